What follows belongs to an exercise in optimizing a design on an open flow for small area and a short achievable clock period; a production flow would make more cautious choices.
RTL that was checked went through simulation tests only; none was proved equivalent to the original.
The runs stand in the order in which they began. Some may have run side by side, so a run need not build on the results above it, and the first need not be the original design.
Some runs may be left out. An edit can pass the tests and still lose a function that they never use.
Function not checked in runs 3 to 5, 10 to 14, 22 and 28: the RTL went through the layout flow alone.

## flow/design.v

```verilog
module float_larger (
  a, b, isLarger
);
  input [15:0] a, b;
  output isLarger;
  wire isEqualSign, isSign, isEx, isEqualEx, isMan;
  assign isEqualSign = a[15] ~^ b[15];
  assign isSign = ~a[15] & b[15];
  assign isEx   = a[14:10] > b[14:10];
  assign isEqualEx   = a[14:10] == b[14:10];
  assign isMan = a[9:0] > b[9:0];
  assign isLarger = isSign | (isEqualSign & (isEx | (isEqualEx & isMan)));
endmodule
module add_float (
  a, b, c
);
  input wire [15:0] a;
  input wire [15:0] b;
  output wire [15:0] c;
  wire [11:0] temp_mantisa_a1, temp_mantisa_b1, temp_mantisa_a2, temp_mantisa_b2, sum;
  wire [4:0] exponent;
  wire aIsLarger;
  float_larger fl (.a(a), .b(b), .isLarger(aIsLarger));
  assign temp_mantisa_a1 = a[9:0] | 11'h400;
  assign temp_mantisa_b1 = b[9:0] | 11'h400;
  assign temp_mantisa_a2 = aIsLarger ? temp_mantisa_a1 : temp_mantisa_a1 >> (b[14:10] - a[14:10]);
  assign temp_mantisa_b2 = ~aIsLarger ? temp_mantisa_b1 : temp_mantisa_b1 >> (a[14:10] - b[14:10]);
  assign sum = (a[15] ? (~temp_mantisa_a2 + 1) : temp_mantisa_a2) + (b[15] ? (~temp_mantisa_b2 + 1) : temp_mantisa_b2);
  assign exponent = sum[11] ? -1 :
                    sum[10] ? 4'd0 :
                    sum[9] ? 4'd1 :
                    sum[8] ? 4'd2 :
                    sum[7] ? 4'd3 :
                    sum[6] ? 4'd4 :
                    sum[5] ? 4'd5 :
                    sum[4] ? 4'd6 :
                    sum[3] ? 4'd7 :
                    sum[2] ? 4'd8 :
                    sum[1] ? 4'd9 : 
                    sum[0] ? 4'd10 : 4'd11;
  assign c[15] = aIsLarger ? a[15] : b[15];
  assign c[14:10] = exponent == 4'd11 ? 0 : ((aIsLarger ? a[14:10] : b[14:10]) - exponent);
  assign c[9:0]  = sum << exponent;
endmodule
module sub_float(
  a, b, c
);
  input wire [15:0] a, b;
  output wire [15:0] c;
  wire [15:0] n_b;
  assign n_b[15] = 1;
  assign n_b[14:0] = b[14:0];
  add_float a1(.a(a), .b(n_b), .c(c));
endmodule
module Multiply (a, b, result);
  input [15:0] a, b;
  output [15:0] result;
  wire [10:0] c1, c2;
  wire [21:0] temp, temp1;
  wire [15:0] re, fb;
  wire [4:0] ex;
  assign re[15] = a[15] ^ b[15];
  assign c1[10] = 1;
  assign c1[9:0] = a[9:0];
  assign c2[10] = 1;
  assign c2[9:0] = b[9:0];
  assign temp = c1 * c2;
  assign ex = temp[21] ? 5'h1f:  
              temp[20] ? 5'd0:
              temp[19] ? 5'd1:
              temp[18] ? 5'd2:
              temp[17] ? 5'd3:
              temp[16] ? 5'd4:
              temp[15] ? 5'd5:
              temp[14] ? 5'd6:
              temp[13] ? 5'd7:
              temp[12] ? 5'd8:
              temp[11] ? 5'd9:
              temp[10] ? 5'd10:
              temp[9] ? 5'd11:
              temp[8] ? 5'd12:
              temp[7] ? 5'd13:
              temp[6] ? 5'd14:
              temp[5] ? 5'd15:
              temp[4] ? 5'd16:
              temp[3] ? 5'd17:
              temp[2] ? 5'd18:
              temp[1] ? 5'd19: 5'd20;
  assign temp1 = temp << (ex == 5'h1f ? 1: (ex + 2));
  assign re[9:0] = temp1[21:12];
  assign re[14:10] = a[14:10] + b[14:10] - 5'd15 - ex;
  assign result = (a == 0 || b == 0) ? 0:re;
endmodule
module resize_datapath (
  clk,
  reset_n,
  enable,
  data_in1,
  data_in2,
  scale, 
  data_out
);
  input wire [15:0] data_in1, data_in2, scale;
  input wire clk, reset_n, enable;
  output reg [15:0] data_out;
  wire [15:0] fsum, fproduct1, fproduct2, sub_scale;
  Multiply  m1(.a(data_in2), .b(scale), .result(fproduct1));
  sub_float sf (.a(16'h3C00), .b(scale), .c(sub_scale));           
  Multiply  m2(.a(data_in1), .b(sub_scale), .result(fproduct2));
  add_float af (.a(fproduct1), .b(fproduct2), .c(fsum));           
  always @(posedge clk or negedge reset_n) begin
      if (~reset_n) begin
          data_out <= 0;
      end
      else begin
        if (enable) begin
          data_out = fsum;
        end
      end
  end
endmodule
```

## flow/run.sh

```bash
#!/bin/bash
# synth_recipe.tcl (not shown) runs the flow's synth.tcl, then flattens the netlist and writes it again
# the make line also repeats each setting of config.mk as NAME=value (left out here)
make -C /OpenROAD-flow-scripts/flow DESIGN_CONFIG=/design/flow/config.mk WORK_HOME=/design/flow/orfs CLKGATE_MAP_FILE= SYNTH_SCRIPT=/design/flow/synth_recipe.tcl finish
```

## flow/config.mk

```make
export PLATFORM = sky130hd
export DESIGN_NAME = resize_datapath
export DESIGN_NICKNAME = resize_datapath
export VERILOG_FILES = /design/flow/design.v
export SDC_FILE = /design/flow/constraint.sdc
export NUM_CORES = 4
export LEC_CHECK = 0
export CAP_MARGIN = 20
export CORE_MARGIN = 2
export CORE_UTILIZATION = 40
export PLACE_DENSITY = 0.6
export SLEW_MARGIN = 20
```

## flow/constraint.sdc

```tcl
create_clock -name core_clock -period 25.0 [get_ports {clk}]
set_input_delay 5.0000 -clock core_clock [delete_from_list [all_inputs] [get_ports {clk}]]
set_output_delay 5.0000 -clock core_clock [all_outputs]
set_load 0.01 [all_outputs]
```

==> results of run 1 <==
==> critical path: cells and delay by family <==
kind	cells	cell delay, ps
compound gates	29	7040
simple gates	11	1680
xor+xnor	9	1490
mux	3	1080
buf+inv	11	1540
fa+ha+maj	16	5810
==> layer usage <==
metal,vias to the layer above,track usage (%),wire length (um)
met5,-,0,0
met4,0,5.55,1530
met3,106,2.25,3990
met2,793,41.8,29400
met1,9511,36.0,29500
li1,9131,-,-
==> layout by cell type (no fill, tap or decap), types with 11 or more instances in the layout <==
cell and instances:
a22oi_1 16, mux2i_1 39, a211oi_1 31, clkdlybuf4s50_1 60
a21oi_1 145, o221ai_1 11, or3_1 12, o22ai_1 16
nand2_1 220, nor2b_1 12, a32oi_1 11, a21o_1 33
ha_1 167, o2111ai_1 16, o21bai_1 15, and3_1 26
a31oi_1 34, nand3_1 63, o21a_1 13, xor2_1 32
buf_4 52, o211ai_1 38, nor2_1 190, o31ai_1 13
nor4_1 29, and2_1 157, o21ai_0 107, o21ai_1 19
fa_1 174, dfrtp_1 16, nand4_1 22, a221oi_1 11
inv_1 299, nand2b_1 17, nor3_1 68, xnor2_1 55
mux2_2 18
==> worst min path at each step <==
| stage | cells past startpoint | slack [ps] | startpoint | end |
|---|---|---|---|---|
| final | 1 | 490 | data_out[11]$_DFFE_PN0P_ | data_out[11]$_DFFE_PN0P_ |
| after detailed placement | 2 | 480 | data_out[0]$_DFFE_PN0P_ | data_out[0]$_DFFE_PN0P_ |
| after floorplan | 2 | 520 | data_out[0]$_DFFE_PN0P_ | data_out[0]$_DFFE_PN0P_ |
| after global placement | 1 | 480 | data_out[10]$_DFFE_PN0P_ | data_out[10]$_DFFE_PN0P_ |
| after CTS | 1 | 490 | data_out[14]$_DFFE_PN0P_ | data_out[14]$_DFFE_PN0P_ |
| after global routing | 1 | 510 | data_out[14]$_DFFE_PN0P_ | data_out[14]$_DFFE_PN0P_ |
==> stage by stage <==
step / setup WS [ps] / hold slack, ps / utilization [%] / area [um^2] / instances
2_1_floorplan: 2670 / 518 / - / 19400 / 2582
3_3_place_gp: 908 / 481 / 42.9 / 20500 / 3167
3_5_place_dp: 391 / 479 / 42.9 / 20500 / 3167
5_1_grt: 18.8 / 509 / 43.3 / 20700 / 3176
4_1_cts: 605 / 493 / 43.1 / 20600 / 3171
6_report: 1450 / 491 / 43.3 / 20700 / 3177
==> repair_timing <==
item / in CTS / in global routing
gates resized for setup: 0 / 25
setup buffers: 0 / 5
setup endpoints to repair: 0 / 15
==> cells by family after synthesis <==
group | after synthesis
flip-flops | 16
XOR/XNOR | 95
multiplexers | 65
buffers and inverters | 450
adder cells (fa/ha/maj) | 342
AO/OA/AOI/OAI | 711
AND/OR/NAND/NOR | 903
==> area by class of cell <==
cell class | count | area (um^2)
Fill cell | 4877 | 27100
Multi-Input combinational cell | 2116 | 17200
Inverter | 307 | 1150
Timing Repair Buffer | 118 | 1070
Tap cell | 615 | 769
Sequential cell | 16 | 400
Clock buffer | 4 | 88.8
Antenna cell | 1 | 2.50
==> out/metrics.yaml, run 1 <==
r2r_slack_ps: 23760
synth-seq-cells: 16
synth_top_area_cell: "fa_1"
clock.fmax_mhz: 42.5
clock-sinks: 16
hold_path.class: "flop to flop"
fin_nets: 2954
required_ps: 25130
reg.largest.list: "data_out (16)"
critPathLaunch: "scale[3]"
die_h_um: 224
critPathMaxStageDelay_ps: 620
overflow: 0
regMostFlops: "data_out"
crit_slowest_cell: "clkdlybuf4s50_1"
grt_pass1_vias: 19105
synth_edf_count: 0
cts_buffer_depth: 2
synth_top_family_by_area: "adder cells"
port_buffers: 66
synth_compound_area_share_pct: 27.1
synth_ff_type: "dfrtp_1"
rows: 80
place.gp.congestion: 0.973
vias: 19541
cp_common_cell: "fa_1"
cts_hold_buf: 0
remaining_drc_errors: 0
hold_violations: 0
synthXorXnorAreaFrac_pct: 4.60
wirelength_um: 64400
crit_end: "data_out[14]$_DFFE_PN0P_"
finClkSkew_ps: 0
area_growth_pct: 6.54
finalCritPeriodShare_pct: 94.2
grt_pass1_wl_um: 105000
ys_warn_count: 1
synth.avg_cell_area_um2: 7.53
tns_ps: 0
synth_most_common_cell: "inv_1"
reg2reg_depth: 5
synth-simple-area-share_pct: 23.9
tightest_slew_ps: 907
io_pins: 67
synth_top_cells_by_area: "fa_1 18%, ha_1 11%, inv_1 5.8%"
clk_pin_slew_ps: 50
routedWlPerCell_um: 20.3
synthArstFlopShare_pct: 100
largest_reg_flops: 16
ys_types: 141
status: "finished clean"
reg2reg_to: "data_out[7]$_DFFE_PN0P_"
crit_type: "primary input to flop"
final-setup-viol-count: 0
ant_nets: 0
grt_use_total_pct: 25.4
syn_area_um2: 19400
drt_iter0_markers: 1961
crit_arrival_ps: 23680
cp-start-kind: "primary input"
synthAdderAreaFrac_pct: 28.7
cts_tree: "yes"
grt_max_degree: 46
finalCriticalPeriod_ps: 23550
yosys-top-cells-count: "299 x inv_1, 220 x nand2_1, 197 x nor2_1"
start_util_pct: 40.6
core_um2: 47800
synth_mux_area_share_pct: 3.93
maxSlewViolCount: 0
path_max_fanout: 15
cts_root_buffer: "clkbuf_16"
clk_latency_ps: 240
die_w_um: 224
antenna_found_initial: 0
yosysSeqAreaShare_pct: 2.06
die-area_um2: 50400
drive_gt1_share_pct: 7.54
maxCapViolations: 0
dp_hpwl_um: 52300
grt_setup_unrepaired: "false"
maxSlewHeadroom_pct: 39.5
synth_top_area_share_pct: 17.9
avgViaCountPerCell: 6.15
rr_startpoint: "data_out[7]$_DFFE_PN0P_"
htree_levels: 1
detail_route.first_pass.iterations: 8
synth_cells: 2582
cp-end-kind: "flop"
cts_made_buffers: 3
Power of run 1 is not shown: default switching activity piles up to over one toggle a cycle in this logic, so the estimate is an artifact.
==> run 2, diff against run 1 <==
==> flow/design.v (replaced) <==
module float_larger (a, b, isLarger);
  input  [15:0] a, b;
  output        isLarger;
  assign isLarger = (~a[15] & b[15]) | ((a[15] ~^ b[15]) & (a[14:0] > b[14:0]));
endmodule
module add_float (a, b, c);
  input  [15:0] a, b;
  output [15:0] c;
  wire l;
  float_larger fl (.a(a), .b(b), .isLarger(l));
  wire [15:0] x = l ? a : b;
  wire [15:0] y = l ? b : a;
  wire [4:0]  d = x[14:10] - y[14:10];
  wire [10:0] my = {1'b1, y[9:0]} >> d;
  wire [11:0] ax = x[15] ? -{1'b1, x[9:0]} : {1'b1, x[9:0]};
  wire [11:0] ay = y[15] ? -{1'b0, my}     : {1'b0, my};
  wire [11:0] s  = ax + ay;
  reg  [3:0]  lz;
  integer i;
  always @* begin
    lz = 4'd11;
    for (i = 0; i <= 10; i = i + 1)
      if (s[i]) lz = 4'd10 - i[3:0];
  end
  wire [10:0] sn = s[10:0] << lz;
  assign c[15]    = x[15];
  assign c[14:10] = s[11] ? x[14:10] + 5'd1 :
                    (s == 12'd0) ? 5'd0 : x[14:10] - {1'b0, lz};
  assign c[9:0]   = s[11] ? 10'd0 : sn[9:0];
endmodule
module sub_float (b, c);
  input  [14:0] b;
  output [15:0] c;
  wire [4:0]  k  = 5'd15 - b[14:10];
  wire [10:0] ms = {1'b1, b[9:0]} >> k;
  wire [11:0] d  = 12'h400 - {1'b0, ms};
  reg  [3:0]  lz;
  integer i;
  always @* begin
    lz = 4'd10;
    for (i = 0; i <= 10; i = i + 1)
      if (d[i]) lz = 4'd10 - i[3:0];
  end
  wire [10:0] dn = d[10:0] << lz;
  assign c = (d == 12'd0) ? 16'd0 :
             d[11]        ? 16'h4000 :
                            {1'b0, 5'd15 - {1'b0, lz}, dn[9:0]};
endmodule
module Multiply (a, b, result);
  input  [15:0] a, b;
  output [15:0] result;
  wire pp0_0 = a[0] & b[0];
  wire pp0_1 = a[0] & b[1];
  wire pp0_2 = a[0] & b[2];
  wire pp0_3 = a[0] & b[3];
  wire pp0_4 = a[0] & b[4];
  wire pp0_5 = a[0] & b[5];
  wire pp0_6 = a[0] & b[6];
  wire pp0_7 = a[0] & b[7];
  wire pp0_8 = a[0] & b[8];
  wire pp0_9 = a[0] & b[9];
  wire pp1_0 = a[1] & b[0];
  wire pp1_1 = a[1] & b[1];
  wire pp1_2 = a[1] & b[2];
  wire pp1_3 = a[1] & b[3];
  wire pp1_4 = a[1] & b[4];
  wire pp1_5 = a[1] & b[5];
  wire pp1_6 = a[1] & b[6];
  wire pp1_7 = a[1] & b[7];
  wire pp1_8 = a[1] & b[8];
  wire pp1_9 = a[1] & b[9];
  wire pp2_0 = a[2] & b[0];
  wire pp2_1 = a[2] & b[1];
  wire pp2_2 = a[2] & b[2];
  wire pp2_3 = a[2] & b[3];
  wire pp2_4 = a[2] & b[4];
  wire pp2_5 = a[2] & b[5];
  wire pp2_6 = a[2] & b[6];
  wire pp2_7 = a[2] & b[7];
  wire pp2_8 = a[2] & b[8];
  wire pp2_9 = a[2] & b[9];
  wire pp3_0 = a[3] & b[0];
  wire pp3_1 = a[3] & b[1];
  wire pp3_2 = a[3] & b[2];
  wire pp3_3 = a[3] & b[3];
  wire pp3_4 = a[3] & b[4];
  wire pp3_5 = a[3] & b[5];
  wire pp3_6 = a[3] & b[6];
  wire pp3_7 = a[3] & b[7];
  wire pp3_8 = a[3] & b[8];
  wire pp3_9 = a[3] & b[9];
  wire pp4_0 = a[4] & b[0];
  wire pp4_1 = a[4] & b[1];
  wire pp4_2 = a[4] & b[2];
  wire pp4_3 = a[4] & b[3];
  wire pp4_4 = a[4] & b[4];
  wire pp4_5 = a[4] & b[5];
  wire pp4_6 = a[4] & b[6];
  wire pp4_7 = a[4] & b[7];
  wire pp4_8 = a[4] & b[8];
  wire pp4_9 = a[4] & b[9];
  wire pp5_0 = a[5] & b[0];
  wire pp5_1 = a[5] & b[1];
  wire pp5_2 = a[5] & b[2];
  wire pp5_3 = a[5] & b[3];
  wire pp5_4 = a[5] & b[4];
  wire pp5_5 = a[5] & b[5];
  wire pp5_6 = a[5] & b[6];
  wire pp5_7 = a[5] & b[7];
  wire pp5_8 = a[5] & b[8];
  wire pp5_9 = a[5] & b[9];
  wire pp6_0 = a[6] & b[0];
  wire pp6_1 = a[6] & b[1];
  wire pp6_2 = a[6] & b[2];
  wire pp6_3 = a[6] & b[3];
  wire pp6_4 = a[6] & b[4];
  wire pp6_5 = a[6] & b[5];
  wire pp6_6 = a[6] & b[6];
  wire pp6_7 = a[6] & b[7];
  wire pp6_8 = a[6] & b[8];
  wire pp6_9 = a[6] & b[9];
  wire pp7_0 = a[7] & b[0];
  wire pp7_1 = a[7] & b[1];
  wire pp7_2 = a[7] & b[2];
  wire pp7_3 = a[7] & b[3];
  wire pp7_4 = a[7] & b[4];
  wire pp7_5 = a[7] & b[5];
  wire pp7_6 = a[7] & b[6];
  wire pp7_7 = a[7] & b[7];
  wire pp7_8 = a[7] & b[8];
  wire pp7_9 = a[7] & b[9];
  wire pp8_0 = a[8] & b[0];
  wire pp8_1 = a[8] & b[1];
  wire pp8_2 = a[8] & b[2];
  wire pp8_3 = a[8] & b[3];
  wire pp8_4 = a[8] & b[4];
  wire pp8_5 = a[8] & b[5];
  wire pp8_6 = a[8] & b[6];
  wire pp8_7 = a[8] & b[7];
  wire pp8_8 = a[8] & b[8];
  wire pp8_9 = a[8] & b[9];
  wire pp9_0 = a[9] & b[0];
  wire pp9_1 = a[9] & b[1];
  wire pp9_2 = a[9] & b[2];
  wire pp9_3 = a[9] & b[3];
  wire pp9_4 = a[9] & b[4];
  wire pp9_5 = a[9] & b[5];
  wire pp9_6 = a[9] & b[6];
  wire pp9_7 = a[9] & b[7];
  wire pp9_8 = a[9] & b[8];
  wire pp9_9 = a[9] & b[9];
  wire s0 = pp0_9 ^ pp1_8;
  wire c0 = pp0_9 & pp1_8;
  wire s1 = pp1_9 ^ pp2_8 ^ pp3_7;
  wire c1 = (pp1_9 & pp2_8) | (pp1_9 & pp3_7) | (pp2_8 & pp3_7);
  wire s2 = pp4_6 ^ pp5_5;
  wire c2 = pp4_6 & pp5_5;
  wire s3 = pp2_9 ^ pp3_8 ^ pp4_7;
  wire c3 = (pp2_9 & pp3_8) | (pp2_9 & pp4_7) | (pp3_8 & pp4_7);
  wire s4 = pp5_6 ^ pp6_5;
  wire c4 = pp5_6 & pp6_5;
  wire s5 = pp3_9 ^ pp4_8 ^ pp5_7;
  wire c5 = (pp3_9 & pp4_8) | (pp3_9 & pp5_7) | (pp4_8 & pp5_7);
  wire s6 = pp0_6 ^ pp1_5;
  wire c6 = pp0_6 & pp1_5;
  wire s7 = pp0_7 ^ pp1_6 ^ pp2_5;
  wire c7 = (pp0_7 & pp1_6) | (pp0_7 & pp2_5) | (pp1_6 & pp2_5);
  wire s8 = pp3_4 ^ pp4_3;
  wire c8 = pp3_4 & pp4_3;
  wire s9 = pp0_8 ^ pp1_7 ^ pp2_6;
  wire c9 = (pp0_8 & pp1_7) | (pp0_8 & pp2_6) | (pp1_7 & pp2_6);
  wire s10 = pp3_5 ^ pp4_4 ^ pp5_3;
  wire c10 = (pp3_5 & pp4_4) | (pp3_5 & pp5_3) | (pp4_4 & pp5_3);
  wire s11 = pp6_2 ^ pp7_1;
  wire c11 = pp6_2 & pp7_1;
  wire s12 = s0 ^ pp2_7 ^ pp3_6;
  wire c12 = (s0 & pp2_7) | (s0 & pp3_6) | (pp2_7 & pp3_6);
  wire s13 = pp4_5 ^ pp5_4 ^ pp6_3;
  wire c13 = (pp4_5 & pp5_4) | (pp4_5 & pp6_3) | (pp5_4 & pp6_3);
  wire s14 = pp7_2 ^ pp8_1 ^ pp9_0;
  wire c14 = (pp7_2 & pp8_1) | (pp7_2 & pp9_0) | (pp8_1 & pp9_0);
  wire s15 = c0 ^ s1 ^ s2;
  wire c15 = (c0 & s1) | (c0 & s2) | (s1 & s2);
  wire s16 = pp6_4 ^ pp7_3 ^ pp8_2;
  wire c16 = (pp6_4 & pp7_3) | (pp6_4 & pp8_2) | (pp7_3 & pp8_2);
  wire s17 = pp9_1 ^ a[0] ^ b[0];
  wire c17 = (pp9_1 & a[0]) | (pp9_1 & b[0]) | (a[0] & b[0]);
  wire s18 = c1 ^ c2 ^ s3;
  wire c18 = (c1 & c2) | (c1 & s3) | (c2 & s3);
  wire s19 = s4 ^ pp7_4 ^ pp8_3;
  wire c19 = (s4 & pp7_4) | (s4 & pp8_3) | (pp7_4 & pp8_3);
  wire s20 = pp9_2 ^ a[1] ^ b[1];
  wire c20 = (pp9_2 & a[1]) | (pp9_2 & b[1]) | (a[1] & b[1]);
  wire s21 = c3 ^ c4 ^ s5;
  wire c21 = (c3 & c4) | (c3 & s5) | (c4 & s5);
  wire s22 = pp6_6 ^ pp7_5 ^ pp8_4;
  wire c22 = (pp6_6 & pp7_5) | (pp6_6 & pp8_4) | (pp7_5 & pp8_4);
  wire s23 = pp9_3 ^ a[2] ^ b[2];
  wire c23 = (pp9_3 & a[2]) | (pp9_3 & b[2]) | (a[2] & b[2]);
  wire s24 = c5 ^ pp4_9 ^ pp5_8;
  wire c24 = (c5 & pp4_9) | (c5 & pp5_8) | (pp4_9 & pp5_8);
  wire s25 = pp6_7 ^ pp7_6 ^ pp8_5;
  wire c25 = (pp6_7 & pp7_6) | (pp6_7 & pp8_5) | (pp7_6 & pp8_5);
  wire s26 = pp9_4 ^ a[3] ^ b[3];
  wire c26 = (pp9_4 & a[3]) | (pp9_4 & b[3]) | (a[3] & b[3]);
  wire s27 = pp5_9 ^ pp6_8 ^ pp7_7;
  wire c27 = (pp5_9 & pp6_8) | (pp5_9 & pp7_7) | (pp6_8 & pp7_7);
  wire s28 = pp8_6 ^ pp9_5 ^ a[4];
  wire c28 = (pp8_6 & pp9_5) | (pp8_6 & a[4]) | (pp9_5 & a[4]);
  wire s29 = pp6_9 ^ pp7_8 ^ pp8_7;
  wire c29 = (pp6_9 & pp7_8) | (pp6_9 & pp8_7) | (pp7_8 & pp8_7);
  wire s30 = pp0_4 ^ pp1_3;
  wire c30 = pp0_4 & pp1_3;
  wire s31 = pp0_5 ^ pp1_4 ^ pp2_3;
  wire c31 = (pp0_5 & pp1_4) | (pp0_5 & pp2_3) | (pp1_4 & pp2_3);
  wire s32 = pp3_2 ^ pp4_1;
  wire c32 = pp3_2 & pp4_1;
  wire s33 = s6 ^ pp2_4 ^ pp3_3;
  wire c33 = (s6 & pp2_4) | (s6 & pp3_3) | (pp2_4 & pp3_3);
  wire s34 = pp4_2 ^ pp5_1 ^ pp6_0;
  wire c34 = (pp4_2 & pp5_1) | (pp4_2 & pp6_0) | (pp5_1 & pp6_0);
  wire s35 = c6 ^ s7 ^ s8;
  wire c35 = (c6 & s7) | (c6 & s8) | (s7 & s8);
  wire s36 = pp5_2 ^ pp6_1 ^ pp7_0;
  wire c36 = (pp5_2 & pp6_1) | (pp5_2 & pp7_0) | (pp6_1 & pp7_0);
  wire s37 = c7 ^ c8 ^ s9;
  wire c37 = (c7 & c8) | (c7 & s9) | (c8 & s9);
  wire s38 = s10 ^ s11 ^ pp8_0;
  wire c38 = (s10 & s11) | (s10 & pp8_0) | (s11 & pp8_0);
  wire s39 = c9 ^ c10 ^ c11;
  wire c39 = (c9 & c10) | (c9 & c11) | (c10 & c11);
  wire s40 = s12 ^ s13 ^ s14;
  wire c40 = (s12 & s13) | (s12 & s14) | (s13 & s14);
  wire s41 = c12 ^ c13 ^ c14;
  wire c41 = (c12 & c13) | (c12 & c14) | (c13 & c14);
  wire s42 = s15 ^ s16 ^ s17;
  wire c42 = (s15 & s16) | (s15 & s17) | (s16 & s17);
  wire s43 = c15 ^ c16 ^ c17;
  wire c43 = (c15 & c16) | (c15 & c17) | (c16 & c17);
  wire s44 = s18 ^ s19 ^ s20;
  wire c44 = (s18 & s19) | (s18 & s20) | (s19 & s20);
  wire s45 = c18 ^ c19 ^ c20;
  wire c45 = (c18 & c19) | (c18 & c20) | (c19 & c20);
  wire s46 = s21 ^ s22 ^ s23;
  wire c46 = (s21 & s22) | (s21 & s23) | (s22 & s23);
  wire s47 = c21 ^ c22 ^ c23;
  wire c47 = (c21 & c22) | (c21 & c23) | (c22 & c23);
  wire s48 = s24 ^ s25 ^ s26;
  wire c48 = (s24 & s25) | (s24 & s26) | (s25 & s26);
  wire s49 = c24 ^ c25 ^ c26;
  wire c49 = (c24 & c25) | (c24 & c26) | (c25 & c26);
  wire s50 = s27 ^ s28 ^ b[4];
  wire c50 = (s27 & s28) | (s27 & b[4]) | (s28 & b[4]);
  wire s51 = c27 ^ c28 ^ s29;
  wire c51 = (c27 & c28) | (c27 & s29) | (c28 & s29);
  wire s52 = pp9_6 ^ a[5] ^ b[5];
  wire c52 = (pp9_6 & a[5]) | (pp9_6 & b[5]) | (a[5] & b[5]);
  wire s53 = c29 ^ pp7_9 ^ pp8_8;
  wire c53 = (c29 & pp7_9) | (c29 & pp8_8) | (pp7_9 & pp8_8);
  wire s54 = pp9_7 ^ a[6] ^ b[6];
  wire c54 = (pp9_7 & a[6]) | (pp9_7 & b[6]) | (a[6] & b[6]);
  wire s55 = pp8_9 ^ pp9_8 ^ a[7];
  wire c55 = (pp8_9 & pp9_8) | (pp8_9 & a[7]) | (pp9_8 & a[7]);
  wire s56 = pp0_3 ^ pp1_2;
  wire c56 = pp0_3 & pp1_2;
  wire s57 = s30 ^ pp2_2 ^ pp3_1;
  wire c57 = (s30 & pp2_2) | (s30 & pp3_1) | (pp2_2 & pp3_1);
  wire s58 = c30 ^ s31 ^ s32;
  wire c58 = (c30 & s31) | (c30 & s32) | (s31 & s32);
  wire s59 = c31 ^ c32 ^ s33;
  wire c59 = (c31 & c32) | (c31 & s33) | (c32 & s33);
  wire s60 = c33 ^ c34 ^ s35;
  wire c60 = (c33 & c34) | (c33 & s35) | (c34 & s35);
  wire s61 = c35 ^ c36 ^ s37;
  wire c61 = (c35 & c36) | (c35 & s37) | (c36 & s37);
  wire s62 = c37 ^ c38 ^ s39;
  wire c62 = (c37 & c38) | (c37 & s39) | (c38 & s39);
  wire s63 = c39 ^ c40 ^ s41;
  wire c63 = (c39 & c40) | (c39 & s41) | (c40 & s41);
  wire s64 = c41 ^ c42 ^ s43;
  wire c64 = (c41 & c42) | (c41 & s43) | (c42 & s43);
  wire s65 = c43 ^ c44 ^ s45;
  wire c65 = (c43 & c44) | (c43 & s45) | (c44 & s45);
  wire s66 = c45 ^ c46 ^ s47;
  wire c66 = (c45 & c46) | (c45 & s47) | (c46 & s47);
  wire s67 = c47 ^ c48 ^ s49;
  wire c67 = (c47 & c48) | (c47 & s49) | (c48 & s49);
  wire s68 = c49 ^ c50 ^ s51;
  wire c68 = (c49 & c50) | (c49 & s51) | (c50 & s51);
  wire s69 = c51 ^ c52 ^ s53;
  wire c69 = (c51 & c52) | (c51 & s53) | (c52 & s53);
  wire s70 = c53 ^ c54 ^ s55;
  wire c70 = (c53 & c54) | (c53 & s55) | (c54 & s55);
  wire s71 = c55 ^ pp9_9 ^ a[8];
  wire c71 = (c55 & pp9_9) | (c55 & a[8]) | (pp9_9 & a[8]);
  wire s72 = pp0_2 ^ pp1_1;
  wire c72 = pp0_2 & pp1_1;
  wire s73 = s56 ^ pp2_1 ^ pp3_0;
  wire c73 = (s56 & pp2_1) | (s56 & pp3_0) | (pp2_1 & pp3_0);
  wire s74 = c56 ^ s57 ^ pp4_0;
  wire c74 = (c56 & s57) | (c56 & pp4_0) | (s57 & pp4_0);
  wire s75 = c57 ^ s58 ^ pp5_0;
  wire c75 = (c57 & s58) | (c57 & pp5_0) | (s58 & pp5_0);
  wire s76 = c58 ^ s59 ^ s34;
  wire c76 = (c58 & s59) | (c58 & s34) | (s59 & s34);
  wire s77 = c59 ^ s60 ^ s36;
  wire c77 = (c59 & s60) | (c59 & s36) | (s60 & s36);
  wire s78 = c60 ^ s61 ^ s38;
  wire c78 = (c60 & s61) | (c60 & s38) | (s61 & s38);
  wire s79 = c61 ^ s62 ^ s40;
  wire c79 = (c61 & s62) | (c61 & s40) | (s62 & s40);
  wire s80 = c62 ^ s63 ^ s42;
  wire c80 = (c62 & s63) | (c62 & s42) | (s63 & s42);
  wire s81 = c63 ^ s64 ^ s44;
  wire c81 = (c63 & s64) | (c63 & s44) | (s64 & s44);
  wire s82 = c64 ^ s65 ^ s46;
  wire c82 = (c64 & s65) | (c64 & s46) | (s65 & s46);
  wire s83 = c65 ^ s66 ^ s48;
  wire c83 = (c65 & s66) | (c65 & s48) | (s66 & s48);
  wire s84 = c66 ^ s67 ^ s50;
  wire c84 = (c66 & s67) | (c66 & s50) | (s67 & s50);
  wire s85 = c67 ^ s68 ^ s52;
  wire c85 = (c67 & s68) | (c67 & s52) | (s68 & s52);
  wire s86 = c68 ^ s69 ^ s54;
  wire c86 = (c68 & s69) | (c68 & s54) | (s69 & s54);
  wire s87 = c69 ^ s70 ^ b[7];
  wire c87 = (c69 & s70) | (c69 & b[7]) | (s70 & b[7]);
  wire s88 = c70 ^ s71 ^ b[8];
  wire c88 = (c70 & s71) | (c70 & b[8]) | (s71 & b[8]);
  wire s89 = c71 ^ a[9] ^ b[9];
  wire c89 = (c71 & a[9]) | (c71 & b[9]) | (a[9] & b[9]);
  wire [21:0] ra = {1'b0, c89, c88, c87, c86, c85, c84, c83, c82, c81, c80, c79, c78, c77, c76, c75, c74, c73, c72, s72, pp0_1, pp0_0};
  wire [21:0] rb = {1'b0, 1'b0, s89, s88, s87, s86, s85, s84, s83, s82, s81, s80, s79, s78, s77, s76, s75, s74, s73, pp2_0, pp1_0, 1'b0};
  wire [21:0] t = ra + rb + 22'h100000;
  wire        h = t[21];
  wire [9:0]  m = h ? t[20:11] : t[19:10];
  wire [4:0]  e = a[14:10] + b[14:10] + 5'd17 + {4'd0, h};    
  assign result = (a == 16'd0 || b == 16'd0) ? 16'd0 : {a[15] ^ b[15], e, m};
endmodule
module resize_datapath (
  clk,
  reset_n,
  enable,
  data_in1,
  data_in2,
  scale,
  data_out
);
  input wire [15:0] data_in1, data_in2, scale;
  input wire clk, reset_n, enable;
  output reg [15:0] data_out;
  wire [15:0] fsum, fproduct1, fproduct2, sub_scale;
  Multiply  m1 (.a(data_in2), .b(scale), .result(fproduct1));
  sub_float sf (.b(scale[14:0]), .c(sub_scale));                   
  Multiply  m2 (.a(data_in1), .b(sub_scale), .result(fproduct2));
  add_float af (.a(fproduct1), .b(fproduct2), .c(fsum));
  always @(posedge clk or negedge reset_n) begin
    if (~reset_n)
      data_out <= 16'd0;
    else if (enable)
      data_out <= fsum;
  end
endmodule
==> out/metrics.yaml, run 2 <==
status: "finished clean"
clock.fmax_mhz: 42.7  # +0.49%
port_buffers: 66  # unchanged
ys_types: 104  # -26%
antenna_found_initial: 0  # unchanged
place.gp.congestion: 0.942  # -3.3%
synth_ff_type: "dfrtp_1"
overflow: 0  # unchanged
synth_edf_count: 0  # unchanged
rows: 66  # -18%
synth-seq-cells: 16  # unchanged
synth_most_common_cell: "inv_1"
start_util_pct: 40.3  # -0.35 points
critPathBufInv: 11  # unchanged
core_um2: 32300  # -33%
required_ps: 25090  # -40 ps
grt_use_total_pct: 21.5  # -3.8 points
synth_top_area_share_pct: 25.2  # +7.3 points
final-setup-viol-count: 0  # unchanged
synth_cells: 1672  # -35%
synth-simple-area-share_pct: 23.6  # -0.26 points
syn_area_um2: 13000  # -33%
cts_buffer_depth: 2  # unchanged
maxSlewHeadroom_pct: 25.7  # -14 points
tns_ps: 0  # unchanged
grt_pass1_wl_um: 60000  # -43%
cts_made_buffers: 3  # unchanged
avgViaCountPerCell: 5.55  # -9.7%
io_pins: 67  # unchanged
maxCapViolations: 0  # unchanged
grt_setup_unrepaired: "false"
cp_top_family: "compound AO/OA/AOI/OAI gates"
insertedDiodeCount: 0  # -1
synth_mux_area_share_pct: 5.37  # +1.4 points
finalCritPeriodShare_pct: 93.7  # -0.46 points
synthArstFlopShare_pct: 100  # unchanged
yosysSeqAreaShare_pct: 3.08  # +1.0 points
area_growth_pct: 8.46
cts_root_buffer: "clkbuf_16"
routedWlPerCell_um: 17.0  # -16%
synth_top_area_cell: "fa_1"
regMostFlops: "data_out"
synth_compound_area_share_pct: 17.8  # -9.3 points
grt_pass1_vias: 12122  # -37%
vias: 11781  # -40%
final_common_cell: "inv_1"
multi_input_area_um2: 11300  # -34%
hold_path.class: "flop to flop"
tightest_slew_ps: 1090  # +179 ps
die_w_um: 184  # -18%
wirelength_um: 36000  # -44%
synth.avg_cell_area_um2: 7.78  # +3.3%
hold_violations: 0  # unchanged
cp-end-kind: "flop"
die_h_um: 184  # -18%
finalCriticalPeriod_ps: 23430  # -115 ps
layout_common_cells: "268 x inv_1, 164 x fa_1, 161 x nand2_1, 153 x and2_1, 110 x ha_1"
clk_latency_ps: 240  # about the same
fin_nets: 2007  # -32%
cp-start-kind: "primary input"
synth_top_cells_by_area: "fa_1 25%, ha_1 11%, inv_1 7.7%"
clock-sinks: 16  # unchanged
maxSlewViolCount: 0  # unchanged
ys_warn_count: 3  # +2
largest_reg_flops: 16  # unchanged
synth_top_family_by_area: "adder cells"
htree_levels: 1  # unchanged
critPathMaxStageDelay_ps: 830  # +210 ps
drive_gt1_share_pct: 4.46  # -3.1 points
grt_max_degree: 26  # -43%
crit_slowest_cell: "clkdlybuf4s50_1"
drt_iter0_markers: 806  # -59%
finClkSkew_ps: 0  # unchanged
detail_route.first_pass.iterations: 5  # -3
synthXorXnorAreaFrac_pct: 3.90  # -0.71 points
remaining_drc_errors: 0  # unchanged
yosys-top-cells-count: "268 x inv_1, 164 x fa_1, 162 x nand2_1"
path_max_fanout: 17  # +2
clk_pin_slew_ps: 50  # about the same
cts_tree: "yes"
die-area_um2: 34000  # -33%
cts_hold_buf: 0  # unchanged
crit_type: "primary input to flop"
seq_area_um2: 400  # unchanged
reg.largest.list: "data_out (16)"
post_cts_buffers: 0  # unchanged
synthAdderAreaFrac_pct: 35.9  # +7.2 points
crit_arrival_ps: 23530  # -150 ps
n_fill_cell: 3230  # -34%
ant_nets: 0  # unchanged
dp_hpwl_um: 29600  # -44%
## run 2: layout make-up
| class | instances | area share, % |
|---|---|---|
| inverters | 270 | 7.18 |
| well taps | 442 | 3.92 |
| multi-input cells | 1311 | 80.0 |
| clock buffers | 4 | 0.630 |
| repair buffers | 79 | 5.39 |
| flip-flops and latches | 16 | 2.84 |
## run 2: worst paths after layout
kind                                                  to  cells after the start  slack [ps]               startpoint
worst max-delay path            data_out[14]$_DFFE_PN0P_                     81        1570                 scale[7]
worst min-delay path             data_out[9]$_DFFE_PN0P_                      1         500  data_out[9]$_DFFE_PN0P_
worst max register to register   data_out[6]$_DFFE_PN0P_                      2       24160  data_out[6]$_DFFE_PN0P_
worst min register to register   data_out[9]$_DFFE_PN0P_                      1         500  data_out[9]$_DFFE_PN0P_
max in group asynchronous       data_out[13]$_DFFE_PN0P_                      1       19350                  reset_n
min in group asynchronous        data_out[3]$_DFFE_PN0P_                      1        5190                  reset_n
## run 2: worst reg2reg max path, delay by kind of cell, from the launching register on
family,cells,cell delay (ps)
compound gates,1,220
flops,1,370
simple gates,1,130
## run 2: cell families after synthesis
family,Yosys count
buffers and inverters,345
multiplexers,63
adder cells (fa/ha/maj),275
AO/OA/AOI/OAI,325
AND/OR/NAND/NOR,591
XOR/XNOR,57
flip-flops,16
## run 2: through the flow
stage / cell area (um^2) / instances / hold slack (ps) / util (%) / worst slack (ps)
4_1_cts: 14100 / 2122 / 500 / 43.6 / 1190
6_report: 14100 / 2122 / 500 / 43.7 / 1570
3_3_place_gp: 14000 / 2118 / 477 / 43.4 / 1530
2_1_floorplan: 13000 / 1672 / 521 / - / 3240
3_5_place_dp: 14000 / 2118 / 473 / 43.4 / 972
5_1_grt: 14100 / 2122 / 523 / 43.7 / 113
## run 2: what timing repair did
action                                  4_1_cts  5_1_grt
endpoints found under the setup margin        0        6
endpoints found under the hold margin         0        0
gates resized for setup                       0        6
## run 2: per-layer routing
layer	global-route usage, %	wire, um	vias to the layer above
met5	0	0	-
met4	4.74	793	0
met3	1.34	1190	51
met2	39.5	18000	282
met1	27.6	16000	5819
li1	-	-	5629
Power of run 2 is left out for the same reason.
==> run 3, diff against run 2 <==
==> flow/design.v (replaced) <==
module float_larger (a, b, isLarger);
  input  [15:0] a, b;
  output        isLarger;
  assign isLarger = (~a[15] & b[15]) | ((a[15] ~^ b[15]) & (a[14:0] > b[14:0]));
endmodule
module add_float (a, b, c);
  input  [15:0] a, b;
  output [15:0] c;
  wire l;
  float_larger fl (.a(a), .b(b), .isLarger(l));
  wire        sx = l ? a[15] : b[15];
  wire        sy = l ? b[15] : a[15];
  wire [4:0]  ex = l ? a[14:10] : b[14:10];
  wire [4:0]  ey = l ? b[14:10] : a[14:10];
  wire [9:0]  mx = l ? a[9:0] : b[9:0];
  wire [9:0]  my = l ? b[9:0] : a[9:0];
  wire [4:0]  d  = ex - ey;
  wire [10:0] y0 = {1'b1, my};
  wire [10:0] y1 = d[0] ? {1'd0, y0[10:1]} : y0;
  wire [10:0] y2 = d[1] ? {2'd0, y1[10:2]} : y1;
  wire [10:0] y3 = d[2] ? {4'd0, y2[10:4]} : y2;
  wire [10:0] y4 = d[3] ? {8'd0, y3[10:8]} : y3;
  wire [10:0] ys = d[4] ? 11'd0 : y4;
  wire [11:0] s = ({1'b0, 1'b1, mx} ^ {12{sx}}) + ({1'b0, ys} ^ {12{sy}})
                  + {10'd0, sx, sy & ~sx};
  wire [10:0] x0 = s[10:0];
  wire        z8 = ~|x0[10:3];
  wire [10:0] x1 = z8 ? {x0[2:0], 8'd0} : x0;
  wire        z4 = ~|x1[10:7];
  wire [10:0] x2 = z4 ? {x1[6:0], 4'd0} : x1;
  wire        z2 = ~|x2[10:9];
  wire [10:0] x3 = z2 ? {x2[8:0], 2'd0} : x2;
  wire        z1 = ~x3[10];
  wire [10:0] x4 = z1 ? {x3[9:0], 1'd0} : x3;
  wire zero = (s == 12'd0);
  assign c[15]    = sx;
  assign c[14:10] = s[11] ? ex + 5'd1 :
                    zero  ? 5'd0 : ex - {1'b0, z8, z4, z2, z1};
  assign c[9:0]   = s[11] ? 10'd0 : x4[9:0];
endmodule
module sub_float (b, c);
  input  [14:0] b;
  output [15:0] c;
  wire [4:0]  se = b[14:10];
  wire [4:0]  k  = 5'd15 - se;
  wire [10:0] v  = {1'b1, b[9:0]} >> k;
  wire        e14 = (se == 5'd14);
  wire [8:0]  w  = -(e14 ? b[9:1] : v[8:0]);
  wire        z8 = ~|w[8:1];
  wire [8:0]  w0 = z8 ? {w[0], 8'd0} : w;
  wire        z4 = ~|w0[8:5];
  wire [8:0]  w1 = z4 ? {w0[4:0], 4'd0} : w0;
  wire        z2 = ~|w1[8:7];
  wire [8:0]  w2 = z2 ? {w1[6:0], 2'd0} : w1;
  wire        z1 = ~w2[8];
  wire [8:0]  w3 = z1 ? {w2[7:0], 1'd0} : w2;
  wire [4:0]  en = 5'd13 - {1'd0, z8, z4, z2, z1};
  wire one  = se[4] | (se <= 5'd4);
  wire e15  = (se == 5'd15);
  wire norm = e14 & (w != 9'd0);
  assign c = one  ? 16'h3C00 :
             e15  ? ((b[9:0] == 10'd0) ? 16'h0000 : 16'h4000) :
             norm ? {1'b0, en, w3[7:0], 2'd0} :
                    {1'b0, 5'd14, w, 1'b0};
endmodule
module Multiply (a, b, result);
  input  [15:0] a, b;
  output [15:0] result;
  wire [9:0] an = ~a[9:0];
  wire [9:0] bn = ~b[9:0];
  wire pn0_0 = ~(a[0] & b[0]);
  wire pn0_1 = ~(a[0] & b[1]);
  wire pn0_2 = ~(a[0] & b[2]);
  wire pn0_3 = ~(a[0] & b[3]);
  wire pn0_4 = ~(a[0] & b[4]);
  wire pn0_5 = ~(a[0] & b[5]);
  wire pn0_6 = ~(a[0] & b[6]);
  wire pn0_7 = ~(a[0] & b[7]);
  wire pn0_8 = ~(a[0] & b[8]);
  wire pn0_9 = ~(a[0] & b[9]);
  wire pn1_0 = ~(a[1] & b[0]);
  wire pn1_1 = ~(a[1] & b[1]);
  wire pn1_2 = ~(a[1] & b[2]);
  wire pn1_3 = ~(a[1] & b[3]);
  wire pn1_4 = ~(a[1] & b[4]);
  wire pn1_5 = ~(a[1] & b[5]);
  wire pn1_6 = ~(a[1] & b[6]);
  wire pn1_7 = ~(a[1] & b[7]);
  wire pn1_8 = ~(a[1] & b[8]);
  wire pn1_9 = ~(a[1] & b[9]);
  wire pn2_0 = ~(a[2] & b[0]);
  wire pn2_1 = ~(a[2] & b[1]);
  wire pn2_2 = ~(a[2] & b[2]);
  wire pn2_3 = ~(a[2] & b[3]);
  wire pn2_4 = ~(a[2] & b[4]);
  wire pn2_5 = ~(a[2] & b[5]);
  wire pn2_6 = ~(a[2] & b[6]);
  wire pn2_7 = ~(a[2] & b[7]);
  wire pn2_8 = ~(a[2] & b[8]);
  wire pn2_9 = ~(a[2] & b[9]);
  wire pn3_0 = ~(a[3] & b[0]);
  wire pn3_1 = ~(a[3] & b[1]);
  wire pn3_2 = ~(a[3] & b[2]);
  wire pn3_3 = ~(a[3] & b[3]);
  wire pn3_4 = ~(a[3] & b[4]);
  wire pn3_5 = ~(a[3] & b[5]);
  wire pn3_6 = ~(a[3] & b[6]);
  wire pn3_7 = ~(a[3] & b[7]);
  wire pn3_8 = ~(a[3] & b[8]);
  wire pn3_9 = ~(a[3] & b[9]);
  wire pn4_0 = ~(a[4] & b[0]);
  wire pn4_1 = ~(a[4] & b[1]);
  wire pn4_2 = ~(a[4] & b[2]);
  wire pn4_3 = ~(a[4] & b[3]);
  wire pn4_4 = ~(a[4] & b[4]);
  wire pn4_5 = ~(a[4] & b[5]);
  wire pn4_6 = ~(a[4] & b[6]);
  wire pn4_7 = ~(a[4] & b[7]);
  wire pn4_8 = ~(a[4] & b[8]);
  wire pn4_9 = ~(a[4] & b[9]);
  wire pn5_0 = ~(a[5] & b[0]);
  wire pn5_1 = ~(a[5] & b[1]);
  wire pn5_2 = ~(a[5] & b[2]);
  wire pn5_3 = ~(a[5] & b[3]);
  wire pn5_4 = ~(a[5] & b[4]);
  wire pn5_5 = ~(a[5] & b[5]);
  wire pn5_6 = ~(a[5] & b[6]);
  wire pn5_7 = ~(a[5] & b[7]);
  wire pn5_8 = ~(a[5] & b[8]);
  wire pn5_9 = ~(a[5] & b[9]);
  wire pn6_0 = ~(a[6] & b[0]);
  wire pn6_1 = ~(a[6] & b[1]);
  wire pn6_2 = ~(a[6] & b[2]);
  wire pn6_3 = ~(a[6] & b[3]);
  wire pn6_4 = ~(a[6] & b[4]);
  wire pn6_5 = ~(a[6] & b[5]);
  wire pn6_6 = ~(a[6] & b[6]);
  wire pn6_7 = ~(a[6] & b[7]);
  wire pn6_8 = ~(a[6] & b[8]);
  wire pn6_9 = ~(a[6] & b[9]);
  wire pn7_0 = ~(a[7] & b[0]);
  wire pn7_1 = ~(a[7] & b[1]);
  wire pn7_2 = ~(a[7] & b[2]);
  wire pn7_3 = ~(a[7] & b[3]);
  wire pn7_4 = ~(a[7] & b[4]);
  wire pn7_5 = ~(a[7] & b[5]);
  wire pn7_6 = ~(a[7] & b[6]);
  wire pn7_7 = ~(a[7] & b[7]);
  wire pn7_8 = ~(a[7] & b[8]);
  wire pn7_9 = ~(a[7] & b[9]);
  wire pn8_0 = ~(a[8] & b[0]);
  wire pn8_1 = ~(a[8] & b[1]);
  wire pn8_2 = ~(a[8] & b[2]);
  wire pn8_3 = ~(a[8] & b[3]);
  wire pn8_4 = ~(a[8] & b[4]);
  wire pn8_5 = ~(a[8] & b[5]);
  wire pn8_6 = ~(a[8] & b[6]);
  wire pn8_7 = ~(a[8] & b[7]);
  wire pn8_8 = ~(a[8] & b[8]);
  wire pn8_9 = ~(a[8] & b[9]);
  wire pn9_0 = ~(a[9] & b[0]);
  wire pn9_1 = ~(a[9] & b[1]);
  wire pn9_2 = ~(a[9] & b[2]);
  wire pn9_3 = ~(a[9] & b[3]);
  wire pn9_4 = ~(a[9] & b[4]);
  wire pn9_5 = ~(a[9] & b[5]);
  wire pn9_6 = ~(a[9] & b[6]);
  wire pn9_7 = ~(a[9] & b[7]);
  wire pn9_8 = ~(a[9] & b[8]);
  wire pn9_9 = ~(a[9] & b[9]);
  wire s0, c0;
  fa u0 (.a(pn0_9), .b(pn1_8), .c(1'b1), .s(s0), .co(c0));
  wire s1, c1;
  fa u1 (.a(pn1_9), .b(pn2_8), .c(pn3_7), .s(s1), .co(c1));
  wire s2, c2;
  fa u2 (.a(pn4_6), .b(pn5_5), .c(1'b1), .s(s2), .co(c2));
  wire s3, c3;
  fa u3 (.a(pn2_9), .b(pn3_8), .c(pn4_7), .s(s3), .co(c3));
  wire s4, c4;
  fa u4 (.a(pn5_6), .b(pn6_5), .c(1'b1), .s(s4), .co(c4));
  wire s5, c5;
  fa u5 (.a(pn3_9), .b(pn4_8), .c(pn5_7), .s(s5), .co(c5));
  wire s6, c6;
  fa u6 (.a(pn0_6), .b(pn1_5), .c(1'b1), .s(s6), .co(c6));
  wire s7, c7;
  fa u7 (.a(pn0_7), .b(pn1_6), .c(pn2_5), .s(s7), .co(c7));
  wire s8, c8;
  fa u8 (.a(pn3_4), .b(pn4_3), .c(1'b1), .s(s8), .co(c8));
  wire s9, c9;
  fa u9 (.a(pn0_8), .b(pn1_7), .c(pn2_6), .s(s9), .co(c9));
  wire s10, c10;
  fa u10 (.a(pn3_5), .b(pn4_4), .c(pn5_3), .s(s10), .co(c10));
  wire s11, c11;
  fa u11 (.a(pn6_2), .b(pn7_1), .c(1'b1), .s(s11), .co(c11));
  wire s12, c12;
  fa u12 (.a(s0), .b(pn2_7), .c(pn3_6), .s(s12), .co(c12));
  wire s13, c13;
  fa u13 (.a(pn4_5), .b(pn5_4), .c(pn6_3), .s(s13), .co(c13));
  wire s14, c14;
  fa u14 (.a(pn7_2), .b(pn8_1), .c(pn9_0), .s(s14), .co(c14));
  wire s15, c15;
  fa u15 (.a(c0), .b(s1), .c(s2), .s(s15), .co(c15));
  wire s16, c16;
  fa u16 (.a(pn6_4), .b(pn7_3), .c(pn8_2), .s(s16), .co(c16));
  wire s17, c17;
  fa u17 (.a(pn9_1), .b(an[0]), .c(bn[0]), .s(s17), .co(c17));
  wire s18, c18;
  fa u18 (.a(c1), .b(c2), .c(s3), .s(s18), .co(c18));
  wire s19, c19;
  fa u19 (.a(s4), .b(pn7_4), .c(pn8_3), .s(s19), .co(c19));
  wire s20, c20;
  fa u20 (.a(pn9_2), .b(an[1]), .c(bn[1]), .s(s20), .co(c20));
  wire s21, c21;
  fa u21 (.a(c3), .b(c4), .c(s5), .s(s21), .co(c21));
  wire s22, c22;
  fa u22 (.a(pn6_6), .b(pn7_5), .c(pn8_4), .s(s22), .co(c22));
  wire s23, c23;
  fa u23 (.a(pn9_3), .b(an[2]), .c(bn[2]), .s(s23), .co(c23));
  wire s24, c24;
  fa u24 (.a(c5), .b(pn4_9), .c(pn5_8), .s(s24), .co(c24));
  wire s25, c25;
  fa u25 (.a(pn6_7), .b(pn7_6), .c(pn8_5), .s(s25), .co(c25));
  wire s26, c26;
  fa u26 (.a(pn9_4), .b(an[3]), .c(bn[3]), .s(s26), .co(c26));
  wire s27, c27;
  fa u27 (.a(pn5_9), .b(pn6_8), .c(pn7_7), .s(s27), .co(c27));
  wire s28, c28;
  fa u28 (.a(pn8_6), .b(pn9_5), .c(an[4]), .s(s28), .co(c28));
  wire s29, c29;
  fa u29 (.a(pn6_9), .b(pn7_8), .c(pn8_7), .s(s29), .co(c29));
  wire s30, c30;
  fa u30 (.a(pn0_4), .b(pn1_3), .c(1'b1), .s(s30), .co(c30));
  wire s31, c31;
  fa u31 (.a(pn0_5), .b(pn1_4), .c(pn2_3), .s(s31), .co(c31));
  wire s32, c32;
  fa u32 (.a(pn3_2), .b(pn4_1), .c(1'b1), .s(s32), .co(c32));
  wire s33, c33;
  fa u33 (.a(s6), .b(pn2_4), .c(pn3_3), .s(s33), .co(c33));
  wire s34, c34;
  fa u34 (.a(pn4_2), .b(pn5_1), .c(pn6_0), .s(s34), .co(c34));
  wire s35, c35;
  fa u35 (.a(c6), .b(s7), .c(s8), .s(s35), .co(c35));
  wire s36, c36;
  fa u36 (.a(pn5_2), .b(pn6_1), .c(pn7_0), .s(s36), .co(c36));
  wire s37, c37;
  fa u37 (.a(c7), .b(c8), .c(s9), .s(s37), .co(c37));
  wire s38, c38;
  fa u38 (.a(s10), .b(s11), .c(pn8_0), .s(s38), .co(c38));
  wire s39, c39;
  fa u39 (.a(c9), .b(c10), .c(c11), .s(s39), .co(c39));
  wire s40, c40;
  fa u40 (.a(s12), .b(s13), .c(s14), .s(s40), .co(c40));
  wire s41, c41;
  fa u41 (.a(c12), .b(c13), .c(c14), .s(s41), .co(c41));
  wire s42, c42;
  fa u42 (.a(s15), .b(s16), .c(s17), .s(s42), .co(c42));
  wire s43, c43;
  fa u43 (.a(c15), .b(c16), .c(c17), .s(s43), .co(c43));
  wire s44, c44;
  fa u44 (.a(s18), .b(s19), .c(s20), .s(s44), .co(c44));
  wire s45, c45;
  fa u45 (.a(c18), .b(c19), .c(c20), .s(s45), .co(c45));
  wire s46, c46;
  fa u46 (.a(s21), .b(s22), .c(s23), .s(s46), .co(c46));
  wire s47, c47;
  fa u47 (.a(c21), .b(c22), .c(c23), .s(s47), .co(c47));
  wire s48, c48;
  fa u48 (.a(s24), .b(s25), .c(s26), .s(s48), .co(c48));
  wire s49, c49;
  fa u49 (.a(c24), .b(c25), .c(c26), .s(s49), .co(c49));
  wire s50, c50;
  fa u50 (.a(s27), .b(s28), .c(bn[4]), .s(s50), .co(c50));
  wire s51, c51;
  fa u51 (.a(c27), .b(c28), .c(s29), .s(s51), .co(c51));
  wire s52, c52;
  fa u52 (.a(pn9_6), .b(an[5]), .c(bn[5]), .s(s52), .co(c52));
  wire s53, c53;
  fa u53 (.a(c29), .b(pn7_9), .c(pn8_8), .s(s53), .co(c53));
  wire s54, c54;
  fa u54 (.a(pn9_7), .b(an[6]), .c(bn[6]), .s(s54), .co(c54));
  wire s55, c55;
  fa u55 (.a(pn8_9), .b(pn9_8), .c(an[7]), .s(s55), .co(c55));
  wire s56, c56;
  fa u56 (.a(pn0_3), .b(pn1_2), .c(1'b1), .s(s56), .co(c56));
  wire s57, c57;
  fa u57 (.a(s30), .b(pn2_2), .c(pn3_1), .s(s57), .co(c57));
  wire s58, c58;
  fa u58 (.a(c30), .b(s31), .c(s32), .s(s58), .co(c58));
  wire s59, c59;
  fa u59 (.a(c31), .b(c32), .c(s33), .s(s59), .co(c59));
  wire s60, c60;
  fa u60 (.a(c33), .b(c34), .c(s35), .s(s60), .co(c60));
  wire s61, c61;
  fa u61 (.a(c35), .b(c36), .c(s37), .s(s61), .co(c61));
  wire s62, c62;
  fa u62 (.a(c37), .b(c38), .c(s39), .s(s62), .co(c62));
  wire s63, c63;
  fa u63 (.a(c39), .b(c40), .c(s41), .s(s63), .co(c63));
  wire s64, c64;
  fa u64 (.a(c41), .b(c42), .c(s43), .s(s64), .co(c64));
  wire s65, c65;
  fa u65 (.a(c43), .b(c44), .c(s45), .s(s65), .co(c65));
  wire s66, c66;
  fa u66 (.a(c45), .b(c46), .c(s47), .s(s66), .co(c66));
  wire s67, c67;
  fa u67 (.a(c47), .b(c48), .c(s49), .s(s67), .co(c67));
  wire s68, c68;
  fa u68 (.a(c49), .b(c50), .c(s51), .s(s68), .co(c68));
  wire s69, c69;
  fa u69 (.a(c51), .b(c52), .c(s53), .s(s69), .co(c69));
  wire s70, c70;
  fa u70 (.a(c53), .b(c54), .c(s55), .s(s70), .co(c70));
  wire s71, c71;
  fa u71 (.a(c55), .b(pn9_9), .c(an[8]), .s(s71), .co(c71));
  wire s72, c72;
  fa u72 (.a(pn0_2), .b(pn1_1), .c(1'b1), .s(s72), .co(c72));
  wire s73, c73;
  fa u73 (.a(s56), .b(pn2_1), .c(pn3_0), .s(s73), .co(c73));
  wire s74, c74;
  fa u74 (.a(c56), .b(s57), .c(pn4_0), .s(s74), .co(c74));
  wire s75, c75;
  fa u75 (.a(c57), .b(s58), .c(pn5_0), .s(s75), .co(c75));
  wire s76, c76;
  fa u76 (.a(c58), .b(s59), .c(s34), .s(s76), .co(c76));
  wire s77, c77;
  fa u77 (.a(c59), .b(s60), .c(s36), .s(s77), .co(c77));
  wire s78, c78;
  fa u78 (.a(c60), .b(s61), .c(s38), .s(s78), .co(c78));
  wire s79, c79;
  fa u79 (.a(c61), .b(s62), .c(s40), .s(s79), .co(c79));
  wire s80, c80;
  fa u80 (.a(c62), .b(s63), .c(s42), .s(s80), .co(c80));
  wire s81, c81;
  fa u81 (.a(c63), .b(s64), .c(s44), .s(s81), .co(c81));
  wire s82, c82;
  fa u82 (.a(c64), .b(s65), .c(s46), .s(s82), .co(c82));
  wire s83, c83;
  fa u83 (.a(c65), .b(s66), .c(s48), .s(s83), .co(c83));
  wire s84, c84;
  fa u84 (.a(c66), .b(s67), .c(s50), .s(s84), .co(c84));
  wire s85, c85;
  fa u85 (.a(c67), .b(s68), .c(s52), .s(s85), .co(c85));
  wire s86, c86;
  fa u86 (.a(c68), .b(s69), .c(s54), .s(s86), .co(c86));
  wire s87, c87;
  fa u87 (.a(c69), .b(s70), .c(bn[7]), .s(s87), .co(c87));
  wire s88, c88;
  fa u88 (.a(c70), .b(s71), .c(bn[8]), .s(s88), .co(c88));
  wire s89, c89;
  fa u89 (.a(c71), .b(an[9]), .c(bn[9]), .s(s89), .co(c89));
  wire [21:0] ran = {1'b1, c89, c88, c87, c86, c85, c84, c83, c82, c81, c80, c79, c78, c77, c76, c75, c74, c73, c72, s72, pn0_1, pn0_0};
  wire [21:0] rbn = {1'b1, 1'b1, s89, s88, s87, s86, s85, s84, s83, s82, s81, s80, s79, s78, s77, s76, s75, s74, s73, pn2_0, pn1_0, 1'b1};
  wire [22:0] cn;    
  assign cn[0] = 1'b1;
  assign cn[1] = (ran[0] & rbn[0]) | (ran[0] & cn[0]) | (rbn[0] & cn[0]);
  assign cn[2] = (ran[1] & rbn[1]) | (ran[1] & cn[1]) | (rbn[1] & cn[1]);
  assign cn[3] = (ran[2] & rbn[2]) | (ran[2] & cn[2]) | (rbn[2] & cn[2]);
  assign cn[4] = (ran[3] & rbn[3]) | (ran[3] & cn[3]) | (rbn[3] & cn[3]);
  assign cn[5] = (ran[4] & rbn[4]) | (ran[4] & cn[4]) | (rbn[4] & cn[4]);
  assign cn[6] = (ran[5] & rbn[5]) | (ran[5] & cn[5]) | (rbn[5] & cn[5]);
  assign cn[7] = (ran[6] & rbn[6]) | (ran[6] & cn[6]) | (rbn[6] & cn[6]);
  assign cn[8] = (ran[7] & rbn[7]) | (ran[7] & cn[7]) | (rbn[7] & cn[7]);
  assign cn[9] = (ran[8] & rbn[8]) | (ran[8] & cn[8]) | (rbn[8] & cn[8]);
  assign cn[10] = (ran[9] & rbn[9]) | (ran[9] & cn[9]) | (rbn[9] & cn[9]);
  wire [21:0] tn;
  fa v10 (.a(ran[10]), .b(rbn[10]), .c(cn[10]), .s(tn[10]), .co(cn[11]));
  fa v11 (.a(ran[11]), .b(rbn[11]), .c(cn[11]), .s(tn[11]), .co(cn[12]));
  fa v12 (.a(ran[12]), .b(rbn[12]), .c(cn[12]), .s(tn[12]), .co(cn[13]));
  fa v13 (.a(ran[13]), .b(rbn[13]), .c(cn[13]), .s(tn[13]), .co(cn[14]));
  fa v14 (.a(ran[14]), .b(rbn[14]), .c(cn[14]), .s(tn[14]), .co(cn[15]));
  fa v15 (.a(ran[15]), .b(rbn[15]), .c(cn[15]), .s(tn[15]), .co(cn[16]));
  fa v16 (.a(ran[16]), .b(rbn[16]), .c(cn[16]), .s(tn[16]), .co(cn[17]));
  fa v17 (.a(ran[17]), .b(rbn[17]), .c(cn[17]), .s(tn[17]), .co(cn[18]));
  fa v18 (.a(ran[18]), .b(rbn[18]), .c(cn[18]), .s(tn[18]), .co(cn[19]));
  fa v19 (.a(ran[19]), .b(rbn[19]), .c(cn[19]), .s(tn[19]), .co(cn[20]));
  wire x20n, k20n;   
  fa v20 (.a(ran[20]), .b(rbn[20]), .c(cn[20]), .s(tn[20]), .co(cn[21]));
  fa v21 (.a(ran[21]), .b(rbn[21]), .c(cn[21]), .s(tn[21]), .co(cn[22]));
  wire [21:0] t = ~tn + 22'h100000;
  wire        h = t[21];
  wire [9:0]  m = h ? t[20:11] : t[19:10];
  wire [4:0]  e = a[14:10] + b[14:10] + 5'd17 + {4'd0, h};    
  assign result = (a == 16'd0 || b == 16'd0) ? 16'd0 : {a[15] ^ b[15], e, m};
endmodule
module fa (a, b, c, s, co);
  input a, b, c;
  output s, co;
  assign s  = a ^ b ^ c;
  assign co = (a & b) | (a & c) | (b & c);
endmodule
module resize_datapath (
  clk,
  reset_n,
  enable,
  data_in1,
  data_in2,
  scale,
  data_out
);
  input wire [15:0] data_in1, data_in2, scale;
  input wire clk, reset_n, enable;
  output reg [15:0] data_out;
  wire [15:0] fsum, fproduct1, fproduct2, sub_scale;
  Multiply  m1 (.a(data_in2), .b(scale), .result(fproduct1));
  sub_float sf (.b(scale[14:0]), .c(sub_scale));                   
  Multiply  m2 (.a(data_in1), .b(sub_scale), .result(fproduct2));
  add_float af (.a(fproduct1), .b(fproduct2), .c(fsum));
  always @(posedge clk or negedge reset_n) begin
    if (~reset_n)
      data_out <= 16'd0;
    else if (enable)
      data_out <= fsum;
  end
endmodule
--- a/flow/config.mk
+++ b/flow/config.mk
@@ -5,8 +5,10 @@
 export SDC_FILE = /design/flow/constraint.sdc
 export NUM_CORES = 4
 export LEC_CHECK = 0
+export ABC_AREA = 1
 export CAP_MARGIN = 20
 export CORE_MARGIN = 2
 export CORE_UTILIZATION = 40
 export PLACE_DENSITY = 0.6
+export SETUP_SLACK_MARGIN = 5
 export SLEW_MARGIN = 20
==> out/metrics.yaml, run 3 <==
clk_pin_slew_ps: 50  # about the same
maxSlewViolCount: 0  # unchanged
hold_violations: 0  # unchanged
ys_warn_count: 21  # +18
die-area_um2: 29900  # -12%
placedCellCount: 2069  # -2.3%
clock.fmax_mhz: 48.5  # +14%
fin_util_pct: 52.3  # +8.6 points
synthArstFlopShare_pct: 100  # unchanged
clk_latency_ps: 240  # about the same
cts_made_buffers: 3  # unchanged
finalCriticalPeriod_ps: 20620  # -2820 ps
rr_startpoint: "data_out[15]$_DFFE_PN0P_"
avgViaCountPerCell: 5.07  # -8.7%
cp_top_family: "adder cells"
grt_pass1_vias: 11438  # -5.6%
maxCapViolations: 0  # unchanged
core_um2: 27900  # -13%
cp-start-kind: "primary input"
ys_types: 52  # -50%
cts_root_buffer: "clkbuf_16"
dp_hpwl_um: 25300  # -14%
finalNonFillerCells: 2206  # +4.0%
yosys-top-cells-count: "456 x nand2_1, 356 x inv_1, 177 x fa_1"
htree_levels: 1  # unchanged
antenna_found_initial: 0  # unchanged
hold_path.class: "flop to flop"
tightest_slew_ps: 728  # -358 ps
status: "finished clean"
finalCritPeriodShare_pct: 82.5  # -11 points
cts_hold_buf: 0  # unchanged
synth_top_cells_by_area: "fa_1 31%, nand2_1 15%, inv_1 12%"
overflow: 0  # unchanged
largest_reg_flops: 16  # unchanged
yosysSeqAreaShare_pct: 3.50  # +0.42 points
port_buffers: 66  # unchanged
reg2reg_depth: 2  # unchanged
synth-seq-cells: 16  # unchanged
start_util_pct: 40.9  # +0.63 points
clock-sinks: 16  # unchanged
critPathMaxStageDelay_ps: 560  # -270 ps
synth_edf_count: 0  # unchanged
synth_top_area_share_pct: 31.0  # +5.8 points
remaining_drc_errors: 0  # unchanged
cts_buffer_depth: 2  # unchanged
io_pins: 67  # unchanged
rows: 61  # -7.6%
grt_max_degree: 20  # -23%
critPathLaunch: "scale[13]"
crit_slowest_cell: "fa_1"
syn_area_um2: 11400  # -12%
wirelength_um: 34500  # -4.1%
layout_common_cells: "414 x nand2_1, 327 x inv_1, 160 x fa_1, 118 x buf_4, 102 x nor2_1"
synth_ff_type: "dfrtp_1"
final-setup-viol-count: 0  # unchanged
grt_setup_unrepaired: "true"
cts_tree: "yes"
regMostFlops: "data_out"
reg2reg_to: "data_out[15]$_DFFE_PN0P_"
hold_path_end: "data_out[10]$_DFFE_PN0P_"
crit_type: "primary input to flop"
detail_route.first_pass.iterations: 6  # +1
place.gp.congestion: 0.906  # -3.8%
synth.avg_cell_area_um2: 6.86  # -12%
synth_most_common_cell: "nand2_1"
crit_arrival_ps: 20750  # -2780 ps
reg.largest.list: "data_out (16)"
r2r_slack_ps: 24320  # +160 ps
path_max_fanout: 9  # -8
die_w_um: 173  # -6.1%
fin_hold_ws_ps: 475  # -24.9 ps
die_h_um: 173  # -6.1%
synth_top_area_cell: "fa_1"
min-delay-start: "data_out[10]$_DFFE_PN0P_"
critPathBufInv: 17  # +6
vias: 11182  # -5.1%
ant_nets: 0  # unchanged
maxSlewHeadroom_pct: 51.3  # +26 points
synth_cells: 1667  # -0.30%
area_growth_pct: 27.9
required_ps: 25130  # +40 ps
finClkSkew_ps: 0  # unchanged
cp-end-kind: "flop"
grt_use_total_pct: 22.3  # +0.76 points
tns_ps: 0  # unchanged
routedWlPerCell_um: 15.6  # -7.7%
min_delay_path_depth: 2  # +1
final_common_cell: "nand2_1"
drive_gt1_share_pct: 23.2  # +19 points
n_fill_cell: 2712  # -16%
fin_nets: 2147  # +7.0%
grt_pass1_wl_um: 55900  # -6.8%
drt_iter0_markers: 790  # -2.0%
[run 3: cell types whose count changed after synthesis, sizes merged, moves of 18 or more]
| cell | before | now |
|---|---|---|
| a21o | 25 | 1 |
| a21oi | 86 | 39 |
| and2 | 153 | 1 |
| clkbuf | 59 | 36 |
| ha | 111 | 91 |
| inv | 269 | 369 |
| mux2i | 48 | 1 |
| nand2 | 162 | 486 |
| nand3 | 37 | 111 |
| nor2 | 93 | 124 |
| nor3 | 26 | 8 |
| o21ai | 45 | 65 |
| xnor2 | 34 | 9 |
[run 3: final cells by class]
cell class	count	area, um^2	area share (%)
Inverter	375	1480	10.1
Multi-Input combinational cell	1231	10400	71.2
Tap cell	378	473	3.24
Antenna cell	1	2.50	0.0171
Timing Repair Buffer	200	1760	12.0
Sequential cell	16	400	2.74
Clock buffer	4	88.8	0.608
Timing Repair inverter	1	6.26	0.0428
[run 3: per-layer routing]
layer | vias to the layer above | share of wire [%] | GRT usage [%]
met5 | - | 0 | 0
met4 | 0 | 1.2 | 3.28
met3 | 44 | 4.1 | 1.69
met2 | 311 | 49 | 39.1
met1 | 5412 | 46 | 30.7
li1 | 5415 | - | -
[run 3: stage by stage]
step	area [um^2]	worst slack, ps
after global placement	12500	1750
after CTS	14000	4690
after global routing	14600	3500
after floorplan	11600	4750
after detailed placement	12500	1450
final	14600	4380
[run 3: logic make-up (layout without fill, tap and decap cells)]
| logic type | count (synthesis) | after routing | synth area share, % |
|---|---|---|---|
| compound gates | 151 | 151 | 8.08 |
| buf+inv | 422 | 580 | 14.2 |
| fa+ha+maj | 268 | 268 | 41.0 |
| xor+xnor | 38 | 38 | 2.91 |
| simple gates | 771 | 773 | 30.2 |
| flops | 16 | 16 | 3.50 |
| other cells | 0 | 1 | 0 |
| mux | 1 | 1 | 0.0876 |
[run 3: how the worst max path moves through the flow]
stage / slack (ps) / depth (start not counted) / end
global route: 3500 / 111 / data_out[14]$_DFFE_PN0P_
detailed placement: 1450 / 108 / data_out[14]$_DFFE_PN0P_
global placement: 1750 / 108 / data_out[14]$_DFFE_PN0P_
finish: 4380 / 108 / data_out[14]$_DFFE_PN0P_
floorplan: 4750 / 109 / data_out[14]$_DFFE_PN0P_
CTS: 4690 / 109 / data_out[14]$_DFFE_PN0P_
[run 3: worst register-to-register path, delay by kind of cell (launching register included)]
family,cells,cell delay (ps)
simple gates,1,70
compound gates,1,90
flops,1,390
[run 3: timing repair]
item,CTS,global route
setup endpoints to repair,15,15
gates cloned,3,1
resized for setup,245,99
hold endpoints to repair,0,0
setup buffers,99,29
pin swaps,113,59
Power of run 3 is left out for the same reason.
==> run 4, diff against run 3 <==
--- a/flow/design.v
+++ b/flow/design.v
@@ -8,20 +8,16 @@
   output [15:0] c;
   wire l;
   float_larger fl (.a(a), .b(b), .isLarger(l));
+  wire [4:0]  da = a[14:10] - b[14:10];
+  wire [4:0]  db = b[14:10] - a[14:10];
+  wire [10:0] ya = align({1'b1, b[9:0]}, da);    
+  wire [10:0] yb = align({1'b1, a[9:0]}, db);    
   wire        sx = l ? a[15] : b[15];
   wire        sy = l ? b[15] : a[15];
   wire [4:0]  ex = l ? a[14:10] : b[14:10];
-  wire [4:0]  ey = l ? b[14:10] : a[14:10];
   wire [9:0]  mx = l ? a[9:0] : b[9:0];
-  wire [9:0]  my = l ? b[9:0] : a[9:0];
-  wire [4:0]  d  = ex - ey;
-  wire [10:0] y0 = {1'b1, my};
-  wire [10:0] y1 = d[0] ? {1'd0, y0[10:1]} : y0;
-  wire [10:0] y2 = d[1] ? {2'd0, y1[10:2]} : y1;
-  wire [10:0] y3 = d[2] ? {4'd0, y2[10:4]} : y2;
-  wire [10:0] y4 = d[3] ? {8'd0, y3[10:8]} : y3;
-  wire [10:0] ys = d[4] ? 11'd0 : y4;
-  wire [11:0] s = ({1'b0, 1'b1, mx} ^ {12{sx}}) + ({1'b0, ys} ^ {12{sy}})
+  wire [10:0] ys = l ? ya : yb;
+  wire [11:0] s = ({2'b01, mx} ^ {12{sx}}) + ({1'b0, ys} ^ {12{sy}})
                   + {10'd0, sx, sy & ~sx};
   wire [10:0] x0 = s[10:0];
   wire        z8 = ~|x0[10:3];
@@ -37,15 +33,25 @@
   assign c[14:10] = s[11] ? ex + 5'd1 :
                     zero  ? 5'd0 : ex - {1'b0, z8, z4, z2, z1};
   assign c[9:0]   = s[11] ? 10'd0 : x4[9:0];
+  function [10:0] align(input [10:0] m, input [4:0] d);
+    reg [10:0] t;
+    begin
+      t = d[0] ? {1'd0, m[10:1]} : m;
+      t = d[1] ? {2'd0, t[10:2]} : t;
+      t = d[2] ? {4'd0, t[10:4]} : t;
+      t = d[3] ? {8'd0, t[10:8]} : t;
+      align = d[4] ? 11'd0 : t;
+    end
+  endfunction
 endmodule
 module sub_float (b, c);
   input  [14:0] b;
   output [15:0] c;
   wire [4:0]  se = b[14:10];
-  wire [4:0]  k  = 5'd15 - se;
+  wire [3:0]  k  = 4'd15 - se[3:0];
   wire [10:0] v  = {1'b1, b[9:0]} >> k;
-  wire        e14 = (se == 5'd14);
-  wire [8:0]  w  = -(e14 ? b[9:1] : v[8:0]);
+  wire [8:0]  wv = -v[8:0];
+  wire [8:0]  w  = -b[9:1];
   wire        z8 = ~|w[8:1];
   wire [8:0]  w0 = z8 ? {w[0], 8'd0} : w;
   wire        z4 = ~|w0[8:5];
@@ -55,13 +61,14 @@
   wire        z1 = ~w2[8];
   wire [8:0]  w3 = z1 ? {w2[7:0], 1'd0} : w2;
   wire [4:0]  en = 5'd13 - {1'd0, z8, z4, z2, z1};
+  wire        wz = (b[9:1] == 9'd0);
   wire one  = se[4] | (se <= 5'd4);
   wire e15  = (se == 5'd15);
-  wire norm = e14 & (w != 9'd0);
+  wire e14  = (se == 5'd14);
   assign c = one  ? 16'h3C00 :
              e15  ? ((b[9:0] == 10'd0) ? 16'h0000 : 16'h4000) :
-             norm ? {1'b0, en, w3[7:0], 2'd0} :
-                    {1'b0, 5'd14, w, 1'b0};
+             e14  ? (wz ? 16'h3800 : {1'b0, en, w3[7:0], 2'd0}) :
+                    {1'b0, 5'd14, wv, 1'b0};
 endmodule
 module Multiply (a, b, result);
   input  [15:0] a, b;
@@ -350,33 +357,123 @@
   fa u89 (.a(c71), .b(an[9]), .c(bn[9]), .s(s89), .co(c89));
   wire [21:0] ran = {1'b1, c89, c88, c87, c86, c85, c84, c83, c82, c81, c80, c79, c78, c77, c76, c75, c74, c73, c72, s72, pn0_1, pn0_0};
   wire [21:0] rbn = {1'b1, 1'b1, s89, s88, s87, s86, s85, s84, s83, s82, s81, s80, s79, s78, s77, s76, s75, s74, s73, pn2_0, pn1_0, 1'b1};
-  wire [22:0] cn;    
-  assign cn[0] = 1'b1;
-  assign cn[1] = (ran[0] & rbn[0]) | (ran[0] & cn[0]) | (rbn[0] & cn[0]);
-  assign cn[2] = (ran[1] & rbn[1]) | (ran[1] & cn[1]) | (rbn[1] & cn[1]);
-  assign cn[3] = (ran[2] & rbn[2]) | (ran[2] & cn[2]) | (rbn[2] & cn[2]);
-  assign cn[4] = (ran[3] & rbn[3]) | (ran[3] & cn[3]) | (rbn[3] & cn[3]);
-  assign cn[5] = (ran[4] & rbn[4]) | (ran[4] & cn[4]) | (rbn[4] & cn[4]);
-  assign cn[6] = (ran[5] & rbn[5]) | (ran[5] & cn[5]) | (rbn[5] & cn[5]);
-  assign cn[7] = (ran[6] & rbn[6]) | (ran[6] & cn[6]) | (rbn[6] & cn[6]);
-  assign cn[8] = (ran[7] & rbn[7]) | (ran[7] & cn[7]) | (rbn[7] & cn[7]);
-  assign cn[9] = (ran[8] & rbn[8]) | (ran[8] & cn[8]) | (rbn[8] & cn[8]);
-  assign cn[10] = (ran[9] & rbn[9]) | (ran[9] & cn[9]) | (rbn[9] & cn[9]);
-  wire [21:0] tn;
-  fa v10 (.a(ran[10]), .b(rbn[10]), .c(cn[10]), .s(tn[10]), .co(cn[11]));
-  fa v11 (.a(ran[11]), .b(rbn[11]), .c(cn[11]), .s(tn[11]), .co(cn[12]));
-  fa v12 (.a(ran[12]), .b(rbn[12]), .c(cn[12]), .s(tn[12]), .co(cn[13]));
-  fa v13 (.a(ran[13]), .b(rbn[13]), .c(cn[13]), .s(tn[13]), .co(cn[14]));
-  fa v14 (.a(ran[14]), .b(rbn[14]), .c(cn[14]), .s(tn[14]), .co(cn[15]));
-  fa v15 (.a(ran[15]), .b(rbn[15]), .c(cn[15]), .s(tn[15]), .co(cn[16]));
-  fa v16 (.a(ran[16]), .b(rbn[16]), .c(cn[16]), .s(tn[16]), .co(cn[17]));
-  fa v17 (.a(ran[17]), .b(rbn[17]), .c(cn[17]), .s(tn[17]), .co(cn[18]));
-  fa v18 (.a(ran[18]), .b(rbn[18]), .c(cn[18]), .s(tn[18]), .co(cn[19]));
-  fa v19 (.a(ran[19]), .b(rbn[19]), .c(cn[19]), .s(tn[19]), .co(cn[20]));
-  wire x20n, k20n;   
-  fa v20 (.a(ran[20]), .b(rbn[20]), .c(cn[20]), .s(tn[20]), .co(cn[21]));
-  fa v21 (.a(ran[21]), .b(rbn[21]), .c(cn[21]), .s(tn[21]), .co(cn[22]));
-  wire [21:0] t = ~tn + 22'h100000;
+  wire [21:0] g0 = ~(ran | rbn);
+  wire [21:0] p0 = ~(ran & rbn);
+  wire [21:0] x0 = ran ^ rbn;
+  wire G1_1 = g0[1] | (p0[1] & g0[0]);
+  wire P1_1 = p0[1] & p0[0];
+  wire G1_3 = g0[3] | (p0[3] & g0[2]);
+  wire P1_3 = p0[3] & p0[2];
+  wire G1_5 = g0[5] | (p0[5] & g0[4]);
+  wire P1_5 = p0[5] & p0[4];
+  wire G1_7 = g0[7] | (p0[7] & g0[6]);
+  wire P1_7 = p0[7] & p0[6];
+  wire G1_9 = g0[9] | (p0[9] & g0[8]);
+  wire P1_9 = p0[9] & p0[8];
+  wire G1_11 = g0[11] | (p0[11] & g0[10]);
+  wire P1_11 = p0[11] & p0[10];
+  wire G1_13 = g0[13] | (p0[13] & g0[12]);
+  wire P1_13 = p0[13] & p0[12];
+  wire G1_15 = g0[15] | (p0[15] & g0[14]);
+  wire P1_15 = p0[15] & p0[14];
+  wire G1_17 = g0[17] | (p0[17] & g0[16]);
+  wire P1_17 = p0[17] & p0[16];
+  wire G1_19 = g0[19] | (p0[19] & g0[18]);
+  wire P1_19 = p0[19] & p0[18];
+  wire G1_21 = g0[21] | (p0[21] & g0[20]);
+  wire P1_21 = p0[21] & p0[20];
+  wire G2_2 = g0[2] | (p0[2] & G1_1);
+  wire P2_2 = p0[2] & P1_1;
+  wire G2_3 = G1_3 | (P1_3 & G1_1);
+  wire P2_3 = P1_3 & P1_1;
+  wire G2_6 = g0[6] | (p0[6] & G1_5);
+  wire P2_6 = p0[6] & P1_5;
+  wire G2_7 = G1_7 | (P1_7 & G1_5);
+  wire P2_7 = P1_7 & P1_5;
+  wire G2_10 = g0[10] | (p0[10] & G1_9);
+  wire P2_10 = p0[10] & P1_9;
+  wire G2_11 = G1_11 | (P1_11 & G1_9);
+  wire P2_11 = P1_11 & P1_9;
+  wire G2_14 = g0[14] | (p0[14] & G1_13);
+  wire P2_14 = p0[14] & P1_13;
+  wire G2_15 = G1_15 | (P1_15 & G1_13);
+  wire P2_15 = P1_15 & P1_13;
+  wire G2_18 = g0[18] | (p0[18] & G1_17);
+  wire P2_18 = p0[18] & P1_17;
+  wire G2_19 = G1_19 | (P1_19 & G1_17);
+  wire P2_19 = P1_19 & P1_17;
+  wire G3_4 = g0[4] | (p0[4] & G2_3);
+  wire P3_4 = p0[4] & P2_3;
+  wire G3_5 = G1_5 | (P1_5 & G2_3);
+  wire P3_5 = P1_5 & P2_3;
+  wire G3_6 = G2_6 | (P2_6 & G2_3);
+  wire P3_6 = P2_6 & P2_3;
+  wire G3_7 = G2_7 | (P2_7 & G2_3);
+  wire P3_7 = P2_7 & P2_3;
+  wire G3_12 = g0[12] | (p0[12] & G2_11);
+  wire P3_12 = p0[12] & P2_11;
+  wire G3_13 = G1_13 | (P1_13 & G2_11);
+  wire P3_13 = P1_13 & P2_11;
+  wire G3_14 = G2_14 | (P2_14 & G2_11);
+  wire P3_14 = P2_14 & P2_11;
+  wire G3_15 = G2_15 | (P2_15 & G2_11);
+  wire P3_15 = P2_15 & P2_11;
+  wire G3_20 = g0[20] | (p0[20] & G2_19);
+  wire P3_20 = p0[20] & P2_19;
+  wire G3_21 = G1_21 | (P1_21 & G2_19);
+  wire P3_21 = P1_21 & P2_19;
+  wire G4_8 = g0[8] | (p0[8] & G3_7);
+  wire P4_8 = p0[8] & P3_7;
+  wire G4_9 = G1_9 | (P1_9 & G3_7);
+  wire P4_9 = P1_9 & P3_7;
+  wire G4_10 = G2_10 | (P2_10 & G3_7);
+  wire P4_10 = P2_10 & P3_7;
+  wire G4_11 = G2_11 | (P2_11 & G3_7);
+  wire P4_11 = P2_11 & P3_7;
+  wire G4_12 = G3_12 | (P3_12 & G3_7);
+  wire P4_12 = P3_12 & P3_7;
+  wire G4_13 = G3_13 | (P3_13 & G3_7);
+  wire P4_13 = P3_13 & P3_7;
+  wire G4_14 = G3_14 | (P3_14 & G3_7);
+  wire P4_14 = P3_14 & P3_7;
+  wire G4_15 = G3_15 | (P3_15 & G3_7);
+  wire P4_15 = P3_15 & P3_7;
+  wire G5_16 = g0[16] | (p0[16] & G4_15);
+  wire P5_16 = p0[16] & P4_15;
+  wire G5_17 = G1_17 | (P1_17 & G4_15);
+  wire P5_17 = P1_17 & P4_15;
+  wire G5_18 = G2_18 | (P2_18 & G4_15);
+  wire P5_18 = P2_18 & P4_15;
+  wire G5_19 = G2_19 | (P2_19 & G4_15);
+  wire P5_19 = P2_19 & P4_15;
+  wire G5_20 = G3_20 | (P3_20 & G4_15);
+  wire P5_20 = P3_20 & P4_15;
+  wire G5_21 = G3_21 | (P3_21 & G4_15);
+  wire P5_21 = P3_21 & P4_15;
+  wire [21:0] sm;
+  assign sm[0] = x0[0];
+  assign sm[1] = x0[1] ^ g0[0];
+  assign sm[2] = x0[2] ^ G1_1;
+  assign sm[3] = x0[3] ^ G2_2;
+  assign sm[4] = x0[4] ^ G2_3;
+  assign sm[5] = x0[5] ^ G3_4;
+  assign sm[6] = x0[6] ^ G3_5;
+  assign sm[7] = x0[7] ^ G3_6;
+  assign sm[8] = x0[8] ^ G3_7;
+  assign sm[9] = x0[9] ^ G4_8;
+  assign sm[10] = x0[10] ^ G4_9;
+  assign sm[11] = x0[11] ^ G4_10;
+  assign sm[12] = x0[12] ^ G4_11;
+  assign sm[13] = x0[13] ^ G4_12;
+  assign sm[14] = x0[14] ^ G4_13;
+  assign sm[15] = x0[15] ^ G4_14;
+  assign sm[16] = x0[16] ^ G4_15;
+  assign sm[17] = x0[17] ^ G5_16;
+  assign sm[18] = x0[18] ^ G5_17;
+  assign sm[19] = x0[19] ^ G5_18;
+  assign sm[20] = x0[20] ^ G5_19;
+  assign sm[21] = x0[21] ^ G5_20;
+  wire [21:0] t = {sm[21] ^ sm[20], ~sm[20], sm[19:0]};
   wire        h = t[21];
   wire [9:0]  m = h ? t[20:11] : t[19:10];
   wire [4:0]  e = a[14:10] + b[14:10] + 5'd17 + {4'd0, h};    
--- a/flow/config.mk
+++ b/flow/config.mk
@@ -12,3 +12,5 @@
 export PLACE_DENSITY = 0.6
 export SETUP_SLACK_MARGIN = 5
 export SLEW_MARGIN = 20
+export SYNTH_HIERARCHICAL = 1
+export SYNTH_MINIMUM_KEEP_SIZE = 0
==> out/metrics.yaml, run 4 <==
fin_util_pct: 44.4  # -8.0 points
cp-end-kind: "flop"
fin_nets: 2259  # +5.2%
min_delay_path_depth: 2  # unchanged
synth_top_area_share_pct: 29.1  # -1.9 points
largest_reg_flops: 16  # unchanged
yosysSeqAreaShare_pct: 3.08  # -0.42 points
drt_iter0_markers: 767  # -2.9%
avgViaCountPerCell: 5.04  # -0.53%
crit_slowest_cell: "dlymetal6s2s_1"
ant_nets: 0  # unchanged
die_h_um: 184  # +6.4%
vias: 11823  # +5.7%
path_max_fanout: 33  # +24
reg.largest.list: "data_out (16)"
area_growth_pct: 8.61
clk_pin_slew_ps: 50  # about the same
final_common_cell: "nand2_1"
port_buffers: 66  # unchanged
htree_levels: 1  # unchanged
reg2reg_depth: 2  # unchanged
io_pins: 67  # unchanged
status: "finished clean"
critPathMaxStageDelay_ps: 590  # +30 ps
dp_hpwl_um: 29000  # +14%
regMostFlops: "data_out"
drive_gt1_share_pct: 6.60  # -17 points
detail_route.first_pass.iterations: 5  # -1
crit_type: "primary input to flop"
die_w_um: 184  # +6.4%
synth_top_cells_by_area: "fa_1 29%, nand2_1 18%, ha_1 10%"
synthArstFlopShare_pct: 100  # unchanged
clock-sinks: 16  # unchanged
grt_setup_unrepaired: "false"
maxCapViolations: 0  # unchanged
grt_pass1_vias: 12180  # +6.5%
overflow: 0  # unchanged
grt_use_total_pct: 21.1  # -1.2 points
crit_arrival_ps: 19040  # -1710 ps
cts_root_buffer: "clkbuf_16"
routedWlPerCell_um: 14.7  # -6.0%
hold_path.class: "flop to flop"
multi_input_area_um2: 11300  # +8.7%
rows: 65  # +6.6%
synth_ff_type: "dfrtp_1"
maxSlewHeadroom_pct: 36.5  # -15 points
cp_common_cell: "nand2_1"
yosys-top-cells-count: "608 x nand2_1, 266 x inv_1, 189 x fa_1"
cts_buffer_depth: 2  # unchanged
final-setup-viol-count: 0  # unchanged
synth-seq-cells: 16  # unchanged
ys_types: 56  # +7.7%
syn_area_um2: 13000  # +14%
ys_warn_count: 8  # -62%
clock.fmax_mhz: 53.0  # +9.3%
synth_cells: 1885  # +13%
cts_made_buffers: 3  # unchanged
finalCriticalPeriod_ps: 18860  # -1750 ps
die-area_um2: 33900  # +13%
tns_ps: 0  # unchanged
placedCellCount: 2341  # +13%
layout_common_cells: "607 x nand2_1, 266 x inv_1, 189 x fa_1, 122 x nor2_1, 107 x ha_1"
required_ps: 25180  # +50 ps
finalCritPeriodShare_pct: 75.4  # -7.0 points
n_fill_cell: 3274  # +21%
finalNonFillerCells: 2345  # +6.3%
place.gp.congestion: 0.895  # -1.2%
seq_area_um2: 400  # unchanged
insertedDiodeCount: 0  # -1
synth_top_area_cell: "fa_1"
finClkSkew_ps: 0  # unchanged
cp-start-kind: "primary input"
tightest_slew_ps: 953  # +225 ps
synth_most_common_cell: "nand2_1"
cts_tree: "yes"
wirelength_um: 34500  # -0.10%
start_util_pct: 40.8  # -0.082 points
core_um2: 31800  # +14%
maxSlewViolCount: 0  # unchanged
synth_edf_count: 0  # unchanged
antenna_found_initial: 0  # unchanged
clk_latency_ps: 240  # about the same
hold_violations: 0  # unchanged
grt_pass1_wl_um: 58600  # +4.9%
remaining_drc_errors: 0  # unchanged
grt_max_degree: 36  # +80%
synth.avg_cell_area_um2: 6.89  # +0.47%
## run 4: path summary, 6_finish.rpt
kind	from	to	slack, ps
max in group asynchronous	reset_n	data_out[0]$_DFFE_PN0P_	19330
min in group asynchronous	reset_n	data_out[6]$_DFFE_PN0P_	5200
min	data_out[13]$_DFFE_PN0P_	data_out[13]$_DFFE_PN0P_	470
max reg2reg	data_out[15]$_DFFE_PN0P_	data_out[15]$_DFFE_PN0P_	24370
max	scale[6]	data_out[14]$_DFFE_PN0P_	6140
min reg2reg	data_out[13]$_DFFE_PN0P_	data_out[13]$_DFFE_PN0P_	470
## run 4: cell type report
class | instances | share of cell area [%]
inverter | 279 | 7.53
clock buffer | 3 | 0.532
sequential | 16 | 2.84
timing repair buffer | 70 | 5.04
multi-input combinational | 1542 | 80.2
tap | 435 | 3.86
## run 4: logic make-up after synthesis
logic type | Yosys count | share of synthesized area [%]
muxes | 7 | 0.540
xor gates and xnor gates | 60 | 4.25
adders and majority gates | 296 | 39.4
DFF | 16 | 3.08
other | 3 | 0.0867
buffers and inverters | 346 | 10.9
and+or+nand+nor | 961 | 32.7
AOI/OAI and AO/OA | 196 | 8.98
## run 4: per-module statistics from Yosys (local to each module, per instance)
module,area [um^2],cells,flip-flops and latches
Multiply,1940,376,0
add_float,3040,541,0
fa,20.0,1,0
float_larger,474,80,0
resize_datapath,644,68,16
sub_float,1340,264,0
## run 4: through the flow
| step | area (um^2) | setup slack (ps) | hold slack (ps) |
|---|---|---|---|
| 6_report | 14100 | 6140 | 466 |
| 4_1_cts | 14000 | 5100 | 471 |
| 3_5_place_dp | 13900 | 3900 | 459 |
| 5_1_grt | 14100 | 5020 | 485 |
| 2_1_floorplan | 13100 | 7270 | 505 |
| 3_3_place_gp | 13900 | 4410 | 454 |
## run 4: repair_timing
item                                    4_1_cts  5_1_grt
endpoints found under the setup margin        7       15
buffers inserted                              0        1
hold buffers                                  0        0
resized for setup                             6       28
pin swaps                                     0        1
## run 4: layer usage
layer	routed length, um	GRT usage [%]	vias up
li1	-	-	5872
met4	548	3.90	0
met3	1430	0.869	36
met1	15300	27.6	5616
met2	17200	38.9	299
met5	0	0	-
## run 4: worst max-delay path, delay by kind of cell
| family | cells | cell delay, ps |
|---|---|---|
| AOI/OAI and AO/OA | 8 | 1470 |
| adders and majority gates | 15 | 5440 |
| xor gates and xnor gates | 2 | 370 |
| and+or+nand+nor | 50 | 5440 |
| buffers and inverters | 9 | 1300 |
Power of run 4 is left out for the same reason.
==> run 5, diff against run 4 <==
--- a/flow/config.mk
+++ b/flow/config.mk
@@ -12,5 +12,3 @@
 export PLACE_DENSITY = 0.6
 export SETUP_SLACK_MARGIN = 5
 export SLEW_MARGIN = 20
-export SYNTH_HIERARCHICAL = 1
-export SYNTH_MINIMUM_KEEP_SIZE = 0
==> out/metrics.yaml, run 5 <==
yosys-top-cells-count: "487 x nand2_1, 421 x inv_1, 161 x fa_1"
cts_made_buffers: 3  # unchanged
routedWlPerCell_um: 14.2  # -3.3%
tns_ps: 0  # unchanged
wirelength_um: 33800  # -2.0%
cp-start-kind: "primary input"
cts_buffer_depth: 2  # unchanged
ant_nets: 0  # unchanged
busiest_layer: "met2"
synthArstFlopShare_pct: 100  # unchanged
die_h_um: 181  # -1.6%
drive_gt1_share_pct: 8.38  # +1.8 points
core_um2: 30700  # -3.3%
cp_common_cell: "nand2_1"
synth_top_cells_by_area: "fa_1 26%, nand2_1 15%, ha_1 13%"
final-setup-viol-count: 0  # unchanged
final_common_cell: "nand2_1"
insertedDiodeCount: 0  # unchanged
clock-sinks: 16  # unchanged
cp-end-kind: "flop"
fin_nets: 2326  # +3.0%
grt_setup_unrepaired: "false"
ys_types: 52  # -7.1%
maxSlewViolCount: 0  # unchanged
place_area_um2: 13600  # -2.7%
io_pins: 67  # unchanged
rows: 64  # -1.5%
synth_most_common_cell: "nand2_1"
status: "finished clean"
critPathLaunch: "scale[3]"
cp_top_family: "adder cells"
clock.fmax_mhz: 52.5  # -1.0%
finClkSkew_ps: 0  # unchanged
hold_path.class: "flop to flop"
finalInstanceArea_um2: 14100  # -0.28%
finalCritPeriodShare_pct: 76.2  # +0.79 points
cts_root_buffer: "clkbuf_16"
layout_common_cells: "481 x nand2_1, 415 x inv_1, 158 x fa_1, 148 x nor2_1, 129 x ha_1"
min-delay-start: "data_out[1]$_DFFE_PN0P_"
place.gp.congestion: 0.964  # +7.7%
start_util_pct: 40.9  # +0.043 points
ys_warn_count: 2  # -6
path_max_fanout: 16  # -52%
crit_type: "primary input to flop"
synth_ff_type: "dfrtp_1"
required_ps: 25170  # about the same
remaining_drc_errors: 0  # unchanged
synth_top_area_share_pct: 25.6  # -3.5 points
grt_use_total_pct: 20.9  # -0.15 points
reg.largest.list: "data_out (16)"
grt_max_degree: 25  # -31%
synth_cells: 1918  # +1.8%
n_fill_cell: 3234  # -1.2%
critPathBufInv: 16  # +7
crit_slowest_cell: "fa_1"
detail_route.first_pass.iterations: 7  # +2
die_w_um: 181  # -1.6%
cts_tree: "yes"
synth-seq-cells: 16  # unchanged
vias: 11902  # +0.67%
regMostFlops: "data_out"
hold_violations: 0  # unchanged
synth.avg_cell_area_um2: 6.55  # -4.9%
htree_levels: 1  # unchanged
critPathMaxStageDelay_ps: 540  # -50 ps
die-area_um2: 32900  # -3.1%
avgViaCountPerCell: 5.01  # -0.65%
clk_latency_ps: 240  # about the same
syn_area_um2: 12600  # -3.2%
overflow: 0  # unchanged
antenna_found_initial: 0  # unchanged
dp_hpwl_um: 28100  # -2.9%
cts_hold_buf: 0  # unchanged
rr_startpoint: "data_out[9]$_DFFE_PN0P_"
met1_usage_pct: 27.7  # +0.050 points
grt_pass1_vias: 12232  # +0.43%
area_growth_pct: 11.9
grt_util_met2_pct: 37.9  # -1.1 points
tightest_slew_ps: 870  # -83.6 ps
clk_pin_slew_ps: 50  # about the same
grt_pass1_wl_um: 57900  # -1.3%
synth_top_area_cell: "fa_1"
maxCapViolations: 0  # unchanged
largest_reg_flops: 16  # unchanged
use_met3_pct: 1.57  # +0.70 points
crit_arrival_ps: 19230  # +190 ps
synth_edf_count: 0  # unchanged
yosysSeqAreaShare_pct: 3.19  # +0.10 points
port_buffers: 66  # unchanged
drt_iter0_markers: 896  # +17%
maxSlewHeadroom_pct: 41.9  # +5.5 points
finalCriticalPeriod_ps: 19060  # +197 ps
run 5: cell count changes in the layout (fill, tap and decap cells not counted), moves of 12 or more:
| cell | change |
|---|---|
| ha_1 | +22 |
| buf_4 | +31 |
| nand2_1 | -126 |
| nand3_1 | +12 |
| fa_1 | -31 |
| nor2_1 | +26 |
| nand4_1 | +13 |
| nand2_2 | -16 |
| conb_1 | -22 |
| inv_2 | +12 |
| inv_1 | +149 |
run 5: path summary, 6_finish.rpt:
check,to,slack [ps],depth (start not counted)
max reg2reg,data_out[9]$_DFFE_PN0P_,24320,2
max in group asynchronous,data_out[2]$_DFFE_PN0P_,19330,1
min in group asynchronous,data_out[15]$_DFFE_PN0P_,5200,1
min,data_out[1]$_DFFE_PN0P_,480,2
max,data_out[14]$_DFFE_PN0P_,5940,94
min reg2reg,data_out[1]$_DFFE_PN0P_,480,2
run 5: area by class of cell:
cell class,instances,area [um^2],area share [%]
repair inverters,1,5.00,0.0356
well taps,396,495,3.52
flip-flops and latches,16,400,2.85
repair buffers,102,928,6.60
clock buffers,4,88.8,0.632
inverters,446,1690,12.0
multi-input cells,1411,10500,74.3
run 5: worst register-to-register path, cell delays in order (launching register included):
cell and delay [ps]:
dfrtp_1 370, nand2_1 90, o31ai_1 90
run 5: kinds of logic after synthesis:
kind of cell,share of synthesized area [%]
AOI/OAI and AO/OA,8.56
xor gates and xnor gates,3.69
DFF,3.19
buffers and inverters,15.1
and+or+nand+nor,30.3
adders and majority gates,38.9
muxes,0.319
run 5: what timing repair did:
action	CTS	global route
setup endpoints to repair	15	15
gates resized for setup	18	59
pin swaps	1	14
buffers inserted	3	28
cloned	1	2
run 5: routing by layer:
layer / vias up / share of wire [%]
met3: 50 / 4.1
met1: 5592 / 46
li1: 5979 / -
met5: - / 0
met4: 0 / 1.7
met2: 281 / 48
run 5: through the flow:
step / utilization [%] / hold slack [ps] / instances / setup WS [ps]
after floorplan: - / 516 / 1918 / 6230
after global placement: 44.1 / 465 / 2338 / 3980
after detailed placement: 44.1 / 470 / 2338 / 3440
after CTS: 44.5 / 486 / 2346 / 5000
after global routing: 45.7 / 511 / 2376 / 4840
final: 45.7 / 485 / 2376 / 5940
Power of run 5 is left out for the same reason.
==> run 6, diff against run 5 <==
--- a/flow/design.v
+++ b/flow/design.v
@@ -44,31 +44,44 @@
     end
   endfunction
 endmodule
-module sub_float (b, c);
+module sub_float (b, x, se, zs);
   input  [14:0] b;
-  output [15:0] c;
-  wire [4:0]  se = b[14:10];
-  wire [3:0]  k  = 4'd15 - se[3:0];
-  wire [10:0] v  = {1'b1, b[9:0]} >> k;
-  wire [8:0]  wv = -v[8:0];
-  wire [8:0]  w  = -b[9:1];
-  wire        z8 = ~|w[8:1];
-  wire [8:0]  w0 = z8 ? {w[0], 8'd0} : w;
-  wire        z4 = ~|w0[8:5];
-  wire [8:0]  w1 = z4 ? {w0[4:0], 4'd0} : w0;
-  wire        z2 = ~|w1[8:7];
-  wire [8:0]  w2 = z2 ? {w1[6:0], 2'd0} : w1;
-  wire        z1 = ~w2[8];
-  wire [8:0]  w3 = z1 ? {w2[7:0], 1'd0} : w2;
-  wire [4:0]  en = 5'd13 - {1'd0, z8, z4, z2, z1};
-  wire        wz = (b[9:1] == 9'd0);
-  wire one  = se[4] | (se <= 5'd4);
-  wire e15  = (se == 5'd15);
-  wire e14  = (se == 5'd14);
-  assign c = one  ? 16'h3C00 :
-             e15  ? ((b[9:0] == 10'd0) ? 16'h0000 : 16'h4000) :
-             e14  ? (wz ? 16'h3800 : {1'b0, en, w3[7:0], 2'd0}) :
-                    {1'b0, 5'd14, wv, 1'b0};
+  output [9:0]  x;
+  output [4:0]  se;
+  output        zs;
+  wire [4:0]  e   = b[14:10];
+  wire        mid = ~e[4] & (e >= 5'd5) & (e <= 5'd13);
+  wire        e14 = (e == 5'd14);
+  wire        e15 = (e == 5'd15);
+  wire [10:0] v   = {1'b1, b[9:0]} >> ~e[3:0];
+  wire [8:0]  u   = b[9:1];
+  wire [9:0]  t;
+  assign t[0] = 1'b1;
+  genvar j;
+  generate
+    for (j = 1; j < 9; j = j + 1) begin : th
+      assign t[j] = ~(&u[8:j] & |u[j-1:0]);
+    end
+  endgenerate
+  assign t[9] = ~|u;
+  wire [9:0]  oh  = t & ~{1'b0, t[9:1]};
+  reg  [9:0]  us;
+  reg  [3:0]  lz;
+  integer q;
+  always @* begin
+    us = 10'd0;
+    lz = 4'd0;
+    for (q = 0; q <= 9; q = q + 1)
+      if (oh[q]) begin
+        us = us | ({u, 10'd0} >> q);
+        lz = lz | (4'd10 - q[3:0]);
+      end
+  end
+  assign x = mid ? {v[8:0], 1'b0} : e14 ? us : 10'd0;
+  wire   xz = (x == 10'd0);
+  assign se = e14 ? 5'd15 - {1'b0, lz} - {4'd0, xz} :
+              e15 ? 5'd15 : 5'd14;
+  assign zs = e15 & (b[9:0] == 10'd0);
 endmodule
 module Multiply (a, b, result);
   input  [15:0] a, b;
@@ -356,7 +369,7 @@
   wire s89, c89;
   fa u89 (.a(c71), .b(an[9]), .c(bn[9]), .s(s89), .co(c89));
   wire [21:0] ran = {1'b1, c89, c88, c87, c86, c85, c84, c83, c82, c81, c80, c79, c78, c77, c76, c75, c74, c73, c72, s72, pn0_1, pn0_0};
-  wire [21:0] rbn = {1'b1, 1'b1, s89, s88, s87, s86, s85, s84, s83, s82, s81, s80, s79, s78, s77, s76, s75, s74, s73, pn2_0, pn1_0, 1'b1};
+  wire [21:0] rbn = {1'b1, 1'b0, s89, s88, s87, s86, s85, s84, s83, s82, s81, s80, s79, s78, s77, s76, s75, s74, s73, pn2_0, pn1_0, 1'b1};
   wire [21:0] g0 = ~(ran | rbn);
   wire [21:0] p0 = ~(ran & rbn);
   wire [21:0] x0 = ran ^ rbn;
@@ -450,35 +463,464 @@
   wire P5_20 = P3_20 & P4_15;
   wire G5_21 = G3_21 | (P3_21 & G4_15);
   wire P5_21 = P3_21 & P4_15;
-  wire [21:0] sm;
-  assign sm[0] = x0[0];
-  assign sm[1] = x0[1] ^ g0[0];
-  assign sm[2] = x0[2] ^ G1_1;
-  assign sm[3] = x0[3] ^ G2_2;
-  assign sm[4] = x0[4] ^ G2_3;
-  assign sm[5] = x0[5] ^ G3_4;
-  assign sm[6] = x0[6] ^ G3_5;
-  assign sm[7] = x0[7] ^ G3_6;
-  assign sm[8] = x0[8] ^ G3_7;
-  assign sm[9] = x0[9] ^ G4_8;
-  assign sm[10] = x0[10] ^ G4_9;
-  assign sm[11] = x0[11] ^ G4_10;
-  assign sm[12] = x0[12] ^ G4_11;
-  assign sm[13] = x0[13] ^ G4_12;
-  assign sm[14] = x0[14] ^ G4_13;
-  assign sm[15] = x0[15] ^ G4_14;
-  assign sm[16] = x0[16] ^ G4_15;
-  assign sm[17] = x0[17] ^ G5_16;
-  assign sm[18] = x0[18] ^ G5_17;
-  assign sm[19] = x0[19] ^ G5_18;
-  assign sm[20] = x0[20] ^ G5_19;
-  assign sm[21] = x0[21] ^ G5_20;
-  wire [21:0] t = {sm[21] ^ sm[20], ~sm[20], sm[19:0]};
+  wire [21:0] t;
+  assign t[0] = x0[0];
+  assign t[1] = x0[1] ^ g0[0];
+  assign t[2] = x0[2] ^ G1_1;
+  assign t[3] = x0[3] ^ G2_2;
+  assign t[4] = x0[4] ^ G2_3;
+  assign t[5] = x0[5] ^ G3_4;
+  assign t[6] = x0[6] ^ G3_5;
+  assign t[7] = x0[7] ^ G3_6;
+  assign t[8] = x0[8] ^ G3_7;
+  assign t[9] = x0[9] ^ G4_8;
+  assign t[10] = x0[10] ^ G4_9;
+  assign t[11] = x0[11] ^ G4_10;
+  assign t[12] = x0[12] ^ G4_11;
+  assign t[13] = x0[13] ^ G4_12;
+  assign t[14] = x0[14] ^ G4_13;
+  assign t[15] = x0[15] ^ G4_14;
+  assign t[16] = x0[16] ^ G4_15;
+  assign t[17] = x0[17] ^ G5_16;
+  assign t[18] = x0[18] ^ G5_17;
+  assign t[19] = x0[19] ^ G5_18;
+  assign t[20] = x0[20] ^ G5_19;
+  assign t[21] = x0[21] ^ G5_20;
   wire        h = t[21];
   wire [9:0]  m = h ? t[20:11] : t[19:10];
   wire [4:0]  e = a[14:10] + b[14:10] + 5'd17 + {4'd0, h};    
   assign result = (a == 16'd0 || b == 16'd0) ? 16'd0 : {a[15] ^ b[15], e, m};
 endmodule
+module Multiply_one_minus (a, x, se, zs, result);
+  input  [15:0] a;
+  input  [9:0]  x;       
+  input  [4:0]  se;      
+  input         zs;      
+  output [15:0] result;
+  wire [9:0] an = ~a[9:0];
+  wire pn0_0 = ~(a[0] & ~x[0]);
+  wire pn0_1 = ~(a[0] & ~x[1]);
+  wire pn0_2 = ~(a[0] & ~x[2]);
+  wire pn0_3 = ~(a[0] & ~x[3]);
+  wire pn0_4 = ~(a[0] & ~x[4]);
+  wire pn0_5 = ~(a[0] & ~x[5]);
+  wire pn0_6 = ~(a[0] & ~x[6]);
+  wire pn0_7 = ~(a[0] & ~x[7]);
+  wire pn0_8 = ~(a[0] & ~x[8]);
+  wire pn0_9 = ~(a[0] & ~x[9]);
+  wire pn1_0 = ~(a[1] & ~x[0]);
+  wire pn1_1 = ~(a[1] & ~x[1]);
+  wire pn1_2 = ~(a[1] & ~x[2]);
+  wire pn1_3 = ~(a[1] & ~x[3]);
+  wire pn1_4 = ~(a[1] & ~x[4]);
+  wire pn1_5 = ~(a[1] & ~x[5]);
+  wire pn1_6 = ~(a[1] & ~x[6]);
+  wire pn1_7 = ~(a[1] & ~x[7]);
+  wire pn1_8 = ~(a[1] & ~x[8]);
+  wire pn1_9 = ~(a[1] & ~x[9]);
+  wire pn2_0 = ~(a[2] & ~x[0]);
+  wire pn2_1 = ~(a[2] & ~x[1]);
+  wire pn2_2 = ~(a[2] & ~x[2]);
+  wire pn2_3 = ~(a[2] & ~x[3]);
+  wire pn2_4 = ~(a[2] & ~x[4]);
+  wire pn2_5 = ~(a[2] & ~x[5]);
+  wire pn2_6 = ~(a[2] & ~x[6]);
+  wire pn2_7 = ~(a[2] & ~x[7]);
+  wire pn2_8 = ~(a[2] & ~x[8]);
+  wire pn2_9 = ~(a[2] & ~x[9]);
+  wire pn3_0 = ~(a[3] & ~x[0]);
+  wire pn3_1 = ~(a[3] & ~x[1]);
+  wire pn3_2 = ~(a[3] & ~x[2]);
+  wire pn3_3 = ~(a[3] & ~x[3]);
+  wire pn3_4 = ~(a[3] & ~x[4]);
+  wire pn3_5 = ~(a[3] & ~x[5]);
+  wire pn3_6 = ~(a[3] & ~x[6]);
+  wire pn3_7 = ~(a[3] & ~x[7]);
+  wire pn3_8 = ~(a[3] & ~x[8]);
+  wire pn3_9 = ~(a[3] & ~x[9]);
+  wire pn4_0 = ~(a[4] & ~x[0]);
+  wire pn4_1 = ~(a[4] & ~x[1]);
+  wire pn4_2 = ~(a[4] & ~x[2]);
+  wire pn4_3 = ~(a[4] & ~x[3]);
+  wire pn4_4 = ~(a[4] & ~x[4]);
+  wire pn4_5 = ~(a[4] & ~x[5]);
+  wire pn4_6 = ~(a[4] & ~x[6]);
+  wire pn4_7 = ~(a[4] & ~x[7]);
+  wire pn4_8 = ~(a[4] & ~x[8]);
+  wire pn4_9 = ~(a[4] & ~x[9]);
+  wire pn5_0 = ~(a[5] & ~x[0]);
+  wire pn5_1 = ~(a[5] & ~x[1]);
+  wire pn5_2 = ~(a[5] & ~x[2]);
+  wire pn5_3 = ~(a[5] & ~x[3]);
+  wire pn5_4 = ~(a[5] & ~x[4]);
+  wire pn5_5 = ~(a[5] & ~x[5]);
+  wire pn5_6 = ~(a[5] & ~x[6]);
+  wire pn5_7 = ~(a[5] & ~x[7]);
+  wire pn5_8 = ~(a[5] & ~x[8]);
+  wire pn5_9 = ~(a[5] & ~x[9]);
+  wire pn6_0 = ~(a[6] & ~x[0]);
+  wire pn6_1 = ~(a[6] & ~x[1]);
+  wire pn6_2 = ~(a[6] & ~x[2]);
+  wire pn6_3 = ~(a[6] & ~x[3]);
+  wire pn6_4 = ~(a[6] & ~x[4]);
+  wire pn6_5 = ~(a[6] & ~x[5]);
+  wire pn6_6 = ~(a[6] & ~x[6]);
+  wire pn6_7 = ~(a[6] & ~x[7]);
+  wire pn6_8 = ~(a[6] & ~x[8]);
+  wire pn6_9 = ~(a[6] & ~x[9]);
+  wire pn7_0 = ~(a[7] & ~x[0]);
+  wire pn7_1 = ~(a[7] & ~x[1]);
+  wire pn7_2 = ~(a[7] & ~x[2]);
+  wire pn7_3 = ~(a[7] & ~x[3]);
+  wire pn7_4 = ~(a[7] & ~x[4]);
+  wire pn7_5 = ~(a[7] & ~x[5]);
+  wire pn7_6 = ~(a[7] & ~x[6]);
+  wire pn7_7 = ~(a[7] & ~x[7]);
+  wire pn7_8 = ~(a[7] & ~x[8]);
+  wire pn7_9 = ~(a[7] & ~x[9]);
+  wire pn8_0 = ~(a[8] & ~x[0]);
+  wire pn8_1 = ~(a[8] & ~x[1]);
+  wire pn8_2 = ~(a[8] & ~x[2]);
+  wire pn8_3 = ~(a[8] & ~x[3]);
+  wire pn8_4 = ~(a[8] & ~x[4]);
+  wire pn8_5 = ~(a[8] & ~x[5]);
+  wire pn8_6 = ~(a[8] & ~x[6]);
+  wire pn8_7 = ~(a[8] & ~x[7]);
+  wire pn8_8 = ~(a[8] & ~x[8]);
+  wire pn8_9 = ~(a[8] & ~x[9]);
+  wire pn9_0 = ~(a[9] & ~x[0]);
+  wire pn9_1 = ~(a[9] & ~x[1]);
+  wire pn9_2 = ~(a[9] & ~x[2]);
+  wire pn9_3 = ~(a[9] & ~x[3]);
+  wire pn9_4 = ~(a[9] & ~x[4]);
+  wire pn9_5 = ~(a[9] & ~x[5]);
+  wire pn9_6 = ~(a[9] & ~x[6]);
+  wire pn9_7 = ~(a[9] & ~x[7]);
+  wire pn9_8 = ~(a[9] & ~x[8]);
+  wire pn9_9 = ~(a[9] & ~x[9]);
+  wire s0, c0;
+  fa u0 (.a(pn0_8), .b(pn1_7), .c(1'b1), .s(s0), .co(c0));
+  wire s1, c1;
+  fa u1 (.a(pn0_9), .b(pn1_8), .c(pn2_7), .s(s1), .co(c1));
+  wire s2, c2;
+  fa u2 (.a(pn3_6), .b(pn4_5), .c(1'b1), .s(s2), .co(c2));
+  wire s3, c3;
+  fa u3 (.a(pn1_9), .b(pn2_8), .c(pn3_7), .s(s3), .co(c3));
+  wire s4, c4;
+  fa u4 (.a(pn4_6), .b(pn5_5), .c(pn6_4), .s(s4), .co(c4));
+  wire s5, c5;
+  fa u5 (.a(pn7_3), .b(pn8_2), .c(1'b1), .s(s5), .co(c5));
+  wire s6, c6;
+  fa u6 (.a(pn2_9), .b(pn3_8), .c(pn4_7), .s(s6), .co(c6));
+  wire s7, c7;
+  fa u7 (.a(pn5_6), .b(pn6_5), .c(pn7_4), .s(s7), .co(c7));
+  wire s8, c8;
+  fa u8 (.a(pn3_9), .b(pn4_8), .c(pn5_7), .s(s8), .co(c8));
+  wire s9, c9;
+  fa u9 (.a(pn0_5), .b(pn1_4), .c(1'b1), .s(s9), .co(c9));
+  wire s10, c10;
+  fa u10 (.a(pn0_6), .b(pn1_5), .c(pn2_4), .s(s10), .co(c10));
+  wire s11, c11;
+  fa u11 (.a(pn3_3), .b(pn4_2), .c(1'b1), .s(s11), .co(c11));
+  wire s12, c12;
+  fa u12 (.a(pn0_7), .b(pn1_6), .c(pn2_5), .s(s12), .co(c12));
+  wire s13, c13;
+  fa u13 (.a(pn3_4), .b(pn4_3), .c(pn5_2), .s(s13), .co(c13));
+  wire s14, c14;
+  fa u14 (.a(pn6_1), .b(pn7_0), .c(1'b1), .s(s14), .co(c14));
+  wire s15, c15;
+  fa u15 (.a(s0), .b(pn2_6), .c(pn3_5), .s(s15), .co(c15));
+  wire s16, c16;
+  fa u16 (.a(pn4_4), .b(pn5_3), .c(pn6_2), .s(s16), .co(c16));
+  wire s17, c17;
+  fa u17 (.a(pn7_1), .b(pn8_0), .c(an[8]), .s(s17), .co(c17));
+  wire s18, c18;
+  fa u18 (.a(c0), .b(s1), .c(s2), .s(s18), .co(c18));
+  wire s19, c19;
+  fa u19 (.a(pn5_4), .b(pn6_3), .c(pn7_2), .s(s19), .co(c19));
+  wire s20, c20;
+  fa u20 (.a(pn8_1), .b(pn9_0), .c(an[9]), .s(s20), .co(c20));
+  wire s21, c21;
+  fa u21 (.a(c1), .b(c2), .c(s3), .s(s21), .co(c21));
+  wire s22, c22;
+  fa u22 (.a(s4), .b(s5), .c(pn9_1), .s(s22), .co(c22));
+  wire s23, c23;
+  fa u23 (.a(an[0]), .b(x[0]), .c(1'b0), .s(s23), .co(c23));
+  wire s24, c24;
+  fa u24 (.a(c3), .b(c4), .c(c5), .s(s24), .co(c24));
+  wire s25, c25;
+  fa u25 (.a(s6), .b(s7), .c(pn8_3), .s(s25), .co(c25));
+  wire s26, c26;
+  fa u26 (.a(pn9_2), .b(an[1]), .c(x[1]), .s(s26), .co(c26));
+  wire s27, c27;
+  fa u27 (.a(c6), .b(c7), .c(s8), .s(s27), .co(c27));
+  wire s28, c28;
+  fa u28 (.a(pn6_6), .b(pn7_5), .c(pn8_4), .s(s28), .co(c28));
+  wire s29, c29;
+  fa u29 (.a(pn9_3), .b(an[2]), .c(x[2]), .s(s29), .co(c29));
+  wire s30, c30;
+  fa u30 (.a(c8), .b(pn4_9), .c(pn5_8), .s(s30), .co(c30));
+  wire s31, c31;
+  fa u31 (.a(pn6_7), .b(pn7_6), .c(pn8_5), .s(s31), .co(c31));
+  wire s32, c32;
+  fa u32 (.a(pn9_4), .b(an[3]), .c(x[3]), .s(s32), .co(c32));
+  wire s33, c33;
+  fa u33 (.a(pn5_9), .b(pn6_8), .c(pn7_7), .s(s33), .co(c33));
+  wire s34, c34;
+  fa u34 (.a(pn8_6), .b(pn9_5), .c(an[4]), .s(s34), .co(c34));
+  wire s35, c35;
+  fa u35 (.a(pn6_9), .b(pn7_8), .c(pn8_7), .s(s35), .co(c35));
+  wire s36, c36;
+  fa u36 (.a(pn0_3), .b(pn1_2), .c(1'b1), .s(s36), .co(c36));
+  wire s37, c37;
+  fa u37 (.a(pn0_4), .b(pn1_3), .c(pn2_2), .s(s37), .co(c37));
+  wire s38, c38;
+  fa u38 (.a(pn3_1), .b(pn4_0), .c(1'b1), .s(s38), .co(c38));
+  wire s39, c39;
+  fa u39 (.a(s9), .b(pn2_3), .c(pn3_2), .s(s39), .co(c39));
+  wire s40, c40;
+  fa u40 (.a(pn4_1), .b(pn5_0), .c(an[5]), .s(s40), .co(c40));
+  wire s41, c41;
+  fa u41 (.a(c9), .b(s10), .c(s11), .s(s41), .co(c41));
+  wire s42, c42;
+  fa u42 (.a(pn5_1), .b(pn6_0), .c(an[6]), .s(s42), .co(c42));
+  wire s43, c43;
+  fa u43 (.a(c10), .b(c11), .c(s12), .s(s43), .co(c43));
+  wire s44, c44;
+  fa u44 (.a(s13), .b(s14), .c(an[7]), .s(s44), .co(c44));
+  wire s45, c45;
+  fa u45 (.a(c12), .b(c13), .c(c14), .s(s45), .co(c45));
+  wire s46, c46;
+  fa u46 (.a(s15), .b(s16), .c(s17), .s(s46), .co(c46));
+  wire s47, c47;
+  fa u47 (.a(c15), .b(c16), .c(c17), .s(s47), .co(c47));
+  wire s48, c48;
+  fa u48 (.a(s18), .b(s19), .c(s20), .s(s48), .co(c48));
+  wire s49, c49;
+  fa u49 (.a(c18), .b(c19), .c(c20), .s(s49), .co(c49));
+  wire s50, c50;
+  fa u50 (.a(s21), .b(s22), .c(s23), .s(s50), .co(c50));
+  wire s51, c51;
+  fa u51 (.a(c21), .b(c22), .c(c23), .s(s51), .co(c51));
+  wire s52, c52;
+  fa u52 (.a(s24), .b(s25), .c(s26), .s(s52), .co(c52));
+  wire s53, c53;
+  fa u53 (.a(c24), .b(c25), .c(c26), .s(s53), .co(c53));
+  wire s54, c54;
+  fa u54 (.a(s27), .b(s28), .c(s29), .s(s54), .co(c54));
+  wire s55, c55;
+  fa u55 (.a(c27), .b(c28), .c(c29), .s(s55), .co(c55));
+  wire s56, c56;
+  fa u56 (.a(s30), .b(s31), .c(s32), .s(s56), .co(c56));
+  wire s57, c57;
+  fa u57 (.a(c30), .b(c31), .c(c32), .s(s57), .co(c57));
+  wire s58, c58;
+  fa u58 (.a(s33), .b(s34), .c(x[4]), .s(s58), .co(c58));
+  wire s59, c59;
+  fa u59 (.a(c33), .b(c34), .c(s35), .s(s59), .co(c59));
+  wire s60, c60;
+  fa u60 (.a(pn9_6), .b(an[5]), .c(x[5]), .s(s60), .co(c60));
+  wire s61, c61;
+  fa u61 (.a(c35), .b(pn7_9), .c(pn8_8), .s(s61), .co(c61));
+  wire s62, c62;
+  fa u62 (.a(pn9_7), .b(an[6]), .c(x[6]), .s(s62), .co(c62));
+  wire s63, c63;
+  fa u63 (.a(pn8_9), .b(pn9_8), .c(an[7]), .s(s63), .co(c63));
+  wire s64, c64;
+  fa u64 (.a(pn0_2), .b(pn1_1), .c(1'b1), .s(s64), .co(c64));
+  wire s65, c65;
+  fa u65 (.a(s36), .b(pn2_1), .c(pn3_0), .s(s65), .co(c65));
+  wire s66, c66;
+  fa u66 (.a(c36), .b(s37), .c(s38), .s(s66), .co(c66));
+  wire s67, c67;
+  fa u67 (.a(c37), .b(c38), .c(s39), .s(s67), .co(c67));
+  wire s68, c68;
+  fa u68 (.a(c39), .b(c40), .c(s41), .s(s68), .co(c68));
+  wire s69, c69;
+  fa u69 (.a(c41), .b(c42), .c(s43), .s(s69), .co(c69));
+  wire s70, c70;
+  fa u70 (.a(c43), .b(c44), .c(s45), .s(s70), .co(c70));
+  wire s71, c71;
+  fa u71 (.a(c45), .b(c46), .c(s47), .s(s71), .co(c71));
+  wire s72, c72;
+  fa u72 (.a(c47), .b(c48), .c(s49), .s(s72), .co(c72));
+  wire s73, c73;
+  fa u73 (.a(c49), .b(c50), .c(s51), .s(s73), .co(c73));
+  wire s74, c74;
+  fa u74 (.a(c51), .b(c52), .c(s53), .s(s74), .co(c74));
+  wire s75, c75;
+  fa u75 (.a(c53), .b(c54), .c(s55), .s(s75), .co(c75));
+  wire s76, c76;
+  fa u76 (.a(c55), .b(c56), .c(s57), .s(s76), .co(c76));
+  wire s77, c77;
+  fa u77 (.a(c57), .b(c58), .c(s59), .s(s77), .co(c77));
+  wire s78, c78;
+  fa u78 (.a(c59), .b(c60), .c(s61), .s(s78), .co(c78));
+  wire s79, c79;
+  fa u79 (.a(c61), .b(c62), .c(s63), .s(s79), .co(c79));
+  wire s80, c80;
+  fa u80 (.a(c63), .b(pn9_9), .c(an[8]), .s(s80), .co(c80));
+  wire s81, c81;
+  fa u81 (.a(pn0_1), .b(pn1_0), .c(1'b1), .s(s81), .co(c81));
+  wire s82, c82;
+  fa u82 (.a(s64), .b(pn2_0), .c(an[2]), .s(s82), .co(c82));
+  wire s83, c83;
+  fa u83 (.a(c64), .b(s65), .c(an[3]), .s(s83), .co(c83));
+  wire s84, c84;
+  fa u84 (.a(c65), .b(s66), .c(an[4]), .s(s84), .co(c84));
+  wire s85, c85;
+  fa u85 (.a(c66), .b(s67), .c(s40), .s(s85), .co(c85));
+  wire s86, c86;
+  fa u86 (.a(c67), .b(s68), .c(s42), .s(s86), .co(c86));
+  wire s87, c87;
+  fa u87 (.a(c68), .b(s69), .c(s44), .s(s87), .co(c87));
+  wire s88, c88;
+  fa u88 (.a(c69), .b(s70), .c(s46), .s(s88), .co(c88));
+  wire s89, c89;
+  fa u89 (.a(c70), .b(s71), .c(s48), .s(s89), .co(c89));
+  wire s90, c90;
+  fa u90 (.a(c71), .b(s72), .c(s50), .s(s90), .co(c90));
+  wire s91, c91;
+  fa u91 (.a(c72), .b(s73), .c(s52), .s(s91), .co(c91));
+  wire s92, c92;
+  fa u92 (.a(c73), .b(s74), .c(s54), .s(s92), .co(c92));
+  wire s93, c93;
+  fa u93 (.a(c74), .b(s75), .c(s56), .s(s93), .co(c93));
+  wire s94, c94;
+  fa u94 (.a(c75), .b(s76), .c(s58), .s(s94), .co(c94));
+  wire s95, c95;
+  fa u95 (.a(c76), .b(s77), .c(s60), .s(s95), .co(c95));
+  wire s96, c96;
+  fa u96 (.a(c77), .b(s78), .c(s62), .s(s96), .co(c96));
+  wire s97, c97;
+  fa u97 (.a(c78), .b(s79), .c(x[7]), .s(s97), .co(c97));
+  wire s98, c98;
+  fa u98 (.a(c79), .b(s80), .c(x[8]), .s(s98), .co(c98));
+  wire s99, c99;
+  fa u99 (.a(c80), .b(an[9]), .c(x[9]), .s(s99), .co(c99));
+  wire [21:0] ran = {1'b1, c99, c98, c97, c96, c95, c94, c93, c92, c91, c90, c89, c88, c87, c86, c85, c84, c83, c82, c81, s81, pn0_0};
+  wire [21:0] rbn = {1'b1, 1'b0, s99, s98, s97, s96, s95, s94, s93, s92, s91, s90, s89, s88, s87, s86, s85, s84, s83, s82, an[1], an[0]};
+  wire [21:0] g0 = ~(ran | rbn);
+  wire [21:0] p0 = ~(ran & rbn);
+  wire [21:0] x0 = ran ^ rbn;
+  wire G1_1 = g0[1] | (p0[1] & g0[0]);
+  wire P1_1 = p0[1] & p0[0];
+  wire G1_3 = g0[3] | (p0[3] & g0[2]);
+  wire P1_3 = p0[3] & p0[2];
+  wire G1_5 = g0[5] | (p0[5] & g0[4]);
+  wire P1_5 = p0[5] & p0[4];
+  wire G1_7 = g0[7] | (p0[7] & g0[6]);
+  wire P1_7 = p0[7] & p0[6];
+  wire G1_9 = g0[9] | (p0[9] & g0[8]);
+  wire P1_9 = p0[9] & p0[8];
+  wire G1_11 = g0[11] | (p0[11] & g0[10]);
+  wire P1_11 = p0[11] & p0[10];
+  wire G1_13 = g0[13] | (p0[13] & g0[12]);
+  wire P1_13 = p0[13] & p0[12];
+  wire G1_15 = g0[15] | (p0[15] & g0[14]);
+  wire P1_15 = p0[15] & p0[14];
+  wire G1_17 = g0[17] | (p0[17] & g0[16]);
+  wire P1_17 = p0[17] & p0[16];
+  wire G1_19 = g0[19] | (p0[19] & g0[18]);
+  wire P1_19 = p0[19] & p0[18];
+  wire G1_21 = g0[21] | (p0[21] & g0[20]);
+  wire P1_21 = p0[21] & p0[20];
+  wire G2_2 = g0[2] | (p0[2] & G1_1);
+  wire P2_2 = p0[2] & P1_1;
+  wire G2_3 = G1_3 | (P1_3 & G1_1);
+  wire P2_3 = P1_3 & P1_1;
+  wire G2_6 = g0[6] | (p0[6] & G1_5);
+  wire P2_6 = p0[6] & P1_5;
+  wire G2_7 = G1_7 | (P1_7 & G1_5);
+  wire P2_7 = P1_7 & P1_5;
+  wire G2_10 = g0[10] | (p0[10] & G1_9);
+  wire P2_10 = p0[10] & P1_9;
+  wire G2_11 = G1_11 | (P1_11 & G1_9);
+  wire P2_11 = P1_11 & P1_9;
+  wire G2_14 = g0[14] | (p0[14] & G1_13);
+  wire P2_14 = p0[14] & P1_13;
+  wire G2_15 = G1_15 | (P1_15 & G1_13);
+  wire P2_15 = P1_15 & P1_13;
+  wire G2_18 = g0[18] | (p0[18] & G1_17);
+  wire P2_18 = p0[18] & P1_17;
+  wire G2_19 = G1_19 | (P1_19 & G1_17);
+  wire P2_19 = P1_19 & P1_17;
+  wire G3_4 = g0[4] | (p0[4] & G2_3);
+  wire P3_4 = p0[4] & P2_3;
+  wire G3_5 = G1_5 | (P1_5 & G2_3);
+  wire P3_5 = P1_5 & P2_3;
+  wire G3_6 = G2_6 | (P2_6 & G2_3);
+  wire P3_6 = P2_6 & P2_3;
+  wire G3_7 = G2_7 | (P2_7 & G2_3);
+  wire P3_7 = P2_7 & P2_3;
+  wire G3_12 = g0[12] | (p0[12] & G2_11);
+  wire P3_12 = p0[12] & P2_11;
+  wire G3_13 = G1_13 | (P1_13 & G2_11);
+  wire P3_13 = P1_13 & P2_11;
+  wire G3_14 = G2_14 | (P2_14 & G2_11);
+  wire P3_14 = P2_14 & P2_11;
+  wire G3_15 = G2_15 | (P2_15 & G2_11);
+  wire P3_15 = P2_15 & P2_11;
+  wire G3_20 = g0[20] | (p0[20] & G2_19);
+  wire P3_20 = p0[20] & P2_19;
+  wire G3_21 = G1_21 | (P1_21 & G2_19);
+  wire P3_21 = P1_21 & P2_19;
+  wire G4_8 = g0[8] | (p0[8] & G3_7);
+  wire P4_8 = p0[8] & P3_7;
+  wire G4_9 = G1_9 | (P1_9 & G3_7);
+  wire P4_9 = P1_9 & P3_7;
+  wire G4_10 = G2_10 | (P2_10 & G3_7);
+  wire P4_10 = P2_10 & P3_7;
+  wire G4_11 = G2_11 | (P2_11 & G3_7);
+  wire P4_11 = P2_11 & P3_7;
+  wire G4_12 = G3_12 | (P3_12 & G3_7);
+  wire P4_12 = P3_12 & P3_7;
+  wire G4_13 = G3_13 | (P3_13 & G3_7);
+  wire P4_13 = P3_13 & P3_7;
+  wire G4_14 = G3_14 | (P3_14 & G3_7);
+  wire P4_14 = P3_14 & P3_7;
+  wire G4_15 = G3_15 | (P3_15 & G3_7);
+  wire P4_15 = P3_15 & P3_7;
+  wire G5_16 = g0[16] | (p0[16] & G4_15);
+  wire P5_16 = p0[16] & P4_15;
+  wire G5_17 = G1_17 | (P1_17 & G4_15);
+  wire P5_17 = P1_17 & P4_15;
+  wire G5_18 = G2_18 | (P2_18 & G4_15);
+  wire P5_18 = P2_18 & P4_15;
+  wire G5_19 = G2_19 | (P2_19 & G4_15);
+  wire P5_19 = P2_19 & P4_15;
+  wire G5_20 = G3_20 | (P3_20 & G4_15);
+  wire P5_20 = P3_20 & P4_15;
+  wire G5_21 = G3_21 | (P3_21 & G4_15);
+  wire P5_21 = P3_21 & P4_15;
+  wire [21:0] t;
+  assign t[0] = x0[0];
+  assign t[1] = x0[1] ^ g0[0];
+  assign t[2] = x0[2] ^ G1_1;
+  assign t[3] = x0[3] ^ G2_2;
+  assign t[4] = x0[4] ^ G2_3;
+  assign t[5] = x0[5] ^ G3_4;
+  assign t[6] = x0[6] ^ G3_5;
+  assign t[7] = x0[7] ^ G3_6;
+  assign t[8] = x0[8] ^ G3_7;
+  assign t[9] = x0[9] ^ G4_8;
+  assign t[10] = x0[10] ^ G4_9;
+  assign t[11] = x0[11] ^ G4_10;
+  assign t[12] = x0[12] ^ G4_11;
+  assign t[13] = x0[13] ^ G4_12;
+  assign t[14] = x0[14] ^ G4_13;
+  assign t[15] = x0[15] ^ G4_14;
+  assign t[16] = x0[16] ^ G4_15;
+  assign t[17] = x0[17] ^ G5_16;
+  assign t[18] = x0[18] ^ G5_17;
+  assign t[19] = x0[19] ^ G5_18;
+  assign t[20] = x0[20] ^ G5_19;
+  assign t[21] = x0[21] ^ G5_20;
+  wire        h = t[21];
+  wire [9:0]  m = h ? t[20:11] : t[19:10];
+  wire [4:0]  e = a[14:10] + se + 5'd17 + {4'd0, h};    
+  assign result = (a == 16'd0 || zs) ? 16'd0 : {a[15], e, m};
+endmodule
 module fa (a, b, c, s, co);
   input a, b, c;
   output s, co;
@@ -497,10 +939,13 @@
   input wire [15:0] data_in1, data_in2, scale;
   input wire clk, reset_n, enable;
   output reg [15:0] data_out;
-  wire [15:0] fsum, fproduct1, fproduct2, sub_scale;
-  Multiply  m1 (.a(data_in2), .b(scale), .result(fproduct1));
-  sub_float sf (.b(scale[14:0]), .c(sub_scale));                   
-  Multiply  m2 (.a(data_in1), .b(sub_scale), .result(fproduct2));
+  wire [15:0] fsum, fproduct1, fproduct2;
+  wire [9:0] sx;
+  wire [4:0] se;
+  wire       zs;
+  Multiply           m1 (.a(data_in2), .b(scale), .result(fproduct1));
+  sub_float          sf (.b(scale[14:0]), .x(sx), .se(se), .zs(zs));   
+  Multiply_one_minus m2 (.a(data_in1), .x(sx), .se(se), .zs(zs), .result(fproduct2));
   add_float af (.a(fproduct1), .b(fproduct2), .c(fsum));
   always @(posedge clk or negedge reset_n) begin
     if (~reset_n)
==> flow/flow/run.sh (new file) <==
#!/bin/bash
# Own layout flow: the standard synthesis, then the combinational logic
# between the registers and the adder cells is mapped again by ABC for area,
# then the standard layout from the floorplan on.
set -euo pipefail
W=$(pwd)
R=$W/orfs/results/$FLOW_PLATFORM/resize_datapath/base
YOSYS=$FLOW_HOME/../tools/install/yosys/bin/yosys
LIB=$FLOW_HOME/platforms/sky130hd/lib/sky130_fd_sc_hd__tt_025C_1v80.lib

bash standard.sh synth > "$W/flow_synth.log" 2>&1
cp "$R/1_2_yosys.v" "$W/standard_1_2_yosys.v"

# cells the platform marks don't-use
DONT=$(sed -n '/^export DONT_USE_CELLS/,/^[^ ]/p' "$FLOW_HOME/platforms/sky130hd/config.mk" \
       | grep -o 'sky130_fd_sc_hd__[A-Za-z0-9_]*' | sed 's/^/-dont_use /' | tr '\n' ' ')
# ABC is not to map to the multi-output adder cells
MO=$(for c in fa_1 fa_2 fa_4 fah_1 fahcin_1 fahcon_1 ha_1 ha_2 ha_4; do printf -- "-dont_use sky130_fd_sc_hd__$c "; done)
printf 'set_driving_cell sky130_fd_sc_hd__buf_1\nset_load 5\n' > "$W/resyn.constr"
cat > "$W/resyn.ys" <<EOS
read_liberty -ignore_miss_func $LIB
blackbox sky130_fd_sc_hd__fa_1 sky130_fd_sc_hd__fa_2 sky130_fd_sc_hd__fa_4 sky130_fd_sc_hd__ha_1 sky130_fd_sc_hd__ha_2 sky130_fd_sc_hd__ha_4 sky130_fd_sc_hd__dfrtp_1 sky130_fd_sc_hd__dfrtp_2 sky130_fd_sc_hd__dfrtp_4
read_verilog $W/standard_1_2_yosys.v
hierarchy -top $FLOW_TOP
flatten
opt_clean -purge
abc -liberty $LIB -constr $W/resyn.constr $DONT $MO
opt_clean -purge
hilomap -singleton -hicell sky130_fd_sc_hd__conb_1 HI -locell sky130_fd_sc_hd__conb_1 LO
splitnets
opt_clean -purge
stat -liberty $LIB
write_verilog -noattr -nohex -nodec $W/resyn.v
EOS
"$YOSYS" -s "$W/resyn.ys" > "$W/flow_resyn.log" 2>&1
# read the new netlist back on its own and check it
"$YOSYS" -p "read_liberty -lib $LIB; read_verilog $W/resyn.v; hierarchy -check -top $FLOW_TOP; check -assert -mapped" > "$W/flow_resyn_check.log" 2>&1
cp "$W/resyn.v" "$R/1_2_yosys.v"
touch "$R/1_2_yosys.v"

bash standard.sh finish > "$W/flow_finish.log" 2>&1
==> flow/standard.sh (new file) <==
#!/bin/bash
# synth_recipe.tcl (not shown) runs the flow's synth.tcl, then flattens the netlist and writes it again
# the make line also repeats each setting of config.mk as NAME=value (left out here)
make -C /OpenROAD-flow-scripts/flow DESIGN_CONFIG=/design/flow/config.mk WORK_HOME=/design/flow/orfs CLKGATE_MAP_FILE= SYNTH_SCRIPT=/design/flow/synth_recipe.tcl "${@:-finish}"
--- a/flow/config.mk
+++ b/flow/config.mk
@@ -12,3 +12,5 @@
 export PLACE_DENSITY = 0.6
 export SETUP_SLACK_MARGIN = 5
 export SLEW_MARGIN = 20
+export SYNTH_HIERARCHICAL = 1
+export SYNTH_MINIMUM_KEEP_SIZE = 0
removed: flow/run.sh
==> out/metrics.yaml, run 6 <==
routedWlPerCell_um: 18.4  # +29%
synth.avg_cell_area_um2: 8.11  # +24%
finalNonFillerCells: 1884  # -21%
cp-start-kind: "primary input"
cts_root_buffer: "clkbuf_16"
crit_slowest_cell: "fa_1"
reg.largest.list: "data_out (16)"
tns_ps: 0  # unchanged
ys_warn_count: 9  # +7
clock.fmax_mhz: 51.4  # -2.1%
cp.depth: 74  # -21%
hold_path.class: "flop to flop"
grt_pass1_vias: 10466  # -14%
insertedDiodeCount: 0  # unchanged
wl_met2_um: 16600  # +1.7%
vias: 10490  # -12%
drive_gt1_share_pct: 11.4  # +3.0 points
min-delay-start: "data_out[15]$_DFFE_PN0P_"
clock-sinks: 16  # unchanged
clk_latency_ps: 250  # about the same
start_util_pct: 40.6  # -0.29 points
cp_common_cell: "a21oi_2"
regMostFlops: "data_out"
finalCritPeriodShare_pct: 77.8  # +1.6 points
area_growth_pct: 16.3
cp-end-kind: "flop"
reg2reg_depth: 2  # unchanged
critPathBufInv: 8  # -8
required_ps: 25170  # about the same
fin_hold_ws_ps: 528  # +43.2 ps
reg2reg_to: "data_out[13]$_DFFE_PN0P_"
dp_hpwl_um: 27500  # -2.3%
grt_pass1_wl_um: 55600  # -3.9%
hold_violations: 0  # unchanged
synth_cells: 1432  # -25%
grt_max_degree: 32  # +28%
io_pins: 67  # unchanged
clk_pin_slew_ps: 50  # about the same
cts_buffer_depth: 2  # unchanged
place.gp.congestion: 0.943  # -2.2%
rr_startpoint: "data_out[13]$_DFFE_PN0P_"
status: "finished clean"
fin_nets: 1859  # -20%
m1WireLength_um: 15300  # -1.9%
finClkSkew_ps: 0  # unchanged
wirelength_um: 34700  # +2.6%
critPathMaxStageDelay_ps: 590  # +50 ps
crit_arrival_ps: 19630  # +400 ps
final_common_cell: "nand2_1"
crit_type: "primary input to flop"
layout_common_cells: "280 x nand2_1, 191 x fa_1, 145 x inv_1, 103 x ha_1, 69 x nor2_1"
finalCriticalPeriod_ps: 19460  # +402 ps
tightest_slew_ps: 1010  # +143 ps
cp_top_family: "compound AO/OA/AOI/OAI gates"
die_w_um: 174  # -3.8%
crit_end: "data_out[14]$_DFFE_PN0P_"
ant_nets: 0  # unchanged
wl_met3_um: 2260  # +64%
detail_route.first_pass.iterations: 8  # +1
maxCapViolations: 0  # unchanged
core_um2: 28600  # -6.9%
remaining_drc_errors: 0  # unchanged
rows: 62  # -3.1%
placedCellCount: 1837  # -21%
maxSlewViolCount: 0  # unchanged
die_h_um: 174  # -3.8%
port_buffers: 66  # unchanged
cts_made_buffers: 3  # unchanged
htree_levels: 1  # unchanged
drt_iter0_markers: 958  # +6.9%
maxSlewHeadroom_pct: 31.6  # -10 points
largest_reg_flops: 16  # unchanged
cts_tree: "yes"
avgViaCountPerCell: 5.57  # +11%
final-setup-viol-count: 0  # unchanged
grt_use_total_pct: 22.6  # +1.7 points
die-area_um2: 30400  # -7.4%
grt_setup_unrepaired: "true"
critPathLaunch: "scale[7]"
highest_layer: "met4"
r2r_slack_ps: 24250  # -70 ps
antenna_found_initial: 0  # unchanged
syn_area_um2: 11600  # -7.6%
overflow: 0  # unchanged
path_max_fanout: 11  # -5
[run 6: how the worst min path moves through the flow]
stage / endpoint / slack, ps / cells past startpoint
global route: data_out[9]$_DFFE_PN0P_ / 580 / 2
floorplan: data_out[0]$_DFFE_PN0P_ / 550 / 2
finish: data_out[15]$_DFFE_PN0P_ / 530 / 2
global placement: data_out[15]$_DFFE_PN0P_ / 510 / 2
detailed placement: data_out[15]$_DFFE_PN0P_ / 520 / 2
CTS: data_out[15]$_DFFE_PN0P_ / 540 / 2
[run 6: worst min-delay path, stage by stage, from the launching register on]
cell	delay, ps
dfrtp_1	340
nor2_1	50
a21oi_1	100
[run 6: area by class of cell]
| cell class | instances | area [um^2] |
|---|---|---|
| multi-input cells | 1201 | 10800 |
| clock buffers | 4 | 88.8 |
| well taps | 384 | 480 |
| inverters | 153 | 574 |
| flip-flops and latches | 16 | 400 |
| repair buffers | 126 | 1150 |
| fillers | 2786 | 15100 |
[run 6: layer usage]
layer	up-vias	track usage (%)
met2	432	38.7
li1	4900	-
met5	-	0
met1	5110	31.5
met3	48	2.45
met4	0	3.71
[run 6: what timing repair did]
action,4_1_cts,5_1_grt
pin swaps,12,46
buffers inserted,11,29
hold buffers,0,0
endpoints found under the setup margin,15,15
gates cloned,1,2
gates resized for setup,40,78
[run 6: metrics by stage]
stage          area (um^2)  utilization (%)  worst slack, ps
4_1_cts              13000             45.3             5030
2_1_floorplan        11700                -             5090
6_report             13500             47.2             5540
5_1_grt              13500             47.2             4850
3_5_place_dp         12700             44.2             2440
3_3_place_gp         12700             44.2             3120
Power of run 6 is left out for the same reason.
==> run 7, diff against run 6 <==
==> flow/run.sh (new file) <==
#!/bin/bash
# synth_recipe.tcl (not shown) runs the flow's synth.tcl, then flattens the netlist and writes it again
# the make line also repeats each setting of config.mk as NAME=value (left out here)
make -C /OpenROAD-flow-scripts/flow DESIGN_CONFIG=/design/flow/config.mk WORK_HOME=/design/flow/orfs CLKGATE_MAP_FILE= SYNTH_SCRIPT=/design/flow/synth_recipe.tcl finish
removed: flow/flow/run.sh
removed: flow/standard.sh
==> out/metrics.yaml, run 7 <==
n_fill_cell: 3494  # +25%
synth.avg_cell_area_um2: 6.99  # -14%
hold_violations: 0  # unchanged
synth_cells: 1920  # +34%
die_h_um: 187  # +7.3%
grt_max_degree: 35  # +9.4%
clk_latency_ps: 250  # about the same
port_buffers: 66  # unchanged
htree_levels: 1  # unchanged
cp-end-kind: "flop"
tightest_slew_ps: 957  # -56.3 ps
antenna_found_initial: 0  # unchanged
finalCritPeriodShare_pct: 74.9  # -3.0 points
area_growth_pct: 8.30
finalCriticalPeriod_ps: 18720  # -738 ps
final-setup-viol-count: 0  # unchanged
critPathMaxStageDelay_ps: 1080  # +490 ps
synth_compound_area_share_pct: 9.66
finClkSkew_ps: 0  # unchanged
synth_edf_count: 0
yosysSeqAreaShare_pct: 2.98
avgViaCountPerCell: 5.09  # -8.6%
cts_resized: 0  # -100%
cts_root_buffer: "clkbuf_16"
clk_pin_slew_ps: 50  # about the same
wirelength_um: 35700  # +3.0%
insertedDiodeCount: 0  # unchanged
largest_reg_flops: 16  # unchanged
path_max_fanout: 32  # +21
status: "finished clean"
maxCapViolations: 0  # unchanged
ant_nets: 0  # unchanged
clock.fmax_mhz: 53.4  # +3.9%
die-area_um2: 35000  # +15%
layout_common_cells: "634 x nand2_1, 265 x inv_1, 200 x fa_1, 107 x ha_1, 99 x nand3_1"
overflow: 0  # unchanged
hold_path.class: "flop to flop"
synth-simple-area-share_pct: 33.0
remaining_drc_errors: 0  # unchanged
synth-seq-cells: 16
cp-start-kind: "primary input"
final_common_cell: "nand2_1"
maxSlewViolCount: 0  # unchanged
synthArstFlopShare_pct: 100
grt_use_total_pct: 21.0  # -1.6 points
required_ps: 25190  # +20 ps
regMostFlops: "data_out"
core_um2: 33300  # +16%
start_util_pct: 40.3  # -0.25 points
ys_types: 63
drt_iter0_markers: 648  # -32%
cp_common_cell: "nand2_1"
crit_arrival_ps: 18910  # -720 ps
tns_ps: 0  # unchanged
maxSlewHeadroom_pct: 36.2  # +4.6 points
io_pins: 67  # unchanged
synth_top_family_by_area: "adder cells"
grt_pass1_vias: 12476  # +19%
crit_type: "primary input to flop"
cts_buffer_depth: 2  # unchanged
rows: 67  # +8.1%
reg.largest.list: "data_out (16)"
vias: 12233  # +17%
grt_setup_unrepaired: "false"
crit_slowest_cell: "clkdlybuf4s50_1"
synth_most_common_cell: "nand2_1"
synthAdderAreaFrac_pct: 39.8
detail_route.first_pass.iterations: 5  # -3
place.gp.congestion: 0.921  # -2.4%
synth_top_cells_by_area: "fa_1 30%, nand2_1 18%, ha_1 10%"
cts_made_buffers: 3  # unchanged
synth_mux_area_share_pct: 0.373
clock-sinks: 16  # unchanged
synthXorXnorAreaFrac_pct: 3.39
synth_top_area_cell: "fa_1"
routedWlPerCell_um: 14.9  # -19%
die_w_um: 187  # +7.3%
syn_area_um2: 13400  # +16%
dp_hpwl_um: 29800  # +8.5%
synth_top_area_share_pct: 29.8
synth_ff_type: "dfrtp_1"
fin_nets: 2314  # +24%
post_cts_buffers: 0  # -11
cts_hold_buf: 0  # unchanged
cts_tree: "yes"
drive_gt1_share_pct: 7.93  # -3.5 points
yosys-top-cells-count: "635 x nand2_1, 265 x inv_1, 200 x fa_1"
ys_warn_count: 9  # unchanged
grt_pass1_wl_um: 61100  # +9.8%
==> run 7: cell type report <==
class / count / area (um^2) / share of cell area, %
Sequential cell: 16 / 400 / 2.75
Multi-Input combinational cell: 1571 / 11700 / 80.3
Inverter: 291 / 1100 / 7.60
Timing Repair Buffer: 73 / 716 / 4.92
Tap cell: 448 / 561 / 3.86
Clock buffer: 4 / 88.8 / 0.611
==> run 7: cell families (layout without fill, tap and decap cells) <==
group | Yosys count | count (layout)
DFF | 16 | 16
buffers and inverters | 351 | 368
and+or+nand+nor | 979 | 979
xor gates and xnor gates | 49 | 49
muxes | 5 | 5
AOI/OAI and AO/OA | 209 | 209
adders and majority gates | 307 | 307
other | 4 | 22
==> run 7: worst max-delay path, delay by kind of cell <==
kind            cells  cell delay [ps]
xor+xnor            2              410
fa+ha+maj          15             5450
buf+inv             8             1930
simple gates       39             4230
compound gates      8             1820
==> run 7: path summary, 6_finish.rpt <==
path | start | end | slack, ps | depth (start not counted)
min reg2reg | data_out[5]$_DFFE_PN0P_ | data_out[5]$_DFFE_PN0P_ | 470 | 2
min in group asynchronous | reset_n | data_out[3]$_DFFE_PN0P_ | 5190 | 1
max in group asynchronous | reset_n | data_out[6]$_DFFE_PN0P_ | 19360 | 1
min | data_out[5]$_DFFE_PN0P_ | data_out[5]$_DFFE_PN0P_ | 470 | 2
max reg2reg | data_out[15]$_DFFE_PN0P_ | data_out[15]$_DFFE_PN0P_ | 24370 | 2
max | scale[8] | data_out[14]$_DFFE_PN0P_ | 6280 | 72
==> run 7: stage by stage <==
| stage | cells | hold WS, ps | area, um^2 | worst slack, ps | util [%] |
|---|---|---|---|---|---|
| floorplan | 1938 | 505 | 13500 | 7950 | - |
| global placement | 2399 | 456 | 14400 | 5480 | 43.4 |
| detailed placement | 2399 | 460 | 14400 | 4930 | 43.4 |
| CTS | 2403 | 472 | 14500 | 5170 | 43.6 |
| global route | 2403 | 498 | 14500 | 5010 | 43.7 |
| finish | 2403 | 469 | 14500 | 6280 | 43.7 |
==> run 7: per-module statistics from Yosys (local to each module, per instance) <==
module,cells inside,area (um^2),flops+latches,copies in the design
Multiply,379,2010,0,1
Multiply_one_minus,373,1970,0,1
fa,1,20.0,0,190
add_float,543,3070,0,1
float_larger,80,474,0,1
resize_datapath,68,644,16,1
sub_float,287,1450,0,1
==> run 7: per-layer routing <==
metal	GRT usage (%)	vias to the layer above	part of all wire [%]
met1	27.1	5836	43
met4	4.98	0	2.5
li1	-	5999	-
met5	0	-	0
met2	38.0	340	49
met3	1.99	58	5.0
Power of run 7 is left out for the same reason.
==> run 8, diff against run 7 <==
==> flow/flow/run.sh (new file) <==
#!/bin/bash
# Own layout flow: the standard synthesis, then the combinational logic
# between the registers and the adder cells is mapped again by ABC for area,
# then the standard layout from the floorplan on.
set -euo pipefail
W=$(pwd)
R=$W/orfs/results/$FLOW_PLATFORM/resize_datapath/base
YOSYS=$FLOW_HOME/../tools/install/yosys/bin/yosys
LIB=$FLOW_HOME/platforms/sky130hd/lib/sky130_fd_sc_hd__tt_025C_1v80.lib

# delay cells are not to be used as port buffers (nor anywhere else)
export DONT_USE_CELLS="sky130_fd_sc_hd__clkdlybuf4s15_1 sky130_fd_sc_hd__clkdlybuf4s15_2 sky130_fd_sc_hd__clkdlybuf4s18_1 sky130_fd_sc_hd__clkdlybuf4s18_2 sky130_fd_sc_hd__clkdlybuf4s25_1 sky130_fd_sc_hd__clkdlybuf4s25_2 sky130_fd_sc_hd__clkdlybuf4s50_1 sky130_fd_sc_hd__clkdlybuf4s50_2 sky130_fd_sc_hd__dlygate4sd1_1 sky130_fd_sc_hd__dlygate4sd2_1 sky130_fd_sc_hd__dlygate4sd3_1 sky130_fd_sc_hd__dlymetal6s2s_1 sky130_fd_sc_hd__dlymetal6s4s_1 sky130_fd_sc_hd__dlymetal6s6s_1"

export SETUP_SLACK_MARGIN=8
bash standard.sh synth > "$W/flow_synth.log" 2>&1
cp "$R/1_2_yosys.v" "$W/standard_1_2_yosys.v"

# cells the platform marks don't-use
DONT=$( (echo $DONT_USE_CELLS; sed -n '/^export DONT_USE_CELLS/,/^[^ ]/p' "$FLOW_HOME/platforms/sky130hd/config.mk") \
       | grep -o 'sky130_fd_sc_hd__[A-Za-z0-9_]*' | sed 's/^/-dont_use /' | tr '\n' ' ')
# ABC is not to map to the multi-output adder cells
MO=$(for c in fa_1 fa_2 fa_4 fah_1 fahcin_1 fahcon_1 ha_1 ha_2 ha_4; do printf -- "-dont_use sky130_fd_sc_hd__$c "; done)
printf 'set_driving_cell sky130_fd_sc_hd__buf_1\nset_load 5\n' > "$W/resyn.constr"
cat > "$W/resyn.ys" <<EOS
read_liberty -ignore_miss_func $LIB
blackbox sky130_fd_sc_hd__fa_1 sky130_fd_sc_hd__fa_2 sky130_fd_sc_hd__fa_4 sky130_fd_sc_hd__ha_1 sky130_fd_sc_hd__ha_2 sky130_fd_sc_hd__ha_4 sky130_fd_sc_hd__dfrtp_1 sky130_fd_sc_hd__dfrtp_2 sky130_fd_sc_hd__dfrtp_4
read_verilog $W/standard_1_2_yosys.v
hierarchy -top $FLOW_TOP
flatten
opt_clean -purge
abc -liberty $LIB -constr $W/resyn.constr $DONT $MO
opt_clean -purge
hilomap -singleton -hicell sky130_fd_sc_hd__conb_1 HI -locell sky130_fd_sc_hd__conb_1 LO
splitnets
opt_clean -purge
stat -liberty $LIB
write_verilog -noattr -nohex -nodec $W/resyn.v
EOS
"$YOSYS" -s "$W/resyn.ys" > "$W/flow_resyn.log" 2>&1
# read the new netlist back on its own and check it
"$YOSYS" -p "read_liberty -lib $LIB; read_verilog $W/resyn.v; hierarchy -check -top $FLOW_TOP; check -assert -mapped" > "$W/flow_resyn_check.log" 2>&1
cp "$W/resyn.v" "$R/1_2_yosys.v"
touch "$R/1_2_yosys.v"

bash standard.sh finish > "$W/flow_finish.log" 2>&1
==> flow/standard.sh (new file) <==
#!/bin/bash
# synth_recipe.tcl (not shown) runs the flow's synth.tcl, then flattens the netlist and writes it again
# the make line also repeats each setting of config.mk as NAME=value (left out here)
make -C /OpenROAD-flow-scripts/flow DESIGN_CONFIG=/design/flow/config.mk WORK_HOME=/design/flow/orfs CLKGATE_MAP_FILE= SYNTH_SCRIPT=/design/flow/synth_recipe.tcl "${@:-finish}"
--- a/flow/config.mk
+++ b/flow/config.mk
@@ -10,7 +10,6 @@
 export CORE_MARGIN = 2
 export CORE_UTILIZATION = 40
 export PLACE_DENSITY = 0.6
-export SETUP_SLACK_MARGIN = 5
 export SLEW_MARGIN = 20
 export SYNTH_HIERARCHICAL = 1
 export SYNTH_MINIMUM_KEEP_SIZE = 0
removed: flow/run.sh
==> out/metrics.yaml, run 8 <==
regMostFlops: "data_out"
clock-sinks: 16  # unchanged
drive_gt1_share_pct: 17.0  # +9.0 points
cts_hold_buf: 0  # unchanged
cp-end-kind: "flop"
avgViaCountPerCell: 5.60  # +10%
place.gp.congestion: 0.858  # -6.9%
final-setup-viol-count: 0  # unchanged
rows: 62  # -7.5%
hold_violations: 0  # unchanged
core_um2: 28600  # -14%
path_max_fanout: 6  # -81%
reg2reg_to: "data_out[12]$_DFFE_PN0P_"
final_common_cell: "nand2_1"
cp_common_cell: "buf_4"
placedCellCount: 1835  # -24%
m1WireLength_um: 15200  # -2.2%
cp.depth: 77  # +6.9%
place_area_um2: 12900  # -11%
critPathBufInv: 19  # +11
clk_pin_slew_ps: 50  # about the same
dp_hpwl_um: 27300  # -8.4%
tightest_slew_ps: 1020  # +61.7 ps
maxCapViolations: 0  # unchanged
io_pins: 67  # unchanged
syn_area_um2: 11600  # -13%
reg.largest.list: "data_out (16)"
maxSlewHeadroom_pct: 31.6  # -4.6 points
cts_root_buffer: "clkbuf_16"
cts_tree: "yes"
vias: 10836  # -11%
crit_type: "primary input to flop"
r2r_slack_ps: 24240  # -130 ps
grt_pass1_vias: 11297  # -9.5%
ant_nets: 0  # unchanged
drt_iter0_markers: 789  # +22%
rr_startpoint: "data_out[12]$_DFFE_PN0P_"
status: "finished clean"
die-area_um2: 30400  # -13%
reg2reg_depth: 2  # unchanged
finalCritPeriodShare_pct: 75.4  # +0.56 points
start_util_pct: 40.6  # +0.25 points
grt_max_degree: 32  # -8.6%
tns_ps: 0  # unchanged
crit_end: "data_out[14]$_DFFE_PN0P_"
wirelength_um: 36100  # +1.2%
finClkSkew_ps: 0  # unchanged
detail_route.first_pass.iterations: 5  # unchanged
routedWlPerCell_um: 18.7  # +26%
cts_made_buffers: 3  # unchanged
cp-start-kind: "primary input"
layout_common_cells: "275 x nand2_1, 191 x fa_1, 138 x inv_1, 97 x ha_1, 95 x buf_4"
die_h_um: 174  # -6.8%
port_buffers: 66  # unchanged
critPathLaunch: "scale[7]"
required_ps: 25160  # -30 ps
cts_buffer_depth: 2  # unchanged
remaining_drc_errors: 0  # unchanged
fin_hold_ws_ps: 533  # +64.4 ps
ys_warn_count: 9  # unchanged
hold_path.class: "flop to flop"
wl_met3_um: 2380  # +32%
die_w_um: 174  # -6.8%
clock.fmax_mhz: 53.0  # -0.74%
finalCriticalPeriod_ps: 18860  # +140 ps
clk_latency_ps: 240  # about the same
grt_use_total_pct: 23.6  # +2.5 points
wl_met2_um: 17700  # +1.4%
grt_setup_unrepaired: "true"
cp_top_family: "compound AO/OA/AOI/OAI gates"
crit_slowest_cell: "fa_1"
htree_levels: 1  # unchanged
fin_nets: 1909  # -18%
antenna_found_initial: 0  # unchanged
critPathMaxStageDelay_ps: 580  # -500 ps
crit_arrival_ps: 19020  # +110 ps
insertedDiodeCount: 0  # unchanged
maxSlewViolCount: 0  # unchanged
largest_reg_flops: 16  # unchanged
overflow: 0  # unchanged
finalInstanceArea_um2: 14400  # -1.1%
synth_cells: 1432  # -25%
grt_pass1_wl_um: 58300  # -4.5%
highest_layer: "met4"
finalNonFillerCells: 1934  # -20%
area_growth_pct: 23.7
synth.avg_cell_area_um2: 8.11  # +16%
-- run 8: how the worst min path moves through the flow --
stage / cells past startpoint / slack, ps / start / to
3_3_place_gp: 2 / 510 / data_out[15]$_DFFE_PN0P_ / data_out[15]$_DFFE_PN0P_
3_5_place_dp: 2 / 520 / data_out[0]$_DFFE_PN0P_ / data_out[0]$_DFFE_PN0P_
6_report: 2 / 530 / data_out[0]$_DFFE_PN0P_ / data_out[0]$_DFFE_PN0P_
5_1_grt: 2 / 570 / data_out[0]$_DFFE_PN0P_ / data_out[0]$_DFFE_PN0P_
2_1_floorplan: 2 / 550 / data_out[0]$_DFFE_PN0P_ / data_out[0]$_DFFE_PN0P_
4_1_cts: 2 / 540 / data_out[0]$_DFFE_PN0P_ / data_out[0]$_DFFE_PN0P_
-- run 8: layer usage --
metal  vias up  GRT usage [%]
met2       438           41.9
met1      5317           30.6
met4         0           4.83
met3        74           3.19
met5         -              0
li1       5007              -
-- run 8: area by class of cell --
type	count	area (um^2)
Clock buffer	4	88.8
Fill cell	2700	14200
Inverter	153	588
Multi-Input combinational cell	1202	11200
Sequential cell	16	400
Tap cell	384	480
Timing Repair Buffer	175	1660
-- run 8: per-stage QoR --
stage / utilization [%] / worst slack, ps
3_3_place_gp: 45.0 / 3300
3_5_place_dp: 45.0 / 2960
5_1_grt: 50.2 / 5600
2_1_floorplan: - / 6650
4_1_cts: 48.7 / 6490
6_report: 50.2 / 6140
-- run 8: worst min-delay path, stage by stage (launching register included) --
cell and delay (ps):
dfrtp_1 370, inv_1 60, o32ai_1 60
-- run 8: repair_timing --
action / CTS / global route
gates cloned: 5 / 0
endpoints found under the hold margin: 0 / 0
buffers inserted: 63 / 27
gates resized for setup: 125 / 40
pin swaps: 76 / 33
setup endpoints to repair: 16 / 15
Power of run 8 is left out for the same reason.
==> run 9, diff against run 8 <==
--- a/flow/flow/run.sh
+++ b/flow/flow/run.sh
@@ -11,7 +11,6 @@
 # delay cells are not to be used as port buffers (nor anywhere else)
 export DONT_USE_CELLS="sky130_fd_sc_hd__clkdlybuf4s15_1 sky130_fd_sc_hd__clkdlybuf4s15_2 sky130_fd_sc_hd__clkdlybuf4s18_1 sky130_fd_sc_hd__clkdlybuf4s18_2 sky130_fd_sc_hd__clkdlybuf4s25_1 sky130_fd_sc_hd__clkdlybuf4s25_2 sky130_fd_sc_hd__clkdlybuf4s50_1 sky130_fd_sc_hd__clkdlybuf4s50_2 sky130_fd_sc_hd__dlygate4sd1_1 sky130_fd_sc_hd__dlygate4sd2_1 sky130_fd_sc_hd__dlygate4sd3_1 sky130_fd_sc_hd__dlymetal6s2s_1 sky130_fd_sc_hd__dlymetal6s4s_1 sky130_fd_sc_hd__dlymetal6s6s_1"
 
-export SETUP_SLACK_MARGIN=8
 bash standard.sh synth > "$W/flow_synth.log" 2>&1
 cp "$R/1_2_yosys.v" "$W/standard_1_2_yosys.v"
 
--- a/flow/config.mk
+++ b/flow/config.mk
@@ -10,6 +10,7 @@
 export CORE_MARGIN = 2
 export CORE_UTILIZATION = 40
 export PLACE_DENSITY = 0.6
+export SETUP_SLACK_MARGIN = 5
 export SLEW_MARGIN = 20
 export SYNTH_HIERARCHICAL = 1
 export SYNTH_MINIMUM_KEEP_SIZE = 0
==> out/metrics.yaml, run 9 <==
regMostFlops: "data_out"
rows: 62  # unchanged
grt_pass1_wl_um: 55400  # -5.1%
cp-start-kind: "primary input"
cts_tree: "yes"
synth.avg_cell_area_um2: 8.11  # unchanged
crit_arrival_ps: 19680  # +660 ps
hold_path.class: "flop to flop"
clk_latency_ps: 250  # about the same
start_util_pct: 40.6  # unchanged
final-setup-viol-count: 0  # unchanged
min-delay-start: "data_out[15]$_DFFE_PN0P_"
overflow: 0  # unchanged
wirelength_um: 34600  # -4.3%
ant_nets: 0  # unchanged
die_h_um: 174  # unchanged
avgViaCountPerCell: 5.55  # -0.88%
largest_reg_flops: 16  # unchanged
reg2reg_to: "data_out[5]$_DFFE_PN0P_"
r2r_slack_ps: 24290  # +50 ps
grt_use_total_pct: 22.5  # -1.1 points
rr_startpoint: "data_out[5]$_DFFE_PN0P_"
crit_type: "primary input to flop"
critPathMaxStageDelay_ps: 550  # -30 ps
seq_area_um2: 400  # unchanged
final_common_cell: "nand2_1"
dp_hpwl_um: 27300  # -0.11%
maxSlewHeadroom_pct: 34.4  # +2.8 points
cts_buffer_depth: 2  # unchanged
drive_gt1_share_pct: 10.7  # -6.3 points
n_fill_cell: 2776  # +2.8%
place.gp.congestion: 0.906  # +5.6%
fin_nets: 1867  # -2.2%
tightest_slew_ps: 980  # -38.0 ps
cts_made_buffers: 3  # unchanged
tns_ps: 0  # unchanged
cp-end-kind: "flop"
grt_pass1_vias: 10605  # -6.1%
die_w_um: 174  # unchanged
maxSlewViolCount: 0  # unchanged
maxCapViolations: 0  # unchanged
detail_route.first_pass.iterations: 12  # +7
antenna_found_initial: 0  # unchanged
core_um2: 28600  # unchanged
htree_levels: 1  # unchanged
fin_util_pct: 47.4  # -2.9 points
routedWlPerCell_um: 18.3  # -2.2%
grt_setup_unrepaired: "true"
status: "finished clean"
drt_iter0_markers: 834  # +5.7%
grt_max_degree: 32  # unchanged
synth_cells: 1432  # unchanged
reg.largest.list: "data_out (16)"
clock.fmax_mhz: 51.3  # -3.3%
clk_pin_slew_ps: 50  # about the same
syn_area_um2: 11600  # unchanged
multi_input_area_um2: 10700  # -3.9%
port_buffers: 66  # unchanged
path_max_fanout: 24  # +18
required_ps: 25180  # +20 ps
layout_common_cells: "282 x nand2_1, 192 x fa_1, 148 x inv_1, 104 x ha_1, 70 x nor2_1"
min_delay_path_depth: 2  # unchanged
reg2reg_depth: 2  # unchanged
finalCritPeriodShare_pct: 78.0  # +2.6 points
die-area_um2: 30400  # unchanged
hold_violations: 0  # unchanged
io_pins: 67  # unchanged
area_growth_pct: 16.7
ys_warn_count: 9  # unchanged
hold_path_end: "data_out[15]$_DFFE_PN0P_"
vias: 10507  # -3.0%
cts_hold_buf: 0  # unchanged
clock-sinks: 16  # unchanged
crit_slowest_cell: "fa_1"
finClkSkew_ps: 0  # unchanged
finalCriticalPeriod_ps: 19500  # +638 ps
fin_hold_ws_ps: 533  # -0.0870 ps
cts_root_buffer: "clkbuf_16"
remaining_drc_errors: 0  # unchanged
insertedDiodeCount: 0  # unchanged
[run 9: layer usage]
layer	wire length, um	GRT usage (%)
met1	15200	31.4
met2	16600	38.7
met5	0	0
met4	547	3.99
met3	2180	1.66
[run 9: worst max-delay path, delay by kind of cell]
kind	cells	cell delay (ps)
and+or+nand+nor	20	3090
adders and majority gates	15	4950
buffers and inverters	13	1520
AOI/OAI and AO/OA	26	4490
xor gates and xnor gates	4	610
[run 9: cell type report]
class	count	area share, %
Clock buffer	4	0.655
Inverter	153	4.24
Multi-Input combinational cell	1201	79.1
Sequential cell	16	2.95
Tap cell	384	3.54
Timing Repair Buffer	134	9.51
[run 9: worst max-delay path by stage]
stage                                           to     start  cells after the start  slack [ps]
after floorplan           data_out[14]$_DFFE_PN0P_  scale[7]                     77        5080
after global placement    data_out[14]$_DFFE_PN0P_  scale[6]                     74        2620
after CTS                 data_out[14]$_DFFE_PN0P_  scale[7]                     79        5000
final                     data_out[14]$_DFFE_PN0P_  scale[2]                     78        5500
after detailed placement  data_out[14]$_DFFE_PN0P_  scale[4]                     74        2020
after global routing      data_out[14]$_DFFE_PN0P_  scale[7]                     79        4740
[run 9: through the flow]
stage          std cells  setup slack, ps  instance area, um^2
2_1_floorplan       1452             5080                11700
3_3_place_gp        1837             2620                12700
3_5_place_dp        1837             2020                12700
4_1_cts             1860             5000                13100
5_1_grt             1892             4740                13600
6_report            1892             5500                13600
[run 9: timing repair]
action / in CTS / in global routing
endpoints found under the setup margin: 15 / 15
gates resized for setup: 40 / 62
setup buffers: 18 / 29
cloned: 1 / 3
pin swaps: 10 / 38
Power of run 9 is left out for the same reason.
==> run 10, diff against run 9 <==
--- a/flow/design.v
+++ b/flow/design.v
@@ -1,46 +1,60 @@
-module float_larger (a, b, isLarger);
-  input  [15:0] a, b;
-  output        isLarger;
-  assign isLarger = (~a[15] & b[15]) | ((a[15] ~^ b[15]) & (a[14:0] > b[14:0]));
+module float_larger (sa, ea, ma, sb, eb, mb, isLarger);
+  input        sa, sb;
+  input  [4:0] ea, eb;
+  input  [9:0] ma, mb;
+  output       isLarger;
+  assign isLarger = (~sa & sb) | ((sa ~^ sb) & ({ea, ma} > {eb, mb}));
 endmodule
-module add_float (a, b, c);
-  input  [15:0] a, b;
+module add_float (za, sa, pa, ha, ma, zb, sb, pb, hb, mb, c);
+  input        za, sa, ha, zb, sb, hb;
+  input  [4:0] pa, pb;
+  input  [9:0] ma, mb;
   output [15:0] c;
+  wire        s1 = ~za & sa;
+  wire        s2 = ~zb & sb;
+  wire        h1 = ~za & ha;
+  wire        h2 = ~zb & hb;
+  wire [4:0]  p1 = za ? 5'd0 : pa;
+  wire [4:0]  p2 = zb ? 5'd0 : pb;
+  wire [9:0]  m1 = za ? 10'd0 : ma;
+  wire [9:0]  m2 = zb ? 10'd0 : mb;
+  wire [4:0]  e1 = p1 + {4'd0, h1};
+  wire [4:0]  e2 = p2 + {4'd0, h2};
   wire l;
-  float_larger fl (.a(a), .b(b), .isLarger(l));
-  wire [4:0]  da = a[14:10] - b[14:10];
-  wire [4:0]  db = b[14:10] - a[14:10];
-  wire [10:0] ya = align({1'b1, b[9:0]}, da);    
-  wire [10:0] yb = align({1'b1, a[9:0]}, db);    
-  wire        sx = l ? a[15] : b[15];
-  wire        sy = l ? b[15] : a[15];
-  wire [4:0]  ex = l ? a[14:10] : b[14:10];
-  wire [9:0]  mx = l ? a[9:0] : b[9:0];
+  float_larger fl (.sa(s1), .ea(e1), .ma(m1),
+                   .sb(s2), .eb(e2), .mb(m2), .isLarger(l));
+  wire [4:0]  da = e1 - e2;
+  wire [4:0]  db = e2 - e1;
+  wire [10:0] ya = align({1'b1, m2}, da);    
+  wire [10:0] yb = align({1'b1, m1}, db);    
+  wire        sx = l ? s1 : s2;
+  wire        sy = l ? s2 : s1;
+  wire [4:0]  ex = l ? e1 : e2;
+  wire [9:0]  mx = l ? m1 : m2;
   wire [10:0] ys = l ? ya : yb;
   wire [11:0] s = ({2'b01, mx} ^ {12{sx}}) + ({1'b0, ys} ^ {12{sy}})
                   + {10'd0, sx, sy & ~sx};
-  wire [10:0] x0 = s[10:0];
-  wire        z8 = ~|x0[10:3];
-  wire [10:0] x1 = z8 ? {x0[2:0], 8'd0} : x0;
-  wire        z4 = ~|x1[10:7];
-  wire [10:0] x2 = z4 ? {x1[6:0], 4'd0} : x1;
-  wire        z2 = ~|x2[10:9];
-  wire [10:0] x3 = z2 ? {x2[8:0], 2'd0} : x2;
-  wire        z1 = ~x3[10];
-  wire [10:0] x4 = z1 ? {x3[9:0], 1'd0} : x3;
+  reg  [3:0]  lz;
+  integer i;
+  always @* begin
+    lz = 4'd0;
+    for (i = 0; i <= 10; i = i + 1)
+      if (s[i]) lz = 4'd10 - i[3:0];
+  end
+  wire [10:0] sn = s[10:0] << lz;
   wire zero = (s == 12'd0);
   assign c[15]    = sx;
   assign c[14:10] = s[11] ? ex + 5'd1 :
-                    zero  ? 5'd0 : ex - {1'b0, z8, z4, z2, z1};
-  assign c[9:0]   = s[11] ? 10'd0 : x4[9:0];
-  function [10:0] align(input [10:0] m, input [4:0] d);
+                    zero  ? 5'd0 : ex - {1'b0, lz};
+  assign c[9:0]   = s[11] ? 10'd0 : sn[9:0];
+  function [10:0] align(input [10:0] mm, input [4:0] sh);
     reg [10:0] t;
     begin
-      t = d[0] ? {1'd0, m[10:1]} : m;
-      t = d[1] ? {2'd0, t[10:2]} : t;
-      t = d[2] ? {4'd0, t[10:4]} : t;
-      t = d[3] ? {8'd0, t[10:8]} : t;
-      align = d[4] ? 11'd0 : t;
+      t = sh[0] ? {1'd0, mm[10:1]} : mm;
+      t = sh[1] ? {2'd0, t[10:2]} : t;
+      t = sh[2] ? {4'd0, t[10:4]} : t;
+      t = sh[3] ? {8'd0, t[10:8]} : t;
+      align = sh[4] ? 11'd0 : t;
     end
   endfunction
 endmodule
@@ -83,9 +97,13 @@
               e15 ? 5'd15 : 5'd14;
   assign zs = e15 & (b[9:0] == 10'd0);
 endmodule
-module Multiply (a, b, result);
+module Multiply (a, b, z, s, ep, h, m);
   input  [15:0] a, b;
-  output [15:0] result;
+  output        z;       
+  output        s;       
+  output [4:0]  ep;      
+  output        h;       
+  output [9:0]  m;       
   wire [9:0] an = ~a[9:0];
   wire [9:0] bn = ~b[9:0];
   wire pn0_0 = ~(a[0] & b[0]);
@@ -486,17 +504,22 @@
   assign t[19] = x0[19] ^ G5_18;
   assign t[20] = x0[20] ^ G5_19;
   assign t[21] = x0[21] ^ G5_20;
-  wire        h = t[21];
-  wire [9:0]  m = h ? t[20:11] : t[19:10];
-  wire [4:0]  e = a[14:10] + b[14:10] + 5'd17 + {4'd0, h};    
-  assign result = (a == 16'd0 || b == 16'd0) ? 16'd0 : {a[15] ^ b[15], e, m};
+  assign h  = t[21];
+  assign m  = h ? t[20:11] : t[19:10];
+  assign ep = a[14:10] + b[14:10] + 5'd17;    
+  assign s  = a[15] ^ b[15];
+  assign z  = (a == 16'd0) | (b == 16'd0);
 endmodule
-module Multiply_one_minus (a, x, se, zs, result);
+module Multiply_one_minus (a, x, se, zs, z, s, ep, h, m);
   input  [15:0] a;
   input  [9:0]  x;       
   input  [4:0]  se;      
   input         zs;      
-  output [15:0] result;
+  output        z;       
+  output        s;       
+  output [4:0]  ep;      
+  output        h;       
+  output [9:0]  m;       
   wire [9:0] an = ~a[9:0];
   wire pn0_0 = ~(a[0] & ~x[0]);
   wire pn0_1 = ~(a[0] & ~x[1]);
@@ -916,10 +939,11 @@
   assign t[19] = x0[19] ^ G5_18;
   assign t[20] = x0[20] ^ G5_19;
   assign t[21] = x0[21] ^ G5_20;
-  wire        h = t[21];
-  wire [9:0]  m = h ? t[20:11] : t[19:10];
-  wire [4:0]  e = a[14:10] + se + 5'd17 + {4'd0, h};    
-  assign result = (a == 16'd0 || zs) ? 16'd0 : {a[15], e, m};
+  assign h  = t[21];
+  assign m  = h ? t[20:11] : t[19:10];
+  assign ep = a[14:10] + se + 5'd17;    
+  assign s  = a[15];
+  assign z  = (a == 16'd0) | zs;
 endmodule
 module fa (a, b, c, s, co);
   input a, b, c;
@@ -939,14 +963,19 @@
   input wire [15:0] data_in1, data_in2, scale;
   input wire clk, reset_n, enable;
   output reg [15:0] data_out;
-  wire [15:0] fsum, fproduct1, fproduct2;
+  wire [15:0] fsum;
+  wire        z1, s1, h1, z2, s2, h2;
+  wire [4:0]  p1, p2;
+  wire [9:0]  q1, q2;
   wire [9:0] sx;
   wire [4:0] se;
   wire       zs;
-  Multiply           m1 (.a(data_in2), .b(scale), .result(fproduct1));
+  Multiply           m1 (.a(data_in2), .b(scale), .z(z1), .s(s1), .ep(p1), .h(h1), .m(q1));
   sub_float          sf (.b(scale[14:0]), .x(sx), .se(se), .zs(zs));   
-  Multiply_one_minus m2 (.a(data_in1), .x(sx), .se(se), .zs(zs), .result(fproduct2));
-  add_float af (.a(fproduct1), .b(fproduct2), .c(fsum));
+  Multiply_one_minus m2 (.a(data_in1), .x(sx), .se(se), .zs(zs),
+                         .z(z2), .s(s2), .ep(p2), .h(h2), .m(q2));
+  add_float          af (.za(z1), .sa(s1), .pa(p1), .ha(h1), .ma(q1),
+                         .zb(z2), .sb(s2), .pb(p2), .hb(h2), .mb(q2), .c(fsum));
   always @(posedge clk or negedge reset_n) begin
     if (~reset_n)
       data_out <= 16'd0;
--- a/flow/flow/run.sh
+++ b/flow/flow/run.sh
@@ -8,14 +8,13 @@
 YOSYS=$FLOW_HOME/../tools/install/yosys/bin/yosys
 LIB=$FLOW_HOME/platforms/sky130hd/lib/sky130_fd_sc_hd__tt_025C_1v80.lib
 
-# delay cells are not to be used as port buffers (nor anywhere else)
-export DONT_USE_CELLS="sky130_fd_sc_hd__clkdlybuf4s15_1 sky130_fd_sc_hd__clkdlybuf4s15_2 sky130_fd_sc_hd__clkdlybuf4s18_1 sky130_fd_sc_hd__clkdlybuf4s18_2 sky130_fd_sc_hd__clkdlybuf4s25_1 sky130_fd_sc_hd__clkdlybuf4s25_2 sky130_fd_sc_hd__clkdlybuf4s50_1 sky130_fd_sc_hd__clkdlybuf4s50_2 sky130_fd_sc_hd__dlygate4sd1_1 sky130_fd_sc_hd__dlygate4sd2_1 sky130_fd_sc_hd__dlygate4sd3_1 sky130_fd_sc_hd__dlymetal6s2s_1 sky130_fd_sc_hd__dlymetal6s4s_1 sky130_fd_sc_hd__dlymetal6s6s_1"
-
 bash standard.sh synth > "$W/flow_synth.log" 2>&1
 cp "$R/1_2_yosys.v" "$W/standard_1_2_yosys.v"
 
 # cells the platform marks don't-use
-DONT=$( (echo $DONT_USE_CELLS; sed -n '/^export DONT_USE_CELLS/,/^[^ ]/p' "$FLOW_HOME/platforms/sky130hd/config.mk") \
+DL="sky130_fd_sc_hd__clkdlybuf4s15_1 sky130_fd_sc_hd__clkdlybuf4s15_2 sky130_fd_sc_hd__clkdlybuf4s18_1 sky130_fd_sc_hd__clkdlybuf4s18_2 sky130_fd_sc_hd__clkdlybuf4s25_1 sky130_fd_sc_hd__clkdlybuf4s25_2 sky130_fd_sc_hd__clkdlybuf4s50_1 sky130_fd_sc_hd__clkdlybuf4s50_2 sky130_fd_sc_hd__dlygate4sd1_1 sky130_fd_sc_hd__dlygate4sd2_1 sky130_fd_sc_hd__dlygate4sd3_1 sky130_fd_sc_hd__dlymetal6s2s_1 sky130_fd_sc_hd__dlymetal6s4s_1 sky130_fd_sc_hd__dlymetal6s6s_1"
+DONT_ALL="$DL $(sed -n '/^export DONT_USE_CELLS/,/^[^ ]/p' "$FLOW_HOME/platforms/sky130hd/config.mk" | grep -o 'sky130_fd_sc_hd__[A-Za-z0-9_]*' | tr '\n' ' ')"
+DONT=$( (echo $DL; sed -n '/^export DONT_USE_CELLS/,/^[^ ]/p' "$FLOW_HOME/platforms/sky130hd/config.mk") \
        | grep -o 'sky130_fd_sc_hd__[A-Za-z0-9_]*' | sed 's/^/-dont_use /' | tr '\n' ' ')
 # ABC is not to map to the multi-output adder cells
 MO=$(for c in fa_1 fa_2 fa_4 fah_1 fahcin_1 fahcon_1 ha_1 ha_2 ha_4; do printf -- "-dont_use sky130_fd_sc_hd__$c "; done)
@@ -41,4 +40,4 @@
 cp "$W/resyn.v" "$R/1_2_yosys.v"
 touch "$R/1_2_yosys.v"
 
-bash standard.sh finish > "$W/flow_finish.log" 2>&1
+bash standard.sh "DONT_USE_CELLS=$DONT_ALL" finish > "$W/flow_finish.log" 2>&1
==> out/metrics.yaml, run 10 <==
min_delay_path_depth: 1  # -1
status: "finished clean"
synth_cells: 1403  # -2.0%
grt_max_degree: 30  # -6.3%
die-area_um2: 30400  # about the same
final_common_cell: "nand2_1"
setup_slack_ps: 5670  # +174 ps
hold_path_end: "data_out[3]$_DFFE_PN0P_"
grt_pass1_vias: 10413  # -1.8%
htree_levels: 1  # unchanged
cts_tree: "yes"
area_growth_pct: 8.64
tightest_slew_ps: 1150  # +171 ps
clock.fmax_mhz: 51.7  # +0.90%
final-setup-viol-count: 0  # unchanged
core_um2: 28600  # unchanged
insertedDiodeCount: 0  # unchanged
io_pins: 67  # unchanged
finClkSkew_ps: 0  # unchanged
grt_setup_unrepaired: "false"
port_buffers: 66  # unchanged
place.gp.congestion: 0.905  # about the same
cp-end-kind: "flop"
cts_root_buffer: "clkbuf_16"
critPathMaxStageDelay_ps: 580  # +30 ps
rows: 62  # unchanged
maxSlewHeadroom_pct: 23.2  # -11 points
path_max_fanout: 12  # -50%
crit_type: "primary input to flop"
routedWlPerCell_um: 18.1  # -1.0%
grt_pass1_wl_um: 53600  # -3.1%
reg2reg_depth: 2  # unchanged
hold_path.class: "flop to flop"
rr_startpoint: "data_out[10]$_DFFE_PN0P_"
cp_common_cell: "fa_1"
fin_nets: 1822  # -2.4%
placedCellCount: 1820  # -0.93%
clk_pin_slew_ps: 50  # about the same
start_util_pct: 40.6  # about the same
drt_iter0_markers: 925  # +11%
detail_route.first_pass.iterations: 8  # -4
reg.largest.list: "data_out (16)"
crit_slowest_cell: "fa_1"
finalNonFillerCells: 1846  # -2.4%
largest_reg_flops: 16  # unchanged
cts_made_buffers: 3  # unchanged
dp_hpwl_um: 26800  # -1.9%
dp_worst_setup_slack_ps: 3370  # +1350 ps
tns_ps: 0  # unchanged
avgViaCountPerCell: 5.58  # +0.41%
crit_arrival_ps: 19460  # -220 ps
required_ps: 25130  # -50 ps
finalCritPeriodShare_pct: 77.3  # -0.70 points
layout_common_cells: "258 x nand2_1, 199 x fa_1, 145 x inv_1, 108 x ha_1, 85 x buf_1"
die_w_um: 174  # about the same
r2r_slack_ps: 24270  # -20 ps
vias: 10294  # -2.0%
reg2reg_to: "data_out[10]$_DFFE_PN0P_"
maxCapViolations: 0  # unchanged
grt_use_total_pct: 21.7  # -0.75 points
regMostFlops: "data_out"
overflow: 0  # unchanged
syn_area_um2: 11600  # about the same
cts_hold_buf: 0  # unchanged
hold_violations: 0  # unchanged
cts_buffer_depth: 2  # unchanged
antenna_found_initial: 0  # unchanged
ys_warn_count: 9  # unchanged
clk_latency_ps: 240  # about the same
synth.avg_cell_area_um2: 8.28  # +2.1%
finalCriticalPeriod_ps: 19330  # -174 ps
wirelength_um: 33400  # -3.4%
remaining_drc_errors: 0  # unchanged
cp-start-kind: "primary input"
clock-sinks: 16  # unchanged
min-delay-start: "data_out[3]$_DFFE_PN0P_"
drive_gt1_share_pct: 6.77  # -3.9 points
maxSlewViolCount: 0  # unchanged
ant_nets: 0  # unchanged
die_h_um: 174  # about the same
-- run 10: what timing repair did --
action | in CTS | in global routing
setup endpoints to repair | 15 | 15
gates resized for setup | 23 | 36
pin swaps | 2 | 10
setup buffers | 4 | 18
endpoints found under the hold margin | 0 | 0
-- run 10: worst max path at each step --
| stage | from | slack [ps] | end | cells after the start |
|---|---|---|---|---|
| 6_report | scale[2] | 5670 | data_out[14]$_DFFE_PN0P_ | 65 |
| 5_1_grt | scale[2] | 4990 | data_out[14]$_DFFE_PN0P_ | 70 |
| 4_1_cts | scale[2] | 5060 | data_out[14]$_DFFE_PN0P_ | 66 |
| 3_5_place_dp | scale[2] | 3370 | data_out[14]$_DFFE_PN0P_ | 69 |
| 3_3_place_gp | scale[2] | 3700 | data_out[14]$_DFFE_PN0P_ | 69 |
| 2_1_floorplan | scale[1] | 5500 | data_out[14]$_DFFE_PN0P_ | 67 |
-- run 10: area by class of cell --
type / instances / area, um^2
Fill cell: 2841 / 16000
Multi-Input combinational cell: 1183 / 10600
Inverter: 146 / 549
Tap cell: 384 / 480
Timing Repair Buffer: 113 / 469
Sequential cell: 16 / 400
Clock buffer: 4 / 88.8
-- run 10: layer usage --
metal,global-route usage [%],vias up,routed length (um)
li1,-,4770,-
met1,30.2,5017,14700
met2,36.3,447,15500
met3,2.54,60,2320
met4,5.11,0,825
met5,0,-,0
-- run 10: critical path, delay by kind of cell --
family / cells / cell delay [ps]
AOI/OAI and AO/OA: 26 / 5070
xor gates and xnor gates: 4 / 620
muxes: 1 / 310
and+or+nand+nor: 14 / 2300
buffers and inverters: 7 / 1330
adders and majority gates: 13 / 4790
-- run 10: stage by stage --
stage	hold slack [ps]	util (%)	instance area, um^2
final	480	44.1	12600
after floorplan	522	-	11700
after global routing	498	44.1	12600
after detailed placement	475	42.7	12200
after CTS	490	43.3	12400
after global placement	474	42.7	12200
Power of run 10 is left out for the same reason.
==> run 11, diff against run 10 <==
==> flow/flow/run.sh (replaced) <==
#!/bin/bash
# Own layout flow: the standard flow, except that the layout steps may not
# use the delay cells (so that the port buffers are plain buffers). The
# platform's own don't-use cells stay don't-use.
set -euo pipefail
W=$(pwd)
bash standard.sh synth > "$W/flow_synth.log" 2>&1
DONT="sky130_fd_sc_hd__clkdlybuf4s15_1 sky130_fd_sc_hd__clkdlybuf4s15_2 sky130_fd_sc_hd__clkdlybuf4s18_1 sky130_fd_sc_hd__clkdlybuf4s18_2 sky130_fd_sc_hd__clkdlybuf4s25_1 sky130_fd_sc_hd__clkdlybuf4s25_2 sky130_fd_sc_hd__clkdlybuf4s50_1 sky130_fd_sc_hd__clkdlybuf4s50_2 sky130_fd_sc_hd__dlygate4sd1_1 sky130_fd_sc_hd__dlygate4sd2_1 sky130_fd_sc_hd__dlygate4sd3_1 sky130_fd_sc_hd__dlymetal6s2s_1 sky130_fd_sc_hd__dlymetal6s4s_1 sky130_fd_sc_hd__dlymetal6s6s_1"
DONT="$DONT $(sed -n '/^export DONT_USE_CELLS/,/^[^ ]/p' "$FLOW_HOME/platforms/sky130hd/config.mk" | grep -o 'sky130_fd_sc_hd__[A-Za-z0-9_]*' | tr '\n' ' ')"
bash standard.sh "DONT_USE_CELLS=$DONT" finish > "$W/flow_finish.log" 2>&1
==> out/metrics.yaml, run 11 <==
post_cts_buffers: 0  # -4
cts_hold_buf: 0  # unchanged
synth_cells: 2031  # +45%
seq_area_um2: 400  # unchanged
tns_ps: 0  # unchanged
cp-end-kind: "flop"
regMostFlops: "data_out"
wirelength_um: 36700  # +9.9%
grt_pass1_wl_um: 63100  # +18%
synth_top_area_cell: "fa_1"
cp_common_cell: "nand2_1"
fin_util_pct: 42.3  # -1.8 points
multi_input_area_um2: 11900  # +12%
dp_hpwl_um: 31300  # +17%
synth.avg_cell_area_um2: 6.81  # -18%
fin_nets: 2429  # +33%
area_growth_pct: 4.74
final_common_cell: "nand2_1"
detail_route.first_pass.iterations: 5  # -3
syn_area_um2: 13800  # +19%
tightest_slew_ps: 1040  # -112 ps
core_um2: 34300  # +20%
htree_levels: 1  # unchanged
wl_met2_um: 18200  # +17%
synth_most_common_cell: "nand2_1"
die_h_um: 190  # +8.9%
vias: 12743  # +24%
crit_arrival_ps: 18240  # -1220 ps
cp-start-kind: "primary input"
ys_warn_count: 9  # unchanged
dp_worst_setup_slack_ps: 6770  # +3400 ps
required_ps: 25140  # about the same
yosysSeqAreaShare_pct: 2.89
highest_layer: "met4"
clk_latency_ps: 240  # about the same
finalCritPeriodShare_pct: 72.4  # -4.9 points
setup_slack_ps: 6900  # +1220 ps
port_buffers: 66  # unchanged
place_area_um2: 14400  # +18%
avgViaCountPerCell: 5.05  # -9.4%
grt_pass1_vias: 13051  # +25%
finalCriticalPeriod_ps: 18100  # -1220 ps
io_pins: 67  # unchanged
crit_slowest_cell: "buf_1"
ant_nets: 0  # unchanged
maxSlewHeadroom_pct: 30.7  # +7.5 points
remaining_drc_errors: 0  # unchanged
synth_top_area_share_pct: 28.8
clock-sinks: 16  # unchanged
path_max_fanout: 22  # +10
start_util_pct: 40.4  # -0.24 points
routedWlPerCell_um: 14.5  # -20%
finalInstanceArea_um2: 14500  # +15%
clock.fmax_mhz: 55.2  # +6.8%
drt_iter0_markers: 709  # -23%
reg.largest.list: "data_out (16)"
hold_path.class: "flop to flop"
synth_ff_type: "dfrtp_1"
maxCapViolations: 0  # unchanged
final-setup-viol-count: 0  # unchanged
cts_made_buffers: 3  # unchanged
ys_types: 61
yosys-top-cells-count: "672 x nand2_1, 308 x inv_1, 199 x fa_1"
hold_violations: 0  # unchanged
antenna_found_initial: 0  # unchanged
largest_reg_flops: 16  # unchanged
cts_resized: 0  # -100%
drive_gt1_share_pct: 7.21  # +0.43 points
die_w_um: 190  # +8.9%
layout_common_cells: "672 x nand2_1, 308 x inv_1, 199 x fa_1, 129 x nand3_1, 109 x ha_1"
synth-seq-cells: 16
maxSlewViolCount: 0  # unchanged
synth_top_cells_by_area: "fa_1 29%, nand2_1 18%, ha_1 9.9%"
die-area_um2: 36100  # +19%
synth_edf_count: 0
n_fill_cell: 3647  # +28%
cts_buffer_depth: 2  # unchanged
overflow: 0  # unchanged
clk_pin_slew_ps: 50  # about the same
place.gp.congestion: 0.899  # -0.66%
crit_type: "primary input to flop"
status: "finished clean"
finClkSkew_ps: 0  # unchanged
grt_setup_unrepaired: "false"
synthArstFlopShare_pct: 100
insertedDiodeCount: 0  # unchanged
grt_max_degree: 23  # -23%
cts_root_buffer: "clkbuf_16"
critPathMaxStageDelay_ps: 600  # +20 ps
wl_met3_um: 1660  # -28%
grt_use_total_pct: 21.2  # -0.57 points
m1WireLength_um: 16200  # +10%
cts_tree: "yes"
rows: 68  # +9.7%
-- run 11: cells by family (layout without fill, tap and decap cells) --
group / after synthesis / in the layout / share of synthesized area (%)
compound gates: 191 / 191 / 8.05
xor+xnor: 48 / 48 / 3.36
fa+ha+maj: 308 / 308 / 38.6
buf+inv: 401 / 420 / 11.8
flops: 16 / 16 / 2.89
mux: 2 / 2 / 0.145
other cells: 4 / 22 / 0.108
simple gates: 1061 / 1061 / 35.0
-- run 11: per-module statistics from Yosys (local to each module, per instance) --
module	copies in the design	cell area, um^2	flip-flops and latches	cells inside
Multiply	1	1890	0	356
resize_datapath	1	644	16	68
Multiply_one_minus	1	1760	0	348
sub_float	1	1450	0	287
fa	190	20.0	0	1
float_larger	1	474	0	80
add_float	1	3810	0	702
-- run 11: area by class of cell --
type / count / share of cell area (%)
multi-input combinational: 1632 / 81.9
sequential: 16 / 2.76
inverter: 340 / 8.92
clock buffer: 3 / 0.518
tap: 455 / 3.93
timing repair buffer: 77 / 1.99
-- run 11: per-layer routing --
| metal | up-vias | global-route usage [%] |
|---|---|---|
| li1 | 6318 | - |
| met2 | 309 | 38.6 |
| met3 | 40 | 1.24 |
| met1 | 6076 | 28.0 |
| met5 | - | 0 |
| met4 | 0 | 3.52 |
-- run 11: worst max-delay path: cells and delay by family --
family / cells / cell delay [ps]
adders and majority gates: 14 / 5020
AOI/OAI and AO/OA: 5 / 650
xor gates and xnor gates: 2 / 490
and+or+nand+nor: 39 / 4110
buffers and inverters: 14 / 2930
-- run 11: per-stage QoR --
step	hold WS, ps	std cells
5_1_grt	499	2523
2_1_floorplan	505	2049
4_1_cts	471	2523
6_report	472	2523
3_5_place_dp	459	2520
3_3_place_gp	453	2520
-- run 11: final timing paths --
kind	from	end	slack, ps	cells past startpoint
hold reg to reg	data_out[13]$_DFFE_PN0P_	data_out[13]$_DFFE_PN0P_	470	2
min in group asynchronous	reset_n	data_out[13]$_DFFE_PN0P_	4840	1
setup / recovery	scale[1]	data_out[14]$_DFFE_PN0P_	6900	74
hold / removal	data_out[13]$_DFFE_PN0P_	data_out[13]$_DFFE_PN0P_	470	2
max in group asynchronous	reset_n	data_out[7]$_DFFE_PN0P_	19630	1
setup reg to reg	data_out[4]$_DFFE_PN0P_	data_out[4]$_DFFE_PN0P_	24390	2
Power of run 11 is left out for the same reason.
==> run 12, diff against run 11 <==
--- a/flow/design.v
+++ b/flow/design.v
@@ -1,9 +1,8 @@
-module float_larger (sa, ea, ma, sb, eb, mb, isLarger);
+module float_larger (sa, ea, sb, eb, isLarger);
   input        sa, sb;
   input  [4:0] ea, eb;
-  input  [9:0] ma, mb;
   output       isLarger;
-  assign isLarger = (~sa & sb) | ((sa ~^ sb) & ({ea, ma} > {eb, mb}));
+  assign isLarger = (sa ^ sb) ? ~sa : (ea >= eb);
 endmodule
 module add_float (za, sa, pa, ha, ma, zb, sb, pb, hb, mb, c);
   input        za, sa, ha, zb, sb, hb;
@@ -21,16 +20,13 @@
   wire [4:0]  e1 = p1 + {4'd0, h1};
   wire [4:0]  e2 = p2 + {4'd0, h2};
   wire l;
-  float_larger fl (.sa(s1), .ea(e1), .ma(m1),
-                   .sb(s2), .eb(e2), .mb(m2), .isLarger(l));
-  wire [4:0]  da = e1 - e2;
-  wire [4:0]  db = e2 - e1;
-  wire [10:0] ya = align({1'b1, m2}, da);    
-  wire [10:0] yb = align({1'b1, m1}, db);    
+  float_larger fl (.sa(s1), .ea(e1), .sb(s2), .eb(e2), .isLarger(l));
   wire        sx = l ? s1 : s2;
   wire        sy = l ? s2 : s1;
   wire [4:0]  ex = l ? e1 : e2;
   wire [9:0]  mx = l ? m1 : m2;
+  wire [10:0] ya = align({1'b1, m2}, e1 - e2);    
+  wire [10:0] yb = align({1'b1, m1}, e2 - e1);    
   wire [10:0] ys = l ? ya : yb;
   wire [11:0] s = ({2'b01, mx} ^ {12{sx}}) + ({1'b0, ys} ^ {12{sy}})
                   + {10'd0, sx, sy & ~sx};
@@ -391,119 +387,101 @@
   wire [21:0] g0 = ~(ran | rbn);
   wire [21:0] p0 = ~(ran & rbn);
   wire [21:0] x0 = ran ^ rbn;
-  wire G1_1 = g0[1] | (p0[1] & g0[0]);
-  wire P1_1 = p0[1] & p0[0];
-  wire G1_3 = g0[3] | (p0[3] & g0[2]);
-  wire P1_3 = p0[3] & p0[2];
-  wire G1_5 = g0[5] | (p0[5] & g0[4]);
-  wire P1_5 = p0[5] & p0[4];
-  wire G1_7 = g0[7] | (p0[7] & g0[6]);
-  wire P1_7 = p0[7] & p0[6];
-  wire G1_9 = g0[9] | (p0[9] & g0[8]);
-  wire P1_9 = p0[9] & p0[8];
-  wire G1_11 = g0[11] | (p0[11] & g0[10]);
-  wire P1_11 = p0[11] & p0[10];
-  wire G1_13 = g0[13] | (p0[13] & g0[12]);
-  wire P1_13 = p0[13] & p0[12];
-  wire G1_15 = g0[15] | (p0[15] & g0[14]);
-  wire P1_15 = p0[15] & p0[14];
-  wire G1_17 = g0[17] | (p0[17] & g0[16]);
-  wire P1_17 = p0[17] & p0[16];
-  wire G1_19 = g0[19] | (p0[19] & g0[18]);
-  wire P1_19 = p0[19] & p0[18];
-  wire G1_21 = g0[21] | (p0[21] & g0[20]);
-  wire P1_21 = p0[21] & p0[20];
-  wire G2_2 = g0[2] | (p0[2] & G1_1);
-  wire P2_2 = p0[2] & P1_1;
-  wire G2_3 = G1_3 | (P1_3 & G1_1);
-  wire P2_3 = P1_3 & P1_1;
-  wire G2_6 = g0[6] | (p0[6] & G1_5);
-  wire P2_6 = p0[6] & P1_5;
-  wire G2_7 = G1_7 | (P1_7 & G1_5);
-  wire P2_7 = P1_7 & P1_5;
-  wire G2_10 = g0[10] | (p0[10] & G1_9);
-  wire P2_10 = p0[10] & P1_9;
-  wire G2_11 = G1_11 | (P1_11 & G1_9);
-  wire P2_11 = P1_11 & P1_9;
-  wire G2_14 = g0[14] | (p0[14] & G1_13);
-  wire P2_14 = p0[14] & P1_13;
-  wire G2_15 = G1_15 | (P1_15 & G1_13);
-  wire P2_15 = P1_15 & P1_13;
-  wire G2_18 = g0[18] | (p0[18] & G1_17);
-  wire P2_18 = p0[18] & P1_17;
-  wire G2_19 = G1_19 | (P1_19 & G1_17);
-  wire P2_19 = P1_19 & P1_17;
-  wire G3_4 = g0[4] | (p0[4] & G2_3);
-  wire P3_4 = p0[4] & P2_3;
-  wire G3_5 = G1_5 | (P1_5 & G2_3);
-  wire P3_5 = P1_5 & P2_3;
-  wire G3_6 = G2_6 | (P2_6 & G2_3);
-  wire P3_6 = P2_6 & P2_3;
-  wire G3_7 = G2_7 | (P2_7 & G2_3);
-  wire P3_7 = P2_7 & P2_3;
-  wire G3_12 = g0[12] | (p0[12] & G2_11);
-  wire P3_12 = p0[12] & P2_11;
-  wire G3_13 = G1_13 | (P1_13 & G2_11);
-  wire P3_13 = P1_13 & P2_11;
-  wire G3_14 = G2_14 | (P2_14 & G2_11);
-  wire P3_14 = P2_14 & P2_11;
-  wire G3_15 = G2_15 | (P2_15 & G2_11);
-  wire P3_15 = P2_15 & P2_11;
-  wire G3_20 = g0[20] | (p0[20] & G2_19);
-  wire P3_20 = p0[20] & P2_19;
-  wire G3_21 = G1_21 | (P1_21 & G2_19);
-  wire P3_21 = P1_21 & P2_19;
-  wire G4_8 = g0[8] | (p0[8] & G3_7);
-  wire P4_8 = p0[8] & P3_7;
-  wire G4_9 = G1_9 | (P1_9 & G3_7);
-  wire P4_9 = P1_9 & P3_7;
-  wire G4_10 = G2_10 | (P2_10 & G3_7);
-  wire P4_10 = P2_10 & P3_7;
-  wire G4_11 = G2_11 | (P2_11 & G3_7);
-  wire P4_11 = P2_11 & P3_7;
-  wire G4_12 = G3_12 | (P3_12 & G3_7);
-  wire P4_12 = P3_12 & P3_7;
-  wire G4_13 = G3_13 | (P3_13 & G3_7);
-  wire P4_13 = P3_13 & P3_7;
-  wire G4_14 = G3_14 | (P3_14 & G3_7);
-  wire P4_14 = P3_14 & P3_7;
-  wire G4_15 = G3_15 | (P3_15 & G3_7);
-  wire P4_15 = P3_15 & P3_7;
-  wire G5_16 = g0[16] | (p0[16] & G4_15);
-  wire P5_16 = p0[16] & P4_15;
-  wire G5_17 = G1_17 | (P1_17 & G4_15);
-  wire P5_17 = P1_17 & P4_15;
-  wire G5_18 = G2_18 | (P2_18 & G4_15);
-  wire P5_18 = P2_18 & P4_15;
-  wire G5_19 = G2_19 | (P2_19 & G4_15);
-  wire P5_19 = P2_19 & P4_15;
-  wire G5_20 = G3_20 | (P3_20 & G4_15);
-  wire P5_20 = P3_20 & P4_15;
-  wire G5_21 = G3_21 | (P3_21 & G4_15);
-  wire P5_21 = P3_21 & P4_15;
+  wire G_1 = g0[1] | (p0[1] & g0[0]);
+  wire P_1 = p0[1] & p0[0];
+  wire G_2 = g0[3] | (p0[3] & g0[2]);
+  wire P_2 = p0[3] & p0[2];
+  wire G_3 = g0[5] | (p0[5] & g0[4]);
+  wire P_3 = p0[5] & p0[4];
+  wire G_4 = g0[7] | (p0[7] & g0[6]);
+  wire P_4 = p0[7] & p0[6];
+  wire G_5 = g0[9] | (p0[9] & g0[8]);
+  wire P_5 = p0[9] & p0[8];
+  wire G_6 = g0[11] | (p0[11] & g0[10]);
+  wire P_6 = p0[11] & p0[10];
+  wire G_7 = g0[13] | (p0[13] & g0[12]);
+  wire P_7 = p0[13] & p0[12];
+  wire G_8 = g0[15] | (p0[15] & g0[14]);
+  wire P_8 = p0[15] & p0[14];
+  wire G_9 = g0[17] | (p0[17] & g0[16]);
+  wire P_9 = p0[17] & p0[16];
+  wire G_10 = g0[19] | (p0[19] & g0[18]);
+  wire P_10 = p0[19] & p0[18];
+  wire G_11 = g0[21] | (p0[21] & g0[20]);
+  wire P_11 = p0[21] & p0[20];
+  wire G_12 = G_2 | (P_2 & G_1);
+  wire P_12 = P_2 & P_1;
+  wire G_13 = G_4 | (P_4 & G_3);
+  wire P_13 = P_4 & P_3;
+  wire G_14 = G_6 | (P_6 & G_5);
+  wire P_14 = P_6 & P_5;
+  wire G_15 = G_8 | (P_8 & G_7);
+  wire P_15 = P_8 & P_7;
+  wire G_16 = G_10 | (P_10 & G_9);
+  wire P_16 = P_10 & P_9;
+  wire G_17 = G_13 | (P_13 & G_12);
+  wire P_17 = P_13 & P_12;
+  wire G_18 = G_15 | (P_15 & G_14);
+  wire P_18 = P_15 & P_14;
+  wire G_19 = G_18 | (P_18 & G_17);
+  wire P_19 = P_18 & P_17;
+  wire G_20 = G_14 | (P_14 & G_17);
+  wire P_20 = P_14 & P_17;
+  wire G_21 = G_16 | (P_16 & G_19);
+  wire P_21 = P_16 & P_19;
+  wire G_22 = G_3 | (P_3 & G_12);
+  wire P_22 = P_3 & P_12;
+  wire G_23 = G_5 | (P_5 & G_17);
+  wire P_23 = P_5 & P_17;
+  wire G_24 = G_7 | (P_7 & G_20);
+  wire P_24 = P_7 & P_20;
+  wire G_25 = G_9 | (P_9 & G_19);
+  wire P_25 = P_9 & P_19;
+  wire G_26 = G_11 | (P_11 & G_21);
+  wire P_26 = P_11 & P_21;
+  wire G_27 = g0[2] | (p0[2] & G_1);
+  wire P_27 = p0[2] & P_1;
+  wire G_28 = g0[4] | (p0[4] & G_12);
+  wire P_28 = p0[4] & P_12;
+  wire G_29 = g0[6] | (p0[6] & G_22);
+  wire P_29 = p0[6] & P_22;
+  wire G_30 = g0[8] | (p0[8] & G_17);
+  wire P_30 = p0[8] & P_17;
+  wire G_31 = g0[10] | (p0[10] & G_23);
+  wire P_31 = p0[10] & P_23;
+  wire G_32 = g0[12] | (p0[12] & G_20);
+  wire P_32 = p0[12] & P_20;
+  wire G_33 = g0[14] | (p0[14] & G_24);
+  wire P_33 = p0[14] & P_24;
+  wire G_34 = g0[16] | (p0[16] & G_19);
+  wire P_34 = p0[16] & P_19;
+  wire G_35 = g0[18] | (p0[18] & G_25);
+  wire P_35 = p0[18] & P_25;
+  wire G_36 = g0[20] | (p0[20] & G_21);
+  wire P_36 = p0[20] & P_21;
   wire [21:0] t;
   assign t[0] = x0[0];
   assign t[1] = x0[1] ^ g0[0];
-  assign t[2] = x0[2] ^ G1_1;
-  assign t[3] = x0[3] ^ G2_2;
-  assign t[4] = x0[4] ^ G2_3;
-  assign t[5] = x0[5] ^ G3_4;
-  assign t[6] = x0[6] ^ G3_5;
-  assign t[7] = x0[7] ^ G3_6;
-  assign t[8] = x0[8] ^ G3_7;
-  assign t[9] = x0[9] ^ G4_8;
-  assign t[10] = x0[10] ^ G4_9;
-  assign t[11] = x0[11] ^ G4_10;
-  assign t[12] = x0[12] ^ G4_11;
-  assign t[13] = x0[13] ^ G4_12;
-  assign t[14] = x0[14] ^ G4_13;
-  assign t[15] = x0[15] ^ G4_14;
-  assign t[16] = x0[16] ^ G4_15;
-  assign t[17] = x0[17] ^ G5_16;
-  assign t[18] = x0[18] ^ G5_17;
-  assign t[19] = x0[19] ^ G5_18;
-  assign t[20] = x0[20] ^ G5_19;
-  assign t[21] = x0[21] ^ G5_20;
+  assign t[2] = x0[2] ^ G_1;
+  assign t[3] = x0[3] ^ G_27;
+  assign t[4] = x0[4] ^ G_12;
+  assign t[5] = x0[5] ^ G_28;
+  assign t[6] = x0[6] ^ G_22;
+  assign t[7] = x0[7] ^ G_29;
+  assign t[8] = x0[8] ^ G_17;
+  assign t[9] = x0[9] ^ G_30;
+  assign t[10] = x0[10] ^ G_23;
+  assign t[11] = x0[11] ^ G_31;
+  assign t[12] = x0[12] ^ G_20;
+  assign t[13] = x0[13] ^ G_32;
+  assign t[14] = x0[14] ^ G_24;
+  assign t[15] = x0[15] ^ G_33;
+  assign t[16] = x0[16] ^ G_19;
+  assign t[17] = x0[17] ^ G_34;
+  assign t[18] = x0[18] ^ G_25;
+  assign t[19] = x0[19] ^ G_35;
+  assign t[20] = x0[20] ^ G_21;
+  assign t[21] = x0[21] ^ G_36;
   assign h  = t[21];
   assign m  = h ? t[20:11] : t[19:10];
   assign ep = a[14:10] + b[14:10] + 5'd17;    
==> out/metrics.yaml, run 12 <==
vias: 12159  # -4.6%
synth.avg_cell_area_um2: 6.83  # +0.25%
synth_edf_count: 0  # unchanged
layout_common_cells: "655 x nand2_1, 255 x inv_1, 203 x fa_1, 126 x nand3_1, 109 x nor2_1"
port_buffers: 66  # unchanged
cts_made_buffers: 3  # unchanged
cts_resized: 0  # unchanged
post_cts_buffers: 0  # unchanged
cts_tree: "yes"
overflow: 0  # unchanged
io_pins: 67  # unchanged
synth_top_cells_by_area: "fa_1 31%, nand2_1 19%, ha_1 9.2%"
largest_reg_flops: 16  # unchanged
wirelength_um: 35300  # -3.8%
setup_slack_ps: 7050  # +158 ps
rows: 66  # -2.9%
rr_startpoint: "data_out[4]$_DFFE_PN0P_"
synth_top_area_cell: "fa_1"
die_h_um: 186  # -2.2%
reg2reg_depth: 2  # unchanged
avgViaCountPerCell: 5.05  # about the same
critPathMaxStageDelay_ps: 680  # +80 ps
yosys-top-cells-count: "655 x nand2_1, 255 x inv_1, 203 x fa_1"
dp_hpwl_um: 30000  # -4.4%
finalCritPeriodShare_pct: 71.8  # -0.63 points
reg2reg_to: "data_out[4]$_DFFE_PN0P_"
clock.fmax_mhz: 55.7  # +0.88%
grt_use_total_pct: 21.3  # +0.14 points
min_delay_path_depth: 2  # unchanged
die_w_um: 186  # -2.2%
synth_most_common_cell: "nand2_1"
hold_path.class: "flop to flop"
ys_warn_count: 9  # unchanged
start_util_pct: 40.6  # +0.27 points
grt_pass1_wl_um: 59900  # -5.1%
ant_nets: 0  # unchanged
hold_violations: 0  # unchanged
detail_route.first_pass.iterations: 6  # +1
regMostFlops: "data_out"
grt_setup_unrepaired: "false"
synthArstFlopShare_pct: 100  # unchanged
dp_worst_setup_slack_ps: 6630  # -140 ps
finClkSkew_ps: 0  # unchanged
drive_gt1_share_pct: 6.62  # -0.58 points
syn_area_um2: 13200  # -4.5%
remaining_drc_errors: 0  # unchanged
core_um2: 32500  # -5.1%
finalCriticalPeriod_ps: 17950  # -158 ps
antenna_found_initial: 1  # +1
htree_levels: 1  # unchanged
clk_latency_ps: 240  # about the same
tns_ps: 0  # unchanged
ys_types: 57  # -6.6%
area_growth_pct: 4.76  # about the same
synth_ff_type: "dfrtp_1"
cts_root_buffer: "clkbuf_16"
drt_iter0_markers: 780  # +10%
grt_max_degree: 24  # +4.3%
maxCapViolations: 0  # unchanged
fin_util_pct: 42.6  # +0.29 points
final-setup-viol-count: 0  # unchanged
maxSlewHeadroom_pct: 30.2  # -0.52 points
hold_path_end: "data_out[8]$_DFFE_PN0P_"
grt_pass1_vias: 12225  # -6.3%
cp-end-kind: "flop"
routedWlPerCell_um: 14.7  # +0.88%
synth_cells: 1935  # -4.7%
cts_buffer_depth: 2  # unchanged
crit_slowest_cell: "buf_1"
crit_arrival_ps: 18080  # -160 ps
synth-seq-cells: 16  # unchanged
required_ps: 25130  # about the same
reg.largest.list: "data_out (16)"
tightest_slew_ps: 1050  # +7.81 ps
fin_nets: 2316  # -4.7%
die-area_um2: 34500  # -4.4%
maxSlewViolCount: 0  # unchanged
cp_common_cell: "nand2_1"
synth_top_area_share_pct: 30.7  # +2.0 points
yosysSeqAreaShare_pct: 3.03  # +0.14 points
cts_hold_buf: 0  # unchanged
cp-start-kind: "primary input"
status: "finished clean"
r2r_slack_ps: 24390  # about the same
final_common_cell: "nand2_1"
clk_pin_slew_ps: 40  # about the same
min-delay-start: "data_out[8]$_DFFE_PN0P_"
crit_type: "primary input to flop"
clock-sinks: 16  # unchanged
place.gp.congestion: 0.971  # +8.0%
path_max_fanout: 23  # +4.5%
==> run 12: changes by cell type after synthesis, sizes merged, moves of 8 or more <==
cell,change
a21oi,-10
nand3,-8
nand2,-33
inv,-48
o21ai,-16
ha,-12
nand4,+10
xor2,+8
==> run 12: layout make-up <==
class	instances	area, um^2
Fill cell	3493	18700
Multi-Input combinational cell	1578	11400
Inverter	292	1110
Tap cell	442	553
Sequential cell	16	400
Timing Repair Buffer	74	278
Clock buffer	3	75.1
Antenna cell	1	2.50
==> run 12: through the flow <==
step / std cells / area, um^2 / hold slack (ps)
3_5_place_dp: 2402 / 13800 / 458
2_1_floorplan: 1953 / 13300 / 505
6_report: 2406 / 13800 / 467
3_3_place_gp: 2402 / 13800 / 453
4_1_cts: 2405 / 13800 / 470
5_1_grt: 2405 / 13800 / 499
==> run 12: worst max-delay path by stage <==
stage / startpoint / endpoint / slack [ps] / depth (start not counted)
finish: scale[7] / data_out[14]$_DFFE_PN0P_ / 7050 / 72
global route: scale[7] / data_out[14]$_DFFE_PN0P_ / 5720 / 72
CTS: scale[7] / data_out[14]$_DFFE_PN0P_ / 6860 / 71
detailed placement: scale[7] / data_out[14]$_DFFE_PN0P_ / 6630 / 71
global placement: scale[7] / data_out[14]$_DFFE_PN0P_ / 7010 / 71
floorplan: scale[4] / data_out[14]$_DFFE_PN0P_ / 9220 / 73
==> run 12: per-module statistics from Yosys, one instance, submodules excluded, excerpt <==
module	flip-flops and latches	times used	cells
fa	0	190	1
sub_float	0	1	287
Multiply_one_minus	0	1	348
resize_datapath	16	1	68
add_float	0	1	684
float_larger	0	1	31
==> run 12: worst max-delay path, delay by kind of cell <==
family                     cells  cell delay, ps
buffers and inverters         18            3810
and+or+nand+nor               31            2780
adders and majority gates     14            5000
xor gates and xnor gates       2             400
AOI/OAI and AO/OA              7            1060
==> run 12: cells by family (layout without fill, tap and decap cells) <==
kind of cell    Yosys count  in the layout  share of synthesized area (%)
fa+ha+maj               300            300                           39.9
buf+inv                 359            369                           11.0
compound gates          167            167                           7.37
simple gates           1035           1035                           34.7
xor+xnor                 54             54                           3.80
other cells               4             23                          0.114
flops                    16             16                           3.03
==> run 12: layer usage <==
layer / vias to the layer above / global-route usage [%] / part of all wire (%)
met1: 5803 / 28.9 / 45
met3: 48 / 1.13 / 4.6
met4: 0 / 4.41 / 2.4
met5: - / 0 / 0
met2: 298 / 37.6 / 48
li1: 6010 / - / -
Power of run 12 is left out for the same reason.
==> run 13, diff against run 12 <==
==> flow/flow/run.sh: back to that of run 10 <==
==> out/metrics.yaml, run 13 <==
layout_common_cells: "268 x nand2_1, 202 x fa_1, 154 x inv_1, 95 x ha_1"
remaining_drc_errors: 0  # unchanged
grt_setup_unrepaired: "false"
cp-end-kind: "flop"
final_common_cell: "nand2_1"
die_h_um: 173  # -6.8%
start_util_pct: 40.9  # +0.26 points
crit_end: "data_out[14]$_DFFE_PN0P_"
tightest_slew_ps: 981  # -66.6 ps
path_max_fanout: 17  # -26%
synth.avg_cell_area_um2: 8.18  # +20%
drive_gt1_share_pct: 4.97  # -1.7 points
critPathMaxStageDelay_ps: 770  # +90 ps
crit_type: "primary input to flop"
hold_path.class: "flop to flop"
clk_pin_slew_ps: 50  # about the same
hold_violations: 0  # unchanged
finalCritPeriodShare_pct: 75.9  # +4.1 points
place.gp.congestion: 0.920  # -5.3%
avgViaCountPerCell: 5.47  # +8.3%
core_um2: 28000  # -14%
maxSlewHeadroom_pct: 34.6  # +4.4 points
grt_max_degree: 33  # +38%
routedWlPerCell_um: 17.2  # +18%
antenna_found_initial: 0  # -1
wirelength_um: 31500  # -11%
port_buffers: 66  # unchanged
final-setup-viol-count: 0  # unchanged
die_w_um: 173  # -6.8%
cts_buffer_depth: 2  # unchanged
reg.largest.list: "data_out (16)"
cts_hold_buf: 0  # unchanged
reg2reg_depth: 2  # unchanged
io_pins: 67  # unchanged
detail_route.first_pass.iterations: 7  # +1
maxCapViolations: 0  # unchanged
fin_nets: 1800  # -22%
n_fill_cell: 2818  # -19%
die-area_um2: 30000  # -13%
finalCriticalPeriod_ps: 18980  # +1040 ps
syn_area_um2: 11500  # -13%
largest_reg_flops: 16  # unchanged
critPathLaunch: "scale[1]"
place_area_um2: 12000  # -13%
grt_pass1_wl_um: 52800  # -12%
ant_nets: 0  # unchanged
cp-start-kind: "primary input"
clock.fmax_mhz: 52.7  # -5.5%
r2r_slack_ps: 24260  # -130 ps
htree_levels: 1  # unchanged
maxSlewViolCount: 0  # unchanged
crit_slowest_cell: "fa_2"
clock-sinks: 16  # unchanged
ys_warn_count: 9  # unchanged
reg2reg_to: "data_out[10]$_DFFE_PN0P_"
dp_hpwl_um: 25900  # -13%
vias: 9993  # -18%
finClkSkew_ps: 0  # unchanged
cts_tree: "yes"
grt_use_total_pct: 21.3  # -0.056 points
overflow: 0  # unchanged
status: "finished clean"
tns_ps: 0  # unchanged
cts_root_buffer: "clkbuf_16"
crit_arrival_ps: 19140  # +1060 ps
synth_cells: 1401  # -28%
area_growth_pct: 7.66
rows: 61  # -7.6%
grt_pass1_vias: 10180  # -17%
drt_iter0_markers: 772  # -1.0%
rr_startpoint: "data_out[10]$_DFFE_PN0P_"
seq_area_um2: 400  # unchanged
multi_input_area_um2: 10400  # -9.3%
finalInstanceArea_um2: 12300  # -11%
insertedDiodeCount: 0  # -1
required_ps: 25160  # +30 ps
clk_latency_ps: 240  # about the same
cts_made_buffers: 3  # unchanged
regMostFlops: "data_out"
run 13: through the flow:
stage | hold WS [ps] | setup slack, ps | util [%] | cells
after floorplan | 549 | 6360 | - | 1421
after global placement | 496 | 4630 | 42.9 | 1807
after detailed placement | 503 | 4240 | 42.9 | 1807
after CTS | 514 | 5050 | 43.3 | 1811
after global routing | 539 | 5030 | 44.0 | 1826
final | 506 | 6020 | 44.0 | 1826
run 13: layer usage:
metal  part of all wire (%)  GRT usage, %
met1                     45          30.0
met2                     48          36.7
met3                    5.3          1.10
met4                    1.5          3.53
met5                      0             0
run 13: final cells by class:
type	count	area share [%]
Timing Repair Buffer	99	3.34
Tap cell	378	3.84
Clock buffer	4	0.720
Sequential cell	16	3.25
Inverter	156	4.78
Multi-Input combinational cell	1173	84.1
run 13: repair_timing:
item,CTS,global route
setup endpoints to repair,6,15
hold endpoints to repair,0,0
pin swaps,0,1
resized for setup,5,26
setup buffers,0,15
run 13: worst min-delay path by stage:
stage | start | end | slack, ps | cells past startpoint
6_report | data_out[13]$_DFFE_PN0P_ | data_out[13]$_DFFE_PN0P_ | 510 | 1
5_1_grt | data_out[13]$_DFFE_PN0P_ | data_out[13]$_DFFE_PN0P_ | 540 | 1
4_1_cts | data_out[13]$_DFFE_PN0P_ | data_out[13]$_DFFE_PN0P_ | 510 | 1
3_5_place_dp | data_out[13]$_DFFE_PN0P_ | data_out[13]$_DFFE_PN0P_ | 500 | 1
3_3_place_gp | data_out[13]$_DFFE_PN0P_ | data_out[13]$_DFFE_PN0P_ | 500 | 1
2_1_floorplan | data_out[12]$_DFFE_PN0P_ | data_out[12]$_DFFE_PN0P_ | 550 | 1
run 13: worst max-delay path: cells and delay by family:
| family | cells | cell delay, ps |
|---|---|---|
| adder cells (fa/ha/maj) | 13 | 5390 |
| AO/OA/AOI/OAI | 24 | 4330 |
| buffers and inverters | 8 | 1610 |
| AND/OR/NAND/NOR | 8 | 1280 |
| multiplexers | 3 | 740 |
| XOR/XNOR | 4 | 730 |
Power of run 13 is left out for the same reason.
==> run 14, diff against run 13 <==
==> flow/flow/run.sh (replaced) <==
#!/bin/bash
# Own layout flow: the standard flow, except that the layout steps may not
# use the delay cells (so that the port buffers are plain buffers). The
# platform's own don't-use cells stay don't-use.
set -euo pipefail
W=$(pwd)
bash standard.sh synth > "$W/flow_synth.log" 2>&1
DONT="sky130_fd_sc_hd__clkdlybuf4s15_1 sky130_fd_sc_hd__clkdlybuf4s15_2 sky130_fd_sc_hd__clkdlybuf4s18_1 sky130_fd_sc_hd__clkdlybuf4s18_2 sky130_fd_sc_hd__clkdlybuf4s25_1 sky130_fd_sc_hd__clkdlybuf4s25_2 sky130_fd_sc_hd__clkdlybuf4s50_1 sky130_fd_sc_hd__clkdlybuf4s50_2 sky130_fd_sc_hd__dlygate4sd1_1 sky130_fd_sc_hd__dlygate4sd2_1 sky130_fd_sc_hd__dlygate4sd3_1 sky130_fd_sc_hd__dlymetal6s2s_1 sky130_fd_sc_hd__dlymetal6s4s_1 sky130_fd_sc_hd__dlymetal6s6s_1"
DONT="$DONT $(sed -n '/^export DONT_USE_CELLS/,/^[^ ]/p' "$FLOW_HOME/platforms/sky130hd/config.mk" | grep -o 'sky130_fd_sc_hd__[A-Za-z0-9_]*' | tr '\n' ' ')"
bash standard.sh "DONT_USE_CELLS=$DONT" SETUP_SLACK_MARGIN=7 finish > "$W/flow_finish.log" 2>&1
==> out/metrics.yaml, run 14 <==
yosys-top-cells-count: "655 x nand2_1, 255 x inv_1, 203 x fa_1"
clock-sinks: 16  # unchanged
syn_area_um2: 13200  # +15%
final-setup-viol-count: 0  # unchanged
crit_type: "primary input to flop"
routedWlPerCell_um: 14.7  # -15%
port_buffers: 66  # unchanged
synth_top_area_share_pct: 30.7
hold_path.class: "flop to flop"
die-area_um2: 34500  # +15%
tns_ps: 0  # unchanged
io_pins: 67  # unchanged
hold_violations: 0  # unchanged
min-delay-start: "data_out[8]$_DFFE_PN0P_"
clock.fmax_mhz: 59.1  # +12%
cts_buffer_depth: 2  # unchanged
htree_levels: 1  # unchanged
layout_common_cells: "655 x nand2_1, 253 x inv_1, 203 x fa_1, 126 x nand3_1, 109 x nor2_1"
critPathMaxStageDelay_ps: 750  # -20 ps
synth_edf_count: 0
grt_use_total_pct: 21.3  # +0.060 points
antenna_found_initial: 1  # +1
final_common_cell: "nand2_1"
ant_nets: 0  # unchanged
synth_top_cells_by_area: "fa_1 31%, nand2_1 19%, ha_1 9.2%"
overflow: 0  # unchanged
core_um2: 32500  # +16%
detail_route.first_pass.iterations: 5  # -2
multi_input_area_um2: 11500  # +11%
maxSlewViolCount: 0  # unchanged
reg.largest.list: "data_out (16)"
cp-start-kind: "primary input"
grt_setup_unrepaired: "false"
clk_latency_ps: 240  # about the same
rr_startpoint: "data_out[4]$_DFFE_PN0P_"
n_fill_cell: 3478  # +23%
synthArstFlopShare_pct: 100
seq_area_um2: 400  # unchanged
ys_warn_count: 9  # unchanged
grt_max_degree: 24  # -27%
grt_pass1_vias: 12226  # +20%
place.gp.congestion: 0.971  # +5.6%
rows: 66  # +8.2%
cp-end-kind: "flop"
cp_common_cell: "nand2_1"
fin_nets: 2329  # +29%
vias: 12220  # +22%
avgViaCountPerCell: 5.05  # -7.7%
r2r_slack_ps: 24390  # +130 ps
finalCritPeriodShare_pct: 67.7  # -8.3 points
finalNonFillerCells: 2419  # +32%
ys_types: 57
cts_root_buffer: "clkbuf_16"
remaining_drc_errors: 0  # unchanged
tightest_slew_ps: 1050  # +66.1 ps
path_max_fanout: 18  # +1
status: "finished clean"
start_util_pct: 40.6  # -0.26 points
crit_arrival_ps: 17050  # -2090 ps
drive_gt1_share_pct: 7.74  # +2.8 points
synth-seq-cells: 16
yosysSeqAreaShare_pct: 3.03
regMostFlops: "data_out"
finalCriticalPeriod_ps: 16920  # -2060 ps
cts_made_buffers: 3  # unchanged
area_growth_pct: 5.61
finClkSkew_ps: 0  # unchanged
synth_ff_type: "dfrtp_1"
dp_hpwl_um: 30000  # +16%
synth_top_area_cell: "fa_1"
placedCellCount: 2402  # +33%
maxCapViolations: 0  # unchanged
drt_iter0_markers: 731  # -5.3%
maxSlewHeadroom_pct: 30.2  # -4.4 points
required_ps: 25130  # -30 ps
clk_pin_slew_ps: 50  # about the same
grt_pass1_wl_um: 59900  # +13%
synth.avg_cell_area_um2: 6.83  # -16%
crit_slowest_cell: "fa_1"
largest_reg_flops: 16  # unchanged
synth_most_common_cell: "nand2_1"
die_w_um: 186  # +7.3%
synth_cells: 1935  # +38%
wirelength_um: 35400  # +13%
cts_tree: "yes"
die_h_um: 186  # +7.3%
critPathLaunch: "scale[3]"
==> run 14: changes by cell type in the layout (fill, tap and decap cells not counted), sizes merged, moves of 10 or more <==
cell    before  now
buf         91   80
a31oi       12    2
nand4        8   27
nand3       28  137
o21ai       61   84
xnor2       56   21
inv        155  279
a21oi       85   40
nand2b      15    0
nor2        78  135
mux2i       28    0
nor3        19    9
nand2      268  697
clkinv       0   10
==> run 14: cell families (layout without fill, tap and decap cells) <==
kind of cell | count (synthesis) | in the layout | share of synthesized area, %
other | 4 | 23 | 0.114
AO/OA/AOI/OAI | 167 | 167 | 7.37
XOR/XNOR | 54 | 54 | 3.80
flip-flops | 16 | 16 | 3.03
adder cells (fa/ha/maj) | 300 | 300 | 39.9
buffers and inverters | 359 | 382 | 11.0
AND/OR/NAND/NOR | 1035 | 1035 | 34.7
==> run 14: critical path: cells and delay by family <==
kind / cells / cell delay [ps]
AO/OA/AOI/OAI: 10 / 1440
buffers and inverters: 12 / 1590
AND/OR/NAND/NOR: 27 / 3060
adder cells (fa/ha/maj): 14 / 5600
XOR/XNOR: 2 / 340
==> run 14: metal layers <==
| layer | vias up | global-route usage (%) | wire [um] |
|---|---|---|---|
| li1 | 6033 | - | - |
| met1 | 5804 | 28.9 | 16000 |
| met2 | 333 | 37.6 | 17000 |
| met3 | 50 | 1.13 | 1690 |
| met4 | 0 | 4.41 | 816 |
| met5 | - | 0 | 0 |
==> run 14: timing repair <==
item | 4_1_cts | 5_1_grt
gates resized for setup | 1 | 14
setup buffers | 0 | 11
pin swaps | 0 | 1
hold buffers | 0 | 0
cloned | 0 | 2
setup endpoints to repair | 2 | 15
==> run 14: final timing paths <==
check,end,cells past startpoint
min reg2reg,data_out[8]$_DFFE_PN0P_,2
max,data_out[14]$_DFFE_PN0P_,65
max reg2reg,data_out[4]$_DFFE_PN0P_,2
max in group asynchronous,data_out[6]$_DFFE_PN0P_,1
min,data_out[8]$_DFFE_PN0P_,2
min in group asynchronous,data_out[0]$_DFFE_PN0P_,1
==> run 14: through the flow <==
stage / util (%) / cell area, um^2 / hold WS (ps) / setup WS, ps
6_report: 42.9 / 14000 / 467 / 8080
5_1_grt: 42.9 / 14000 / 499 / 7000
4_1_cts: 42.6 / 13800 / 470 / 7130
3_5_place_dp: 42.3 / 13800 / 458 / 6630
3_3_place_gp: 42.3 / 13800 / 453 / 7010
2_1_floorplan: - / 13300 / 505 / 9220
==> run 14: final cells by class <==
| cell class | instances | share of cell area, % |
|---|---|---|
| Multi-Input combinational cell | 1578 | 82.1 |
| Inverter | 292 | 8.00 |
| Tap cell | 442 | 3.96 |
| Sequential cell | 16 | 2.87 |
| Timing Repair Buffer | 85 | 2.47 |
| Clock buffer | 3 | 0.538 |
| Timing Repair inverter | 2 | 0.0717 |
| Antenna cell | 1 | 0.0179 |
==> run 14: Yosys stat by module, one instance, submodules excluded, a selection <==
module              cells inside  flip-flops and latches
Multiply_one_minus           348                       0
add_float                    684                       0
fa                             1                       0
float_larger                  31                       0
resize_datapath               68                      16
sub_float                    287                       0
Power of run 14 is left out for the same reason.
==> run 15, diff against run 14 <==
--- a/flow/design.v
+++ b/flow/design.v
@@ -25,9 +25,10 @@
   wire        sy = l ? s2 : s1;
   wire [4:0]  ex = l ? e1 : e2;
   wire [9:0]  mx = l ? m1 : m2;
-  wire [10:0] ya = align({1'b1, m2}, e1 - e2);    
-  wire [10:0] yb = align({1'b1, m1}, e2 - e1);    
-  wire [10:0] ys = l ? ya : yb;
+  wire [9:0]  my = l ? m2 : m1;
+  wire [4:0]  da = e1 - e2;
+  wire [4:0]  db = e2 - e1;
+  wire [10:0] ys = align({1'b1, my}, l ? da : db);
   wire [11:0] s = ({2'b01, mx} ^ {12{sx}}) + ({1'b0, ys} ^ {12{sy}})
                   + {10'd0, sx, sy & ~sx};
   reg  [3:0]  lz;
@@ -203,29 +204,35 @@
   wire pn9_8 = ~(a[9] & b[8]);
   wire pn9_9 = ~(a[9] & b[9]);
   wire s0, c0;
-  fa u0 (.a(pn0_9), .b(pn1_8), .c(1'b1), .s(s0), .co(c0));
+  assign s0 = ~(pn0_9 ^ pn1_8);
+  assign c0 = pn0_9 | pn1_8;
   wire s1, c1;
   fa u1 (.a(pn1_9), .b(pn2_8), .c(pn3_7), .s(s1), .co(c1));
   wire s2, c2;
-  fa u2 (.a(pn4_6), .b(pn5_5), .c(1'b1), .s(s2), .co(c2));
+  assign s2 = ~(pn4_6 ^ pn5_5);
+  assign c2 = pn4_6 | pn5_5;
   wire s3, c3;
   fa u3 (.a(pn2_9), .b(pn3_8), .c(pn4_7), .s(s3), .co(c3));
   wire s4, c4;
-  fa u4 (.a(pn5_6), .b(pn6_5), .c(1'b1), .s(s4), .co(c4));
+  assign s4 = ~(pn5_6 ^ pn6_5);
+  assign c4 = pn5_6 | pn6_5;
   wire s5, c5;
   fa u5 (.a(pn3_9), .b(pn4_8), .c(pn5_7), .s(s5), .co(c5));
   wire s6, c6;
-  fa u6 (.a(pn0_6), .b(pn1_5), .c(1'b1), .s(s6), .co(c6));
+  assign s6 = ~(pn0_6 ^ pn1_5);
+  assign c6 = pn0_6 | pn1_5;
   wire s7, c7;
   fa u7 (.a(pn0_7), .b(pn1_6), .c(pn2_5), .s(s7), .co(c7));
   wire s8, c8;
-  fa u8 (.a(pn3_4), .b(pn4_3), .c(1'b1), .s(s8), .co(c8));
+  assign s8 = ~(pn3_4 ^ pn4_3);
+  assign c8 = pn3_4 | pn4_3;
   wire s9, c9;
   fa u9 (.a(pn0_8), .b(pn1_7), .c(pn2_6), .s(s9), .co(c9));
   wire s10, c10;
   fa u10 (.a(pn3_5), .b(pn4_4), .c(pn5_3), .s(s10), .co(c10));
   wire s11, c11;
-  fa u11 (.a(pn6_2), .b(pn7_1), .c(1'b1), .s(s11), .co(c11));
+  assign s11 = ~(pn6_2 ^ pn7_1);
+  assign c11 = pn6_2 | pn7_1;
   wire s12, c12;
   fa u12 (.a(s0), .b(pn2_7), .c(pn3_6), .s(s12), .co(c12));
   wire s13, c13;
@@ -263,11 +270,13 @@
   wire s29, c29;
   fa u29 (.a(pn6_9), .b(pn7_8), .c(pn8_7), .s(s29), .co(c29));
   wire s30, c30;
-  fa u30 (.a(pn0_4), .b(pn1_3), .c(1'b1), .s(s30), .co(c30));
+  assign s30 = ~(pn0_4 ^ pn1_3);
+  assign c30 = pn0_4 | pn1_3;
   wire s31, c31;
   fa u31 (.a(pn0_5), .b(pn1_4), .c(pn2_3), .s(s31), .co(c31));
   wire s32, c32;
-  fa u32 (.a(pn3_2), .b(pn4_1), .c(1'b1), .s(s32), .co(c32));
+  assign s32 = ~(pn3_2 ^ pn4_1);
+  assign c32 = pn3_2 | pn4_1;
   wire s33, c33;
   fa u33 (.a(s6), .b(pn2_4), .c(pn3_3), .s(s33), .co(c33));
   wire s34, c34;
@@ -315,7 +324,8 @@
   wire s55, c55;
   fa u55 (.a(pn8_9), .b(pn9_8), .c(an[7]), .s(s55), .co(c55));
   wire s56, c56;
-  fa u56 (.a(pn0_3), .b(pn1_2), .c(1'b1), .s(s56), .co(c56));
+  assign s56 = ~(pn0_3 ^ pn1_2);
+  assign c56 = pn0_3 | pn1_2;
   wire s57, c57;
   fa u57 (.a(s30), .b(pn2_2), .c(pn3_1), .s(s57), .co(c57));
   wire s58, c58;
@@ -347,7 +357,8 @@
   wire s71, c71;
   fa u71 (.a(c55), .b(pn9_9), .c(an[8]), .s(s71), .co(c71));
   wire s72, c72;
-  fa u72 (.a(pn0_2), .b(pn1_1), .c(1'b1), .s(s72), .co(c72));
+  assign s72 = ~(pn0_2 ^ pn1_1);
+  assign c72 = pn0_2 | pn1_1;
   wire s73, c73;
   fa u73 (.a(s56), .b(pn2_1), .c(pn3_0), .s(s73), .co(c73));
   wire s74, c74;
@@ -600,17 +611,20 @@
   wire pn9_8 = ~(a[9] & ~x[8]);
   wire pn9_9 = ~(a[9] & ~x[9]);
   wire s0, c0;
-  fa u0 (.a(pn0_8), .b(pn1_7), .c(1'b1), .s(s0), .co(c0));
+  assign s0 = ~(pn0_8 ^ pn1_7);
+  assign c0 = pn0_8 | pn1_7;
   wire s1, c1;
   fa u1 (.a(pn0_9), .b(pn1_8), .c(pn2_7), .s(s1), .co(c1));
   wire s2, c2;
-  fa u2 (.a(pn3_6), .b(pn4_5), .c(1'b1), .s(s2), .co(c2));
+  assign s2 = ~(pn3_6 ^ pn4_5);
+  assign c2 = pn3_6 | pn4_5;
   wire s3, c3;
   fa u3 (.a(pn1_9), .b(pn2_8), .c(pn3_7), .s(s3), .co(c3));
   wire s4, c4;
   fa u4 (.a(pn4_6), .b(pn5_5), .c(pn6_4), .s(s4), .co(c4));
   wire s5, c5;
-  fa u5 (.a(pn7_3), .b(pn8_2), .c(1'b1), .s(s5), .co(c5));
+  assign s5 = ~(pn7_3 ^ pn8_2);
+  assign c5 = pn7_3 | pn8_2;
   wire s6, c6;
   fa u6 (.a(pn2_9), .b(pn3_8), .c(pn4_7), .s(s6), .co(c6));
   wire s7, c7;
@@ -618,17 +632,20 @@
   wire s8, c8;
   fa u8 (.a(pn3_9), .b(pn4_8), .c(pn5_7), .s(s8), .co(c8));
   wire s9, c9;
-  fa u9 (.a(pn0_5), .b(pn1_4), .c(1'b1), .s(s9), .co(c9));
+  assign s9 = ~(pn0_5 ^ pn1_4);
+  assign c9 = pn0_5 | pn1_4;
   wire s10, c10;
   fa u10 (.a(pn0_6), .b(pn1_5), .c(pn2_4), .s(s10), .co(c10));
   wire s11, c11;
-  fa u11 (.a(pn3_3), .b(pn4_2), .c(1'b1), .s(s11), .co(c11));
+  assign s11 = ~(pn3_3 ^ pn4_2);
+  assign c11 = pn3_3 | pn4_2;
   wire s12, c12;
   fa u12 (.a(pn0_7), .b(pn1_6), .c(pn2_5), .s(s12), .co(c12));
   wire s13, c13;
   fa u13 (.a(pn3_4), .b(pn4_3), .c(pn5_2), .s(s13), .co(c13));
   wire s14, c14;
-  fa u14 (.a(pn6_1), .b(pn7_0), .c(1'b1), .s(s14), .co(c14));
+  assign s14 = ~(pn6_1 ^ pn7_0);
+  assign c14 = pn6_1 | pn7_0;
   wire s15, c15;
   fa u15 (.a(s0), .b(pn2_6), .c(pn3_5), .s(s15), .co(c15));
   wire s16, c16;
@@ -646,7 +663,8 @@
   wire s22, c22;
   fa u22 (.a(s4), .b(s5), .c(pn9_1), .s(s22), .co(c22));
   wire s23, c23;
-  fa u23 (.a(an[0]), .b(x[0]), .c(1'b0), .s(s23), .co(c23));
+  assign s23 = an[0] ^ x[0];
+  assign c23 = an[0] & x[0];
   wire s24, c24;
   fa u24 (.a(c3), .b(c4), .c(c5), .s(s24), .co(c24));
   wire s25, c25;
@@ -672,11 +690,13 @@
   wire s35, c35;
   fa u35 (.a(pn6_9), .b(pn7_8), .c(pn8_7), .s(s35), .co(c35));
   wire s36, c36;
-  fa u36 (.a(pn0_3), .b(pn1_2), .c(1'b1), .s(s36), .co(c36));
+  assign s36 = ~(pn0_3 ^ pn1_2);
+  assign c36 = pn0_3 | pn1_2;
   wire s37, c37;
   fa u37 (.a(pn0_4), .b(pn1_3), .c(pn2_2), .s(s37), .co(c37));
   wire s38, c38;
-  fa u38 (.a(pn3_1), .b(pn4_0), .c(1'b1), .s(s38), .co(c38));
+  assign s38 = ~(pn3_1 ^ pn4_0);
+  assign c38 = pn3_1 | pn4_0;
   wire s39, c39;
   fa u39 (.a(s9), .b(pn2_3), .c(pn3_2), .s(s39), .co(c39));
   wire s40, c40;
@@ -728,7 +748,8 @@
   wire s63, c63;
   fa u63 (.a(pn8_9), .b(pn9_8), .c(an[7]), .s(s63), .co(c63));
   wire s64, c64;
-  fa u64 (.a(pn0_2), .b(pn1_1), .c(1'b1), .s(s64), .co(c64));
+  assign s64 = ~(pn0_2 ^ pn1_1);
+  assign c64 = pn0_2 | pn1_1;
   wire s65, c65;
   fa u65 (.a(s36), .b(pn2_1), .c(pn3_0), .s(s65), .co(c65));
   wire s66, c66;
@@ -762,7 +783,8 @@
   wire s80, c80;
   fa u80 (.a(c63), .b(pn9_9), .c(an[8]), .s(s80), .co(c80));
   wire s81, c81;
-  fa u81 (.a(pn0_1), .b(pn1_0), .c(1'b1), .s(s81), .co(c81));
+  assign s81 = ~(pn0_1 ^ pn1_0);
+  assign c81 = pn0_1 | pn1_0;
   wire s82, c82;
   fa u82 (.a(s64), .b(pn2_0), .c(an[2]), .s(s82), .co(c82));
   wire s83, c83;
==> flow/flow/run.sh (replaced) <==
#!/bin/bash
# Own layout flow:
#  1. the standard synthesis (bash standard.sh synth);
#  2. the logic between the registers and the full-adder cells is mapped
#     again by ABC for area (registers and full adders kept as they are);
#  3. the standard layout from the floorplan on, except that the delay
#     cells may not be used (so the port buffers are plain buffers); the
#     platform's own don't-use cells stay don't-use.
# Each tool's output goes to a log file of its own here (flow_*.log).
set -euo pipefail
W=$(pwd)
R=$W/orfs/results/$FLOW_PLATFORM/resize_datapath/base
YOSYS=$FLOW_HOME/../tools/install/yosys/bin/yosys
LIB=$FLOW_HOME/platforms/sky130hd/lib/sky130_fd_sc_hd__tt_025C_1v80.lib

bash standard.sh synth > "$W/flow_synth.log" 2>&1
cp "$R/1_2_yosys.v" "$W/standard_1_2_yosys.v"

DL="sky130_fd_sc_hd__clkdlybuf4s15_1 sky130_fd_sc_hd__clkdlybuf4s15_2 sky130_fd_sc_hd__clkdlybuf4s18_1 sky130_fd_sc_hd__clkdlybuf4s18_2 sky130_fd_sc_hd__clkdlybuf4s25_1 sky130_fd_sc_hd__clkdlybuf4s25_2 sky130_fd_sc_hd__clkdlybuf4s50_1 sky130_fd_sc_hd__clkdlybuf4s50_2 sky130_fd_sc_hd__dlygate4sd1_1 sky130_fd_sc_hd__dlygate4sd2_1 sky130_fd_sc_hd__dlygate4sd3_1 sky130_fd_sc_hd__dlymetal6s2s_1 sky130_fd_sc_hd__dlymetal6s4s_1 sky130_fd_sc_hd__dlymetal6s6s_1"
PLAT=$(sed -n '/^export DONT_USE_CELLS/,/^[^ ]/p' "$FLOW_HOME/platforms/sky130hd/config.mk" | grep -o 'sky130_fd_sc_hd__[A-Za-z0-9_]*' | tr '\n' ' ')
DONT_ALL="$DL $PLAT"
# ABC may not use the don't-use cells, nor the multi-output adder cells
ABC_DONT=$(for c in $DONT_ALL sky130_fd_sc_hd__fa_1 sky130_fd_sc_hd__fa_2 sky130_fd_sc_hd__fa_4 sky130_fd_sc_hd__fah_1 sky130_fd_sc_hd__fahcin_1 sky130_fd_sc_hd__fahcon_1 sky130_fd_sc_hd__ha_1 sky130_fd_sc_hd__ha_2 sky130_fd_sc_hd__ha_4; do printf -- "-dont_use $c "; done)
printf 'set_driving_cell sky130_fd_sc_hd__buf_1\nset_load 5\n' > "$W/resyn.constr"
echo 'strash; dch; map -a; topo; stime -c; upsize -c; dnsize -c' > "$W/resyn.abc"
cat > "$W/resyn.ys" <<EOS
read_liberty -ignore_miss_func $LIB
blackbox sky130_fd_sc_hd__fa_1 sky130_fd_sc_hd__fa_2 sky130_fd_sc_hd__fa_4 sky130_fd_sc_hd__dfrtp_1 sky130_fd_sc_hd__dfrtp_2 sky130_fd_sc_hd__dfrtp_4
read_verilog $W/standard_1_2_yosys.v
hierarchy -top $FLOW_TOP
flatten
opt_clean -purge
abc -liberty $LIB -constr $W/resyn.constr -script $W/resyn.abc $ABC_DONT
opt_clean -purge
hilomap -singleton -hicell sky130_fd_sc_hd__conb_1 HI -locell sky130_fd_sc_hd__conb_1 LO
splitnets
opt_clean -purge
write_verilog -noattr -nohex -nodec $W/resyn.v
EOS
"$YOSYS" -s "$W/resyn.ys" > "$W/flow_resyn.log" 2>&1
# read the new netlist back on its own and check it
"$YOSYS" -p "read_liberty -lib $LIB; read_verilog $W/resyn.v; hierarchy -check -top $FLOW_TOP; check -assert -mapped; stat -liberty $LIB" > "$W/flow_resyn_check.log" 2>&1
cp "$W/resyn.v" "$R/1_2_yosys.v"
touch "$R/1_2_yosys.v"

bash standard.sh "DONT_USE_CELLS=$DONT_ALL" SETUP_SLACK_MARGIN=8 finish > "$W/flow_finish.log" 2>&1
==> out/metrics.yaml, run 15 <==
status: "finished clean"
reg.largest.list: "data_out (16)"
reg2reg_depth: 1  # -1
maxSlewViolCount: 0  # unchanged
fin_nets: 1919  # -18%
reg2reg_to: "data_out[0]$_DFFE_PN0P_"
tightest_slew_ps: 1160  # +115 ps
critPathLaunch: "scale[2]"
critPathMaxStageDelay_ps: 530  # -220 ps
crit_type: "primary input to flop"
crit_end: "data_out[14]$_DFFE_PN0P_"
final_common_cell: "nand2_1"
detail_route.first_pass.iterations: 7  # +2
maxSlewHeadroom_pct: 22.3  # -7.9 points
htree_levels: 1  # unchanged
min_delay_path_depth: 2  # unchanged
clock.fmax_mhz: 60.2  # +1.9%
hold_path.class: "flop to flop"
cp_common_cell: "nor2_4"
drive_gt1_share_pct: 21.2  # +13 points
rows: 58  # -12%
vias: 10800  # -12%
cts_hold_buf: 0  # unchanged
n_fill_cell: 2565  # -26%
grt_pass1_wl_um: 51300  # -14%
finalCritPeriodShare_pct: 66.4  # -1.3 points
layout_common_cells: "352 x nand2_1, 206 x nor2_1, 168 x fa_1, 138 x clkinv_1, 87 x buf_1"
finalCriticalPeriod_ps: 16600  # -314 ps
largest_reg_flops: 16  # unchanged
cts_tree: "yes"
grt_pass1_vias: 10016  # -18%
wirelength_um: 33100  # -6.7%
finClkSkew_ps: 0  # unchanged
r2r_slack_ps: 24310  # -80 ps
maxCapViolations: 0  # unchanged
io_pins: 67  # unchanged
overflow: 0  # unchanged
port_buffers: 66  # unchanged
die_w_um: 164  # -12%
ys_warn_count: 9  # unchanged
antenna_found_initial: 0  # -1
cp-end-kind: "flop"
start_util_pct: 40.8  # +0.21 points
synth_cells: 1507  # -22%
crit_arrival_ps: 16720  # -330 ps
drt_iter0_markers: 770  # +5.3%
syn_area_um2: 10300  # -22%
core_um2: 25200  # -23%
clk_pin_slew_ps: 50  # about the same
dp_hpwl_um: 25700  # -14%
die-area_um2: 27000  # -22%
hold_violations: 0  # unchanged
path_max_fanout: 6  # -12
tns_ps: 0  # unchanged
final-setup-viol-count: 0  # unchanged
cts_made_buffers: 3  # unchanged
clock-sinks: 16  # unchanged
grt_setup_unrepaired: "true"
cts_buffer_depth: 2  # unchanged
synth.avg_cell_area_um2: 6.82  # -0.11%
place_area_um2: 10900  # -21%
dp_worst_setup_slack_ps: 6370  # -263 ps
regMostFlops: "data_out"
avgViaCountPerCell: 5.36  # +6.2%
rr_startpoint: "data_out[0]$_DFFE_PN0P_"
cp-start-kind: "primary input"
area_growth_pct: 20.2
grt_max_degree: 22  # -8.3%
cts_root_buffer: "clkbuf_16"
ant_nets: 0  # unchanged
grt_use_total_pct: 23.8  # +2.5 points
place.gp.congestion: 0.926  # -4.6%
insertedDiodeCount: 0  # -1
finalInstanceArea_um2: 12400  # -11%
required_ps: 25120  # about the same
remaining_drc_errors: 0  # unchanged
setup_slack_ps: 8400  # +314 ps
routedWlPerCell_um: 16.4  # +12%
crit_slowest_cell: "fa_2"
die_h_um: 164  # -12%
clk_latency_ps: 240  # about the same
## run 15: cell types whose count changed in the layout (fill, tap and decap cells not counted), sizes merged, moves of 41 or more
cell    delta
a21oi     +41
buf       +88
clkinv   +133
ha        -97
inv      -199
nand2    -318
nand3    -112
nor2     +140
## run 15: timing repair
action,4_1_cts,5_1_grt
setup endpoints to repair,15,15
resized for setup,30,219
buffers inserted,14,90
cloned,3,2
pin swaps,10,103
## run 15: metrics by stage
step	std cells	util (%)	hold WS, ps
after floorplan	1507	-	517
after global placement	1902	43.5	467
after detailed placement	1902	43.5	473
after CTS	1922	44.5	490
after global routing	2014	49.1	513
final	2014	49.1	486
## run 15: how the worst min path moves through the flow
stage	startpoint	to
finish	data_out[6]$_DFFE_PN0P_	data_out[6]$_DFFE_PN0P_
global route	data_out[9]$_DFFE_PN0P_	data_out[9]$_DFFE_PN0P_
CTS	data_out[9]$_DFFE_PN0P_	data_out[9]$_DFFE_PN0P_
detailed placement	data_out[6]$_DFFE_PN0P_	data_out[6]$_DFFE_PN0P_
global placement	data_out[8]$_DFFE_PN0P_	data_out[8]$_DFFE_PN0P_
floorplan	data_out[8]$_DFFE_PN0P_	data_out[8]$_DFFE_PN0P_
## run 15: worst max-delay path, delay by kind of cell
kind | cells | cell delay, ps
AO/OA/AOI/OAI | 18 | 2700
XOR/XNOR | 2 | 340
adder cells (fa/ha/maj) | 8 | 3330
buffers and inverters | 16 | 1090
AND/OR/NAND/NOR | 40 | 4220
## run 15: metal layers
metal / vias up / global-route usage, % / part of all wire, %
li1: 5154 / - / -
met5: - / 0 / 0
met2: 429 / 40.5 / 48
met4: 0 / 5.78 / 3.0
met3: 66 / 1.01 / 6.4
met1: 5151 / 33.5 / 42
## run 15: area by class of cell
class | instances | area [um^2] | share of cell area [%]
clock buffers | 3 | 75.1 | 0.607
inverters | 230 | 930 | 7.52
multi-input cells | 1260 | 9660 | 78.1
flip-flops and latches | 16 | 400 | 3.24
well taps | 330 | 413 | 3.34
repair buffers | 175 | 887 | 7.18
Power of run 15 is left out for the same reason.
==> run 16, diff against run 15 <==
--- a/flow/flow/run.sh
+++ b/flow/flow/run.sh
@@ -43,4 +43,4 @@
 cp "$W/resyn.v" "$R/1_2_yosys.v"
 touch "$R/1_2_yosys.v"
 
-bash standard.sh "DONT_USE_CELLS=$DONT_ALL" SETUP_SLACK_MARGIN=8 finish > "$W/flow_finish.log" 2>&1
+bash standard.sh "DONT_USE_CELLS=$DONT_ALL" finish > "$W/flow_finish.log" 2>&1
==> out/metrics.yaml, run 16 <==
detail_route.first_pass.iterations: 6  # -1
die-area_um2: 27000  # unchanged
crit_type: "primary input to flop"
required_ps: 25120  # about the same
critPathBufInv: 17  # +1
grt_max_degree: 50  # +130%
cp_common_cell: "nor2_1"
cts_resized: 0  # -100%
cp-end-kind: "flop"
grt_setup_unrepaired: "false"
layout_common_cells: "371 x nand2_1, 243 x nor2_1, 182 x fa_1, 160 x clkinv_1"
rr_startpoint: "data_out[12]$_DFFE_PN0P_"
core_um2: 25200  # unchanged
vias: 9969  # -7.7%
grt_use_total_pct: 23.4  # -0.45 points
dp_hpwl_um: 25700  # unchanged
grt_pass1_wl_um: 50300  # -2.0%
ant_nets: 0  # unchanged
finClkSkew_ps: 0  # unchanged
largest_reg_flops: 16  # unchanged
crit_slowest_cell: "fa_1"
area_growth_pct: 7.12
die_h_um: 164  # unchanged
status: "finished clean"
die_w_um: 164  # unchanged
cp_top_family: "simple AND/OR/NAND/NOR gates"
tns_ps: 0  # unchanged
cts_tree: "yes"
routedWlPerCell_um: 15.9  # -3.0%
finalCriticalPeriod_ps: 18600  # +2000 ps
avgViaCountPerCell: 5.23  # -2.4%
grt_pass1_vias: 9820  # -2.0%
cp-start-kind: "primary input"
critPathLaunch: "scale[9]"
overflow: 0  # unchanged
clk_latency_ps: 240  # about the same
maxSlewViolCount: 0  # unchanged
post_cts_buffers: 0  # -14
final-setup-viol-count: 0  # unchanged
final_common_cell: "nand2_1"
syn_area_um2: 10300  # unchanged
start_util_pct: 40.8  # unchanged
clock.fmax_mhz: 53.8  # -11%
remaining_drc_errors: 0  # unchanged
hold_path.class: "flop to flop"
port_buffers: 66  # unchanged
finalCritPeriodShare_pct: 74.4  # +8.0 points
tightest_slew_ps: 881  # -281 ps
insertedDiodeCount: 0  # unchanged
maxSlewHeadroom_pct: 41.3  # +19 points
path_max_fanout: 49  # +43
drt_iter0_markers: 755  # -1.9%
htree_levels: 1  # unchanged
io_pins: 67  # unchanged
rows: 58  # unchanged
clk_pin_slew_ps: 50  # about the same
synth.avg_cell_area_um2: 6.82  # unchanged
critPathMaxStageDelay_ps: 540  # about the same
cts_buffer_depth: 2  # unchanged
reg.largest.list: "data_out (16)"
crit_arrival_ps: 18730  # +2010 ps
cts_root_buffer: "clkbuf_16"
cts_made_buffers: 3  # unchanged
wirelength_um: 30400  # -8.2%
clock-sinks: 16  # unchanged
hold_violations: 0  # unchanged
ys_warn_count: 9  # unchanged
min-delay-start: "data_out[6]$_DFFE_PN0P_"
maxCapViolations: 0  # unchanged
antenna_found_initial: 0  # unchanged
synth_cells: 1507  # unchanged
place.gp.congestion: 0.926  # unchanged
cts_hold_buf: 0  # unchanged
drive_gt1_share_pct: 7.87  # -13 points
regMostFlops: "data_out"
fin_nets: 1810  # -5.7%
-- run 16: final cells by class --
cell class,count,area [um^2]
repair buffers,71,267
clock buffers,3,75.1
flip-flops and latches,16,400
multi-input cells,1255,8980
fillers,2666,14200
inverters,230,878
well taps,330,413
-- run 16: path summary, 6_finish.rpt --
path,slack (ps),cells past startpoint,endpoint
max,6400,82,data_out[14]$_DFFE_PN0P_
min,490,2,data_out[6]$_DFFE_PN0P_
max reg2reg,24310,2,data_out[12]$_DFFE_PN0P_
min reg2reg,490,2,data_out[6]$_DFFE_PN0P_
max in group asynchronous,19620,1,data_out[11]$_DFFE_PN0P_
min in group asynchronous,4850,1,data_out[0]$_DFFE_PN0P_
-- run 16: per-layer routing --
layer | up-vias | share of wire, % | track usage [%]
met5 | - | 0 | 0
met4 | 0 | 2.9 | 5.78
met3 | 56 | 4.9 | 1.11
met2 | 283 | 47 | 39.4
met1 | 4704 | 46 | 33.0
li1 | 4926 | - | -
-- run 16: worst reg2reg max path, cell delays in order (launching register included) --
cell and delay (ps):
dfrtp_1 400, nor2_1 110, a31oi_1 50
-- run 16: stage by stage --
| step | setup slack, ps | area [um^2] | util [%] | std cells | hold WS, ps |
|---|---|---|---|---|---|
| after floorplan | 8460 | 10300 | - | 1507 | 517 |
| final | 6400 | 11000 | 43.7 | 1905 | 488 |
| after CTS | 6560 | 11000 | 43.7 | 1905 | 490 |
| after global placement | 6530 | 10900 | 43.5 | 1902 | 467 |
| after global routing | 5040 | 11000 | 43.7 | 1905 | 513 |
| after detailed placement | 6370 | 10900 | 43.5 | 1902 | 473 |
Power of run 16 is left out for the same reason.
==> run 17, diff against run 16 <==
--- a/flow/config.mk
+++ b/flow/config.mk
@@ -8,8 +8,8 @@
 export ABC_AREA = 1
 export CAP_MARGIN = 20
 export CORE_MARGIN = 2
-export CORE_UTILIZATION = 40
-export PLACE_DENSITY = 0.6
+export CORE_UTILIZATION = 55
+export PLACE_DENSITY = 0.7
 export SETUP_SLACK_MARGIN = 5
 export SLEW_MARGIN = 20
 export SYNTH_HIERARCHICAL = 1
==> out/metrics.yaml, run 17 <==
status: "finished clean"
dp_hpwl_um: 24600  # -4.1%
cp-end-kind: "flop"
cp-start-kind: "primary input"
critPathMaxStageDelay_ps: 550  # about the same
final-setup-viol-count: 0  # unchanged
finClkSkew_ps: 0  # unchanged
hold_violations: 0  # unchanged
avgViaCountPerCell: 5.65  # +7.9%
tightest_slew_ps: 958  # +76.8 ps
cts_hold_buf: 0  # unchanged
synth.avg_cell_area_um2: 6.82  # unchanged
reg2reg_depth: 1  # -1
grt_setup_unrepaired: "false"
cts_root_buffer: "clkbuf_16"
layout_common_cells: "371 x nand2_1, 243 x nor2_1, 182 x fa_1, 160 x clkinv_1"
htree_levels: 1  # unchanged
rows: 50  # -14%
core_um2: 18500  # -26%
maxSlewViolCount: 0  # unchanged
regMostFlops: "data_out"
drt_iter0_markers: 732  # -3.0%
clock.fmax_mhz: 54.7  # +1.8%
cts_made_buffers: 3  # unchanged
crit_slowest_cell: "fa_1"
post_cts_buffers: 0  # unchanged
die_w_um: 141  # -14%
maxSlewHeadroom_pct: 35.9  # -5.4 points
area_growth_pct: 6.01
syn_area_um2: 10300  # unchanged
crit_arrival_ps: 18390  # -340 ps
die_h_um: 141  # -14%
grt_use_total_pct: 30.6  # +7.3 points
finalCriticalPeriod_ps: 18270  # -337 ps
insertedDiodeCount: 0  # unchanged
path_max_fanout: 49  # unchanged
required_ps: 25130  # about the same
ys_warn_count: 9  # unchanged
clock-sinks: 16  # unchanged
tns_ps: 0  # unchanged
antenna_found_initial: 0  # unchanged
detail_route.first_pass.iterations: 5  # -1
place.gp.congestion: 0.996  # +7.6%
final_common_cell: "nand2_1"
clk_pin_slew_ps: 50  # about the same
routedWlPerCell_um: 16.3  # +2.1%
vias: 10213  # +2.4%
finalCritPeriodShare_pct: 73.1  # -1.3 points
maxCapViolations: 0  # unchanged
overflow: 0  # unchanged
fin_nets: 1808  # -0.11%
grt_pass1_vias: 10023  # +2.1%
remaining_drc_errors: 0  # unchanged
largest_reg_flops: 16  # unchanged
drive_gt1_share_pct: 7.94  # +0.069 points
cts_tree: "yes"
wirelength_um: 29400  # -3.1%
clk_latency_ps: 240  # about the same
min_delay_path_depth: 2  # unchanged
grt_max_degree: 50  # unchanged
port_buffers: 66  # unchanged
crit_type: "primary input to flop"
cts_resized: 0  # unchanged
io_pins: 67  # unchanged
synth_cells: 1507  # unchanged
start_util_pct: 55.5  # +15 points
ant_nets: 0  # unchanged
grt_pass1_wl_um: 49100  # -2.3%
hold_path.class: "flop to flop"
reg.largest.list: "data_out (16)"
cp_common_cell: "nor2_1"
cts_buffer_depth: 2  # unchanged
die-area_um2: 19800  # -27%
## run 17: worst max-delay path, delay by kind of cell
family | cells | cell delay (ps)
xor+xnor | 2 | 620
compound gates | 17 | 2070
buf+inv | 16 | 2410
simple gates | 34 | 4770
fa+ha+maj | 8 | 3460
## run 17: path summary, 6_finish.rpt
path                                          from                        to  slack [ps]
max                                       scale[9]  data_out[14]$_DFFE_PN0P_        6730
max in group asynchronous                  reset_n   data_out[9]$_DFFE_PN0P_       19630
min in group asynchronous                  reset_n   data_out[0]$_DFFE_PN0P_        4850
min                        data_out[8]$_DFFE_PN0P_   data_out[8]$_DFFE_PN0P_         480
min reg2reg                data_out[8]$_DFFE_PN0P_   data_out[8]$_DFFE_PN0P_         480
max reg2reg                data_out[0]$_DFFE_PN0P_   data_out[0]$_DFFE_PN0P_       24310
## run 17: layout make-up
class,count,area [um^2]
multi-input cells,1255,8980
fillers,1830,7610
inverters,230,878
flip-flops and latches,16,400
well taps,234,293
repair buffers,69,259
clock buffers,4,88.8
## run 17: per-stage QoR
stage,hold slack [ps],setup slack (ps),instance area [um^2],utilization [%],cells
after floorplan,517,8460,10300,-,1507
after global placement,466,6770,10800,58.4,1804
after detailed placement,476,6630,10800,58.4,1804
after CTS,489,6830,10900,58.9,1808
after global routing,503,5230,10900,58.9,1808
final,482,6730,10900,58.9,1808
## run 17: metal layers
layer | share of wire (%) | GRT usage [%] | wire length [um]
met4 | 3.4 | 10.8 | 1000
met5 | 0 | 0 | 0
met1 | 43 | 42.8 | 12500
met2 | 45 | 48.8 | 13300
met3 | 8.9 | 4.86 | 2620
Power of run 17 is left out for the same reason.
==> run 18, diff against run 17 <==
--- a/flow/design.v
+++ b/flow/design.v
@@ -29,8 +29,10 @@
   wire [4:0]  da = e1 - e2;
   wire [4:0]  db = e2 - e1;
   wire [10:0] ys = align({1'b1, my}, l ? da : db);
-  wire [11:0] s = ({2'b01, mx} ^ {12{sx}}) + ({1'b0, ys} ^ {12{sy}})
-                  + {10'd0, sx, sy & ~sx};
+  wire [11:0] xp = {2'b01, mx};
+  wire [11:0] xn = ~xp + 12'd1;
+  wire [11:0] ax = sx ? xn : xp;
+  wire [11:0] s  = ax + ({1'b0, ys} ^ {12{sy}}) + {11'd0, sy};
   reg  [3:0]  lz;
   integer i;
   always @* begin
==> out/metrics.yaml, run 18 <==
status: "finished clean"
crit_type: "primary input to flop"
largest_reg_flops: 16  # unchanged
drive_gt1_share_pct: 9.78  # +1.8 points
tightest_slew_ps: 1000  # +46.2 ps
crit_slowest_cell: "fa_1"
crit_arrival_ps: 18340  # -50 ps
remaining_drc_errors: 0  # unchanged
area_growth_pct: 6.19
final_common_cell: "nand2_1"
clk_latency_ps: 240  # about the same
grt_pass1_wl_um: 48700  # -0.89%
maxSlewHeadroom_pct: 33.1  # -2.8 points
cp_top_family: "simple AND/OR/NAND/NOR gates"
vias: 9915  # -2.9%
finalCritPeriodShare_pct: 72.7  # -0.34 points
finalCriticalPeriod_ps: 18180  # -84.6 ps
maxCapViolations: 0  # unchanged
ant_nets: 0  # unchanged
regMostFlops: "data_out"
clock-sinks: 16  # unchanged
post_cts_buffers: 0  # unchanged
hold_violations: 0  # unchanged
routedWlPerCell_um: 16.3  # about the same
synth.avg_cell_area_um2: 6.99  # +2.5%
grt_max_degree: 23  # -54%
critPathBufInv: 17  # +1
reg.largest.list: "data_out (16)"
cts_made_buffers: 3  # unchanged
clock.fmax_mhz: 55.0  # +0.47%
core_um2: 18500  # unchanged
die_h_um: 141  # about the same
hold_path.class: "flop to flop"
finClkSkew_ps: 0  # unchanged
clk_pin_slew_ps: 50  # about the same
die_w_um: 141  # about the same
min-delay-start: "data_out[11]$_DFFE_PN0P_"
overflow: 0  # unchanged
rr_startpoint: "data_out[9]$_DFFE_PN0P_"
fin_util_pct: 59.0  # +0.15 points
cp_common_cell: "inv_2"
cts_tree: "yes"
die-area_um2: 19800  # about the same
wirelength_um: 28900  # -1.6%
detail_route.first_pass.iterations: 8  # +3
ys_warn_count: 9  # unchanged
tns_ps: 0  # unchanged
maxSlewViolCount: 0  # unchanged
synth_cells: 1472  # -2.3%
required_ps: 25160  # +30 ps
grt_setup_unrepaired: "false"
grt_pass1_vias: 9920  # -1.0%
start_util_pct: 55.6  # about the same
drt_iter0_markers: 774  # +5.7%
antenna_found_initial: 0  # unchanged
n_fill_cell: 1849  # +1.0%
htree_levels: 1  # unchanged
insertedDiodeCount: 0  # unchanged
avgViaCountPerCell: 5.58  # -1.3%
port_buffers: 66  # unchanged
cts_hold_buf: 0  # unchanged
path_max_fanout: 20  # -59%
fin_nets: 1777  # -1.7%
cts_buffer_depth: 2  # unchanged
layout_common_cells: "402 x nand2_1, 202 x nor2_1, 181 x fa_1, 138 x clkinv_1, 74 x buf_1"
rows: 50  # unchanged
critPathMaxStageDelay_ps: 540  # about the same
dp_hpwl_um: 24300  # -1.4%
syn_area_um2: 10300  # about the same
final-setup-viol-count: 0  # unchanged
io_pins: 67  # unchanged
cp-end-kind: "flop"
cts_resized: 0  # unchanged
dp_worst_setup_slack_ps: 6720  # +95.1 ps
place.gp.congestion: 0.961  # -3.6%
cts_root_buffer: "clkbuf_16"
critPathLaunch: "scale[1]"
setup_slack_ps: 6820  # +84.6 ps
cp-start-kind: "primary input"
grt_use_total_pct: 30.3  # -0.34 points
run 18: area by class of cell:
type                       instances  area (um^2)  area share, %
multi-input combinational       1234         9040           82.7
sequential                        16          400           3.66
inverter                         216          835           7.64
clock buffer                       4         88.8          0.813
tap                              234          293           2.68
timing repair buffer              74          278           2.54
run 18: worst paths after layout:
check | to | slack [ps] | cells past startpoint
hold / removal | data_out[11]$_DFFE_PN0P_ | 480 | 2
hold reg to reg | data_out[11]$_DFFE_PN0P_ | 480 | 2
setup / recovery | data_out[14]$_DFFE_PN0P_ | 6820 | 78
setup reg to reg | data_out[9]$_DFFE_PN0P_ | 24290 | 1
min in group asynchronous | data_out[6]$_DFFE_PN0P_ | 4830 | 1
max in group asynchronous | data_out[11]$_DFFE_PN0P_ | 19660 | 1
run 18: per-stage QoR:
stage / cell area (um^2) / hold slack [ps] / instances
after floorplan: 10300 / 519 / 1472
after detailed placement: 10800 / 476 / 1774
final: 10900 / 483 / 1778
after CTS: 10900 / 488 / 1778
after global routing: 10900 / 504 / 1778
after global placement: 10800 / 466 / 1774
run 18: routing by layer:
layer,up-vias,global-route usage [%],routed length (um)
li1,4847,-,-
met1,4628,42.0,12600
met2,373,52.2,13700
met3,67,1.97,1910
met4,0,7.58,770
met5,-,0,0
Power of run 18 is left out for the same reason.
==> run 19, diff against run 18 <==
--- a/flow/flow/run.sh
+++ b/flow/flow/run.sh
@@ -43,4 +43,4 @@
 cp "$W/resyn.v" "$R/1_2_yosys.v"
 touch "$R/1_2_yosys.v"
 
-bash standard.sh "DONT_USE_CELLS=$DONT_ALL" finish > "$W/flow_finish.log" 2>&1
+bash standard.sh "DONT_USE_CELLS=$DONT_ALL" SETUP_SLACK_MARGIN=6.5 finish > "$W/flow_finish.log" 2>&1
==> out/metrics.yaml, run 19 <==
status: "finished clean"
clock-sinks: 16  # unchanged
cts_tree: "yes"
cp-start-kind: "primary input"
cp-end-kind: "flop"
antenna_found_initial: 0  # unchanged
min_delay_path_depth: 2  # unchanged
io_pins: 67  # unchanged
syn_area_um2: 10300  # unchanged
maxSlewViolCount: 0  # unchanged
grt_pass1_vias: 9920  # unchanged
cts_root_buffer: "clkbuf_16"
rows: 50  # unchanged
finClkSkew_ps: 0  # unchanged
crit_type: "primary input to flop"
fin_nets: 1795  # +1.0%
area_growth_pct: 7.63
place.gp.congestion: 0.961  # unchanged
hold_path.class: "flop to flop"
drt_iter0_markers: 751  # -3.0%
htree_levels: 1  # unchanged
maxCapViolations: 0  # unchanged
grt_setup_unrepaired: "false"
hold_violations: 0  # unchanged
clk_pin_slew_ps: 50  # about the same
seq_area_um2: 400  # unchanged
drive_gt1_share_pct: 11.4  # +1.6 points
cts_hold_buf: 0  # unchanged
reg2reg_depth: 1  # unchanged
crit_arrival_ps: 17690  # -650 ps
remaining_drc_errors: 0  # unchanged
cp_common_cell: "inv_2"
highest_layer: "met4"
setup_slack_ps: 7470  # +646 ps
ant_nets: 0  # unchanged
die-area_um2: 19800  # unchanged
clock.fmax_mhz: 57.0  # +3.7%
port_buffers: 66  # unchanged
overflow: 0  # unchanged
reg.largest.list: "data_out (16)"
final-setup-viol-count: 0  # unchanged
wirelength_um: 29400  # +1.4%
wl_met2_um: 14000  # +2.3%
grt_use_total_pct: 30.3  # unchanged
m1WireLength_um: 12500  # -0.63%
tns_ps: 0  # unchanged
maxSlewHeadroom_pct: 36.3  # +3.3 points
cts_made_buffers: 3  # unchanged
critPathMaxStageDelay_ps: 530  # about the same
fin_util_pct: 59.8  # +0.80 points
grt_max_degree: 23  # unchanged
core_um2: 18500  # unchanged
cp_top_family: "compound AO/OA/AOI/OAI gates"
finalCriticalPeriod_ps: 17530  # -646 ps
start_util_pct: 55.6  # unchanged
wl_met3_um: 2110  # +10%
regMostFlops: "data_out"
synth_cells: 1472  # unchanged
routedWlPerCell_um: 16.3  # +0.40%
avgViaCountPerCell: 5.62  # +0.77%
detail_route.first_pass.iterations: 7  # -1
clk_latency_ps: 240  # about the same
die_h_um: 141  # unchanged
largest_reg_flops: 16  # unchanged
grt_pass1_wl_um: 48700  # unchanged
layout_common_cells: "401 x nand2_1, 200 x nor2_1, 181 x fa_1, 135 x clkinv_1, 77 x buf_1"
cts_buffer_depth: 2  # unchanged
synth.avg_cell_area_um2: 6.99  # unchanged
dp_hpwl_um: 24300  # unchanged
die_w_um: 141  # unchanged
dp_worst_setup_slack_ps: 6720  # unchanged
insertedDiodeCount: 0  # unchanged
critPathBufInv: 18  # +1
required_ps: 25160  # about the same
crit_slowest_cell: "fa_1"
multi_input_area_um2: 9090  # +0.58%
vias: 10092  # +1.8%
final_common_cell: "nand2_1"
tightest_slew_ps: 955  # -49.2 ps
cp.depth: 82  # +5.1%
finalCritPeriodShare_pct: 70.1  # -2.6 points
n_fill_cell: 1847  # -0.11%
ys_warn_count: 9  # unchanged
path_max_fanout: 15  # -25%
-- run 19: stage by stage --
step                      cell area, um^2  std cells  hold slack (ps)
after floorplan                     10300       1472              519
after global routing                11100       1796              504
after detailed placement            10800       1774              476
after global placement              10800       1774              466
final                               11100       1796              483
after CTS                           10900       1778              488
-- run 19: cell type report --
cell class	instances	share of cell area, %
clock buffers	4	0.802
well taps	234	2.64
inverters	216	7.69
flip-flops and latches	16	3.61
repair buffers	90	3.22
multi-input cells	1236	82.0
-- run 19: worst paths after layout --
kind / start / to / slack (ps)
max in group asynchronous: reset_n / data_out[11]$_DFFE_PN0P_ / 19660
max reg2reg: data_out[9]$_DFFE_PN0P_ / data_out[9]$_DFFE_PN0P_ / 24290
min: data_out[11]$_DFFE_PN0P_ / data_out[11]$_DFFE_PN0P_ / 480
min in group asynchronous: reset_n / data_out[6]$_DFFE_PN0P_ / 4830
min reg2reg: data_out[11]$_DFFE_PN0P_ / data_out[11]$_DFFE_PN0P_ / 480
max: scale[1] / data_out[14]$_DFFE_PN0P_ / 7470
-- run 19: what timing repair did --
| item | in CTS | in global routing |
|---|---|---|
| endpoints found under the hold margin | 0 | 0 |
| resized for setup | 0 | 22 |
| endpoints found under the setup margin | 0 | 15 |
| setup buffers | 0 | 16 |
-- run 19: per-layer routing --
metal  global-route usage [%]  vias up
met5                        0        -
met3                     1.97       57
met1                     42.0     4742
met4                     7.58        0
met2                     52.2      409
li1                         -     4884
Power of run 19 is left out for the same reason.
==> run 20, diff against run 19 <==
--- a/flow/flow/run.sh
+++ b/flow/flow/run.sh
@@ -22,7 +22,7 @@
 # ABC may not use the don't-use cells, nor the multi-output adder cells
 ABC_DONT=$(for c in $DONT_ALL sky130_fd_sc_hd__fa_1 sky130_fd_sc_hd__fa_2 sky130_fd_sc_hd__fa_4 sky130_fd_sc_hd__fah_1 sky130_fd_sc_hd__fahcin_1 sky130_fd_sc_hd__fahcon_1 sky130_fd_sc_hd__ha_1 sky130_fd_sc_hd__ha_2 sky130_fd_sc_hd__ha_4; do printf -- "-dont_use $c "; done)
 printf 'set_driving_cell sky130_fd_sc_hd__buf_1\nset_load 5\n' > "$W/resyn.constr"
-echo 'strash; dch; map -a; topo; stime -c; upsize -c; dnsize -c' > "$W/resyn.abc"
+echo 'strash; balance; dch; map -a; topo; stime -c; upsize -c; dnsize -c' > "$W/resyn.abc"
 cat > "$W/resyn.ys" <<EOS
 read_liberty -ignore_miss_func $LIB
 blackbox sky130_fd_sc_hd__fa_1 sky130_fd_sc_hd__fa_2 sky130_fd_sc_hd__fa_4 sky130_fd_sc_hd__dfrtp_1 sky130_fd_sc_hd__dfrtp_2 sky130_fd_sc_hd__dfrtp_4
==> out/metrics.yaml, run 20 <==
hold_path_end: "data_out[3]$_DFFE_PN0P_"
place_area_um2: 10700  # -1.5%
layout_common_cells: "388 x nand2_1, 230 x nor2_1, 181 x fa_1, 138 x clkinv_1, 68 x buf_1"
cts_made_buffers: 3  # unchanged
crit_slowest_cell: "fa_1"
overflow: 0  # unchanged
reg2reg_to: "data_out[1]$_DFFE_PN0P_"
die_w_um: 140  # -0.66%
min-delay-start: "data_out[3]$_DFFE_PN0P_"
vias: 10012  # -0.79%
fin_nets: 1773  # -1.2%
hold_path.class: "flop to flop"
io_pins: 67  # unchanged
tightest_slew_ps: 1010  # +54.3 ps
rows: 49  # -2.0%
maxSlewHeadroom_pct: 32.0  # -4.3 points
fin_hold_ws_ps: 484  # +0.576 ps
finalInstanceArea_um2: 10800  # -2.6%
min_delay_path_depth: 2  # unchanged
place.gp.congestion: 0.991  # +3.1%
start_util_pct: 56.3  # +0.74 points
clk_latency_ps: 250  # about the same
multi_input_area_um2: 8950  # -1.5%
final-setup-viol-count: 0  # unchanged
cp-start-kind: "primary input"
seq_area_um2: 400  # unchanged
area_growth_pct: 6.31
clk_pin_slew_ps: 50  # about the same
r2r_slack_ps: 24310  # +20 ps
crit_arrival_ps: 17620  # -70 ps
path_max_fanout: 23  # +8
insertedDiodeCount: 0  # unchanged
final_common_cell: "nand2_1"
grt_max_degree: 24  # +4.3%
finClkSkew_ps: 0  # unchanged
cts_root_buffer: "clkbuf_16"
cp-end-kind: "flop"
grt_use_total_pct: 30.5  # +0.16 points
critPathMaxStageDelay_ps: 570  # +40 ps
synth_cells: 1469  # -0.20%
grt_pass1_vias: 9658  # -2.6%
avgViaCountPerCell: 5.66  # +0.72%
die_h_um: 140  # -0.66%
crit_type: "primary input to flop"
core_um2: 18000  # -2.7%
finalCritPeriodShare_pct: 69.8  # -0.34 points
synth.avg_cell_area_um2: 6.91  # -1.2%
syn_area_um2: 10200  # -1.4%
cts_tree: "yes"
finalCriticalPeriod_ps: 17450  # -85.2 ps
reg.largest.list: "data_out (16)"
largest_reg_flops: 16  # unchanged
antenna_found_initial: 0  # unchanged
required_ps: 25170  # about the same
dp_hpwl_um: 24700  # +1.6%
remaining_drc_errors: 0  # unchanged
clock-sinks: 16  # unchanged
cts_hold_buf: 0  # unchanged
rr_startpoint: "data_out[1]$_DFFE_PN0P_"
grt_setup_unrepaired: "false"
die-area_um2: 19600  # -1.3%
n_fill_cell: 1792  # -3.0%
status: "finished clean"
port_buffers: 66  # unchanged
placedCellCount: 1761  # -0.73%
drt_iter0_markers: 891  # +19%
drive_gt1_share_pct: 7.53  # -3.9 points
cp_common_cell: "nand2_1"
reg2reg_depth: 1  # unchanged
finalNonFillerCells: 1769  # -1.5%
tns_ps: 0  # unchanged
maxSlewViolCount: 0  # unchanged
clock.fmax_mhz: 57.3  # +0.49%
hold_violations: 0  # unchanged
ant_nets: 0  # unchanged
cts_buffer_depth: 2  # unchanged
routedWlPerCell_um: 16.6  # +1.6%
detail_route.first_pass.iterations: 5  # -2
ys_warn_count: 9  # unchanged
regMostFlops: "data_out"
wirelength_um: 29400  # about the same
grt_pass1_wl_um: 48600  # -0.16%
htree_levels: 1  # unchanged
maxCapViolations: 0  # unchanged
==> run 20: per-layer routing <==
metal / up-vias / routed length (um) / track usage, %
li1: 4860 / - / -
met1: 4701 / 12800 / 43.5
met2: 393 / 13600 / 49.8
met3: 58 / 2170 / 4.75
met4: 0 / 732 / 5.84
met5: - / 0 / 0
==> run 20: layout make-up <==
type | count | area share, %
clock buffer | 4 | 0.823
inverter | 206 | 7.27
multi-input combinational | 1241 | 82.9
sequential | 16 | 3.71
tap | 229 | 2.65
timing repair buffer | 73 | 2.60
==> run 20: timing repair <==
action | CTS | global route
endpoints found under the setup margin | 0 | 5
gates resized for setup | 0 | 4
setup buffers | 0 | 4
==> run 20: critical path: cells and delay by family <==
family | cells | cell delay (ps)
fa+ha+maj | 7 | 3100
mux | 1 | 110
compound gates | 20 | 3410
buf+inv | 12 | 1600
simple gates | 35 | 4370
==> run 20: per-stage QoR <==
| step | setup WS [ps] | util [%] |
|---|---|---|
| 6_report | 7550 | 59.9 |
| 3_3_place_gp | 7390 | 59.2 |
| 3_5_place_dp | 7240 | 59.2 |
| 4_1_cts | 7460 | 59.7 |
| 2_1_floorplan | 9250 | - |
| 5_1_grt | 6500 | 59.9 |
==> run 20: worst max path at each step <==
| stage | start | to | slack [ps] | cells after the start |
|---|---|---|---|---|
| after detailed placement | scale[9] | data_out[14]$_DFFE_PN0P_ | 7240 | 79 |
| after global routing | scale[7] | data_out[14]$_DFFE_PN0P_ | 6500 | 73 |
| final | scale[2] | data_out[14]$_DFFE_PN0P_ | 7550 | 75 |
| after CTS | scale[9] | data_out[14]$_DFFE_PN0P_ | 7460 | 79 |
| after floorplan | scale[1] | data_out[14]$_DFFE_PN0P_ | 9250 | 72 |
| after global placement | scale[9] | data_out[14]$_DFFE_PN0P_ | 7390 | 75 |
Power of run 20 is left out for the same reason.
==> run 21, diff against run 20 <==
--- a/flow/flow/run.sh
+++ b/flow/flow/run.sh
@@ -43,4 +43,4 @@
 cp "$W/resyn.v" "$R/1_2_yosys.v"
 touch "$R/1_2_yosys.v"
 
-bash standard.sh "DONT_USE_CELLS=$DONT_ALL" SETUP_SLACK_MARGIN=6.5 finish > "$W/flow_finish.log" 2>&1
+bash standard.sh "DONT_USE_CELLS=$DONT_ALL" SETUP_SLACK_MARGIN=7 finish > "$W/flow_finish.log" 2>&1
==> out/metrics.yaml, run 21 <==
status: "finished clean"
rows: 49  # unchanged
routedWlPerCell_um: 16.5  # -0.34%
io_pins: 67  # unchanged
finalCritPeriodShare_pct: 68.3  # -1.5 points
critPathLaunch: "scale[3]"
rr_startpoint: "data_out[1]$_DFFE_PN0P_"
crit_slowest_cell: "fa_1"
cts_hold_buf: 0  # unchanged
reg2reg_to: "data_out[1]$_DFFE_PN0P_"
tightest_slew_ps: 999  # -9.95 ps
core_um2: 18000  # unchanged
cp_common_cell: "nand2_1"
tns_ps: 0  # unchanged
wirelength_um: 29400  # +0.28%
start_util_pct: 56.3  # unchanged
antenna_found_initial: 0  # unchanged
ant_nets: 0  # unchanged
critPathBufInv: 13  # +1
die-area_um2: 19600  # unchanged
fin_nets: 1784  # +0.62%
final-setup-viol-count: 0  # unchanged
crit_type: "primary input to flop"
grt_pass1_vias: 9658  # unchanged
grt_setup_unrepaired: "false"
die_w_um: 140  # unchanged
drive_gt1_share_pct: 9.16  # +1.6 points
reg2reg_depth: 1  # unchanged
hold_violations: 0  # unchanged
grt_pass1_wl_um: 48600  # unchanged
place.gp.congestion: 0.991  # unchanged
required_ps: 25170  # about the same
r2r_slack_ps: 24310  # about the same
cts_buffer_depth: 2  # unchanged
clk_latency_ps: 250  # about the same
finalCriticalPeriod_ps: 17070  # -384 ps
grt_max_degree: 24  # unchanged
maxSlewViolCount: 0  # unchanged
vias: 10067  # +0.55%
dp_hpwl_um: 24700  # unchanged
cts_tree: "yes"
reg.largest.list: "data_out (16)"
maxCapViolations: 0  # unchanged
n_fill_cell: 1787  # -0.28%
synth.avg_cell_area_um2: 6.91  # unchanged
regMostFlops: "data_out"
hold_path_end: "data_out[3]$_DFFE_PN0P_"
syn_area_um2: 10200  # unchanged
area_growth_pct: 7.36
die_h_um: 140  # unchanged
layout_common_cells: "386 x nand2_1, 229 x nor2_1, 181 x fa_1, 134 x clkinv_1, 65 x o21ai_0"
synth_cells: 1469  # unchanged
min_delay_path_depth: 2  # unchanged
maxSlewHeadroom_pct: 32.7  # +0.67 points
largest_reg_flops: 16  # unchanged
min-delay-start: "data_out[3]$_DFFE_PN0P_"
htree_levels: 1  # unchanged
avgViaCountPerCell: 5.66  # about the same
drt_iter0_markers: 902  # +1.2%
remaining_drc_errors: 0  # unchanged
ys_warn_count: 9  # unchanged
critPathMaxStageDelay_ps: 570  # about the same
cp-start-kind: "primary input"
detail_route.first_pass.iterations: 7  # +2
cts_made_buffers: 3  # unchanged
insertedDiodeCount: 0  # unchanged
hold_path.class: "flop to flop"
grt_use_total_pct: 30.5  # unchanged
crit_arrival_ps: 17230  # -390 ps
finClkSkew_ps: 0  # unchanged
cp-end-kind: "flop"
port_buffers: 66  # unchanged
overflow: 0  # unchanged
cts_root_buffer: "clkbuf_16"
cp_top_family: "simple AND/OR/NAND/NOR gates"
final_common_cell: "nand2_1"
clk_pin_slew_ps: 50  # about the same
clock.fmax_mhz: 58.6  # +2.2%
fin_util_pct: 60.5  # +0.59 points
clock-sinks: 16  # unchanged
path_max_fanout: 23  # unchanged
run 21: cell type report:
type	count	area, um^2	share of cell area (%)
Multi-Input combinational cell	1241	8980	82.4
Tap cell	229	287	2.63
Clock buffer	4	88.8	0.815
Timing Repair Buffer	84	348	3.19
Inverter	206	800	7.33
Sequential cell	16	400	3.67
run 21: through the flow:
| stage | setup WS, ps | hold WS (ps) | instances | area (um^2) |
|---|---|---|---|---|
| after global routing | 6990 | 511 | 1780 | 10900 |
| after floorplan | 9250 | 516 | 1469 | 10200 |
| final | 7930 | 484 | 1780 | 10900 |
| after global placement | 7390 | 462 | 1761 | 10700 |
| after detailed placement | 7240 | 477 | 1761 | 10700 |
| after CTS | 7460 | 489 | 1765 | 10800 |
run 21: worst max-delay path by stage:
stage / slack, ps / depth (start not counted) / endpoint
2_1_floorplan: 9250 / 72 / data_out[14]$_DFFE_PN0P_
3_3_place_gp: 7390 / 75 / data_out[14]$_DFFE_PN0P_
3_5_place_dp: 7240 / 79 / data_out[14]$_DFFE_PN0P_
4_1_cts: 7460 / 79 / data_out[14]$_DFFE_PN0P_
5_1_grt: 6990 / 72 / data_out[14]$_DFFE_PN0P_
6_report: 7930 / 73 / data_out[14]$_DFFE_PN0P_
run 21: layer usage:
layer | part of all wire (%) | vias up | GRT usage (%)
li1 | - | 4874 | -
met1 | 43 | 4722 | 43.5
met2 | 47 | 418 | 49.8
met3 | 8.5 | 53 | 4.75
met4 | 2.3 | 0 | 5.84
met5 | 0 | - | 0
run 21: what timing repair did:
action	4_1_cts	5_1_grt
setup buffers	0	15
resized for setup	0	25
endpoints found under the setup margin	0	15
Power of run 21 is left out for the same reason.
==> run 22, diff against run 21 <==
--- a/flow/design.v
+++ b/flow/design.v
@@ -25,10 +25,9 @@
   wire        sy = l ? s2 : s1;
   wire [4:0]  ex = l ? e1 : e2;
   wire [9:0]  mx = l ? m1 : m2;
-  wire [9:0]  my = l ? m2 : m1;
-  wire [4:0]  da = e1 - e2;
-  wire [4:0]  db = e2 - e1;
-  wire [10:0] ys = align({1'b1, my}, l ? da : db);
+  wire [10:0] ya = align({1'b1, m2}, e1 - e2);    
+  wire [10:0] yb = align({1'b1, m1}, e2 - e1);    
+  wire [10:0] ys = l ? ya : yb;
   wire [11:0] xp = {2'b01, mx};
   wire [11:0] xn = ~xp + 12'd1;
   wire [11:0] ax = sx ? xn : xp;
==> out/metrics.yaml, run 22 <==
start_util_pct: 55.6  # -0.77 points
crit_slowest_cell: "fa_2"
clk_pin_slew_ps: 50  # about the same
crit_type: "primary input to flop"
drt_iter0_markers: 864  # -4.2%
synth_cells: 1565  # +6.5%
synth.avg_cell_area_um2: 6.84  # -1.0%
vias: 10418  # +3.5%
fin_nets: 1864  # +4.5%
wirelength_um: 30100  # +2.1%
final-setup-viol-count: 0  # unchanged
cts_root_buffer: "clkbuf_16"
min_delay_path_depth: 2  # unchanged
hold_violations: 0  # unchanged
path_max_fanout: 16  # -30%
clock-sinks: 16  # unchanged
finalCritPeriodShare_pct: 67.1  # -1.1 points
maxSlewHeadroom_pct: 36.3  # +3.6 points
cp_top_family: "adder cells"
maxCapViolations: 0  # unchanged
maxSlewViolCount: 0  # unchanged
status: "finished clean"
hold_path.class: "flop to flop"
htree_levels: 1  # unchanged
rows: 51  # +4.1%
grt_use_total_pct: 30.2  # -0.23 points
drive_gt1_share_pct: 11.3  # +2.2 points
cts_hold_buf: 0  # unchanged
clk_latency_ps: 250  # about the same
reg2reg_depth: 1  # unchanged
layout_common_cells: "404 x nand2_1, 212 x nor2_1, 180 x fa_1, 145 x clkinv_1, 77 x o21ai_0"
finalCriticalPeriod_ps: 16790  # -278 ps
grt_pass1_vias: 10168  # +5.3%
antenna_found_initial: 0  # unchanged
grt_pass1_wl_um: 50000  # +3.0%
syn_area_um2: 10700  # +5.5%
cts_tree: "yes"
critPathMaxStageDelay_ps: 680  # +110 ps
regMostFlops: "data_out"
required_ps: 25130  # -40 ps
die_h_um: 144  # +2.6%
area_growth_pct: 6.24
cts_made_buffers: 3  # unchanged
ys_warn_count: 9  # unchanged
crit_arrival_ps: 16910  # -320 ps
ant_nets: 0  # unchanged
clock.fmax_mhz: 59.6  # +1.7%
cp_common_cell: "inv_2"
largest_reg_flops: 16  # unchanged
post_cts_buffers: 0  # unchanged
avgViaCountPerCell: 5.49  # -2.8%
reg.largest.list: "data_out (16)"
die_w_um: 144  # +2.6%
grt_max_degree: 31  # +29%
overflow: 0  # unchanged
port_buffers: 66  # unchanged
detail_route.first_pass.iterations: 5  # -2
finClkSkew_ps: 0  # unchanged
io_pins: 67  # unchanged
place.gp.congestion: 0.995  # +0.43%
grt_setup_unrepaired: "false"
die-area_um2: 20600  # +5.3%
dp_hpwl_um: 25400  # +2.8%
remaining_drc_errors: 0  # unchanged
routedWlPerCell_um: 15.9  # -4.2%
tightest_slew_ps: 955  # -44.2 ps
core_um2: 19300  # +6.9%
cp-start-kind: "primary input"
insertedDiodeCount: 0  # unchanged
cp.depth: 79  # +8.2%
cp-end-kind: "flop"
final_common_cell: "nand2_1"
tns_ps: 0  # unchanged
critPathBufInv: 17  # +4
cts_buffer_depth: 2  # unchanged
-- run 22: cell types whose count changed in the layout (fill, tap and decap cells not counted), sizes merged, moves of 6 or more --
cell,change
nor3,+6
a32o,-6
clkinv,+12
inv,+27
xnor2,+10
xor2,-12
a21oi,+10
nand2,+26
nor2,+6
nand3,+10
buf,-16
o21ai,+20
-- run 22: worst paths after layout --
kind                            slack, ps               startpoint                        to
max in group asynchronous           19630                  reset_n  data_out[10]$_DFFE_PN0P_
min in group asynchronous            4840                  reset_n   data_out[2]$_DFFE_PN0P_
worst min register to register        480  data_out[2]$_DFFE_PN0P_   data_out[2]$_DFFE_PN0P_
worst min-delay path                  480  data_out[2]$_DFFE_PN0P_   data_out[2]$_DFFE_PN0P_
worst max-delay path                 8210                 scale[9]  data_out[14]$_DFFE_PN0P_
worst max register to register      24320  data_out[7]$_DFFE_PN0P_   data_out[7]$_DFFE_PN0P_
-- run 22: stage by stage --
stage,cells,hold slack [ps],worst slack (ps),instance area (um^2),utilization [%]
6_report,1896,478,8210,11400,59.0
5_1_grt,1896,513,7050,11400,59.0
4_1_cts,1896,484,7820,11400,59.0
3_5_place_dp,1892,471,7610,11300,58.5
3_3_place_gp,1892,467,7890,11300,58.5
2_1_floorplan,1565,518,9400,10700,-
-- run 22: area by class of cell --
class                   instances  area [um^2]
fillers                      1910         7900
well taps                     265          332
clock buffers                   4         88.8
repair buffers                 68          265
flip-flops and latches         16          400
multi-input cells            1303         9370
inverters                     240          917
-- run 22: worst min-delay path, stage by stage, from the launching register on --
cell	delay, ps
dfrtp_1	340
nand2_1	50
o21ai_0	50
-- run 22: timing repair --
item                                    4_1_cts  5_1_grt
resized for setup                             0       10
hold endpoints to repair                      0        0
endpoints found under the setup margin        0        4
-- run 22: layer usage --
layer	up-vias	routed length (um)	track usage, %
met5	-	0	0
met4	0	862	7.43
met3	75	2800	7.50
met2	413	13300	47.2
met1	4802	13100	42.4
li1	5128	-	-
Power of run 22 is left out for the same reason.
==> run 23, diff against run 22 <==
--- a/flow/design.v
+++ b/flow/design.v
@@ -25,9 +25,10 @@
   wire        sy = l ? s2 : s1;
   wire [4:0]  ex = l ? e1 : e2;
   wire [9:0]  mx = l ? m1 : m2;
-  wire [10:0] ya = align({1'b1, m2}, e1 - e2);    
-  wire [10:0] yb = align({1'b1, m1}, e2 - e1);    
-  wire [10:0] ys = l ? ya : yb;
+  wire [9:0]  my = l ? m2 : m1;
+  wire [4:0]  da = e1 - e2;
+  wire [4:0]  db = e2 - e1;
+  wire [10:0] ys = align({1'b1, my}, l ? da : db);
   wire [11:0] xp = {2'b01, mx};
   wire [11:0] xn = ~xp + 12'd1;
   wire [11:0] ax = sx ? xn : xp;
--- a/flow/flow/run.sh
+++ b/flow/flow/run.sh
@@ -43,4 +43,4 @@
 cp "$W/resyn.v" "$R/1_2_yosys.v"
 touch "$R/1_2_yosys.v"
 
-bash standard.sh "DONT_USE_CELLS=$DONT_ALL" SETUP_SLACK_MARGIN=7 finish > "$W/flow_finish.log" 2>&1
+bash standard.sh "DONT_USE_CELLS=$DONT_ALL" SETUP_SLACK_MARGIN=8.5 finish > "$W/flow_finish.log" 2>&1
==> out/metrics.yaml, run 23 <==
status: "finished clean"
maxCapViolations: 0  # unchanged
crit_slowest_cell: "fa_2"
finClkSkew_ps: 0  # unchanged
clk_latency_ps: 250  # about the same
cp_top_family: "simple AND/OR/NAND/NOR gates"
critPathLaunch: "scale[5]"
reg.largest.list: "data_out (16)"
area_growth_pct: 17.0
largest_reg_flops: 16  # unchanged
die_w_um: 140  # -2.5%
clock-sinks: 16  # unchanged
final_common_cell: "nand2_1"
rr_startpoint: "data_out[1]$_DFFE_PN0P_"
hold_path_end: "data_out[3]$_DFFE_PN0P_"
routedWlPerCell_um: 17.1  # +7.9%
remaining_drc_errors: 0  # unchanged
die-area_um2: 19600  # -5.0%
cts_root_buffer: "clkbuf_16"
ant_nets: 0  # unchanged
finalCriticalPeriod_ps: 16240  # -545 ps
critPathBufInv: 17  # unchanged
hold_path.class: "flop to flop"
overflow: 0  # unchanged
htree_levels: 1  # unchanged
core_um2: 18000  # -6.5%
regMostFlops: "data_out"
vias: 10568  # +1.4%
cts_tree: "yes"
finalCritPeriodShare_pct: 65.0  # -2.2 points
wirelength_um: 31800  # +5.7%
placedCellCount: 1761  # -6.9%
reg2reg_to: "data_out[1]$_DFFE_PN0P_"
drive_gt1_share_pct: 17.6  # +6.3 points
maxSlewViolCount: 0  # unchanged
dp_hpwl_um: 24700  # -2.7%
avgViaCountPerCell: 5.69  # +3.6%
finalNonFillerCells: 1857  # -2.1%
start_util_pct: 56.3  # +0.77 points
cp-end-kind: "flop"
final-setup-viol-count: 0  # unchanged
cts_made_buffers: 3  # unchanged
io_pins: 67  # unchanged
grt_max_degree: 23  # -26%
clk_pin_slew_ps: 50  # about the same
cp_common_cell: "nor2_4"
cts_buffer_depth: 2  # unchanged
rows: 49  # -3.9%
tightest_slew_ps: 1260  # +304 ps
detail_route.first_pass.iterations: 5  # unchanged
place.gp.congestion: 0.991  # -0.43%
die_h_um: 140  # -2.5%
tns_ps: 0  # unchanged
grt_use_total_pct: 30.7  # +0.50 points
crit_arrival_ps: 16370  # -540 ps
ys_warn_count: 9  # unchanged
antenna_found_initial: 0  # unchanged
fin_nets: 1861  # -0.16%
hold_violations: 0  # unchanged
insertedDiodeCount: 0  # unchanged
critPathMaxStageDelay_ps: 590  # -90 ps
r2r_slack_ps: 24310  # about the same
maxSlewHeadroom_pct: 15.2  # -21 points
required_ps: 25120  # about the same
n_fill_cell: 1666  # -13%
clock.fmax_mhz: 61.6  # +3.4%
grt_pass1_wl_um: 49000  # -2.0%
drt_iter0_markers: 1049  # +21%
syn_area_um2: 10200  # -5.2%
path_max_fanout: 12  # -4
min_delay_path_depth: 2  # unchanged
grt_pass1_vias: 9745  # -4.2%
min-delay-start: "data_out[3]$_DFFE_PN0P_"
synth_cells: 1469  # -6.1%
grt_setup_unrepaired: "true"
reg2reg_depth: 1  # unchanged
cp-start-kind: "primary input"
layout_common_cells: "377 x nand2_1, 204 x nor2_1, 165 x fa_1, 126 x clkinv_1, 89 x buf_1"
port_buffers: 66  # unchanged
crit_type: "primary input to flop"
fin_hold_ws_ps: 484  # +5.95 ps
synth.avg_cell_area_um2: 6.91  # +1.0%
==> run 23: area by class of cell <==
cell class / instances / area [um^2] / area share (%)
tap: 229 / 287 / 2.41
inverter: 206 / 851 / 7.16
sequential: 16 / 400 / 3.37
timing repair buffer: 158 / 776 / 6.53
clock buffer: 4 / 88.8 / 0.748
multi-input combinational: 1244 / 9480 / 79.8
==> run 23: how the worst max path moves through the flow <==
| stage | cells past startpoint | endpoint | slack [ps] |
|---|---|---|---|
| finish | 72 | data_out[14]$_DFFE_PN0P_ | 8760 |
| global route | 77 | data_out[14]$_DFFE_PN0P_ | 8170 |
| CTS | 79 | data_out[14]$_DFFE_PN0P_ | 8520 |
| detailed placement | 79 | data_out[14]$_DFFE_PN0P_ | 7240 |
| global placement | 75 | data_out[14]$_DFFE_PN0P_ | 7390 |
| floorplan | 72 | data_out[14]$_DFFE_PN0P_ | 9250 |
==> run 23: repair_timing <==
action                     in CTS  in global routing
gates cloned                    1                  2
resized for setup              41                161
hold buffers                    0                  0
pin swaps                       8                 92
buffers inserted                7                 82
setup endpoints to repair      15                 15
==> run 23: metal layers <==
| metal | share of wire, % | GRT usage [%] |
|---|---|---|
| met4 | 2.5 | 5.47 |
| met5 | 0 | 0 |
| met2 | 48 | 50.8 |
| met3 | 8.5 | 4.99 |
| met1 | 41 | 43.4 |
==> run 23: through the flow <==
step                      area [um^2]  worst slack (ps)  utilization [%]
after floorplan                 10200              9250                -
after global placement          10700              7390             59.2
after detailed placement        10700              7240             59.2
after CTS                       10900              8520             60.6
after global routing            11900              8170             65.9
final                           11900              8760             65.9
Power of run 23 is left out for the same reason.
==> run 24, diff against run 23 <==
--- a/flow/flow/run.sh
+++ b/flow/flow/run.sh
@@ -43,4 +43,4 @@
 cp "$W/resyn.v" "$R/1_2_yosys.v"
 touch "$R/1_2_yosys.v"
 
-bash standard.sh "DONT_USE_CELLS=$DONT_ALL" SETUP_SLACK_MARGIN=8.5 finish > "$W/flow_finish.log" 2>&1
+bash standard.sh "DONT_USE_CELLS=$DONT_ALL" SETUP_SLACK_MARGIN=7 finish > "$W/flow_finish.log" 2>&1
--- a/flow/config.mk
+++ b/flow/config.mk
@@ -8,8 +8,8 @@
 export ABC_AREA = 1
 export CAP_MARGIN = 20
 export CORE_MARGIN = 2
-export CORE_UTILIZATION = 55
-export PLACE_DENSITY = 0.7
+export CORE_UTILIZATION = 65
+export PLACE_DENSITY = 0.8
 export SETUP_SLACK_MARGIN = 5
 export SLEW_MARGIN = 20
 export SYNTH_HIERARCHICAL = 1
==> out/metrics.yaml, run 24 <==
status: "finished clean"
remaining_drc_errors: 0  # unchanged
cts_made_buffers: 3  # unchanged
clock.fmax_mhz: 58.5  # -5.1%
crit_slowest_cell: "fa_1"
min-delay-start: "data_out[15]$_DFFE_PN0P_"
reg2reg_depth: 2  # +1
routedWlPerCell_um: 17.2  # +0.66%
final_common_cell: "nand2_1"
core_um2: 15300  # -15%
synth_cells: 1469  # unchanged
antenna_found_initial: 0  # unchanged
largest_reg_flops: 16  # unchanged
cts_root_buffer: "clkbuf_16"
path_max_fanout: 23  # +11
grt_use_total_pct: 37.1  # +6.4 points
overflow: 0  # unchanged
reg.largest.list: "data_out (16)"
avgViaCountPerCell: 5.92  # +4.0%
synth.avg_cell_area_um2: 6.91  # unchanged
highest_layer: "met4"
drt_iter0_markers: 886  # -16%
die-area_um2: 16600  # -15%
die_h_um: 129  # -7.8%
n_fill_cell: 1316  # -21%
drive_gt1_share_pct: 9.13  # -8.5 points
grt_max_degree: 24  # +4.3%
critPathMaxStageDelay_ps: 590  # about the same
wl_met3_um: 3070  # +14%
tns_ps: 0  # unchanged
wl_met2_um: 13900  # -8.4%
clk_latency_ps: 240  # about the same
io_pins: 67  # unchanged
cp-end-kind: "flop"
clock-sinks: 16  # unchanged
placedCellCount: 1743  # -1.0%
start_util_pct: 66.5  # +10 points
cts_buffer_depth: 2  # unchanged
maxSlewViolCount: 0  # unchanged
tightest_slew_ps: 1080  # -182 ps
insertedDiodeCount: 0  # unchanged
grt_pass1_vias: 10022  # +2.8%
rr_startpoint: "data_out[11]$_DFFE_PN0P_"
min_delay_path_depth: 2  # unchanged
hold_path.class: "flop to flop"
cp-start-kind: "primary input"
area_growth_pct: 6.99
crit_type: "primary input to flop"
cp_top_family: "simple AND/OR/NAND/NOR gates"
m1WireLength_um: 12100  # -8.2%
cp_common_cell: "nor2_1"
cts_tree: "yes"
wirelength_um: 30200  # -4.9%
dp_hpwl_um: 25300  # +2.5%
finalNonFillerCells: 1755  # -5.5%
syn_area_um2: 10200  # unchanged
finalCriticalPeriod_ps: 17110  # +865 ps
r2r_slack_ps: 24280  # -30 ps
port_buffers: 66  # unchanged
hold_path_end: "data_out[15]$_DFFE_PN0P_"
ant_nets: 0  # unchanged
grt_setup_unrepaired: "false"
finClkSkew_ps: 0  # unchanged
detail_route.first_pass.iterations: 8  # +3
maxCapViolations: 0  # unchanged
final-setup-viol-count: 0  # unchanged
grt_pass1_wl_um: 49200  # +0.34%
place.gp.congestion: 0.984  # -0.65%
layout_common_cells: "386 x nand2_1, 229 x nor2_1, 181 x fa_1, 133 x clkinv_1, 65 x o21ai_0"
crit_arrival_ps: 17270  # +900 ps
ys_warn_count: 9  # unchanged
reg2reg_to: "data_out[11]$_DFFE_PN0P_"
clk_pin_slew_ps: 50  # about the same
regMostFlops: "data_out"
finalCritPeriodShare_pct: 68.4  # +3.5 points
rows: 45  # -8.2%
die_w_um: 129  # -7.8%
fin_nets: 1778  # -4.5%
place_area_um2: 10700  # -0.22%
maxSlewHeadroom_pct: 27.4  # +12 points
vias: 10384  # -1.7%
critPathBufInv: 14  # -3
hold_violations: 0  # unchanged
fin_util_pct: 71.2  # +5.3 points
cts_hold_buf: 0  # unchanged
required_ps: 25170  # +50 ps
finalInstanceArea_um2: 10900  # -8.6%
htree_levels: 1  # unchanged
## run 24: layer usage
metal	track usage, %	vias to the layer above
li1	-	4876
met2	61.3	549
met5	0	-
met3	7.11	103
met1	49.6	4856
met4	12.3	0
## run 24: cell type report
class                   count  area [um^2]  area share (%)
repair buffers             78          320            2.95
clock buffers               3         75.1           0.691
inverters                 206          803            7.39
well taps                 211          264            2.43
multi-input cells        1241         9000            82.8
flip-flops and latches     16          400            3.69
## run 24: repair_timing
item / in CTS / in global routing
resized for setup: 0 / 32
endpoints found under the setup margin: 0 / 15
buffers inserted: 0 / 9
endpoints found under the hold margin: 0 / 0
## run 24: worst max path at each step
| stage | from | endpoint | slack [ps] | cells past startpoint |
|---|---|---|---|---|
| 6_report | scale[3] | data_out[14]$_DFFE_PN0P_ | 7890 | 76 |
| 5_1_grt | scale[3] | data_out[14]$_DFFE_PN0P_ | 6890 | 76 |
| 4_1_cts | scale[9] | data_out[14]$_DFFE_PN0P_ | 7380 | 79 |
| 3_5_place_dp | scale[9] | data_out[14]$_DFFE_PN0P_ | 7180 | 79 |
| 3_3_place_gp | scale[9] | data_out[14]$_DFFE_PN0P_ | 7470 | 79 |
| 2_1_floorplan | scale[1] | data_out[14]$_DFFE_PN0P_ | 9250 | 72 |
## run 24: metrics by stage
step,setup WS (ps),hold WS [ps]
global route,6890,506
global placement,7470,465
finish,7890,478
detailed placement,7180,471
floorplan,9250,516
CTS,7380,482
## run 24: worst min-delay path: stages (launching register included)
cell and delay, ps:
dfrtp_1 330, nand2_1 50, o21ai_0 60
Power of run 24 is left out for the same reason.
==> run 25, diff against run 24 <==
--- a/flow/flow/run.sh
+++ b/flow/flow/run.sh
@@ -22,7 +22,7 @@
 # ABC may not use the don't-use cells, nor the multi-output adder cells
 ABC_DONT=$(for c in $DONT_ALL sky130_fd_sc_hd__fa_1 sky130_fd_sc_hd__fa_2 sky130_fd_sc_hd__fa_4 sky130_fd_sc_hd__fah_1 sky130_fd_sc_hd__fahcin_1 sky130_fd_sc_hd__fahcon_1 sky130_fd_sc_hd__ha_1 sky130_fd_sc_hd__ha_2 sky130_fd_sc_hd__ha_4; do printf -- "-dont_use $c "; done)
 printf 'set_driving_cell sky130_fd_sc_hd__buf_1\nset_load 5\n' > "$W/resyn.constr"
-echo 'strash; balance; dch; map -a; topo; stime -c; upsize -c; dnsize -c' > "$W/resyn.abc"
+echo 'strash; dc2; balance; dch; map -a; topo; stime -c; upsize -c; dnsize -c' > "$W/resyn.abc"
 cat > "$W/resyn.ys" <<EOS
 read_liberty -ignore_miss_func $LIB
 blackbox sky130_fd_sc_hd__fa_1 sky130_fd_sc_hd__fa_2 sky130_fd_sc_hd__fa_4 sky130_fd_sc_hd__dfrtp_1 sky130_fd_sc_hd__dfrtp_2 sky130_fd_sc_hd__dfrtp_4
--- a/flow/config.mk
+++ b/flow/config.mk
@@ -8,8 +8,8 @@
 export ABC_AREA = 1
 export CAP_MARGIN = 20
 export CORE_MARGIN = 2
-export CORE_UTILIZATION = 65
-export PLACE_DENSITY = 0.8
+export CORE_UTILIZATION = 55
+export PLACE_DENSITY = 0.7
 export SETUP_SLACK_MARGIN = 5
 export SLEW_MARGIN = 20
 export SYNTH_HIERARCHICAL = 1
==> out/metrics.yaml, run 25 <==
status: "finished clean"
routedWlPerCell_um: 17.0  # -1.6%
rows: 49  # +8.9%
multi_input_area_um2: 9070  # +0.74%
largest_reg_flops: 16  # unchanged
io_pins: 67  # unchanged
required_ps: 25160  # about the same
r2r_slack_ps: 24270  # about the same
finClkSkew_ps: 0  # unchanged
avgViaCountPerCell: 5.82  # -1.6%
regMostFlops: "data_out"
clk_latency_ps: 240  # about the same
die_h_um: 138  # +7.2%
grt_max_degree: 28  # +17%
grt_use_total_pct: 30.5  # -6.6 points
core_um2: 17800  # +17%
final_common_cell: "nand2_1"
n_fill_cell: 1680  # +28%
grt_pass1_vias: 9918  # -1.0%
cp.depth: 90  # +18%
hold_path.class: "flop to flop"
cp_top_family: "simple AND/OR/NAND/NOR gates"
hold_violations: 0  # unchanged
maxCapViolations: 0  # unchanged
die-area_um2: 19100  # +15%
clock.fmax_mhz: 58.4  # about the same
clock-sinks: 16  # unchanged
layout_common_cells: "377 x nand2_1, 174 x fa_1, 147 x nor2_1, 126 x clkinv_1, 87 x buf_1"
min-delay-start: "data_out[15]$_DFFE_PN0P_"
tightest_slew_ps: 1000  # -73.3 ps
drt_iter0_markers: 893  # +0.79%
syn_area_um2: 9920  # -2.3%
critPathMaxStageDelay_ps: 540  # -50 ps
port_buffers: 66  # unchanged
place.gp.congestion: 0.993  # +0.92%
finalCriticalPeriod_ps: 17110  # +6.53 ps
cts_tree: "yes"
fin_hold_ws_ps: 474  # -4.12 ps
grt_pass1_wl_um: 48200  # -1.9%
crit_end: "data_out[14]$_DFFE_PN0P_"
detail_route.first_pass.iterations: 6  # -2
reg2reg_depth: 1  # -1
cp_common_cell: "nand2_1"
overflow: 0  # unchanged
ant_nets: 0  # unchanged
seq_area_um2: 400  # unchanged
critPathBufInv: 14  # unchanged
remaining_drc_errors: 0  # unchanged
cp-end-kind: "flop"
drive_gt1_share_pct: 13.2  # +4.0 points
reg2reg_to: "data_out[5]$_DFFE_PN0P_"
final-setup-viol-count: 0  # unchanged
area_growth_pct: 11.8
die_w_um: 138  # +7.2%
synth.avg_cell_area_um2: 7.15  # +3.5%
tns_ps: 0  # unchanged
maxSlewHeadroom_pct: 33.1  # +5.6 points
synth_cells: 1387  # -5.6%
dp_hpwl_um: 23700  # -6.4%
critPathLaunch: "scale[2]"
cp-start-kind: "primary input"
cts_made_buffers: 3  # unchanged
rr_startpoint: "data_out[5]$_DFFE_PN0P_"
start_util_pct: 55.6  # -11 points
fin_nets: 1744  # -1.9%
cts_buffer_depth: 2  # unchanged
htree_levels: 1  # unchanged
reg.largest.list: "data_out (16)"
crit_slowest_cell: "fa_1"
antenna_found_initial: 1  # +1
finalCritPeriodShare_pct: 68.5  # about the same
clk_pin_slew_ps: 40  # about the same
wirelength_um: 29500  # -2.4%
cts_root_buffer: "clkbuf_16"
ys_warn_count: 9  # unchanged
grt_setup_unrepaired: "false"
path_max_fanout: 7  # -70%
cts_hold_buf: 0  # unchanged
vias: 10133  # -2.4%
crit_type: "primary input to flop"
crit_arrival_ps: 17280  # about the same
maxSlewViolCount: 0  # unchanged
## run 25: through the flow
step | cell area [um^2] | cells | util [%] | setup WS [ps]
final | 11100 | 1740 | 62.2 | 7890
after CTS | 10500 | 1688 | 59.1 | 7150
after detailed placement | 10500 | 1685 | 58.7 | 6550
after global routing | 11100 | 1739 | 62.2 | 6870
after global placement | 10500 | 1685 | 58.7 | 6790
after floorplan | 9920 | 1387 | - | 8680
## run 25: timing repair
item | in CTS | in global routing
buffers inserted | 0 | 47
gates resized for setup | 3 | 79
pin swaps | 0 | 44
cloned | 0 | 4
setup endpoints to repair | 1 | 15
## run 25: worst min-delay path by stage
| stage | depth (start not counted) | end | slack [ps] |
|---|---|---|---|
| final | 2 | data_out[15]$_DFFE_PN0P_ | 470 |
| after global routing | 2 | data_out[15]$_DFFE_PN0P_ | 520 |
| after CTS | 2 | data_out[15]$_DFFE_PN0P_ | 480 |
| after detailed placement | 2 | data_out[15]$_DFFE_PN0P_ | 470 |
| after global placement | 2 | data_out[15]$_DFFE_PN0P_ | 470 |
| after floorplan | 2 | data_out[15]$_DFFE_PN0P_ | 520 |
## run 25: metal layers
layer | routed length (um) | track usage [%]
met2 | 13600 | 49.1
met1 | 12200 | 41.9
met5 | 0 | 0
met3 | 2560 | 5.51
met4 | 1070 | 10.5
## run 25: layout make-up
type                    count  area share (%)
clock buffers               3           0.677
multi-input cells        1184            81.7
repair buffers            122            4.85
well taps                 229            2.58
repair inverters            1          0.0451
inverters                 184            6.50
diodes                      1          0.0226
flip-flops and latches     16            3.61
Power of run 25 is left out for the same reason.
==> run 26, diff against run 25 <==
--- a/flow/flow/run.sh
+++ b/flow/flow/run.sh
@@ -22,7 +22,7 @@
 # ABC may not use the don't-use cells, nor the multi-output adder cells
 ABC_DONT=$(for c in $DONT_ALL sky130_fd_sc_hd__fa_1 sky130_fd_sc_hd__fa_2 sky130_fd_sc_hd__fa_4 sky130_fd_sc_hd__fah_1 sky130_fd_sc_hd__fahcin_1 sky130_fd_sc_hd__fahcon_1 sky130_fd_sc_hd__ha_1 sky130_fd_sc_hd__ha_2 sky130_fd_sc_hd__ha_4; do printf -- "-dont_use $c "; done)
 printf 'set_driving_cell sky130_fd_sc_hd__buf_1\nset_load 5\n' > "$W/resyn.constr"
-echo 'strash; dc2; balance; dch; map -a; topo; stime -c; upsize -c; dnsize -c' > "$W/resyn.abc"
+echo 'strash; &get -n; &syn2; &put; dc2; balance; dch; map -a; topo; stime -c; upsize -c; dnsize -c' > "$W/resyn.abc"
 cat > "$W/resyn.ys" <<EOS
 read_liberty -ignore_miss_func $LIB
 blackbox sky130_fd_sc_hd__fa_1 sky130_fd_sc_hd__fa_2 sky130_fd_sc_hd__fa_4 sky130_fd_sc_hd__dfrtp_1 sky130_fd_sc_hd__dfrtp_2 sky130_fd_sc_hd__dfrtp_4
==> out/metrics.yaml, run 26 <==
status: "finished clean"
largest_reg_flops: 16  # unchanged
cp_common_cell: "nand2_2"
syn_area_um2: 9890  # -0.37%
drt_iter0_markers: 759  # -15%
hold_violations: 0  # unchanged
crit_slowest_cell: "fa_1"
place_area_um2: 10400  # -0.38%
vias: 10042  # -0.90%
critPathMaxStageDelay_ps: 560  # +20 ps
synth_cells: 1389  # +0.14%
finalInstanceArea_um2: 10800  # -2.7%
multi_input_area_um2: 8820  # -2.8%
crit_type: "primary input to flop"
detail_route.first_pass.iterations: 6  # unchanged
grt_pass1_vias: 9779  # -1.4%
finClkSkew_ps: 0  # unchanged
port_buffers: 66  # unchanged
start_util_pct: 55.6  # about the same
htree_levels: 1  # unchanged
grt_use_total_pct: 30.4  # -0.13 points
required_ps: 25170  # about the same
cts_hold_buf: 0  # unchanged
finalCritPeriodShare_pct: 68.9  # +0.49 points
setup_slack_ps: 7760  # -122 ps
cp-end-kind: "flop"
rows: 49  # unchanged
maxSlewViolCount: 0  # unchanged
finalCriticalPeriod_ps: 17240  # +122 ps
place.gp.congestion: 0.944  # -4.9%
dp_worst_setup_slack_ps: 5960  # -590 ps
die_h_um: 138  # -0.18%
final_common_cell: "nand2_1"
die-area_um2: 19100  # -0.36%
synth.avg_cell_area_um2: 7.12  # -0.51%
hold_path.class: "flop to flop"
routedWlPerCell_um: 16.9  # -0.46%
crit_arrival_ps: 17400  # +120 ps
tightest_slew_ps: 935  # -69.1 ps
fin_nets: 1728  # -0.92%
clk_pin_slew_ps: 50  # about the same
n_fill_cell: 1667  # -0.77%
ant_nets: 0  # unchanged
grt_setup_unrepaired: "false"
ys_warn_count: 9  # unchanged
cts_tree: "yes"
core_um2: 17800  # -0.34%
overflow: 0  # unchanged
insertedDiodeCount: 0  # -1
cp-start-kind: "primary input"
cts_root_buffer: "clkbuf_16"
antenna_found_initial: 0  # -1
final-setup-viol-count: 0  # unchanged
dp_hpwl_um: 23800  # +0.58%
clock-sinks: 16  # unchanged
io_pins: 67  # unchanged
avgViaCountPerCell: 5.82  # about the same
layout_common_cells: "360 x nand2_1, 180 x fa_1, 154 x nor2_1, 132 x clkinv_1, 80 x o21ai_0"
cts_buffer_depth: 2  # unchanged
grt_max_degree: 25  # -11%
die_w_um: 138  # -0.18%
path_max_fanout: 24  # +17
reg.largest.list: "data_out (16)"
drive_gt1_share_pct: 10.8  # -2.4 points
area_growth_pct: 9.19
remaining_drc_errors: 0  # unchanged
clock.fmax_mhz: 58.0  # -0.71%
tns_ps: 0  # unchanged
grt_pass1_wl_um: 47700  # -1.0%
regMostFlops: "data_out"
cts_made_buffers: 3  # unchanged
seq_area_um2: 400  # unchanged
wirelength_um: 29100  # -1.4%
maxSlewHeadroom_pct: 37.7  # +4.6 points
maxCapViolations: 0  # unchanged
clk_latency_ps: 240  # about the same
[run 26: path summary, 6_finish.rpt]
path                                         start                  endpoint  slack (ps)  cells after the start
setup / recovery                          scale[2]  data_out[14]$_DFFE_PN0P_        7760                     82
hold / removal             data_out[9]$_DFFE_PN0P_   data_out[9]$_DFFE_PN0P_         480                      2
setup reg to reg           data_out[8]$_DFFE_PN0P_   data_out[8]$_DFFE_PN0P_       24280                      1
hold reg to reg            data_out[9]$_DFFE_PN0P_   data_out[9]$_DFFE_PN0P_         480                      2
max in group asynchronous                  reset_n  data_out[13]$_DFFE_PN0P_       19680                      1
min in group asynchronous                  reset_n   data_out[5]$_DFFE_PN0P_        4820                      1
[run 26: layout make-up]
type                       count  area share, %
inverter                     185           6.76
multi-input combinational   1183           81.7
sequential                    16           3.71
timing repair buffer         106           4.34
clock buffer                   4          0.823
timing repair inverter         1         0.0464
tap                          229           2.65
[run 26: through the flow]
step                utilization [%]  instances  hold WS (ps)
floorplan                         -       1389           516
CTS                            59.2       1691           484
detailed placement             58.6       1686           471
global route                   60.7       1724           507
global placement               58.6       1686           467
finish                         60.7       1724           477
[run 26: layer usage]
layer  part of all wire, %  GRT usage [%]  wire length, um  up-vias
met3                   8.0           2.91             2340       74
met2                    46           49.7            13300      468
met5                     0              0                0        -
li1                      -              -                -     4762
met1                    43           43.1            12500     4738
met4                   3.3           9.67              948        0
[run 26: repair_timing]
action,4_1_cts,5_1_grt
gates resized for setup,6,24
setup endpoints to repair,15,15
setup buffers,0,32
cloned,1,1
pin swaps,1,9
[run 26: critical path, delay by kind of cell]
family,cells,cell delay (ps)
AOI/OAI and AO/OA,23,3690
and+or+nand+nor,37,4100
adders and majority gates,7,2940
buffers and inverters,14,1360
xor gates and xnor gates,1,260
Power of run 26 is left out for the same reason.
==> run 27, diff against run 26 <==
--- a/flow/flow/run.sh
+++ b/flow/flow/run.sh
@@ -22,7 +22,7 @@
 # ABC may not use the don't-use cells, nor the multi-output adder cells
 ABC_DONT=$(for c in $DONT_ALL sky130_fd_sc_hd__fa_1 sky130_fd_sc_hd__fa_2 sky130_fd_sc_hd__fa_4 sky130_fd_sc_hd__fah_1 sky130_fd_sc_hd__fahcin_1 sky130_fd_sc_hd__fahcon_1 sky130_fd_sc_hd__ha_1 sky130_fd_sc_hd__ha_2 sky130_fd_sc_hd__ha_4; do printf -- "-dont_use $c "; done)
 printf 'set_driving_cell sky130_fd_sc_hd__buf_1\nset_load 5\n' > "$W/resyn.constr"
-echo 'strash; &get -n; &syn2; &put; dc2; balance; dch; map -a; topo; stime -c; upsize -c; dnsize -c' > "$W/resyn.abc"
+echo 'strash; balance; dch; map -a; topo; stime -c; upsize -c; dnsize -c' > "$W/resyn.abc"
 cat > "$W/resyn.ys" <<EOS
 read_liberty -ignore_miss_func $LIB
 blackbox sky130_fd_sc_hd__fa_1 sky130_fd_sc_hd__fa_2 sky130_fd_sc_hd__fa_4 sky130_fd_sc_hd__dfrtp_1 sky130_fd_sc_hd__dfrtp_2 sky130_fd_sc_hd__dfrtp_4
@@ -43,4 +43,4 @@
 cp "$W/resyn.v" "$R/1_2_yosys.v"
 touch "$R/1_2_yosys.v"
 
-bash standard.sh "DONT_USE_CELLS=$DONT_ALL" SETUP_SLACK_MARGIN=7 finish > "$W/flow_finish.log" 2>&1
+bash standard.sh "DONT_USE_CELLS=$DONT_ALL" SETUP_SLACK_MARGIN=7.5 finish > "$W/flow_finish.log" 2>&1
==> out/metrics.yaml, run 27 <==
regMostFlops: "data_out"
reg2reg_depth: 1  # unchanged
crit_end: "data_out[14]$_DFFE_PN0P_"
maxSlewViolCount: 0  # unchanged
grt_pass1_wl_um: 48600  # +1.8%
synth_cells: 1469  # +5.8%
cts_buffer_depth: 2  # unchanged
detail_route.first_pass.iterations: 5  # -1
final-setup-viol-count: 0  # unchanged
insertedDiodeCount: 0  # unchanged
clock.fmax_mhz: 59.8  # +3.1%
remaining_drc_errors: 0  # unchanged
grt_max_degree: 24  # -4.0%
critPathBufInv: 14  # unchanged
drt_iter0_markers: 977  # +29%
avgViaCountPerCell: 5.68  # -2.5%
cp.depth: 73  # -11%
antenna_found_initial: 0  # unchanged
cp-end-kind: "flop"
tns_ps: 0  # unchanged
crit_type: "primary input to flop"
reg.largest.list: "data_out (16)"
maxSlewHeadroom_pct: 32.5  # -5.2 points
port_buffers: 66  # unchanged
required_ps: 25170  # about the same
place.gp.congestion: 0.991  # +4.9%
die_h_um: 140  # +1.3%
finalCritPeriodShare_pct: 66.8  # -2.1 points
status: "finished clean"
min_delay_path_depth: 2  # unchanged
crit_arrival_ps: 16880  # -520 ps
synth.avg_cell_area_um2: 6.91  # -2.9%
core_um2: 18000  # +1.4%
cts_made_buffers: 3  # unchanged
clock-sinks: 16  # unchanged
fin_hold_ws_ps: 484  # +6.91 ps
area_growth_pct: 8.59
cp-start-kind: "primary input"
rr_startpoint: "data_out[1]$_DFFE_PN0P_"
reg2reg_to: "data_out[1]$_DFFE_PN0P_"
layout_common_cells: "385 x nand2_1, 224 x nor2_1, 181 x fa_1, 132 x clkinv_1, 65 x o21ai_0"
r2r_slack_ps: 24310  # +30 ps
tightest_slew_ps: 1000  # +67.5 ps
syn_area_um2: 10200  # +2.7%
grt_use_total_pct: 30.5  # +0.088 points
largest_reg_flops: 16  # unchanged
maxCapViolations: 0  # unchanged
dp_hpwl_um: 24700  # +3.6%
critPathMaxStageDelay_ps: 600  # +40 ps
dp_worst_setup_slack_ps: 7240  # +1280 ps
routedWlPerCell_um: 16.6  # -1.7%
cts_root_buffer: "clkbuf_16"
hold_path.class: "flop to flop"
finalCriticalPeriod_ps: 16710  # -525 ps
cts_tree: "yes"
clk_pin_slew_ps: 50  # about the same
critPathLaunch: "scale[4]"
cts_hold_buf: 0  # unchanged
die-area_um2: 19600  # +2.6%
wirelength_um: 29700  # +2.2%
vias: 10178  # +1.4%
n_fill_cell: 1775  # +6.5%
crit_slowest_cell: "buf_1"
fin_nets: 1797  # +4.0%
hold_violations: 0  # unchanged
final_common_cell: "nand2_1"
ys_warn_count: 9  # unchanged
clk_latency_ps: 250  # about the same
setup_slack_ps: 8290  # +525 ps
ant_nets: 0  # unchanged
drive_gt1_share_pct: 10.7  # -0.028 points
start_util_pct: 56.3  # +0.73 points
grt_setup_unrepaired: "false"
cp_top_family: "simple AND/OR/NAND/NOR gates"
die_w_um: 140  # +1.3%
overflow: 0  # unchanged
io_pins: 67  # unchanged
finClkSkew_ps: 0  # unchanged
path_max_fanout: 16  # -33%
grt_pass1_vias: 9658  # -1.2%
rows: 49  # unchanged
htree_levels: 1  # unchanged
[run 27: what timing repair did]
| item | 4_1_cts | 5_1_grt |
|---|---|---|
| buffers inserted | 0 | 27 |
| cloned | 0 | 1 |
| setup endpoints to repair | 1 | 15 |
| pin swaps | 0 | 10 |
| resized for setup | 1 | 43 |
[run 27: final cells by class]
cell class	instances	area, um^2	area share, %
flip-flops and latches	16	400	3.63
well taps	229	287	2.60
inverters	206	810	7.34
multi-input cells	1242	9030	81.9
clock buffers	4	88.8	0.806
repair buffers	96	407	3.69
[run 27: how the worst min path moves through the flow]
| stage | from | endpoint | slack, ps |
|---|---|---|---|
| 2_1_floorplan | data_out[8]$_DFFE_PN0P_ | data_out[8]$_DFFE_PN0P_ | 520 |
| 3_3_place_gp | data_out[8]$_DFFE_PN0P_ | data_out[8]$_DFFE_PN0P_ | 460 |
| 4_1_cts | data_out[8]$_DFFE_PN0P_ | data_out[8]$_DFFE_PN0P_ | 490 |
| 6_report | data_out[3]$_DFFE_PN0P_ | data_out[3]$_DFFE_PN0P_ | 480 |
| 3_5_place_dp | data_out[3]$_DFFE_PN0P_ | data_out[3]$_DFFE_PN0P_ | 480 |
| 5_1_grt | data_out[5]$_DFFE_PN0P_ | data_out[5]$_DFFE_PN0P_ | 510 |
[run 27: per-layer routing]
layer	up-vias	routed length, um	global-route usage (%)
met2	443	13900	49.8
met4	0	699	5.84
met1	4779	12800	43.5
met5	-	0	0
li1	4903	-	-
met3	53	2440	4.75
[run 27: through the flow]
stage / cell area (um^2) / utilization, % / instances
6_report: 11000 / 61.2 / 1793
4_1_cts: 10800 / 59.7 / 1765
3_5_place_dp: 10700 / 59.2 / 1761
3_3_place_gp: 10700 / 59.2 / 1761
2_1_floorplan: 10200 / - / 1469
5_1_grt: 11000 / 61.2 / 1793
Power of run 27 is left out for the same reason.
==> run 28, diff against run 27 <==
--- a/flow/design.v
+++ b/flow/design.v
@@ -1,34 +1,49 @@
-module float_larger (sa, ea, sb, eb, isLarger);
-  input        sa, sb;
-  input  [4:0] ea, eb;
+module float_larger (sa, pa, ha, sb, pb, hb, isLarger);
+  input        sa, ha, sb, hb;
+  input  [4:0] pa, pb;
   output       isLarger;
-  assign isLarger = (sa ^ sb) ? ~sa : (ea >= eb);
+  wire [4:0] pa1 = pa + 5'd1;
+  wire [4:0] pb1 = pb + 5'd1;
+  wire ge00 = pa  >= pb;
+  wire ge01 = pa  >= pb1;
+  wire ge10 = pa1 >= pb;
+  wire ge11 = pa1 >= pb1;
+  wire ge = ha ? (hb ? ge11 : ge10) : (hb ? ge01 : ge00);
+  assign isLarger = (sa ^ sb) ? ~sa : ge;
 endmodule
-module add_float (za, sa, pa, ha, ma, zb, sb, pb, hb, mb, c);
-  input        za, sa, ha, zb, sb, hb;
+module add_float (za, sa, pa, ta, zb, sb, pb, tb, c);
+  input        za, sa, zb, sb;
   input  [4:0] pa, pb;
-  input  [9:0] ma, mb;
+  input  [11:0] ta, tb;
   output [15:0] c;
   wire        s1 = ~za & sa;
   wire        s2 = ~zb & sb;
-  wire        h1 = ~za & ha;
-  wire        h2 = ~zb & hb;
   wire [4:0]  p1 = za ? 5'd0 : pa;
   wire [4:0]  p2 = zb ? 5'd0 : pb;
-  wire [9:0]  m1 = za ? 10'd0 : ma;
-  wire [9:0]  m2 = zb ? 10'd0 : mb;
+  wire [11:0] t1 = za ? 12'h400 : ta;
+  wire [11:0] t2 = zb ? 12'h400 : tb;
+  wire        h1 = t1[11];
+  wire        h2 = t2[11];
+  wire [9:0]  m1 = h1 ? t1[10:1] : t1[9:0];
+  wire [9:0]  m2 = h2 ? t2[10:1] : t2[9:0];
   wire [4:0]  e1 = p1 + {4'd0, h1};
   wire [4:0]  e2 = p2 + {4'd0, h2};
   wire l;
-  float_larger fl (.sa(s1), .ea(e1), .sb(s2), .eb(e2), .isLarger(l));
+  float_larger fl (.sa(s1), .pa(p1), .ha(h1), .sb(s2), .pb(p2), .hb(h2), .isLarger(l));
+  wire [4:0]  d  = p1 - p2;
+  wire [4:0]  d1 = d + 5'd1;
+  wire [4:0]  n  = p2 - p1;
+  wire [4:0]  n1 = n + 5'd1;
+  wire [4:0]  aa = h1 ? d1 : d;      
+  wire [4:0]  ab = h2 ? n1 : n;      
   wire        sx = l ? s1 : s2;
   wire        sy = l ? s2 : s1;
   wire [4:0]  ex = l ? e1 : e2;
   wire [9:0]  mx = l ? m1 : m2;
-  wire [9:0]  my = l ? m2 : m1;
-  wire [4:0]  da = e1 - e2;
-  wire [4:0]  db = e2 - e1;
-  wire [10:0] ys = align({1'b1, my}, l ? da : db);
+  wire [11:0] ty = l ? t2 : t1;
+  wire        hy = l ? h2 : h1;
+  wire [4:0]  am = l ? aa : ab;
+  wire [10:0] ys = (hy && am == 5'd0) ? 11'd0 : align(ty, am);
   wire [11:0] xp = {2'b01, mx};
   wire [11:0] xn = ~xp + 12'd1;
   wire [11:0] ax = sx ? xn : xp;
@@ -46,14 +61,14 @@
   assign c[14:10] = s[11] ? ex + 5'd1 :
                     zero  ? 5'd0 : ex - {1'b0, lz};
   assign c[9:0]   = s[11] ? 10'd0 : sn[9:0];
-  function [10:0] align(input [10:0] mm, input [4:0] sh);
-    reg [10:0] t;
+  function [10:0] align(input [11:0] tt, input [4:0] sh);
+    reg [11:0] t;
     begin
-      t = sh[0] ? {1'd0, mm[10:1]} : mm;
-      t = sh[1] ? {2'd0, t[10:2]} : t;
-      t = sh[2] ? {4'd0, t[10:4]} : t;
-      t = sh[3] ? {8'd0, t[10:8]} : t;
-      align = sh[4] ? 11'd0 : t;
+      t = sh[0] ? {1'd0, tt[11:1]} : tt;
+      t = sh[1] ? {2'd0, t[11:2]} : t;
+      t = sh[2] ? {4'd0, t[11:4]} : t;
+      t = sh[3] ? {8'd0, t[11:8]} : t;
+      align = sh[4] ? 11'd0 : t[10:0];
     end
   endfunction
 endmodule
@@ -96,13 +111,12 @@
               e15 ? 5'd15 : 5'd14;
   assign zs = e15 & (b[9:0] == 10'd0);
 endmodule
-module Multiply (a, b, z, s, ep, h, m);
+module Multiply (a, b, z, s, ep, p);
   input  [15:0] a, b;
   output        z;       
   output        s;       
   output [4:0]  ep;      
-  output        h;       
-  output [9:0]  m;       
+  output [11:0] p;       
   wire [9:0] an = ~a[9:0];
   wire [9:0] bn = ~b[9:0];
   wire pn0_0 = ~(a[0] & b[0]);
@@ -495,13 +509,12 @@
   assign t[19] = x0[19] ^ G_35;
   assign t[20] = x0[20] ^ G_21;
   assign t[21] = x0[21] ^ G_36;
-  assign h  = t[21];
-  assign m  = h ? t[20:11] : t[19:10];
+  assign p  = t[21:10];
   assign ep = a[14:10] + b[14:10] + 5'd17;    
   assign s  = a[15] ^ b[15];
   assign z  = (a == 16'd0) | (b == 16'd0);
 endmodule
-module Multiply_one_minus (a, x, se, zs, z, s, ep, h, m);
+module Multiply_one_minus (a, x, se, zs, z, s, ep, p);
   input  [15:0] a;
   input  [9:0]  x;       
   input  [4:0]  se;      
@@ -509,8 +522,7 @@
   output        z;       
   output        s;       
   output [4:0]  ep;      
-  output        h;       
-  output [9:0]  m;       
+  output [11:0] p;       
   wire [9:0] an = ~a[9:0];
   wire pn0_0 = ~(a[0] & ~x[0]);
   wire pn0_1 = ~(a[0] & ~x[1]);
@@ -941,8 +953,7 @@
   assign t[19] = x0[19] ^ G5_18;
   assign t[20] = x0[20] ^ G5_19;
   assign t[21] = x0[21] ^ G5_20;
-  assign h  = t[21];
-  assign m  = h ? t[20:11] : t[19:10];
+  assign p  = t[21:10];
   assign ep = a[14:10] + se + 5'd17;    
   assign s  = a[15];
   assign z  = (a == 16'd0) | zs;
@@ -966,18 +977,18 @@
   input wire clk, reset_n, enable;
   output reg [15:0] data_out;
   wire [15:0] fsum;
-  wire        z1, s1, h1, z2, s2, h2;
+  wire        z1, s1, z2, s2;
   wire [4:0]  p1, p2;
-  wire [9:0]  q1, q2;
+  wire [11:0] q1, q2;
   wire [9:0] sx;
   wire [4:0] se;
   wire       zs;
-  Multiply           m1 (.a(data_in2), .b(scale), .z(z1), .s(s1), .ep(p1), .h(h1), .m(q1));
+  Multiply           m1 (.a(data_in2), .b(scale), .z(z1), .s(s1), .ep(p1), .p(q1));
   sub_float          sf (.b(scale[14:0]), .x(sx), .se(se), .zs(zs));   
   Multiply_one_minus m2 (.a(data_in1), .x(sx), .se(se), .zs(zs),
-                         .z(z2), .s(s2), .ep(p2), .h(h2), .m(q2));
-  add_float          af (.za(z1), .sa(s1), .pa(p1), .ha(h1), .ma(q1),
-                         .zb(z2), .sb(s2), .pb(p2), .hb(h2), .mb(q2), .c(fsum));
+                         .z(z2), .s(s2), .ep(p2), .p(q2));
+  add_float          af (.za(z1), .sa(s1), .pa(p1), .ta(q1),
+                         .zb(z2), .sb(s2), .pb(p2), .tb(q2), .c(fsum));
   always @(posedge clk or negedge reset_n) begin
     if (~reset_n)
       data_out <= 16'd0;
==> out/metrics.yaml, run 28 <==
status: "finished clean"
final-setup-viol-count: 0  # unchanged
cts_tree: "yes"
die-area_um2: 20500  # +5.0%
finalNonFillerCells: 1961  # +9.4%
clock-sinks: 16  # unchanged
port_buffers: 66  # unchanged
cts_root_buffer: "clkbuf_16"
tightest_slew_ps: 848  # -155 ps
grt_pass1_wl_um: 53500  # +10%
grt_pass1_vias: 10785  # +12%
core_um2: 18900  # +4.8%
layout_common_cells: "424 x nand2_1, 243 x nor2_1, 181 x fa_1, 158 x clkinv_1, 94 x o21ai_0"
final_common_cell: "nand2_1"
regMostFlops: "data_out"
hold_violations: 0  # unchanged
cts_buffer_depth: 2  # unchanged
cp_common_cell: "nand2_1"
grt_setup_unrepaired: "false"
drive_gt1_share_pct: 10.1  # -0.63 points
hold_path.class: "flop to flop"
crit_arrival_ps: 16660  # -220 ps
place.gp.congestion: 0.995  # +0.41%
critPathMaxStageDelay_ps: 580  # -20 ps
overflow: 0  # unchanged
drt_iter0_markers: 894  # -8.5%
antenna_found_initial: 0  # unchanged
routedWlPerCell_um: 16.4  # -1.4%
die_h_um: 143  # +2.5%
cts_made_buffers: 3  # unchanged
cp-end-kind: "flop"
rows: 50  # +2.0%
multi_input_area_um2: 9480  # +4.9%
cp-start-kind: "primary input"
wirelength_um: 32100  # +7.9%
start_util_pct: 56.5  # +0.17 points
crit_slowest_cell: "fa_1"
grt_use_total_pct: 32.6  # +2.2 points
vias: 11166  # +9.7%
n_fill_cell: 1876  # +5.7%
syn_area_um2: 10700  # +5.1%
synth.avg_cell_area_um2: 6.68  # -3.3%
htree_levels: 1  # unchanged
maxSlewViolCount: 0  # unchanged
fin_util_pct: 61.6  # +0.43 points
ys_warn_count: 9  # unchanged
die_w_um: 143  # +2.5%
clock.fmax_mhz: 60.5  # +1.0%
crit_type: "primary input to flop"
cts_hold_buf: 0  # unchanged
clk_pin_slew_ps: 50  # about the same
clk_latency_ps: 240  # about the same
synth_cells: 1597  # +8.7%
fin_nets: 1934  # +7.6%
seq_area_um2: 400  # unchanged
reg.largest.list: "data_out (16)"
maxSlewHeadroom_pct: 43.3  # +11 points
placedCellCount: 1920  # +9.0%
finalCriticalPeriod_ps: 16540  # -171 ps
avgViaCountPerCell: 5.69  # +0.31%
dp_hpwl_um: 26600  # +7.8%
grt_max_degree: 37  # +54%
area_growth_pct: 9.03
ant_nets: 0  # unchanged
largest_reg_flops: 16  # unchanged
maxCapViolations: 0  # unchanged
io_pins: 67  # unchanged
required_ps: 25130  # -40 ps
remaining_drc_errors: 0  # unchanged
detail_route.first_pass.iterations: 6  # +1
path_max_fanout: 36  # +20
tns_ps: 0  # unchanged
insertedDiodeCount: 0  # unchanged
finClkSkew_ps: 0  # unchanged
finalCritPeriodShare_pct: 66.2  # -0.68 points
run 28: area by class of cell:
cell class                      count  area share [%]
Multi-Input combinational cell   1349            81.4
Inverter                          227            7.71
Timing Repair Buffer              104            3.82
Sequential cell                    16            3.44
Tap cell                          260            2.80
Clock buffer                        4           0.763
Timing Repair inverter              1          0.0430
run 28: stage by stage:
| step | instance area, um^2 | hold slack (ps) | setup WS, ps |
|---|---|---|---|
| floorplan | 10700 | 518 | 9010 |
| finish | 11600 | 474 | 8460 |
| global route | 11600 | 504 | 7410 |
| CTS | 11300 | 481 | 7500 |
| global placement | 11200 | 460 | 7480 |
| detailed placement | 11200 | 470 | 7220 |
run 28: critical path, delay by kind of cell:
family / cells / cell delay (ps)
AOI/OAI and AO/OA: 23 / 3120
xor gates and xnor gates: 1 / 190
adders and majority gates: 6 / 2880
buffers and inverters: 12 / 1350
and+or+nand+nor: 32 / 4150
run 28: path summary, 6_finish.rpt:
check | start | to | slack, ps | depth (start not counted)
hold reg to reg | data_out[5]$_DFFE_PN0P_ | data_out[5]$_DFFE_PN0P_ | 470 | 1
max in group asynchronous | reset_n | data_out[8]$_DFFE_PN0P_ | 19670 | 1
hold / removal | data_out[5]$_DFFE_PN0P_ | data_out[5]$_DFFE_PN0P_ | 470 | 1
setup reg to reg | data_out[7]$_DFFE_PN0P_ | data_out[7]$_DFFE_PN0P_ | 24310 | 1
min in group asynchronous | reset_n | data_out[4]$_DFFE_PN0P_ | 4830 | 1
setup / recovery | scale[3] | data_out[14]$_DFFE_PN0P_ | 8460 | 74
run 28: metal layers:
layer,vias up,global-route usage [%],share of wire (%)
met5,-,0,0
met4,0,11.1,4.0
met3,98,1.93,8.1
met2,532,54.7,46
met1,5203,45.4,42
li1,5333,-,-
run 28: what timing repair did:
action | CTS | global route
resized for setup | 3 | 43
endpoints found under the setup margin | 2 | 15
pin swaps | 0 | 10
endpoints found under the hold margin | 0 | 0
setup buffers | 0 | 35
cloned | 0 | 2
Power of run 28 is left out for the same reason.
==> run 29, diff against run 28 <==
==> flow/design.v: back to that of run 18 <==
--- a/flow/flow/run.sh
+++ b/flow/flow/run.sh
@@ -22,7 +22,7 @@
 # ABC may not use the don't-use cells, nor the multi-output adder cells
 ABC_DONT=$(for c in $DONT_ALL sky130_fd_sc_hd__fa_1 sky130_fd_sc_hd__fa_2 sky130_fd_sc_hd__fa_4 sky130_fd_sc_hd__fah_1 sky130_fd_sc_hd__fahcin_1 sky130_fd_sc_hd__fahcon_1 sky130_fd_sc_hd__ha_1 sky130_fd_sc_hd__ha_2 sky130_fd_sc_hd__ha_4; do printf -- "-dont_use $c "; done)
 printf 'set_driving_cell sky130_fd_sc_hd__buf_1\nset_load 5\n' > "$W/resyn.constr"
-echo 'strash; balance; dch; map -a; topo; stime -c; upsize -c; dnsize -c' > "$W/resyn.abc"
+echo 'strash; dc2; balance; dch; map -a; topo; stime -c; upsize -c; dnsize -c' > "$W/resyn.abc"
 cat > "$W/resyn.ys" <<EOS
 read_liberty -ignore_miss_func $LIB
 blackbox sky130_fd_sc_hd__fa_1 sky130_fd_sc_hd__fa_2 sky130_fd_sc_hd__fa_4 sky130_fd_sc_hd__dfrtp_1 sky130_fd_sc_hd__dfrtp_2 sky130_fd_sc_hd__dfrtp_4
==> out/metrics.yaml, run 29 <==
fin_hold_ws_ps: 474  # -0.0110 ps
vias: 10236  # -8.3%
final-setup-viol-count: 0  # unchanged
path_max_fanout: 7  # -81%
grt_max_degree: 22  # -41%
multi_input_area_um2: 9100  # -4.0%
overflow: 0  # unchanged
regMostFlops: "data_out"
port_buffers: 66  # unchanged
rows: 49  # -2.0%
start_util_pct: 55.6  # -0.89 points
ant_nets: 0  # unchanged
maxSlewHeadroom_pct: 34.4  # -8.9 points
remaining_drc_errors: 0  # unchanged
grt_use_total_pct: 30.7  # -2.0 points
finClkSkew_ps: 0  # unchanged
cp-end-kind: "flop"
fin_util_pct: 62.7  # +1.1 points
hold_violations: 0  # unchanged
routedWlPerCell_um: 17.0  # +4.0%
crit_type: "primary input to flop"
rr_startpoint: "data_out[5]$_DFFE_PN0P_"
syn_area_um2: 9920  # -7.1%
grt_setup_unrepaired: "true"
seq_area_um2: 400  # unchanged
cts_made_buffers: 3  # unchanged
clock-sinks: 16  # unchanged
finalCritPeriodShare_pct: 68.2  # +2.0 points
cp-start-kind: "primary input"
cp_common_cell: "nand2_1"
r2r_slack_ps: 24260  # -50 ps
avgViaCountPerCell: 5.83  # +2.4%
wirelength_um: 29900  # -6.9%
hold_path.class: "flop to flop"
cts_hold_buf: 0  # unchanged
n_fill_cell: 1664  # -11%
cp.depth: 91  # +23%
io_pins: 67  # unchanged
grt_pass1_wl_um: 48500  # -9.3%
die-area_um2: 19100  # -6.9%
antenna_found_initial: 1  # +1
dp_hpwl_um: 23700  # -11%
tns_ps: 0  # unchanged
synth_cells: 1387  # -13%
critPathBufInv: 16  # +4
finalCriticalPeriod_ps: 17050  # +507 ps
detail_route.first_pass.iterations: 6  # unchanged
die_w_um: 138  # -3.5%
cts_root_buffer: "clkbuf_16"
cts_tree: "yes"
tightest_slew_ps: 984  # +137 ps
ys_warn_count: 9  # unchanged
required_ps: 25160  # +30 ps
reg2reg_to: "data_out[5]$_DFFE_PN0P_"
maxCapViolations: 0  # unchanged
reg.largest.list: "data_out (16)"
final_common_cell: "nand2_1"
maxSlewViolCount: 0  # unchanged
largest_reg_flops: 16  # unchanged
layout_common_cells: "377 x nand2_1, 175 x fa_1, 147 x nor2_1, 124 x clkinv_1, 96 x buf_1"
min_delay_path_depth: 2  # +1
min-delay-start: "data_out[15]$_DFFE_PN0P_"
cp_top_family: "simple AND/OR/NAND/NOR gates"
core_um2: 17800  # -5.6%
crit_slowest_cell: "fa_2"
place.gp.congestion: 0.993  # -0.14%
drive_gt1_share_pct: 13.9  # +3.8 points
critPathMaxStageDelay_ps: 600  # +20 ps
fin_nets: 1759  # -9.0%
synth.avg_cell_area_um2: 7.15  # +7.0%
status: "finished clean"
clk_pin_slew_ps: 40  # about the same
area_growth_pct: 12.8
crit_arrival_ps: 17210  # +550 ps
htree_levels: 1  # unchanged
drt_iter0_markers: 871  # -2.6%
cts_buffer_depth: 2  # unchanged
reg2reg_depth: 1  # unchanged
hold_path_end: "data_out[15]$_DFFE_PN0P_"
clock.fmax_mhz: 58.7  # -3.0%
grt_pass1_vias: 9957  # -7.7%
die_h_um: 138  # -3.5%
clk_latency_ps: 240  # about the same
-- run 29: worst max path at each step --
stage                          endpoint     start  slack [ps]
6_report       data_out[14]$_DFFE_PN0P_  scale[2]        7950
5_1_grt        data_out[14]$_DFFE_PN0P_  scale[2]        7120
4_1_cts        data_out[14]$_DFFE_PN0P_  scale[1]        7540
3_5_place_dp   data_out[14]$_DFFE_PN0P_  scale[3]        6550
3_3_place_gp   data_out[14]$_DFFE_PN0P_  scale[3]        6790
2_1_floorplan  data_out[14]$_DFFE_PN0P_  scale[3]        8680
-- run 29: metrics by stage --
stage | instance area [um^2] | std cells | setup slack [ps]
after detailed placement | 10500 | 1685 | 6550
after CTS | 10600 | 1693 | 7540
after global placement | 10500 | 1685 | 6790
after floorplan | 9920 | 1387 | 8680
after global routing | 11200 | 1754 | 7120
final | 11200 | 1755 | 7950
-- run 29: area by class of cell --
cell class / instances / area share, %
diodes: 1 / 0.0224
flip-flops and latches: 16 / 3.58
well taps: 229 / 2.56
clock buffers: 3 / 0.671
repair inverters: 1 / 0.0447
inverters: 184 / 6.45
repair buffers: 137 / 5.37
multi-input cells: 1184 / 81.3
-- run 29: metal layers --
| layer | vias to the layer above | wire (um) | GRT usage [%] |
|---|---|---|---|
| met3 | 101 | 2660 | 5.51 |
| li1 | 4816 | - | - |
| met2 | 513 | 13800 | 49.2 |
| met4 | 0 | 1200 | 10.8 |
| met5 | - | 0 | 0 |
| met1 | 4806 | 12200 | 42.2 |
-- run 29: tightest hold or removal path, delay by kind of cell (launching register included) --
family	cells	cell delay, ps
flops	1	330
simple gates	1	50
compound gates	1	50
-- run 29: timing repair --
action	CTS	global route
setup endpoints to repair	15	15
buffers inserted	4	58
gates resized for setup	16	80
pin swaps	4	52
gates cloned	1	3
Power of run 29 is left out for the same reason.
==> run 30, diff against run 29 <==
--- a/flow/flow/run.sh
+++ b/flow/flow/run.sh
@@ -22,7 +22,7 @@
 # ABC may not use the don't-use cells, nor the multi-output adder cells
 ABC_DONT=$(for c in $DONT_ALL sky130_fd_sc_hd__fa_1 sky130_fd_sc_hd__fa_2 sky130_fd_sc_hd__fa_4 sky130_fd_sc_hd__fah_1 sky130_fd_sc_hd__fahcin_1 sky130_fd_sc_hd__fahcon_1 sky130_fd_sc_hd__ha_1 sky130_fd_sc_hd__ha_2 sky130_fd_sc_hd__ha_4; do printf -- "-dont_use $c "; done)
 printf 'set_driving_cell sky130_fd_sc_hd__buf_1\nset_load 5\n' > "$W/resyn.constr"
-echo 'strash; dc2; balance; dch; map -a; topo; stime -c; upsize -c; dnsize -c' > "$W/resyn.abc"
+echo 'strash; balance; dch; map -a; topo; stime -c; upsize -c; dnsize -c' > "$W/resyn.abc"
 cat > "$W/resyn.ys" <<EOS
 read_liberty -ignore_miss_func $LIB
 blackbox sky130_fd_sc_hd__fa_1 sky130_fd_sc_hd__fa_2 sky130_fd_sc_hd__fa_4 sky130_fd_sc_hd__dfrtp_1 sky130_fd_sc_hd__dfrtp_2 sky130_fd_sc_hd__dfrtp_4
--- a/flow/config.mk
+++ b/flow/config.mk
@@ -8,8 +8,8 @@
 export ABC_AREA = 1
 export CAP_MARGIN = 20
 export CORE_MARGIN = 2
-export CORE_UTILIZATION = 55
-export PLACE_DENSITY = 0.7
+export CORE_UTILIZATION = 65
+export PLACE_DENSITY = 0.8
 export SETUP_SLACK_MARGIN = 5
 export SLEW_MARGIN = 20
 export SYNTH_HIERARCHICAL = 1
==> out/metrics.yaml, run 30 <==
status: "finished clean"
ys_warn_count: 9  # unchanged
antenna_found_initial: 0  # -1
vias: 10512  # +2.7%
maxSlewViolCount: 0  # unchanged
n_fill_cell: 1308  # -21%
remaining_drc_errors: 0  # unchanged
placedCellCount: 1743  # +3.4%
area_growth_pct: 8.08
r2r_slack_ps: 24280  # +20 ps
grt_use_total_pct: 37.1  # +6.4 points
finClkSkew_ps: 0  # unchanged
clk_pin_slew_ps: 50  # about the same
wirelength_um: 30600  # +2.6%
hold_violations: 0  # unchanged
avgViaCountPerCell: 5.93  # +1.7%
cts_hold_buf: 0  # unchanged
fin_hold_ws_ps: 478  # +3.59 ps
reg2reg_depth: 2  # +1
clk_latency_ps: 240  # about the same
rows: 45  # -8.2%
synth_cells: 1469  # +5.9%
detail_route.first_pass.iterations: 7  # +1
core_um2: 15300  # -14%
path_max_fanout: 16  # +9
die_w_um: 129  # -6.7%
final-setup-viol-count: 0  # unchanged
reg2reg_to: "data_out[11]$_DFFE_PN0P_"
place_area_um2: 10700  # +1.8%
required_ps: 25170  # about the same
hold_path_end: "data_out[15]$_DFFE_PN0P_"
largest_reg_flops: 16  # unchanged
cts_root_buffer: "clkbuf_16"
routedWlPerCell_um: 17.3  # +1.6%
cp_common_cell: "nor2_1"
port_buffers: 66  # unchanged
ant_nets: 0  # unchanged
finalInstanceArea_um2: 11000  # -1.9%
dp_hpwl_um: 25300  # +6.9%
overflow: 0  # unchanged
finalCritPeriodShare_pct: 66.6  # -1.6 points
clock.fmax_mhz: 60.1  # +2.4%
layout_common_cells: "386 x nand2_1, 226 x nor2_1, 181 x fa_1, 132 x clkinv_1"
cts_buffer_depth: 2  # unchanged
grt_pass1_vias: 10027  # +0.70%
io_pins: 67  # unchanged
cts_made_buffers: 3  # unchanged
tns_ps: 0  # unchanged
critPathMaxStageDelay_ps: 600  # about the same
crit_type: "primary input to flop"
regMostFlops: "data_out"
crit_arrival_ps: 16810  # -400 ps
place.gp.congestion: 0.984  # -0.92%
cts_tree: "yes"
cp-start-kind: "primary input"
clock-sinks: 16  # unchanged
syn_area_um2: 10200  # +2.3%
synth.avg_cell_area_um2: 6.91  # -3.4%
finalNonFillerCells: 1772  # +0.97%
reg.largest.list: "data_out (16)"
finalCriticalPeriod_ps: 16640  # -406 ps
cp-end-kind: "flop"
maxSlewHeadroom_pct: 27.0  # -7.4 points
start_util_pct: 66.5  # +11 points
insertedDiodeCount: 0  # -1
min_delay_path_depth: 2  # unchanged
rr_startpoint: "data_out[11]$_DFFE_PN0P_"
die_h_um: 129  # -6.7%
crit_slowest_cell: "fa_1"
grt_max_degree: 24  # +9.1%
maxCapViolations: 0  # unchanged
fin_nets: 1795  # +2.0%
drt_iter0_markers: 821  # -5.7%
tightest_slew_ps: 1080  # +99.5 ps
min-delay-start: "data_out[15]$_DFFE_PN0P_"
htree_levels: 1  # unchanged
drive_gt1_share_pct: 10.1  # -3.8 points
grt_pass1_wl_um: 49200  # +1.4%
die-area_um2: 16600  # -13%
hold_path.class: "flop to flop"
final_common_cell: "nand2_1"
grt_setup_unrepaired: "false"
run 30: worst max path at each step:
stage	startpoint	end	slack, ps	depth (start not counted)
floorplan	scale[1]	data_out[14]$_DFFE_PN0P_	9250	72
global placement	scale[9]	data_out[14]$_DFFE_PN0P_	7470	79
detailed placement	scale[9]	data_out[14]$_DFFE_PN0P_	7180	79
CTS	scale[3]	data_out[14]$_DFFE_PN0P_	7570	71
global route	scale[3]	data_out[14]$_DFFE_PN0P_	7440	76
finish	scale[12]	data_out[14]$_DFFE_PN0P_	8360	69
run 30: area by class of cell:
type / count / area [um^2] / share of cell area [%]
Clock buffer: 3 / 75.1 / 0.684
Sequential cell: 16 / 400 / 3.65
Timing Repair Buffer: 94 / 407 / 3.71
Tap cell: 211 / 264 / 2.41
Inverter: 206 / 805 / 7.33
Multi-Input combinational cell: 1242 / 9020 / 82.2
run 30: worst max-delay path, delay by kind of cell:
family / cells / cell delay, ps
adder cells (fa/ha/maj): 5 / 2390
XOR/XNOR: 2 / 460
buffers and inverters: 9 / 1750
AO/OA/AOI/OAI: 19 / 3020
AND/OR/NAND/NOR: 34 / 4170
run 30: layer usage:
metal  wire [um]  global-route usage, %  up-vias
li1            -                      -     4916
met1       12100                   49.6     4882
met2       14100                   61.3      617
met3        3250                   7.11       97
met4        1150                   12.3        0
met5           0                      0        -
run 30: through the flow:
| step | util, % | worst slack, ps |
|---|---|---|
| 2_1_floorplan | - | 9250 |
| 3_3_place_gp | 69.8 | 7470 |
| 3_5_place_dp | 69.8 | 7180 |
| 4_1_cts | 70.3 | 7570 |
| 5_1_grt | 71.9 | 7440 |
| 6_report | 71.9 | 8360 |
run 30: timing repair:
action                     4_1_cts  5_1_grt
cloned                           0        1
setup endpoints to repair        1       15
resized for setup                3       40
buffers inserted                 0       25
pin swaps                        0        7
Power of run 30 is left out for the same reason.
==> run 31, diff against run 30 <==
--- a/flow/flow/run.sh
+++ b/flow/flow/run.sh
@@ -43,4 +43,4 @@
 cp "$W/resyn.v" "$R/1_2_yosys.v"
 touch "$R/1_2_yosys.v"
 
-bash standard.sh "DONT_USE_CELLS=$DONT_ALL" SETUP_SLACK_MARGIN=7.5 finish > "$W/flow_finish.log" 2>&1
+bash standard.sh "DONT_USE_CELLS=$DONT_ALL" SETUP_SLACK_MARGIN=8 finish > "$W/flow_finish.log" 2>&1
==> out/metrics.yaml, run 31 <==
status: "finished clean"
reg2reg_depth: 2  # unchanged
port_buffers: 66  # unchanged
fin_hold_ws_ps: 478  # +0.112 ps
vias: 10631  # +1.1%
setup_slack_ps: 8460  # +99.8 ps
cts_made_buffers: 3  # unchanged
crit_end: "data_out[14]$_DFFE_PN0P_"
finalCriticalPeriod_ps: 16540  # -99.8 ps
die_h_um: 129  # unchanged
maxSlewViolCount: 0  # unchanged
drt_iter0_markers: 824  # +0.37%
antenna_found_initial: 0  # unchanged
clk_latency_ps: 240  # about the same
tightest_slew_ps: 1120  # +32.8 ps
tns_ps: 0  # unchanged
cts_hold_buf: 0  # unchanged
die_w_um: 129  # unchanged
fin_util_pct: 74.0  # +2.1 points
fin_nets: 1817  # +1.2%
cp_top_family: "simple AND/OR/NAND/NOR gates"
cp.depth: 74  # +7.2%
layout_common_cells: "385 x nand2_1, 215 x nor2_1, 176 x fa_1, 130 x clkinv_1, 75 x buf_1"
grt_use_total_pct: 37.2  # +0.089 points
crit_arrival_ps: 16710  # -100 ps
grt_setup_unrepaired: "true"
core_um2: 15300  # unchanged
die-area_um2: 16600  # unchanged
wirelength_um: 31200  # +2.0%
dp_hpwl_um: 25300  # unchanged
avgViaCountPerCell: 5.93  # -0.11%
cp-end-kind: "flop"
critPathBufInv: 17  # +8
hold_violations: 0  # unchanged
grt_pass1_vias: 10042  # +0.15%
routedWlPerCell_um: 17.4  # +0.74%
path_max_fanout: 15  # -1
rr_startpoint: "data_out[11]$_DFFE_PN0P_"
regMostFlops: "data_out"
critPathMaxStageDelay_ps: 550  # -50 ps
required_ps: 25170  # about the same
start_util_pct: 66.5  # unchanged
place.gp.congestion: 0.984  # unchanged
cts_tree: "yes"
critPathLaunch: "scale[4]"
syn_area_um2: 10200  # unchanged
cts_buffer_depth: 2  # unchanged
cts_root_buffer: "clkbuf_16"
synth.avg_cell_area_um2: 6.91  # unchanged
area_growth_pct: 11.3
rows: 45  # unchanged
hold_path.class: "flop to flop"
synth_cells: 1469  # unchanged
detail_route.first_pass.iterations: 5  # -2
htree_levels: 1  # unchanged
finalCritPeriodShare_pct: 66.2  # -0.40 points
maxCapViolations: 0  # unchanged
clock-sinks: 16  # unchanged
final_common_cell: "nand2_1"
grt_pass1_wl_um: 49300  # +0.21%
r2r_slack_ps: 24280  # about the same
crit_type: "primary input to flop"
overflow: 0  # unchanged
reg.largest.list: "data_out (16)"
finClkSkew_ps: 0  # unchanged
dp_worst_setup_slack_ps: 7180  # unchanged
drive_gt1_share_pct: 13.0  # +2.9 points
remaining_drc_errors: 0  # unchanged
clk_pin_slew_ps: 50  # about the same
insertedDiodeCount: 0  # unchanged
cp_common_cell: "nor2_1"
final-setup-viol-count: 0  # unchanged
grt_max_degree: 24  # unchanged
crit_slowest_cell: "fa_1"
clock.fmax_mhz: 60.5  # +0.60%
io_pins: 67  # unchanged
ant_nets: 0  # unchanged
reg2reg_to: "data_out[11]$_DFFE_PN0P_"
ys_warn_count: 9  # unchanged
largest_reg_flops: 16  # unchanged
maxSlewHeadroom_pct: 24.8  # -2.2 points
cp-start-kind: "primary input"
run 31: cell count changes in the layout (fill, tap and decap cells not counted), moves of 5 or more:
cell,previous run,this run
fa_2,0,5
buf_2,21,30
fa_1,181,176
nor2_1,226,215
inv_4,1,6
buf_1,65,75
nor2_2,16,25
inv_2,43,38
run 31: through the flow:
step,instance area (um^2),cells
detailed placement,10700,1743
global route,11300,1794
global placement,10700,1743
finish,11300,1794
floorplan,10200,1469
CTS,10800,1746
run 31: how the worst min path moves through the flow:
stage                             start                        to  slack, ps  cells past startpoint
5_1_grt         data_out[9]$_DFFE_PN0P_   data_out[9]$_DFFE_PN0P_        510                      2
4_1_cts        data_out[15]$_DFFE_PN0P_  data_out[15]$_DFFE_PN0P_        480                      2
6_report       data_out[15]$_DFFE_PN0P_  data_out[15]$_DFFE_PN0P_        480                      2
3_3_place_gp    data_out[8]$_DFFE_PN0P_   data_out[8]$_DFFE_PN0P_        470                      2
3_5_place_dp   data_out[15]$_DFFE_PN0P_  data_out[15]$_DFFE_PN0P_        470                      2
2_1_floorplan   data_out[8]$_DFFE_PN0P_   data_out[8]$_DFFE_PN0P_        520                      2
run 31: area by class of cell:
| type | count | area, um^2 |
|---|---|---|
| tap | 211 | 264 |
| clock buffer | 3 | 75.1 |
| multi-input combinational | 1243 | 9210 |
| inverter | 206 | 822 |
| sequential | 16 | 400 |
| timing repair buffer | 115 | 526 |
| fill | 1245 | 3960 |
run 31: routing by layer:
metal  global-route usage (%)  share of wire (%)  vias to the layer above
li1                         -                  -                     4955
met1                     49.6                 39                     4953
met2                     61.4                 46                      607
met3                     7.23                 10                      116
met4                     12.6                4.2                        0
met5                        0                  0                        -
run 31: repair_timing:
action,CTS,global route
buffers inserted,0,46
setup endpoints to repair,15,15
resized for setup,16,80
cloned,0,2
pin swaps,0,37
run 31: worst register-to-register path, cell delays in order, from the launching register on:
cell and delay, ps:
dfrtp_1 370, nor2_1 140, a31oi_1 70
Power of run 31 is left out for the same reason.
==> run 32, diff against run 31 <==
--- a/flow/flow/run.sh
+++ b/flow/flow/run.sh
@@ -22,7 +22,7 @@
 # ABC may not use the don't-use cells, nor the multi-output adder cells
 ABC_DONT=$(for c in $DONT_ALL sky130_fd_sc_hd__fa_1 sky130_fd_sc_hd__fa_2 sky130_fd_sc_hd__fa_4 sky130_fd_sc_hd__fah_1 sky130_fd_sc_hd__fahcin_1 sky130_fd_sc_hd__fahcon_1 sky130_fd_sc_hd__ha_1 sky130_fd_sc_hd__ha_2 sky130_fd_sc_hd__ha_4; do printf -- "-dont_use $c "; done)
 printf 'set_driving_cell sky130_fd_sc_hd__buf_1\nset_load 5\n' > "$W/resyn.constr"
-echo 'strash; balance; dch; map -a; topo; stime -c; upsize -c; dnsize -c' > "$W/resyn.abc"
+echo 'strash; balance; dch; amap -m; topo; stime -c; upsize -c; dnsize -c' > "$W/resyn.abc"
 cat > "$W/resyn.ys" <<EOS
 read_liberty -ignore_miss_func $LIB
 blackbox sky130_fd_sc_hd__fa_1 sky130_fd_sc_hd__fa_2 sky130_fd_sc_hd__fa_4 sky130_fd_sc_hd__dfrtp_1 sky130_fd_sc_hd__dfrtp_2 sky130_fd_sc_hd__dfrtp_4
@@ -43,4 +43,4 @@
 cp "$W/resyn.v" "$R/1_2_yosys.v"
 touch "$R/1_2_yosys.v"
 
-bash standard.sh "DONT_USE_CELLS=$DONT_ALL" SETUP_SLACK_MARGIN=8 finish > "$W/flow_finish.log" 2>&1
+bash standard.sh "DONT_USE_CELLS=$DONT_ALL" SETUP_SLACK_MARGIN=7.5 finish > "$W/flow_finish.log" 2>&1
==> out/metrics.yaml, run 32 <==
status: "finished clean"
n_fill_cell: 905  # -27%
cp-start-kind: "primary input"
area_growth_pct: 25.4
grt_pass1_wl_um: 48500  # -1.6%
hold_path.class: "flop to flop"
cts_made_buffers: 3  # unchanged
syn_area_um2: 9570  # -5.7%
grt_max_degree: 19  # -21%
overflow: 0  # unchanged
grt_pass1_vias: 9859  # -1.8%
clk_pin_slew_ps: 50  # about the same
remaining_drc_errors: 0  # unchanged
htree_levels: 1  # unchanged
maxSlewViolCount: 0  # unchanged
synth_cells: 1260  # -14%
crit_arrival_ps: 17800  # +1090 ps
finalCriticalPeriod_ps: 17660  # +1120 ps
avgViaCountPerCell: 6.83  # +15%
crit_type: "primary input to flop"
clk_latency_ps: 250  # about the same
io_pins: 67  # unchanged
cts_tree: "yes"
maxSlewHeadroom_pct: 36.7  # +12 points
crit_slowest_cell: "fa_1"
layout_common_cells: "195 x nor2_1, 170 x fa_1, 159 x nand2_1, 119 x buf_1, 86 x clkinv_1"
critPathLaunch: "scale[7]"
vias: 11289  # +6.2%
r2r_slack_ps: 24240  # -40 ps
grt_use_total_pct: 37.9  # +0.68 points
finalCritPeriodShare_pct: 70.7  # +4.5 points
fin_nets: 1701  # -6.4%
die_w_um: 125  # -2.8%
tightest_slew_ps: 937  # -180 ps
busiest_layer: "met2"
synth.avg_cell_area_um2: 7.60  # +9.9%
drt_iter0_markers: 1580  # +92%
largest_reg_flops: 16  # unchanged
rows: 44  # -2.2%
detail_route.first_pass.iterations: 6  # +1
wirelength_um: 34400  # +10%
ys_warn_count: 9  # unchanged
grt_setup_unrepaired: "true"
grt_util_met2_pct: 61.9  # +0.55 points
reg.largest.list: "data_out (16)"
clock-sinks: 16  # unchanged
dp_hpwl_um: 22700  # -10%
crit_end: "data_out[14]$_DFFE_PN0P_"
critPathMaxStageDelay_ps: 540  # about the same
antenna_found_initial: 0  # unchanged
start_util_pct: 66.1  # -0.43 points
cp-end-kind: "flop"
multi_input_area_um2: 9720  # +5.5%
port_buffers: 66  # unchanged
maxCapViolations: 0  # unchanged
hold_violations: 0  # unchanged
cts_hold_buf: 0  # unchanged
insertedDiodeCount: 0  # unchanged
cp_common_cell: "nor2_4"
finClkSkew_ps: 0  # unchanged
clock.fmax_mhz: 56.6  # -6.4%
die-area_um2: 15700  # -5.5%
seq_area_um2: 400  # unchanged
required_ps: 25130  # -40 ps
reg2reg_depth: 1  # -1
ant_nets: 0  # unchanged
cts_buffer_depth: 2  # unchanged
place.gp.congestion: 0.994  # +0.96%
final-setup-viol-count: 0  # unchanged
regMostFlops: "data_out"
tns_ps: 0  # unchanged
rr_startpoint: "data_out[10]$_DFFE_PN0P_"
cts_root_buffer: "clkbuf_16"
met1_usage_pct: 53.3  # +3.7 points
core_um2: 14500  # -5.1%
use_met3_pct: 5.18  # -2.1 points
routedWlPerCell_um: 20.8  # +20%
path_max_fanout: 16  # +1
reg2reg_to: "data_out[10]$_DFFE_PN0P_"
drive_gt1_share_pct: 21.1  # +8.2 points
final_common_cell: "nor2_1"
die_h_um: 125  # -2.8%
-- run 32: cell count changes in the layout (fill, tap and decap cells not counted), moves of 21 or more --
cell	delta
xnor2_1	-24
inv_1	-21
buf_1	+44
clkinv_1	-44
buf_2	+30
xor2_1	-33
nand3_1	-21
nand2_1	-226
or2_0	+65
-- run 32: critical path: cells and delay by family --
kind	cells	cell delay, ps
AOI/OAI and AO/OA	18	3430
adders and majority gates	6	2860
buffers and inverters	13	1820
and+or+nand+nor	30	4640
-- run 32: area by class of cell --
type	count	area share (%)
multi-input cells	1114	81.0
repair buffers	209	8.71
inverters	125	4.34
flip-flops and latches	16	3.34
well taps	184	1.92
clock buffers	4	0.740
-- run 32: worst min path at each step --
stage / startpoint / to / slack, ps / cells after the start
2_1_floorplan: data_out[1]$_DFFE_PN0P_ / data_out[1]$_DFFE_PN0P_ / 520 / 2
3_3_place_gp: data_out[1]$_DFFE_PN0P_ / data_out[1]$_DFFE_PN0P_ / 470 / 2
3_5_place_dp: data_out[1]$_DFFE_PN0P_ / data_out[1]$_DFFE_PN0P_ / 470 / 2
4_1_cts: data_out[1]$_DFFE_PN0P_ / data_out[1]$_DFFE_PN0P_ / 480 / 2
5_1_grt: data_out[3]$_DFFE_PN0P_ / data_out[3]$_DFFE_PN0P_ / 520 / 1
6_report: data_out[1]$_DFFE_PN0P_ / data_out[1]$_DFFE_PN0P_ / 480 / 2
-- run 32: stage by stage --
step                      cell area (um^2)  util, %  setup slack [ps]  std cells  hold WS, ps
after floorplan                       9570        -              7640       1260          516
after global placement               10100     69.6              5640       1517          468
after detailed placement             10100     69.6              5340       1517          474
after CTS                            10600     73.2              7490       1548          485
after global routing                 12000     82.9              6920       1652          518
final                                12000     82.9              7340       1652          482
-- run 32: metal layers --
layer  part of all wire (%)  up-vias
met5                      0        -
met4                    6.4        0
met3                     11      243
met2                     46      871
met1                     37     5359
li1                       -     4816
-- run 32: what timing repair did --
action                     in CTS  in global routing
setup endpoints to repair      15                 15
cloned                          0                  1
setup buffers                  27                103
gates resized for setup        86                253
pin swaps                      19                107
Power of run 32 is left out for the same reason.
==> run 33, diff against run 32 <==
--- a/flow/flow/run.sh
+++ b/flow/flow/run.sh
@@ -22,7 +22,7 @@
 # ABC may not use the don't-use cells, nor the multi-output adder cells
 ABC_DONT=$(for c in $DONT_ALL sky130_fd_sc_hd__fa_1 sky130_fd_sc_hd__fa_2 sky130_fd_sc_hd__fa_4 sky130_fd_sc_hd__fah_1 sky130_fd_sc_hd__fahcin_1 sky130_fd_sc_hd__fahcon_1 sky130_fd_sc_hd__ha_1 sky130_fd_sc_hd__ha_2 sky130_fd_sc_hd__ha_4; do printf -- "-dont_use $c "; done)
 printf 'set_driving_cell sky130_fd_sc_hd__buf_1\nset_load 5\n' > "$W/resyn.constr"
-echo 'strash; balance; dch; amap -m; topo; stime -c; upsize -c; dnsize -c' > "$W/resyn.abc"
+echo 'strash; balance; dch; map -a; topo; stime -c; upsize -c; dnsize -c' > "$W/resyn.abc"
 cat > "$W/resyn.ys" <<EOS
 read_liberty -ignore_miss_func $LIB
 blackbox sky130_fd_sc_hd__fa_1 sky130_fd_sc_hd__fa_2 sky130_fd_sc_hd__fa_4 sky130_fd_sc_hd__dfrtp_1 sky130_fd_sc_hd__dfrtp_2 sky130_fd_sc_hd__dfrtp_4
--- a/flow/config.mk
+++ b/flow/config.mk
@@ -5,7 +5,7 @@
 export SDC_FILE = /design/flow/constraint.sdc
 export NUM_CORES = 4
 export LEC_CHECK = 0
-export ABC_AREA = 1
+export ABC_AREA = 0
 export CAP_MARGIN = 20
 export CORE_MARGIN = 2
 export CORE_UTILIZATION = 65
==> out/metrics.yaml, run 33 <==
final_common_cell: "nand2_1"
crit_type: "primary input to flop"
cts_root_buffer: "clkbuf_16"
cp-start-kind: "primary input"
start_util_pct: 66.7  # +0.57 points
path_max_fanout: 13  # -3
cts_hold_buf: 0  # unchanged
hold_path.class: "flop to flop"
grt_pass1_wl_um: 52400  # +8.0%
crit_slowest_cell: "fa_2"
routedWlPerCell_um: 17.4  # -16%
n_fill_cell: 1288  # +42%
ys_warn_count: 9  # unchanged
m1WireLength_um: 12700  # +1.2%
maxSlewHeadroom_pct: 36.4  # -0.28 points
cts_tree: "yes"
layout_common_cells: "353 x nand2_1, 215 x nor2_1, 168 x fa_1, 157 x clkinv_1, 84 x buf_1"
placedCellCount: 1835  # +21%
area_growth_pct: 12.6
clk_pin_slew_ps: 50  # about the same
grt_setup_unrepaired: "false"
synth_cells: 1553  # +23%
wl_met2_um: 15100  # -5.4%
status: "finished clean"
die_w_um: 132  # +5.0%
die-area_um2: 17300  # +10%
setup_slack_ps: 8060  # +725 ps
finalCritPeriodShare_pct: 67.8  # -2.9 points
antenna_found_initial: 1  # +1
drive_gt1_share_pct: 16.3  # -4.8 points
hold_violations: 0  # unchanged
avgViaCountPerCell: 6.04  # -12%
port_buffers: 66  # unchanged
clock.fmax_mhz: 59.0  # +4.3%
highest_layer: "met4"
drt_iter0_markers: 1221  # -23%
grt_max_degree: 23  # +4
clock-sinks: 16  # unchanged
maxSlewViolCount: 0  # unchanged
wl_met3_um: 3730  # +2.5%
place.gp.congestion: 0.997  # +0.30%
required_ps: 25110  # -20 ps
core_um2: 15900  # +9.7%
die_h_um: 132  # +5.0%
finalCriticalPeriod_ps: 16940  # -725 ps
rows: 46  # +4.5%
htree_levels: 1  # unchanged
crit_arrival_ps: 17050  # -750 ps
overflow: 0  # unchanged
cts_made_buffers: 3  # unchanged
dp_hpwl_um: 25900  # +14%
grt_use_total_pct: 37.1  # -0.76 points
ant_nets: 0  # unchanged
min_delay_path_depth: 2  # unchanged
maxCapViolations: 0  # unchanged
finalNonFillerCells: 1894  # +15%
remaining_drc_errors: 0  # unchanged
wirelength_um: 33000  # -3.9%
synth.avg_cell_area_um2: 6.82  # -10%
grt_pass1_vias: 10858  # +10%
cp_common_cell: "nor2_4"
tns_ps: 0  # unchanged
final-setup-viol-count: 0  # unchanged
vias: 11441  # +1.3%
detail_route.first_pass.iterations: 10  # +4
reg.largest.list: "data_out (16)"
clk_latency_ps: 250  # about the same
io_pins: 67  # unchanged
finClkSkew_ps: 0  # unchanged
dp_worst_setup_slack_ps: 6370  # +1030 ps
cp-end-kind: "flop"
largest_reg_flops: 16  # unchanged
critPathMaxStageDelay_ps: 600  # +60 ps
fin_nets: 1911  # +12%
tightest_slew_ps: 944  # +7.49 ps
insertedDiodeCount: 0  # unchanged
regMostFlops: "data_out"
syn_area_um2: 10600  # +11%
reg2reg_depth: 1  # unchanged
cts_buffer_depth: 2  # unchanged
## run 33: changes by cell type in the layout (fill, tap and decap cells not counted), sizes merged, moves of 24 or more
cell    previous run  this run
buf              199       116
o22ai             67        15
xor2               1        32
clkinv            88       166
nor2             225       266
nand2            179       374
inv               36        87
xnor2              5        29
or2               74        14
## run 33: per-layer routing
layer  up-vias  global-route usage [%]
met5         -                       0
met4         0                    13.4
met3       145                    6.64
met2       747                    60.0
met1      5301                    50.5
li1       5248                       -
## run 33: final timing paths
kind / start / to / slack, ps
worst max register to register: data_out[5]$_DFFE_PN0P_ / data_out[5]$_DFFE_PN0P_ / 24240
max in group asynchronous: reset_n / data_out[12]$_DFFE_PN0P_ / 19680
worst min register to register: data_out[9]$_DFFE_PN0P_ / data_out[9]$_DFFE_PN0P_ / 480
worst min-delay path: data_out[9]$_DFFE_PN0P_ / data_out[9]$_DFFE_PN0P_ / 480
worst max-delay path: scale[2] / data_out[14]$_DFFE_PN0P_ / 8060
min in group asynchronous: reset_n / data_out[8]$_DFFE_PN0P_ / 4810
## run 33: stage by stage
| step | cell area [um^2] | hold WS, ps | util [%] |
|---|---|---|---|
| floorplan | 10600 | 516 | - |
| global placement | 11100 | 464 | 69.9 |
| detailed placement | 11100 | 473 | 69.9 |
| CTS | 11300 | 486 | 71.1 |
| global route | 11900 | 513 | 75.1 |
| finish | 11900 | 484 | 75.1 |
## run 33: repair_timing
action / CTS / global route
pin swaps: 1 / 37
gates cloned: 1 / 0
setup buffers: 5 / 49
setup endpoints to repair: 15 / 15
endpoints found under the hold margin: 0 / 0
resized for setup: 29 / 117
## run 33: worst max-delay path: cells and delay by family
family	cells	cell delay [ps]
fa+ha+maj	7	3040
compound gates	19	2840
buf+inv	19	1760
simple gates	41	4170
xor+xnor	1	190
## run 33: cell type report
cell class                 count  area [um^2]  share of cell area (%)
timing repair buffer         126          548                    4.60
sequential                    16          400                    3.36
clock buffer                   4         88.8                   0.745
inverter                     256         1020                    8.55
tap                          216          270                    2.27
multi-input combinational   1276         9600                    80.5
Power of run 33 is left out for the same reason.
==> run 34, diff against run 33 <==
--- a/flow/flow/run.sh
+++ b/flow/flow/run.sh
@@ -43,4 +43,4 @@
 cp "$W/resyn.v" "$R/1_2_yosys.v"
 touch "$R/1_2_yosys.v"
 
-bash standard.sh "DONT_USE_CELLS=$DONT_ALL" SETUP_SLACK_MARGIN=7.5 finish > "$W/flow_finish.log" 2>&1
+bash standard.sh "DONT_USE_CELLS=$DONT_ALL" SETUP_SLACK_MARGIN=7.5 RECOVER_POWER=100 finish > "$W/flow_finish.log" 2>&1
--- a/flow/config.mk
+++ b/flow/config.mk
@@ -5,7 +5,7 @@
 export SDC_FILE = /design/flow/constraint.sdc
 export NUM_CORES = 4
 export LEC_CHECK = 0
-export ABC_AREA = 0
+export ABC_AREA = 1
 export CAP_MARGIN = 20
 export CORE_MARGIN = 2
 export CORE_UTILIZATION = 65
==> out/metrics.yaml, run 34 <==
synth.avg_cell_area_um2: 6.91  # +1.3%
drt_iter0_markers: 864  # -29%
ant_nets: 0  # unchanged
detail_route.first_pass.iterations: 7  # -3
largest_reg_flops: 16  # unchanged
critPathMaxStageDelay_ps: 550  # -50 ps
dp_hpwl_um: 25300  # -2.4%
fin_nets: 1795  # -6.1%
grt_pass1_vias: 10027  # -7.7%
routedWlPerCell_um: 17.2  # -1.3%
final-setup-viol-count: 0  # unchanged
place.gp.congestion: 0.984  # -1.2%
multi_input_area_um2: 9000  # -6.3%
reg2reg_depth: 2  # +1
cts_hold_buf: 0  # unchanged
rr_startpoint: "data_out[11]$_DFFE_PN0P_"
required_ps: 25170  # +60 ps
port_buffers: 66  # unchanged
cts_tree: "yes"
final_common_cell: "nand2_1"
cts_buffer_depth: 2  # unchanged
crit_type: "primary input to flop"
r2r_slack_ps: 24270  # +30 ps
ys_warn_count: 9  # unchanged
critPathBufInv: 14  # -5
io_pins: 67  # unchanged
htree_levels: 1  # unchanged
crit_slowest_cell: "fa_1"
hold_path_end: "data_out[15]$_DFFE_PN0P_"
cp_common_cell: "nand2_1"
area_growth_pct: 7.80
cp-end-kind: "flop"
crit_arrival_ps: 17640  # +590 ps
finalCritPeriodShare_pct: 69.9  # +2.1 points
finClkSkew_ps: 0  # unchanged
layout_common_cells: "387 x nand2_1, 229 x nor2_1, 181 x fa_1, 132 x clkinv_1, 70 x o21ai_0"
regMostFlops: "data_out"
wirelength_um: 30500  # -7.6%
hold_path.class: "flop to flop"
grt_setup_unrepaired: "false"
grt_use_total_pct: 37.1  # about the same
die-area_um2: 16600  # -4.0%
status: "finished clean"
die_w_um: 129  # -2.0%
clk_latency_ps: 240  # about the same
cp_top_family: "simple AND/OR/NAND/NOR gates"
start_util_pct: 66.5  # -0.14 points
tns_ps: 0  # unchanged
reg.largest.list: "data_out (16)"
syn_area_um2: 10200  # -4.1%
maxSlewHeadroom_pct: 25.8  # -11 points
synth_cells: 1469  # -5.4%
seq_area_um2: 400  # unchanged
cts_root_buffer: "clkbuf_16"
path_max_fanout: 16  # +3
grt_pass1_wl_um: 49200  # -6.1%
hold_violations: 0  # unchanged
antenna_found_initial: 0  # -1
remaining_drc_errors: 0  # unchanged
n_fill_cell: 1314  # +2.0%
maxCapViolations: 0  # unchanged
tightest_slew_ps: 1100  # +157 ps
insertedDiodeCount: 0  # unchanged
drive_gt1_share_pct: 9.48  # -6.8 points
avgViaCountPerCell: 5.93  # -1.8%
die_h_um: 129  # -2.0%
rows: 45  # -2.2%
grt_max_degree: 24  # +4.3%
min_delay_path_depth: 2  # unchanged
reg2reg_to: "data_out[11]$_DFFE_PN0P_"
maxSlewViolCount: 0  # unchanged
clock.fmax_mhz: 57.2  # -3.1%
clock-sinks: 16  # unchanged
min-delay-start: "data_out[15]$_DFFE_PN0P_"
core_um2: 15300  # -3.9%
cp-start-kind: "primary input"
cts_made_buffers: 3  # unchanged
finalCriticalPeriod_ps: 17480  # +536 ps
vias: 10511  # -8.1%
overflow: 0  # unchanged
clk_pin_slew_ps: 50  # about the same
[run 34: timing repair]
item | in CTS | in global routing
setup endpoints to repair | 1 | 15
gates cloned | 0 | 1
setup buffers | 0 | 25
resized for setup | 3 | 40
hold endpoints to repair | 0 | 0
pin swaps | 0 | 7
[run 34: worst reg2reg max path, delay by kind of cell (launching register included)]
kind / cells / cell delay [ps]
simple gates: 1 / 140
flops: 1 / 370
compound gates: 1 / 70
[run 34: layer usage]
| metal | track usage [%] | share of wire, % |
|---|---|---|
| met5 | 0 | 0 |
| met4 | 12.3 | 4.0 |
| met3 | 7.11 | 10 |
| met2 | 61.3 | 46 |
| met1 | 49.6 | 40 |
[run 34: worst max-delay path by stage]
| stage | slack [ps] | depth (start not counted) | start | end |
|---|---|---|---|---|
| floorplan | 9250 | 72 | scale[1] | data_out[14]$_DFFE_PN0P_ |
| global placement | 7470 | 79 | scale[9] | data_out[14]$_DFFE_PN0P_ |
| detailed placement | 7180 | 79 | scale[9] | data_out[14]$_DFFE_PN0P_ |
| CTS | 7570 | 71 | scale[3] | data_out[14]$_DFFE_PN0P_ |
| global route | 6410 | 79 | scale[7] | data_out[14]$_DFFE_PN0P_ |
| finish | 7520 | 80 | scale[7] | data_out[14]$_DFFE_PN0P_ |
[run 34: cell type report]
| class | count | area share, % |
|---|---|---|
| well taps | 211 | 2.41 |
| multi-input cells | 1242 | 82.2 |
| inverters | 206 | 7.35 |
| repair buffers | 94 | 3.70 |
| flip-flops and latches | 16 | 3.66 |
| clock buffers | 3 | 0.686 |
[run 34: stage by stage]
stage	setup slack (ps)	hold slack [ps]	cells	utilization (%)	instance area [um^2]
finish	7520	478	1772	71.7	10900
global route	6410	506	1772	71.7	10900
CTS	7570	482	1746	70.3	10700
detailed placement	7180	471	1743	69.8	10700
global placement	7470	465	1743	69.8	10700
floorplan	9250	516	1469	-	10200
Power of run 34 is left out for the same reason.

[port drivers added, routing unchanged]
How much do the figures lean on ideal ports? The routed layouts below were timed once more, with nothing changed but the port constraints. Step 1: set_driving_cell puts a clkbuf_16 on clk and a buf_2 on each other input, an assumption about the parent block. Step 2, shift: input delay + t, output delay - t, t = (earliest + latest rising clock arrival at the registers) / 2. This alone moves slack from input paths to output paths. Slacks: no drivers / after step 1 / after step 2; pairs: no drivers / after step 1.
run | shift t [ns] | setup slack, ns | worst setup path at the end
run 1 | 0.273 | 1.453 / 1.460 / 1.187 | input to register
run 2 | 0.271 | 1.568 / 1.569 / 1.299 | input to register
run 3 | 0.272 | 4.383 / 4.358 / 4.086 | input to register
run 4 | 0.269 | 6.138 / 6.144 / 5.875 | input to register
run 5 | 0.273 | 5.941 / 5.950 / 5.677 | input to register
run 6 | 0.277 | 5.539 / 5.547 / 5.271 | input to register
run 7 | 0.274 | 6.277 / 6.283 / 6.009 | input to register
run 8 | 0.269 | 6.138 / 6.133 / 5.864 | input to register
run 9 | 0.279 | 5.499 / 5.509 / 5.229 | input to register
run 10 | 0.272 | 5.673 / 5.677 / 5.405 | input to register
run 11 | 0.271 | 6.897 / 6.899 / 6.628 | input to register
run 12 | 0.265 | 7.054 / 7.054 / 6.789 | input to register
run 13 | 0.270 | 6.019 / 6.026 / 5.756 | input to register
run 14 | 0.266 | 8.084 / 8.089 / 7.824 | input to register
run 15 | 0.268 | 8.397 / 8.352 / 8.084 | input to register
run 16 | 0.268 | 6.398 / 6.401 / 6.134 | input to register
run 17 | 0.267 | 6.735 / 6.738 / 6.471 | input to register
run 18 | 0.269 | 6.820 / 6.827 / 6.558 | input to register
run 19 | 0.269 | 7.466 / 7.472 / 7.204 | input to register
run 20 | 0.269 | 7.551 / 7.549 / 7.281 | input to register
run 21 | 0.269 | 7.935 / 7.938 / 7.669 | input to register
run 22 | 0.275 | 8.213 / 8.221 / 7.946 | input to register
run 23 | 0.272 | 8.758 / 8.703 / 8.431 | input to register
run 24 | 0.266 | 7.893 / 7.896 / 7.631 | input to register
run 25 | 0.260 | 7.886 / 7.885 / 7.625 | input to register
run 26 | 0.265 | 7.765 / 7.769 / 7.505 | input to register
run 27 | 0.270 | 8.290 / 8.294 / 8.024 | input to register
run 28 | 0.272 | 8.461 / 8.470 / 8.198 | input to register
run 29 | 0.260 | 7.954 / 7.948 / 7.688 | input to register
run 30 | 0.264 | 8.360 / 8.345 / 8.081 | input to register
run 31 | 0.265 | 8.460 / 8.465 / 8.200 | input to register
run 32 | 0.273 | 7.336 / 7.297 / 7.024 | input to register
run 33 | 0.275 | 8.060 / 8.066 / 7.791 | input to register
run 34 | 0.266 | 7.524 / 7.512 / 7.247 | input to register
After both steps setup and hold are still met in every run listed. The setup slack of run 23, which loses most, moves by -0.055 ns with the drivers and by -0.327 ns with both steps.
